This is an optimization exercise on Yosys and OpenROAD, whose aim is small area, not a production implementation.
Where RTL was checked, it was by simulation tests only, not by an equivalence proof against the original.
Order is by start time. A run may have started before the one above it ended, and the first run may already hold edits.
The series may have gaps, and a smaller design here may also do less where the tests do not look.
The RTL of runs 6, 29, 32 and 35 was laid out without a check of its function.
The clock port is modelled as an ideal driver; clocking choices that lean on that would not hold on a real chip.
Power is estimated from default activity; no workload was simulated.

## design/flow/design.v

```verilog
module spi_slave(clk, rst_n, ss_n, mosi, miso, we, wdata, rgrp, rdata);
input clk, rst_n, ss_n, mosi;
output miso;
output [15:0] we;
output [7:0] wdata;
output [3:0] rgrp;
input [7:0] rdata;
reg [4:0] cnt;         
reg [3:0] ph;          
reg wpend;             
reg [8:0] sh;          
reg [7:0] addr;        
reg [7:0] wa, wd;      
reg [7:0] rb;          
wire frame_end = (cnt == 5'd11);      
wire [7:0] fbyte = {sh[6:0], mosi};
wire set_addr = frame_end & ~sh[7];   
wire write = frame_end & sh[7] & ~sh[8];
wire commit = wpend & (ph == wa[3:0]);
wire shift_out = (cnt >= 5'd15) & (cnt <= 5'd21);
always @(posedge clk or negedge rst_n)
  if (~rst_n) begin
    cnt <= 5'd0;
    ph <= 4'd0;
    wpend <= 1'b0;
  end else begin
    ph <= ph + 4'd1;
    if (ss_n)
      cnt <= 5'd0;
    else if (cnt != 5'd31)
      cnt <= cnt + 5'd1;
    if (write)
      wpend <= 1'b1;
    else if (commit)
      wpend <= 1'b0;
  end
always @(posedge clk) begin
  sh <= {sh[7:0], mosi};
  if (set_addr)
    addr <= fbyte;
  if (write) begin
    wd <= fbyte;
    wa <= addr;
  end
  if (shift_out)
    rb <= {rb[6:0], 1'b0};
  else if (ph == addr[3:0])
    rb <= rdata;
end
assign miso = rb[7];
assign wdata = wd;
assign rgrp = addr[7:4];
assign we = commit ? (16'd1 << wa[7:4]) : 16'd0;
endmodule
module ram(clk, we, wdata, rgrp, rdata);
input clk;
input [15:0] we;       
input [7:0] wdata;
input [3:0] rgrp;      
output [7:0] rdata;    
wire [127:0] ins;
genvar g;
generate
  for (g = 0; g < 16; g = g + 1) begin : grp
    reg [127:0] r;     
    assign ins[8*g+7:8*g] = we[g] ? wdata : r[127:120];
    always @(posedge clk)
      r <= {r[119:0], ins[8*g+7:8*g]};
  end
endgenerate
assign rdata = ins[8*rgrp +: 8];
endmodule
module spi_ram(clk,rst_n,ss_n,mosi,miso);
input clk,rst_n,ss_n,mosi;
output miso;
wire [15:0] we;
wire [7:0] wdata, rdata;
wire [3:0] rgrp;
ram r(clk,we,wdata,rgrp,rdata);
spi_slave s(clk,rst_n,ss_n,mosi,miso,we,wdata,rgrp,rdata);
endmodule
```

## design/flow/constraint.sdc

```tcl
create_clock -name core_clock -period 10.0 [get_ports {clk}]
set_input_delay 2.0000 -clock core_clock [delete_from_list [all_inputs] [get_ports {clk}]]
set_output_delay 2.0000 -clock core_clock [all_outputs]
set_load 0.01 [all_outputs]
```

## design/flow/config.mk

```make
export PLATFORM = sky130hd
export DESIGN_NAME = spi_ram
export DESIGN_NICKNAME = spi_ram
export VERILOG_FILES = /design/flow/design.v
export SDC_FILE = /design/flow/constraint.sdc
export NUM_CORES = 4
export LEC_CHECK = 0
export CAP_MARGIN = 40
export CORE_MARGIN = 2
export CORE_UTILIZATION = 40
export SLEW_MARGIN = 40
```

## design/flow/run.sh

```bash
#!/bin/bash
# synth_recipe.tcl (not shown) runs the flow's synth.tcl, then flattens the netlist and writes it again
# the make line also repeats each setting of config.mk as NAME=value (left out here)
make -C /OpenROAD-flow-scripts/flow DESIGN_CONFIG=/design/flow/config.mk WORK_HOME=/design/flow/orfs CLKGATE_MAP_FILE= SYNTH_SCRIPT=/design/flow/synth_recipe.tcl finish
```

==> summary.txt, run 1 <==
Global route
  – Total GRT Usage: 12.9%
  – Vias in the first global route: 18,200
  – First-pass GRT wire length: 113,000 um
  – GR Util met2: 19.0%
  – Grt peak-use layer: met2
  – Met1 Track Usage GR: 18.1%
  – Largest net degree at the start of global routing: 49
  – Initial antenna violation count: 12
  – Total grt overflow: 0
  – GR Layer Usage met3: 3.06%

Synthesis
  – Ys flop type: dfxtp_1
  – Post-Syn Nets: 2,768
  – Asr flop ratio synth: 0.476%
  – Synthesized area: 0.0466 mm2
  – Post-synth EDFFs: 31
  – Sequential share of the synthesized area: 90.9%
  – Syn Inst Count: 2,759
  – Flops & latches, synth: 2,099
  – Avg Cell Area, Syn: 16.9 um2
  – YS warnings: 2
  – Count of cell types in the netlist: 72

Routing
  – Routed vias/inst: 4.12
  – Vias post-DR: 18,800
  – Drt initial violations: 1,115
  – Post-route antenna net violation count: 0
  – First drt pass iteration count: 5
  – DRC viols: 0
  – Final wirelength: 76,600 um
  – DR WL/cell: 16.8 um

Setup path
  – Critical Path Slowest Stage Cell: clkdlybuf4s50_1
  – CP Cell Sequence: clkdlybuf4s50_1
  – Worst path bufs/invs: 1
  – CP top delay family: buffers and inverters
  – Max FO, Critical Path: 1
  – Worst EP arrival: 1750 ps
  – Largest stage delay, worst path: 600 ps
  – Worst setup path class: reg2out
  – Crit path required time: 8000 ps
  – Worst Setup End Kind: output pin
  – Startpoint Class: register

Clock network
  – Num CTS Buffers: 181
  – Number of H-tree levels: 4
  – Clock root cell: clkbuf_16
  – Clk buf depth: 3
  – Clock sinks: 2,099
  – Post-CTS setup repair buffer count: 0
  – Clk pin slew, worst setup/hold paths: 60 ps
  – Worst-skew pair later-pin latency: 770 ps
  – Post-CTS Hold Buffers: 0
  – CTS tree: done
  – # resized after CTS: 0

STA
  – Final min period: 3750 ps
  – Final Max Tran Viols: 0
  – Rel. slew slack: 44.5%
  – Tcrit/Tclk final: 37.5%
  – Final hold vios: 0
  – Least-Margin Pin Slew: 827 ps
  – Clock skew: 52.4 ps
  – TNS Setup: 0 ps
  – FMAX: 267 MHz
  – Setup-failing EPs final: 0
  – RSZ-0062 raised after global routing: no

Floorplanning
  – Die Y: 345 um
  – Die width: 345 um
  – Core region area: 0.116 mm2
  – FP Rows: 125
  – Die Area: 0.119 mm2
  – IO Pins: 5
  – Initial Util: 40.2%

Placed design
  – Port bufs: 4
  – Routability congestion estimate: 0.899
  – Post-DP HPWL: 48,500 um

Finish
  – Fillers: 9,739
  – Layout overhead on the synthesized area: 17.2%
  – Layout cells sized above 1: 13.4%
  – # nets final: 2,907

Run
  – Maxcap violations: 0

Worst hold path
  – Hold Crit Class: reg2reg

Outcome
  – Outcome: finished clean
synthesized netlist by cell type (8+ instances only):
master | number | area [um2]
dfxtp_1 | 2058 | 41200
xnor2_1 | 12 | 105
dfrtp_1 | 10 | 250
inv_1 | 23 | 86.3
nand3_1 | 25 | 125
clkbuf_1 | 47 | 176
edfxtp_1 | 31 | 931
o211ai_1 | 13 | 97.6
o32ai_1 | 8 | 70.1
nor3_1 | 27 | 135
a31oi_1 | 13 | 81.3
mux2_2 | 74 | 833
nand2_1 | 96 | 360
nand4_1 | 13 | 81.3
buf_2 | 13 | 65.1
o221ai_1 | 12 | 105
a21oi_1 | 17 | 85.1
and3_1 | 11 | 68.8
o21ai_0 | 67 | 335
nor4_1 | 9 | 56.3
or3_1 | 9 | 56.3
nor2_1 | 44 | 165
o22ai_1 | 8 | 50.1
metrics by stage:
step           std cells  hold slack [ps]  utilization, %  cell area (um2)  setup slack (ps)
6_report            4573              278            47.1            54600              6250
5_1_grt             4571              282            47.1            54600              6130
4_1_cts             4571              269            47.1            54600              6150
3_5_place_dp        4239              312            41.8            48500              6470
3_3_place_gp        4237              309            41.8            48400              6430
2_1_floorplan       2759              310               -            46600              7210
sequential cells by signal (all words and copies together) (netlist names):
name,count
r.grp.r,2048
s.sh,9
s.addr,8
s.rb,8
s.wa,8
s.wd,8
s.cnt,5
s.ph,4
s.wpend,1
path summary, 6_finish.rpt:
check | start | to | slack (ps) | depth (start not counted)
max in group asynchronous | rst_n | s.ph[1]$_DFF_PN0_ | 8050 | 1
worst max register to register | s.ph[0]$_DFF_PN0_ | s.rb[0]$_SDFFE_PP0P_ | 6480 | 7
worst min-delay path | r.grp[1].r[8]$_DFF_P_ | r.grp[1].r[16]$_DFF_P_ | 280 | 0
worst min register to register | r.grp[1].r[8]$_DFF_P_ | r.grp[1].r[16]$_DFF_P_ | 280 | 0
worst max-delay path | s.rb[7]$_DFFE_PP_ | miso | 6250 | 1
min in group asynchronous | rst_n | s.ph[3]$_DFF_PN0_ | 1580 | 1
layout by cell type (no fill, tap or decap), types with 8 or more instances in the layout:
| cell | count |
|---|---|
| o32ai_1 | 8 |
| nor2_1 | 44 |
| buf_4 | 17 |
| nand2_1 | 96 |
| clkbuf_8 | 42 |
| nor4_1 | 8 |
| dfrtp_1 | 10 |
| clkbuf_1 | 43 |
| bufinv_16 | 11 |
| clkbuf_16 | 183 |
| a31oi_1 | 13 |
| nand4_1 | 13 |
| nor3_1 | 26 |
| edfxtp_1 | 31 |
| and3_1 | 11 |
| o22ai_1 | 8 |
| dfxtp_1 | 2058 |
| nand3_1 | 25 |
| o211ai_1 | 13 |
| clkinv_2 | 24 |
| o221ai_1 | 12 |
| xnor2_1 | 12 |
| or3_1 | 9 |
| a21oi_1 | 17 |
| mux2_2 | 74 |
| inv_1 | 22 |
| o21ai_0 | 67 |
kinds of logic after synthesis:
family | after synthesis | share of synthesized area, %
AO/OA/AOI/OAI | 200 | 2.94
XOR/XNOR | 17 | 0.319
adder cells (fa/ha/maj) | 5 | 0.134
buffers and inverters | 90 | 0.807
flip-flops | 2099 | 90.9
multiplexers | 84 | 2.10
AND/OR/NAND/NOR | 264 | 2.82
layer usage:
| metal | share of wire (%) | vias up |
|---|---|---|
| met5 | 0 | - |
| met4 | 3.3 | 0 |
| met3 | 4.9 | 167 |
| met2 | 42 | 419 |
| met1 | 50 | 8949 |
| li1 | - | 9308 |
cell type report:
cell class / instances / area (um2) / area share, %
Antenna cell: 2 / 5.00 / 0.00916
Clock buffer: 268 / 5320 / 9.73
Clock inverter: 64 / 857 / 1.57
Inverter: 23 / 86.3 / 0.158
Multi-Input combinational cell: 570 / 3890 / 7.13
Sequential cell: 2099 / 42400 / 77.6
Tap cell: 1524 / 1910 / 3.49
Timing Repair Buffer: 23 / 194 / 0.355
Power of run 1 is not shown: the default activity estimate is doubtful for this run.
==> run 2, diff against run 1 <==
--- a/design/flow/config.mk
+++ b/design/flow/config.mk
@@ -7,5 +7,5 @@
 export LEC_CHECK = 0
 export CAP_MARGIN = 40
 export CORE_MARGIN = 2
-export CORE_UTILIZATION = 40
+export CORE_UTILIZATION = 70
 export SLEW_MARGIN = 40
==> run 2 against run 1 <==
Still clean. Critical path depth grew 6. Utilization grew 34 points. Synthesized area is the same. Die area shrank 42%. Worst setup slack lost 21 ps. Final area shrank 2.0%. Flip-flop and latch count is the same. Count of clock-buffer cells in the layout shrank 11. Register-to-register slack lost 250 ps. Global-route usage grew 17 points. Critical endpoint is now s.rb[5]$_DFFE_PP_. Largest cell class unchanged.
==> summary.txt, run 2 <==
STA
  – FMAX: 265 MHz (-0.55%)
  – Min Hold Slack: 304 ps (+25.3 ps)
  – Clock skew: 47.0 ps (-5.49 ps)
  – Setup-failing EPs final: 0 (unchanged)
  – Final Max Tran Viols: 0 (unchanged)
  – Least-Margin Pin Slew: 925 ps (+98.0 ps)
  – TNS Setup: 0 ps (unchanged)
  – Final min period: 3770 ps (+20.9 ps)
  – RSZ-0062 raised after global routing: no
  – Final hold vios: 0 (unchanged)
  – Tcrit/Tclk final: 37.7% (+0.21 points)
  – Rel. slew slack: 38.2% (-6.3 points)

Setup path
  – CP top delay family: simple AND/OR/NAND/NOR gates
  – Reg-to-reg startpoint: s.ph[0]$_DFF_PN0_
  – Worst EP arrival: 4250 ps (+2500 ps)
  – Crit path top cell by count: nand3_1
  – Worst Reg2Reg Path Length in Cells: 7 (unchanged)
  – Critical Path Slowest Stage Cell: nand3_1
  – Worst Setup End Kind: register
  – Worst setup path class: reg2reg
  – CP Cell Sequence: xnor2_1, and4_4, nand3_1, nand3_1, o21ai_0, a2111oi_0, o41ai_1
  – Crit path required time: 10,470 ps (+2470 ps)
  – Startpoint Class: register
  – Max FO, Critical Path: 48 (+47)
  – Worst path bufs/invs: 0 (-1)
  – Largest stage delay, worst path: 740 ps (+140 ps)
  – Setup slack of the most critical reg-to-reg path: 6230 ps (-250 ps)
  – Reg2Reg Capture Point: s.rb[5]$_DFFE_PP_

Floorplanning
  – IO Pins: 5 (unchanged)
  – Die Y: 262 um (-24%)
  – FP Rows: 94 (-25%)
  – Die Area: 0.0687 mm2 (-42%)
  – Core region area: 0.0659 mm2 (-43%)
  – Die width: 262 um (-24%)
  – Initial Util: 70.8% (+31 points)

Finish
  – Final Non-Filler Cells: 3,897 (-15%)
  – Regs by FF count: r.grp.r: 2048 flops, s.sh: 9 flops
  – Layout cells sized above 1: 13.0% (-0.42 points)
  – Cell area after layout: 0.0536 mm2 (-2.0%)
  – Layout overhead on the synthesized area: 14.9%
  – Commonest non-fill, non-tap cell in the layout: dfxtp_1
  – Top reg by flops: r.grp.r
  – Max reg flops: 2,048 (unchanged)
  – # nets final: 2,897 (-0.34%)
  – Commonest non-fill, non-tap cells in the layout: dfxtp_1 (2,058), clkbuf_16 (175), nand2_1 (96), mux2_2 (74), o21ai_0 (67)

Synthesis
  – Sequential share of the synthesized area: 90.9% (unchanged)
  – Ys flop type: dfxtp_1
  – Area leader, netlist: dfxtp_1
  – Flops & latches, synth: 2,099 (unchanged)
  – Asr flop ratio synth: 0.476% (unchanged)
  – Post-synth top cells: dfxtp_1 (2,058), nand2_1 (96), mux2_2 (74)
  – Avg Cell Area, Syn: 16.9 um2 (unchanged)
  – Post-synth EDFFs: 31 (unchanged)
  – Post-Syn Nets: 2,768 (unchanged)
  – Most frequent cell after synthesis: dfxtp_1
  – Synth top area share: 88.3% (unchanged)
  – Top post-synthesis cells by area: dfxtp_1 (88%), edfxtp_1 (2.0%), mux2_2 (1.8%), nand2_1 (0.77%), o21ai_0 (0.72%)
  – Syn Inst Count: 2,759 (unchanged)
  – Count of cell types in the netlist: 72 (unchanged)
  – Synthesized area: 0.0466 mm2 (unchanged)
  – YS warnings: 2 (unchanged)

Routing
  – Routed vias/inst: 5.35 (+30%)
  – Drt initial violations: 2,211 (+98%)
  – DRC viols: 0 (unchanged)
  – First drt pass iteration count: 7 (+2)
  – Final wirelength: 102,000 um (+33%)
  – DR WL/cell: 26.1 um (+56%)
  – Vias post-DR: 20,800 (+11%)
  – Post-route antenna net violation count: 0 (unchanged)

Run
  – Maxcap violations: 0 (unchanged)

Clock network
  – Clk buf depth: 3 (unchanged)
  – # resized after CTS: 0 (unchanged)
  – Post-CTS setup repair buffer count: 0 (unchanged)
  – Num CTS Buffers: 172 (-5.0%)
  – Clock sinks: 2,099 (unchanged)
  – Post-CTS Hold Buffers: 0 (unchanged)
  – Clock root cell: clkbuf_16
  – Clk pin slew, worst setup/hold paths: 70 ps (about the same)
  – CTS tree: done
  – Worst-skew pair later-pin latency: 780 ps (about the same)
  – Number of H-tree levels: 4 (unchanged)

Worst hold path
  – Hold Crit Class: reg2reg
  – Hold path depth: 0 (unchanged)
  – Hold path startpoint: r.grp[0].r[13]$_DFF_P_
  – Hold path endpoint: r.grp[0].r[21]$_DFF_P_

Global route
  – Vias in the first global route: 22,400 (+23%)
  – First-pass GRT wire length: 149,000 um (+32%)
  – Total grt overflow: 0 (unchanged)
  – Largest net degree at the start of global routing: 49 (unchanged)
  – Initial antenna violation count: 13 (+1)
  – Total GRT Usage: 30.1% (+17 points)

Placed design
  – Placed insts: 3,578 (-16%)
  – Routability congestion estimate: 0.847 (-5.8%)
  – Post-DP HPWL: 51,800 um (+6.8%)
  – Post-DP Area: 0.0476 mm2 (-1.7%)
  – Port bufs: 4 (unchanged)

Outcome
  – Outcome: finished clean
[run 2: final cells by class]
| type | instances | area, um2 |
|---|---|---|
| Multi-Input combinational cell | 570 | 3900 |
| Clock inverter | 59 | 832 |
| Timing Repair Buffer | 22 | 179 |
| Inverter | 23 | 86.3 |
| Antenna cell | 3 | 7.51 |
| Sequential cell | 2099 | 42400 |
| Fill cell | 2737 | 12300 |
| Tap cell | 864 | 1080 |
| Clock buffer | 257 | 5110 |
[run 2: worst reg2reg max path, stage by stage, from the launching register on]
cell       delay (ps)
dfrtp_1           460
xnor2_1           290
and4_4            660
nand3_1           750
nand3_1           330
o21ai_0           140
a2111oi_0         670
o41ai_1           180
[run 2: logic make-up after synthesis]
logic type	count (synthesis)	share of synthesized area, %
xor+xnor	17	0.319
simple gates	264	2.82
compound gates	200	2.94
mux	84	2.10
buf+inv	90	0.807
flops	2099	90.9
fa+ha+maj	5	0.134
[run 2: worst max path at each step]
stage                                    to  cells past startpoint            startpoint
after floorplan           s.wa[0]$_DFFE_PP_                      3  s.cnt[0]$_DFFE_PN0P_
after CTS                              miso                      1     s.rb[7]$_DFFE_PP_
after global routing      s.rb[5]$_DFFE_PP_                      7     s.ph[0]$_DFF_PN0_
after global placement    s.rb[3]$_DFFE_PP_                      6     s.wa[6]$_DFFE_PP_
after detailed placement  s.rb[3]$_DFFE_PP_                      7     s.wa[6]$_DFFE_PP_
final                     s.rb[5]$_DFFE_PP_                      7     s.ph[0]$_DFF_PN0_
[run 2: per-layer routing]
layer	part of all wire, %	track usage [%]	up-vias	routed length, um
li1	-	-	9303	-
met1	43	40.6	10200	43500
met2	47	47.7	998	47400
met3	6.7	6.84	283	6840
met4	3.9	12.3	4	3940
met5	0.019	0	-	19
[run 2: through the flow]
step / util [%] / worst slack [ps]
5_1_grt: 81.3 / 5950
6_report: 81.3 / 6230
4_1_cts: 81.3 / 6220
2_1_floorplan: - / 7210
3_3_place_gp: 72.3 / 6380
3_5_place_dp: 72.3 / 6410
Power of run 2 is not shown: the default activity estimate is doubtful for this run.
==> run 3, diff against run 2 <==
--- a/design/flow/config.mk
+++ b/design/flow/config.mk
@@ -7,5 +7,8 @@
 export LEC_CHECK = 0
 export CAP_MARGIN = 40
 export CORE_MARGIN = 2
-export CORE_UTILIZATION = 70
+export CORE_UTILIZATION = 60
+export CTS_BUF_LIST = sky130_fd_sc_hd__clkbuf_4 sky130_fd_sc_hd__clkbuf_8
+export CTS_CLUSTER_DIAMETER = 60
+export CTS_CLUSTER_SIZE = 20
 export SLEW_MARGIN = 40
==> run 3 against run 2 <==
Routed wire length down 27%. Maximum frequency down 0.56%. Cell count up 0.15%. Synthesized area unchanged. Critical path type is now reg2out. Worst hold slack better by 3.0 ps. Still clean on timing, DRC and antenna. Count of clock-buffer cells in the layout down 126. Clock skew down 3.3 ps. Die area up 16%. Register-to-register slack better by 180 ps. Worst setup slack worse by 21 ps. Sequential share of layout area up 6.0 points. Critical path depth down 6.
==> summary.txt, run 3 <==
Floorplanning
  – FP Rows: 102 (+8.5%)
  – Die width: 283 um (+7.9%)
  – Die Area: 0.0800 mm2 (+16%)
  – Core region area: 0.0772 mm2 (+17%)
  – Die Y: 283 um (+7.9%)
  – Initial Util: 60.4% (-10 points)
  – IO Pins: 5 (unchanged)

Placed design
  – Placed insts: 3,754 (+4.9%)
  – Routability congestion estimate: 0.836 (-1.4%)
  – Port bufs: 4 (unchanged)
  – DP Worst Slack: 6410 ps (+4.98 ps)
  – Post-DP HPWL: 48,500 um (-6.4%)

Clock network
  – # resized after CTS: 0 (unchanged)
  – Clock root cell: clkbuf_8
  – Clk buf depth: 3 (unchanged)
  – Clock sinks: 2,099 (unchanged)
  – CTS tree: done
  – Clk pin slew, worst setup/hold paths: 120 ps (+50 ps)
  – Number of H-tree levels: 3 (-1)
  – Worst-skew pair later-pin latency: 780 ps (about the same)
  – Num CTS Buffers: 120 (-30%)
  – Post-CTS setup repair buffer count: 0 (unchanged)
  – Post-CTS Hold Buffers: 0 (unchanged)

Setup path
  – Worst EP arrival: 1790 ps (-2460 ps)
  – Crit path required time: 8000 ps (-2470 ps)
  – Largest stage delay, worst path: 570 ps (-170 ps)
  – Startpoint Class: register
  – CP Cell Sequence: clkdlybuf4s50_1
  – Worst Reg2Reg Path Length in Cells: 7 (unchanged)
  – Setup slack of the most critical reg-to-reg path: 6410 ps (+180 ps)
  – Critical Path Slowest Stage Cell: clkdlybuf4s50_1
  – Worst path bufs/invs: 1 (+1)
  – Worst setup path class: reg2out
  – Number of cells on the critical path: 1 (-6)
  – Max FO, Critical Path: 1 (-98%)
  – Worst Setup End Kind: output pin
  – CP top delay family: buffers and inverters

Routing
  – DR WL/cell: 19.0 um (-27%)
  – Post-route antenna net violation count: 0 (unchanged)
  – Final wirelength: 74,300 um (-27%)
  – Drt initial violations: 1,200 (-46%)
  – First drt pass iteration count: 6 (-1)
  – DRC viols: 0 (unchanged)
  – Routed vias/inst: 4.68 (-13%)
  – Vias post-DR: 18,300 (-12%)

STA
  – Final min period: 3790 ps (+21.3 ps)
  – Setup-failing EPs final: 0 (unchanged)
  – FMAX: 264 MHz (-0.56%)
  – Clock skew: 43.7 ps (-3.25 ps)
  – Final Max Tran Viols: 0 (unchanged)
  – Min Hold Slack: 307 ps (+2.98 ps)
  – Setup ws final: 6210 ps (-21.3 ps)
  – Tcrit/Tclk final: 37.9% (+0.21 points)
  – Final hold vios: 0 (unchanged)
  – RSZ-0062 raised after global routing: no
  – Rel. slew slack: 48.2% (+10 points)
  – Least-Margin Pin Slew: 775 ps (-151 ps)
  – TNS Setup: 0 ps (unchanged)

Finish
  – Fillers: 5,350 (+95%)
  – Final Non-Filler Cells: 3,903 (+0.15%)
  – Layout overhead on the synthesized area: 6.82%
  – Multi-input gate area: 0.00390 mm2 (unchanged)
  – Commonest non-fill, non-tap cell in the layout: dfxtp_1
  – Max reg flops: 2,048 (unchanged)
  – Layout cells sized above 1: 9.23% (-3.7 points)
  – # nets final: 2,845 (-1.8%)
  – Register Area: 0.0424 mm2 (unchanged)
  – Top reg by flops: r.grp.r
  – Commonest non-fill, non-tap cells in the layout: dfxtp_1 (2,058), clkbuf_8 (124), nand2_1 (96), mux2_2 (74), o21ai_0 (67)
  – Regs by FF count: r.grp.r: 2048 flops, s.sh: 9 flops

Synthesis
  – Post-synth EDFFs: 31 (unchanged)
  – Most frequent cell after synthesis: dfxtp_1
  – Synth top area share: 88.3% (unchanged)
  – Top post-synthesis cells by area: dfxtp_1 (88%), edfxtp_1 (2.0%), mux2_2 (1.8%), nand2_1 (0.77%), o21ai_0 (0.72%)
  – Sequential share of the synthesized area: 90.9% (unchanged)
  – Flops & latches, synth: 2,099 (unchanged)
  – Post-Syn Nets: 2,768 (unchanged)
  – Synthesized area: 0.0466 mm2 (unchanged)
  – Post-synth top cells: dfxtp_1 (2,058), nand2_1 (96), mux2_2 (74)
  – Area leader, netlist: dfxtp_1
  – Asr flop ratio synth: 0.476% (unchanged)
  – YS warnings: 2 (unchanged)
  – Syn Inst Count: 2,759 (unchanged)
  – Count of cell types in the netlist: 72 (unchanged)
  – Avg Cell Area, Syn: 16.9 um2 (unchanged)
  – Ys flop type: dfxtp_1

Global route
  – GR Layer Usage met3: 4.15% (-2.7 points)
  – GR Util met2: 26.7% (-21 points)
  – Total GRT Usage: 18.7% (-11 points)
  – First-pass GRT wire length: 109,000 um (-27%)
  – Grt peak-use layer: met1
  – Total grt overflow: 0 (unchanged)
  – Initial antenna violation count: 6 (-7)
  – Vias in the first global route: 17,700 (-21%)
  – Largest net degree at the start of global routing: 58 (+18%)
  – Met1 Track Usage GR: 27.6% (-13 points)

Worst hold path
  – Hold Crit Class: reg2reg
  – Hold path depth: 0 (unchanged)

Outcome
  – Outcome: finished clean

Run
  – Maxcap violations: 0 (unchanged)
==> run 3: kinds of logic (layout without fill, tap and decap cells) <==
| logic type | Yosys count | count (layout) | share of synthesized area [%] |
|---|---|---|---|
| fa+ha+maj | 5 | 5 | 0.134 |
| other cells | 0 | 3 | 0 |
| simple gates | 264 | 264 | 2.82 |
| flops | 2099 | 2099 | 90.9 |
| buf+inv | 90 | 191 | 0.807 |
| xor+xnor | 17 | 17 | 0.319 |
| mux | 84 | 84 | 2.10 |
| compound gates | 200 | 200 | 2.94 |
==> run 3: worst paths after layout <==
kind,to,startpoint
min in group asynchronous,s.cnt[1]$_DFFE_PN0P_,rst_n
setup / recovery,miso,s.rb[7]$_DFFE_PP_
hold / removal,r.grp[13].r[103]$_DFF_P_,r.grp[13].r[95]$_DFF_P_
setup reg to reg,s.rb[0]$_SDFFE_PP0P_,s.ph[1]$_DFF_PN0_
hold reg to reg,r.grp[13].r[103]$_DFF_P_,r.grp[13].r[95]$_DFF_P_
max in group asynchronous,s.wpend$_DFFE_PN0P_,rst_n
==> run 3: cell type report <==
type,count,share of cell area [%]
multi-input cells,570,7.83
clock inverters,15,0.404
clock buffers,131,3.53
repair buffers,22,0.367
inverters,23,0.173
flip-flops and latches,2099,85.1
well taps,1040,2.61
diodes,3,0.0151
==> run 3: metrics by stage <==
step           instance area (um2)  util, %
3_5_place_dp                 47800     62.0
4_1_cts                      49800     64.5
2_1_floorplan                46600        -
6_report                     49800     64.5
3_3_place_gp                 47800     61.9
5_1_grt                      49800     64.5
==> run 3: layer usage <==
metal,routed length (um),up-vias
li1,-,9045
met1,37400,8655
met2,30300,412
met3,3690,143
met4,2950,0
met5,0,-
Power of run 3 is not shown: the default activity estimate is doubtful for this run.
==> run 4, diff against run 3 <==
--- a/design/flow/config.mk
+++ b/design/flow/config.mk
@@ -8,7 +8,7 @@
 export CAP_MARGIN = 40
 export CORE_MARGIN = 2
 export CORE_UTILIZATION = 60
-export CTS_BUF_LIST = sky130_fd_sc_hd__clkbuf_4 sky130_fd_sc_hd__clkbuf_8
-export CTS_CLUSTER_DIAMETER = 60
+export CTS_BUF_LIST = sky130_fd_sc_hd__clkbuf_8
+export CTS_CLUSTER_DIAMETER = 50
 export CTS_CLUSTER_SIZE = 20
 export SLEW_MARGIN = 40
==> run 4 against run 3 <==
Largest cell class unchanged. Worst hold slack worse by 6.3 ps. Routed wire length is 0.80% higher. Highest routed layer unchanged. Synthesized area did not move. Sequential share of layout area shrank 0.99 points. Register-to-register slack hardly changed. Via count is 0.54% higher. Global-route usage up 0.32 points.
==> summary.txt, run 4 <==
STA
  – FMAX: 262 MHz (-0.52%)
  – Min Hold Slack: 300 ps (-6.29 ps)
  – Final min period: 3810 ps (+19.9 ps)
  – RSZ-0062 raised after global routing: no
  – TNS Setup: 0 ps (unchanged)
  – Setup ws final: 6190 ps (-19.9 ps)
  – Setup-failing EPs final: 0 (unchanged)
  – Tcrit/Tclk final: 38.1% (+0.20 points)
  – Rel. slew slack: 46.5% (-1.8 points)
  – Least-Margin Pin Slew: 802 ps (+27.3 ps)
  – Final Max Tran Viols: 0 (unchanged)
  – Final hold vios: 0 (unchanged)
  – Clock skew: 34.1 ps (-9.61 ps)

Synthesis
  – YS warnings: 2 (unchanged)
  – Count of cell types in the netlist: 72 (unchanged)
  – Top post-synthesis cells by area: dfxtp_1 (88%), edfxtp_1 (2.0%), mux2_2 (1.8%), nand2_1 (0.77%), o21ai_0 (0.72%)
  – Area leader, netlist: dfxtp_1
  – Post-synth top cells: dfxtp_1 (2,058), nand2_1 (96), mux2_2 (74)
  – Asr flop ratio synth: 0.476% (unchanged)
  – Synth top area share: 88.3% (unchanged)
  – Post-synth EDFFs: 31 (unchanged)
  – Synthesized area: 0.0466 mm2 (unchanged)
  – Flops & latches, synth: 2,099 (unchanged)
  – Post-Syn Nets: 2,768 (unchanged)
  – Sequential share of the synthesized area: 90.9% (unchanged)
  – Ys flop type: dfxtp_1
  – Avg Cell Area, Syn: 16.9 um2 (unchanged)
  – Most frequent cell after synthesis: dfxtp_1
  – Syn Inst Count: 2,759 (unchanged)

Floorplanning
  – Die Area: 0.0800 mm2 (unchanged)
  – FP Rows: 102 (unchanged)
  – Core region area: 0.0772 mm2 (unchanged)
  – Initial Util: 60.4% (unchanged)
  – IO Pins: 5 (unchanged)
  – Die width: 283 um (unchanged)
  – Die Y: 283 um (unchanged)

Worst hold path
  – Hold Crit Class: reg2reg
  – Hold path endpoint: r.grp[9].r[59]$_DFF_P_
  – Hold path depth: 0 (unchanged)
  – Hold path startpoint: r.grp[9].r[51]$_DFF_P_

Finish
  – Top reg by flops: r.grp.r
  – Commonest non-fill, non-tap cells in the layout: dfxtp_1 (2,058), clkbuf_8 (140), nand2_1 (96), mux2_2 (74), o21ai_0 (67)
  – Max reg flops: 2,048 (unchanged)
  – Multi-input gate area: 0.00390 mm2 (unchanged)
  – Register Area: 0.0424 mm2 (unchanged)
  – Layout cells sized above 1: 10.2% (+1.0 points)
  – # nets final: 2,859 (+0.49%)
  – Util after Layout: 65.3% (+0.76 points)
  – Layout overhead on the synthesized area: 8.09%
  – Commonest non-fill, non-tap cell in the layout: dfxtp_1
  – Fillers: 5,295 (-1.0%)
  – Regs by FF count: r.grp.r: 2048 flops, s.sh: 9 flops

Setup path
  – Crit path required time: 8000 ps (about the same)
  – Max FO, Critical Path: 1 (unchanged)
  – Worst path bufs/invs: 1 (unchanged)
  – Worst setup path class: reg2out
  – Worst Setup End Kind: output pin
  – Setup slack of the most critical reg-to-reg path: 6410 ps (about the same)
  – Largest stage delay, worst path: 570 ps (about the same)
  – Reg2Reg Capture Point: s.rb[0]$_SDFFE_PP0P_
  – Startpoint Class: register
  – Worst Reg2Reg Path Length in Cells: 7 (unchanged)
  – CP top delay family: buffers and inverters
  – Critical Path Slowest Stage Cell: clkdlybuf4s50_1
  – CP Cell Sequence: clkdlybuf4s50_1
  – Worst EP arrival: 1810 ps (+20 ps)
  – Reg-to-reg startpoint: s.ph[0]$_DFF_PN0_

Global route
  – Vias in the first global route: 17,900 (+1.1%)
  – Total grt overflow: 0 (unchanged)
  – Initial antenna violation count: 3 (-3)
  – Total GRT Usage: 19.0% (+0.32 points)
  – First-pass GRT wire length: 110,000 um (+1.3%)
  – Largest net degree at the start of global routing: 58 (unchanged)

Routing
  – First drt pass iteration count: 5 (-1)
  – Final wirelength: 74,900 um (+0.80%)
  – Drt initial violations: 1,104 (-8.0%)
  – DR WL/cell: 19.0 um (-0.22%)
  – Post-route antenna net violation count: 0 (unchanged)
  – DRC viols: 0 (unchanged)
  – Routed vias/inst: 4.65 (-0.48%)
  – Vias post-DR: 18,400 (+0.54%)

Clock network
  – Number of H-tree levels: 4 (+1)
  – # resized after CTS: 0 (unchanged)
  – Post-CTS Hold Buffers: 0 (unchanged)
  – Post-CTS setup repair buffer count: 0 (unchanged)
  – CTS tree: done
  – Clock root cell: clkbuf_8
  – Clk pin slew, worst setup/hold paths: 110 ps (about the same)
  – Num CTS Buffers: 134 (+12%)
  – Worst-skew pair later-pin latency: 810 ps (+30 ps)
  – Clock sinks: 2,099 (unchanged)
  – Clk buf depth: 3 (unchanged)

Placed design
  – Port bufs: 4 (unchanged)
  – Post-DP HPWL: 48,500 um (unchanged)
  – Routability congestion estimate: 0.836 (unchanged)
  – DP Worst Slack: 6410 ps (unchanged)

Outcome
  – Outcome: finished clean

Run
  – Maxcap violations: 0 (unchanged)
run 4: cell families after synthesis:
kind of cell | after synthesis | synth area share, %
xor gates and xnor gates | 17 | 0.319
adders and majority gates | 5 | 0.134
and+or+nand+nor | 264 | 2.82
buffers and inverters | 90 | 0.807
AOI/OAI and AO/OA | 200 | 2.94
DFF | 2099 | 90.9
muxes | 84 | 2.10
run 4: worst max path at each step:
stage                            to  cells past startpoint  slack, ps            startpoint
5_1_grt                        miso                      1       6110     s.rb[7]$_DFFE_PP_
2_1_floorplan     s.wa[0]$_DFFE_PP_                      3       7210  s.cnt[0]$_DFFE_PN0P_
3_5_place_dp   s.rb[0]$_SDFFE_PP0P_                      7       6410     s.ph[0]$_DFF_PN0_
3_3_place_gp   s.rb[0]$_SDFFE_PP0P_                      7       6470     s.ph[0]$_DFF_PN0_
4_1_cts                        miso                      1       6100     s.rb[7]$_DFFE_PP_
6_report                       miso                      1       6190     s.rb[7]$_DFFE_PP_
run 4: layer usage:
layer	vias to the layer above	GRT usage, %	wire (um)
met5	-	0	0
met4	0	8.06	2520
met3	134	4.11	3350
met2	391	27.4	31200
met1	8720	28.0	37900
li1	9108	-	-
run 4: through the flow:
| stage | instances | area [um2] |
|---|---|---|
| 2_1_floorplan | 2759 | 46600 |
| 3_3_place_gp | 3753 | 47800 |
| 3_5_place_dp | 3754 | 47800 |
| 4_1_cts | 3941 | 50400 |
| 5_1_grt | 3942 | 50400 |
| 6_report | 3943 | 50400 |
run 4: layout make-up:
type / count / area share, %
antenna: 2 / 0.00993
tap: 1040 / 2.58
sequential: 2099 / 84.1
multi-input combinational: 570 / 7.74
timing repair buffer: 22 / 0.362
clock inverter: 47 / 1.24
clock buffer: 140 / 3.82
inverter: 23 / 0.171
Power of run 4 is not shown: the default activity estimate is doubtful for this run.
==> run 5, diff against run 4 <==
--- a/design/flow/config.mk
+++ b/design/flow/config.mk
@@ -8,7 +8,7 @@
 export CAP_MARGIN = 40
 export CORE_MARGIN = 2
 export CORE_UTILIZATION = 60
-export CTS_BUF_LIST = sky130_fd_sc_hd__clkbuf_8
-export CTS_CLUSTER_DIAMETER = 50
-export CTS_CLUSTER_SIZE = 20
+export CTS_BUF_LIST = sky130_fd_sc_hd__clkbuf_16
+export CTS_CLUSTER_DIAMETER = 60
+export CTS_CLUSTER_SIZE = 30
 export SLEW_MARGIN = 40
==> run 5 against run 4 <==
Maximum frequency up 2.5%. Synthesized cell count is the same. Count of clock-buffer cells in the layout fell by 43. Critical path depth stayed put. Flip-flop and latch count did not move. Non-clock buffer count unchanged. Worst hold slack improved by 11 ps. Utilization increased by 0.76 points. Critical endpoint unchanged. Largest cell class unchanged.
==> summary.txt, run 5 <==
Clock network
  – Worst-skew pair later-pin latency: 680 ps (-130 ps)
  – Num CTS Buffers: 94 (-30%)
  – Clk pin slew, worst setup/hold paths: 100 ps (about the same)
  – Clock sinks: 2,099 (unchanged)
  – Post-CTS setup repair buffer count: 0 (unchanged)
  – CTS tree: done
  – Clk buf depth: 3 (unchanged)
  – Number of H-tree levels: 3 (-1)
  – # resized after CTS: 0 (unchanged)
  – Clock root cell: clkbuf_16
  – Post-CTS Hold Buffers: 0 (unchanged)

Synthesis
  – Avg Cell Area, Syn: 16.9 um2 (unchanged)
  – Sequential share of the synthesized area: 90.9% (unchanged)
  – Area leader, netlist: dfxtp_1
  – Synthesized area: 0.0466 mm2 (unchanged)
  – Syn Inst Count: 2,759 (unchanged)
  – Asr flop ratio synth: 0.476% (unchanged)
  – YS warnings: 2 (unchanged)
  – Flops & latches, synth: 2,099 (unchanged)
  – Synth top area share: 88.3% (unchanged)
  – Most frequent cell after synthesis: dfxtp_1
  – Post-synth top cells: dfxtp_1 (2,058), nand2_1 (96), mux2_2 (74)
  – Ys flop type: dfxtp_1
  – Top post-synthesis cells by area: dfxtp_1 (88%), edfxtp_1 (2.0%), mux2_2 (1.8%), nand2_1 (0.77%), o21ai_0 (0.72%)
  – Count of cell types in the netlist: 72 (unchanged)
  – Post-Syn Nets: 2,768 (unchanged)
  – Post-synth EDFFs: 31 (unchanged)

Routing
  – Drt initial violations: 1,157 (+4.8%)
  – Routed vias/inst: 4.67 (+0.38%)
  – Post-route antenna net violation count: 0 (unchanged)
  – DR WL/cell: 19.4 um (+1.9%)
  – Final wirelength: 75,600 um (+0.97%)
  – First drt pass iteration count: 7 (+2)
  – DRC viols: 0 (unchanged)
  – Vias post-DR: 18,300 (-0.53%)

STA
  – Least-Margin Pin Slew: 876 ps (+73.9 ps)
  – FMAX: 269 MHz (+2.5%)
  – Rel. slew slack: 40.7% (-5.8 points)
  – Tcrit/Tclk final: 37.2% (-0.93 points)
  – Final min period: 3720 ps (-93.4 ps)
  – Final hold vios: 0 (unchanged)
  – TNS Setup: 0 ps (unchanged)
  – Final Max Tran Viols: 0 (unchanged)
  – Setup-failing EPs final: 0 (unchanged)
  – Clock skew: 36.4 ps (+2.36 ps)
  – RSZ-0062 raised after global routing: no

Placed design
  – Post-DP HPWL: 48,500 um (unchanged)
  – Port bufs: 4 (unchanged)
  – Routability congestion estimate: 0.836 (unchanged)

Global route
  – Largest net degree at the start of global routing: 58 (unchanged)
  – Initial antenna violation count: 1 (-2)
  – First-pass GRT wire length: 110,000 um (+0.37%)
  – Total grt overflow: 0 (unchanged)
  – Total GRT Usage: 19.1% (+0.052 points)
  – Vias in the first global route: 17,600 (-1.5%)

Setup path
  – Worst EP arrival: 1720 ps (-90 ps)
  – Worst setup path class: reg2out
  – CP top delay family: buffers and inverters
  – Worst Setup End Kind: output pin
  – Startpoint Class: register
  – Largest stage delay, worst path: 580 ps (about the same)
  – Crit path required time: 8000 ps (about the same)
  – CP Cell Sequence: clkdlybuf4s50_1
  – Max FO, Critical Path: 1 (unchanged)
  – Worst path bufs/invs: 1 (unchanged)
  – Critical Path Slowest Stage Cell: clkdlybuf4s50_1

Floorplanning
  – Die Area: 0.0800 mm2 (unchanged)
  – FP Rows: 102 (unchanged)
  – Die width: 283 um (unchanged)
  – IO Pins: 5 (unchanged)
  – Initial Util: 60.4% (unchanged)
  – Die Y: 283 um (unchanged)
  – Core region area: 0.0772 mm2 (unchanged)

Finish
  – # nets final: 2,819 (-1.4%)
  – Regs by FF count: r.grp.r: 2048 flops, s.sh: 9 flops
  – Commonest non-fill, non-tap cell in the layout: dfxtp_1
  – Layout overhead on the synthesized area: 9.34%
  – Commonest non-fill, non-tap cells in the layout: dfxtp_1 (2,058), clkbuf_16 (97), nand2_1 (96), mux2_2 (74), o21ai_0 (67)
  – Max reg flops: 2,048 (unchanged)
  – Top reg by flops: r.grp.r
  – Layout cells sized above 1: 9.18% (-1.1 points)

Run
  – Maxcap violations: 0 (unchanged)

Outcome
  – Outcome: finished clean

Worst hold path
  – Hold Crit Class: reg2reg
[run 5: per-layer routing]
| layer | vias up | share of wire [%] | GRT usage [%] |
|---|---|---|---|
| met5 | - | 0 | 0 |
| met2 | 363 | 42 | 27.8 |
| met4 | 0 | 4.0 | 8.06 |
| li1 | 9050 | - | - |
| met3 | 141 | 4.3 | 3.53 |
| met1 | 8701 | 50 | 28.2 |
[run 5: cells by family after synthesis]
group	count (synthesis)	share of synthesized area, %
buffers and inverters	90	0.807
multiplexers	84	2.10
XOR/XNOR	17	0.319
AO/OA/AOI/OAI	200	2.94
AND/OR/NAND/NOR	264	2.82
adder cells (fa/ha/maj)	5	0.134
flip-flops	2099	90.9
[run 5: final cells by class]
type	count	area, um2
antenna	2	5.00
clock buffer	97	2430
clock inverter	54	709
fill	5184	26200
inverter	23	86.3
multi-input combinational	570	3900
sequential	2099	42400
tap	1040	1300
timing repair buffer	22	183
[run 5: per-stage QoR]
step	util [%]	worst slack, ps	hold slack (ps)	instance area (um2)	cells
global route	66.0	6220	312	51000	3905
finish	66.0	6280	311	51000	3907
floorplan	-	7210	310	46600	2759
CTS	66.0	6230	307	51000	3905
detailed placement	62.0	6410	312	47800	3754
global placement	61.9	6470	310	47800	3753
[run 5: final timing paths]
check / start / endpoint / slack [ps] / depth (start not counted)
worst max-delay path: s.rb[7]$_DFFE_PP_ / miso / 6280 / 1
min in group asynchronous: rst_n / s.cnt[1]$_DFFE_PN0P_ / 1720 / 1
worst min register to register: r.grp[9].r[51]$_DFF_P_ / r.grp[9].r[59]$_DFF_P_ / 310 / 0
max in group asynchronous: rst_n / s.wpend$_DFFE_PN0P_ / 7830 / 1
worst min-delay path: r.grp[9].r[51]$_DFF_P_ / r.grp[9].r[59]$_DFF_P_ / 310 / 0
worst max register to register: s.ph[0]$_DFF_PN0_ / s.rb[0]$_SDFFE_PP0P_ / 6420 / 7
Power of run 5 is not shown: the default activity estimate is doubtful for this run.
==> run 6, diff against run 5 <==
--- a/design/flow/design.v
+++ b/design/flow/design.v
@@ -3,7 +3,7 @@
 output miso;
 output [15:0] we;
 output [7:0] wdata;
-output [3:0] rgrp;
+output [15:0] rgrp;
 input [7:0] rdata;
 reg [4:0] cnt;         
 reg [3:0] ph;          
@@ -18,6 +18,7 @@
 wire write = frame_end & sh[7] & ~sh[8];
 wire commit = wpend & (ph == wa[3:0]);
 wire shift_out = (cnt >= 5'd15) & (cnt <= 5'd21);
+wire bypass = commit & (wa[7:4] == addr[7:4]);
 always @(posedge clk or negedge rst_n)
   if (~rst_n) begin
     cnt <= 5'd0;
@@ -45,37 +46,40 @@
   if (shift_out)
     rb <= {rb[6:0], 1'b0};
   else if (ph == addr[3:0])
-    rb <= rdata;
+    rb <= bypass ? wd : rdata;
 end
 assign miso = rb[7];
 assign wdata = wd;
-assign rgrp = addr[7:4];
+assign rgrp = 16'd1 << addr[7:4];
 assign we = commit ? (16'd1 << wa[7:4]) : 16'd0;
 endmodule
 module ram(clk, we, wdata, rgrp, rdata);
 input clk;
 input [15:0] we;       
 input [7:0] wdata;
-input [3:0] rgrp;      
+input [15:0] rgrp;     
 output [7:0] rdata;    
-wire [127:0] ins;
+wire [127:0] sel;
 genvar g;
 generate
   for (g = 0; g < 16; g = g + 1) begin : grp
     reg [127:0] r;     
-    assign ins[8*g+7:8*g] = we[g] ? wdata : r[127:120];
     always @(posedge clk)
-      r <= {r[119:0], ins[8*g+7:8*g]};
+      r <= {r[119:0], we[g] ? wdata : r[127:120]};
+    assign sel[8*g+7:8*g] = rgrp[g] ? r[127:120] : 8'd0;
   end
 endgenerate
-assign rdata = ins[8*rgrp +: 8];
+assign rdata = sel[7:0] | sel[15:8] | sel[23:16] | sel[31:24]
+             | sel[39:32] | sel[47:40] | sel[55:48] | sel[63:56]
+             | sel[71:64] | sel[79:72] | sel[87:80] | sel[95:88]
+             | sel[103:96] | sel[111:104] | sel[119:112] | sel[127:120];
 endmodule
 module spi_ram(clk,rst_n,ss_n,mosi,miso);
 input clk,rst_n,ss_n,mosi;
 output miso;
 wire [15:0] we;
 wire [7:0] wdata, rdata;
-wire [3:0] rgrp;
+wire [15:0] rgrp;
 ram r(clk,we,wdata,rgrp,rdata);
 spi_slave s(clk,rst_n,ss_n,mosi,miso,we,wdata,rgrp,rdata);
 endmodule
--- a/design/flow/config.mk
+++ b/design/flow/config.mk
@@ -8,7 +8,7 @@
 export CAP_MARGIN = 40
 export CORE_MARGIN = 2
 export CORE_UTILIZATION = 60
-export CTS_BUF_LIST = sky130_fd_sc_hd__clkbuf_16
+export CTS_BUF_LIST = sky130_fd_sc_hd__clkbuf_4 sky130_fd_sc_hd__clkbuf_8
 export CTS_CLUSTER_DIAMETER = 60
-export CTS_CLUSTER_SIZE = 30
+export CTS_CLUSTER_SIZE = 20
 export SLEW_MARGIN = 40
==> run 6 against run 5 <==
Maximum frequency decreased by 1.7%. Clock skew is 9.5 ps lower. First-iteration DRC count is 9.9% lower. Critical path type unchanged. Cell count fell by 6.8%. Non-clock buffer count fell by 1. Via count decreased by 8.8%. Die area decreased by 1.6%. Worst setup slack worse by 64 ps.
==> summary.txt, run 6 <==
Outcome
  – Outcome: finished clean

Synthesis
  – Top post-synthesis cells by area: dfxtp_1 (90%), mux2_2 (3.3%), edfxtp_1 (2.0%), dfrtp_1 (0.55%), mux2i_1 (0.48%)
  – YS warnings: 2 (unchanged)
  – Synth top area share: 89.7% (+1.4 points)
  – Avg Cell Area, Syn: 18.1 um2 (+7.2%)
  – Count of cell types in the netlist: 56 (-22%)
  – Post-Syn Nets: 2,541 (-8.2%)
  – Flops & latches, synth: 2,099 (unchanged)
  – Post-synth top cells: dfxtp_1 (2,058), mux2_2 (136), edfxtp_1 (31)
  – Syn Inst Count: 2,532 (-8.2%)
  – Ys flop type: dfxtp_1
  – Synthesized area: 0.0459 mm2 (-1.6%)
  – Asr flop ratio synth: 0.476% (unchanged)
  – Most frequent cell after synthesis: dfxtp_1
  – Sequential share of the synthesized area: 92.3% (+1.5 points)
  – Post-synth EDFFs: 31 (unchanged)
  – Area leader, netlist: dfxtp_1

Global route
  – First-pass GRT wire length: 95,600 um (-13%)
  – Vias in the first global route: 16,400 (-6.8%)
  – Largest net degree at the start of global routing: 56 (-3.4%)
  – Total GRT Usage: 16.4% (-2.6 points)
  – Total grt overflow: 0 (unchanged)
  – GR Util met2: 24.1% (-3.7 points)
  – Initial antenna violation count: 4 (+3)
  – Grt peak-use layer: met1
  – Met1 Track Usage GR: 24.3% (-3.8 points)
  – GR Layer Usage met3: 2.97% (-0.56 points)

Setup path
  – Setup slack of the most critical reg-to-reg path: 6900 ps (+480 ps)
  – Max FO, Critical Path: 1 (unchanged)
  – Worst Reg2Reg Path Length in Cells: 7 (unchanged)
  – Worst setup path class: reg2out
  – CP top delay family: buffers and inverters
  – Largest stage delay, worst path: 570 ps (about the same)
  – Worst EP arrival: 1780 ps (+60 ps)
  – Worst Setup End Kind: output pin
  – Reg2Reg Capture Point: s.rb[4]$_DFFE_PP_
  – Critical Path Slowest Stage Cell: clkdlybuf4s50_1
  – Worst path bufs/invs: 1 (unchanged)
  – CP Cell Sequence: clkdlybuf4s50_1
  – Reg-to-reg startpoint: s.addr[6]$_DFFE_PP_
  – Crit path required time: 8000 ps (about the same)
  – Startpoint Class: register

Routing
  – Drt initial violations: 1,043 (-9.9%)
  – DR WL/cell: 17.4 um (-10%)
  – First drt pass iteration count: 5 (-2)
  – Post-route antenna net violation count: 0 (unchanged)
  – DRC viols: 0 (unchanged)
  – Vias post-DR: 16,600 (-8.8%)
  – Routed vias/inst: 4.57 (-2.2%)
  – Final wirelength: 63,300 um (-16%)

Placed design
  – Port bufs: 4 (unchanged)
  – Routability congestion estimate: 0.870 (+4.1%)
  – Post-DP HPWL: 39,500 um (-19%)
  – DP Worst Slack: 6970 ps (+555 ps)

Worst hold path
  – Hold path endpoint: r.grp[10].r[121]$_DFF_P_
  – Hold path startpoint: r.grp[10].r[113]$_DFF_P_
  – Hold Crit Class: reg2reg
  – Hold path depth: 0 (unchanged)

Clock network
  – CTS tree: done
  – Num CTS Buffers: 117 (+24%)
  – Clock sinks: 2,099 (unchanged)
  – Clk pin slew, worst setup/hold paths: 120 ps (+20 ps)
  – Clk buf depth: 3 (unchanged)
  – Post-CTS setup repair buffer count: 0 (unchanged)
  – Clock root cell: clkbuf_8
  – # resized after CTS: 0 (unchanged)
  – Number of H-tree levels: 3 (unchanged)
  – Post-CTS Hold Buffers: 0 (unchanged)
  – Worst-skew pair later-pin latency: 760 ps (+80 ps)

Finish
  – Commonest non-fill, non-tap cell in the layout: dfxtp_1
  – Fillers: 5,315 (+2.5%)
  – Commonest non-fill, non-tap cells in the layout: dfxtp_1 (2,058), mux2_2 (136), clkbuf_8 (121), edfxtp_1 (31)
  – Top reg by flops: r.grp.r
  – Regs by FF count: r.grp.r: 2048 flops, s.sh: 9 flops
  – Layout cells sized above 1: 11.9% (+2.7 points)
  – Layout overhead on the synthesized area: 6.97%
  – Max reg flops: 2,048 (unchanged)
  – # nets final: 2,649 (-6.0%)

Floorplanning
  – Die Area: 0.0787 mm2 (-1.6%)
  – Core region area: 0.0758 mm2 (-1.8%)
  – IO Pins: 5 (unchanged)
  – Die width: 281 um (-0.78%)
  – Die Y: 281 um (-0.78%)
  – FP Rows: 101 (-0.98%)
  – Initial Util: 60.5% (+0.14 points)

STA
  – TNS Setup: 0 ps (unchanged)
  – Final Max Tran Viols: 0 (unchanged)
  – Setup ws final: 6220 ps (-63.7 ps)
  – Rel. slew slack: 50.0% (+9.3 points)
  – Final min period: 3780 ps (+63.7 ps)
  – FMAX: 264 MHz (-1.7%)
  – Final hold vios: 0 (unchanged)
  – Setup-failing EPs final: 0 (unchanged)
  – Least-Margin Pin Slew: 750 ps (-126 ps)
  – Tcrit/Tclk final: 37.8% (+0.64 points)
  – RSZ-0062 raised after global routing: no
  – Clock skew: 27.0 ps (-9.47 ps)

Run
  – Maxcap violations: 0 (unchanged)
==> run 6: cell count changes after synthesis, moves of 12 or more <==
cell      previous run  this run
mux2_2              74       136
nor2_1              44        21
inv_1               23         8
a21oi_1             17         5
nand3_1             25        11
clkbuf_1            47        16
o211ai_1            13         1
o21ai_0             67        28
mux2i_1              5        22
nor3_1              27         2
nand2_1             96        28
==> run 6: worst max path at each step <==
stage,endpoint,depth (start not counted),from,slack [ps]
finish,miso,1,s.rb[7]$_DFFE_PP_,6220
global route,miso,1,s.rb[7]$_DFFE_PP_,6130
CTS,miso,1,s.rb[7]$_DFFE_PP_,6160
detailed placement,s.rb[4]$_DFFE_PP_,7,s.addr[6]$_DFFE_PP_,6970
global placement,s.rb[4]$_DFFE_PP_,7,s.addr[6]$_DFFE_PP_,7000
floorplan,s.wa[0]$_DFFE_PP_,3,s.cnt[0]$_DFFE_PN0P_,7230
==> run 6: area by class of cell <==
type | instances | area (um2) | share of cell area (%)
Clock buffer | 127 | 1710 | 3.48
Sequential cell | 2099 | 42400 | 86.3
Antenna cell | 3 | 7.51 | 0.0153
Tap cell | 978 | 1220 | 2.49
Clock inverter | 13 | 200 | 0.408
Multi-Input combinational cell | 393 | 3370 | 6.86
Timing Repair Buffer | 21 | 183 | 0.372
Inverter | 8 | 30.0 | 0.0612
==> run 6: metal layers <==
metal  up-vias  wire length (um)
met4         0              2010
met2       269             26500
met3       121              2500
met1      7998             32300
li1       8252                 -
met5         -                 0
==> run 6: cells by family after synthesis <==
| kind of cell | Yosys count | share of synthesized area (%) |
|---|---|---|
| AO/OA/AOI/OAI | 78 | 1.15 |
| flip-flops | 2099 | 92.3 |
| XOR/XNOR | 16 | 0.305 |
| multiplexers | 163 | 4.01 |
| AND/OR/NAND/NOR | 131 | 1.72 |
| adder cells (fa/ha/maj) | 5 | 0.136 |
| buffers and inverters | 40 | 0.354 |
==> run 6: stage by stage <==
step           cell area (um2)  cells  utilization (%)  hold WS (ps)
4_1_cts                  49100   3639             64.8           316
3_3_place_gp             47100   3495             62.2           310
6_report                 49100   3642             64.8           315
2_1_floorplan            45900   2532                -           310
5_1_grt                  49100   3641             64.8           313
3_5_place_dp             47200   3499             62.2           312
Power of run 6 is not shown: the default activity estimate is doubtful for this run.
==> run 7, diff against run 6 <==
--- a/design/flow/design.v
+++ b/design/flow/design.v
@@ -8,14 +8,14 @@
 reg [4:0] cnt;         
 reg [3:0] ph;          
 reg wpend;             
-reg [8:0] sh;          
+reg m1;                
+reg ta, tw;            
 reg [7:0] addr;        
 reg [7:0] wa, wd;      
 reg [7:0] rb;          
-wire frame_end = (cnt == 5'd11);      
-wire [7:0] fbyte = {sh[6:0], mosi};
-wire set_addr = frame_end & ~sh[7];   
-wire write = frame_end & sh[7] & ~sh[8];
+wire typ = (cnt == 5'd3);                      
+wire body = (cnt >= 5'd4) & (cnt <= 5'd11);    
+wire write = (cnt == 5'd11) & tw;
 wire commit = wpend & (ph == wa[3:0]);
 wire shift_out = (cnt >= 5'd15) & (cnt <= 5'd21);
 wire bypass = commit & (wa[7:4] == addr[7:4]);
@@ -36,13 +36,17 @@
       wpend <= 1'b0;
   end
 always @(posedge clk) begin
-  sh <= {sh[7:0], mosi};
-  if (set_addr)
-    addr <= fbyte;
-  if (write) begin
-    wd <= fbyte;
+  m1 <= mosi;
+  if (typ) begin
+    ta <= ~mosi;
+    tw <= mosi & ~m1;
+  end
+  if (body & ta)
+    addr <= {addr[6:0], mosi};
+  if (body & tw)
+    wd <= {wd[6:0], mosi};
+  if (write)
     wa <= addr;
-  end
   if (shift_out)
     rb <= {rb[6:0], 1'b0};
   else if (ph == addr[3:0])
==> run 7 against run 6 <==
Final area down 0.31%. Clock skew down 4.9 ps. Count of clock-buffer cells in the layout up 2. First-iteration DRC count down 4.3%. Die area down 0.15%. Sequential share of layout area up 0.063 points. Via count up 0.25%. Flip-flop and latch count down 6. Synthesized area down 0.16%. Critical path depth unchanged. Synthesized cell count down 0.55%. Register-to-register slack better by 110 ps.
==> summary.txt, run 7 <==
Setup path
  – Number of cells on the critical path: 1 (unchanged)
  – Worst Reg2Reg Path Length in Cells: 8 (+1)
  – Critical Path Slowest Stage Cell: clkdlybuf4s50_1
  – Setup slack of the most critical reg-to-reg path: 7010 ps (+110 ps)
  – Reg-to-reg startpoint: s.cnt[0]$_DFFE_PN0P_
  – Startpoint Class: register
  – Crit path required time: 8000 ps (about the same)
  – Worst Setup End Kind: output pin
  – Crit path from: s.rb[7]$_DFFE_PP_
  – Worst path bufs/invs: 1 (unchanged)
  – Max FO, Critical Path: 1 (unchanged)
  – Largest stage delay, worst path: 540 ps (-30 ps)
  – Worst setup path class: reg2out
  – Setup crit end: miso
  – CP Cell Sequence: clkdlybuf4s50_1
  – CP top delay family: buffers and inverters
  – Worst EP arrival: 1630 ps (-150 ps)
  – Reg2Reg Capture Point: s.rb[7]$_DFFE_PP_

Clock network
  – CTS tree: done
  – # resized after CTS: 0 (unchanged)
  – Clock root cell: clkbuf_8
  – Clock sinks: 2,093 (-0.29%)
  – Number of H-tree levels: 3 (unchanged)
  – Clk buf depth: 3 (unchanged)
  – Clk pin slew, worst setup/hold paths: 110 ps (about the same)
  – Worst-skew pair later-pin latency: 760 ps (about the same)
  – Post-CTS setup repair buffer count: 0 (unchanged)
  – Num CTS Buffers: 116 (-0.85%)
  – Post-CTS Hold Buffers: 0 (unchanged)

Synthesis
  – Post-synth EDFFs: 33 (+6.5%)
  – YS warnings: 2 (unchanged)
  – Post-synth top cells: dfxtp_1 (2,050), mux2_2 (137), edfxtp_1 (33)
  – Synthesized area: 0.0458 mm2 (-0.16%)
  – Sequential share of the synthesized area: 92.2% (about the same)
  – Synth top area share: 89.5% (-0.21 points)
  – Post-Syn Nets: 2,528 (-0.51%)
  – Asr flop ratio synth: 0.478% (+0.0014 points)
  – Top post-synthesis cells by area: dfxtp_1 (90%), mux2_2 (3.4%), edfxtp_1 (2.2%), dfrtp_1 (0.55%), mux2i_1 (0.35%)
  – Avg Cell Area, Syn: 18.2 um2 (+0.40%)
  – Flops & latches, synth: 2,093 (-0.29%)
  – Most frequent cell after synthesis: dfxtp_1
  – Count of cell types in the netlist: 65 (+16%)
  – Area leader, netlist: dfxtp_1
  – Ys flop type: dfxtp_1
  – Syn Inst Count: 2,518 (-0.55%)

Routing
  – First drt pass iteration count: 5 (unchanged)
  – Routed vias/inst: 4.60 (+0.72%)
  – Drt initial violations: 998 (-4.3%)
  – DRC viols: 0 (unchanged)
  – Post-route antenna net violation count: 0 (unchanged)
  – Final wirelength: 64,000 um (+1.1%)
  – DR WL/cell: 17.6 um (+1.5%)
  – Vias post-DR: 16,700 (+0.25%)

Placed design
  – Routability congestion estimate: 0.883 (+1.5%)
  – Post-DP Area: 0.0471 mm2 (-0.17%)
  – Post-DP HPWL: 40,500 um (+2.6%)
  – Port bufs: 4 (unchanged)
  – DP Worst Slack: 7120 ps (+158 ps)

Floorplanning
  – Die Y: 280 um (about the same)
  – IO Pins: 5 (unchanged)
  – Die width: 280 um (about the same)
  – Die Area: 0.0786 mm2 (-0.15%)
  – Initial Util: 60.4% (-0.096 points)
  – Core region area: 0.0758 mm2 (unchanged)
  – FP Rows: 101 (unchanged)

Finish
  – Cell area after layout: 0.0490 mm2 (-0.31%)
  – # nets final: 2,631 (-0.68%)
  – Layout overhead on the synthesized area: 6.81%
  – Layout cells sized above 1: 11.8% (-0.11 points)
  – Commonest non-fill, non-tap cells in the layout: dfxtp_1 (2,050), mux2_2 (137), clkbuf_8 (120), edfxtp_1 (33), nor2_1 (18)
  – Top reg by flops: r.grp.r
  – Max reg flops: 2,048 (unchanged)
  – Commonest non-fill, non-tap cell in the layout: dfxtp_1

STA
  – RSZ-0062 raised after global routing: no
  – Least-Margin Pin Slew: 811 ps (+60.6 ps)
  – Tcrit/Tclk final: 36.3% (-1.5 points)
  – Final Max Tran Viols: 0 (unchanged)
  – Setup ws final: 6370 ps (+150 ps)
  – Setup-failing EPs final: 0 (unchanged)
  – Rel. slew slack: 45.8% (-4.2 points)
  – FMAX: 275 MHz (+4.1%)
  – Final hold vios: 0 (unchanged)
  – Clock skew: 22.1 ps (-4.92 ps)
  – Final min period: 3630 ps (-150 ps)
  – TNS Setup: 0 ps (unchanged)

Global route
  – Total GRT Usage: 16.6% (+0.14 points)
  – Met1 Track Usage GR: 24.5% (+0.14 points)
  – First-pass GRT wire length: 96,100 um (+0.50%)
  – Vias in the first global route: 16,200 (-1.4%)
  – Total grt overflow: 0 (unchanged)
  – GR Layer Usage met3: 3.17% (+0.20 points)
  – Initial antenna violation count: 2 (-2)
  – GR Util met2: 24.7% (+0.54 points)
  – Largest net degree at the start of global routing: 49 (-13%)
  – Grt peak-use layer: met2

Outcome
  – Outcome: finished clean

Run
  – Maxcap violations: 0 (unchanged)

Worst hold path
  – Hold Crit Class: reg2reg
## run 7: cell count changes after synthesis, moves of 5 or more
cell	before	now
buf_2	10	5
clkbuf_1	16	22
nand2_1	28	16
dfxtp_1	2058	2050
o21ai_0	28	14
mux2i_1	22	16
inv_1	8	13
## run 7: per-layer routing
metal  share of wire, %  vias to the layer above
met3                3.8                      136
met4                3.1                        0
met5                  0                        -
met1                 50                     8018
li1                   -                     8237
met2                 43                      291
## run 7: logic make-up after synthesis
logic type,share of synthesized area (%)
fa+ha+maj,0.164
buf+inv,0.382
simple gates,1.44
mux,3.91
compound gates,1.52
flops,92.2
xor+xnor,0.325
## run 7: final cells by class
type	count	area, um2
fill	5345	26900
antenna	4	10.0
inverter	13	48.8
timing repair buffer	17	153
sequential	2093	42300
clock inverter	11	111
tap	978	1220
multi-input combinational	380	3410
clock buffer	129	1720
## run 7: worst min-delay path by stage
stage	startpoint	end	slack, ps	cells after the start
after CTS	r.grp[1].r[23]$_DFF_P_	r.grp[1].r[31]$_DFF_P_	320	0
after floorplan	r.grp[0].r[92]$_DFF_P_	r.grp[0].r[100]$_DFF_P_	310	0
after detailed placement	r.grp[0].r[111]$_DFF_P_	r.grp[0].r[119]$_DFF_P_	310	0
after global placement	r.grp[0].r[84]$_DFF_P_	r.grp[0].r[92]$_DFF_P_	310	0
final	r.grp[12].r[4]$_DFF_P_	r.grp[12].r[12]$_DFF_P_	320	0
after global routing	r.grp[8].r[108]$_DFF_P_	r.grp[8].r[116]$_DFF_P_	330	0
## run 7: per-stage QoR
stage                     util [%]  instances  hold WS [ps]
after floorplan                  -       2518           310
after global placement        62.0       3478           309
after detailed placement      62.1       3481           312
after CTS                     64.5       3621           317
after global routing          64.6       3622           327
final                         64.6       3625           322
Power of run 7 is not shown: the default activity estimate is doubtful for this run.
==> run 8, diff against run 7 <==
--- a/design/flow/config.mk
+++ b/design/flow/config.mk
@@ -12,3 +12,4 @@
 export CTS_CLUSTER_DIAMETER = 60
 export CTS_CLUSTER_SIZE = 20
 export SLEW_MARGIN = 40
+export SYNTH_HIERARCHICAL = 1
==> run 8 against run 7 <==
Synthesized cell count down 1.2%. Utilization up 0.10 points. Worst hold slack worse by 7.5 ps. Via count down 1.1%. Die area down 0.55%. Flip-flop and latch count unchanged. Worst setup slack worse by 120 ps. Maximum frequency down 3.1%. Register-to-register slack worse by 30 ps. Synthesized area down 0.56%.
==> summary.txt, run 8 <==
Placed design
  – Routability congestion estimate: 0.846 (-4.2%)
  – Post-DP Area: 0.0468 mm2 (-0.57%)
  – DP Worst Slack: 6880 ps (-246 ps)
  – Port bufs: 4 (unchanged)
  – Post-DP HPWL: 38,800 um (-4.1%)

Floorplanning
  – Die Area: 0.0782 mm2 (-0.55%)
  – Die width: 280 um (-0.28%)
  – Die Y: 280 um (-0.28%)
  – Core region area: 0.0756 mm2 (-0.33%)
  – Initial Util: 60.3% (-0.14 points)
  – FP Rows: 101 (unchanged)
  – IO Pins: 5 (unchanged)

Clock network
  – Clk buf depth: 3 (unchanged)
  – Worst-skew pair later-pin latency: 750 ps (about the same)
  – Num CTS Buffers: 119 (+2.6%)
  – # resized after CTS: 0 (unchanged)
  – Clock sinks: 2,093 (unchanged)
  – CTS tree: done
  – Clk pin slew, worst setup/hold paths: 100 ps (about the same)
  – Post-CTS setup repair buffer count: 0 (unchanged)
  – Number of H-tree levels: 3 (unchanged)
  – Clock root cell: clkbuf_8
  – Post-CTS Hold Buffers: 0 (unchanged)

Global route
  – Total grt overflow: 0 (unchanged)
  – First-pass GRT wire length: 93,100 um (-3.1%)
  – Largest net degree at the start of global routing: 22 (-55%)
  – Total GRT Usage: 16.0% (-0.60 points)
  – Initial antenna violation count: 2 (unchanged)
  – Vias in the first global route: 16,000 (-1.1%)

Synthesis
  – Post-synth EDFFs: 33 (unchanged)
  – Count of cell types in the netlist: 46 (-29%)
  – Post-Syn Nets: 2,499 (-1.1%)
  – Sequential share of the synthesized area: 92.8% (+0.52 points)
  – Synthesized area: 0.0456 mm2 (-0.56%)
  – Syn Inst Count: 2,489 (-1.2%)
  – Flops & latches, synth: 2,093 (unchanged)
  – Post-synth top cells: dfxtp_1 (2,050), mux2_2 (128), edfxtp_1 (33)
  – Top post-synthesis cells by area: dfxtp_1 (90%), mux2_2 (3.2%), edfxtp_1 (2.2%), a221oi_1 (0.61%), a22o_1 (0.61%)
  – Most frequent cell after synthesis: dfxtp_1
  – Asr flop ratio synth: 0.478% (unchanged)
  – Avg Cell Area, Syn: 18.3 um2 (+0.60%)
  – Ys flop type: dfxtp_1
  – YS warnings: 8 (+6)
  – Synth top area share: 90.0% (+0.50 points)
  – Area leader, netlist: dfxtp_1

Finish
  – Commonest non-fill, non-tap cells in the layout: dfxtp_1 (2,050), mux2_2 (128), clkbuf_8 (122), edfxtp_1 (33)
  – Cell area after layout: 0.0489 mm2 (-0.18%)
  – Layout overhead on the synthesized area: 7.21%
  – # nets final: 2,594 (-1.4%)
  – Max reg flops: 2,048 (unchanged)
  – Top reg by flops: r.grp.r
  – Commonest non-fill, non-tap cell in the layout: dfxtp_1
  – Layout cells sized above 1: 12.5% (+0.69 points)
  – Fillers: 5,303 (-0.79%)

Outcome
  – Outcome: finished clean

STA
  – Final min period: 3750 ps (+117 ps)
  – Final Max Tran Viols: 0 (unchanged)
  – Clock skew: 37.2 ps (+15.2 ps)
  – Setup ws final: 6250 ps (-117 ps)
  – Min Hold Slack: 314 ps (-7.50 ps)
  – Final hold vios: 0 (unchanged)
  – RSZ-0062 raised after global routing: no
  – Setup-failing EPs final: 0 (unchanged)
  – Least-Margin Pin Slew: 849 ps (+37.8 ps)
  – TNS Setup: 0 ps (unchanged)
  – Rel. slew slack: 43.3% (-2.5 points)
  – FMAX: 267 MHz (-3.1%)
  – Tcrit/Tclk final: 37.5% (+1.2 points)

Setup path
  – Worst Setup End Kind: output pin
  – Crit path required time: 8000 ps (about the same)
  – Startpoint Class: register
  – Max FO, Critical Path: 1 (unchanged)
  – Worst EP arrival: 1750 ps (+120 ps)
  – Worst path bufs/invs: 1 (unchanged)
  – Worst setup path class: reg2out
  – Largest stage delay, worst path: 570 ps (+30 ps)
  – Critical Path Slowest Stage Cell: clkdlybuf4s50_1
  – CP top delay family: buffers and inverters
  – CP Cell Sequence: clkdlybuf4s50_1

Routing
  – Drt initial violations: 978 (-2.0%)
  – Final wirelength: 61,600 um (-3.8%)
  – Post-route antenna net violation count: 0 (unchanged)
  – Vias post-DR: 16,500 (-1.1%)
  – DRC viols: 0 (unchanged)
  – DR WL/cell: 17.1 um (-3.1%)
  – Routed vias/inst: 4.58 (-0.42%)
  – First drt pass iteration count: 8 (+3)

Worst hold path
  – Hold Crit Class: reg2reg

Run
  – Maxcap violations: 0 (unchanged)
[run 8: cell types whose count changed after synthesis, moves of 7 or more]
cell / previous run / this run
nor2_2: 9 / 1
nand4_1: 2 / 19
nand2_1: 16 / 6
a22oi_1: 10 / 0
o21ai_0: 14 / 0
a22o_1: 5 / 32
nand3_1: 8 / 1
a221oi_1: 6 / 32
mux2i_1: 16 / 1
buf_2: 5 / 21
clkbuf_1: 22 / 13
mux2_2: 137 / 128
o31ai_1: 0 / 8
nor2_1: 18 / 26
[run 8: layout make-up]
class	instances	area (um2)	share of cell area (%)
repair buffers	25	225	0.461
diodes	3	7.51	0.0154
clock buffers	134	1770	3.62
flip-flops and latches	2093	42300	86.5
clock inverters	21	211	0.433
inverters	9	33.8	0.0691
well taps	978	1220	2.50
multi-input cells	336	3110	6.37
[run 8: kinds of logic after synthesis]
| group | count (synthesis) | synth area share (%) |
|---|---|---|
| flops | 2093 | 92.8 |
| simple gates | 89 | 1.13 |
| compound gates | 95 | 1.76 |
| xor+xnor | 17 | 0.327 |
| mux | 129 | 3.18 |
| buf+inv | 60 | 0.673 |
| fa+ha+maj | 6 | 0.165 |
[run 8: worst paths after layout]
check,from,endpoint,slack [ps],depth (start not counted)
setup reg to reg,s.ph[2]$_DFF_PN0_,r.grp[1].r[4]$_DFF_P_,6980,5
max in group asynchronous,rst_n,s.ph[3]$_DFF_PN0_,8070,1
setup / recovery,s.rb[7]$_DFFE_PP_,miso,6250,1
hold / removal,r.grp[15].r[75]$_DFF_P_,r.grp[15].r[83]$_DFF_P_,310,0
min in group asynchronous,rst_n,s.ph[0]$_DFF_PN0_,1570,1
hold reg to reg,r.grp[15].r[75]$_DFF_P_,r.grp[15].r[83]$_DFF_P_,310,0
[run 8: Yosys stat by module, one instance, submodules excluded, excerpt]
module | flops+latches | copies in the design | cells inside
ram | 2048 | 1 | 2288
spi_slave | 45 | 1 | 201
[run 8: per-layer routing]
| metal | share of wire [%] | wire length [um] | track usage (%) | vias up |
|---|---|---|---|---|
| met4 | 3.4 | 2090 | 6.32 | 0 |
| met3 | 4.3 | 2660 | 3.40 | 128 |
| met1 | 50 | 30700 | 23.2 | 7916 |
| met5 | 0 | 0 | 0 | - |
| met2 | 42 | 26100 | 23.6 | 298 |
| li1 | - | - | - | 8150 |
[run 8: through the flow]
stage / util, % / cells
finish: 64.7 / 3599
detailed placement: 62.0 / 3440
floorplan: - / 2489
global placement: 61.8 / 3434
global route: 64.7 / 3597
CTS: 64.6 / 3595
Power of run 8 is not shown: the default activity estimate is doubtful for this run.
==> run 9, diff against run 8 <==
==> design/flow/config.mk (replaced) <==
export PLATFORM = sky130hd
export DESIGN_NAME = spi_ram
export DESIGN_NICKNAME = spi_ram
export VERILOG_FILES = /design/flow/design.v
export SDC_FILE = /design/flow/constraint.sdc
export NUM_CORES = 4
export LEC_CHECK = 0
export CAP_MARGIN = 40
export CORE_MARGIN = 2
export CORE_UTILIZATION = 75
export CTS_BUF_LIST = sky130_fd_sc_hd__clkbuf_16
export CTS_CLUSTER_DIAMETER = 40
export CTS_CLUSTER_SIZE = 40
export SLEW_MARGIN = 40
==> run 9 against run 8 <==
Largest cell class unchanged. Register-to-register slack barely moved. Utilization rose by 22 points. Non-clock buffer count fell by 8. Worst setup slack improved by 160 ps. Worst hold slack got worse by 9.7 ps.
==> summary.txt, run 9 <==
Clock network
  – Post-CTS Hold Buffers: 0 (unchanged)
  – Clk pin slew, worst setup/hold paths: 90 ps (about the same)
  – Clock root cell: clkbuf_16
  – Clk buf depth: 3 (unchanged)
  – Post-CTS setup repair buffer count: 0 (unchanged)
  – Worst-skew pair later-pin latency: 740 ps (about the same)
  – Number of H-tree levels: 4 (+1)
  – Num CTS Buffers: 142 (+19%)
  – CTS tree: done
  – # resized after CTS: 0 (unchanged)
  – Clock sinks: 2,093 (unchanged)

Synthesis
  – YS warnings: 2 (-6)
  – Area leader, netlist: dfxtp_1
  – Avg Cell Area, Syn: 18.2 um2 (-0.60%)
  – Syn Inst Count: 2,518 (+1.2%)
  – Flops & latches, synth: 2,093 (unchanged)
  – Synthesized area: 0.0458 mm2 (+0.56%)
  – Post-synth EDFFs: 33 (unchanged)
  – Ys flop type: dfxtp_1
  – Count of cell types in the netlist: 65 (+41%)
  – Most frequent cell after synthesis: dfxtp_1
  – Synth top area share: 89.5% (-0.50 points)
  – Post-Syn Nets: 2,528 (+1.2%)
  – Sequential share of the synthesized area: 92.2% (-0.52 points)
  – Post-synth top cells: dfxtp_1 (2,050), mux2_2 (137), edfxtp_1 (33)
  – Asr flop ratio synth: 0.478% (unchanged)
  – Top post-synthesis cells by area: dfxtp_1 (90%), mux2_2 (3.4%), edfxtp_1 (2.2%), dfrtp_1 (0.55%), mux2i_1 (0.35%)

STA
  – FMAX: 278 MHz (+4.3%)
  – Final hold vios: 0 (unchanged)
  – Tcrit/Tclk final: 36.0% (-1.6 points)
  – Clock skew: 36.7 ps (-0.545 ps)
  – RSZ-0062 raised after global routing: no
  – Rel. slew slack: 39.4% (-3.9 points)
  – Least-Margin Pin Slew: 908 ps (+59.5 ps)
  – Final Max Tran Viols: 0 (unchanged)
  – TNS Setup: 0 ps (unchanged)
  – Final min period: 3600 ps (-155 ps)
  – Setup-failing EPs final: 0 (unchanged)

Floorplanning
  – Initial Util: 75.9% (+16 points)
  – Die Y: 251 um (-10%)
  – IO Pins: 5 (unchanged)
  – FP Rows: 90 (-11%)
  – Die width: 251 um (-10%)
  – Core region area: 0.0604 mm2 (-20%)
  – Die Area: 0.0631 mm2 (-19%)

Global route
  – Total grt overflow: 0 (unchanged)
  – Vias in the first global route: 20,400 (+27%)
  – Total GRT Usage: 28.5% (+13 points)
  – Initial antenna violation count: 7 (+5)
  – First-pass GRT wire length: 129,000 um (+39%)
  – Largest net degree at the start of global routing: 54 (+150%)

Setup path
  – Largest stage delay, worst path: 540 ps (-30 ps)
  – CP top delay family: buffers and inverters
  – CP Cell Sequence: clkdlybuf4s50_1
  – Worst Setup End Kind: output pin
  – Crit path required time: 8000 ps (about the same)
  – Worst path bufs/invs: 1 (unchanged)
  – Max FO, Critical Path: 1 (unchanged)
  – Worst EP arrival: 1600 ps (-150 ps)
  – Worst setup path class: reg2out
  – Startpoint Class: register
  – Critical Path Slowest Stage Cell: clkdlybuf4s50_1

Routing
  – Routed vias/inst: 5.20 (+14%)
  – DRC viols: 0 (unchanged)
  – Final wirelength: 88,100 um (+43%)
  – Post-route antenna net violation count: 0 (unchanged)
  – DR WL/cell: 24.8 um (+45%)
  – Vias post-DR: 18,500 (+12%)
  – Drt initial violations: 1,586 (+62%)
  – First drt pass iteration count: 8 (unchanged)

Finish
  – Layout cells sized above 1: 14.9% (+2.5 points)
  – Multi-input gate area: 0.00341 mm2 (+9.4%)
  – Layout overhead on the synthesized area: 13.6%
  – Fillers: 2,130 (-60%)
  – # nets final: 2,657 (+2.4%)
  – Commonest non-fill, non-tap cells in the layout: dfxtp_1 (2,050), clkbuf_16 (152), mux2_2 (137), edfxtp_1 (33)
  – Top reg by flops: r.grp.r
  – Commonest non-fill, non-tap cell in the layout: dfxtp_1
  – Max reg flops: 2,048 (unchanged)
  – Register Area: 0.0423 mm2 (unchanged)

Outcome
  – Outcome: finished clean

Placed design
  – Post-DP HPWL: 41,800 um (+7.7%)
  – Routability congestion estimate: 0.834 (-1.5%)
  – Port bufs: 4 (unchanged)

Run
  – Maxcap violations: 0 (unchanged)

Worst hold path
  – Hold Crit Class: reg2reg
run 9: path summary, 6_finish.rpt:
check / startpoint / endpoint / slack, ps / cells after the start
max in group asynchronous: rst_n / s.ph[0]$_DFF_PN0_ / 8060 / 1
worst max-delay path: s.rb[7]$_DFFE_PP_ / miso / 6400 / 1
worst min register to register: r.grp[13].r[29]$_DFF_P_ / r.grp[13].r[37]$_DFF_P_ / 300 / 0
min in group asynchronous: rst_n / s.ph[1]$_DFF_PN0_ / 1600 / 1
worst max register to register: s.addr[6]$_DFFE_PP_ / s.rb[7]$_DFFE_PP_ / 6990 / 6
worst min-delay path: r.grp[13].r[29]$_DFF_P_ / r.grp[13].r[37]$_DFF_P_ / 300 / 0
run 9: routing by layer:
layer	vias up	global-route usage (%)	share of wire [%]
li1	8417	-	-
met1	9073	36.3	42
met2	709	47.0	48
met3	257	5.40	5.2
met4	4	15.0	5.1
met5	-	0	0.027
run 9: area by class of cell:
class / instances / share of cell area (%)
clock inverters: 109 / 2.60
clock buffers: 152 / 7.31
flip-flops and latches: 2093 / 81.2
repair buffers: 17 / 0.344
multi-input cells: 380 / 6.54
well taps: 782 / 1.88
diodes: 3 / 0.0144
inverters: 13 / 0.0937
run 9: cell families after synthesis:
family,count (synthesis),share of synthesized area [%]
buffers and inverters,45,0.382
muxes,157,3.91
and+or+nand+nor,109,1.44
xor gates and xnor gates,17,0.325
adders and majority gates,6,0.164
AOI/OAI and AO/OA,91,1.52
DFF,2093,92.2
run 9: per-stage QoR:
step	utilization, %	setup WS, ps	area [um2]	hold slack, ps	std cells
finish	86.2	6400	52100	305	3549
global route	86.2	6360	52000	304	3546
CTS	86.2	6370	52000	307	3544
detailed placement	77.6	7100	46900	312	3283
global placement	77.5	7120	46800	309	3276
floorplan	-	7610	45800	310	2518
Power of run 9 is not shown: the default activity estimate is doubtful for this run.
==> run 10, diff against run 9 <==
==> design/flow/config.mk (replaced) <==
export PLATFORM = sky130hd
export DESIGN_NAME = spi_ram
export DESIGN_NICKNAME = spi_ram
export VERILOG_FILES = /design/flow/design.v
export SDC_FILE = /design/flow/constraint.sdc
export NUM_CORES = 4
export LEC_CHECK = 0
export CAP_MARGIN = 40
export CORE_MARGIN = 2
export CORE_UTILIZATION = 60
export CTS_BUF_LIST = sky130_fd_sc_hd__clkbuf_8
export CTS_CLUSTER_DIAMETER = 60
export CTS_CLUSTER_SIZE = 18
export SLEW_MARGIN = 40
==> run 10 against run 9 <==
Still clean on timing, DRC and antenna. Maximum frequency shrank 1.8%. Register-to-register slack gained 70 ps. Clock skew shrank 9.7 ps. Cell count grew 2.9%. Non-clock buffer count is the same. Final area shrank 5.3%. Sequential share of layout area grew 4.6 points. Critical path depth is the same. Via count shrank 8.8%. Synthesized cell count is the same. Worst hold slack gained 16 ps. Critical path type unchanged.
==> summary.txt, run 10 <==
STA
  – Final min period: 3660 ps (+65.0 ps)
  – Tcrit/Tclk final: 36.6% (+0.65 points)
  – Setup-failing EPs final: 0 (unchanged)
  – Least-Margin Pin Slew: 822 ps (-86.2 ps)
  – Final hold vios: 0 (unchanged)
  – Final Max Tran Viols: 0 (unchanged)
  – Rel. slew slack: 45.1% (+5.8 points)
  – Min Hold Slack: 320 ps (+15.5 ps)
  – Setup ws final: 6340 ps (-65.0 ps)
  – FMAX: 273 MHz (-1.8%)
  – TNS Setup: 0 ps (unchanged)
  – Clock skew: 27.0 ps (-9.68 ps)
  – RSZ-0062 raised after global routing: no

Routing
  – Drt initial violations: 957 (-40%)
  – DRC viols: 0 (unchanged)
  – Post-route antenna net violation count: 0 (unchanged)
  – Vias post-DR: 16,800 (-8.8%)
  – Final wirelength: 64,300 um (-27%)
  – DR WL/cell: 17.6 um (-29%)
  – First drt pass iteration count: 6 (-2)
  – Routed vias/inst: 4.61 (-11%)

Clock network
  – CTS tree: done
  – Clock sinks: 2,093 (unchanged)
  – Clk pin slew, worst setup/hold paths: 100 ps (about the same)
  – # resized after CTS: 0 (unchanged)
  – Number of H-tree levels: 4 (unchanged)
  – Clk buf depth: 3 (unchanged)
  – Clock root cell: clkbuf_8
  – Num CTS Buffers: 136 (-4.2%)
  – Post-CTS Hold Buffers: 0 (unchanged)
  – Post-CTS setup repair buffer count: 0 (unchanged)
  – Worst-skew pair later-pin latency: 790 ps (+50 ps)

Floorplanning
  – Core region area: 0.0758 mm2 (+26%)
  – FP Rows: 101 (+12%)
  – Initial Util: 60.4% (-15 points)
  – Die Area: 0.0786 mm2 (+25%)
  – Die width: 280 um (+12%)
  – IO Pins: 5 (unchanged)
  – Die Y: 280 um (+12%)

Synthesis
  – Top post-synthesis cells by area: dfxtp_1 (90%), mux2_2 (3.4%), edfxtp_1 (2.2%), dfrtp_1 (0.55%), mux2i_1 (0.35%)
  – Area leader, netlist: dfxtp_1
  – YS warnings: 2 (unchanged)
  – Avg Cell Area, Syn: 18.2 um2 (unchanged)
  – Sequential share of the synthesized area: 92.2% (unchanged)
  – Synthesized area: 0.0458 mm2 (unchanged)
  – Post-synth top cells: dfxtp_1 (2,050), mux2_2 (137), edfxtp_1 (33)
  – Post-synth EDFFs: 33 (unchanged)
  – Asr flop ratio synth: 0.478% (unchanged)
  – Count of cell types in the netlist: 65 (unchanged)
  – Syn Inst Count: 2,518 (unchanged)
  – Flops & latches, synth: 2,093 (unchanged)
  – Synth top area share: 89.5% (unchanged)
  – Ys flop type: dfxtp_1
  – Most frequent cell after synthesis: dfxtp_1
  – Post-Syn Nets: 2,528 (unchanged)

Worst hold path
  – Hold Crit Class: reg2reg

Setup path
  – Worst EP arrival: 1660 ps (+60 ps)
  – CP top delay family: buffers and inverters
  – Worst Setup End Kind: output pin
  – Worst path bufs/invs: 1 (unchanged)
  – CP Cell Sequence: clkdlybuf4s50_1
  – Setup slack of the most critical reg-to-reg path: 7060 ps (+70 ps)
  – Largest stage delay, worst path: 540 ps (about the same)
  – Startpoint Class: register
  – Crit path required time: 8000 ps (about the same)
  – Max FO, Critical Path: 1 (unchanged)
  – Worst setup path class: reg2out
  – Critical Path Slowest Stage Cell: clkdlybuf4s50_1

Finish
  – Fillers: 5,322 (+150%)
  – Top reg by flops: r.grp.r
  – Commonest non-fill, non-tap cell in the layout: dfxtp_1
  – Layout overhead on the synthesized area: 7.52%
  – Multi-input gate area: 0.00341 mm2 (unchanged)
  – Commonest non-fill, non-tap cells in the layout: dfxtp_1 (2,050), clkbuf_8 (144), mux2_2 (137), edfxtp_1 (33), inv_1 (22)
  – Layout cells sized above 1: 12.3% (-2.7 points)
  – # nets final: 2,651 (-0.23%)
  – Register Area: 0.0423 mm2 (unchanged)
  – Max reg flops: 2,048 (unchanged)

Global route
  – Largest net degree at the start of global routing: 49 (-9.3%)
  – Initial antenna violation count: 3 (-4)
  – First-pass GRT wire length: 96,500 um (-25%)
  – Vias in the first global route: 16,400 (-20%)
  – Total grt overflow: 0 (unchanged)
  – Total GRT Usage: 16.8% (-12 points)

Outcome
  – Outcome: finished clean

Placed design
  – Post-DP HPWL: 40,500 um (-3.2%)
  – Routability congestion estimate: 0.883 (+5.9%)
  – Port bufs: 4 (unchanged)
  – DP Worst Slack: 7120 ps (+25.8 ps)

Run
  – Maxcap violations: 0 (unchanged)
==> run 10: stage by stage <==
stage	std cells	util (%)	instance area, um2
2_1_floorplan	2518	-	45800
3_3_place_gp	3478	62.0	47000
3_5_place_dp	3481	62.1	47100
4_1_cts	3647	65.0	49300
5_1_grt	3648	65.0	49300
6_report	3652	65.0	49300
==> run 10: routing by layer <==
metal	track usage [%]	vias to the layer above	share of wire, %
met1	24.3	8102	50
li1	-	8285	-
met2	24.7	306	42
met3	3.77	147	4.2
met4	6.61	0	3.1
met5	0	-	0
==> run 10: path summary, 6_finish.rpt <==
check | start | endpoint | cells past startpoint
max | s.rb[7]$_DFFE_PP_ | miso | 1
min | r.grp[6].r[89]$_DFF_P_ | r.grp[6].r[97]$_DFF_P_ | 0
max reg2reg | s.cnt[0]$_DFFE_PN0P_ | s.rb[7]$_DFFE_PP_ | 8
min reg2reg | r.grp[6].r[89]$_DFF_P_ | r.grp[6].r[97]$_DFF_P_ | 0
max in group asynchronous | rst_n | s.ph[2]$_DFF_PN0_ | 1
min in group asynchronous | rst_n | s.cnt[3]$_DFFE_PN0P_ | 1
==> run 10: final cells by class <==
| type | instances | share of cell area, % |
|---|---|---|
| Timing Repair Buffer | 17 | 0.310 |
| Inverter | 13 | 0.0990 |
| Clock buffer | 144 | 4.02 |
| Antenna cell | 5 | 0.0254 |
| Sequential cell | 2093 | 85.8 |
| Tap cell | 978 | 2.48 |
| Clock inverter | 22 | 0.353 |
| Multi-Input combinational cell | 380 | 6.91 |
==> run 10: logic make-up (layout without fill, tap and decap cells) <==
family | Yosys count | after routing | share of synthesized area (%)
DFF | 2093 | 2093 | 92.2
muxes | 157 | 157 | 3.91
and+or+nand+nor | 109 | 109 | 1.44
AOI/OAI and AO/OA | 91 | 91 | 1.52
buffers and inverters | 45 | 196 | 0.382
xor gates and xnor gates | 17 | 17 | 0.325
adders and majority gates | 6 | 6 | 0.164
other | 0 | 5 | 0
Power of run 10 is not shown: the default activity estimate is doubtful for this run.
==> run 11, diff against run 10 <==
--- a/design/flow/config.mk
+++ b/design/flow/config.mk
@@ -8,7 +8,7 @@
 export CAP_MARGIN = 40
 export CORE_MARGIN = 2
 export CORE_UTILIZATION = 60
-export CTS_BUF_LIST = sky130_fd_sc_hd__clkbuf_8
-export CTS_CLUSTER_DIAMETER = 60
-export CTS_CLUSTER_SIZE = 18
+export CTS_BUF_LIST = sky130_fd_sc_hd__clkbuf_16
+export CTS_CLUSTER_DIAMETER = 80
+export CTS_CLUSTER_SIZE = 32
 export SLEW_MARGIN = 40
==> run 11 against run 10 <==
Synthesized cell count unchanged. Worst setup slack gained 120 ps. First-iteration DRC count grew 10%. Via count is 2.7% lower. Sequential share of layout area increased by 0.18 points. Maximum frequency up 3.5%. Cell count fell by 2.1%. Still clean. Final area down 0.21%.
==> summary.txt, run 11 <==
Global route
  – Vias in the first global route: 15,700 (-4.1%)
  – Total grt overflow: 0 (unchanged)
  – Initial antenna violation count: 2 (-1)
  – Total GRT Usage: 16.4% (-0.40 points)
  – Largest net degree at the start of global routing: 49 (unchanged)
  – First-pass GRT wire length: 94,800 um (-1.8%)

Worst hold path
  – Hold Crit Class: reg2reg
  – Hold path depth: 0 (unchanged)
  – Hold path endpoint: r.grp[0].r[48]$_DFF_P_
  – Hold path startpoint: r.grp[0].r[40]$_DFF_P_

Synthesis
  – YS warnings: 2 (unchanged)
  – Count of cell types in the netlist: 65 (unchanged)
  – Synthesized area: 0.0458 mm2 (unchanged)
  – Post-Syn Nets: 2,528 (unchanged)
  – Post-synth EDFFs: 33 (unchanged)
  – Sequential share of the synthesized area: 92.2% (unchanged)
  – Avg Cell Area, Syn: 18.2 um2 (unchanged)
  – Synth top area share: 89.5% (unchanged)
  – Area leader, netlist: dfxtp_1
  – Asr flop ratio synth: 0.478% (unchanged)
  – Top post-synthesis cells by area: dfxtp_1 (90%), mux2_2 (3.4%), edfxtp_1 (2.2%), dfrtp_1 (0.55%), mux2i_1 (0.35%)
  – Syn Inst Count: 2,518 (unchanged)
  – Flops & latches, synth: 2,093 (unchanged)
  – Ys flop type: dfxtp_1
  – Most frequent cell after synthesis: dfxtp_1
  – Post-synth top cells: dfxtp_1 (2,050), mux2_2 (137), edfxtp_1 (33)

Setup path
  – Worst setup path class: reg2out
  – Worst EP arrival: 1540 ps (-120 ps)
  – Largest stage delay, worst path: 540 ps (about the same)
  – CP top delay family: buffers and inverters
  – Startpoint Class: register
  – Setup slack of the most critical reg-to-reg path: 7070 ps (about the same)
  – Reg2Reg Capture Point: s.rb[7]$_DFFE_PP_
  – Max FO, Critical Path: 1 (unchanged)
  – Crit path required time: 8000 ps (about the same)
  – Critical Path Slowest Stage Cell: clkdlybuf4s50_1
  – Worst Reg2Reg Path Length in Cells: 8 (unchanged)
  – Worst Setup End Kind: output pin
  – Reg-to-reg startpoint: s.cnt[0]$_DFFE_PN0P_
  – CP Cell Sequence: clkdlybuf4s50_1
  – Worst path bufs/invs: 1 (unchanged)

Finish
  – # nets final: 2,590 (-2.3%)
  – Commonest non-fill, non-tap cells in the layout: dfxtp_1 (2,050), mux2_2 (137), clkbuf_16 (78), edfxtp_1 (33), inv_1 (22)
  – Max reg flops: 2,048 (unchanged)
  – Top reg by flops: r.grp.r
  – Layout overhead on the synthesized area: 7.29%
  – Cell area after layout: 0.0492 mm2 (-0.21%)
  – Layout cells sized above 1: 9.79% (-2.5 points)
  – Commonest non-fill, non-tap cell in the layout: dfxtp_1

Clock network
  – # resized after CTS: 0 (unchanged)
  – Number of H-tree levels: 3 (-1)
  – Clk buf depth: 3 (unchanged)
  – CTS tree: done
  – Clock sinks: 2,093 (unchanged)
  – Clk pin slew, worst setup/hold paths: 110 ps (about the same)
  – Worst-skew pair later-pin latency: 660 ps (-130 ps)
  – Post-CTS Hold Buffers: 0 (unchanged)
  – Clock root cell: clkbuf_16
  – Post-CTS setup repair buffer count: 0 (unchanged)
  – Num CTS Buffers: 75 (-45%)

STA
  – Setup-failing EPs final: 0 (unchanged)
  – Final hold vios: 0 (unchanged)
  – Final Max Tran Viols: 0 (unchanged)
  – RSZ-0062 raised after global routing: no
  – Least-Margin Pin Slew: 818 ps (-4.10 ps)
  – Final min period: 3540 ps (-124 ps)
  – FMAX: 283 MHz (+3.5%)
  – Setup ws final: 6460 ps (+124 ps)
  – Tcrit/Tclk final: 35.4% (-1.2 points)
  – Rel. slew slack: 45.4% (+0.27 points)
  – TNS Setup: 0 ps (unchanged)
  – Clock skew: 22.6 ps (-4.39 ps)

Floorplanning
  – Die width: 280 um (unchanged)
  – Die Area: 0.0786 mm2 (unchanged)
  – Core region area: 0.0758 mm2 (unchanged)
  – Initial Util: 60.4% (unchanged)
  – IO Pins: 5 (unchanged)
  – Die Y: 280 um (unchanged)
  – FP Rows: 101 (unchanged)

Placed design
  – Post-DP Area: 0.0471 mm2 (unchanged)
  – Routability congestion estimate: 0.883 (unchanged)
  – DP Worst Slack: 7120 ps (unchanged)
  – Port bufs: 4 (unchanged)
  – Post-DP HPWL: 40,500 um (unchanged)

Outcome
  – Outcome: finished clean

Routing
  – First drt pass iteration count: 5 (-1)
  – Routed vias/inst: 4.58 (-0.59%)
  – Post-route antenna net violation count: 0 (unchanged)
  – DR WL/cell: 17.8 um (+1.1%)
  – DRC viols: 0 (unchanged)
  – Vias post-DR: 16,400 (-2.7%)
  – Final wirelength: 63,600 um (-1.0%)
  – Drt initial violations: 1,053 (+10%)

Run
  – Maxcap violations: 0 (unchanged)
[run 11: cell counts after synthesis]
No cell type changed its count.
[run 11: layout make-up]
class,count,area (um2)
Sequential cell,2093,42300
Fill cell,5295,26600
Multi-Input combinational cell,380,3410
Clock buffer,78,1950
Tap cell,978,1220
Timing Repair Buffer,17,153
Clock inverter,14,108
Inverter,13,48.8
Antenna cell,2,5.00
[run 11: worst register-to-register path, cell delays in order, from the launching register on]
cell and delay, ps:
dfrtp_1 480, ha_1 280, and3_1 220, ha_1 210, a41oi_1 220, nor2_1 80
nor3b_2 580, nand2_1 120, o21ai_0 480
[run 11: metrics by stage]
step | instances | util (%) | hold slack, ps
finish | 3575 | 64.9 | 315
global route | 3573 | 64.8 | 317
CTS | 3573 | 64.8 | 318
detailed placement | 3481 | 62.1 | 312
global placement | 3478 | 62.0 | 309
floorplan | 2518 | - | 310
[run 11: routing by layer]
| metal | GRT usage (%) | wire length (um) | part of all wire [%] |
|---|---|---|---|
| met3 | 2.81 | 2180 | 3.4 |
| met5 | 0 | 0 | 0 |
| met1 | 24.5 | 32700 | 51 |
| met2 | 24.7 | 27200 | 43 |
| met4 | 4.70 | 1610 | 2.5 |
[run 11: worst max path at each step]
| stage | startpoint | to | slack (ps) | cells after the start |
|---|---|---|---|---|
| 3_5_place_dp | mosi | s.tw$_DFFE_PN_ | 7120 | 3 |
| 6_report | s.rb[7]$_DFFE_PP_ | miso | 6460 | 1 |
| 4_1_cts | s.rb[7]$_DFFE_PP_ | miso | 6410 | 1 |
| 3_3_place_gp | s.cnt[0]$_DFFE_PN0P_ | s.rb[7]$_DFFE_PP_ | 6840 | 8 |
| 5_1_grt | s.rb[7]$_DFFE_PP_ | miso | 6370 | 1 |
| 2_1_floorplan | s.rb[7]$_DFFE_PP_ | miso | 7610 | 0 |
[run 11: kinds of logic after synthesis]
family / share of synthesized area (%)
mux: 3.91
compound gates: 1.52
simple gates: 1.44
buf+inv: 0.382
fa+ha+maj: 0.164
flops: 92.2
xor+xnor: 0.325
Power of run 11 is not shown: the default activity estimate is doubtful for this run.
==> run 12, diff against run 11 <==
==> design/flow/config.mk (replaced) <==
export PLATFORM = sky130hd
export DESIGN_NAME = spi_ram
export DESIGN_NICKNAME = spi_ram
export VERILOG_FILES = /design/flow/design.v
export SDC_FILE = /design/flow/constraint.sdc
export NUM_CORES = 4
export LEC_CHECK = 0
export CAP_MARGIN = 0
export CORE_MARGIN = 2
export CORE_UTILIZATION = 60
export CTS_BUF_LIST = sky130_fd_sc_hd__clkbuf_8
export CTS_CLUSTER_DIAMETER = 60
export CTS_CLUSTER_SIZE = 18
export SLEW_MARGIN = 0
==> run 12 against run 11 <==
First-iteration DRC count down 28%. Utilization rose by 0.055 points. Flip-flop and latch count is the same. Still clean on timing, DRC and antenna. Final area about the same. Cell count increased by 2.0%. Critical path depth is the same. Largest cell class unchanged. Critical path type unchanged.
==> summary.txt, run 12 <==
Clock network
  – Worst-skew pair later-pin latency: 810 ps (+150 ps)
  – Clk buf depth: 3 (unchanged)
  – Post-CTS Hold Buffers: 0 (unchanged)
  – Clock sinks: 2,093 (unchanged)
  – # resized after CTS: 0 (unchanged)
  – Clock root cell: clkbuf_8
  – Clk pin slew, worst setup/hold paths: 110 ps (about the same)
  – CTS tree: done
  – Number of H-tree levels: 4 (+1)
  – Post-CTS setup repair buffer count: 0 (unchanged)
  – Num CTS Buffers: 136 (+81%)

Synthesis
  – Post-synth top cells: dfxtp_1 (2,050), mux2_2 (137), edfxtp_1 (33)
  – Syn Inst Count: 2,518 (unchanged)
  – Most frequent cell after synthesis: dfxtp_1
  – Asr flop ratio synth: 0.478% (unchanged)
  – Synth top area share: 89.5% (unchanged)
  – Flops & latches, synth: 2,093 (unchanged)
  – YS warnings: 2 (unchanged)
  – Sequential share of the synthesized area: 92.2% (unchanged)
  – Post-Syn Nets: 2,528 (unchanged)
  – Ys flop type: dfxtp_1
  – Avg Cell Area, Syn: 18.2 um2 (unchanged)
  – Count of cell types in the netlist: 65 (unchanged)
  – Area leader, netlist: dfxtp_1
  – Synthesized area: 0.0458 mm2 (unchanged)
  – Top post-synthesis cells by area: dfxtp_1 (90%), mux2_2 (3.4%), edfxtp_1 (2.2%), dfrtp_1 (0.55%), mux2i_1 (0.35%)
  – Post-synth EDFFs: 33 (unchanged)

Routing
  – Routed vias/inst: 4.60 (+0.42%)
  – DR WL/cell: 17.6 um (-1.2%)
  – Metal3 WL: 2420 um (+11%)
  – Top Layer Used: met4
  – Post-route antenna net violation count: 0 (unchanged)
  – Final wirelength: 64,100 um (+0.75%)
  – Met1 WL: 32,100 um (-1.6%)
  – First drt pass iteration count: 5 (unchanged)
  – DRC viols: 0 (unchanged)
  – Met2 wire len: 27,400 um (+0.79%)
  – Drt initial violations: 762 (-28%)
  – Vias post-DR: 16,800 (+2.4%)

Setup path
  – Largest stage delay, worst path: 530 ps (about the same)
  – Startpoint Class: register
  – Number of cells on the critical path: 1 (unchanged)
  – Critical Path Slowest Stage Cell: clkdlybuf4s50_1
  – Max FO, Critical Path: 1 (unchanged)
  – Worst Setup End Kind: output pin
  – CP Cell Sequence: clkdlybuf4s50_1
  – Worst EP arrival: 1670 ps (+130 ps)
  – Worst setup path class: reg2out
  – Worst path bufs/invs: 1 (unchanged)
  – Worst Reg2Reg Path Length in Cells: 8 (unchanged)
  – CP top delay family: buffers and inverters
  – Crit path required time: 8000 ps (about the same)

STA
  – TNS Setup: 0 ps (unchanged)
  – Final Max Tran Viols: 0 (unchanged)
  – Setup ws final: 6330 ps (-136 ps)
  – Final hold vios: 0 (unchanged)
  – Setup-failing EPs final: 0 (unchanged)
  – Final min period: 3670 ps (+136 ps)
  – Least-Margin Pin Slew: 1240 ps (+427 ps)
  – Tcrit/Tclk final: 36.7% (+1.4 points)
  – Rel. slew slack: 16.6% (-29 points)
  – Min Hold Slack: 310 ps (-4.19 ps)
  – FMAX: 272 MHz (-3.7%)
  – RSZ-0062 raised after global routing: no
  – Clock skew: 33.3 ps (+10.7 ps)

Placed design
  – Routability congestion estimate: 0.883 (unchanged)
  – Port bufs: 4 (unchanged)
  – DP Worst Slack: 6780 ps (-347 ps)
  – Placed insts: 3,478 (-0.086%)
  – Post-DP HPWL: 40,300 um (-0.56%)

Global route
  – Vias in the first global route: 16,400 (+4.4%)
  – Largest net degree at the start of global routing: 49 (unchanged)
  – First-pass GRT wire length: 96,100 um (+1.4%)
  – Total grt overflow: 0 (unchanged)
  – Total GRT Usage: 16.7% (+0.33 points)
  – Initial antenna violation count: 7 (+5)

Outcome
  – Outcome: finished clean

Finish
  – Max reg flops: 2,048 (unchanged)
  – Top reg by flops: r.grp.r
  – # nets final: 2,648 (+2.2%)
  – Commonest non-fill, non-tap cells in the layout: dfxtp_1 (2,050), clkbuf_8 (140), mux2_2 (137), edfxtp_1 (33), inv_1 (21)
  – Layout overhead on the synthesized area: 7.38% (about the same)
  – Multi-input gate area: 0.00338 mm2 (-0.85%)
  – Commonest non-fill, non-tap cell in the layout: dfxtp_1
  – Fillers: 5,362 (+1.3%)
  – Register Area: 0.0423 mm2 (unchanged)
  – Final Non-Filler Cells: 3,647 (+2.0%)
  – Layout cells sized above 1: 12.2% (+2.4 points)

Floorplanning
  – Die width: 280 um (unchanged)
  – Initial Util: 60.4% (unchanged)
  – Die Y: 280 um (unchanged)
  – FP Rows: 101 (unchanged)
  – Die Area: 0.0786 mm2 (unchanged)
  – IO Pins: 5 (unchanged)
  – Core region area: 0.0758 mm2 (unchanged)

Run
  – Maxcap violations: 0 (unchanged)

Worst hold path
  – Hold Crit Class: reg2reg
  – Hold path depth: 0 (unchanged)
run 12: cell types whose count changed in the layout (fill, tap and decap cells not counted), sizes merged:
cell,delta
buf,-3
clkbuf,+62
clkinv,+3
clkinvlp,+6
inv,+3
bufinv,+1
run 12: kinds of logic (layout without fill, tap and decap cells):
family	after synthesis	count (layout)	synth area share, %
flip-flops	2093	2093	92.2
multiplexers	157	157	3.91
AND/OR/NAND/NOR	109	109	1.44
AO/OA/AOI/OAI	91	91	1.52
buffers and inverters	45	194	0.382
XOR/XNOR	17	17	0.325
adder cells (fa/ha/maj)	6	6	0.164
other	0	2	0
run 12: path summary, 6_finish.rpt:
check / startpoint / endpoint / slack (ps)
hold / removal: r.grp[5].r[113]$_DFF_P_ / r.grp[5].r[121]$_DFF_P_ / 310
min in group asynchronous: rst_n / s.cnt[2]$_DFFE_PN0P_ / 1510
setup / recovery: s.rb[7]$_DFFE_PP_ / miso / 6330
setup reg to reg: s.cnt[0]$_DFFE_PN0P_ / s.rb[7]$_DFFE_PP_ / 6560
max in group asynchronous: rst_n / s.ph[3]$_DFF_PN0_ / 8120
hold reg to reg: r.grp[5].r[113]$_DFF_P_ / r.grp[5].r[121]$_DFF_P_ / 310
run 12: layer usage:
layer	GRT usage, %	vias to the layer above
met5	0	-
met4	7.43	0
met3	3.46	140
met2	24.6	289
met1	24.1	8079
li1	-	8279
run 12: cell type report:
class / instances / area share, %
Antenna cell: 2 / 0.0102
Multi-Input combinational cell: 380 / 6.86
Timing Repair Buffer: 14 / 0.234
Tap cell: 978 / 2.49
Sequential cell: 2093 / 85.9
Clock inverter: 27 / 0.488
Inverter: 13 / 0.0991
Clock buffer: 140 / 3.91
run 12: metrics by stage:
step           utilization, %  instance area (um2)
2_1_floorplan               -                45800
3_3_place_gp             62.0                47000
3_5_place_dp             62.0                47000
4_1_cts                  64.9                49200
5_1_grt                  64.9                49200
6_report                 64.9                49200
Power of run 12 is not shown: the default activity estimate is doubtful for this run.
==> run 13, diff against run 12 <==
--- a/design/flow/config.mk
+++ b/design/flow/config.mk
@@ -7,8 +7,9 @@
 export LEC_CHECK = 0
 export CAP_MARGIN = 0
 export CORE_MARGIN = 2
-export CORE_UTILIZATION = 60
+export CORE_UTILIZATION = 50
 export CTS_BUF_LIST = sky130_fd_sc_hd__clkbuf_8
 export CTS_CLUSTER_DIAMETER = 60
 export CTS_CLUSTER_SIZE = 18
+export PLACE_DENSITY = 0.7
 export SLEW_MARGIN = 0
==> run 13 against run 12 <==
Cell count grew 5.5%. Critical path depth unchanged. Non-clock buffer count fell by 5. Sequential share of layout area down 0.32 points. Still clean. Final area rose by 0.38%. Synthesized area is the same. Via count grew 1.3%. Clock skew grew 5.1 ps. Register-to-register slack better by 370 ps. Utilization shrank 11 points. Maximum frequency decreased by 6.1%.
==> summary.txt, run 13 <==
Synthesis
  – Most frequent cell after synthesis: dfxtp_1
  – Ys flop type: dfxtp_1
  – Flops & latches, synth: 2,093 (unchanged)
  – Post-synth EDFFs: 33 (unchanged)
  – Area leader, netlist: dfxtp_1
  – Synth top area share: 89.5% (unchanged)
  – Asr flop ratio synth: 0.478% (unchanged)
  – Avg Cell Area, Syn: 18.2 um2 (unchanged)
  – Synthesized area: 0.0458 mm2 (unchanged)
  – Post-Syn Nets: 2,528 (unchanged)
  – Top post-synthesis cells by area: dfxtp_1 (90%), mux2_2 (3.4%), edfxtp_1 (2.2%), dfrtp_1 (0.55%), mux2i_1 (0.35%)
  – YS warnings: 2 (unchanged)
  – Sequential share of the synthesized area: 92.2% (unchanged)
  – Count of cell types in the netlist: 65 (unchanged)
  – Post-synth top cells: dfxtp_1 (2,050), mux2_2 (137), edfxtp_1 (33)
  – Syn Inst Count: 2,518 (unchanged)

STA
  – Final min period: 3910 ps (+240 ps)
  – RSZ-0062 raised after global routing: no
  – FMAX: 256 MHz (-6.1%)
  – Least-Margin Pin Slew: 1120 ps (-127 ps)
  – TNS Setup: 0 ps (unchanged)
  – Rel. slew slack: 25.1% (+8.5 points)
  – Setup-failing EPs final: 0 (unchanged)
  – Final Max Tran Viols: 0 (unchanged)
  – Final hold vios: 0 (unchanged)
  – Tcrit/Tclk final: 39.1% (+2.4 points)
  – Clock skew: 38.3 ps (+5.07 ps)

Setup path
  – CP Cell Sequence: clkdlybuf4s50_1
  – CP top delay family: buffers and inverters
  – Startpoint Class: register
  – Worst path bufs/invs: 1 (unchanged)
  – Worst EP arrival: 1910 ps (+240 ps)
  – Critical Path Slowest Stage Cell: clkdlybuf4s50_1
  – Worst setup path class: reg2out
  – Crit path required time: 8000 ps (about the same)
  – Worst Setup End Kind: output pin
  – Largest stage delay, worst path: 600 ps (+70 ps)
  – Max FO, Critical Path: 1 (unchanged)

Routing
  – Top Layer Used: met4
  – DRC viols: 0 (unchanged)
  – Met2 wire len: 27,600 um (+0.90%)
  – Metal3 WL: 3180 um (+31%)
  – Vias post-DR: 17,000 (+1.3%)
  – Routed vias/inst: 4.42 (-4.0%)
  – First drt pass iteration count: 8 (+3)
  – Final wirelength: 64,300 um (+0.34%)
  – Met1 WL: 31,400 um (-2.3%)
  – Drt initial violations: 1,047 (+37%)
  – DR WL/cell: 16.7 um (-4.9%)
  – Post-route antenna net violation count: 0 (unchanged)

Finish
  – Layout cells sized above 1: 11.9% (-0.31 points)
  – Top reg by flops: r.grp.r
  – Commonest non-fill, non-tap cell in the layout: dfxtp_1
  – Layout overhead on the synthesized area: 7.79%
  – Max reg flops: 2,048 (unchanged)
  – # nets final: 2,643 (-0.19%)
  – Commonest non-fill, non-tap cells in the layout: dfxtp_1 (2,050), clkbuf_8 (140), mux2_2 (137), edfxtp_1 (33), inv_1 (23)

Global route
  – First-pass GRT wire length: 98,500 um (+2.5%)
  – Initial antenna violation count: 7 (unchanged)
  – Total grt overflow: 0 (unchanged)
  – Total GRT Usage: 14.0% (-2.7 points)
  – Largest net degree at the start of global routing: 47 (-4.1%)
  – Vias in the first global route: 17,400 (+5.7%)

Outcome
  – Outcome: finished clean

Floorplanning
  – FP Rows: 111 (+9.9%)
  – IO Pins: 5 (unchanged)
  – Die Y: 307 um (+9.4%)
  – Initial Util: 50.2% (-10 points)
  – Core region area: 0.0912 mm2 (+20%)
  – Die width: 307 um (+9.4%)
  – Die Area: 0.0941 mm2 (+20%)

Clock network
  – Clk buf depth: 3 (unchanged)
  – CTS tree: done
  – Post-CTS setup repair buffer count: 0 (unchanged)
  – Clock root cell: clkbuf_8
  – Worst-skew pair later-pin latency: 820 ps (about the same)
  – Clk pin slew, worst setup/hold paths: 110 ps (about the same)
  – Num CTS Buffers: 136 (unchanged)
  – Clock sinks: 2,093 (unchanged)
  – Number of H-tree levels: 4 (unchanged)
  – Post-CTS Hold Buffers: 0 (unchanged)
  – # resized after CTS: 0 (unchanged)

Run
  – Maxcap violations: 0 (unchanged)

Placed design
  – Post-DP HPWL: 40,200 um (-0.28%)
  – Port bufs: 4 (unchanged)
  – Routability congestion estimate: 0.913 (+3.4%)

Worst hold path
  – Hold Crit Class: reg2reg
-- run 13: cell counts after synthesis --
No cell type changed its count.
-- run 13: metrics by stage --
step / cell area [um2] / cells / utilization (%) / setup slack (ps) / hold slack [ps]
floorplan: 45800 / 2518 / - / 7610 / 310
global placement: 47300 / 3681 / 51.8 / 6990 / 310
detailed placement: 47300 / 3681 / 51.8 / 6930 / 312
CTS: 49400 / 3846 / 54.1 / 6040 / 298
global route: 49400 / 3847 / 54.1 / 6030 / 308
finish: 49400 / 3847 / 54.1 / 6090 / 304
-- run 13: area by class of cell --
type                       count  area, um2
antenna                        1       2.50
clock buffer                 140       1930
timing repair buffer           9       77.6
sequential                  2093      42300
clock inverter                25        206
tap                         1186       1480
inverter                      13       48.8
fill                        6850      41800
multi-input combinational    380       3380
-- run 13: path summary, 6_finish.rpt --
path / slack (ps) / to / startpoint / cells past startpoint
max: 6090 / miso / s.rb[7]$_DFFE_PP_ / 1
min: 300 / r.grp[11].r[77]$_DFF_P_ / r.grp[11].r[69]$_DFF_P_ / 0
max reg2reg: 6930 / s.rb[1]$_DFFE_PP_ / s.cnt[1]$_DFFE_PN0P_ / 6
min reg2reg: 300 / r.grp[11].r[77]$_DFF_P_ / r.grp[11].r[69]$_DFF_P_ / 0
max in group asynchronous: 8080 / s.ph[0]$_DFF_PN0_ / rst_n / 1
min in group asynchronous: 1530 / s.cnt[0]$_DFFE_PN0P_ / rst_n / 1
-- run 13: cells by family (layout without fill, tap and decap cells) --
family / Yosys count / count (layout) / share of synthesized area [%]
fa+ha+maj: 6 / 6 / 0.164
buf+inv: 45 / 187 / 0.382
xor+xnor: 17 / 17 / 0.325
mux: 157 / 157 / 3.91
simple gates: 109 / 109 / 1.44
flops: 2093 / 2093 / 92.2
other cells: 0 / 1 / 0
compound gates: 91 / 91 / 1.52
-- run 13: worst register-to-register path: stages, from the launching register on --
cell	delay (ps)
dfrtp_1	470
inv_1	90
ha_1	180
o311ai_0	640
o21ai_0	610
a2111oi_0	650
a22oi_1	140
-- run 13: layer usage --
metal | up-vias | global-route usage, %
li1 | 8271 | -
met1 | 8155 | 19.5
met2 | 423 | 21.0
met3 | 154 | 3.14
met4 | 0 | 6.32
met5 | - | 0
Power of run 13 is not shown: the default activity estimate is doubtful for this run.
==> run 14, diff against run 13 <==
--- a/design/flow/design.v
+++ b/design/flow/design.v
@@ -1,7 +1,7 @@
-module spi_slave(clk, rst_n, ss_n, mosi, miso, we, wdata, rgrp, rdata);
+module spi_slave(clk, rst_n, ss_n, mosi, miso, we, nwe, wdata, rgrp, rdata);
 input clk, rst_n, ss_n, mosi;
 output miso;
-output [15:0] we;
+output [15:0] we, nwe;
 output [7:0] wdata;
 output [15:0] rgrp;
 input [7:0] rdata;
@@ -56,10 +56,12 @@
 assign wdata = wd;
 assign rgrp = 16'd1 << addr[7:4];
 assign we = commit ? (16'd1 << wa[7:4]) : 16'd0;
+assign nwe = ~we;
 endmodule
-module ram(clk, we, wdata, rgrp, rdata);
+module ram(clk, we, nwe, wdata, rgrp, rdata);
 input clk;
 input [15:0] we;       
+input [15:0] nwe;      
 input [7:0] wdata;
 input [15:0] rgrp;     
 output [7:0] rdata;    
@@ -69,7 +71,7 @@
   for (g = 0; g < 16; g = g + 1) begin : grp
     reg [127:0] r;     
     always @(posedge clk)
-      r <= {r[119:0], we[g] ? wdata : r[127:120]};
+      r <= {r[119:0], {8{we[g]}} & wdata | {8{nwe[g]}} & r[127:120]};
     assign sel[8*g+7:8*g] = rgrp[g] ? r[127:120] : 8'd0;
   end
 endgenerate
@@ -81,9 +83,9 @@
 module spi_ram(clk,rst_n,ss_n,mosi,miso);
 input clk,rst_n,ss_n,mosi;
 output miso;
-wire [15:0] we;
+wire [15:0] we, nwe;
 wire [7:0] wdata, rdata;
 wire [15:0] rgrp;
-ram r(clk,we,wdata,rgrp,rdata);
-spi_slave s(clk,rst_n,ss_n,mosi,miso,we,wdata,rgrp,rdata);
+ram r(clk,we,nwe,wdata,rgrp,rdata);
+spi_slave s(clk,rst_n,ss_n,mosi,miso,we,nwe,wdata,rgrp,rdata);
 endmodule
==> design/flow/flow/run.sh (new file) <==
#!/bin/bash
# The standard layout, with two changes to clock tree synthesis: the sinks are
# clustered under clkbuf_8 leaf buffers without dummy loads, and afterwards
# post_cts.tcl upsizes every clock buffer whose sinks see a slow clock edge.
set -euo pipefail
here=$(pwd)
export CTS_ARGS="-sink_clustering_enable -repair_clock_nets -sink_clustering_size ${CTS_SIZE:-24} -sink_clustering_max_diameter ${CTS_DIAM:-70} -buf_list sky130_fd_sc_hd__clkbuf_8 -dont_use_dummy_load"
export POST_CTS_TCL="$here/flow/post_cts.tcl"
export CLK_SLEW_TARGET="${CLK_SLEW_TARGET:-0.100}"
bash standard.sh > "$here/standard.log" 2>&1
==> design/flow/flow/post_cts.tcl (new file) <==
# Upsize clock buffers whose flip-flop clock pins see a slew above
# CLK_SLEW_TARGET (ns, placement-estimated parasitics), then legalize.
set thr $::env(CLK_SLEW_TARGET)
set up [dict create \
  sky130_fd_sc_hd__clkbuf_1 sky130_fd_sc_hd__clkbuf_2 \
  sky130_fd_sc_hd__clkbuf_2 sky130_fd_sc_hd__clkbuf_4 \
  sky130_fd_sc_hd__clkbuf_4 sky130_fd_sc_hd__clkbuf_8 \
  sky130_fd_sc_hd__clkbuf_8 sky130_fd_sc_hd__clkbuf_16]
for {set it 0} {$it < 4} {incr it} {
  estimate_parasitics -placement
  set drv [dict create]
  set worst 0
  foreach pin [get_pins -hierarchical */CLK] {
    set s [get_property $pin slew_max]
    if {$s > $worst} { set worst $s }
    if {$s > $thr} {
      foreach d [get_pins -of_objects [get_nets -of_objects $pin] -filter "direction==output"] {
        dict set drv [get_full_name [get_cells -of_objects $d]] 1
      }
    }
  }
  set n 0
  foreach inst [dict keys $drv] {
    set master [get_property [get_cells $inst] ref_name]
    if {[dict exists $up $master]} {
      replace_cell $inst [dict get $up $master]
      incr n
    }
  }
  puts "post_cts: pass $it worst clock pin slew $worst, upsized $n buffers"
  if {$n == 0} { break }
}
detailed_placement
check_placement -verbose
estimate_parasitics -placement
==> design/flow/standard.sh (new file) <==
#!/bin/bash
# synth_recipe.tcl (not shown) runs the flow's synth.tcl, then flattens the netlist and writes it again
# the make line also repeats each setting of config.mk as NAME=value (left out here)
make -C /OpenROAD-flow-scripts/flow DESIGN_CONFIG=/design/flow/config.mk WORK_HOME=/design/flow/orfs CLKGATE_MAP_FILE= SYNTH_SCRIPT=/design/flow/synth_recipe.tcl "${@:-finish}"
==> design/flow/config.mk (replaced) <==
export PLATFORM = sky130hd
export DESIGN_NAME = spi_ram
export DESIGN_NICKNAME = spi_ram
export VERILOG_FILES = /design/flow/design.v
export SDC_FILE = /design/flow/constraint.sdc
export NUM_CORES = 4
export LEC_CHECK = 0
export CAP_MARGIN = 40
export CORE_MARGIN = 2
export CORE_UTILIZATION = 60
export CTS_BUF_LIST = sky130_fd_sc_hd__clkbuf_16
export CTS_CLUSTER_DIAMETER = 80
export CTS_CLUSTER_SIZE = 32
export SLEW_MARGIN = 40
export SYNTH_HIERARCHICAL = 1
removed: design/flow/run.sh
==> run 14 against run 13 <==
Sequential share of layout area grew 1.0 points. Utilization grew 11 points. Non-clock buffer count grew 8. Still clean. Highest routed layer unchanged.
==> summary.txt, run 14 <==
Outcome
  – Outcome: finished clean

Global route
  – Total grt overflow: 0 (unchanged)
  – Largest net degree at the start of global routing: 25 (-47%)
  – First-pass GRT wire length: 92,900 um (-5.7%)
  – Total GRT Usage: 16.1% (+2.1 points)
  – Initial antenna violation count: 4 (-3)
  – Vias in the first global route: 15,800 (-9.0%)

Finish
  – Layout overhead on the synthesized area: 7.49%
  – Commonest non-fill, non-tap cells in the layout: dfxtp_1 (2,050), a22o_1 (160), clkbuf_16 (87), edfxtp_1 (33), a221oi_1 (32)
  – Final Non-Filler Cells: 3,541 (-8.0%)
  – # nets final: 2,580 (-2.4%)
  – Fillers: 5,178 (-24%)
  – Layout cells sized above 1: 4.95% (-7.0 points)
  – Top reg by flops: r.grp.r
  – Cell area after layout: 0.0488 mm2 (-1.2%)
  – Commonest non-fill, non-tap cell in the layout: dfxtp_1
  – Max reg flops: 2,048 (unchanged)

Placed design
  – Placed insts: 3,440 (-6.5%)
  – Port bufs: 4 (unchanged)
  – Post-DP HPWL: 39,200 um (-2.3%)
  – Post-DP Area: 0.0465 mm2 (-1.7%)
  – Routability congestion estimate: 0.785 (-14%)
  – DP Worst Slack: 7090 ps (+160 ps)

Floorplanning
  – Core region area: 0.0747 mm2 (-18%)
  – Initial Util: 60.8% (+11 points)
  – Die Y: 279 um (-9.0%)
  – Die width: 279 um (-9.0%)
  – IO Pins: 5 (unchanged)
  – FP Rows: 100 (-9.9%)
  – Die Area: 0.0779 mm2 (-17%)

Synthesis
  – Avg Cell Area, Syn: 17.9 um2 (-1.5%)
  – Ys flop type: dfxtp_1
  – Post-Syn Nets: 2,543 (+0.59%)
  – Post-synth top cells: dfxtp_1 (2,050), a22o_1 (160), clkbuf_1 (41)
  – Count of cell types in the netlist: 45 (-31%)
  – Sequential share of the synthesized area: 93.1% (+0.83 points)
  – Post-synth EDFFs: 33 (unchanged)
  – YS warnings: 8 (+6)
  – Synth top area share: 90.3% (+0.80 points)
  – Synthesized area: 0.0454 mm2 (-0.89%)
  – Asr flop ratio synth: 0.478% (unchanged)
  – Syn Inst Count: 2,533 (+0.60%)
  – Top post-synthesis cells by area: dfxtp_1 (90%), a22o_1 (3.1%), edfxtp_1 (2.2%), a221oi_1 (0.62%), dfrtp_1 (0.55%)
  – Flops & latches, synth: 2,093 (unchanged)
  – Most frequent cell after synthesis: dfxtp_1
  – Area leader, netlist: dfxtp_1

STA
  – Tcrit/Tclk final: 36.1% (-3.0 points)
  – Rel. slew slack: 39.6% (+15 points)
  – RSZ-0062 raised after global routing: no
  – Final hold vios: 0 (unchanged)
  – Setup-failing EPs final: 0 (unchanged)
  – Least-Margin Pin Slew: 898 ps (-220 ps)
  – Clock skew: 83.3 ps (+44.9 ps)
  – Final min period: 3610 ps (-300 ps)
  – Setup ws final: 6390 ps (+300 ps)
  – Final Max Tran Viols: 0 (unchanged)
  – TNS Setup: 0 ps (unchanged)
  – FMAX: 277 MHz (+8.3%)

Setup path
  – Crit path required time: 8000 ps (about the same)
  – Max FO, Critical Path: 1 (unchanged)
  – CP Cell Sequence: clkdlybuf4s50_1
  – Largest stage delay, worst path: 530 ps (-70 ps)
  – Worst Setup End Kind: output pin
  – Worst setup path class: reg2out
  – Critical Path Slowest Stage Cell: clkdlybuf4s50_1
  – Reg-to-reg startpoint: s.cnt[0]$_DFFE_PN0P_
  – Crit path from: s.rb[7]$_DFFE_PP_
  – Worst path bufs/invs: 1 (unchanged)
  – CP top delay family: buffers and inverters
  – Startpoint Class: register
  – Worst EP arrival: 1610 ps (-300 ps)

Routing
  – Vias post-DR: 16,600 (-2.3%)
  – Post-route antenna net violation count: 0 (unchanged)
  – Routed vias/inst: 4.69 (+6.2%)
  – Drt initial violations: 1,027 (-1.9%)
  – DR WL/cell: 17.6 um (+5.1%)
  – Final wirelength: 62,200 um (-3.2%)
  – DRC viols: 0 (unchanged)
  – First drt pass iteration count: 4 (-4)

Clock network
  – Clock sinks: 2,093 (unchanged)
  – Worst-skew pair later-pin latency: 780 ps (-40 ps)
  – CTS tree: done
  – Clk pin slew, worst setup/hold paths: 90 ps (-20 ps)

Run
  – Maxcap violations: 0 (unchanged)

Worst hold path
  – Hold path startpoint: r.grp[6].r[23]$_DFF_P_
  – Hold Crit Class: reg2reg
run 14: cell count changes in the layout (fill, tap and decap cells not counted), moves of 17 or more:
cell / previous run / this run
nand4_1: 2 / 19
a221oi_1: 6 / 32
clkbuf_16: 0 / 87
mux2_2: 137 / 0
clkbuf_8: 140 / 10
a22o_1: 5 / 160
run 14: cells by family after synthesis:
| logic type | share of synthesized area [%] |
|---|---|
| AO/OA/AOI/OAI | 4.21 |
| XOR/XNOR | 0.328 |
| adder cells (fa/ha/maj) | 0.165 |
| buffers and inverters | 0.859 |
| flip-flops | 93.1 |
| multiplexers | 0.0220 |
| AND/OR/NAND/NOR | 1.34 |
run 14: Yosys stat by module, one instance, submodules excluded, a selection:
module,area (um2),flops+latches,cells inside
ram,43000,2048,2312
spi_slave,2400,45,221
run 14: final timing paths:
kind | slack, ps | depth (start not counted) | endpoint
max | 6390 | 1 | miso
min | 260 | 0 | r.grp[6].r[31]$_DFF_P_
max reg2reg | 7050 | 7 | s.rb[4]$_DFFE_PP_
min reg2reg | 260 | 0 | r.grp[6].r[31]$_DFF_P_
max in group asynchronous | 8050 | 1 | s.wpend$_DFFE_PN0P_
min in group asynchronous | 1540 | 1 | s.cnt[3]$_DFFE_PN0P_
run 14: cell type report:
type                       count  area [um2]  area share [%]
antenna                        4        10.0          0.0205
clock buffer                  97        2310            4.74
sequential                  2093       42300            86.6
inverter                       9        33.8          0.0692
tap                          969        1210            2.48
multi-input combinational    352        2840            5.81
timing repair buffer          17         135           0.277
run 14: stage by stage:
step                      utilization, %  hold slack (ps)
after floorplan                        -              310
after global placement              62.1              309
after detailed placement            62.2              312
after global routing                65.4              240
final                               65.4              258
run 14: metal layers:
metal | share of wire, % | GRT usage, % | wire, um
met1 | 52 | 24.6 | 32500
met2 | 40 | 22.4 | 25000
met3 | 4.5 | 3.40 | 2810
met4 | 3.2 | 6.08 | 1980
met5 | 0 | 0 | 0
Power of run 14 is not shown: the default activity estimate is doubtful for this run.
==> run 15, diff against run 14 <==
==> design/flow/run.sh (new file) <==
#!/bin/bash
# synth_recipe.tcl (not shown) runs the flow's synth.tcl, then flattens the netlist and writes it again
# the make line also repeats each setting of config.mk as NAME=value (left out here)
make -C /OpenROAD-flow-scripts/flow DESIGN_CONFIG=/design/flow/config.mk WORK_HOME=/design/flow/orfs CLKGATE_MAP_FILE= SYNTH_SCRIPT=/design/flow/synth_recipe.tcl finish
removed: design/flow/flow/run.sh
removed: design/flow/flow/post_cts.tcl
removed: design/flow/standard.sh
==> run 15 against run 14 <==
Global-route usage is 0.14 points lower. Worst hold slack better by 48 ps. Non-clock buffer count did not move. Clock skew fell by 46 ps. Routed wire length shrank 0.59%. Sequential share of layout area up 0.35 points. Maximum frequency increased by 2.9%. Flip-flop and latch count is the same. Synthesized cell count did not move. Worst setup slack gained 100 ps. Critical path depth did not move. Critical path type unchanged. Critical endpoint unchanged.
==> summary.txt, run 15 <==
Clock network
  – Worst-skew pair later-pin latency: 670 ps (-110 ps)
  – Post-CTS setup repair buffer count: 0
  – Clock sinks: 2,093 (unchanged)
  – Clk buf depth: 3
  – Number of H-tree levels: 3
  – # resized after CTS: 0
  – Num CTS Buffers: 76
  – CTS tree: done
  – Post-CTS Hold Buffers: 0
  – Clock root cell: clkbuf_16
  – Clk pin slew, worst setup/hold paths: 110 ps (+20 ps)

Setup path
  – Crit path required time: 8000 ps (about the same)
  – Worst Setup End Kind: output pin
  – Worst path bufs/invs: 1 (unchanged)
  – CP top delay family: buffers and inverters
  – Worst setup path class: reg2out
  – Worst Reg2Reg Path Length in Cells: 7 (unchanged)
  – Worst EP arrival: 1510 ps (-100 ps)
  – Reg-to-reg startpoint: s.addr[4]$_DFFE_PP_
  – Crit path from: s.rb[7]$_DFFE_PP_
  – Critical Path Slowest Stage Cell: clkdlybuf4s50_1
  – Reg2Reg Capture Point: s.rb[7]$_DFFE_PP_
  – Setup slack of the most critical reg-to-reg path: 7070 ps (+20 ps)
  – Startpoint Class: register
  – CP Cell Sequence: clkdlybuf4s50_1
  – Max FO, Critical Path: 1 (unchanged)
  – Largest stage delay, worst path: 530 ps (about the same)

STA
  – Final hold vios: 0 (unchanged)
  – Final min period: 3510 ps (-103 ps)
  – Tcrit/Tclk final: 35.1% (-1.0 points)
  – Rel. slew slack: 42.8% (+3.1 points)
  – Final Max Tran Viols: 0 (unchanged)
  – TNS Setup: 0 ps (unchanged)
  – Least-Margin Pin Slew: 851 ps (-46.5 ps)
  – FMAX: 285 MHz (+2.9%)
  – RSZ-0062 raised after global routing: no
  – Clock skew: 36.8 ps (-46.4 ps)
  – Setup-failing EPs final: 0 (unchanged)
  – Setup ws final: 6490 ps (+103 ps)

Routing
  – First drt pass iteration count: 5 (+1)
  – Final wirelength: 61,900 um (-0.59%)
  – Post-route antenna net violation count: 0 (unchanged)
  – Routed vias/inst: 4.66 (-0.64%)
  – Drt initial violations: 997 (-2.9%)
  – DRC viols: 0 (unchanged)
  – Vias post-DR: 16,500 (-0.70%)
  – DR WL/cell: 17.5 um (-0.53%)

Finish
  – Max reg flops: 2,048 (unchanged)
  – Layout overhead on the synthesized area: 7.06%
  – Commonest non-fill, non-tap cell in the layout: dfxtp_1
  – # nets final: 2,559 (-0.81%)
  – Commonest non-fill, non-tap cells in the layout: dfxtp_1 (2,050), a22o_1 (160), clkbuf_16 (79), edfxtp_1 (33), a221oi_1 (32)
  – Layout cells sized above 1: 4.52% (-0.43 points)
  – Top reg by flops: r.grp.r

Worst hold path
  – Hold path startpoint: r.grp[0].r[45]$_DFF_P_
  – Hold path depth: 0 (unchanged)
  – Hold path endpoint: r.grp[0].r[53]$_DFF_P_
  – Hold Crit Class: reg2reg

Floorplanning
  – Initial Util: 60.8% (unchanged)
  – Core region area: 0.0747 mm2 (unchanged)
  – Die Area: 0.0779 mm2 (unchanged)
  – Die width: 279 um (unchanged)
  – IO Pins: 5 (unchanged)
  – FP Rows: 100 (unchanged)
  – Die Y: 279 um (unchanged)

Synthesis
  – Synth Area in Adders: 0.165% (unchanged)
  – Synth top area share: 90.3% (unchanged)
  – Synth Area in Compound Gates: 4.21% (unchanged)
  – Most frequent cell after synthesis: dfxtp_1
  – Post-Syn Nets: 2,543 (unchanged)
  – Post-synth top cells: dfxtp_1 (2,050), a22o_1 (160), clkbuf_1 (41)
  – Asr flop ratio synth: 0.478% (unchanged)
  – Ys flop type: dfxtp_1
  – Simple-gate share of the synthesized area: 1.34% (unchanged)
  – Flops & latches, synth: 2,093 (unchanged)
  – Synth Area in XOR/XNOR: 0.328% (unchanged)
  – Count of cell types in the netlist: 45 (unchanged)
  – Avg Cell Area, Syn: 17.9 um2 (unchanged)
  – Post-synthesis mux area share: 0.0220% (unchanged)
  – Sequential share of the synthesized area: 93.1% (unchanged)
  – Synthesized area: 0.0454 mm2 (unchanged)
  – Top post-synthesis cells by area: dfxtp_1 (90%), a22o_1 (3.1%), edfxtp_1 (2.2%), a221oi_1 (0.62%), dfrtp_1 (0.55%)
  – Area leader, netlist: dfxtp_1
  – Main combinational cell family by area after synthesis: compound AO/OA/AOI/OAI gates
  – YS warnings: 8 (unchanged)
  – Syn Inst Count: 2,533 (unchanged)
  – Post-synth EDFFs: 33 (unchanged)

Global route
  – Total GRT Usage: 15.9% (-0.14 points)
  – Initial antenna violation count: 4 (unchanged)
  – Total grt overflow: 0 (unchanged)
  – Largest net degree at the start of global routing: 34 (+36%)
  – Vias in the first global route: 15,700 (-0.94%)
  – First-pass GRT wire length: 92,200 um (-0.74%)

Placed design
  – Routability congestion estimate: 0.785 (unchanged)
  – Post-DP HPWL: 39,200 um (unchanged)
  – Port bufs: 4 (unchanged)
  – DP Worst Slack: 7090 ps (unchanged)

Run
  – Maxcap violations: 0 (unchanged)

Outcome
  – Outcome: finished clean
-- run 15: area by class of cell --
class / instances / area [um2]
antenna: 2 / 5.00
clock buffer: 79 / 1980
clock inverter: 18 / 149
fill: 5199 / 26100
inverter: 9 / 33.8
multi-input combinational: 352 / 2840
sequential: 2093 / 42300
tap: 969 / 1210
timing repair buffer: 17 / 135
-- run 15: how the worst max path moves through the flow --
stage / end / slack [ps] / cells past startpoint
5_1_grt: miso / 6420 / 1
4_1_cts: miso / 6440 / 1
3_3_place_gp: s.rb[7]$_DFFE_PP_ / 6420 / 6
6_report: miso / 6490 / 1
2_1_floorplan: miso / 7610 / 0
3_5_place_dp: s.tw$_DFFE_PN_ / 7090 / 3
-- run 15: modules after synthesis (local to each module, per instance), a selection --
module	copies in the design	cell area, um2	cells inside
ram	1	43000	2312
spi_slave	1	2400	221
-- run 15: kinds of logic after synthesis --
kind of cell / after synthesis
buffers and inverters: 88
AND/OR/NAND/NOR: 105
multiplexers: 1
adder cells (fa/ha/maj): 6
flip-flops: 2093
AO/OA/AOI/OAI: 223
XOR/XNOR: 17
-- run 15: through the flow --
step,utilization [%],cells,area (um2),hold slack (ps)
after floorplan,-,2533,45400,310
after global placement,62.1,3439,46400,309
after detailed placement,62.2,3440,46500,312
after CTS,65.1,3537,48600,301
after global routing,65.1,3537,48600,307
final,65.1,3539,48600,306
-- run 15: metal layers --
metal,up-vias,GRT usage (%),wire (um),share of wire [%]
met5,-,0,0,0
met4,0,5.73,1880,3.0
met3,132,3.07,2370,3.8
met2,296,22.3,24800,40
met1,7858,24.7,32900,53
li1,8217,-,-,-
Power of run 15 is not shown: the default activity estimate is doubtful for this run.
==> run 16, diff against run 15 <==
--- a/design/flow/config.mk
+++ b/design/flow/config.mk
@@ -7,9 +7,9 @@
 export LEC_CHECK = 0
 export CAP_MARGIN = 40
 export CORE_MARGIN = 2
-export CORE_UTILIZATION = 60
+export CORE_UTILIZATION = 80
 export CTS_BUF_LIST = sky130_fd_sc_hd__clkbuf_16
 export CTS_CLUSTER_DIAMETER = 80
-export CTS_CLUSTER_SIZE = 32
+export CTS_CLUSTER_SIZE = 36
 export SLEW_MARGIN = 40
 export SYNTH_HIERARCHICAL = 1
==> run 16 against run 15 <==
The run now fails in clock tree synthesis (4_1_cts). Synthesized cell count is the same. Synthesized area did not move.
==> summary.txt, run 16 <==
Placed design
  – Post-DP Area: 0.0462 mm2 (-0.58%)
  – Placed insts: 3,223 (-6.3%)
  – Port bufs: 4 (unchanged)
  – Post-DP HPWL: 45,900 um (+17%)
  – Routability congestion estimate: 0.863 (+10%)

Synthesis
  – Most frequent cell after synthesis: dfxtp_1
  – Top post-synthesis cells by area: dfxtp_1 (90%), a22o_1 (3.1%), edfxtp_1 (2.2%), a221oi_1 (0.62%), dfrtp_1 (0.55%)
  – Asr flop ratio synth: 0.478% (unchanged)
  – Post-synth top cells: dfxtp_1 (2,050), a22o_1 (160), clkbuf_1 (41)
  – Flops & latches, synth: 2,093 (unchanged)
  – Post-Syn Nets: 2,543 (unchanged)
  – YS warnings: 8 (unchanged)
  – Ys flop type: dfxtp_1
  – Area leader, netlist: dfxtp_1
  – Synth top area share: 90.3% (unchanged)
  – Post-synth EDFFs: 33 (unchanged)
  – Syn Inst Count: 2,533 (unchanged)
  – Avg Cell Area, Syn: 17.9 um2 (unchanged)
  – Sequential share of the synthesized area: 93.1% (unchanged)
  – Count of cell types in the netlist: 45 (unchanged)
  – Synthesized area: 0.0454 mm2 (unchanged)

Floorplanning
  – FP Rows: 87 (-13%)
  – IO Pins: 5 (unchanged)
  – Die width: 242 um (-13%)
  – Die Y: 242 um (-13%)
  – Initial Util: 80.7% (+20 points)

Clock network
  – Clock root cell: clkbuf_16
  – Clock sinks: 2,093 (unchanged)
  – Clk buf depth: 3 (unchanged)
  – Post-CTS Hold Buffers: 0 (unchanged)
  – Post-CTS setup repair buffer count: 0 (unchanged)
  – # resized after CTS: 0 (unchanged)
  – Num CTS Buffers: 68 (-11%)
  – Number of H-tree levels: 3 (unchanged)

Outcome
  – Tool Error: [ERROR DPL-0033] detailed placement checks failed during check placement.
  – Last stage reached: clock tree synthesis (4_1_cts)
  – Outcome: stopped before the end
[run 16: cells by family after synthesis]
| logic type | count (synthesis) | share of synthesized area, % |
|---|---|---|
| and+or+nand+nor | 105 | 1.34 |
| buffers and inverters | 88 | 0.859 |
| adders and majority gates | 6 | 0.165 |
| xor gates and xnor gates | 17 | 0.328 |
| DFF | 2093 | 93.1 |
| muxes | 1 | 0.0220 |
| AOI/OAI and AO/OA | 223 | 4.21 |
[run 16: per-module statistics from Yosys (local to each module, per instance), excerpt]
module | flops+latches | copies in the design | area (um2)
ram | 2048 | 1 | 43000
spi_slave | 45 | 1 | 2400
[run 16: through the flow]
stage / setup WS, ps / utilization [%]
after detailed placement: 6890 / 82.1
after global placement: 6670 / 81.9
after floorplan: 7610 / -
[run 16: worst max path at each step]
stage	from	endpoint	slack (ps)	cells past startpoint
floorplan	s.rb[7]$_DFFE_PP_	miso	7610	0
global placement	s.addr[5]$_DFFE_PP_	s.rb[7]$_DFFE_PP_	6670	6
detailed placement	s.addr[7]$_DFFE_PP_	s.rb[7]$_DFFE_PP_	6890	7
[run 16: power by group through the flow]
stage                     clock, mW  sequential, mW  combinational (mW)
after detailed placement          0            8.55              0.0210
after global placement            0            8.55              0.0178
after floorplan                   0            8.55              0.0126
==> run 17, diff against run 16 <==
==> design/flow/flow/run.sh (new file) <==
#!/bin/bash
# The standard layout, with two changes to clock tree synthesis: the sinks are
# clustered under clkbuf_8 leaf buffers without dummy loads, and afterwards
# post_cts.tcl upsizes every clock buffer whose sinks see a slow clock edge.
set -euo pipefail
here=$(pwd)
export CTS_ARGS="-sink_clustering_enable -repair_clock_nets -sink_clustering_size ${CTS_SIZE:-24} -sink_clustering_max_diameter ${CTS_DIAM:-70} -buf_list sky130_fd_sc_hd__clkbuf_8 -dont_use_dummy_load"
export POST_CTS_TCL="$here/flow/post_cts.tcl"
export CLK_SLEW_TARGET="${CLK_SLEW_TARGET:-0.112}"
bash standard.sh > "$here/standard.log" 2>&1
==> design/flow/flow/post_cts.tcl (new file) <==
# Upsize clock buffers whose flip-flop clock pins see a slew above
# CLK_SLEW_TARGET (ns, placement-estimated parasitics), then legalize.
set thr $::env(CLK_SLEW_TARGET)
set up [dict create \
  sky130_fd_sc_hd__clkbuf_1 sky130_fd_sc_hd__clkbuf_2 \
  sky130_fd_sc_hd__clkbuf_2 sky130_fd_sc_hd__clkbuf_4 \
  sky130_fd_sc_hd__clkbuf_4 sky130_fd_sc_hd__clkbuf_8 \
  sky130_fd_sc_hd__clkbuf_8 sky130_fd_sc_hd__clkbuf_16]
for {set it 0} {$it < 4} {incr it} {
  estimate_parasitics -placement
  set drv [dict create]
  set worst 0
  foreach pin [get_pins -hierarchical */CLK] {
    set s [get_property $pin slew_max]
    if {$s > $worst} { set worst $s }
    if {$s > $thr} {
      foreach d [get_pins -of_objects [get_nets -of_objects $pin] -filter "direction==output"] {
        dict set drv [get_full_name [get_cells -of_objects $d]] 1
      }
    }
  }
  if {$it == 0} {
    set hist [dict create]
    foreach pin [get_pins -hierarchical */CLK] {
      set b [expr {int([get_property $pin slew_max] * 100) * 10}]
      dict incr hist $b
    }
    puts "post_cts: clock pin slew histogram (ps bucket: pins) [lsort -stride 2 -integer $hist]"
  }
  set n 0
  foreach inst [dict keys $drv] {
    set master [get_property [get_cells $inst] ref_name]
    if {[dict exists $up $master]} {
      replace_cell $inst [dict get $up $master]
      incr n
    }
  }
  puts "post_cts: pass $it worst clock pin slew $worst, upsized $n buffers"
  if {$n == 0} { break }
}
detailed_placement
check_placement -verbose
estimate_parasitics -placement
==> design/flow/standard.sh (new file) <==
#!/bin/bash
# synth_recipe.tcl (not shown) runs the flow's synth.tcl, then flattens the netlist and writes it again
# the make line also repeats each setting of config.mk as NAME=value (left out here)
make -C /OpenROAD-flow-scripts/flow DESIGN_CONFIG=/design/flow/config.mk WORK_HOME=/design/flow/orfs CLKGATE_MAP_FILE= SYNTH_SCRIPT=/design/flow/synth_recipe.tcl "${@:-finish}"
--- a/design/flow/config.mk
+++ b/design/flow/config.mk
@@ -7,9 +7,9 @@
 export LEC_CHECK = 0
 export CAP_MARGIN = 40
 export CORE_MARGIN = 2
-export CORE_UTILIZATION = 80
+export CORE_UTILIZATION = 60
 export CTS_BUF_LIST = sky130_fd_sc_hd__clkbuf_16
 export CTS_CLUSTER_DIAMETER = 80
-export CTS_CLUSTER_SIZE = 36
+export CTS_CLUSTER_SIZE = 32
 export SLEW_MARGIN = 40
 export SYNTH_HIERARCHICAL = 1
removed: design/flow/run.sh
==> run 17 against run 16 <==
Now clean on timing, DRC and antenna. Synthesized area unchanged. Synthesized cell count unchanged.
==> summary.txt, run 17 <==
Setup path
  – Worst Setup End Kind: output pin
  – Worst path bufs/invs: 1
  – Largest stage delay, worst path: 530 ps
  – Max FO, Critical Path: 1
  – Worst setup path class: reg2out
  – CP Cell Sequence: clkdlybuf4s50_1
  – Reg2Reg Capture Point: s.rb[4]$_DFFE_PP_
  – Crit path required time: 8000 ps
  – Setup slack of the most critical reg-to-reg path: 6980 ps
  – Startpoint Class: register
  – Worst Reg2Reg Path Length in Cells: 7
  – Critical Path Slowest Stage Cell: clkdlybuf4s50_1
  – Worst EP arrival: 1610 ps
  – Reg-to-reg startpoint: s.cnt[0]$_DFFE_PN0P_
  – Number of cells on the critical path: 1
  – CP top delay family: buffers and inverters

Synthesis
  – Synthesized area: 0.0454 mm2 (unchanged)
  – Flops & latches, synth: 2,093 (unchanged)
  – Area leader, netlist: dfxtp_1
  – Avg Cell Area, Syn: 17.9 um2 (unchanged)
  – Post-synth EDFFs: 33 (unchanged)
  – Asr flop ratio synth: 0.478% (unchanged)
  – Post-synth top cells: dfxtp_1 (2,050), a22o_1 (160), clkbuf_1 (41)
  – Sequential share of the synthesized area: 93.1% (unchanged)
  – Top post-synthesis cells by area: dfxtp_1 (90%), a22o_1 (3.1%), edfxtp_1 (2.2%), a221oi_1 (0.62%), dfrtp_1 (0.55%)
  – Ys flop type: dfxtp_1
  – YS warnings: 8 (unchanged)
  – Most frequent cell after synthesis: dfxtp_1
  – Post-Syn Nets: 2,543 (unchanged)
  – Synth top area share: 90.3% (unchanged)
  – Count of cell types in the netlist: 45 (unchanged)
  – Syn Inst Count: 2,533 (unchanged)

Global route
  – Total grt overflow: 0
  – Total GRT Usage: 16.1%
  – Vias in the first global route: 15,800
  – Largest net degree at the start of global routing: 25
  – Initial antenna violation count: 4
  – First-pass GRT wire length: 92,900 um

Finish
  – Max reg flops: 2,048
  – Commonest non-fill, non-tap cell in the layout: dfxtp_1
  – Layout cells sized above 1: 4.95%
  – Util after Layout: 65.3%
  – # nets final: 2,580
  – Layout overhead on the synthesized area: 7.45%
  – Top reg by flops: r.grp.r
  – Commonest non-fill, non-tap cells in the layout: dfxtp_1 (2,050), a22o_1 (160), clkbuf_16 (86), edfxtp_1 (33), a221oi_1 (32)

STA
  – Least-Margin Pin Slew: 882 ps
  – RSZ-0062 raised after global routing: no
  – Rel. slew slack: 40.7%
  – Tcrit/Tclk final: 36.1%
  – Final hold vios: 0
  – Min Hold Slack: 257 ps
  – Final Max Tran Viols: 0
  – Clock skew: 81.2 ps
  – Final min period: 3610 ps
  – Setup-failing EPs final: 0
  – FMAX: 277 MHz
  – TNS Setup: 0 ps

Floorplanning
  – Initial Util: 60.8% (-20 points)
  – Core region area: 0.0747 mm2
  – Die Y: 279 um (+15%)
  – IO Pins: 5 (unchanged)
  – Die width: 279 um (+15%)
  – FP Rows: 100 (+15%)
  – Die Area: 0.0779 mm2

Placed design
  – Post-DP HPWL: 39,200 um (-15%)
  – Routability congestion estimate: 0.785 (-9.1%)
  – Port bufs: 4 (unchanged)

Worst hold path
  – Hold path endpoint: r.grp[6].r[31]$_DFF_P_
  – Hold path startpoint: r.grp[6].r[23]$_DFF_P_
  – Hold path depth: 0
  – Hold Crit Class: reg2reg

Routing
  – Vias post-DR: 16,700
  – DRC viols: 0
  – Post-route antenna net violation count: 0
  – First drt pass iteration count: 5
  – Final wirelength: 62,200 um
  – Drt initial violations: 1,024
  – DR WL/cell: 17.6 um
  – Routed vias/inst: 4.71

Outcome
  – Outcome: finished clean

Clock network
  – CTS tree: done
  – Worst-skew pair later-pin latency: 780 ps
  – Clock sinks: 2,093 (unchanged)
  – Clk pin slew, worst setup/hold paths: 90 ps

Run
  – Maxcap violations: 0
run 17: cell families after synthesis:
kind of cell               count (synthesis)  share of synthesized area, %
DFF                                     2093                          93.1
xor gates and xnor gates                  17                         0.328
muxes                                      1                        0.0220
buffers and inverters                     88                         0.859
and+or+nand+nor                          105                          1.34
adders and majority gates                  6                         0.165
AOI/OAI and AO/OA                        223                          4.21
run 17: metrics by stage:
stage | cells | instance area (um2) | worst slack, ps
global route | 3538 | 48800 | 6280
finish | 3539 | 48800 | 6390
floorplan | 2533 | 45400 | 7610
detailed placement | 3440 | 46500 | 7090
global placement | 3439 | 46400 | 6420
run 17: cell type report:
class / instances / area [um2]
clock buffers: 97 / 2300
fillers: 5178 / 25900
flip-flops and latches: 2093 / 42300
diodes: 2 / 5.00
inverters: 9 / 33.8
multi-input cells: 352 / 2840
repair buffers: 17 / 135
well taps: 969 / 1210
run 17: how the worst max path moves through the flow:
stage,start,to
floorplan,s.rb[7]$_DFFE_PP_,miso
global placement,s.addr[4]$_DFFE_PP_,s.rb[7]$_DFFE_PP_
detailed placement,mosi,s.tw$_DFFE_PN_
global route,s.rb[7]$_DFFE_PP_,miso
finish,s.rb[7]$_DFFE_PP_,miso
run 17: modules after synthesis, one instance, submodules excluded, excerpt:
module	flops+latches	cells	times used
ram	2048	2312	1
spi_slave	45	221	1
run 17: metal layers:
layer  global-route usage [%]  vias to the layer above  share of wire, %
li1                         -                     8253                 -
met5                        0                        -                 0
met3                     3.40                      126               4.6
met1                     24.6                     7937                52
met2                     22.4                      336                40
met4                     6.08                        0               3.2
Power of run 17 is not shown: the default activity estimate is doubtful for this run.
==> run 18, diff against run 17 <==
==> design/flow/flow/run.sh (replaced) <==
#!/bin/bash
# The standard layout, with two changes to clock tree synthesis: the sinks are
# clustered under clkbuf_8 leaf buffers without dummy loads, and afterwards
# post_cts.tcl upsizes every clock buffer whose sinks see a slow clock edge.
set -euo pipefail
here=$(pwd)
export CTS_ARGS="-sink_clustering_enable -repair_clock_nets -sink_clustering_size ${CTS_SIZE:-26} -sink_clustering_max_diameter ${CTS_DIAM:-70} -buf_list sky130_fd_sc_hd__clkbuf_8 -dont_use_dummy_load"
export POST_CTS_TCL="$here/flow/post_cts.tcl"
export CLK_SLEW_TARGET="${CLK_SLEW_TARGET:-0.115}"
bash standard.sh > "$here/standard.log" 2>&1
==> design/flow/flow/post_cts.tcl (replaced) <==
# Make the clock edges at the flip-flops sharp enough: upsize the clock
# buffers above the leaf level to clkbuf_16, then upsize any leaf buffer
# whose flip-flop clock pins see a slew above CLK_SLEW_TARGET (ns, with
# placement-estimated parasitics), and legalize the placement.
set thr $::env(CLK_SLEW_TARGET)
set up [dict create \
  sky130_fd_sc_hd__clkbuf_1 sky130_fd_sc_hd__clkbuf_2 \
  sky130_fd_sc_hd__clkbuf_2 sky130_fd_sc_hd__clkbuf_4 \
  sky130_fd_sc_hd__clkbuf_4 sky130_fd_sc_hd__clkbuf_8 \
  sky130_fd_sc_hd__clkbuf_8 sky130_fd_sc_hd__clkbuf_16]

proc clock_loads {inst} {
  set x [get_pins -of_objects $inst -filter "direction==output"]
  return [get_pins -of_objects [get_nets -of_objects $x] -filter "direction==input"]
}

set n 0
foreach inst [get_cells clkbuf_*] {
  set inner 0
  foreach l [clock_loads $inst] {
    if {[string match *clkbuf* [get_property [get_cells -of_objects $l] ref_name]]} {
      set inner 1
    }
  }
  if {$inner && [get_property $inst ref_name] ne "sky130_fd_sc_hd__clkbuf_16"} {
    replace_cell [get_full_name $inst] sky130_fd_sc_hd__clkbuf_16
    incr n
  }
}
puts "post_cts: upsized $n clock buffers above the leaves"

for {set it 0} {$it < 4} {incr it} {
  estimate_parasitics -placement
  set drv [dict create]
  set worst 0
  set hist [dict create]
  foreach pin [get_pins -hierarchical */CLK] {
    set s [get_property $pin slew_max]
    dict incr hist [expr {int($s * 200) * 5}]
    if {$s > $worst} { set worst $s }
    if {$s > $thr} {
      foreach d [get_pins -of_objects [get_nets -of_objects $pin] -filter "direction==output"] {
        dict set drv [get_full_name [get_cells -of_objects $d]] 1
      }
    }
  }
  puts "post_cts: pass $it clock pin slews (ps bucket: pins) [lsort -stride 2 -integer $hist]"
  set n 0
  foreach inst [dict keys $drv] {
    set master [get_property [get_cells $inst] ref_name]
    if {[dict exists $up $master]} {
      replace_cell $inst [dict get $up $master]
      incr n
    }
  }
  puts "post_cts: pass $it worst clock pin slew $worst, upsized $n leaf buffers"
  if {$n == 0} { break }
}
detailed_placement
check_placement -verbose
estimate_parasitics -placement
==> design/flow/config.mk (replaced) <==
export PLATFORM = sky130hd
export DESIGN_NAME = spi_ram
export DESIGN_NICKNAME = spi_ram
export VERILOG_FILES = /design/flow/design.v
export SDC_FILE = /design/flow/constraint.sdc
export NUM_CORES = 4
export LEC_CHECK = 0
export CAP_MARGIN = 40
export CORE_MARGIN = 2
export CORE_UTILIZATION = 70
export SLEW_MARGIN = 40
export SYNTH_HIERARCHICAL = 1
==> run 18 against run 17 <==
Still clean. Count of clock-buffer cells in the layout down 7. Via count up 2.5%. Worst hold slack better by 23 ps. Sequential share of layout area up 0.37 points. Flip-flop and latch count unchanged. Synthesized area unchanged. Worst setup slack better by 95 ps. Routed wire length up 7.1%. Non-clock buffer count down 1. Critical path type unchanged.
==> summary.txt, run 18 <==
Routing
  – Vias post-DR: 17,100 (+2.5%)
  – First drt pass iteration count: 5 (unchanged)
  – Post-route antenna net violation count: 0 (unchanged)
  – DRC viols: 0 (unchanged)
  – Routed vias/inst: 4.99 (+6.1%)
  – DR WL/cell: 19.5 um (+11%)
  – Drt initial violations: 1,128 (+10%)
  – Final wirelength: 66,700 um (+7.1%)

Global route
  – Vias in the first global route: 16,900 (+6.6%)
  – First-pass GRT wire length: 99,300 um (+6.9%)
  – Initial antenna violation count: 8 (+4)
  – Total grt overflow: 0 (unchanged)
  – Largest net degree at the start of global routing: 27 (+8.0%)
  – Total GRT Usage: 20.1% (+4.0 points)

Finish
  – Cell area after layout: 0.0486 mm2 (-0.43%)
  – Top reg by flops: r.grp.r
  – Layout overhead on the synthesized area: 6.99%
  – Layout cells sized above 1: 4.65% (-0.30 points)
  – # nets final: 2,572 (-0.31%)
  – Commonest non-fill, non-tap cell in the layout: dfxtp_1
  – Max reg flops: 2,048 (unchanged)
  – Commonest non-fill, non-tap cells in the layout: dfxtp_1 (2,050), a22o_1 (160), clkbuf_16 (89), edfxtp_1 (33), a221oi_1 (32)
  – Final Non-Filler Cells: 3,421 (-3.3%)

Floorplanning
  – Die Y: 259 um (-7.3%)
  – Die Area: 0.0669 mm2 (-14%)
  – IO Pins: 5 (unchanged)
  – Die width: 259 um (-7.3%)
  – Core region area: 0.0643 mm2 (-14%)
  – Initial Util: 70.6% (+9.8 points)
  – FP Rows: 93 (-7.0%)

Placed design
  – Port bufs: 4 (unchanged)
  – Placed insts: 3,324 (-3.4%)
  – Post-DP Area: 0.0463 mm2 (-0.34%)
  – Post-DP HPWL: 39,600 um (+1.0%)
  – Routability congestion estimate: 0.872 (+11%)

Setup path
  – Worst setup path class: reg2out
  – Largest stage delay, worst path: 530 ps (about the same)
  – CP top delay family: buffers and inverters
  – Crit path required time: 8000 ps (about the same)
  – Worst path bufs/invs: 1 (unchanged)
  – Critical Path Slowest Stage Cell: clkdlybuf4s50_1
  – CP Cell Sequence: clkdlybuf4s50_1
  – Max FO, Critical Path: 1 (unchanged)
  – Startpoint Class: register
  – Worst EP arrival: 1520 ps (-90 ps)
  – Worst Setup End Kind: output pin

STA
  – RSZ-0062 raised after global routing: no
  – FMAX: 284 MHz (+2.7%)
  – Min Hold Slack: 280 ps (+23.0 ps)
  – Rel. slew slack: 43.2% (+2.5 points)
  – Final min period: 3520 ps (-95.1 ps)
  – Least-Margin Pin Slew: 845 ps (-36.9 ps)
  – Final Max Tran Viols: 0 (unchanged)
  – Final hold vios: 0 (unchanged)
  – Tcrit/Tclk final: 35.2% (-0.95 points)
  – TNS Setup: 0 ps (unchanged)
  – Clock skew: 53.0 ps (-28.1 ps)
  – Setup-failing EPs final: 0 (unchanged)

Synthesis
  – Flops & latches, synth: 2,093 (unchanged)
  – Asr flop ratio synth: 0.478% (unchanged)
  – Post-synth top cells: dfxtp_1 (2,050), a22o_1 (160), clkbuf_1 (41)
  – Sequential share of the synthesized area: 93.1% (unchanged)
  – Ys flop type: dfxtp_1
  – Count of cell types in the netlist: 45 (unchanged)
  – Post-synth EDFFs: 33 (unchanged)
  – YS warnings: 8 (unchanged)
  – Area leader, netlist: dfxtp_1
  – Synth top area share: 90.3% (unchanged)
  – Avg Cell Area, Syn: 17.9 um2 (unchanged)
  – Syn Inst Count: 2,533 (unchanged)
  – Most frequent cell after synthesis: dfxtp_1
  – Synthesized area: 0.0454 mm2 (unchanged)
  – Post-Syn Nets: 2,543 (unchanged)
  – Top post-synthesis cells by area: dfxtp_1 (90%), a22o_1 (3.1%), edfxtp_1 (2.2%), a221oi_1 (0.62%), dfrtp_1 (0.55%)

Clock network
  – Worst-skew pair later-pin latency: 650 ps (-130 ps)
  – Clk pin slew, worst setup/hold paths: 100 ps (about the same)
  – CTS tree: done
  – Clock sinks: 2,093 (unchanged)

Outcome
  – Outcome: finished clean

Run
  – Maxcap violations: 0 (unchanged)

Worst hold path
  – Hold Crit Class: reg2reg
run 18: cell counts after synthesis:
No cell type changed its count.
run 18: final timing paths:
kind	from	endpoint	slack, ps	depth (start not counted)
hold / removal	r.grp[1].r[11]$_DFF_P_	r.grp[1].r[19]$_DFF_P_	280	0
hold reg to reg	r.grp[1].r[11]$_DFF_P_	r.grp[1].r[19]$_DFF_P_	280	0
setup reg to reg	s.addr[5]$_DFFE_PP_	s.rb[7]$_DFFE_PP_	6940	7
setup / recovery	s.rb[7]$_DFFE_PP_	miso	6480	1
min in group asynchronous	rst_n	s.cnt[1]$_DFFE_PN0P_	1680	1
max in group asynchronous	rst_n	s.wpend$_DFFE_PN0P_	7920	1
run 18: cell families (layout without fill, tap and decap cells):
group	Yosys count	in the layout	synth area share, %
multiplexers	1	1	0.0220
adder cells (fa/ha/maj)	6	6	0.165
AND/OR/NAND/NOR	105	105	1.34
buffers and inverters	88	115	0.859
XOR/XNOR	17	17	0.328
other	0	6	0
flip-flops	2093	2093	93.1
AO/OA/AOI/OAI	223	223	4.21
run 18: final cells by class:
type | instances | area (um2)
flip-flops and latches | 2093 | 42300
fillers | 3601 | 15700
multi-input cells | 352 | 2820
clock buffers | 90 | 2240
well taps | 855 | 1070
repair buffers | 16 | 138
inverters | 9 | 33.8
diodes | 6 | 15.0
run 18: per-layer routing:
metal  vias to the layer above  global-route usage (%)  share of wire (%)
met5                         -                       0                  0
met3                       143                    2.96                4.0
li1                       8228                       -                  -
met2                       436                    29.6                 43
met4                         0                    8.35                3.5
met1                      8266                    30.3                 50
run 18: Yosys stat by module (local to each module, per instance), excerpt:
module / copies in the design / flip-flops and latches / cells
spi_slave: 1 / 45 / 221
ram: 1 / 2048 / 2312
run 18: stage by stage:
stage,util (%),worst slack (ps)
after floorplan,-,7610
final,75.5,6480
after global placement,71.9,6790
after detailed placement,72.0,6970
after global routing,75.5,6410
Power of run 18 is not shown: the default activity estimate is doubtful for this run.
==> run 19, diff against run 18 <==
==> design/flow/flow/run.sh (replaced) <==
#!/bin/bash
# The standard layout, with two changes to clock tree synthesis: the sinks are
# clustered under clkbuf_8 leaf buffers without dummy loads, and afterwards
# post_cts.tcl upsizes every clock buffer whose sinks see a slow clock edge.
set -euo pipefail
here=$(pwd)
export CTS_ARGS="-sink_clustering_enable -repair_clock_nets -sink_clustering_size ${CTS_SIZE:-22} -sink_clustering_max_diameter ${CTS_DIAM:-65} -buf_list sky130_fd_sc_hd__clkbuf_8 -dont_use_dummy_load"
export POST_CTS_TCL="$here/flow/post_cts.tcl"
export CLK_SLEW_TARGET="${CLK_SLEW_TARGET:-0.115}"
bash standard.sh > "$here/standard.log" 2>&1
==> run 19 against run 18 <==
Still clean. Utilization barely moved. First-iteration DRC count fell by 4.5%. Cell count rose by 0.32%. Maximum frequency fell by 1.4%. Final area barely moved. Non-clock buffer count did not move. Flip-flop and latch count did not move. Worst setup slack got worse by 50 ps.
==> summary.txt, run 19 <==
Synthesis
  – Area leader, netlist: dfxtp_1
  – Synth Area in XOR/XNOR: 0.328% (unchanged)
  – Post-synth top cells: dfxtp_1 (2,050), a22o_1 (160), clkbuf_1 (41)
  – Simple-gate share of the synthesized area: 1.34% (unchanged)
  – Synth Area in Adders: 0.165% (unchanged)
  – Post-Syn Nets: 2,543 (unchanged)
  – Syn Inst Count: 2,533 (unchanged)
  – Flops & latches, synth: 2,093 (unchanged)
  – Synth Area in Compound Gates: 4.21% (unchanged)
  – Post-synth EDFFs: 33 (unchanged)
  – Avg Cell Area, Syn: 17.9 um2 (unchanged)
  – Post-synthesis mux area share: 0.0220% (unchanged)
  – Top post-synthesis cells by area: dfxtp_1 (90%), a22o_1 (3.1%), edfxtp_1 (2.2%), a221oi_1 (0.62%), dfrtp_1 (0.55%)
  – Main combinational cell family by area after synthesis: compound AO/OA/AOI/OAI gates
  – Synth top area share: 90.3% (unchanged)
  – Asr flop ratio synth: 0.478% (unchanged)
  – Sequential share of the synthesized area: 93.1% (unchanged)
  – YS warnings: 8 (unchanged)
  – Count of cell types in the netlist: 45 (unchanged)
  – Synthesized area: 0.0454 mm2 (unchanged)
  – Most frequent cell after synthesis: dfxtp_1
  – Ys flop type: dfxtp_1

Floorplanning
  – Die Area: 0.0669 mm2 (unchanged)
  – IO Pins: 5 (unchanged)
  – FP Rows: 93 (unchanged)
  – Initial Util: 70.6% (unchanged)
  – Core region area: 0.0643 mm2 (unchanged)
  – Die width: 259 um (unchanged)
  – Die Y: 259 um (unchanged)

STA
  – Min Hold Slack: 279 ps (-1.24 ps)
  – Setup-failing EPs final: 0 (unchanged)
  – Tcrit/Tclk final: 35.7% (+0.50 points)
  – Least-Margin Pin Slew: 872 ps (+26.7 ps)
  – Final hold vios: 0 (unchanged)
  – TNS Setup: 0 ps (unchanged)
  – Final min period: 3570 ps (+49.8 ps)
  – FMAX: 280 MHz (-1.4%)
  – RSZ-0062 raised after global routing: no
  – Rel. slew slack: 41.8% (-1.4 points)
  – Final Max Tran Viols: 0 (unchanged)
  – Clock skew: 94.8 ps (+41.8 ps)

Finish
  – Multi-input gate area: 0.00282 mm2 (unchanged)
  – Layout overhead on the synthesized area: 6.97% (about the same)
  – Fillers: 3,639 (+1.1%)
  – Top reg by flops: r.grp.r
  – Layout cells sized above 1: 5.20% (+0.56 points)
  – Register Area: 0.0423 mm2 (unchanged)
  – # nets final: 2,587 (+0.58%)
  – Max reg flops: 2,048 (unchanged)
  – Commonest non-fill, non-tap cell in the layout: dfxtp_1
  – Commonest non-fill, non-tap cells in the layout: dfxtp_1 (2,050), a22o_1 (160), clkbuf_16 (71), clkbuf_8 (34), edfxtp_1 (33)

Clock network
  – Clock sinks: 2,093 (unchanged)
  – CTS tree: done
  – Worst-skew pair later-pin latency: 690 ps (+40 ps)
  – Clk pin slew, worst setup/hold paths: 120 ps (+20 ps)

Routing
  – Vias post-DR: 16,900 (-0.98%)
  – Final wirelength: 64,600 um (-3.1%)
  – DR WL/cell: 18.8 um (-3.4%)
  – Drt initial violations: 1,077 (-4.5%)
  – Post-route antenna net violation count: 0 (unchanged)
  – First drt pass iteration count: 5 (unchanged)
  – Routed vias/inst: 4.93 (-1.3%)
  – DRC viols: 0 (unchanged)

Setup path
  – Worst Reg2Reg Path Length in Cells: 7 (unchanged)
  – Critical Path Slowest Stage Cell: clkdlybuf4s50_1
  – Largest stage delay, worst path: 530 ps (about the same)
  – Reg-to-reg startpoint: s.addr[6]$_DFFE_PP_
  – Max FO, Critical Path: 1 (unchanged)
  – Reg2Reg Capture Point: s.rb[7]$_DFFE_PP_
  – CP top delay family: buffers and inverters
  – Worst path bufs/invs: 1 (unchanged)
  – Crit path required time: 8000 ps (about the same)
  – Worst setup path class: reg2out
  – Startpoint Class: register
  – CP Cell Sequence: clkdlybuf4s50_1
  – Setup slack of the most critical reg-to-reg path: 6960 ps (+20 ps)
  – Worst EP arrival: 1570 ps (+50 ps)
  – Number of cells on the critical path: 1 (unchanged)
  – Worst Setup End Kind: output pin

Worst hold path
  – Hold path startpoint: r.grp[0].r[35]$_DFF_P_
  – Hold path depth: 0 (unchanged)
  – Hold Crit Class: reg2reg
  – Hold path endpoint: r.grp[0].r[43]$_DFF_P_

Global route
  – First-pass GRT wire length: 96,600 um (-2.6%)
  – Initial antenna violation count: 3 (-5)
  – Largest net degree at the start of global routing: 23 (-15%)
  – Total GRT Usage: 19.5% (-0.56 points)
  – Vias in the first global route: 16,600 (-1.7%)
  – Total grt overflow: 0 (unchanged)

Placed design
  – Port bufs: 4 (unchanged)
  – Post-DP HPWL: 39,600 um (unchanged)
  – Routability congestion estimate: 0.872 (unchanged)

Outcome
  – Outcome: finished clean

Run
  – Maxcap violations: 0 (unchanged)
==> run 19: per-module statistics from Yosys, one instance, submodules excluded, a selection <==
module | cells inside | copies in the design | cell area (um2) | flops+latches
ram | 2312 | 1 | 43000 | 2048
spi_slave | 221 | 1 | 2400 | 45
==> run 19: logic make-up (layout without fill, tap and decap cells) <==
| group | after synthesis | count (layout) |
|---|---|---|
| buffers and inverters | 88 | 130 |
| xor gates and xnor gates | 17 | 17 |
| other | 0 | 2 |
| and+or+nand+nor | 105 | 105 |
| muxes | 1 | 1 |
| DFF | 2093 | 2093 |
| AOI/OAI and AO/OA | 223 | 223 |
| adders and majority gates | 6 | 6 |
==> run 19: worst max-delay path by stage <==
stage | end | slack [ps] | from
2_1_floorplan | miso | 7610 | s.rb[7]$_DFFE_PP_
3_3_place_gp | s.rb[7]$_DFFE_PP_ | 6790 | s.addr[4]$_DFFE_PP_
3_5_place_dp | s.rb[7]$_DFFE_PP_ | 6970 | s.addr[6]$_DFFE_PP_
5_1_grt | miso | 6350 | s.rb[7]$_DFFE_PP_
6_report | miso | 6430 | s.rb[7]$_DFFE_PP_
==> run 19: metrics by stage <==
| stage | utilization, % | std cells | setup slack, ps | instance area, um2 |
|---|---|---|---|---|
| global route | 75.5 | 3430 | 6350 | 48600 |
| global placement | 71.9 | 3324 | 6790 | 46300 |
| finish | 75.5 | 3432 | 6430 | 48600 |
| detailed placement | 72.0 | 3324 | 6970 | 46300 |
| floorplan | - | 2533 | 7610 | 45400 |
==> run 19: area by class of cell <==
type                            instances  area share (%)
Timing Repair Buffer                   16           0.283
Antenna cell                            2          0.0103
Clock buffer                          105            4.62
Multi-Input combinational cell        352            5.81
Sequential cell                      2093            87.0
Tap cell                              855            2.20
Inverter                                9          0.0695
==> run 19: metal layers <==
metal / share of wire [%] / wire [um] / vias up / global-route usage (%)
li1: - / - / 8245 / -
met5: 0 / 0 / - / 0
met3: 4.7 / 3060 / 155 / 3.63
met2: 41 / 26500 / 415 / 27.8
met4: 3.5 / 2270 / 0 / 8.19
met1: 51 / 32700 / 8091 / 29.8
Power of run 19 is not shown: the default activity estimate is doubtful for this run.
==> run 20, diff against run 19 <==
==> design/flow/flow/run.sh (replaced) <==
#!/bin/bash
# The standard layout, with two changes to clock tree synthesis: the sinks are
# clustered under clkbuf_8 leaf buffers without dummy loads, and afterwards
# post_cts.tcl upsizes every clock buffer whose sinks see a slow clock edge.
set -euo pipefail
here=$(pwd)
export CTS_ARGS="-sink_clustering_enable -repair_clock_nets -sink_clustering_size ${CTS_SIZE:-20} -sink_clustering_max_diameter ${CTS_DIAM:-60} -buf_list sky130_fd_sc_hd__clkbuf_8 -dont_use_dummy_load"
export POST_CTS_TCL="$here/flow/post_cts.tcl"
export CLK_SLEW_TARGET="${CLK_SLEW_TARGET:-0.115}"
bash standard.sh > "$here/standard.log" 2>&1
--- a/design/flow/config.mk
+++ b/design/flow/config.mk
@@ -7,6 +7,6 @@
 export LEC_CHECK = 0
 export CAP_MARGIN = 40
 export CORE_MARGIN = 2
-export CORE_UTILIZATION = 70
+export CORE_UTILIZATION = 75
 export SLEW_MARGIN = 40
 export SYNTH_HIERARCHICAL = 1
==> run 20 against run 19 <==
Routed wire length grew 3.5%. Utilization grew 4.3 points. Die area shrank 6.6%. Maximum frequency grew 1.5%. Critical path type unchanged. Cell count shrank 1.9%. Synthesized area is the same. Critical path depth is the same.
==> summary.txt, run 20 <==
STA
  – TNS Setup: 0 ps (unchanged)
  – FMAX: 284 MHz (+1.5%)
  – Rel. slew slack: 43.6% (+1.8 points)
  – Final min period: 3520 ps (-52.7 ps)
  – Final hold vios: 0 (unchanged)
  – RSZ-0062 raised after global routing: no
  – Final Max Tran Viols: 0 (unchanged)
  – Setup-failing EPs final: 0 (unchanged)
  – Least-Margin Pin Slew: 841 ps (-30.8 ps)
  – Tcrit/Tclk final: 35.2% (-0.53 points)
  – Clock skew: 58.0 ps (-36.7 ps)

Worst hold path
  – Hold Crit Class: reg2reg

Synthesis
  – Ys flop type: dfxtp_1
  – Synthesized area: 0.0454 mm2 (unchanged)
  – Post-synthesis mux area share: 0.0220% (unchanged)
  – Flops & latches, synth: 2,093 (unchanged)
  – Post-synth top cells: dfxtp_1 (2,050), a22o_1 (160), clkbuf_1 (41)
  – Most frequent cell after synthesis: dfxtp_1
  – Synth top area share: 90.3% (unchanged)
  – Main combinational cell family by area after synthesis: compound AO/OA/AOI/OAI gates
  – YS warnings: 8 (unchanged)
  – Synth Area in Compound Gates: 4.21% (unchanged)
  – Simple-gate share of the synthesized area: 1.34% (unchanged)
  – Sequential share of the synthesized area: 93.1% (unchanged)
  – Avg Cell Area, Syn: 17.9 um2 (unchanged)
  – Synth Area in Adders: 0.165% (unchanged)
  – Count of cell types in the netlist: 45 (unchanged)
  – Area leader, netlist: dfxtp_1
  – Post-Syn Nets: 2,543 (unchanged)
  – Post-synth EDFFs: 33 (unchanged)
  – Synth Area in XOR/XNOR: 0.328% (unchanged)
  – Asr flop ratio synth: 0.478% (unchanged)
  – Syn Inst Count: 2,533 (unchanged)
  – Top post-synthesis cells by area: dfxtp_1 (90%), a22o_1 (3.1%), edfxtp_1 (2.2%), a221oi_1 (0.62%), dfrtp_1 (0.55%)

Global route
  – Initial antenna violation count: 3 (unchanged)
  – Vias in the first global route: 16,900 (+2.1%)
  – Total GRT Usage: 21.6% (+2.0 points)
  – First-pass GRT wire length: 99,800 um (+3.3%)
  – Total grt overflow: 0 (unchanged)
  – Largest net degree at the start of global routing: 21 (-8.7%)

Run
  – Maxcap violations: 0 (unchanged)

Setup path
  – Largest stage delay, worst path: 540 ps (about the same)
  – CP top delay family: buffers and inverters
  – Worst setup path class: reg2out
  – Worst EP arrival: 1520 ps (-50 ps)
  – CP Cell Sequence: clkdlybuf4s50_1
  – Worst path bufs/invs: 1 (unchanged)
  – Worst Setup End Kind: output pin
  – Critical Path Slowest Stage Cell: clkdlybuf4s50_1
  – Crit path required time: 8000 ps (about the same)
  – Max FO, Critical Path: 1 (unchanged)
  – Startpoint Class: register

Routing
  – DR WL/cell: 19.9 um (+5.5%)
  – Post-route antenna net violation count: 0 (unchanged)
  – Drt initial violations: 1,122 (+4.2%)
  – First drt pass iteration count: 6 (+1)
  – Final wirelength: 66,900 um (+3.5%)
  – Routed vias/inst: 5.06 (+2.6%)
  – Vias post-DR: 17,000 (+0.69%)
  – DRC viols: 0 (unchanged)

Floorplanning
  – Core region area: 0.0601 mm2 (-6.6%)
  – Die Y: 250 um (-3.3%)
  – Die width: 250 um (-3.3%)
  – FP Rows: 90 (-3.2%)
  – Die Area: 0.0626 mm2 (-6.6%)
  – Initial Util: 75.5% (+4.9 points)
  – IO Pins: 5 (unchanged)

Finish
  – Layout overhead on the synthesized area: 5.60%
  – Max reg flops: 2,048 (unchanged)
  – Commonest non-fill, non-tap cell in the layout: dfxtp_1
  – Cell area after layout: 0.0480 mm2 (-1.3%)
  – # nets final: 2,596 (+0.35%)
  – Commonest non-fill, non-tap cells in the layout: dfxtp_1 (2,050), a22o_1 (160), clkbuf_8 (102), edfxtp_1 (33), a221oi_1 (32)
  – Layout cells sized above 1: 5.57% (+0.37 points)
  – Top reg by flops: r.grp.r

Clock network
  – CTS tree: done
  – Worst-skew pair later-pin latency: 640 ps (-50 ps)
  – Clock sinks: 2,093 (unchanged)
  – Clk pin slew, worst setup/hold paths: 110 ps (about the same)

Placed design
  – Port bufs: 4 (unchanged)
  – Post-DP Area: 0.0462 mm2 (-0.19%)
  – Post-DP HPWL: 40,800 um (+3.1%)
  – Routability congestion estimate: 0.896 (+2.8%)

Outcome
  – Outcome: finished clean
run 20: Yosys stat by module (local to each module, per instance), excerpt:
module	copies in the design	flops+latches	cells inside
ram	1	2048	2312
spi_slave	1	45	221
run 20: cell families (layout without fill, tap and decap cells):
kind of cell	after synthesis	in the layout
flip-flops	2093	2093
AND/OR/NAND/NOR	105	105
other	0	1
AO/OA/AOI/OAI	223	223
adder cells (fa/ha/maj)	6	6
multiplexers	1	1
buffers and inverters	88	139
XOR/XNOR	17	17
run 20: routing by layer:
metal	track usage, %	share of wire [%]	up-vias	wire, um
li1	-	-	8249	-
met1	32.2	49	8157	32800
met2	31.6	43	454	28400
met3	4.23	5.0	160	3330
met4	8.73	3.4	2	2270
met5	0	0.019	-	13
run 20: path summary, 6_finish.rpt:
path / cells after the start / end / from / slack [ps]
worst max-delay path: 1 / miso / s.rb[7]$_DFFE_PP_ / 6480
worst min-delay path: 0 / r.grp[1].r[57]$_DFF_P_ / r.grp[1].r[49]$_DFF_P_ / 290
worst max register to register: 7 / s.rb[7]$_DFFE_PP_ / s.addr[4]$_DFFE_PP_ / 6870
worst min register to register: 0 / r.grp[1].r[57]$_DFF_P_ / r.grp[1].r[49]$_DFF_P_ / 290
max in group asynchronous: 1 / s.ph[2]$_DFF_PN0_ / rst_n / 7910
min in group asynchronous: 1 / s.wpend$_DFFE_PN0P_ / rst_n / 1720
run 20: area by class of cell:
cell class              count  area [um2]
diodes                      1        2.50
clock buffers             114        1700
inverters                   9        33.8
well taps                 782         978
flip-flops and latches   2093       42300
repair buffers             16         141
multi-input cells         352        2830
fillers                  3081       12200
run 20: per-stage QoR:
step                hold slack [ps]  util, %  worst slack (ps)  cells
floorplan                       310        -              7610   2533
global route                    293     79.8              6440   3366
global placement                309     76.8              6800   3250
finish                          291     79.8              6480   3367
detailed placement              312     76.9              6910   3251
Power of run 20 is not shown: the default activity estimate is doubtful for this run.
==> run 21, diff against run 20 <==
--- a/design/flow/config.mk
+++ b/design/flow/config.mk
@@ -7,6 +7,6 @@
 export LEC_CHECK = 0
 export CAP_MARGIN = 40
 export CORE_MARGIN = 2
-export CORE_UTILIZATION = 75
+export CORE_UTILIZATION = 70
 export SLEW_MARGIN = 40
 export SYNTH_HIERARCHICAL = 1
==> run 21 against run 20 <==
Final area up 0.20%. Clock skew decreased by 1.1 ps. Die area rose by 7.0%. Synthesized cell count is the same. Global-route usage is 2.5 points lower. Maximum frequency grew 0.26%. Register-to-register slack improved by 70 ps. Flip-flop and latch count stayed put. Still clean.
==> summary.txt, run 21 <==
Finish
  – # nets final: 2,597 (+0.039%)
  – Layout cells sized above 1: 5.57% (about the same)
  – Commonest non-fill, non-tap cells in the layout: dfxtp_1 (2,050), a22o_1 (160), clkbuf_8 (103), edfxtp_1 (33), a221oi_1 (32)
  – Top reg by flops: r.grp.r
  – Register Area: 0.0423 mm2 (unchanged)
  – Max reg flops: 2,048 (unchanged)
  – Fillers: 3,745 (+22%)
  – Commonest non-fill, non-tap cell in the layout: dfxtp_1
  – Layout overhead on the synthesized area: 5.81%
  – Multi-input gate area: 0.00282 mm2 (-0.22%)
  – Cell area after layout: 0.0481 mm2 (+0.20%)

Floorplanning
  – Die Area: 0.0669 mm2 (+7.0%)
  – Core region area: 0.0643 mm2 (+7.0%)
  – Die width: 259 um (+3.5%)
  – FP Rows: 93 (+3.3%)
  – IO Pins: 5 (unchanged)
  – Die Y: 259 um (+3.5%)
  – Initial Util: 70.6% (-4.9 points)

Setup path
  – Crit path from: s.rb[7]$_DFFE_PP_
  – Critical Path Slowest Stage Cell: clkdlybuf4s50_1
  – Crit path required time: 8000 ps (about the same)
  – Max FO, Critical Path: 1 (unchanged)
  – CP top delay family: buffers and inverters
  – Reg-to-reg startpoint: s.addr[5]$_DFFE_PP_
  – Worst path bufs/invs: 1 (unchanged)
  – Worst Setup End Kind: output pin
  – Worst setup path class: reg2out
  – CP Cell Sequence: clkdlybuf4s50_1
  – Worst EP arrival: 1510 ps (about the same)
  – Startpoint Class: register
  – Largest stage delay, worst path: 530 ps (about the same)

Synthesis
  – Synthesized area: 0.0454 mm2 (unchanged)
  – Post-synth EDFFs: 33 (unchanged)
  – Avg Cell Area, Syn: 17.9 um2 (unchanged)
  – Most frequent cell after synthesis: dfxtp_1
  – Sequential share of the synthesized area: 93.1% (unchanged)
  – Area leader, netlist: dfxtp_1
  – Post-synth top cells: dfxtp_1 (2,050), a22o_1 (160), clkbuf_1 (41)
  – Flops & latches, synth: 2,093 (unchanged)
  – Count of cell types in the netlist: 45 (unchanged)
  – Ys flop type: dfxtp_1
  – Asr flop ratio synth: 0.478% (unchanged)
  – Synth top area share: 90.3% (unchanged)
  – Top post-synthesis cells by area: dfxtp_1 (90%), a22o_1 (3.1%), edfxtp_1 (2.2%), a221oi_1 (0.62%), dfrtp_1 (0.55%)
  – YS warnings: 8 (unchanged)
  – Syn Inst Count: 2,533 (unchanged)
  – Post-Syn Nets: 2,543 (unchanged)

STA
  – Least-Margin Pin Slew: 857 ps (+16.4 ps)
  – Clock skew: 56.9 ps (-1.12 ps)
  – Final min period: 3510 ps (-9.00 ps)
  – Setup-failing EPs final: 0 (unchanged)
  – Final hold vios: 0 (unchanged)
  – Min Hold Slack: 279 ps (-12.1 ps)
  – FMAX: 285 MHz (+0.26%)
  – Rel. slew slack: 42.7% (-0.81 points)
  – Final Max Tran Viols: 0 (unchanged)
  – Tcrit/Tclk final: 35.1% (-0.090 points)
  – Setup ws final: 6490 ps (+9.00 ps)
  – TNS Setup: 0 ps (unchanged)
  – RSZ-0062 raised after global routing: no

Routing
  – DR WL/cell: 18.3 um (-8.1%)
  – Vias post-DR: 16,800 (-1.2%)
  – Routed vias/inst: 4.89 (-3.3%)
  – First drt pass iteration count: 5 (-1)
  – Post-route antenna net violation count: 0 (unchanged)
  – DRC viols: 0 (unchanged)
  – Final wirelength: 62,900 um (-6.0%)
  – Drt initial violations: 992 (-12%)

Global route
  – Initial antenna violation count: 2 (-1)
  – Vias in the first global route: 16,500 (-2.6%)
  – First-pass GRT wire length: 94,300 um (-5.6%)
  – Total grt overflow: 0 (unchanged)
  – Largest net degree at the start of global routing: 21 (unchanged)
  – Total GRT Usage: 19.0% (-2.5 points)

Outcome
  – Outcome: finished clean

Placed design
  – Port bufs: 4 (unchanged)
  – Post-DP HPWL: 39,600 um (-3.0%)
  – DP Worst Slack: 6970 ps (+58.4 ps)
  – Post-DP Area: 0.0463 mm2 (+0.19%)
  – Routability congestion estimate: 0.872 (-2.7%)

Worst hold path
  – Hold Crit Class: reg2reg
  – Hold path startpoint: r.grp[15].r[55]$_DFF_P_

Clock network
  – CTS tree: done
  – Clk pin slew, worst setup/hold paths: 110 ps (about the same)
  – Clock sinks: 2,093 (unchanged)
  – Worst-skew pair later-pin latency: 640 ps (about the same)

Run
  – Maxcap violations: 0 (unchanged)
run 21: cell counts after synthesis:
Identical to the previous run, type by type.
run 21: modules after synthesis (local to each module, per instance), excerpt:
| module | area [um2] | flops+latches |
|---|---|---|
| ram | 43000 | 2048 |
| spi_slave | 2400 | 45 |
run 21: per-stage QoR:
stage	utilization [%]	instances
floorplan	-	2533
global placement	71.9	3324
detailed placement	72.0	3324
global route	74.7	3440
finish	74.7	3442
run 21: logic make-up (layout without fill, tap and decap cells):
family                     after synthesis  in the layout  synth area share (%)
AOI/OAI and AO/OA                      223            223                  4.21
xor gates and xnor gates                17             17                 0.328
adders and majority gates                6              6                 0.165
buffers and inverters                   88            140                 0.859
DFF                                   2093           2093                  93.1
muxes                                    1              1                0.0220
other                                    0              2                     0
and+or+nand+nor                        105            105                  1.34
run 21: worst paths after layout:
kind,end,slack (ps),cells after the start
worst min-delay path,r.grp[15].r[63]$_DFF_P_,280,0
min in group asynchronous,s.wpend$_DFFE_PN0P_,1710,1
worst min register to register,r.grp[15].r[63]$_DFF_P_,280,0
worst max register to register,s.rb[7]$_DFFE_PP_,6940,7
worst max-delay path,miso,6490,1
max in group asynchronous,s.cnt[3]$_DFFE_PN0P_,7930,1
run 21: layout make-up:
class	count	area share, %
antenna	2	0.0104
multi-input combinational	352	5.87
timing repair buffer	16	0.286
inverter	9	0.0703
clock buffer	115	3.57
sequential	2093	88.0
tap	855	2.23
run 21: layer usage:
metal  part of all wire, %  routed length [um]  global-route usage (%)
met3                   5.1                3210                    3.93
met2                    41               25600                    26.9
met1                    51               31900                    28.7
met4                   3.4                2140                    8.35
met5                     0                   0                       0
Power of run 21 is not shown: the default activity estimate is doubtful for this run.
==> run 22, diff against run 21 <==
--- a/design/flow/design.v
+++ b/design/flow/design.v
@@ -18,7 +18,6 @@
 wire write = (cnt == 5'd11) & tw;
 wire commit = wpend & (ph == wa[3:0]);
 wire shift_out = (cnt >= 5'd15) & (cnt <= 5'd21);
-wire bypass = commit & (wa[7:4] == addr[7:4]);
 always @(posedge clk or negedge rst_n)
   if (~rst_n) begin
     cnt <= 5'd0;
@@ -50,7 +49,7 @@
   if (shift_out)
     rb <= {rb[6:0], 1'b0};
   else if (ph == addr[3:0])
-    rb <= bypass ? wd : rdata;
+    rb <= rdata;
 end
 assign miso = rb[7];
 assign wdata = wd;
@@ -70,9 +69,10 @@
 generate
   for (g = 0; g < 16; g = g + 1) begin : grp
     reg [127:0] r;     
+    wire [7:0] ins = {8{we[g]}} & wdata | {8{nwe[g]}} & r[127:120];
     always @(posedge clk)
-      r <= {r[119:0], {8{we[g]}} & wdata | {8{nwe[g]}} & r[127:120]};
-    assign sel[8*g+7:8*g] = rgrp[g] ? r[127:120] : 8'd0;
+      r <= {r[119:0], ins};
+    assign sel[8*g+7:8*g] = rgrp[g] ? ins : 8'd0;
   end
 endgenerate
 assign rdata = sel[7:0] | sel[15:8] | sel[23:16] | sel[31:24]
==> run 22 against run 21 <==
Synthesized area is 0.21% lower. Still clean on timing, DRC and antenna. Critical path depth is 9 higher. Critical path type is now reg2reg. Largest cell class unchanged. Flip-flop and latch count stayed put. Highest routed layer unchanged.
==> summary.txt, run 22 <==
Synthesis
  – Asr flop ratio synth: 0.478% (unchanged)
  – Top post-synthesis cells by area: dfxtp_1 (91%), a22o_1 (3.1%), edfxtp_1 (2.2%), a221oi_1 (0.58%), dfrtp_1 (0.55%)
  – Flops & latches, synth: 2,093 (unchanged)
  – Ys flop type: dfxtp_1
  – Most frequent cell after synthesis: dfxtp_1
  – Synth Area in XOR/XNOR: 0.251% (-0.077 points)
  – Synth top area share: 90.5% (+0.19 points)
  – Count of cell types in the netlist: 41 (-8.9%)
  – Post-Syn Nets: 2,525 (-0.71%)
  – Synthesized area: 0.0453 mm2 (-0.21%)
  – Synth Area in Adders: 0.166% (+0.00034 points)
  – Sequential share of the synthesized area: 93.3% (+0.19 points)
  – Synth Area in Compound Gates: 3.82% (-0.39 points)
  – Area leader, netlist: dfxtp_1
  – Avg Cell Area, Syn: 18.0 um2 (+0.51%)
  – Post-synth EDFFs: 33 (unchanged)
  – Simple-gate share of the synthesized area: 1.27% (-0.069 points)
  – YS warnings: 8 (unchanged)
  – Syn Inst Count: 2,515 (-0.71%)
  – Post-synthesis mux area share: 0.210% (+0.19 points)
  – Main combinational cell family by area after synthesis: compound AO/OA/AOI/OAI gates
  – Post-synth top cells: dfxtp_1 (2,050), a22o_1 (160), clkbuf_1 (41)

Floorplanning
  – IO Pins: 5 (unchanged)
  – Die width: 258 um (-0.10%)
  – Die Area: 0.0668 mm2 (-0.20%)
  – Initial Util: 70.6% (about the same)
  – Core region area: 0.0642 mm2 (-0.18%)
  – Die Y: 258 um (-0.10%)
  – FP Rows: 93 (unchanged)

Finish
  – Layout overhead on the synthesized area: 5.44%
  – Final Non-Filler Cells: 3,428 (-0.41%)
  – Layout cells sized above 1: 5.14% (-0.43 points)
  – Util after Layout: 74.4% (-0.28 points)
  – Fillers: 3,849 (+2.8%)
  – Commonest non-fill, non-tap cells in the layout: dfxtp_1 (2,050), a22o_1 (160), clkbuf_8 (104), nor2_1 (33), edfxtp_1 (33)
  – # nets final: 2,581 (-0.62%)
  – Register Area: 0.0423 mm2 (unchanged)
  – Commonest non-fill, non-tap cell in the layout: dfxtp_1
  – Cell area after layout: 0.0478 mm2 (-0.56%)
  – Multi-input gate area: 0.00262 mm2 (-7.1%)
  – Top reg by flops: r.grp.r
  – Max reg flops: 2,048 (unchanged)

Worst hold path
  – Hold Crit Class: reg2reg
  – Hold path endpoint: r.grp[15].r[22]$_DFF_P_
  – Hold path startpoint: r.grp[15].r[14]$_DFF_P_
  – Hold path depth: 0 (unchanged)

Setup path
  – Worst Setup End Kind: register
  – CP Cell Sequence: xnor2_1, nand4_1, nor3_1, nand2_1, a22o_1, a22o_1, a221oi_1, nand4_1, mux2_4, and2_1
  – Worst path bufs/invs: 0 (-1)
  – Crit path required time: 10,520 ps (+2520 ps)
  – Setup slack of the most critical reg-to-reg path: 6330 ps (-610 ps)
  – Reg2Reg Capture Point: s.rb[0]$_SDFFE_PP0N_
  – Worst EP arrival: 4190 ps (+2680 ps)
  – Worst setup path class: reg2reg
  – CP top delay family: simple AND/OR/NAND/NOR gates
  – Reg-to-reg startpoint: s.ph[2]$_DFF_PN0_
  – Max FO, Critical Path: 9 (+8)
  – Critical Path Slowest Stage Cell: nor3_1
  – Largest stage delay, worst path: 580 ps (+50 ps)
  – Startpoint Class: register
  – Worst Reg2Reg Path Length in Cells: 10 (+3)

Placed design
  – Post-DP HPWL: 41,600 um (+4.9%)
  – Port bufs: 4 (unchanged)
  – Placed insts: 3,307 (-0.51%)
  – Post-DP Area: 0.0461 mm2 (-0.52%)
  – Routability congestion estimate: 0.929 (+6.4%)

STA
  – FMAX: 273 MHz (-4.4%)
  – Final hold vios: 0 (unchanged)
  – Rel. slew slack: 37.9% (-4.8 points)
  – Clock skew: 35.5 ps (-21.5 ps)
  – Tcrit/Tclk final: 36.7% (+1.6 points)
  – Final min period: 3670 ps (+160 ps)
  – Least-Margin Pin Slew: 931 ps (+74.0 ps)
  – Setup-failing EPs final: 0 (unchanged)
  – Final Max Tran Viols: 0 (unchanged)
  – TNS Setup: 0 ps (unchanged)
  – RSZ-0062 raised after global routing: no

Routing
  – DRC viols: 0 (unchanged)
  – DR WL/cell: 18.4 um (+0.72%)
  – Drt initial violations: 1,002 (+1.0%)
  – First drt pass iteration count: 5 (unchanged)
  – Routed vias/inst: 4.79 (-1.9%)
  – Vias post-DR: 16,400 (-2.3%)
  – Post-route antenna net violation count: 0 (unchanged)
  – Final wirelength: 63,000 um (+0.31%)

Global route
  – Largest net degree at the start of global routing: 21 (unchanged)
  – Initial antenna violation count: 7 (+5)
  – Total GRT Usage: 18.9% (-0.14 points)
  – First-pass GRT wire length: 92,200 um (-2.2%)
  – Total grt overflow: 0 (unchanged)
  – Vias in the first global route: 15,800 (-4.4%)

Run
  – Maxcap violations: 0 (unchanged)

Clock network
  – CTS tree: done
  – Clk pin slew, worst setup/hold paths: 110 ps (about the same)
  – Clock sinks: 2,093 (unchanged)
  – Worst-skew pair later-pin latency: 630 ps (about the same)

Outcome
  – Outcome: finished clean
-- run 22: final cells by class --
| class | count | share of cell area [%] |
|---|---|---|
| flip-flops and latches | 2093 | 88.5 |
| repair buffers | 8 | 0.170 |
| multi-input cells | 340 | 5.48 |
| inverters | 14 | 0.110 |
| diodes | 4 | 0.0209 |
| well taps | 855 | 2.24 |
| clock buffers | 114 | 3.52 |
-- run 22: how the worst max path moves through the flow --
stage / start / to / slack, ps / depth (start not counted)
2_1_floorplan: s.ph[2]$_DFF_PN0_ / s.rb[0]$_SDFFE_PP0N_ / 7320 / 11
3_3_place_gp: s.ph[3]$_DFF_PN0_ / s.rb[0]$_SDFFE_PP0N_ / 6460 / 10
3_5_place_dp: s.ph[2]$_DFF_PN0_ / s.rb[0]$_SDFFE_PP0N_ / 6450 / 10
6_report: s.ph[2]$_DFF_PN0_ / s.rb[0]$_SDFFE_PP0N_ / 6330 / 10
5_1_grt: s.ph[2]$_DFF_PN0_ / s.rb[5]$_DFFE_PP_ / 6170 / 10
-- run 22: kinds of logic (layout without fill, tap and decap cells) --
group / after synthesis / count (layout)
AO/OA/AOI/OAI: 198 / 198
XOR/XNOR: 13 / 13
adder cells (fa/ha/maj): 6 / 6
buffers and inverters: 82 / 136
flip-flops: 2093 / 2093
multiplexers: 9 / 9
other: 0 / 4
AND/OR/NAND/NOR: 114 / 114
-- run 22: metal layers --
layer / vias to the layer above / wire [um] / GRT usage, %
met4: 0 / 1960 / 7.51
met1: 7717 / 32500 / 29.3
met5: - / 0 / 0
met3: 121 / 3500 / 3.77
met2: 446 / 25100 / 26.3
li1: 8143 / - / -
-- run 22: modules after synthesis, one instance, submodules excluded, a selection --
module / area, um2 / copies in the design / cells / flip-flops and latches
ram: 43100 / 1 / 2312 / 2048
spi_slave: 2200 / 1 / 203 / 45
-- run 22: metrics by stage --
stage | worst slack [ps] | hold slack [ps]
final | 6330 | 301
after global routing | 6170 | 310
after detailed placement | 6450 | 312
after global placement | 6460 | 309
after floorplan | 7320 | 310
-- run 22: worst reg2reg max path: stages (launching register included) --
cell and delay [ps]:
dfrtp_1 470, xnor2_1 200, nand4_1 320, nor3_1 580, nand2_1 370, a22o_1 300
a22o_1 230, a221oi_1 520, nand4_1 160, mux2_4 280, and2_1 150
Power of run 22 is not shown: the default activity estimate is doubtful for this run.
==> run 23, diff against run 22 <==
--- a/design/flow/flow/run.sh
+++ b/design/flow/flow/run.sh
@@ -6,5 +6,5 @@
 here=$(pwd)
 export CTS_ARGS="-sink_clustering_enable -repair_clock_nets -sink_clustering_size ${CTS_SIZE:-20} -sink_clustering_max_diameter ${CTS_DIAM:-60} -buf_list sky130_fd_sc_hd__clkbuf_8 -dont_use_dummy_load"
 export POST_CTS_TCL="$here/flow/post_cts.tcl"
-export CLK_SLEW_TARGET="${CLK_SLEW_TARGET:-0.115}"
+export CLK_SLEW_TARGET="${CLK_SLEW_TARGET:-0.110}"
 bash standard.sh > "$here/standard.log" 2>&1
==> run 23 against run 22 <==
Still clean. Critical path depth did not move. Flip-flop and latch count did not move. Synthesized cell count is the same. Register-to-register slack barely moved. Worst hold slack better by 0.67 ps. Routed wire length is essentially flat. Maximum frequency barely moved. Global-route usage is essentially flat. Die area unchanged. Via count is 0.12% lower. Critical endpoint is now s.rb[5]$_DFFE_PP_.
==> summary.txt, run 23 <==
Outcome
  – Outcome: finished clean

Synthesis
  – Avg Cell Area, Syn: 18.0 um2 (unchanged)
  – Post-synth EDFFs: 33 (unchanged)
  – YS warnings: 8 (unchanged)
  – Area leader, netlist: dfxtp_1
  – Top post-synthesis cells by area: dfxtp_1 (91%), a22o_1 (3.1%), edfxtp_1 (2.2%), a221oi_1 (0.58%), dfrtp_1 (0.55%)
  – Ys flop type: dfxtp_1
  – Syn Inst Count: 2,515 (unchanged)
  – Synth top area share: 90.5% (unchanged)
  – Post-synth top cells: dfxtp_1 (2,050), a22o_1 (160), clkbuf_1 (41)
  – Most frequent cell after synthesis: dfxtp_1
  – Synthesized area: 0.0453 mm2 (unchanged)
  – Sequential share of the synthesized area: 93.3% (unchanged)
  – Asr flop ratio synth: 0.478% (unchanged)
  – Count of cell types in the netlist: 41 (unchanged)
  – Flops & latches, synth: 2,093 (unchanged)
  – Post-Syn Nets: 2,525 (unchanged)

Floorplanning
  – Die width: 258 um (unchanged)
  – Initial Util: 70.6% (unchanged)
  – IO Pins: 5 (unchanged)
  – Core region area: 0.0642 mm2 (unchanged)
  – Die Area: 0.0668 mm2 (unchanged)
  – Die Y: 258 um (unchanged)
  – FP Rows: 93 (unchanged)

Routing
  – Drt initial violations: 1,112 (+11%)
  – Vias post-DR: 16,400 (-0.12%)
  – Routed vias/inst: 4.79 (about the same)
  – DR WL/cell: 18.4 um (about the same)
  – Post-route antenna net violation count: 0 (unchanged)
  – First drt pass iteration count: 5 (unchanged)
  – Final wirelength: 63,000 um (about the same)
  – DRC viols: 0 (unchanged)

STA
  – Final hold vios: 0 (unchanged)
  – Final Max Tran Viols: 0 (unchanged)
  – Tcrit/Tclk final: 36.7% (about the same)
  – Final min period: 3670 ps (+1.69 ps)
  – TNS Setup: 0 ps (unchanged)
  – Setup-failing EPs final: 0 (unchanged)
  – Least-Margin Pin Slew: 918 ps (-13.2 ps)
  – Clock skew: 38.5 ps (+3.04 ps)
  – RSZ-0062 raised after global routing: no
  – Rel. slew slack: 38.8% (+0.88 points)
  – FMAX: 272 MHz (about the same)

Setup path
  – Critical Path Slowest Stage Cell: a221oi_1
  – CP top delay family: simple AND/OR/NAND/NOR gates
  – Worst Setup End Kind: register
  – Worst EP arrival: 4000 ps (-190 ps)
  – Worst path bufs/invs: 0 (unchanged)
  – Reg2Reg Capture Point: s.rb[5]$_DFFE_PP_
  – Max FO, Critical Path: 9 (unchanged)
  – Largest stage delay, worst path: 590 ps (about the same)
  – Reg-to-reg startpoint: s.ph[2]$_DFF_PN0_
  – Crit path required time: 10,330 ps (-190 ps)
  – Startpoint Class: register
  – Worst setup path class: reg2reg
  – CP Cell Sequence: xnor2_1, nand4_1, nor3_1, nand2_1, a22o_1, a22o_1, a221oi_1, nand4_1, nand2_1, mux2i_1
  – Setup slack of the most critical reg-to-reg path: 6330 ps (about the same)
  – Worst Reg2Reg Path Length in Cells: 10 (unchanged)

Finish
  – Top reg by flops: r.grp.r
  – Final Non-Filler Cells: 3,426 (-0.058%)
  – # nets final: 2,581 (unchanged)
  – Layout overhead on the synthesized area: 5.63%
  – Commonest non-fill, non-tap cell in the layout: dfxtp_1
  – Commonest non-fill, non-tap cells in the layout: dfxtp_1 (2,050), a22o_1 (160), clkbuf_8 (96), nor2_1 (33), edfxtp_1 (33)
  – Layout cells sized above 1: 5.14% (unchanged)
  – Max reg flops: 2,048 (unchanged)

Clock network
  – Clock sinks: 2,093 (unchanged)
  – Clk pin slew, worst setup/hold paths: 110 ps (about the same)
  – Worst-skew pair later-pin latency: 630 ps (about the same)
  – CTS tree: done

Global route
  – Vias in the first global route: 15,800 (+0.019%)
  – Total grt overflow: 0 (unchanged)
  – Total GRT Usage: 18.9% (about the same)
  – First-pass GRT wire length: 92,300 um (about the same)
  – Initial antenna violation count: 7 (unchanged)
  – Largest net degree at the start of global routing: 21 (unchanged)

Placed design
  – Post-DP HPWL: 41,600 um (unchanged)
  – Placed insts: 3,307 (unchanged)
  – Port bufs: 4 (unchanged)
  – Routability congestion estimate: 0.929 (unchanged)

Worst hold path
  – Hold path startpoint: r.grp[7].r[14]$_DFF_P_
  – Hold path depth: 0 (unchanged)
  – Hold Crit Class: reg2reg
  – Hold path endpoint: r.grp[7].r[22]$_DFF_P_

Run
  – Maxcap violations: 0 (unchanged)
-- run 23: cell type report --
type | instances | area [um2]
clock buffer | 114 | 1770
multi-input combinational | 340 | 2620
tap | 855 | 1070
timing repair buffer | 8 | 81.3
antenna | 2 | 5.00
sequential | 2093 | 42300
fill | 3840 | 16300
inverter | 14 | 52.6
-- run 23: per-layer routing --
| layer | wire, um | track usage (%) | vias to the layer above |
|---|---|---|---|
| li1 | - | - | 8136 |
| met1 | 32500 | 29.4 | 7710 |
| met2 | 25000 | 26.3 | 434 |
| met3 | 3510 | 3.75 | 128 |
| met4 | 1990 | 7.55 | 0 |
| met5 | 0 | 0 | - |
-- run 23: worst max path at each step --
stage,start,to,cells past startpoint
3_5_place_dp,s.ph[2]$_DFF_PN0_,s.rb[0]$_SDFFE_PP0N_,10
5_1_grt,s.ph[2]$_DFF_PN0_,s.rb[5]$_DFFE_PP_,10
6_report,s.ph[2]$_DFF_PN0_,s.rb[5]$_DFFE_PP_,10
2_1_floorplan,s.ph[2]$_DFF_PN0_,s.rb[0]$_SDFFE_PP0N_,11
3_3_place_gp,s.ph[3]$_DFF_PN0_,s.rb[0]$_SDFFE_PP0N_,10
-- run 23: metrics by stage --
step / utilization [%] / area, um2 / worst slack (ps) / hold slack (ps)
finish: 74.5 / 47900 / 6330 / 302
global placement: 71.7 / 46000 / 6460 / 309
floorplan: - / 45300 / 7320 / 310
global route: 74.5 / 47900 / 6170 / 296
detailed placement: 71.7 / 46100 / 6450 / 312
-- run 23: logic make-up after synthesis --
group / synth area share (%)
AND/OR/NAND/NOR: 1.27
buffers and inverters: 1.01
AO/OA/AOI/OAI: 3.82
adder cells (fa/ha/maj): 0.166
multiplexers: 0.210
flip-flops: 93.3
XOR/XNOR: 0.251
-- run 23: per-module statistics from Yosys (local to each module, per instance), excerpt --
module     copies in the design  area [um2]
spi_slave                     1        2200
ram                           1       43100
-- run 23: worst reg2reg max path, stage by stage, from the launching register on --
cell and delay (ps):
dfrtp_1 460, xnor2_1 200, nand4_1 320, nor3_1 580, nand2_1 370, a22o_1 290
a22o_1 230, a221oi_1 590, nand4_1 180, nand2_1 100, mux2i_1 60
Power of run 23 is not shown: the default activity estimate is doubtful for this run.
==> run 24, diff against run 23 <==
--- a/design/flow/design.v
+++ b/design/flow/design.v
@@ -13,21 +13,21 @@
 reg [7:0] addr;        
 reg [7:0] wa, wd;      
 reg [7:0] rb;          
-wire typ = (cnt == 5'd3);                      
-wire body = (cnt >= 5'd4) & (cnt <= 5'd11);    
-wire write = (cnt == 5'd11) & tw;
+wire typ = (cnt == 5'd7);                      
+wire body = (cnt[4:3] == 2'b01);               
+wire write = (cnt == 5'd15) & tw;
 wire commit = wpend & (ph == wa[3:0]);
-wire shift_out = (cnt >= 5'd15) & (cnt <= 5'd21);
+wire shift_out = (cnt >= 5'd19);                  
 always @(posedge clk or negedge rst_n)
   if (~rst_n) begin
-    cnt <= 5'd0;
+    cnt <= 5'd4;
     ph <= 4'd0;
     wpend <= 1'b0;
   end else begin
-    ph <= ph + 4'd1;
+    ph <= {ph[2:0], ph[3] ^ (ph[2] | ~(ph[1] | ph[0]))};
     if (ss_n)
-      cnt <= 5'd0;
-    else if (cnt != 5'd31)
+      cnt <= 5'd4;
+    else if (~shift_out)
       cnt <= cnt + 5'd1;
     if (write)
       wpend <= 1'b1;
==> design/flow/flow/run.sh (replaced) <==
#!/bin/bash
# The standard layout, with two changes to clock tree synthesis: the sinks are
# clustered under clkbuf_8 leaf buffers without dummy loads, and afterwards
# post_cts.tcl upsizes every clock buffer whose sinks see a slow clock edge.
set -euo pipefail
here=$(pwd)
export CTS_ARGS="-sink_clustering_enable -repair_clock_nets -sink_clustering_size ${CTS_SIZE:-10} -sink_clustering_max_diameter ${CTS_DIAM:-40} -buf_list sky130_fd_sc_hd__clkbuf_4 -dont_use_dummy_load"
export POST_CTS_TCL="$here/flow/post_cts.tcl"
export CLK_SLEW_TARGET="${CLK_SLEW_TARGET:-0.110}"
bash standard.sh > "$here/standard.log" 2>&1
==> run 24 against run 23 <==
Still clean on timing, DRC and antenna. Worst hold slack worse by 7.0 ps. Cell count grew 2.6%. Synthesized area down 0.44%. Sequential share of layout area shrank 0.19 points.
==> summary.txt, run 24 <==
Setup path
  – Startpoint Class: register
  – CP Cell Sequence: xnor2_1, nand4_2, nor3_1, nand2_1, a22o_1, a22o_1, a221oi_1, nand4_1, a22o_1
  – CP top delay family: compound AO/OA/AOI/OAI gates
  – Number of cells on the critical path: 9 (-1)
  – Worst Reg2Reg Path Length in Cells: 9 (-1)
  – Crit path top cell by count: a22o_1
  – Worst Setup End Kind: register
  – Critical Path Slowest Stage Cell: a221oi_1
  – Max FO, Critical Path: 9 (unchanged)
  – Worst EP arrival: 4320 ps (+320 ps)
  – Largest stage delay, worst path: 780 ps (+190 ps)
  – Worst path bufs/invs: 0 (unchanged)
  – Worst setup path class: reg2reg
  – Crit path required time: 10,460 ps (+130 ps)

Finish
  – Max reg flops: 2,048 (unchanged)
  – Top reg by flops: r.grp.r
  – Commonest non-fill, non-tap cell in the layout: dfxtp_1
  – Layout cells sized above 1: 9.52% (+4.4 points)
  – Commonest non-fill, non-tap cells in the layout: dfxtp_1 (2,050), clkbuf_4 (211), a22o_1 (167), edfxtp_1 (33), nor2_1 (31)
  – # nets final: 2,665 (+3.3%)
  – Layout overhead on the synthesized area: 6.32%

Power and ir drop
  – Maximum vdd drop: 0.000183 V
  – P_leak: 19.0 nW
  – Switch Pwr: 2.31 mW
  – Sw frac: 19.2%
  – Combinational fraction of design power: 0.6%
  – Total power: 12.0 mW
  – Pwr Density: 250 mW/mm2
  – Seq pwr share: 70.1%
  – Internal power: 9.68 mW
  – Clk pwr share: 29.3%

STA
  – Tcrit/Tclk final: 38.6% (+2.0 points)
  – Final Max Tran Viols: 0 (unchanged)
  – RSZ-0062 raised after global routing: no
  – FMAX: 259 MHz (-5.0%)
  – TNS Setup: 0 ps (unchanged)
  – Rel. slew slack: 33.9% (-4.9 points)
  – Least-Margin Pin Slew: 991 ps (+72.9 ps)
  – Final min period: 3860 ps (+195 ps)
  – Setup ws final: 6140 ps (-195 ps)
  – Clock skew: 53.8 ps (+15.3 ps)
  – Setup-failing EPs final: 0 (unchanged)
  – Final hold vios: 0 (unchanged)

Routing
  – Routed vias/inst: 4.79 (+0.12%)
  – DR WL/cell: 18.0 um (-2.1%)
  – Drt initial violations: 1,029 (-7.5%)
  – First drt pass iteration count: 7 (+2)
  – Post-route antenna net violation count: 0 (unchanged)
  – Final wirelength: 63,300 um (+0.41%)
  – Vias post-DR: 16,800 (+2.7%)
  – DRC viols: 0 (unchanged)

Synthesis
  – Post-synth EDFFs: 33 (unchanged)
  – Asr flop ratio synth: 0.478% (unchanged)
  – Top post-synthesis cells by area: dfxtp_1 (91%), a22o_1 (3.2%), edfxtp_1 (2.2%), a221oi_1 (0.58%), dfrtp_1 (0.50%)
  – Count of cell types in the netlist: 40 (-2.4%)
  – Synth top area share: 90.9% (+0.40 points)
  – Avg Cell Area, Syn: 18.2 um2 (+0.88%)
  – Post-synth top cells: dfxtp_1 (2,050), a22o_1 (167), clkbuf_1 (37)
  – Area leader, netlist: dfxtp_1
  – Syn Inst Count: 2,482 (-1.3%)
  – YS warnings: 8 (unchanged)
  – Flops & latches, synth: 2,093 (unchanged)
  – Synthesized area: 0.0451 mm2 (-0.44%)
  – Post-Syn Nets: 2,488 (-1.5%)
  – Ys flop type: dfxtp_1
  – Most frequent cell after synthesis: dfxtp_1
  – Sequential share of the synthesized area: 93.7% (+0.42 points)

Floorplanning
  – Initial Util: 70.4% (-0.18 points)
  – Die width: 258 um (-0.22%)
  – Die Area: 0.0665 mm2 (-0.43%)
  – IO Pins: 5 (unchanged)
  – FP Rows: 93 (unchanged)
  – Die Y: 258 um (-0.22%)
  – Core region area: 0.0641 mm2 (-0.18%)

Clock network
  – Clock sinks: 2,093 (unchanged)
  – Clk pin slew, worst setup/hold paths: 110 ps (about the same)
  – Worst-skew pair later-pin latency: 700 ps (+70 ps)
  – CTS tree: done

Global route
  – Met1 Track Usage GR: 30.2% (+0.86 points)
  – GR Layer Usage met3: 5.20% (+1.5 points)
  – Total grt overflow: 0 (unchanged)
  – Total GRT Usage: 19.6% (+0.71 points)
  – GR Util met2: 26.2% (-0.12 points)
  – Vias in the first global route: 16,600 (+5.6%)
  – Largest net degree at the start of global routing: 18 (-14%)
  – First-pass GRT wire length: 95,400 um (+3.4%)
  – Grt peak-use layer: met1
  – Initial antenna violation count: 6 (-1)

Worst hold path
  – Hold path depth: 0 (unchanged)
  – Hold Crit Class: reg2reg

Placed design
  – Routability congestion estimate: 0.884 (-4.8%)
  – Post-DP HPWL: 40,700 um (-2.1%)
  – Port bufs: 4 (unchanged)
  – DP Worst Slack: 6250 ps (-196 ps)

Run
  – Maxcap violations: 0 (unchanged)

Outcome
  – Outcome: finished clean
## run 24: cell types whose count changed in the layout (fill, tap and decap cells not counted), moves of 5 or more
cell,change
clkbuf_4,+211
nand3_1,-5
mux2i_1,-7
clkbuf_8,-96
a22o_1,+7
inv_1,-11
## run 24: cell families (layout without fill, tap and decap cells)
group	Yosys count	in the layout	share of synthesized area (%)
other cells	0	2	0
flops	2093	2093	93.7
xor+xnor	11	11	0.213
compound gates	207	207	4.01
mux	1	1	0.0222
simple gates	100	100	1.11
buf+inv	68	243	0.904
fa+ha+maj	2	2	0.0554
## run 24: modules after synthesis, one instance, submodules excluded, a selection
module     cell area [um2]  cells  copies in the design  flops+latches
spi_slave             2000    170                     1             45
ram                  43100   2312                     1           2048
## run 24: per-layer routing
layer / share of wire [%] / wire (um) / vias up
li1: - / - / 8387
met1: 52 / 32900 / 7943
met2: 40 / 25600 / 402
met3: 4.9 / 3100 / 115
met4: 2.7 / 1680 / 2
met5: 0.022 / 14 / -
## run 24: final cells by class
type / instances / area, um2
antenna: 2 / 5.00
clock buffer: 228 / 2010
fill: 3741 / 16100
inverter: 3 / 11.3
multi-input combinational: 321 / 2470
sequential: 2093 / 42300
tap: 855 / 1070
timing repair buffer: 12 / 134
## run 24: worst reg2reg max path, delay by kind of cell, from the launching register on
family           cells  cell delay, ps
AO/OA/AOI/OAI        4            1540
XOR/XNOR             1             240
flip-flops           1             440
AND/OR/NAND/NOR      4            1430
## run 24: path summary, 6_finish.rpt
kind	startpoint	to	slack, ps
max in group asynchronous	rst_n	s.ph[1]$_DFF_PN0_	7880
setup / recovery	s.ph[0]$_DFF_PN0_	s.rb[6]$_DFFE_PP_	6140
min in group asynchronous	rst_n	s.cnt[3]$_DFFE_PN0P_	1670
hold reg to reg	r.grp[12].r[83]$_DFF_P_	r.grp[12].r[91]$_DFF_P_	290
hold / removal	r.grp[12].r[83]$_DFF_P_	r.grp[12].r[91]$_DFF_P_	290
setup reg to reg	s.ph[0]$_DFF_PN0_	s.rb[6]$_DFFE_PP_	6140
## run 24: per-stage QoR
step	hold slack (ps)	instances	utilization [%]	area (um2)
floorplan	310	2482	-	45100
global route	297	3512	74.8	48000
detailed placement	312	3281	71.6	45900
global placement	310	3277	71.5	45900
finish	295	3514	74.8	48000
## run 24: power groups by stage
stage                     sequential (mW)  clock [mW]  combinational (mW)
final                                8.40        3.52              0.0719
after global routing                 8.41        4.01              0.0776
after detailed placement             8.60           0              0.0669
after global placement               8.60           0              0.0557
after floorplan                      8.58           0              0.0555
==> run 25, diff against run 24 <==
==> design/flow/flow/run.sh (replaced) <==
#!/bin/bash
# The standard layout, with two changes to clock tree synthesis: the sinks are
# clustered under clkbuf_8 leaf buffers without dummy loads, and afterwards
# post_cts.tcl upsizes every clock buffer whose sinks see a slow clock edge.
set -euo pipefail
here=$(pwd)
export CTS_ARGS="-sink_clustering_enable -repair_clock_nets -sink_clustering_size ${CTS_SIZE:-14} -sink_clustering_max_diameter ${CTS_DIAM:-45} -buf_list sky130_fd_sc_hd__clkbuf_4 -dont_use_dummy_load"
export POST_CTS_TCL="$here/flow/post_cts.tcl"
export CLK_SLEW_TARGET="${CLK_SLEW_TARGET:-0.110}"
bash standard.sh > "$here/standard.log" 2>&1
==> run 25 against run 24 <==
Non-clock buffer count shrank 1. Final area up 0.96%. Sequential share of layout area shrank 0.84 points. Utilization up 0.72 points. Register-to-register slack worse by 40 ps.
==> summary.txt, run 25 <==
Routing
  – DRC viols: 0 (unchanged)
  – First drt pass iteration count: 5 (-2)
  – Routed vias/inst: 4.80 (+0.11%)
  – Drt initial violations: 1,095 (+6.4%)
  – Post-route antenna net violation count: 0 (unchanged)
  – Vias post-DR: 16,600 (-1.6%)
  – Final wirelength: 64,800 um (+2.4%)
  – DR WL/cell: 18.8 um (+4.2%)

Synthesis
  – Post-Syn Nets: 2,488 (unchanged)
  – Asr flop ratio synth: 0.478% (unchanged)
  – Post-synth top cells: dfxtp_1 (2,050), a22o_1 (167), clkbuf_1 (37)
  – Area leader, netlist: dfxtp_1
  – Most frequent cell after synthesis: dfxtp_1
  – Flops & latches, synth: 2,093 (unchanged)
  – Ys flop type: dfxtp_1
  – Count of cell types in the netlist: 40 (unchanged)
  – Syn Inst Count: 2,482 (unchanged)
  – Synth top area share: 90.9% (unchanged)
  – Post-synth EDFFs: 33 (unchanged)
  – Top post-synthesis cells by area: dfxtp_1 (91%), a22o_1 (3.2%), edfxtp_1 (2.2%), a221oi_1 (0.58%), dfrtp_1 (0.50%)
  – Avg Cell Area, Syn: 18.2 um2 (unchanged)
  – Sequential share of the synthesized area: 93.7% (unchanged)
  – YS warnings: 8 (unchanged)
  – Synthesized area: 0.0451 mm2 (unchanged)

STA
  – Final Max Tran Viols: 0 (unchanged)
  – TNS Setup: 0 ps (unchanged)
  – FMAX: 256 MHz (-1.1%)
  – Final min period: 3910 ps (+43.0 ps)
  – RSZ-0062 raised after global routing: no
  – Least-Margin Pin Slew: 992 ps (+1.12 ps)
  – Rel. slew slack: 33.9% (-0.075 points)
  – Clock skew: 50.6 ps (-3.16 ps)
  – Tcrit/Tclk final: 39.1% (+0.43 points)
  – Final hold vios: 0 (unchanged)
  – Setup-failing EPs final: 0 (unchanged)

Run
  – Maxcap violations: 0 (unchanged)

Setup path
  – Critical Path Slowest Stage Cell: a221oi_1
  – Max FO, Critical Path: 9 (unchanged)
  – Crit path top cell by count: a22o_1
  – Reg2Reg Capture Point: s.rb[6]$_DFFE_PP_
  – Reg-to-reg startpoint: s.ph[0]$_DFF_PN0_
  – Worst Setup End Kind: register
  – Crit path required time: 10,420 ps (-40 ps)
  – Largest stage delay, worst path: 780 ps (about the same)
  – Worst Reg2Reg Path Length in Cells: 9 (unchanged)
  – Worst EP arrival: 4330 ps (about the same)
  – Worst setup path class: reg2reg
  – CP Cell Sequence: xnor2_1, nand4_2, nor3_1, nand2_1, a22o_1, a22o_1, a221oi_1, nand4_1, a22o_1
  – Startpoint Class: register
  – Setup slack of the most critical reg-to-reg path: 6090 ps (-40 ps)

Finish
  – # nets final: 2,605 (-2.3%)
  – Commonest non-fill, non-tap cells in the layout: dfxtp_1 (2,050), a22o_1 (167), clkbuf_8 (147), edfxtp_1 (33), nor2_1 (31)
  – Layout cells sized above 1: 7.43% (-2.1 points)
  – Top reg by flops: r.grp.r
  – Layout overhead on the synthesized area: 7.35%
  – Max reg flops: 2,048 (unchanged)
  – Commonest non-fill, non-tap cell in the layout: dfxtp_1
  – Cell area after layout: 0.0484 mm2 (+0.96%)
  – Final Non-Filler Cells: 3,453 (-1.7%)

Worst hold path
  – Hold path startpoint: r.grp[12].r[83]$_DFF_P_
  – Hold path endpoint: r.grp[12].r[91]$_DFF_P_
  – Hold Crit Class: reg2reg
  – Hold path depth: 0 (unchanged)

Clock network
  – Worst-skew pair later-pin latency: 700 ps (about the same)
  – CTS tree: done
  – Clk pin slew, worst setup/hold paths: 80 ps (-30 ps)
  – Clock sinks: 2,093 (unchanged)

Power and ir drop
  – Internal power: 10.0 mW (+3.7%)
  – Sw frac: 19.1% (-0.18 points)
  – Combinational fraction of design power: 0.6% (about the same)
  – Seq pwr share: 67.7% (-2.4 points)
  – Switch Pwr: 2.37 mW (+2.5%)
  – P_leak: 19.1 nW (+0.54%)
  – Maximum vdd drop: 0.000212 V (+16%)
  – Pwr Density: 256 mW/mm2 (+2.5%)
  – Clk pwr share: 31.7% (+2.4 points)

Floorplanning
  – Die Area: 0.0665 mm2 (unchanged)
  – FP Rows: 93 (unchanged)
  – IO Pins: 5 (unchanged)
  – Initial Util: 70.4% (unchanged)
  – Die width: 258 um (unchanged)
  – Die Y: 258 um (unchanged)
  – Core region area: 0.0641 mm2 (unchanged)

Placed design
  – Post-DP Area: 0.0459 mm2 (unchanged)
  – Routability congestion estimate: 0.884 (unchanged)
  – Post-DP HPWL: 40,700 um (unchanged)
  – Placed insts: 3,281 (unchanged)
  – Port bufs: 4 (unchanged)

Global route
  – Largest net degree at the start of global routing: 18 (unchanged)
  – Initial antenna violation count: 4 (-2)
  – Total GRT Usage: 20.0% (+0.40 points)
  – First-pass GRT wire length: 96,700 um (+1.3%)
  – Vias in the first global route: 16,300 (-2.2%)
  – Total grt overflow: 0 (unchanged)

Outcome
  – Outcome: finished clean
[run 25: changes by cell type in the layout (fill, tap and decap cells not counted)]
cell	before	now
buf_6	5	4
clkbuf_8	0	147
clkbuf_4	211	5
diode_2	2	1
[run 25: metal layers]
layer / track usage, % / share of wire [%] / up-vias
met3: 4.27 / 4.2 / 148
met4: 8.69 / 3.3 / 0
met5: 0 / 0 / -
met1: 31.0 / 52 / 7865
li1: - / - / 8193
met2: 27.4 / 40 / 369
[run 25: layout make-up]
cell class	instances	area [um2]
clock buffer	169	2490
fill	3561	15700
inverter	3	11.3
sequential	2093	42300
antenna	1	2.50
multi-input combinational	321	2470
timing repair buffer	11	123
tap	855	1070
[run 25: worst max path at each step]
stage	startpoint	end	slack [ps]	cells past startpoint
floorplan	s.ph[2]$_DFF_PN0_	s.rb[7]$_DFFE_PP_	7430	10
global placement	s.ph[3]$_DFF_PN0_	s.rb[3]$_DFFE_PP_	6330	9
detailed placement	s.ph[0]$_DFF_PN0_	s.rb[6]$_DFFE_PP_	6250	9
global route	s.ph[0]$_DFF_PN0_	s.rb[3]$_DFFE_PP_	6100	9
finish	s.ph[0]$_DFF_PN0_	s.rb[6]$_DFFE_PP_	6090	9
[run 25: cells by family after synthesis]
group | Yosys count | synth area share (%)
adders and majority gates | 2 | 0.0554
buffers and inverters | 68 | 0.904
DFF | 2093 | 93.7
xor gates and xnor gates | 11 | 0.213
AOI/OAI and AO/OA | 207 | 4.01
muxes | 1 | 0.0222
and+or+nand+nor | 100 | 1.11
[run 25: power by group through the flow]
| stage | combinational, mW | sequential [mW] | clock, mW |
|---|---|---|---|
| final | 0.0709 | 8.40 | 3.93 |
| after global routing | 0.0762 | 8.41 | 4.38 |
| after detailed placement | 0.0669 | 8.60 | 0 |
| after global placement | 0.0557 | 8.60 | 0 |
| after floorplan | 0.0555 | 8.58 | 0 |
[run 25: metrics by stage]
stage / hold WS, ps / setup slack [ps] / power [mW] / util (%)
after floorplan: 310 / 7430 / 8.64 / -
after global placement: 310 / 6330 / 8.66 / 71.5
after detailed placement: 312 / 6250 / 8.67 / 71.6
after global routing: 289 / 6100 / 12.9 / 75.6
final: 293 / 6090 / 12.4 / 75.6
[run 25: per-module statistics from Yosys (local to each module, per instance), excerpt]
module     area, um2  flip-flops and latches  copies in the design  cells inside
spi_slave       2000                      45                     1           170
ram            43100                    2048                     1          2312
[run 25: worst max-delay path, delay by kind of cell, from the launching register on]
family	cells	cell delay, ps
DFF	1	440
xor gates and xnor gates	1	250
and+or+nand+nor	4	1430
AOI/OAI and AO/OA	4	1540
==> run 26, diff against run 25 <==
==> design/flow/flow/run.sh (replaced) <==
#!/bin/bash
# The standard layout, with two changes to clock tree synthesis: the sinks are
# clustered under clkbuf_8 leaf buffers without dummy loads, and afterwards
# post_cts.tcl upsizes every clock buffer whose sinks see a slow clock edge.
set -euo pipefail
here=$(pwd)
export CTS_ARGS="-sink_clustering_enable -repair_clock_nets -sink_clustering_size ${CTS_SIZE:-12} -sink_clustering_max_diameter ${CTS_DIAM:-45} -buf_list sky130_fd_sc_hd__clkbuf_4 -dont_use_dummy_load"
export POST_CTS_TCL="$here/flow/post_cts.tcl"
export CLK_SLEW_TARGET="${CLK_SLEW_TARGET:-0.110}"
bash standard.sh > "$here/standard.log" 2>&1
==> run 26 against run 25 <==
Synthesized cell count stayed put. First-iteration DRC count fell by 16%. Worst setup slack better by 10 ps. Via count up 0.75%. Register-to-register slack is essentially flat. Flip-flop and latch count stayed put. Cell count increased by 0.75%. Non-clock buffer count increased by 1.
==> summary.txt, run 26 <==
Setup path
  – Startpoint Class: register
  – Largest stage delay, worst path: 760 ps (-20 ps)
  – Worst path bufs/invs: 0 (unchanged)
  – CP top delay family: compound AO/OA/AOI/OAI gates
  – Crit path top cell by count: a22o_1
  – Critical Path Slowest Stage Cell: a221oi_1
  – Reg2Reg Capture Point: s.rb[6]$_DFFE_PP_
  – Max FO, Critical Path: 9 (unchanged)
  – Setup slack of the most critical reg-to-reg path: 6100 ps (about the same)
  – Worst Reg2Reg Path Length in Cells: 9 (unchanged)
  – Crit path required time: 10,410 ps (about the same)
  – Worst EP arrival: 4310 ps (-20 ps)
  – Worst setup path class: reg2reg
  – Worst Setup End Kind: register
  – CP Cell Sequence: xnor2_1, nand4_2, nor3_1, nand2_1, a22o_1, a22o_1, a221oi_1, nand4_1, a22o_1
  – Reg-to-reg startpoint: s.ph[0]$_DFF_PN0_

Power and ir drop
  – Maximum vdd drop: 0.000210 V (-0.97%)
  – P_leak: 19.1 nW (-0.41%)
  – Total power: 12.1 mW (-2.1%)
  – Pwr Density: 252 mW/mm2 (-1.5%)

Floorplanning
  – Core region area: 0.0641 mm2 (unchanged)
  – Die Area: 0.0665 mm2 (unchanged)
  – IO Pins: 5 (unchanged)
  – Initial Util: 70.4% (unchanged)
  – Die Y: 258 um (unchanged)
  – Die width: 258 um (unchanged)
  – FP Rows: 93 (unchanged)

Clock network
  – Clock sinks: 2,093 (unchanged)
  – CTS tree: done
  – Worst-skew pair later-pin latency: 710 ps (about the same)
  – Clk pin slew, worst setup/hold paths: 110 ps (+30 ps)

Synthesis
  – Area leader, netlist: dfxtp_1
  – Asr flop ratio synth: 0.478% (unchanged)
  – Post-synth EDFFs: 33 (unchanged)
  – Avg Cell Area, Syn: 18.2 um2 (unchanged)
  – Count of cell types in the netlist: 40 (unchanged)
  – Most frequent cell after synthesis: dfxtp_1
  – Synthesized area: 0.0451 mm2 (unchanged)
  – Post-synth top cells: dfxtp_1 (2,050), a22o_1 (167), clkbuf_1 (37)
  – Synth top area share: 90.9% (unchanged)
  – Ys flop type: dfxtp_1
  – Post-Syn Nets: 2,488 (unchanged)
  – Top post-synthesis cells by area: dfxtp_1 (91%), a22o_1 (3.2%), edfxtp_1 (2.2%), a221oi_1 (0.58%), dfrtp_1 (0.50%)
  – YS warnings: 8 (unchanged)
  – Flops & latches, synth: 2,093 (unchanged)
  – Syn Inst Count: 2,482 (unchanged)
  – Sequential share of the synthesized area: 93.7% (unchanged)

Global route
  – Initial antenna violation count: 4 (unchanged)
  – Largest net degree at the start of global routing: 18 (unchanged)
  – Vias in the first global route: 16,500 (+1.4%)
  – Total grt overflow: 0 (unchanged)
  – First-pass GRT wire length: 95,800 um (-0.93%)
  – Total GRT Usage: 19.7% (-0.27 points)

Placed design
  – Placed insts: 3,281 (unchanged)
  – DP Worst Slack: 6250 ps (unchanged)
  – Routability congestion estimate: 0.884 (unchanged)
  – Post-DP HPWL: 40,700 um (unchanged)
  – Port bufs: 4 (unchanged)
  – Post-DP Area: 0.0459 mm2 (unchanged)

Routing
  – First drt pass iteration count: 5 (unchanged)
  – Final wirelength: 63,700 um (-1.7%)
  – Routed vias/inst: 4.80 (about the same)
  – Post-route antenna net violation count: 0 (unchanged)
  – Drt initial violations: 925 (-16%)
  – Vias post-DR: 16,700 (+0.75%)
  – DRC viols: 0 (unchanged)
  – DR WL/cell: 18.3 um (-2.4%)

Worst hold path
  – Hold path depth: 0 (unchanged)
  – Hold Crit Class: reg2reg
  – Hold path endpoint: r.grp[14].r[53]$_DFF_P_
  – Hold path startpoint: r.grp[14].r[45]$_DFF_P_

STA
  – FMAX: 257 MHz (+0.26%)
  – Clock skew: 65.8 ps (+15.2 ps)
  – Final hold vios: 0 (unchanged)
  – Min Hold Slack: 260 ps (-33.9 ps)
  – Setup ws final: 6100 ps (+10.1 ps)
  – Final min period: 3900 ps (-10.1 ps)
  – RSZ-0062 raised after global routing: no
  – Setup-failing EPs final: 0 (unchanged)
  – TNS Setup: 0 ps (unchanged)
  – Final Max Tran Viols: 0 (unchanged)
  – Rel. slew slack: 35.3% (+1.4 points)
  – Tcrit/Tclk final: 39.0% (-0.10 points)
  – Least-Margin Pin Slew: 971 ps (-21.0 ps)

Finish
  – Commonest non-fill, non-tap cell in the layout: dfxtp_1
  – Final Non-Filler Cells: 3,479 (+0.75%)
  – Util after Layout: 75.1% (-0.44 points)
  – Max reg flops: 2,048 (unchanged)
  – Top reg by flops: r.grp.r
  – Cell area after layout: 0.0482 mm2 (-0.58%)
  – Fillers: 3,671 (+3.1%)
  – Layout overhead on the synthesized area: 6.72%
  – Commonest non-fill, non-tap cells in the layout: dfxtp_1 (2,050), a22o_1 (167), clkbuf_4 (107), clkbuf_8 (70), edfxtp_1 (33)
  – # nets final: 2,631 (+1.0%)
  – Layout cells sized above 1: 8.35% (+0.92 points)

Outcome
  – Outcome: finished clean

Run
  – Maxcap violations: 0 (unchanged)
[run 26: cell type report]
type                            count  area [um2]  share of cell area [%]
Antenna cell                        1        2.50                 0.00520
Clock buffer                      194        2190                    4.55
Inverter                            3        11.3                  0.0234
Multi-Input combinational cell    321        2470                    5.14
Sequential cell                  2093       42300                    87.8
Tap cell                          855        1070                    2.22
Timing Repair Buffer               12         134                   0.278
[run 26: cells by family after synthesis]
kind of cell / share of synthesized area (%)
DFF: 93.7
AOI/OAI and AO/OA: 4.01
xor gates and xnor gates: 0.213
buffers and inverters: 0.904
adders and majority gates: 0.0554
muxes: 0.0222
and+or+nand+nor: 1.11
[run 26: worst max-delay path by stage]
stage | endpoint | slack [ps] | start | depth (start not counted)
floorplan | s.rb[7]$_DFFE_PP_ | 7430 | s.ph[2]$_DFF_PN0_ | 10
global placement | s.rb[3]$_DFFE_PP_ | 6330 | s.ph[3]$_DFF_PN0_ | 9
detailed placement | s.rb[6]$_DFFE_PP_ | 6250 | s.ph[0]$_DFF_PN0_ | 9
global route | s.rb[3]$_DFFE_PP_ | 6090 | s.ph[0]$_DFF_PN0_ | 9
finish | s.rb[6]$_DFFE_PP_ | 6100 | s.ph[0]$_DFF_PN0_ | 9
[run 26: power breakdown]
group          total [mW]  leakage (nW)  switching (mW)  internal (mW)
clock network        3.67          1.21            2.24           1.43
logic              0.0728         0.915          0.0494         0.0233
registers            8.41          16.9          0.0281           8.38
[run 26: per-layer routing]
| layer | up-vias | part of all wire, % | routed length, um | GRT usage, % |
|---|---|---|---|---|
| li1 | 8273 | - | - | - |
| met5 | - | 0 | 0 | 0 |
| met1 | 7901 | 52 | 33300 | 30.8 |
| met3 | 134 | 4.6 | 2950 | 4.44 |
| met2 | 392 | 40 | 25500 | 26.4 |
| met4 | 0 | 3.2 | 2030 | 9.07 |
[run 26: modules after synthesis, one instance, submodules excluded, excerpt]
module	cell area, um2	times used
ram	43100	1
spi_slave	2000	1
==> run 27, diff against run 26 <==
==> design/flow/flow/run.sh (replaced) <==
#!/bin/bash
# The standard layout, with two changes to clock tree synthesis: the sinks are
# clustered under clkbuf_8 leaf buffers without dummy loads, and afterwards
# post_cts.tcl upsizes every clock buffer whose sinks see a slow clock edge.
set -euo pipefail
here=$(pwd)
export CTS_ARGS="-sink_clustering_enable -repair_clock_nets -sink_clustering_size ${CTS_SIZE:-34} -sink_clustering_max_diameter ${CTS_DIAM:-70} -buf_list sky130_fd_sc_hd__clkbuf_16 -dont_use_dummy_load"
export POST_CTS_TCL="$here/flow/post_cts.tcl"
export CLK_SLEW_TARGET="${CLK_SLEW_TARGET:-0.110}"
bash standard.sh > "$here/standard.log" 2>&1
==> run 27 against run 26 <==
Maximum frequency decreased by 1.2%. Utilization decreased by 0.61 points. Sequential power about the same. Clock power decreased by 4%. Flip-flop and latch count unchanged. Via count decreased by 3.0%. Count of clock-buffer cells in the layout decreased by 122. Register-to-register slack got worse by 50 ps. Highest routed layer unchanged.
==> summary.txt, run 27 <==
Clock network
  – Clock sinks: 2,093 (unchanged)
  – Worst-skew pair later-pin latency: 650 ps (-60 ps)
  – CTS tree: done
  – Clk pin slew, worst setup/hold paths: 110 ps (about the same)

Synthesis
  – YS warnings: 8 (unchanged)
  – Most frequent cell after synthesis: dfxtp_1
  – Count of cell types in the netlist: 40 (unchanged)
  – Flops & latches, synth: 2,093 (unchanged)
  – Asr flop ratio synth: 0.478% (unchanged)
  – Sequential share of the synthesized area: 93.7% (unchanged)
  – Post-synth EDFFs: 33 (unchanged)
  – Synth top area share: 90.9% (unchanged)
  – Ys flop type: dfxtp_1
  – Syn Inst Count: 2,482 (unchanged)
  – Top post-synthesis cells by area: dfxtp_1 (91%), a22o_1 (3.2%), edfxtp_1 (2.2%), a221oi_1 (0.58%), dfrtp_1 (0.50%)
  – Post-Syn Nets: 2,488 (unchanged)
  – Post-synth top cells: dfxtp_1 (2,050), a22o_1 (167), clkbuf_1 (37)
  – Avg Cell Area, Syn: 18.2 um2 (unchanged)
  – Area leader, netlist: dfxtp_1
  – Synthesized area: 0.0451 mm2 (unchanged)

Global route
  – Vias in the first global route: 15,900 (-3.4%)
  – Total GRT Usage: 20.2% (+0.50 points)
  – Initial antenna violation count: 5 (+1)
  – Largest net degree at the start of global routing: 35 (+17)
  – First-pass GRT wire length: 98,400 um (+2.6%)
  – Total grt overflow: 0 (unchanged)

Finish
  – Commonest non-fill, non-tap cells in the layout: dfxtp_1 (2,050), a22o_1 (167), clkbuf_16 (72), edfxtp_1 (33), nor2_1 (31)
  – Commonest non-fill, non-tap cell in the layout: dfxtp_1
  – Fillers: 3,637 (-0.93%)
  – Layout overhead on the synthesized area: 5.86%
  – # nets final: 2,509 (-4.6%)
  – Cell area after layout: 0.0478 mm2 (-0.81%)
  – Layout cells sized above 1: 3.88% (-4.5 points)
  – Final Non-Filler Cells: 3,357 (-3.5%)
  – Top reg by flops: r.grp.r
  – Max reg flops: 2,048 (unchanged)

Worst hold path
  – Hold Crit Class: reg2reg
  – Hold path startpoint: r.grp[9].r[34]$_DFF_P_
  – Hold path endpoint: r.grp[9].r[42]$_DFF_P_
  – Hold path depth: 0 (unchanged)

Floorplanning
  – Initial Util: 70.4% (unchanged)
  – Die width: 258 um (unchanged)
  – Core region area: 0.0641 mm2 (unchanged)
  – Die Y: 258 um (unchanged)
  – FP Rows: 93 (unchanged)
  – Die Area: 0.0665 mm2 (unchanged)
  – IO Pins: 5 (unchanged)

Setup path
  – Worst EP arrival: 4320 ps (about the same)
  – Crit path required time: 10,370 ps (-40 ps)
  – Startpoint Class: register
  – Worst setup path class: reg2reg
  – Worst Reg2Reg Path Length in Cells: 9 (unchanged)
  – Reg-to-reg startpoint: s.ph[0]$_DFF_PN0_
  – Max FO, Critical Path: 9 (unchanged)
  – Setup slack of the most critical reg-to-reg path: 6050 ps (-50 ps)
  – Reg2Reg Capture Point: s.rb[6]$_DFFE_PP_
  – Worst Setup End Kind: register
  – Crit path from: s.ph[0]$_DFF_PN0_

STA
  – TNS Setup: 0 ps (unchanged)
  – Least-Margin Pin Slew: 990 ps (+19.2 ps)
  – Rel. slew slack: 34.0% (-1.3 points)
  – RSZ-0062 raised after global routing: no
  – Final Max Tran Viols: 0 (unchanged)
  – Min Hold Slack: 291 ps (+31.6 ps)
  – Clock skew: 70.4 ps (+4.57 ps)
  – Final hold vios: 0 (unchanged)
  – Setup-failing EPs final: 0 (unchanged)
  – Final min period: 3950 ps (+49.3 ps)
  – FMAX: 253 MHz (-1.2%)
  – Tcrit/Tclk final: 39.5% (+0.49 points)
  – Setup ws final: 6050 ps (-49.3 ps)

Placed design
  – Post-DP Area: 0.0459 mm2 (unchanged)
  – Post-DP HPWL: 40,700 um (unchanged)
  – Routability congestion estimate: 0.884 (unchanged)
  – Port bufs: 4 (unchanged)
  – DP Worst Slack: 6250 ps (unchanged)
  – Placed insts: 3,281 (unchanged)

Run
  – Maxcap violations: 0 (unchanged)

Routing
  – Final wirelength: 66,700 um (+4.7%)
  – First drt pass iteration count: 5 (unchanged)
  – DR WL/cell: 19.9 um (+8.5%)
  – Routed vias/inst: 4.83 (+0.54%)
  – DRC viols: 0 (unchanged)
  – Drt initial violations: 1,247 (+35%)
  – Post-route antenna net violation count: 0 (unchanged)
  – Vias post-DR: 16,200 (-3.0%)

Power and ir drop
  – P_leak: 18.7 nW (-1.7%)
  – Maximum vdd drop: 0.000190 V (-9.6%)
  – Pwr Density: 251 mW/mm2 (-0.45%)

Outcome
  – Outcome: finished clean
run 27: cell type report:
class                           count  area, um2  share of cell area [%]
Antenna cell                        1       2.50                 0.00524
Clock buffer                       72       1800                    3.77
Multi-Input combinational cell    321       2470                    5.18
Sequential cell                  2093      42300                    88.5
Timing Repair Buffer               12        134                   0.280
Tap cell                          855       1070                    2.24
Inverter                            3       11.3                  0.0236
run 27: kinds of logic (layout without fill, tap and decap cells):
logic type | Yosys count | in the layout | share of synthesized area, %
flops | 2093 | 2093 | 93.7
compound gates | 207 | 207 | 4.01
simple gates | 100 | 100 | 1.11
buf+inv | 68 | 87 | 0.904
xor+xnor | 11 | 11 | 0.213
fa+ha+maj | 2 | 2 | 0.0554
mux | 1 | 1 | 0.0222
other cells | 0 | 1 | 0
run 27: how the worst max path moves through the flow:
stage / end / cells past startpoint
3_3_place_gp: s.rb[3]$_DFFE_PP_ / 9
5_1_grt: s.rb[3]$_DFFE_PP_ / 9
3_5_place_dp: s.rb[6]$_DFFE_PP_ / 9
2_1_floorplan: s.rb[7]$_DFFE_PP_ / 10
6_report: s.rb[6]$_DFFE_PP_ / 9
run 27: power breakdown:
| part | internal, mW | leakage [nW] | switching (mW) | total [mW] |
|---|---|---|---|---|
| Combinational | 0.0237 | 0.915 | 0.0520 | 0.0757 |
| Sequential | 8.38 | 16.9 | 0.0289 | 8.41 |
| Clock | 1.31 | 0.887 | 2.20 | 3.51 |
run 27: worst max-delay path: stages (launching register included):
cell and delay, ps:
dfrtp_1 450, xnor2_1 250, nand4_2 250, nor3_1 620, nand2_1 420, a22o_1 330, a22o_1 180, a221oi_1 780
nand4_1 170, a22o_1 270
run 27: stage by stage:
| stage | power [mW] | utilization, % |
|---|---|---|
| after global routing | 12.4 | 74.5 |
| after global placement | 8.66 | 71.5 |
| final | 12.0 | 74.5 |
| after detailed placement | 8.67 | 71.6 |
| after floorplan | 8.64 | - |
run 27: routing by layer:
metal	track usage (%)	vias up	routed length, um
met2	28.9	322	27500
met5	0	-	0
met1	31.7	7748	34600
li1	-	8002	-
met3	2.71	129	2280
met4	7.98	0	2380
run 27: Yosys stat by module, one instance, submodules excluded, a selection:
module / flip-flops and latches / cells / area (um2) / copies in the design
spi_slave: 45 / 170 / 2000 / 1
ram: 2048 / 2312 / 43100 / 1
==> run 28, diff against run 27 <==
==> design/flow/flow/run.sh (replaced) <==
#!/bin/bash
# The standard layout, with two changes to clock tree synthesis: the sinks are
# clustered under clkbuf_8 leaf buffers without dummy loads, and afterwards
# post_cts.tcl upsizes every clock buffer whose sinks see a slow clock edge.
set -euo pipefail
here=$(pwd)
export CTS_ARGS="-sink_clustering_enable -repair_clock_nets -sink_clustering_size ${CTS_SIZE:-20} -sink_clustering_max_diameter ${CTS_DIAM:-60} -buf_list sky130_fd_sc_hd__clkbuf_8 -dont_use_dummy_load"
export POST_CTS_TCL="$here/flow/post_cts.tcl"
export CLK_SLEW_TARGET="${CLK_SLEW_TARGET:-0.110}"
bash standard.sh > "$here/standard.log" 2>&1
==> run 28 against run 27 <==
Sequential share of layout area shrank 0.090 points. Largest cell class unchanged. Synthesized cell count is the same. Power shrank 0.76%. Critical endpoint unchanged. Routed wire length shrank 5.8%. Clock skew shrank 20 ps. Maximum frequency grew 2.2%.
==> summary.txt, run 28 <==
Global route
  – Vias in the first global route: 15,700 (-1.9%)
  – Initial antenna violation count: 4 (-1)
  – Total GRT Usage: 19.1% (-1.2 points)
  – First-pass GRT wire length: 93,100 um (-5.4%)
  – Total grt overflow: 0 (unchanged)
  – Largest net degree at the start of global routing: 21 (-40%)

Power and ir drop
  – Maximum vdd drop: 0.000205 V (+8.1%)
  – P_leak: 18.8 nW (+0.32%)
  – Sw frac: 18.9% (-0.11 points)
  – Seq pwr share: 70.6% (+0.5 points)
  – Pwr Density: 249 mW/mm2 (-0.86%)
  – Combinational fraction of design power: 0.6% (about the same)
  – Switch Pwr: 2.25 mW (-1.3%)
  – Clk pwr share: 28.8% (-0.5 points)
  – Internal power: 9.66 mW (-0.62%)

Synthesis
  – Post-Syn Nets: 2,488 (unchanged)
  – Flops & latches, synth: 2,093 (unchanged)
  – Synth top area share: 90.9% (unchanged)
  – Area leader, netlist: dfxtp_1
  – Avg Cell Area, Syn: 18.2 um2 (unchanged)
  – Ys flop type: dfxtp_1
  – Count of cell types in the netlist: 40 (unchanged)
  – Syn Inst Count: 2,482 (unchanged)
  – Sequential share of the synthesized area: 93.7% (unchanged)
  – Synthesized area: 0.0451 mm2 (unchanged)
  – Most frequent cell after synthesis: dfxtp_1
  – Top post-synthesis cells by area: dfxtp_1 (91%), a22o_1 (3.2%), edfxtp_1 (2.2%), a221oi_1 (0.58%), dfrtp_1 (0.50%)
  – Post-synth EDFFs: 33 (unchanged)
  – Asr flop ratio synth: 0.478% (unchanged)
  – YS warnings: 8 (unchanged)
  – Post-synth top cells: dfxtp_1 (2,050), a22o_1 (167), clkbuf_1 (37)

STA
  – RSZ-0062 raised after global routing: no
  – Setup-failing EPs final: 0 (unchanged)
  – Final min period: 3860 ps (-83.4 ps)
  – Final Max Tran Viols: 0 (unchanged)
  – Least-Margin Pin Slew: 984 ps (-6.67 ps)
  – Clock skew: 50.5 ps (-19.9 ps)
  – Tcrit/Tclk final: 38.6% (-0.83 points)
  – FMAX: 259 MHz (+2.2%)
  – Final hold vios: 0 (unchanged)
  – Rel. slew slack: 34.4% (+0.44 points)
  – TNS Setup: 0 ps (unchanged)

Floorplanning
  – Die Area: 0.0665 mm2 (unchanged)
  – FP Rows: 93 (unchanged)
  – Initial Util: 70.4% (unchanged)
  – Core region area: 0.0641 mm2 (unchanged)
  – IO Pins: 5 (unchanged)
  – Die width: 258 um (unchanged)
  – Die Y: 258 um (unchanged)

Placed design
  – Post-DP HPWL: 40,700 um (unchanged)
  – Routability congestion estimate: 0.884 (unchanged)
  – Port bufs: 4 (unchanged)
  – Post-DP Area: 0.0459 mm2 (unchanged)

Routing
  – Routed vias/inst: 4.77 (-1.2%)
  – Final wirelength: 62,800 um (-5.8%)
  – Vias post-DR: 16,200 (+0.012%)
  – First drt pass iteration count: 5 (unchanged)
  – Post-route antenna net violation count: 0 (unchanged)
  – Drt initial violations: 1,011 (-19%)
  – DR WL/cell: 18.5 um (-7.0%)
  – DRC viols: 0 (unchanged)

Finish
  – Register Area: 0.0423 mm2 (unchanged)
  – Commonest non-fill, non-tap cell in the layout: dfxtp_1
  – Util after Layout: 74.6% (+0.076 points)
  – Fillers: 3,663 (+0.71%)
  – Max reg flops: 2,048 (unchanged)
  – Top reg by flops: r.grp.r
  – # nets final: 2,551 (+1.7%)
  – Multi-input gate area: 0.00247 mm2 (unchanged)
  – Layout cells sized above 1: 5.47% (+1.6 points)
  – Commonest non-fill, non-tap cells in the layout: dfxtp_1 (2,050), a22o_1 (167), clkbuf_8 (89), edfxtp_1 (33), nor2_1 (31)
  – Layout overhead on the synthesized area: 5.97%
  – Cell area after layout: 0.0478 mm2 (+0.10%)

Outcome
  – Outcome: finished clean

Clock network
  – Clock sinks: 2,093 (unchanged)
  – Worst-skew pair later-pin latency: 650 ps (about the same)
  – Clk pin slew, worst setup/hold paths: 110 ps (about the same)
  – CTS tree: done

Worst hold path
  – Hold Crit Class: reg2reg

Setup path
  – Worst setup path class: reg2reg
  – Worst Setup End Kind: register
  – Startpoint Class: register
  – Max FO, Critical Path: 9 (unchanged)
  – Crit path required time: 10,390 ps (+20 ps)
  – Worst EP arrival: 4250 ps (-70 ps)

Run
  – Maxcap violations: 0 (unchanged)
[run 28: Yosys stat by module (local to each module, per instance), excerpt]
module / times used / flops+latches
ram: 1 / 2048
spi_slave: 1 / 45
[run 28: layout make-up]
type                            count  share of cell area [%]
Timing Repair Buffer               12                   0.280
Clock buffer                      114                    3.87
Antenna cell                        1                 0.00523
Multi-Input combinational cell    321                    5.17
Sequential cell                  2093                    88.4
Inverter                            3                  0.0235
Tap cell                          855                    2.24
[run 28: cell families (layout without fill, tap and decap cells)]
logic type	count (synthesis)	count (layout)	synth area share (%)
adders and majority gates	2	2	0.0554
muxes	1	1	0.0222
DFF	2093	2093	93.7
and+or+nand+nor	100	100	1.11
other	0	1	0
AOI/OAI and AO/OA	207	207	4.01
buffers and inverters	68	129	0.904
xor gates and xnor gates	11	11	0.213
[run 28: final timing paths]
kind / start / endpoint / slack, ps / cells after the start
worst max register to register: s.ph[0]$_DFF_PN0_ / s.rb[6]$_DFFE_PP_ / 6140 / 9
worst max-delay path: s.ph[0]$_DFF_PN0_ / s.rb[6]$_DFFE_PP_ / 6140 / 9
max in group asynchronous: rst_n / s.cnt[4]$_DFFE_PN0P_ / 7850 / 1
worst min register to register: r.grp[7].r[21]$_DFF_P_ / r.grp[7].r[29]$_DFF_P_ / 280 / 0
worst min-delay path: r.grp[7].r[21]$_DFF_P_ / r.grp[7].r[29]$_DFF_P_ / 280 / 0
min in group asynchronous: rst_n / s.ph[3]$_DFF_PN0_ / 1750 / 1
[run 28: metrics by stage]
step / total power [mW] / cells / setup WS, ps / hold slack, ps
finish: 11.9 / 3399 / 6140 / 284
global route: 12.3 / 3398 / 6080 / 280
detailed placement: 8.67 / 3281 / 6250 / 312
global placement: 8.66 / 3277 / 6330 / 310
floorplan: 8.64 / 2482 / 7430 / 310
[run 28: worst max-delay path, stage by stage, from the launching register on]
cell and delay [ps]:
dfrtp_1 440, xnor2_1 250, nand4_2 250, nor3_1 590, nand2_1 410, a22o_1 320
a22o_1 170, a221oi_1 770, nand4_1 170, a22o_1 260
[run 28: routing by layer]
layer	vias to the layer above	track usage [%]	part of all wire, %
li1	8070	-	-
met1	7694	30.3	53
met2	312	26.1	39
met3	125	3.07	3.9
met4	2	8.06	3.3
met5	-	0	0.027
[run 28: power by group through the flow]
stage / registers, mW / logic [mW] / clock network, mW
6_report: 8.40 / 0.0732 / 3.43
5_1_grt: 8.41 / 0.0782 / 3.83
3_5_place_dp: 8.60 / 0.0669 / 0
3_3_place_gp: 8.60 / 0.0557 / 0
2_1_floorplan: 8.58 / 0.0555 / 0
==> run 29, diff against run 28 <==
--- a/design/flow/design.v
+++ b/design/flow/design.v
@@ -7,6 +7,8 @@
 input [7:0] rdata;
 reg [4:0] cnt;         
 reg [3:0] ph;          
+reg lap;               
+reg rbp;               
 reg wpend;             
 reg m1;                
 reg ta, tw;            
@@ -22,9 +24,12 @@
   if (~rst_n) begin
     cnt <= 5'd4;
     ph <= 4'd0;
+    lap <= 1'b0;
     wpend <= 1'b0;
   end else begin
     ph <= {ph[2:0], ph[3] ^ (ph[2] | ~(ph[1] | ph[0]))};
+    if (ph == 4'd0)
+      lap <= ~lap;
     if (ss_n)
       cnt <= 5'd4;
     else if (~shift_out)
@@ -48,11 +53,13 @@
     wa <= addr;
   if (shift_out)
     rb <= {rb[6:0], 1'b0};
-  else if (ph == addr[3:0])
+  else if (ph == addr[3:0]) begin
     rb <= rdata;
+    rbp <= lap;
+  end
 end
-assign miso = rb[7];
-assign wdata = wd;
+assign miso = rb[7] ^ rbp;
+assign wdata = wd ^ {8{~lap}};
 assign rgrp = 16'd1 << addr[7:4];
 assign we = commit ? (16'd1 << wa[7:4]) : 16'd0;
 assign nwe = ~we;
@@ -61,7 +68,7 @@
 input clk;
 input [15:0] we;       
 input [15:0] nwe;      
-input [7:0] wdata;
+input [7:0] wdata;     
 input [15:0] rgrp;     
 output [7:0] rdata;    
 wire [127:0] sel;
@@ -69,7 +76,7 @@
 generate
   for (g = 0; g < 16; g = g + 1) begin : grp
     reg [127:0] r;     
-    wire [7:0] ins = {8{we[g]}} & wdata | {8{nwe[g]}} & r[127:120];
+    wire [7:0] ins = ~(({8{we[g]}} | r[127:120]) & ({8{nwe[g]}} | wdata));
     always @(posedge clk)
       r <= {r[119:0], ins};
     assign sel[8*g+7:8*g] = rgrp[g] ? ins : 8'd0;
==> design/flow/flow/run.sh (replaced) <==
#!/bin/bash
# The standard layout, with two changes to clock tree synthesis: the sinks are
# clustered under clkbuf_8 leaf buffers without dummy loads, and afterwards
# post_cts.tcl upsizes every clock buffer whose sinks see a slow clock edge.
set -euo pipefail
here=$(pwd)
export CTS_ARGS="-sink_clustering_enable -repair_clock_nets -sink_clustering_size ${CTS_SIZE:-34} -sink_clustering_max_diameter ${CTS_DIAM:-70} -buf_list sky130_fd_sc_hd__clkbuf_16 -dont_use_dummy_load"
export POST_CTS_TCL="$here/flow/post_cts.tcl"
export CLK_SLEW_TARGET="${CLK_SLEW_TARGET:-0.110}"
bash standard.sh > "$here/standard.log" 2>&1
--- a/design/flow/config.mk
+++ b/design/flow/config.mk
@@ -5,8 +5,8 @@
 export SDC_FILE = /design/flow/constraint.sdc
 export NUM_CORES = 4
 export LEC_CHECK = 0
-export CAP_MARGIN = 40
+export CAP_MARGIN = 10
 export CORE_MARGIN = 2
 export CORE_UTILIZATION = 70
-export SLEW_MARGIN = 40
+export SLEW_MARGIN = 10
 export SYNTH_HIERARCHICAL = 1
==> run 29 against run 28 <==
Critical path type is now reg2out. Global-route usage up 0.73 points. Critical path depth decreased by 7. Routed wire length increased by 4.4%. Worst hold slack better by 17 ps. Count of clock-buffer cells in the layout is 42 lower. Register-to-register slack about the same. Sequential share of layout area rose by 0.053 points. Die area up 0.34%.
==> summary.txt, run 29 <==
Floorplanning
  – FP Rows: 93 (unchanged)
  – Initial Util: 70.5% (+0.12 points)
  – Die Area: 0.0667 mm2 (+0.34%)
  – Die width: 258 um (+0.17%)
  – Core region area: 0.0642 mm2 (+0.18%)
  – IO Pins: 5 (unchanged)
  – Die Y: 258 um (+0.17%)

Setup path
  – CP Cell Sequence: xor2_1, clkdlybuf4s50_1
  – Reg-to-reg startpoint: s.ph[2]$_DFF_PN0_
  – CP top delay family: buffers and inverters
  – Worst setup path class: reg2out
  – Worst path bufs/invs: 1 (+1)
  – Setup slack of the most critical reg-to-reg path: 6140 ps (about the same)
  – Crit path required time: 8000 ps (-2390 ps)
  – Worst Reg2Reg Path Length in Cells: 9 (unchanged)
  – Largest stage delay, worst path: 630 ps (-140 ps)
  – Max FO, Critical Path: 1 (-8)
  – Reg2Reg Capture Point: s.rb[1]$_DFFE_PP_
  – Critical Path Slowest Stage Cell: clkdlybuf4s50_1
  – Worst EP arrival: 2110 ps (-2140 ps)
  – Worst Setup End Kind: output pin
  – Startpoint Class: register

Synthesis
  – Asr flop ratio synth: 0.525% (+0.047 points)
  – Post-synthesis mux area share: 0.0221% (-0.000077 points)
  – Synth Area in Adders: 0.0553% (-0.00019 points)
  – Syn Inst Count: 2,497 (+0.60%)
  – Area leader, netlist: dfxtp_1
  – Sequential share of the synthesized area: 93.5% (-0.20 points)
  – YS warnings: 8 (unchanged)
  – Top post-synthesis cells by area: dfxtp_1 (91%), edfxtp_1 (2.3%), o22ai_1 (1.5%), a22o_1 (0.75%), dfrtp_1 (0.55%)
  – Main combinational cell family by area after synthesis: compound AO/OA/AOI/OAI gates
  – Ys flop type: dfxtp_1
  – Synthesized area: 0.0453 mm2 (+0.35%)
  – Count of cell types in the netlist: 45 (+13%)
  – Synth Area in Compound Gates: 3.80% (-0.21 points)
  – Post-Syn Nets: 2,503 (+0.60%)
  – Simple-gate share of the synthesized area: 1.14% (+0.027 points)
  – Synth top area share: 90.6% (-0.31 points)
  – Avg Cell Area, Syn: 18.1 um2 (-0.26%)
  – Post-synth top cells: dfxtp_1 (2,050), o22ai_1 (106), a22o_1 (39)
  – Post-synth EDFFs: 34 (+3.0%)
  – Flops & latches, synth: 2,095 (+0.096%)
  – Most frequent cell after synthesis: dfxtp_1
  – Synth Area in XOR/XNOR: 0.406% (+0.19 points)

Power and ir drop
  – Combinational fraction of design power: 0.7% (about the same)
  – Sw frac: 18.8% (-0.070 points)
  – Clk pwr share: 29.1% (+0.3 points)
  – Switch Pwr: 2.25 mW (+0.31%)
  – Seq pwr share: 70.2% (-0.4 points)
  – Maximum vdd drop: 0.000195 V (-5.0%)
  – P_leak: 18.8 nW (+0.18%)
  – Internal power: 9.73 mW (+0.77%)
  – Total power: 12.0 mW (+0.68%)
  – Pwr Density: 250 mW/mm2 (+0.61%)

STA
  – FMAX: 244 MHz (-5.9%)
  – Clock skew: 51.4 ps (+0.873 ps)
  – Final Max Tran Viols: 0 (unchanged)
  – RSZ-0062 raised after global routing: no
  – Final min period: 4110 ps (+242 ps)
  – Least-Margin Pin Slew: 1260 ps (+279 ps)
  – Final hold vios: 0 (unchanged)
  – TNS Setup: 0 ps (unchanged)
  – Rel. slew slack: 15.5% (-19 points)
  – Setup-failing EPs final: 0 (unchanged)
  – Tcrit/Tclk final: 41.1% (+2.4 points)

Routing
  – DR WL/cell: 19.4 um (+5.2%)
  – First drt pass iteration count: 5 (unchanged)
  – Post-route antenna net violation count: 0 (unchanged)
  – DRC viols: 0 (unchanged)
  – Final wirelength: 65,600 um (+4.4%)
  – Vias post-DR: 16,500 (+1.9%)
  – Routed vias/inst: 4.89 (+2.6%)
  – Drt initial violations: 1,089 (+7.7%)

Finish
  – Fillers: 3,710 (+1.3%)
  – # nets final: 2,524 (-1.1%)
  – Layout overhead on the synthesized area: 5.67%
  – Commonest non-fill, non-tap cells in the layout: dfxtp_1 (2,050), o22ai_1 (106), clkbuf_16 (72), a22o_1 (39), edfxtp_1 (34)
  – Max reg flops: 2,048 (unchanged)
  – Layout cells sized above 1: 4.93% (-0.54 points)
  – Commonest non-fill, non-tap cell in the layout: dfxtp_1
  – Top reg by flops: r.grp.r

Clock network
  – Worst-skew pair later-pin latency: 650 ps (about the same)
  – Clk pin slew, worst setup/hold paths: 110 ps (about the same)
  – CTS tree: done
  – Clock sinks: 2,095 (+0.096%)

Placed design
  – Port bufs: 4 (unchanged)
  – Routability congestion estimate: 0.934 (+5.7%)
  – Post-DP HPWL: 42,400 um (+4.1%)

Worst hold path
  – Hold path depth: 0 (unchanged)
  – Hold path endpoint: r.grp[1].r[31]$_DFF_P_
  – Hold Crit Class: reg2reg
  – Hold path startpoint: r.grp[1].r[23]$_DFF_P_

Global route
  – Total grt overflow: 0 (unchanged)
  – Total GRT Usage: 19.8% (+0.73 points)
  – Vias in the first global route: 16,100 (+3.0%)
  – Largest net degree at the start of global routing: 35 (+67%)
  – First-pass GRT wire length: 96,600 um (+3.7%)
  – Initial antenna violation count: 9 (+5)

Run
  – Maxcap violations: 0 (unchanged)

Outcome
  – Outcome: finished clean
run 29: changes by cell type after synthesis, moves of 6 or more:
cell	previous run	this run
a22o_1	167	39
buf_12	0	6
buf_2	5	16
buf_4	0	11
buf_8	7	0
clkbuf_1	37	13
o22ai_1	0	106
o22ai_2	0	10
o22ai_4	0	12
xnor2_1	8	17
run 29: routing by layer:
layer / part of all wire, % / GRT usage (%) / up-vias
met4: 3.7 / 7.42 / 4
met3: 4.2 / 3.40 / 146
li1: - / - / 8055
met5: 0.035 / 0 / -
met1: 50 / 29.8 / 7921
met2: 42 / 29.3 / 390
run 29: final cells by class:
cell class	instances	area [um2]	share of cell area [%]
flip-flops and latches	2095	42300	88.5
well taps	855	1070	2.24
multi-input cells	333	2520	5.26
diodes	5	12.5	0.0261
clock buffers	72	1800	3.76
repair buffers	13	108	0.225
inverters	3	11.3	0.0235
run 29: power groups by stage:
stage	Combinational, mW	Sequential, mW	Clock [mW]
2_1_floorplan	0.0635	8.60	0
3_3_place_gp	0.0787	8.60	0
3_5_place_dp	0.0841	8.60	0
5_1_grt	0.0931	8.42	3.82
6_report	0.0856	8.41	3.49
run 29: worst max-delay path by stage:
stage,from,end,slack [ps],depth (start not counted)
finish,s.rbp$_DFFE_PP_,miso,5890,2
global placement,s.ph[3]$_DFF_PN0_,s.rb[3]$_DFFE_PP_,6200,9
global route,s.rbp$_DFFE_PP_,miso,5880,2
detailed placement,s.ph[0]$_DFF_PN0_,s.rb[1]$_DFFE_PP_,6160,9
floorplan,s.rbp$_DFFE_PP_,miso,7400,1
run 29: stage by stage:
stage	cell area [um2]	worst slack, ps	std cells	hold WS, ps	utilization, %
6_report	47900	5890	3376	302	74.5
5_1_grt	47800	5880	3371	298	74.5
3_5_place_dp	46000	6160	3299	312	71.7
3_3_place_gp	46000	6200	3299	310	71.7
2_1_floorplan	45300	7400	2497	310	-
run 29: cells by family after synthesis:
group | after synthesis
and+or+nand+nor | 103
adders and majority gates | 2
DFF | 2095
AOI/OAI and AO/OA | 206
buffers and inverters | 69
muxes | 1
xor gates and xnor gates | 21
run 29: per-module statistics from Yosys (local to each module, per instance), excerpt:
module | copies in the design | cells | area (um2)
spi_slave | 1 | 185 | 2150
ram | 1 | 2312 | 43100
==> run 30, diff against run 29 <==
--- a/design/flow/design.v
+++ b/design/flow/design.v
@@ -7,8 +7,6 @@
 input [7:0] rdata;
 reg [4:0] cnt;         
 reg [3:0] ph;          
-reg lap;               
-reg rbp;               
 reg wpend;             
 reg m1;                
 reg ta, tw;            
@@ -24,12 +22,9 @@
   if (~rst_n) begin
     cnt <= 5'd4;
     ph <= 4'd0;
-    lap <= 1'b0;
     wpend <= 1'b0;
   end else begin
     ph <= {ph[2:0], ph[3] ^ (ph[2] | ~(ph[1] | ph[0]))};
-    if (ph == 4'd0)
-      lap <= ~lap;
     if (ss_n)
       cnt <= 5'd4;
     else if (~shift_out)
@@ -53,13 +48,11 @@
     wa <= addr;
   if (shift_out)
     rb <= {rb[6:0], 1'b0};
-  else if (ph == addr[3:0]) begin
+  else if (ph == addr[3:0])
     rb <= rdata;
-    rbp <= lap;
-  end
 end
-assign miso = rb[7] ^ rbp;
-assign wdata = wd ^ {8{~lap}};
+assign miso = rb[7];
+assign wdata = wd;
 assign rgrp = 16'd1 << addr[7:4];
 assign we = commit ? (16'd1 << wa[7:4]) : 16'd0;
 assign nwe = ~we;
@@ -68,7 +61,7 @@
 input clk;
 input [15:0] we;       
 input [15:0] nwe;      
-input [7:0] wdata;     
+input [7:0] wdata;
 input [15:0] rgrp;     
 output [7:0] rdata;    
 wire [127:0] sel;
@@ -76,7 +69,7 @@
 generate
   for (g = 0; g < 16; g = g + 1) begin : grp
     reg [127:0] r;     
-    wire [7:0] ins = ~(({8{we[g]}} | r[127:120]) & ({8{nwe[g]}} | wdata));
+    wire [7:0] ins = {8{we[g]}} & wdata | {8{nwe[g]}} & r[127:120];
     always @(posedge clk)
       r <= {r[119:0], ins};
     assign sel[8*g+7:8*g] = rgrp[g] ? ins : 8'd0;
==> design/flow/flow/run.sh (replaced) <==
#!/bin/bash
# The standard layout, with two changes to clock tree synthesis: the sinks are
# clustered under clkbuf_8 leaf buffers without dummy loads, and afterwards
# post_cts.tcl upsizes every clock buffer whose sinks see a slow clock edge.
set -euo pipefail
here=$(pwd)
export CTS_ARGS="-sink_clustering_enable -repair_clock_nets -sink_clustering_size ${CTS_SIZE:-35} -sink_clustering_max_diameter ${CTS_DIAM:-75} -buf_list sky130_fd_sc_hd__clkbuf_16 -root_buf sky130_fd_sc_hd__clkbuf_16 -tree_buf sky130_fd_sc_hd__clkbuf_16 -dont_use_dummy_load"
export POST_CTS_TCL="$here/flow/post_cts.tcl"
export CLK_SLEW_TARGET="${CLK_SLEW_TARGET:-0.110}"
bash standard.sh > "$here/standard.log" 2>&1
==> run 30 against run 29 <==
Routed wire length grew 0.96%. Clock power barely moved. Sequential share of layout area grew 0.34 points. Via count is 2.7% lower. Count of clock-buffer cells in the layout fell by 2. Non-clock buffer count shrank 8. Flip-flop and latch count fell by 2. Worst setup slack gained 200 ps. Cell count down 0.74%. Global-route usage rose by 0.31 points. Synthesized cell count shrank 0.60%.
==> summary.txt, run 30 <==
Routing
  – Final wirelength: 66,300 um (+0.96%)
  – DRC viols: 0 (unchanged)
  – DR WL/cell: 19.8 um (+1.7%)
  – Vias post-DR: 16,100 (-2.7%)
  – First drt pass iteration count: 5 (unchanged)
  – Routed vias/inst: 4.79 (-2.0%)
  – Post-route antenna net violation count: 0 (unchanged)
  – Drt initial violations: 1,230 (+13%)

STA
  – Tcrit/Tclk final: 39.0% (-2.0 points)
  – Setup-failing EPs final: 0 (unchanged)
  – Final hold vios: 0 (unchanged)
  – RSZ-0062 raised after global routing: no
  – TNS Setup: 0 ps (unchanged)
  – Clock skew: 63.5 ps (+12.2 ps)
  – FMAX: 256 MHz (+5.2%)
  – Final min period: 3900 ps (-201 ps)
  – Rel. slew slack: 17.7% (+2.1 points)
  – Least-Margin Pin Slew: 1230 ps (-36.8 ps)
  – Final Max Tran Viols: 0 (unchanged)

Setup path
  – Setup slack of the most critical reg-to-reg path: 6100 ps (-40 ps)
  – Reg-to-reg startpoint: s.ph[0]$_DFF_PN0_
  – CP Cell Sequence: xnor2_1, nand4_2, nor3_1, nand2_1, a22o_1, a22o_1, a221oi_1, nand4_1, a22o_1
  – Setup crit end: s.rb[6]$_DFFE_PP_
  – Critical Path Slowest Stage Cell: a221oi_1
  – Largest stage delay, worst path: 750 ps (+120 ps)
  – Crit path from: s.ph[0]$_DFF_PN0_
  – Max FO, Critical Path: 9 (+8)
  – Startpoint Class: register
  – Worst EP arrival: 4300 ps (+2190 ps)
  – Worst Reg2Reg Path Length in Cells: 9 (unchanged)
  – Crit path required time: 10,390 ps (+2390 ps)
  – Reg2Reg Capture Point: s.rb[6]$_DFFE_PP_
  – Worst Setup End Kind: register
  – Worst setup path class: reg2reg
  – Crit path top cell by count: a22o_1

Synthesis
  – Post-Syn Nets: 2,488 (-0.60%)
  – Synth top area share: 90.9% (+0.31 points)
  – Synthesized area: 0.0451 mm2 (-0.35%)
  – Top post-synthesis cells by area: dfxtp_1 (91%), a22o_1 (3.2%), edfxtp_1 (2.2%), a221oi_1 (0.58%), dfrtp_1 (0.50%)
  – Asr flop ratio synth: 0.478% (-0.047 points)
  – YS warnings: 8 (unchanged)
  – Flops & latches, synth: 2,093 (-0.095%)
  – Most frequent cell after synthesis: dfxtp_1
  – Syn Inst Count: 2,482 (-0.60%)
  – Ys flop type: dfxtp_1
  – Area leader, netlist: dfxtp_1
  – Sequential share of the synthesized area: 93.7% (+0.20 points)
  – Avg Cell Area, Syn: 18.2 um2 (+0.26%)
  – Post-synth top cells: dfxtp_1 (2,050), a22o_1 (167), clkbuf_1 (37)
  – Post-synth EDFFs: 33 (-2.9%)
  – Count of cell types in the netlist: 40 (-11%)

Global route
  – Total GRT Usage: 20.1% (+0.31 points)
  – Initial antenna violation count: 6 (-3)
  – Largest net degree at the start of global routing: 36 (+2.9%)
  – Total grt overflow: 0 (unchanged)
  – Vias in the first global route: 15,900 (-1.6%)
  – First-pass GRT wire length: 97,400 um (+0.86%)

Power and ir drop
  – P_leak: 18.7 nW (-0.90%)
  – Pwr Density: 251 mW/mm2 (+0.18%)
  – Maximum vdd drop: 0.000195 V (about the same)

Placed design
  – Placed insts: 3,277 (-0.67%)
  – Routability congestion estimate: 0.884 (-5.4%)
  – Post-DP HPWL: 40,500 um (-4.5%)
  – Port bufs: 4 (unchanged)

Clock network
  – CTS tree: done
  – Clock sinks: 2,093 (-0.095%)
  – Worst-skew pair later-pin latency: 650 ps (about the same)
  – Clk pin slew, worst setup/hold paths: 110 ps (about the same)

Finish
  – Commonest non-fill, non-tap cell in the layout: dfxtp_1
  – Max reg flops: 2,048 (unchanged)
  – Layout cells sized above 1: 3.25% (-1.7 points)
  – Final Non-Filler Cells: 3,351 (-0.74%)
  – Multi-input gate area: 0.00244 mm2 (-3.0%)
  – # nets final: 2,500 (-0.95%)
  – Top reg by flops: r.grp.r
  – Fillers: 3,605 (-2.8%)
  – Layout overhead on the synthesized area: 5.50%
  – Register Area: 0.0423 mm2 (-0.13%)
  – Commonest non-fill, non-tap cells in the layout: dfxtp_1 (2,050), a22o_1 (167), clkbuf_16 (70), edfxtp_1 (33), nor2_1 (32)

Floorplanning
  – Core region area: 0.0641 mm2 (-0.18%)
  – FP Rows: 93 (unchanged)
  – Initial Util: 70.4% (-0.12 points)
  – IO Pins: 5 (unchanged)
  – Die Y: 258 um (-0.17%)
  – Die width: 258 um (-0.17%)
  – Die Area: 0.0665 mm2 (-0.34%)

Outcome
  – Outcome: finished clean

Run
  – Maxcap violations: 0 (unchanged)

Worst hold path
  – Hold Crit Class: reg2reg
==> run 30: layer usage <==
metal,track usage (%),share of wire [%],vias up
met4,6.55,2.9,0
met1,31.8,52,7679
met5,0,0,-
met3,3.13,3.9,110
met2,28.7,41,290
li1,-,-,7989
==> run 30: modules after synthesis, one instance, submodules excluded, excerpt <==
module | cell area [um2] | copies in the design | cells
ram | 43100 | 1 | 2312
spi_slave | 2000 | 1 | 170
==> run 30: stage by stage <==
stage	power (mW)	hold slack, ps	utilization (%)	worst slack, ps	area [um2]
2_1_floorplan	8.64	310	-	7430	45100
6_report	11.9	257	74.3	6100	47600
5_1_grt	12.3	254	74.2	6040	47600
3_3_place_gp	8.66	310	71.5	6330	45900
3_5_place_dp	8.66	312	71.5	6280	45900
==> run 30: power by group <==
group / internal (mW) / total, mW / switching [mW]
logic: 0.0196 / 0.0623 / 0.0427
clock network: 1.28 / 3.47 / 2.19
registers: 8.38 / 8.42 / 0.0355
==> run 30: cell type report <==
| type | count | area share, % |
|---|---|---|
| Tap cell | 855 | 2.25 |
| Inverter | 3 | 0.0237 |
| Multi-Input combinational cell | 321 | 5.13 |
| Timing Repair Buffer | 5 | 0.0999 |
| Sequential cell | 2093 | 88.8 |
| Antenna cell | 4 | 0.0210 |
| Clock buffer | 70 | 3.68 |
==> run 30: worst min path at each step <==
stage,start,endpoint,cells past startpoint
2_1_floorplan,r.grp[0].r[92]$_DFF_P_,r.grp[0].r[100]$_DFF_P_,0
3_3_place_gp,r.grp[6].r[69]$_DFF_P_,r.grp[6].r[77]$_DFF_P_,0
3_5_place_dp,r.grp[0].r[98]$_DFF_P_,r.grp[0].r[106]$_DFF_P_,0
5_1_grt,r.grp[8].r[18]$_DFF_P_,r.grp[8].r[26]$_DFF_P_,0
6_report,r.grp[8].r[18]$_DFF_P_,r.grp[8].r[26]$_DFF_P_,0
==> run 30: cell families after synthesis <==
logic type,after synthesis,share of synthesized area [%]
DFF,2093,93.7
adders and majority gates,2,0.0554
muxes,1,0.0222
xor gates and xnor gates,11,0.213
AOI/OAI and AO/OA,207,4.01
and+or+nand+nor,100,1.11
buffers and inverters,68,0.904
==> run 30: critical path, delay by kind of cell (launching register included) <==
family	cells	cell delay, ps
AOI/OAI and AO/OA	4	1510
and+or+nand+nor	4	1450
DFF	1	450
xor gates and xnor gates	1	240
==> run 31, diff against run 30 <==
==> design/flow/flow/run.sh (replaced) <==
#!/bin/bash
# The standard layout, with two changes to clock tree synthesis: the sinks are
# clustered under clkbuf_8 leaf buffers without dummy loads, and afterwards
# post_cts.tcl upsizes every clock buffer whose sinks see a slow clock edge.
set -euo pipefail
here=$(pwd)
export CTS_ARGS="-sink_clustering_enable -repair_clock_nets -sink_clustering_size ${CTS_SIZE:-32} -sink_clustering_max_diameter ${CTS_DIAM:-70} -buf_list sky130_fd_sc_hd__clkbuf_16 -root_buf sky130_fd_sc_hd__clkbuf_16 -tree_buf sky130_fd_sc_hd__clkbuf_16 -dont_use_dummy_load"
export POST_CTS_TCL="$here/flow/post_cts.tcl"
export CLK_SLEW_TARGET="${CLK_SLEW_TARGET:-0.110}"
bash standard.sh > "$here/standard.log" 2>&1
==> run 31 against run 30 <==
Clock power grew 3%. Critical path type unchanged. Highest routed layer unchanged. Flip-flop and latch count stayed put. Utilization rose by 0.19 points. Non-clock buffer count did not move. Via count increased by 1.2%. Final area grew 0.25%. Synthesized cell count unchanged. Maximum frequency is 1.2% higher.
==> summary.txt, run 31 <==
Floorplanning
  – Core region area: 0.0641 mm2 (unchanged)
  – IO Pins: 5 (unchanged)
  – Die Y: 258 um (unchanged)
  – Die Area: 0.0665 mm2 (unchanged)
  – FP Rows: 93 (unchanged)
  – Initial Util: 70.4% (unchanged)
  – Die width: 258 um (unchanged)

Synthesis
  – Synth top area share: 90.9% (unchanged)
  – Asr flop ratio synth: 0.478% (unchanged)
  – Synth Area in Compound Gates: 4.01% (unchanged)
  – Post-synth EDFFs: 33 (unchanged)
  – Synth Area in XOR/XNOR: 0.213% (unchanged)
  – YS warnings: 8 (unchanged)
  – Post-Syn Nets: 2,488 (unchanged)
  – Post-synthesis mux area share: 0.0222% (unchanged)
  – Most frequent cell after synthesis: dfxtp_1
  – Synthesized area: 0.0451 mm2 (unchanged)
  – Count of cell types in the netlist: 40 (unchanged)
  – Post-synth top cells: dfxtp_1 (2,050), a22o_1 (167), clkbuf_1 (37)
  – Avg Cell Area, Syn: 18.2 um2 (unchanged)
  – Top post-synthesis cells by area: dfxtp_1 (91%), a22o_1 (3.2%), edfxtp_1 (2.2%), a221oi_1 (0.58%), dfrtp_1 (0.50%)
  – Simple-gate share of the synthesized area: 1.11% (unchanged)
  – Syn Inst Count: 2,482 (unchanged)
  – Sequential share of the synthesized area: 93.7% (unchanged)
  – Flops & latches, synth: 2,093 (unchanged)
  – Area leader, netlist: dfxtp_1
  – Main combinational cell family by area after synthesis: compound AO/OA/AOI/OAI gates
  – Ys flop type: dfxtp_1
  – Synth Area in Adders: 0.0554% (unchanged)

STA
  – Rel. slew slack: 16.0% (-1.7 points)
  – Tcrit/Tclk final: 38.6% (-0.46 points)
  – Final hold vios: 0 (unchanged)
  – RSZ-0062 raised after global routing: no
  – FMAX: 259 MHz (+1.2%)
  – Setup-failing EPs final: 0 (unchanged)
  – Setup ws final: 6140 ps (+46.1 ps)
  – Final Max Tran Viols: 0 (unchanged)
  – Least-Margin Pin Slew: 1250 ps (+25.5 ps)
  – Clock skew: 34.1 ps (-29.4 ps)
  – Final min period: 3860 ps (-46.1 ps)
  – TNS Setup: 0 ps (unchanged)

Routing
  – DR WL/cell: 19.9 um (+0.47%)
  – Drt initial violations: 1,178 (-4.2%)
  – Post-route antenna net violation count: 0 (unchanged)
  – Routed vias/inst: 4.85 (+1.1%)
  – DRC viols: 0 (unchanged)
  – Final wirelength: 66,600 um (+0.56%)
  – First drt pass iteration count: 5 (unchanged)
  – Vias post-DR: 16,300 (+1.2%)

Setup path
  – Largest stage delay, worst path: 780 ps (+30 ps)
  – Crit path required time: 10,380 ps (about the same)
  – Worst EP arrival: 4240 ps (-60 ps)
  – Critical Path Slowest Stage Cell: a221oi_1
  – Crit path top cell by count: a22o_1
  – Startpoint Class: register
  – CP Cell Sequence: xnor2_1, nand4_2, nor3_1, nand2_1, a22o_1, a22o_1, a221oi_1, nand4_1, a22o_1
  – Worst Setup End Kind: register
  – Setup slack of the most critical reg-to-reg path: 6140 ps (+50 ps)
  – Worst setup path class: reg2reg
  – Max FO, Critical Path: 9 (unchanged)

Global route
  – Vias in the first global route: 16,200 (+2.1%)
  – First-pass GRT wire length: 98,400 um (+1.1%)
  – Total GRT Usage: 20.2% (+0.14 points)
  – Largest net degree at the start of global routing: 33 (-8.3%)
  – Total grt overflow: 0 (unchanged)
  – Initial antenna violation count: 6 (unchanged)

Placed design
  – Routability congestion estimate: 0.884 (unchanged)
  – Placed insts: 3,277 (unchanged)
  – Post-DP HPWL: 40,500 um (unchanged)
  – DP Worst Slack: 6280 ps (unchanged)
  – Port bufs: 4 (unchanged)

Power and ir drop
  – Maximum vdd drop: 0.000209 V (+7.2%)
  – P_leak: 18.7 nW (+0.33%)
  – Pwr Density: 252 mW/mm2 (+0.50%)

Run
  – Maxcap violations: 0 (unchanged)

Outcome
  – Outcome: finished clean

Finish
  – Commonest non-fill, non-tap cell in the layout: dfxtp_1
  – Top reg by flops: r.grp.r
  – # nets final: 2,505 (+0.20%)
  – Util after Layout: 74.4% (+0.19 points)
  – Layout overhead on the synthesized area: 5.77%
  – Fillers: 3,580 (-0.69%)
  – Layout cells sized above 1: 3.44% (+0.19 points)
  – Commonest non-fill, non-tap cells in the layout: dfxtp_1 (2,050), a22o_1 (167), clkbuf_16 (75), edfxtp_1 (33), nor2_1 (32)
  – Max reg flops: 2,048 (unchanged)
  – Final Non-Filler Cells: 3,354 (+0.090%)

Clock network
  – CTS tree: done
  – Worst-skew pair later-pin latency: 640 ps (about the same)
  – Clk pin slew, worst setup/hold paths: 110 ps (about the same)
  – Clock sinks: 2,093 (unchanged)

Worst hold path
  – Hold Crit Class: reg2reg
==> run 31: changes by cell type in the layout (fill, tap and decap cells not counted) <==
cell / before / now
clkbuf_16: 70 / 75
diode_2: 4 / 2
==> run 31: routing by layer <==
layer  GRT usage (%)  share of wire, %  up-vias
met3            3.23               4.1      136
met4            7.21               3.2        0
met1            31.7                51     7796
met5               0                 0        -
li1                -                 -     7995
met2            28.9                41      340
==> run 31: modules after synthesis, one instance, submodules excluded, a selection <==
module     cells  flops+latches  copies in the design
ram         2312           2048                     1
spi_slave    170             45                     1
==> run 31: layout make-up <==
cell class	instances	area, um2	area share [%]
Timing Repair Buffer	5	47.5	0.0996
Antenna cell	2	5.00	0.0105
Multi-Input combinational cell	321	2440	5.11
Tap cell	855	1070	2.24
Inverter	3	11.3	0.0236
Clock buffer	75	1880	3.93
Sequential cell	2093	42300	88.6
==> run 31: final timing paths <==
kind                                             start                endpoint  cells after the start
worst max-delay path                 s.ph[0]$_DFF_PN0_       s.rb[6]$_DFFE_PP_                      9
worst min-delay path            r.grp[9].r[34]$_DFF_P_  r.grp[9].r[42]$_DFF_P_                      0
worst max register to register       s.ph[0]$_DFF_PN0_       s.rb[6]$_DFFE_PP_                      9
worst min register to register  r.grp[9].r[34]$_DFF_P_  r.grp[9].r[42]$_DFF_P_                      0
max in group asynchronous                        rst_n     s.wpend$_DFFE_PN0P_                      1
min in group asynchronous                        rst_n    s.cnt[3]$_DFFE_PN0P_                      1
==> run 31: logic make-up after synthesis <==
family | Yosys count
buf+inv | 68
mux | 1
simple gates | 100
flops | 2093
compound gates | 207
fa+ha+maj | 2
xor+xnor | 11
==> run 31: through the flow <==
stage | hold slack (ps) | cell area (um2) | power [mW]
6_report | 307 | 47700 | 12.0
3_5_place_dp | 312 | 45900 | 8.66
2_1_floorplan | 310 | 45100 | 8.64
5_1_grt | 312 | 47700 | 12.4
3_3_place_gp | 310 | 45900 | 8.66
==> run 31: power by group <==
part	internal, mW	leakage, nW	switching (mW)
logic	0.0193	0.863	0.0429
clock network	1.36	0.924	2.19
registers	8.38	16.9	0.0353
total	9.76	18.7	2.27
==> run 31: worst max-delay path: cells and delay by family, from the launching register on <==
kind | cells | cell delay [ps]
XOR/XNOR | 1 | 240
flip-flops | 1 | 440
AND/OR/NAND/NOR | 4 | 1400
AO/OA/AOI/OAI | 4 | 1530
==> run 32, diff against run 31 <==
--- a/design/flow/design.v
+++ b/design/flow/design.v
@@ -7,6 +7,8 @@
 input [7:0] rdata;
 reg [4:0] cnt;         
 reg [3:0] ph;          
+reg lap;               
+reg rbp;               
 reg wpend;             
 reg m1;                
 reg ta, tw;            
@@ -22,9 +24,12 @@
   if (~rst_n) begin
     cnt <= 5'd4;
     ph <= 4'd0;
+    lap <= 1'b0;
     wpend <= 1'b0;
   end else begin
     ph <= {ph[2:0], ph[3] ^ (ph[2] | ~(ph[1] | ph[0]))};
+    if (ph == 4'd0)
+      lap <= ~lap;
     if (ss_n)
       cnt <= 5'd4;
     else if (~shift_out)
@@ -48,11 +53,13 @@
     wa <= addr;
   if (shift_out)
     rb <= {rb[6:0], 1'b0};
-  else if (ph == addr[3:0])
+  else if (ph == addr[3:0]) begin
     rb <= rdata;
+    rbp <= lap;
+  end
 end
-assign miso = rb[7];
-assign wdata = wd;
+assign miso = rb[7] ^ rbp;
+assign wdata = wd ^ {8{~lap}};
 assign rgrp = 16'd1 << addr[7:4];
 assign we = commit ? (16'd1 << wa[7:4]) : 16'd0;
 assign nwe = ~we;
@@ -61,7 +68,7 @@
 input clk;
 input [15:0] we;       
 input [15:0] nwe;      
-input [7:0] wdata;
+input [7:0] wdata;     
 input [15:0] rgrp;     
 output [7:0] rdata;    
 wire [127:0] sel;
@@ -69,7 +76,7 @@
 generate
   for (g = 0; g < 16; g = g + 1) begin : grp
     reg [127:0] r;     
-    wire [7:0] ins = {8{we[g]}} & wdata | {8{nwe[g]}} & r[127:120];
+    wire [7:0] ins = ~(({8{we[g]}} | r[127:120]) & ({8{nwe[g]}} | wdata));
     always @(posedge clk)
       r <= {r[119:0], ins};
     assign sel[8*g+7:8*g] = rgrp[g] ? ins : 8'd0;
==> design/flow/flow/run.sh (replaced) <==
#!/bin/bash
# The standard layout, with two changes to clock tree synthesis: the sinks are
# clustered under clkbuf_8 leaf buffers without dummy loads, and afterwards
# post_cts.tcl upsizes every clock buffer whose sinks see a slow clock edge.
set -euo pipefail
here=$(pwd)
export CTS_ARGS="-sink_clustering_enable -repair_clock_nets -sink_clustering_size ${CTS_SIZE:-34} -sink_clustering_max_diameter ${CTS_DIAM:-70} -buf_list sky130_fd_sc_hd__clkbuf_16 -dont_use_dummy_load"
export POST_CTS_TCL="$here/flow/post_cts.tcl"
export POST_FLOORPLAN_TCL="$here/flow/post_floorplan.tcl"
export CLK_SLEW_TARGET="${CLK_SLEW_TARGET:-0.110}"
bash standard.sh > "$here/standard.log" 2>&1
==> design/flow/flow/post_floorplan.tcl (new file) <==
# Give every logic cell that synthesis sized up its smallest drive strength;
# the repair after global placement sizes cells up again wherever slew,
# capacitance or fanout need it. Flip-flops and clock cells are left alone.
set n 0
foreach inst [get_cells *] {
  set m [get_property $inst ref_name]
  if {![regexp {^sky130_fd_sc_hd__([a-z0-9]+)_([0-9]+)$} $m -> base drv]} { continue }
  if {$drv <= 1} { continue }
  if {[regexp {^(s?e?df|dl|clk|conb|tap|fill|decap|diode|ebuf|einv|lpflow|probe)} $base]} { continue }
  set new sky130_fd_sc_hd__${base}_1
  if {[llength [get_lib_cells -quiet */$new]] == 0} { continue }
  replace_cell [get_full_name $inst] $new
  incr n
}
puts "post_floorplan: downsized $n cells"
==> run 32 against run 31 <==
Global-route usage rose by 0.83 points. Sequential share of layout area rose by 0.38 points. Worst hold slack got worse by 7.0 ps. Final area fell by 0.30%.
==> summary.txt, run 32 <==
Synthesis
  – Synth Area in Compound Gates: 3.80% (-0.21 points)
  – Post-synth top cells: dfxtp_1 (2,050), o22ai_1 (106), a22o_1 (39)
  – Main combinational cell family by area after synthesis: compound AO/OA/AOI/OAI gates
  – Area leader, netlist: dfxtp_1
  – Sequential share of the synthesized area: 93.5% (-0.20 points)
  – Ys flop type: dfxtp_1
  – Most frequent cell after synthesis: dfxtp_1
  – Flops & latches, synth: 2,095 (+0.096%)
  – Synthesized area: 0.0453 mm2 (+0.35%)
  – Synth top area share: 90.6% (-0.31 points)
  – Top post-synthesis cells by area: dfxtp_1 (91%), edfxtp_1 (2.3%), o22ai_1 (1.5%), a22o_1 (0.75%), dfrtp_1 (0.55%)
  – Avg Cell Area, Syn: 18.1 um2 (-0.26%)
  – Syn Inst Count: 2,497 (+0.60%)
  – Post-Syn Nets: 2,503 (+0.60%)
  – Synth Area in Adders: 0.0553% (-0.00019 points)
  – Post-synth EDFFs: 34 (+3.0%)
  – Synth Area in XOR/XNOR: 0.406% (+0.19 points)
  – YS warnings: 8 (unchanged)
  – Post-synthesis mux area share: 0.0221% (-0.000077 points)
  – Asr flop ratio synth: 0.525% (+0.047 points)
  – Simple-gate share of the synthesized area: 1.14% (+0.027 points)
  – Count of cell types in the netlist: 45 (+13%)

Clock network
  – Clk pin slew, worst setup/hold paths: 110 ps (about the same)
  – CTS tree: done
  – Worst-skew pair later-pin latency: 650 ps (about the same)
  – Clock sinks: 2,095 (+0.096%)

Setup path
  – Worst EP arrival: 2070 ps (-2170 ps)
  – Worst Setup End Kind: output pin
  – Worst setup path class: reg2out
  – Startpoint Class: register
  – Crit path from: s.rbp$_DFFE_PP_
  – Critical Path Slowest Stage Cell: clkdlybuf4s50_1
  – Max FO, Critical Path: 1 (-8)
  – Crit path required time: 8000 ps (-2380 ps)
  – Reg-to-reg startpoint: s.ph[0]$_DFF_PN0_
  – CP Cell Sequence: xor2_1, clkdlybuf4s50_1
  – Largest stage delay, worst path: 630 ps (-150 ps)

Routing
  – DR WL/cell: 20.7 um (+4.1%)
  – Final wirelength: 69,700 um (+4.6%)
  – Drt initial violations: 1,632 (+39%)
  – Routed vias/inst: 4.89 (+0.82%)
  – DRC viols: 0 (unchanged)
  – First drt pass iteration count: 5 (unchanged)
  – Post-route antenna net violation count: 0 (unchanged)
  – Vias post-DR: 16,500 (+1.3%)

STA
  – Final hold vios: 0 (unchanged)
  – Setup-failing EPs final: 0 (unchanged)
  – RSZ-0062 raised after global routing: no
  – Rel. slew slack: 12.3% (-3.6 points)
  – TNS Setup: 0 ps (unchanged)
  – Final Max Tran Viols: 0 (unchanged)
  – Setup ws final: 5930 ps (-209 ps)
  – FMAX: 246 MHz (-5.1%)
  – Least-Margin Pin Slew: 1310 ps (+54.0 ps)
  – Final min period: 4070 ps (+209 ps)
  – Clock skew: 76.2 ps (+42.0 ps)
  – Tcrit/Tclk final: 40.7% (+2.1 points)

Power and ir drop
  – P_leak: 18.8 nW (+0.35%)
  – Internal power: 9.75 mW (-0.14%)
  – Sw frac: 19.0% (+0.11 points)
  – Clk pwr share: 29.4% (-0.2 points)
  – Seq pwr share: 69.9% (about the same)
  – Switch Pwr: 2.29 mW (+0.58%)
  – Combinational fraction of design power: 0.7% (+0.2 points)
  – Maximum vdd drop: 0.000193 V (-7.7%)
  – Pwr Density: 253 mW/mm2 (+0.30%)

Placed design
  – Post-DP HPWL: 41,900 um (+3.5%)
  – Post-DP Area: 0.0457 mm2 (-0.23%)
  – Port bufs: 4 (unchanged)
  – DP Worst Slack: 6250 ps (-25.7 ps)
  – Routability congestion estimate: 0.885 (+0.16%)

Finish
  – Cell area after layout: 0.0476 mm2 (-0.30%)
  – # nets final: 2,522 (+0.68%)
  – Commonest non-fill, non-tap cells in the layout: dfxtp_1 (2,050), o22ai_1 (128), clkbuf_16 (73), a22o_1 (39), nor2_1 (35)
  – Max reg flops: 2,048 (unchanged)
  – Top reg by flops: r.grp.r
  – Fillers: 3,580 (unchanged)
  – Commonest non-fill, non-tap cell in the layout: dfxtp_1
  – Layout cells sized above 1: 3.54% (+0.096 points)
  – Layout overhead on the synthesized area: 5.08%

Global route
  – First-pass GRT wire length: 103,000 um (+4.4%)
  – Vias in the first global route: 16,500 (+2.1%)
  – Total grt overflow: 0 (unchanged)
  – Initial antenna violation count: 10 (+4)
  – Total GRT Usage: 21.1% (+0.83 points)
  – Largest net degree at the start of global routing: 35 (+6.1%)

Worst hold path
  – Hold path startpoint: r.grp[1].r[6]$_DFF_P_
  – Hold Crit Class: reg2reg

Floorplanning
  – Die width: 258 um (+0.17%)
  – Core region area: 0.0642 mm2 (+0.18%)
  – Die Area: 0.0667 mm2 (+0.34%)
  – Die Y: 258 um (+0.17%)
  – IO Pins: 5 (unchanged)
  – FP Rows: 93 (unchanged)
  – Initial Util: 70.5% (+0.12 points)

Outcome
  – Outcome: finished clean

Run
  – Maxcap violations: 0 (unchanged)
-- run 32: cell count changes in the layout (fill, tap and decap cells not counted), sizes merged, moves of 2 or more --
cell and change:
a22o -128, o22ai +128, xnor2 +9, buf +5
clkbuf -2, nor2 +2
-- run 32: modules after synthesis (local to each module, per instance), a selection --
module	copies in the design	cells
ram	1	2312
spi_slave	1	185
-- run 32: worst paths after layout --
kind,endpoint,slack [ps],cells past startpoint
max in group asynchronous,s.wpend$_DFFE_PN0P_,7860,1
min reg2reg,r.grp[1].r[14]$_DFF_P_,300,0
max reg2reg,s.rb[3]$_DFFE_PP_,6150,9
min in group asynchronous,s.cnt[0]$_DFFE_PN0P_,1700,1
min,r.grp[1].r[14]$_DFF_P_,300,0
max,miso,5930,2
-- run 32: layout make-up --
class / count / area, um2 / share of cell area [%]
antenna: 1 / 2.50 / 0.00526
clock buffer: 73 / 1830 / 3.84
inverter: 3 / 11.3 / 0.0237
multi-input combinational: 333 / 2250 / 4.74
sequential: 2095 / 42300 / 89.0
tap: 855 / 1070 / 2.25
timing repair buffer: 10 / 88.8 / 0.187
-- run 32: worst max-delay path: cells and delay by family (launching register included) --
kind                   cells  cell delay [ps]
XOR/XNOR                   1              440
flip-flops                 1              420
buffers and inverters      1              630
-- run 32: per-layer routing --
metal / wire, um / track usage (%) / vias to the layer above
met3: 3170 / 3.39 / 140
met4: 2070 / 7.16 / 0
met5: 0 / 0 / -
met1: 34400 / 32.0 / 7898
met2: 30000 / 31.4 / 412
li1: - / - / 8029
-- run 32: cells by family (layout without fill, tap and decap cells) --
logic type	count (synthesis)	in the layout
flops	2095	2095
simple gates	103	103
other cells	0	1
compound gates	206	206
xor+xnor	21	21
fa+ha+maj	2	2
buf+inv	69	86
mux	1	1
-- run 32: power groups by stage --
stage / combinational [mW] / sequential [mW] / clock (mW)
6_report: 0.0833 / 8.42 / 3.54
5_1_grt: 0.0907 / 8.42 / 3.88
3_5_place_dp: 0.0794 / 8.60 / 0
3_3_place_gp: 0.0768 / 8.60 / 0
2_1_floorplan: 0.0635 / 8.60 / 0
-- run 32: through the flow --
stage                     utilization [%]  std cells  hold slack (ps)  power (mW)
after floorplan                         -       2497              310        8.66
after global placement               71.2       3295              310        8.68
after detailed placement             71.2       3295              312        8.68
after global routing                 74.1       3369              290        12.4
final                                74.1       3370              300        12.0
==> run 33, diff against run 32 <==
--- a/design/flow/design.v
+++ b/design/flow/design.v
@@ -7,8 +7,6 @@
 input [7:0] rdata;
 reg [4:0] cnt;         
 reg [3:0] ph;          
-reg lap;               
-reg rbp;               
 reg wpend;             
 reg m1;                
 reg ta, tw;            
@@ -24,12 +22,9 @@
   if (~rst_n) begin
     cnt <= 5'd4;
     ph <= 4'd0;
-    lap <= 1'b0;
     wpend <= 1'b0;
   end else begin
     ph <= {ph[2:0], ph[3] ^ (ph[2] | ~(ph[1] | ph[0]))};
-    if (ph == 4'd0)
-      lap <= ~lap;
     if (ss_n)
       cnt <= 5'd4;
     else if (~shift_out)
@@ -53,13 +48,11 @@
     wa <= addr;
   if (shift_out)
     rb <= {rb[6:0], 1'b0};
-  else if (ph == addr[3:0]) begin
+  else if (ph == addr[3:0])
     rb <= rdata;
-    rbp <= lap;
-  end
 end
-assign miso = rb[7] ^ rbp;
-assign wdata = wd ^ {8{~lap}};
+assign miso = rb[7];
+assign wdata = wd;
 assign rgrp = 16'd1 << addr[7:4];
 assign we = commit ? (16'd1 << wa[7:4]) : 16'd0;
 assign nwe = ~we;
@@ -68,7 +61,7 @@
 input clk;
 input [15:0] we;       
 input [15:0] nwe;      
-input [7:0] wdata;     
+input [7:0] wdata;
 input [15:0] rgrp;     
 output [7:0] rdata;    
 wire [127:0] sel;
@@ -76,7 +69,7 @@
 generate
   for (g = 0; g < 16; g = g + 1) begin : grp
     reg [127:0] r;     
-    wire [7:0] ins = ~(({8{we[g]}} | r[127:120]) & ({8{nwe[g]}} | wdata));
+    wire [7:0] ins = {8{we[g]}} & wdata | {8{nwe[g]}} & r[127:120];
     always @(posedge clk)
       r <= {r[119:0], ins};
     assign sel[8*g+7:8*g] = rgrp[g] ? ins : 8'd0;
==> design/flow/flow/run.sh (replaced) <==
#!/bin/bash
# The standard layout, with two changes to clock tree synthesis: the sinks are
# clustered under clkbuf_8 leaf buffers without dummy loads, and afterwards
# post_cts.tcl upsizes every clock buffer whose sinks see a slow clock edge.
set -euo pipefail
here=$(pwd)
export CTS_ARGS="-sink_clustering_enable -repair_clock_nets -sink_clustering_size ${CTS_SIZE:-38} -sink_clustering_max_diameter ${CTS_DIAM:-80} -buf_list sky130_fd_sc_hd__clkbuf_16 -dont_use_dummy_load"
export POST_CTS_TCL="$here/flow/post_cts.tcl"
export POST_FLOORPLAN_TCL="$here/flow/post_floorplan.tcl"
export CLK_SLEW_TARGET="${CLK_SLEW_TARGET:-0.112}"
bash standard.sh > "$here/standard.log" 2>&1
--- a/design/flow/flow/post_cts.tcl
+++ b/design/flow/flow/post_cts.tcl
@@ -1,17 +1,69 @@
-# Make the clock edges at the flip-flops sharp enough: upsize the clock
-# buffers above the leaf level to clkbuf_16, then upsize any leaf buffer
-# whose flip-flop clock pins see a slew above CLK_SLEW_TARGET (ns, with
-# placement-estimated parasitics), and legalize the placement.
+# Make the clock edges at the flip-flops sharp enough. First upsize the clock
+# buffers above the leaf level to clkbuf_16. Then, while a leaf buffer's
+# flip-flop clock pins see a slew above CLK_SLEW_TARGET (ns, with
+# placement-estimated parasitics), upsize it, or if it already is a clkbuf_16,
+# split its sinks in two halves and give the farther half a new clkbuf_16
+# driven from the same net as the leaf. Finally legalize the placement.
 set thr $::env(CLK_SLEW_TARGET)
 set up [dict create \
   sky130_fd_sc_hd__clkbuf_1 sky130_fd_sc_hd__clkbuf_2 \
   sky130_fd_sc_hd__clkbuf_2 sky130_fd_sc_hd__clkbuf_4 \
   sky130_fd_sc_hd__clkbuf_4 sky130_fd_sc_hd__clkbuf_8 \
   sky130_fd_sc_hd__clkbuf_8 sky130_fd_sc_hd__clkbuf_16]
+set block [ord::get_db_block]
+set big [[ord::get_db] findMaster sky130_fd_sc_hd__clkbuf_16]
 
 proc clock_loads {inst} {
   set x [get_pins -of_objects $inst -filter "direction==output"]
   return [get_pins -of_objects [get_nets -of_objects $x] -filter "direction==input"]
+}
+
+# split the sinks of leaf buffer name in two; the half away from the buffer
+# gets a new clkbuf_16 at its centre, on the same input net
+proc split_leaf {name} {
+  global block big
+  set leaf [$block findInst $name]
+  set onet [[$leaf findITerm X] getNet]
+  set inet [[$leaf findITerm A] getNet]
+  set pts {}
+  foreach it [$onet getITerms] {
+    if {[$it isInputSignal]} {
+      lassign [[$it getInst] getLocation] x y
+      lappend pts [list $it $x $y]
+    }
+  }
+  set n [llength $pts]
+  if {$n < 8} { return 0 }
+  set xs [lsort -integer [lmap p $pts {lindex $p 1}]]
+  set ys [lsort -integer [lmap p $pts {lindex $p 2}]]
+  if {[lindex $xs end] - [lindex $xs 0] >= [lindex $ys end] - [lindex $ys 0]} {
+    set k 1
+  } else {
+    set k 2
+  }
+  set pts [lsort -integer -index $k $pts]
+  set lo [lrange $pts 0 [expr {$n / 2 - 1}]]
+  set hi [lrange $pts [expr {$n / 2}] end]
+  lassign [$leaf getLocation] bx by
+  set b [expr {$k == 1 ? $bx : $by}]
+  set mid [lindex [lindex $hi 0] $k]
+  set moved [expr {$b < $mid ? $hi : $lo}]
+  set sx 0; set sy 0
+  foreach p $moved { set sx [expr {$sx + [lindex $p 1]}]; set sy [expr {$sy + [lindex $p 2]}] }
+  set m [llength $moved]
+  set new [odb::dbInst_create $block $big ${name}_split]
+  set net [odb::dbNet_create $block ${name}_split]
+  $net setSigType CLOCK
+  [$new findITerm A] connect $inet
+  [$new findITerm X] connect $net
+  foreach p $moved {
+    set it [lindex $p 0]
+    $it disconnect
+    $it connect $net
+  }
+  $new setLocation [expr {$sx / $m}] [expr {$sy / $m}]
+  $new setPlacementStatus PLACED
+  return 1
 }
 
 set n 0
@@ -46,16 +98,21 @@
   }
   puts "post_cts: pass $it clock pin slews (ps bucket: pins) [lsort -stride 2 -integer $hist]"
   set n 0
+  set s 0
   foreach inst [dict keys $drv] {
     set master [get_property [get_cells $inst] ref_name]
     if {[dict exists $up $master]} {
       replace_cell $inst [dict get $up $master]
       incr n
+    } elseif {$master eq "sky130_fd_sc_hd__clkbuf_16" && [string match clkbuf_* $inst]} {
+      incr s [split_leaf $inst]
     }
   }
-  puts "post_cts: pass $it worst clock pin slew $worst, upsized $n leaf buffers"
-  if {$n == 0} { break }
+  puts "post_cts: pass $it worst clock pin slew $worst, upsized $n and split $s leaf buffers"
+  if {$n + $s == 0} { break }
+  detailed_placement
 }
+global_connect
 detailed_placement
 check_placement -verbose
 estimate_parasitics -placement
==> run 33 against run 32 <==
The run now fails in clock tree synthesis (4_1_cts). Synthesized area decreased by 0.35%. Synthesized cell count is 0.60% lower.
==> summary.txt, run 33 <==
Outcome
  – Last stage reached: clock tree synthesis (4_1_cts)
  – Outcome: stopped before the end
  – Tool Error: Error: cts.tcl, 90 can't read "block": no such variable

Synthesis
  – Post-synth top cells: dfxtp_1 (2,050), a22o_1 (167), clkbuf_1 (37)
  – Syn Inst Count: 2,482 (-0.60%)
  – Count of cell types in the netlist: 40 (-11%)
  – Post-Syn Nets: 2,488 (-0.60%)
  – Asr flop ratio synth: 0.478% (-0.047 points)
  – Ys flop type: dfxtp_1
  – Top post-synthesis cells by area: dfxtp_1 (91%), a22o_1 (3.2%), edfxtp_1 (2.2%), a221oi_1 (0.58%), dfrtp_1 (0.50%)
  – Avg Cell Area, Syn: 18.2 um2 (+0.26%)
  – Synthesized area: 0.0451 mm2 (-0.35%)
  – YS warnings: 8 (unchanged)
  – Synth top area share: 90.9% (+0.31 points)
  – Flops & latches, synth: 2,093 (-0.095%)
  – Sequential share of the synthesized area: 93.7% (+0.20 points)
  – Most frequent cell after synthesis: dfxtp_1
  – Post-synth EDFFs: 33 (-2.9%)
  – Area leader, netlist: dfxtp_1

Placed design
  – Post-DP HPWL: 41,000 um (-2.0%)
  – DP Worst Slack: 6270 ps (+13.4 ps)
  – Port bufs: 4 (unchanged)
  – Routability congestion estimate: 0.894 (+0.97%)
  – Post-DP Area: 0.0458 mm2 (+0.19%)

Floorplanning
  – Initial Util: 70.4% (-0.12 points)
  – Die width: 258 um (-0.17%)
  – Die Y: 258 um (-0.17%)
  – IO Pins: 5 (unchanged)
  – FP Rows: 93 (unchanged)

Clock network
  – Clock sinks: 2,093 (-0.095%)
==> run 33: worst min-delay path by stage <==
stage	slack, ps	end	depth (start not counted)
after floorplan	310	r.grp[0].r[100]$_DFF_P_	0
after global placement	310	r.grp[3].r[102]$_DFF_P_	0
after detailed placement	310	r.grp[0].r[113]$_DFF_P_	0
==> run 33: Yosys stat by module (local to each module, per instance), a selection <==
module / cells / area (um2)
ram: 2312 / 43100
spi_slave: 170 / 2000
==> run 33: power by group through the flow <==
| stage | Combinational [mW] | Clock (mW) | Sequential [mW] |
|---|---|---|---|
| floorplan | 0.0555 | 0 | 8.58 |
| detailed placement | 0.0587 | 0 | 8.60 |
| global placement | 0.0562 | 0 | 8.60 |
==> run 33: cells by family after synthesis <==
group	Yosys count	synth area share, %
muxes	1	0.0222
buffers and inverters	68	0.904
adders and majority gates	2	0.0554
DFF	2093	93.7
AOI/OAI and AO/OA	207	4.01
and+or+nand+nor	100	1.11
xor gates and xnor gates	11	0.213
==> run 33: through the flow <==
step	hold WS, ps	instances
after floorplan	310	2482
after global placement	309	3278
after detailed placement	312	3278
==> run 34, diff against run 33 <==
==> design/flow/flow/run.sh (replaced) <==
#!/bin/bash
# The standard layout, with two changes to clock tree synthesis: the sinks are
# clustered under clkbuf_8 leaf buffers without dummy loads, and afterwards
# post_cts.tcl upsizes every clock buffer whose sinks see a slow clock edge.
set -euo pipefail
here=$(pwd)
export CTS_ARGS="-sink_clustering_enable -repair_clock_nets -sink_clustering_size ${CTS_SIZE:-34} -sink_clustering_max_diameter ${CTS_DIAM:-70} -buf_list sky130_fd_sc_hd__clkbuf_16 -dont_use_dummy_load"
export POST_CTS_TCL="$here/flow/post_cts.tcl"
export CLK_SLEW_TARGET="${CLK_SLEW_TARGET:-0.110}"
bash standard.sh > "$here/standard.log" 2>&1
==> design/flow/flow/post_cts.tcl (replaced) <==
# Make the clock edges at the flip-flops sharp enough: upsize the clock
# buffers above the leaf level to clkbuf_16, then upsize any leaf buffer
# whose flip-flop clock pins see a slew above CLK_SLEW_TARGET (ns, with
# placement-estimated parasitics), and legalize the placement.
set thr $::env(CLK_SLEW_TARGET)
set up [dict create \
  sky130_fd_sc_hd__clkbuf_1 sky130_fd_sc_hd__clkbuf_2 \
  sky130_fd_sc_hd__clkbuf_2 sky130_fd_sc_hd__clkbuf_4 \
  sky130_fd_sc_hd__clkbuf_4 sky130_fd_sc_hd__clkbuf_8 \
  sky130_fd_sc_hd__clkbuf_8 sky130_fd_sc_hd__clkbuf_16]

proc clock_loads {inst} {
  set x [get_pins -of_objects $inst -filter "direction==output"]
  return [get_pins -of_objects [get_nets -of_objects $x] -filter "direction==input"]
}

set n 0
foreach inst [get_cells clkbuf_*] {
  set inner 0
  foreach l [clock_loads $inst] {
    if {[string match *clkbuf* [get_property [get_cells -of_objects $l] ref_name]]} {
      set inner 1
    }
  }
  if {$inner && [get_property $inst ref_name] ne "sky130_fd_sc_hd__clkbuf_16"} {
    replace_cell [get_full_name $inst] sky130_fd_sc_hd__clkbuf_16
    incr n
  }
}
puts "post_cts: upsized $n clock buffers above the leaves"

for {set it 0} {$it < 4} {incr it} {
  estimate_parasitics -placement
  set drv [dict create]
  set worst 0
  set hist [dict create]
  foreach pin [get_pins -hierarchical */CLK] {
    set s [get_property $pin slew_max]
    dict incr hist [expr {int($s * 200) * 5}]
    if {$s > $worst} { set worst $s }
    if {$s > $thr} {
      foreach d [get_pins -of_objects [get_nets -of_objects $pin] -filter "direction==output"] {
        dict set drv [get_full_name [get_cells -of_objects $d]] 1
      }
    }
  }
  puts "post_cts: pass $it clock pin slews (ps bucket: pins) [lsort -stride 2 -integer $hist]"
  set n 0
  foreach inst [dict keys $drv] {
    set master [get_property [get_cells $inst] ref_name]
    if {[dict exists $up $master]} {
      replace_cell $inst [dict get $up $master]
      incr n
    }
  }
  puts "post_cts: pass $it worst clock pin slew $worst, upsized $n leaf buffers"
  if {$n == 0} { break }
}
detailed_placement
check_placement -verbose
estimate_parasitics -placement
removed: design/flow/flow/post_floorplan.tcl
==> run 34 against run 33 <==
The run now finishes clean. Synthesized cell count did not move. Synthesized area did not move.
==> summary.txt, run 34 <==
Synthesis
  – YS warnings: 8 (unchanged)
  – Post-synth top cells: dfxtp_1 (2,050), a22o_1 (167), clkbuf_1 (37)
  – Ys flop type: dfxtp_1
  – Most frequent cell after synthesis: dfxtp_1
  – Post-Syn Nets: 2,488 (unchanged)
  – Sequential share of the synthesized area: 93.7% (unchanged)
  – Count of cell types in the netlist: 40 (unchanged)
  – Asr flop ratio synth: 0.478% (unchanged)
  – Area leader, netlist: dfxtp_1
  – Avg Cell Area, Syn: 18.2 um2 (unchanged)
  – Synthesized area: 0.0451 mm2 (unchanged)
  – Synth top area share: 90.9% (unchanged)
  – Post-synth EDFFs: 33 (unchanged)
  – Flops & latches, synth: 2,093 (unchanged)
  – Syn Inst Count: 2,482 (unchanged)
  – Top post-synthesis cells by area: dfxtp_1 (91%), a22o_1 (3.2%), edfxtp_1 (2.2%), a221oi_1 (0.58%), dfrtp_1 (0.50%)

Finish
  – Commonest non-fill, non-tap cells in the layout: dfxtp_1 (2,050), a22o_1 (167), clkbuf_16 (72), edfxtp_1 (33), nor2_1 (32)
  – Max reg flops: 2,048
  – Top reg by flops: r.grp.r
  – Final Non-Filler Cells: 3,349
  – Layout cells sized above 1: 3.33%
  – Fillers: 3,617
  – Util after Layout: 74.3%
  – # nets final: 2,502
  – Cell area after layout: 0.0477 mm2
  – # diodes: 0
  – Layout overhead on the synthesized area: 5.59%
  – Commonest non-fill, non-tap cell in the layout: dfxtp_1

STA
  – Final Max Tran Viols: 0
  – Final hold vios: 0
  – Setup-failing EPs final: 0
  – TNS Setup: 0 ps
  – Clock skew: 65.6 ps
  – Min Hold Slack: 293 ps
  – RSZ-0062 raised after global routing: no
  – Rel. slew slack: 14.4%
  – FMAX: 256 MHz
  – Setup ws final: 6100 ps
  – Tcrit/Tclk final: 39.0%
  – Least-Margin Pin Slew: 1270 ps
  – Final min period: 3900 ps

Routing
  – Post-route antenna net violation count: 0
  – Vias post-DR: 16,200
  – Drt initial violations: 1,064
  – DR WL/cell: 19.7 um
  – DRC viols: 0
  – First drt pass iteration count: 5
  – Routed vias/inst: 4.83
  – Final wirelength: 65,900 um

Clock network
  – CTS tree: done
  – Clk pin slew, worst setup/hold paths: 110 ps
  – Worst-skew pair later-pin latency: 650 ps
  – Clock sinks: 2,093 (unchanged)

Power and ir drop
  – Total power: 12.0 mW
  – Pwr Density: 251 mW/mm2
  – P_leak: 18.7 nW
  – Maximum vdd drop: 0.000202 V

Placed design
  – Routability congestion estimate: 0.884 (-1.1%)
  – DP Worst Slack: 6280 ps (+12.3 ps)
  – Port bufs: 4 (unchanged)
  – Post-DP Area: 0.0459 mm2 (about the same)
  – Post-DP HPWL: 40,500 um (-1.4%)
  – Placed insts: 3,277 (-0.031%)

Setup path
  – Reg2Reg Capture Point: s.rb[6]$_DFFE_PP_
  – Worst Setup End Kind: register
  – Crit path from: s.ph[0]$_DFF_PN0_
  – Setup slack of the most critical reg-to-reg path: 6100 ps
  – Crit path required time: 10,380 ps
  – Max FO, Critical Path: 9
  – Worst EP arrival: 4280 ps
  – Worst Reg2Reg Path Length in Cells: 9
  – Worst setup path class: reg2reg
  – Reg-to-reg startpoint: s.ph[0]$_DFF_PN0_
  – Startpoint Class: register
  – Setup crit end: s.rb[6]$_DFFE_PP_

Floorplanning
  – FP Rows: 93 (unchanged)
  – Die Y: 258 um (unchanged)
  – IO Pins: 5 (unchanged)
  – Die width: 258 um (unchanged)
  – Core region area: 0.0641 mm2
  – Die Area: 0.0665 mm2
  – Initial Util: 70.4% (unchanged)

Worst hold path
  – Hold Crit Class: reg2reg

Global route
  – Largest net degree at the start of global routing: 35
  – Initial antenna violation count: 8
  – First-pass GRT wire length: 97,300 um
  – Total GRT Usage: 20.0%
  – Total grt overflow: 0
  – Vias in the first global route: 15,800

Run
  – Maxcap violations: 0

Outcome
  – Outcome: finished clean
## run 34: cell counts after synthesis
No cell type changed its count.
## run 34: critical path, cell delays in order, from the launching register on
cell      delay [ps]
dfrtp_1          440
xnor2_1          250
nand4_2          250
nor3_1           600
nand2_1          420
a22o_1           320
a22o_1           170
a221oi_1         790
nand4_1          170
a22o_1           260
## run 34: Yosys stat by module (local to each module, per instance), excerpt
module | area (um2) | flops+latches | cells inside
spi_slave | 2000 | 45 | 170
ram | 43100 | 2048 | 2312
## run 34: worst min path at each step
stage	start	to	slack (ps)	cells past startpoint
detailed placement	r.grp[0].r[98]$_DFF_P_	r.grp[0].r[106]$_DFF_P_	310	0
finish	r.grp[9].r[34]$_DFF_P_	r.grp[9].r[42]$_DFF_P_	290	0
global route	r.grp[9].r[34]$_DFF_P_	r.grp[9].r[42]$_DFF_P_	300	0
global placement	r.grp[6].r[69]$_DFF_P_	r.grp[6].r[77]$_DFF_P_	310	0
floorplan	r.grp[0].r[92]$_DFF_P_	r.grp[0].r[100]$_DFF_P_	310	0
## run 34: cells by family after synthesis
kind of cell             after synthesis  synth area share [%]
multiplexers                           1                0.0222
AND/OR/NAND/NOR                      100                  1.11
buffers and inverters                 68                 0.904
AO/OA/AOI/OAI                        207                  4.01
flip-flops                          2093                  93.7
adder cells (fa/ha/maj)                2                0.0554
XOR/XNOR                              11                 0.213
## run 34: layout make-up
type	count	area [um2]	share of cell area, %
tap	855	1070	2.24
inverter	3	11.3	0.0236
clock buffer	72	1800	3.78
sequential	2093	42300	88.7
multi-input combinational	321	2440	5.12
timing repair buffer	5	47.5	0.0998
## run 34: routing by layer
layer | up-vias | global-route usage, % | wire length (um)
met5 | - | 0 | 0
met4 | 0 | 5.80 | 1790
met3 | 107 | 3.07 | 2380
met2 | 291 | 29.2 | 27600
met1 | 7784 | 31.6 | 34200
li1 | 7985 | - | -
## run 34: report_power, final
group          leakage [nW]  internal [mW]  switching [mW]
registers              16.9           8.38          0.0350
clock network         0.887           1.31            2.18
logic                 0.863         0.0193          0.0436
total                  18.7           9.71            2.26
==> run 35, diff against run 34 <==
--- a/design/flow/design.v
+++ b/design/flow/design.v
@@ -7,6 +7,8 @@
 input [7:0] rdata;
 reg [4:0] cnt;         
 reg [3:0] ph;          
+reg lap;               
+reg rbp;               
 reg wpend;             
 reg m1;                
 reg ta, tw;            
@@ -22,9 +24,12 @@
   if (~rst_n) begin
     cnt <= 5'd4;
     ph <= 4'd0;
+    lap <= 1'b0;
     wpend <= 1'b0;
   end else begin
     ph <= {ph[2:0], ph[3] ^ (ph[2] | ~(ph[1] | ph[0]))};
+    if (ph == 4'd0)
+      lap <= ~lap;
     if (ss_n)
       cnt <= 5'd4;
     else if (~shift_out)
@@ -48,11 +53,13 @@
     wa <= addr;
   if (shift_out)
     rb <= {rb[6:0], 1'b0};
-  else if (ph == addr[3:0])
+  else if (ph == addr[3:0]) begin
     rb <= rdata;
+    rbp <= lap;
+  end
 end
-assign miso = rb[7];
-assign wdata = wd;
+assign miso = rb[7] ^ rbp;
+assign wdata = wd ^ {8{~lap}};
 assign rgrp = 16'd1 << addr[7:4];
 assign we = commit ? (16'd1 << wa[7:4]) : 16'd0;
 assign nwe = ~we;
@@ -61,7 +68,7 @@
 input clk;
 input [15:0] we;       
 input [15:0] nwe;      
-input [7:0] wdata;
+input [7:0] wdata;     
 input [15:0] rgrp;     
 output [7:0] rdata;    
 wire [127:0] sel;
@@ -69,7 +76,7 @@
 generate
   for (g = 0; g < 16; g = g + 1) begin : grp
     reg [127:0] r;     
-    wire [7:0] ins = {8{we[g]}} & wdata | {8{nwe[g]}} & r[127:120];
+    wire [7:0] ins = ~(({8{we[g]}} | r[127:120]) & ({8{nwe[g]}} | wdata));
     always @(posedge clk)
       r <= {r[119:0], ins};
     assign sel[8*g+7:8*g] = rgrp[g] ? ins : 8'd0;
==> design/flow/flow/run.sh (replaced) <==
#!/bin/bash
# The standard layout, with two changes to clock tree synthesis: the sinks are
# clustered under clkbuf_8 leaf buffers without dummy loads, and afterwards
# post_cts.tcl upsizes every clock buffer whose sinks see a slow clock edge.
set -euo pipefail
here=$(pwd)
export CTS_ARGS="-sink_clustering_enable -repair_clock_nets -sink_clustering_size ${CTS_SIZE:-32} -sink_clustering_max_diameter ${CTS_DIAM:-70} -buf_list sky130_fd_sc_hd__clkbuf_16 -dont_use_dummy_load"
export POST_CTS_TCL="$here/flow/post_cts.tcl"
export POST_FLOORPLAN_TCL="$here/flow/post_floorplan.tcl"
export CLK_SLEW_TARGET="${CLK_SLEW_TARGET:-0.110}"
bash standard.sh > "$here/standard.log" 2>&1
==> design/flow/flow/post_floorplan.tcl (new file) <==
# Give every logic cell that synthesis sized up its smallest drive strength;
# the repair after global placement sizes cells up again wherever slew,
# capacitance or fanout need it. Flip-flops and clock cells are left alone.
set n 0
foreach inst [get_cells *] {
  set m [get_property $inst ref_name]
  if {![regexp {^sky130_fd_sc_hd__([a-z0-9]+)_([0-9]+)$} $m -> base drv]} { continue }
  if {$drv <= 1} { continue }
  if {[regexp {^(s?e?df|dl|clk|conb|tap|fill|decap|diode|ebuf|einv|lpflow|probe)} $base]} { continue }
  set new sky130_fd_sc_hd__${base}_1
  if {[llength [get_lib_cells -quiet */$new]] == 0} { continue }
  replace_cell [get_full_name $inst] $new
  incr n
}
puts "post_floorplan: downsized $n cells"
==> run 35 against run 34 <==
Sequential power about the same. Flip-flop and latch count increased by 2. Worst hold slack got worse by 4.6 ps. Via count increased by 2.7%. Synthesized area increased by 0.35%. Clock power increased by 4%. Synthesized cell count increased by 0.60%.
==> summary.txt, run 35 <==
Outcome
  – Outcome: finished clean

Floorplanning
  – FP Rows: 93 (unchanged)
  – Core region area: 0.0642 mm2 (+0.18%)
  – IO Pins: 5 (unchanged)
  – Die width: 258 um (+0.17%)
  – Initial Util: 70.5% (+0.12 points)
  – Die Y: 258 um (+0.17%)
  – Die Area: 0.0667 mm2 (+0.34%)

Synthesis
  – Post-Syn Nets: 2,503 (+0.60%)
  – Count of cell types in the netlist: 45 (+13%)
  – Asr flop ratio synth: 0.525% (+0.047 points)
  – Top post-synthesis cells by area: dfxtp_1 (91%), edfxtp_1 (2.3%), o22ai_1 (1.5%), a22o_1 (0.75%), dfrtp_1 (0.55%)
  – Synth top area share: 90.6% (-0.31 points)
  – Area leader, netlist: dfxtp_1
  – Flops & latches, synth: 2,095 (+0.096%)
  – Post-synth top cells: dfxtp_1 (2,050), o22ai_1 (106), a22o_1 (39)
  – Avg Cell Area, Syn: 18.1 um2 (-0.26%)
  – Post-synth EDFFs: 34 (+3.0%)
  – Synthesized area: 0.0453 mm2 (+0.35%)
  – Ys flop type: dfxtp_1
  – YS warnings: 8 (unchanged)
  – Most frequent cell after synthesis: dfxtp_1
  – Syn Inst Count: 2,497 (+0.60%)
  – Sequential share of the synthesized area: 93.5% (-0.20 points)

Worst hold path
  – Hold Crit Class: reg2reg

STA
  – FMAX: 244 MHz (-4.9%)
  – Final hold vios: 0 (unchanged)
  – Rel. slew slack: 8.87% (-5.5 points)
  – Final min period: 4100 ps (+200 ps)
  – Final Max Tran Viols: 0 (unchanged)
  – Clock skew: 64.7 ps (-0.931 ps)
  – Tcrit/Tclk final: 41.0% (+2.0 points)
  – Least-Margin Pin Slew: 1360 ps (+81.9 ps)
  – RSZ-0062 raised after global routing: no
  – TNS Setup: 0 ps (unchanged)
  – Min Hold Slack: 288 ps (-4.57 ps)
  – Setup-failing EPs final: 0 (unchanged)

Routing
  – Vias post-DR: 16,600 (+2.7%)
  – Routed vias/inst: 4.92 (+1.9%)
  – Drt initial violations: 1,521 (+43%)
  – Post-route antenna net violation count: 0 (unchanged)
  – DR WL/cell: 21.0 um (+6.5%)
  – DRC viols: 0 (unchanged)
  – First drt pass iteration count: 8 (+3)
  – Final wirelength: 70,800 um (+7.3%)

Clock network
  – Worst-skew pair later-pin latency: 640 ps (about the same)
  – CTS tree: done
  – Clock sinks: 2,095 (+0.096%)
  – Clk pin slew, worst setup/hold paths: 110 ps (about the same)

Setup path
  – Critical Path Slowest Stage Cell: clkdlybuf4s50_1
  – Largest stage delay, worst path: 630 ps (-160 ps)
  – Worst EP arrival: 2100 ps (-2180 ps)
  – Max FO, Critical Path: 1 (-8)
  – Crit path required time: 8000 ps (-2380 ps)
  – CP Cell Sequence: xor2_1, clkdlybuf4s50_1
  – Startpoint Class: register
  – Worst path bufs/invs: 1 (+1)
  – Worst Setup End Kind: output pin
  – CP top delay family: buffers and inverters
  – Worst setup path class: reg2out

Global route
  – Largest net degree at the start of global routing: 33 (-5.7%)
  – Vias in the first global route: 16,600 (+5.5%)
  – First-pass GRT wire length: 104,000 um (+6.9%)
  – Total grt overflow: 0 (unchanged)
  – Total GRT Usage: 21.4% (+1.3 points)
  – Initial antenna violation count: 6 (-2)

Finish
  – Commonest non-fill, non-tap cells in the layout: dfxtp_1 (2,050), o22ai_1 (128), clkbuf_16 (77), a22o_1 (39), nor2_1 (35)
  – Max reg flops: 2,048 (unchanged)
  – Layout cells sized above 1: 3.69% (+0.36 points)
  – # nets final: 2,527 (+1.0%)
  – Cell area after layout: 0.0477 mm2 (about the same)
  – Top reg by flops: r.grp.r
  – Commonest non-fill, non-tap cell in the layout: dfxtp_1
  – Final Non-Filler Cells: 3,375 (+0.78%)
  – Layout overhead on the synthesized area: 5.31%

Placed design
  – Routability congestion estimate: 0.885 (+0.16%)
  – Post-DP HPWL: 41,900 um (+3.5%)
  – Placed insts: 3,295 (+0.55%)
  – Post-DP Area: 0.0457 mm2 (-0.23%)
  – Port bufs: 4 (unchanged)

Power and ir drop
  – Total power: 12.1 mW (+1.4%)
  – Maximum vdd drop: 0.000199 V (-1.4%)
  – P_leak: 18.8 nW (+0.83%)
  – Pwr Density: 254 mW/mm2 (+1.3%)

Run
  – Maxcap violations: 0 (unchanged)
## run 35: cell types whose count changed in the layout (fill, tap and decap cells not counted), moves of 3 or more
cell       delta
a22o_1      -128
o22ai_1     +128
xnor2_2       +8
clkbuf_16     +5
buf_4         +4
nor2_1        +3
or3b_1        +3
## run 35: layout make-up
cell class / count / area (um2)
Tap cell: 855 / 1070
Antenna cell: 1 / 2.50
Clock buffer: 77 / 1930
Inverter: 3 / 11.3
Sequential cell: 2095 / 42300
Fill cell: 3565 / 16500
Timing Repair Buffer: 11 / 96.3
Multi-Input combinational cell: 333 / 2250
## run 35: layer usage
| metal | up-vias | GRT usage (%) | routed length [um] |
|---|---|---|---|
| met5 | - | 0 | 0 |
| met4 | 0 | 7.08 | 2020 |
| met3 | 138 | 3.57 | 3060 |
| met2 | 409 | 32.2 | 30800 |
| met1 | 8009 | 32.1 | 34900 |
| li1 | 8049 | - | - |
## run 35: cells by family after synthesis
kind of cell	synth area share, %
muxes	0.0221
and+or+nand+nor	1.14
adders and majority gates	0.0552
buffers and inverters	1.09
AOI/OAI and AO/OA	3.80
DFF	93.5
xor gates and xnor gates	0.406
## run 35: power by group
part	switching, mW	internal [mW]	total [mW]	leakage, nW
clock	2.23	1.40	3.63	0.949
combinational	0.0618	0.0247	0.0865	0.803
sequential	0.0223	8.39	8.41	17.1
## run 35: worst paths after layout
check,start,endpoint,slack (ps),cells after the start
max in group asynchronous,rst_n,s.wpend$_DFFE_PN0P_,7890,1
min in group asynchronous,rst_n,s.cnt[4]$_DFFE_PN0P_,1710,1
worst min-delay path,r.grp[7].r[5]$_DFF_P_,r.grp[7].r[13]$_DFF_P_,290,0
worst max-delay path,s.rbp$_DFFE_PP_,miso,5900,2
worst max register to register,s.ph[0]$_DFF_PN0_,s.rb[3]$_DFFE_PP_,6070,9
worst min register to register,r.grp[7].r[5]$_DFF_P_,r.grp[7].r[13]$_DFF_P_,290,0
## run 35: worst register-to-register path: cells and delay by family (launching register included)
kind            cells  cell delay [ps]
simple gates        4             1640
compound gates      4             1320
flops               1              450
xor+xnor            1              210
## run 35: stage by stage
stage               utilization, %  worst slack (ps)
detailed placement            71.2              6250
floorplan                        -              7400
finish                        74.3              5900
global placement              71.2              6360
global route                  74.2              5880
## run 35: per-module statistics from Yosys, one instance, submodules excluded, a selection
module	flops+latches	area (um2)	cells inside	times used
ram	2048	43100	2312	1
spi_slave	47	2150	185	1
==> run 36, diff against run 35 <==
--- a/design/flow/design.v
+++ b/design/flow/design.v
@@ -7,8 +7,6 @@
 input [7:0] rdata;
 reg [4:0] cnt;         
 reg [3:0] ph;          
-reg lap;               
-reg rbp;               
 reg wpend;             
 reg m1;                
 reg ta, tw;            
@@ -24,12 +22,9 @@
   if (~rst_n) begin
     cnt <= 5'd4;
     ph <= 4'd0;
-    lap <= 1'b0;
     wpend <= 1'b0;
   end else begin
     ph <= {ph[2:0], ph[3] ^ (ph[2] | ~(ph[1] | ph[0]))};
-    if (ph == 4'd0)
-      lap <= ~lap;
     if (ss_n)
       cnt <= 5'd4;
     else if (~shift_out)
@@ -53,13 +48,11 @@
     wa <= addr;
   if (shift_out)
     rb <= {rb[6:0], 1'b0};
-  else if (ph == addr[3:0]) begin
+  else if (ph == addr[3:0])
     rb <= rdata;
-    rbp <= lap;
-  end
 end
-assign miso = rb[7] ^ rbp;
-assign wdata = wd ^ {8{~lap}};
+assign miso = rb[7];
+assign wdata = wd;
 assign rgrp = 16'd1 << addr[7:4];
 assign we = commit ? (16'd1 << wa[7:4]) : 16'd0;
 assign nwe = ~we;
@@ -68,7 +61,7 @@
 input clk;
 input [15:0] we;       
 input [15:0] nwe;      
-input [7:0] wdata;     
+input [7:0] wdata;
 input [15:0] rgrp;     
 output [7:0] rdata;    
 wire [127:0] sel;
@@ -76,7 +69,7 @@
 generate
   for (g = 0; g < 16; g = g + 1) begin : grp
     reg [127:0] r;     
-    wire [7:0] ins = ~(({8{we[g]}} | r[127:120]) & ({8{nwe[g]}} | wdata));
+    wire [7:0] ins = {8{we[g]}} & wdata | {8{nwe[g]}} & r[127:120];
     always @(posedge clk)
       r <= {r[119:0], ins};
     assign sel[8*g+7:8*g] = rgrp[g] ? ins : 8'd0;
==> design/flow/flow/run.sh (replaced) <==
#!/bin/bash
# The standard layout, with two changes to clock tree synthesis: the sinks are
# clustered under clkbuf_8 leaf buffers without dummy loads, and afterwards
# post_cts.tcl upsizes every clock buffer whose sinks see a slow clock edge.
set -euo pipefail
here=$(pwd)
export CTS_ARGS="-sink_clustering_enable -repair_clock_nets -sink_clustering_size ${CTS_SIZE:-34} -sink_clustering_max_diameter ${CTS_DIAM:-60} -buf_list sky130_fd_sc_hd__clkbuf_16 -dont_use_dummy_load"
export POST_CTS_TCL="$here/flow/post_cts.tcl"
export POST_FLOORPLAN_TCL="$here/flow/post_floorplan.tcl"
export CLK_SLEW_TARGET="${CLK_SLEW_TARGET:-0.110}"
bash standard.sh > "$here/standard.log" 2>&1
--- a/design/flow/config.mk
+++ b/design/flow/config.mk
@@ -7,6 +7,6 @@
 export LEC_CHECK = 0
 export CAP_MARGIN = 10
 export CORE_MARGIN = 2
-export CORE_UTILIZATION = 70
+export CORE_UTILIZATION = 75
 export SLEW_MARGIN = 10
 export SYNTH_HIERARCHICAL = 1
==> run 36 against run 35 <==
Still clean on timing, DRC and antenna. Routed wire length grew 8.4%. First-iteration DRC count shrank 0.66%. Non-clock buffer count shrank 6. Critical path type is now reg2reg. Critical endpoint is now s.rb[3]$_DFFE_PP_. Largest cell class unchanged. Largest power group unchanged.
==> summary.txt, run 36 <==
Outcome
  – Outcome: finished clean

Synthesis
  – Top post-synthesis cells by area: dfxtp_1 (91%), a22o_1 (3.2%), edfxtp_1 (2.2%), a221oi_1 (0.58%), dfrtp_1 (0.50%)
  – Post-synth top cells: dfxtp_1 (2,050), a22o_1 (167), clkbuf_1 (37)
  – Asr flop ratio synth: 0.478% (-0.047 points)
  – Synthesized area: 0.0451 mm2 (-0.35%)
  – Synth top area share: 90.9% (+0.31 points)
  – Count of cell types in the netlist: 40 (-11%)
  – Most frequent cell after synthesis: dfxtp_1
  – Post-Syn Nets: 2,488 (-0.60%)
  – YS warnings: 8 (unchanged)
  – Flops & latches, synth: 2,093 (-0.095%)
  – Sequential share of the synthesized area: 93.7% (+0.20 points)
  – Avg Cell Area, Syn: 18.2 um2 (+0.26%)
  – Post-synth EDFFs: 33 (-2.9%)
  – Area leader, netlist: dfxtp_1
  – Syn Inst Count: 2,482 (-0.60%)
  – Ys flop type: dfxtp_1

Clock network
  – CTS tree: done
  – Clock sinks: 2,093 (-0.095%)
  – Worst-skew pair later-pin latency: 650 ps (about the same)
  – Clk pin slew, worst setup/hold paths: 120 ps (about the same)

Floorplanning
  – Die width: 249 um (-3.5%)
  – Initial Util: 76.2% (+5.7 points)
  – Die Y: 249 um (-3.5%)
  – FP Rows: 89 (-4.3%)
  – IO Pins: 5 (unchanged)
  – Core region area: 0.0592 mm2 (-7.8%)
  – Die Area: 0.0622 mm2 (-6.9%)

Global route
  – Total GRT Usage: 25.1% (+3.7 points)
  – Largest net degree at the start of global routing: 35 (+6.1%)
  – First-pass GRT wire length: 113,000 um (+8.9%)
  – Total grt overflow: 0 (unchanged)
  – Initial antenna violation count: 12 (+6)
  – Vias in the first global route: 17,700 (+6.5%)

Routing
  – Vias post-DR: 16,800 (+1.4%)
  – Drt initial violations: 1,511 (-0.66%)
  – Top Layer Used: met5
  – Met2 wire len: 35,300 um (+15%)
  – First drt pass iteration count: 5 (-3)
  – Routed vias/inst: 5.15 (+4.6%)
  – Met1 WL: 35,900 um (+2.9%)
  – Post-route antenna net violation count: 0 (unchanged)
  – DRC viols: 0 (unchanged)
  – DR WL/cell: 23.4 um (+12%)
  – Final wirelength: 76,700 um (+8.4%)
  – Metal3 WL: 3400 um (+11%)

Placed design
  – Port bufs: 4 (unchanged)
  – Routability congestion estimate: 0.937 (+5.9%)
  – Post-DP HPWL: 44,700 um (+6.7%)
  – DP Worst Slack: 6180 ps (-74.1 ps)
  – Placed insts: 3,195 (-3.0%)

Run
  – Maxcap violations: 0 (unchanged)

Finish
  – # nets final: 2,502 (-0.99%)
  – Commonest non-fill, non-tap cells in the layout: dfxtp_1 (2,050), a22o_1 (167), clkbuf_16 (72), nor2_1 (33), edfxtp_1 (33)
  – Final Non-Filler Cells: 3,272 (-3.1%)
  – Max reg flops: 2,048 (unchanged)
  – Layout overhead on the synthesized area: 5.34% (about the same)
  – Layout cells sized above 1: 3.01% (-0.68 points)
  – Commonest non-fill, non-tap cell in the layout: dfxtp_1
  – Top reg by flops: r.grp.r
  – Util after Layout: 80.3% (+6.0 points)

Worst hold path
  – Hold Crit Class: reg2reg
  – Hold path depth: 0 (unchanged)

STA
  – Least-Margin Pin Slew: 1340 ps (-17.3 ps)
  – Tcrit/Tclk final: 39.3% (-1.8 points)
  – Final hold vios: 0 (unchanged)
  – Setup ws final: 6070 ps (+176 ps)
  – Rel. slew slack: 10.0% (+1.2 points)
  – Final Max Tran Viols: 0 (unchanged)
  – RSZ-0062 raised after global routing: no
  – Min Hold Slack: 297 ps (+9.49 ps)
  – Setup-failing EPs final: 0 (unchanged)
  – Final min period: 3930 ps (-176 ps)
  – TNS Setup: 0 ps (unchanged)
  – FMAX: 255 MHz (+4.5%)
  – Clock skew: 52.3 ps (-12.4 ps)

Setup path
  – Max FO, Critical Path: 9 (+8)
  – Worst Setup End Kind: register
  – Worst setup path class: reg2reg
  – Crit path required time: 10,390 ps (+2390 ps)
  – Setup slack of the most critical reg-to-reg path: 6070 ps (about the same)
  – Startpoint Class: register
  – Worst Reg2Reg Path Length in Cells: 9 (unchanged)
  – Worst EP arrival: 4320 ps (+2220 ps)

Power and ir drop
  – Maximum vdd drop: 0.000214 V (+7.1%)
  – P_leak: 18.7 nW (-0.89%)
  – Pwr Density: 254 mW/mm2 (-0.31%)
==> run 36: cell types whose count changed in the layout (fill, tap and decap cells not counted), sizes merged <==
cell	previous run	this run
a22o	39	167
edfxtp	34	33
xor2	4	3
clkbuf	78	72
nor2	35	33
o21bai	1	2
nor4	2	1
diode	1	5
xnor2	17	8
o22ai	128	0
dfrtp	10	9
buf	6	1
==> run 36: Yosys stat by module, one instance, submodules excluded, a selection <==
module	flops+latches	cell area, um2
ram	2048	43100
spi_slave	45	2000
==> run 36: metal layers <==
| layer | GRT usage [%] | vias to the layer above |
|---|---|---|
| met2 | 40.2 | 471 |
| met5 | 0 | - |
| met1 | 36.1 | 8248 |
| met3 | 4.25 | 144 |
| li1 | - | 7977 |
| met4 | 6.71 | 4 |
==> run 36: cell families after synthesis <==
family          after synthesis  synth area share [%]
buf+inv                      68                 0.904
compound gates              207                  4.01
xor+xnor                     11                 0.213
fa+ha+maj                     2                0.0554
mux                           1                0.0222
flops                      2093                  93.7
simple gates                100                  1.11
==> run 36: power by group <==
group / total [mW] / switching, mW / internal, mW
clock network: 3.57 / 2.25 / 1.32
logic: 0.0682 / 0.0482 / 0.0200
registers: 8.42 / 0.0386 / 8.38
total: 12.1 / 2.34 / 9.72
==> run 36: final cells by class <==
class,instances,area (um2)
antenna,5,12.5
clock buffer,72,1800
fill,2748,11700
inverter,3,11.3
multi-input combinational,321,2420
sequential,2093,42300
tap,773,967
timing repair buffer,5,47.5
==> run 36: worst paths after layout <==
check,from,endpoint
min in group asynchronous,rst_n,s.cnt[3]$_DFFE_PN0P_
worst max register to register,s.ph[0]$_DFF_PN0_,s.rb[3]$_DFFE_PP_
worst min-delay path,r.grp[9].r[45]$_DFF_P_,r.grp[9].r[53]$_DFF_P_
worst max-delay path,s.ph[0]$_DFF_PN0_,s.rb[3]$_DFFE_PP_
max in group asynchronous,rst_n,s.ph[3]$_DFF_PN0_
worst min register to register,r.grp[9].r[45]$_DFF_P_,r.grp[9].r[53]$_DFF_P_
==> run 36: critical path, stage by stage (launching register included) <==
cell and delay (ps):
dfrtp_1 460, xnor2_1 230, nand4_1 350, nor3b_1 660, nand2_1 460, a22o_1 360
a22o_1 210, a221oi_1 550, nand4_1 160, a22o_1 240
==> run 36: per-stage QoR <==
stage	total power, mW	instance area, um2
after floorplan	8.64	45100
after global placement	8.66	45700
after detailed placement	8.67	45700
after global routing	12.4	47500
final	12.1	47500
==> run 37, diff against run 36 <==
==> design/flow/run.sh (new file) <==
#!/bin/bash
# synth_recipe.tcl (not shown) runs the flow's synth.tcl, then flattens the netlist and writes it again
# the make line also repeats each setting of config.mk as NAME=value (left out here)
make -C /OpenROAD-flow-scripts/flow DESIGN_CONFIG=/design/flow/config.mk WORK_HOME=/design/flow/orfs CLKGATE_MAP_FILE= SYNTH_SCRIPT=/design/flow/synth_recipe.tcl finish
--- a/design/flow/config.mk
+++ b/design/flow/config.mk
@@ -7,6 +7,9 @@
 export LEC_CHECK = 0
 export CAP_MARGIN = 10
 export CORE_MARGIN = 2
-export CORE_UTILIZATION = 75
+export CORE_UTILIZATION = 70
+export CTS_BUF_LIST = sky130_fd_sc_hd__clkbuf_16
+export CTS_CLUSTER_DIAMETER = 70
+export CTS_CLUSTER_SIZE = 30
 export SLEW_MARGIN = 10
 export SYNTH_HIERARCHICAL = 1
removed: design/flow/flow/run.sh
removed: design/flow/flow/post_cts.tcl
removed: design/flow/flow/post_floorplan.tcl
removed: design/flow/standard.sh
==> run 37 against run 36 <==
Critical endpoint is now s.rb[6]$_DFFE_PP_. Register-to-register slack better by 100 ps. Count of clock-buffer cells in the layout up 8. Synthesized cell count did not move. Critical path depth unchanged. Routed wire length down 12%. Global-route usage shrank 4.6 points.
==> summary.txt, run 37 <==
Routing
  – Post-route antenna net violation count: 0 (unchanged)
  – Vias post-DR: 16,300 (-3.1%)
  – Drt initial violations: 1,209 (-20%)
  – Routed vias/inst: 4.84 (-6.1%)
  – Final wirelength: 67,600 um (-12%)
  – DRC viols: 0 (unchanged)
  – First drt pass iteration count: 5 (unchanged)
  – DR WL/cell: 20.0 um (-15%)

Synthesis
  – Post-synthesis mux area share: 0.0222% (unchanged)
  – Flops & latches, synth: 2,093 (unchanged)
  – Ys flop type: dfxtp_1
  – Synth Area in Adders: 0.0554% (unchanged)
  – Count of cell types in the netlist: 40 (unchanged)
  – Avg Cell Area, Syn: 18.2 um2 (unchanged)
  – Most frequent cell after synthesis: dfxtp_1
  – Synth top area share: 90.9% (unchanged)
  – Synth Area in Compound Gates: 4.01% (unchanged)
  – Post-synth EDFFs: 33 (unchanged)
  – Area leader, netlist: dfxtp_1
  – Sequential share of the synthesized area: 93.7% (unchanged)
  – Main combinational cell family by area after synthesis: compound AO/OA/AOI/OAI gates
  – Post-Syn Nets: 2,488 (unchanged)
  – Asr flop ratio synth: 0.478% (unchanged)
  – Synth Area in XOR/XNOR: 0.213% (unchanged)
  – Simple-gate share of the synthesized area: 1.11% (unchanged)
  – Post-synth top cells: dfxtp_1 (2,050), a22o_1 (167), clkbuf_1 (37)
  – Syn Inst Count: 2,482 (unchanged)
  – Synthesized area: 0.0451 mm2 (unchanged)
  – YS warnings: 8 (unchanged)
  – Top post-synthesis cells by area: dfxtp_1 (91%), a22o_1 (3.2%), edfxtp_1 (2.2%), a221oi_1 (0.58%), dfrtp_1 (0.50%)

Clock network
  – Post-CTS Hold Buffers: 0
  – CTS tree: done
  – Clock sinks: 2,093 (unchanged)
  – Clk buf depth: 3
  – Clk pin slew, worst setup/hold paths: 120 ps (about the same)
  – # resized after CTS: 0
  – Num CTS Buffers: 80
  – Worst-skew pair later-pin latency: 660 ps (about the same)
  – Post-CTS setup repair buffer count: 0
  – Clock root cell: clkbuf_16
  – Number of H-tree levels: 3

Run
  – Maxcap violations: 0 (unchanged)

Setup path
  – Worst EP arrival: 4220 ps (-100 ps)
  – Worst Setup End Kind: register
  – Max FO, Critical Path: 9 (unchanged)
  – Crit path required time: 10,400 ps (about the same)
  – Reg-to-reg startpoint: s.ph[0]$_DFF_PN0_
  – Worst Reg2Reg Path Length in Cells: 9 (unchanged)
  – Worst setup path class: reg2reg
  – Crit path top cell by count: a22o_1
  – Startpoint Class: register
  – CP Cell Sequence: xnor2_1, nand4_2, nor3_1, nand2_1, a22o_1, a22o_1, a221oi_1, nand4_1, a22o_1
  – Reg2Reg Capture Point: s.rb[6]$_DFFE_PP_
  – Largest stage delay, worst path: 770 ps (+110 ps)
  – Crit path from: s.ph[0]$_DFF_PN0_
  – Critical Path Slowest Stage Cell: a221oi_1
  – Setup slack of the most critical reg-to-reg path: 6180 ps (+100 ps)

Finish
  – Top reg by flops: r.grp.r
  – Layout cells sized above 1: 4.01% (+1.0 points)
  – Max reg flops: 2,048 (unchanged)
  – Commonest non-fill, non-tap cell in the layout: dfxtp_1
  – Commonest non-fill, non-tap cells in the layout: dfxtp_1 (2,050), a22o_1 (167), clkbuf_16 (80), edfxtp_1 (33), nor2_1 (32)
  – Cell area after layout: 0.0480 mm2 (+0.96%)
  – # nets final: 2,510 (+0.32%)
  – Layout overhead on the synthesized area: 6.35%

Placed design
  – Port bufs: 4 (unchanged)
  – Routability congestion estimate: 0.884 (-5.7%)
  – Post-DP HPWL: 40,500 um (-9.5%)
  – Post-DP Area: 0.0459 mm2 (+0.28%)
  – DP Worst Slack: 6280 ps (+99.9 ps)

STA
  – Setup-failing EPs final: 0 (unchanged)
  – Final min period: 3820 ps (-104 ps)
  – TNS Setup: 0 ps (unchanged)
  – Min Hold Slack: 312 ps (+14.7 ps)
  – Final Max Tran Viols: 0 (unchanged)
  – Clock skew: 36.5 ps (-15.8 ps)
  – Setup ws final: 6180 ps (+104 ps)
  – Least-Margin Pin Slew: 1220 ps (-121 ps)
  – Tcrit/Tclk final: 38.2% (-1.0 points)
  – FMAX: 262 MHz (+2.7%)
  – RSZ-0062 raised after global routing: no
  – Rel. slew slack: 18.5% (+8.5 points)
  – Final hold vios: 0 (unchanged)

Global route
  – Total GRT Usage: 20.5% (-4.6 points)
  – Largest net degree at the start of global routing: 32 (-8.6%)
  – Vias in the first global route: 16,100 (-9.0%)
  – First-pass GRT wire length: 99,500 um (-12%)
  – Initial antenna violation count: 7 (-5)
  – Total grt overflow: 0 (unchanged)

Floorplanning
  – Initial Util: 70.4% (-5.8 points)
  – IO Pins: 5 (unchanged)
  – Die width: 258 um (+3.5%)
  – FP Rows: 93 (+4.5%)
  – Core region area: 0.0641 mm2 (+8.2%)
  – Die Area: 0.0665 mm2 (+7.0%)
  – Die Y: 258 um (+3.5%)

Worst hold path
  – Hold path startpoint: r.grp[1].r[69]$_DFF_P_
  – Hold Crit Class: reg2reg
  – Hold path endpoint: r.grp[1].r[77]$_DFF_P_
  – Hold path depth: 0 (unchanged)

Outcome
  – Outcome: finished clean

Power and ir drop
  – Maximum vdd drop: 0.000223 V (+4.2%)
  – Pwr Density: 255 mW/mm2 (+0.54%)
  – P_leak: 18.9 nW (+1.1%)
==> run 37: cell counts after synthesis <==
No cell type changed its count.
==> run 37: modules after synthesis, one instance, submodules excluded, excerpt <==
module     flip-flops and latches  area [um2]  cells inside
ram                          2048       43100          2312
spi_slave                      45        2000           170
==> run 37: layout make-up <==
| type | instances | area (um2) |
|---|---|---|
| sequential | 2093 | 42300 |
| fill | 3578 | 16100 |
| multi-input combinational | 321 | 2440 |
| clock buffer | 80 | 2000 |
| tap | 855 | 1070 |
| clock inverter | 17 | 140 |
| timing repair buffer | 5 | 47.5 |
| inverter | 3 | 11.3 |
| antenna | 2 | 5.00 |
==> run 37: critical path, delay by kind of cell (launching register included) <==
family / cells / cell delay [ps]
flops: 1 / 440
simple gates: 4 / 1400
compound gates: 4 / 1510
xor+xnor: 1 / 230
==> run 37: how the worst max path moves through the flow <==
stage | endpoint | slack [ps]
CTS | s.rb[6]$_DFFE_PP_ | 6270
finish | s.rb[6]$_DFFE_PP_ | 6180
global placement | s.rb[3]$_DFFE_PP_ | 6330
floorplan | s.rb[7]$_DFFE_PP_ | 7430
global route | s.rb[6]$_DFFE_PP_ | 6070
detailed placement | s.rb[6]$_DFFE_PP_ | 6280
==> run 37: per-stage QoR <==
stage | util (%) | std cells | power [mW]
after global routing | 74.9 | 3374 | 12.6
after floorplan | - | 2482 | 8.64
after detailed placement | 71.5 | 3277 | 8.66
after CTS | 74.9 | 3374 | 12.3
after global placement | 71.5 | 3277 | 8.66
final | 74.9 | 3376 | 12.2
==> run 37: kinds of logic after synthesis <==
group                    after synthesis
AO/OA/AOI/OAI                        207
XOR/XNOR                              11
adder cells (fa/ha/maj)                2
buffers and inverters                 68
flip-flops                          2093
multiplexers                           1
AND/OR/NAND/NOR                      100
==> run 37: per-layer routing <==
layer  part of all wire (%)  up-vias  global-route usage, %
met3                    3.9      111                   3.26
met2                     42      301                   29.9
li1                       -     8036                      -
met1                     51     7876                   31.9
met4                    3.0        0                   6.81
met5                      0        -                      0
==> run 37: power breakdown <==
part	internal (mW)	leakage, nW	total (mW)	switching (mW)
sequential	8.38	16.9	8.41	0.0354
clock	1.50	1.08	3.76	2.26
combinational	0.0194	0.863	0.0618	0.0425
total	9.90	18.9	12.2	2.34
==> run 38, diff against run 37 <==
==> design/flow/flow/run.sh (new file) <==
#!/bin/bash
# The standard layout, with two changes to clock tree synthesis: the sinks are
# clustered under clkbuf_8 leaf buffers without dummy loads, and afterwards
# post_cts.tcl upsizes every clock buffer whose sinks see a slow clock edge.
set -euo pipefail
here=$(pwd)
export CTS_ARGS="-sink_clustering_enable -repair_clock_nets -sink_clustering_size ${CTS_SIZE:-22} -sink_clustering_max_diameter ${CTS_DIAM:-55} -buf_list sky130_fd_sc_hd__clkbuf_8 -dont_use_dummy_load"
export POST_CTS_TCL="$here/flow/post_cts.tcl"
export POST_FLOORPLAN_TCL="$here/flow/post_floorplan.tcl"
export CLK_SLEW_TARGET="${CLK_SLEW_TARGET:-0.110}"
bash standard.sh > "$here/standard.log" 2>&1
==> design/flow/flow/post_cts.tcl (new file) <==
# Make the clock edges at the flip-flops sharp enough: upsize the clock
# buffers above the leaf level to clkbuf_16, then upsize any leaf buffer
# whose flip-flop clock pins see a slew above CLK_SLEW_TARGET (ns, with
# placement-estimated parasitics), and legalize the placement.
set thr $::env(CLK_SLEW_TARGET)
set up [dict create \
  sky130_fd_sc_hd__clkbuf_1 sky130_fd_sc_hd__clkbuf_2 \
  sky130_fd_sc_hd__clkbuf_2 sky130_fd_sc_hd__clkbuf_4 \
  sky130_fd_sc_hd__clkbuf_4 sky130_fd_sc_hd__clkbuf_8 \
  sky130_fd_sc_hd__clkbuf_8 sky130_fd_sc_hd__clkbuf_16]

proc clock_loads {inst} {
  set x [get_pins -of_objects $inst -filter "direction==output"]
  return [get_pins -of_objects [get_nets -of_objects $x] -filter "direction==input"]
}

set n 0
foreach inst [get_cells clkbuf_*] {
  set inner 0
  foreach l [clock_loads $inst] {
    if {[string match *clkbuf* [get_property [get_cells -of_objects $l] ref_name]]} {
      set inner 1
    }
  }
  if {$inner && [get_property $inst ref_name] ne "sky130_fd_sc_hd__clkbuf_16"} {
    replace_cell [get_full_name $inst] sky130_fd_sc_hd__clkbuf_16
    incr n
  }
}
puts "post_cts: upsized $n clock buffers above the leaves"

for {set it 0} {$it < 4} {incr it} {
  estimate_parasitics -placement
  set drv [dict create]
  set worst 0
  set hist [dict create]
  foreach pin [get_pins -hierarchical */CLK] {
    set s [get_property $pin slew_max]
    dict incr hist [expr {int($s * 200) * 5}]
    if {$s > $worst} { set worst $s }
    if {$s > $thr} {
      foreach d [get_pins -of_objects [get_nets -of_objects $pin] -filter "direction==output"] {
        dict set drv [get_full_name [get_cells -of_objects $d]] 1
      }
    }
  }
  puts "post_cts: pass $it clock pin slews (ps bucket: pins) [lsort -stride 2 -integer $hist]"
  set n 0
  foreach inst [dict keys $drv] {
    set master [get_property [get_cells $inst] ref_name]
    if {[dict exists $up $master]} {
      replace_cell $inst [dict get $up $master]
      incr n
    }
  }
  puts "post_cts: pass $it worst clock pin slew $worst, upsized $n leaf buffers"
  if {$n == 0} { break }
}
detailed_placement
check_placement -verbose
estimate_parasitics -placement
==> design/flow/flow/post_floorplan.tcl (new file) <==
# Give every logic cell that synthesis sized up its smallest drive strength;
# the repair after global placement sizes cells up again wherever slew,
# capacitance or fanout need it. Flip-flops and clock cells are left alone.
set n 0
foreach inst [get_cells *] {
  set m [get_property $inst ref_name]
  if {![regexp {^sky130_fd_sc_hd__([a-z0-9]+)_([0-9]+)$} $m -> base drv]} { continue }
  if {$drv <= 1} { continue }
  if {[regexp {^(s?e?df|dl|clk|conb|tap|fill|decap|diode|ebuf|einv|lpflow|probe)} $base]} { continue }
  set new sky130_fd_sc_hd__${base}_1
  if {[llength [get_lib_cells -quiet */$new]] == 0} { continue }
  replace_cell [get_full_name $inst] $new
  incr n
}
puts "post_floorplan: downsized $n cells"
==> design/flow/standard.sh (new file) <==
#!/bin/bash
# synth_recipe.tcl (not shown) runs the flow's synth.tcl, then flattens the netlist and writes it again
# the make line also repeats each setting of config.mk as NAME=value (left out here)
make -C /OpenROAD-flow-scripts/flow DESIGN_CONFIG=/design/flow/config.mk WORK_HOME=/design/flow/orfs CLKGATE_MAP_FILE= SYNTH_SCRIPT=/design/flow/synth_recipe.tcl "${@:-finish}"
==> design/flow/config.mk (replaced) <==
export PLATFORM = sky130hd
export DESIGN_NAME = spi_ram
export DESIGN_NICKNAME = spi_ram
export VERILOG_FILES = /design/flow/design.v
export SDC_FILE = /design/flow/constraint.sdc
export NUM_CORES = 4
export LEC_CHECK = 0
export CAP_MARGIN = 10
export CORE_MARGIN = 2
export CORE_UTILIZATION = 75
export SLEW_MARGIN = 10
export SYNTH_HIERARCHICAL = 1
removed: design/flow/run.sh
==> run 38 against run 37 <==
Critical endpoint is now s.rb[5]$_DFFE_PP_. First-iteration DRC count is 22% higher. Synthesized area stayed put. Clock skew is 18 ps higher. Synthesized cell count stayed put.
==> summary.txt, run 38 <==
STA
  – FMAX: 252 MHz (-3.7%)
  – Tcrit/Tclk final: 39.7% (+1.5 points)
  – Final hold vios: 0 (unchanged)
  – Clock skew: 54.7 ps (+18.2 ps)
  – Least-Margin Pin Slew: 1340 ps (+124 ps)
  – Final min period: 3970 ps (+146 ps)
  – Setup-failing EPs final: 0 (unchanged)
  – RSZ-0062 raised after global routing: no
  – Final Max Tran Viols: 0 (unchanged)
  – TNS Setup: 0 ps (unchanged)
  – Rel. slew slack: 9.85% (-8.6 points)

Synthesis
  – Avg Cell Area, Syn: 18.2 um2 (unchanged)
  – Top post-synthesis cells by area: dfxtp_1 (91%), a22o_1 (3.2%), edfxtp_1 (2.2%), a221oi_1 (0.58%), dfrtp_1 (0.50%)
  – Post-synth top cells: dfxtp_1 (2,050), a22o_1 (167), clkbuf_1 (37)
  – Post-synth EDFFs: 33 (unchanged)
  – Area leader, netlist: dfxtp_1
  – Synthesized area: 0.0451 mm2 (unchanged)
  – Sequential share of the synthesized area: 93.7% (unchanged)
  – Flops & latches, synth: 2,093 (unchanged)
  – Syn Inst Count: 2,482 (unchanged)
  – Most frequent cell after synthesis: dfxtp_1
  – YS warnings: 8 (unchanged)
  – Post-Syn Nets: 2,488 (unchanged)
  – Ys flop type: dfxtp_1
  – Asr flop ratio synth: 0.478% (unchanged)
  – Count of cell types in the netlist: 40 (unchanged)
  – Synth top area share: 90.9% (unchanged)

Global route
  – Initial antenna violation count: 9 (+2)
  – Total grt overflow: 0 (unchanged)
  – Largest net degree at the start of global routing: 23 (-28%)
  – First-pass GRT wire length: 120,000 um (+20%)
  – Total GRT Usage: 26.5% (+6.0 points)
  – Vias in the first global route: 18,700 (+16%)

Setup path
  – CP Cell Sequence: xnor2_1, nand4_1, nor3b_1, nand2_1, a22o_1, a22o_1, a221oi_1, nand4_1, a22o_1
  – Worst setup path class: reg2reg
  – Setup slack of the most critical reg-to-reg path: 6030 ps (-150 ps)
  – Worst Setup End Kind: register
  – Startpoint Class: register
  – Max FO, Critical Path: 9 (unchanged)
  – Critical Path Slowest Stage Cell: nor3b_1
  – Worst EP arrival: 4390 ps (+170 ps)
  – Largest stage delay, worst path: 650 ps (-120 ps)
  – Crit path required time: 10,420 ps (+20 ps)
  – Worst Reg2Reg Path Length in Cells: 9 (unchanged)
  – Reg2Reg Capture Point: s.rb[5]$_DFFE_PP_
  – Reg-to-reg startpoint: s.ph[0]$_DFF_PN0_
  – Crit path top cell by count: a22o_1

Finish
  – Fillers: 2,601 (-27%)
  – Layout overhead on the synthesized area: 6.90%
  – Layout cells sized above 1: 4.39% (+0.38 points)
  – Cell area after layout: 0.0482 mm2 (+0.51%)
  – Top reg by flops: r.grp.r
  – Max reg flops: 2,048 (unchanged)
  – Commonest non-fill, non-tap cells in the layout: dfxtp_1 (2,050), a22o_1 (167), clkbuf_16 (91), nor2_1 (33), edfxtp_1 (33)
  – Commonest non-fill, non-tap cell in the layout: dfxtp_1
  – # nets final: 2,538 (+1.1%)

Routing
  – DR WL/cell: 24.5 um (+22%)
  – Final wirelength: 81,000 um (+20%)
  – DRC viols: 0 (unchanged)
  – Routed vias/inst: 5.26 (+8.7%)
  – First drt pass iteration count: 5 (unchanged)
  – Vias post-DR: 17,400 (+6.4%)
  – Post-route antenna net violation count: 0 (unchanged)
  – Drt initial violations: 1,476 (+22%)

Clock network
  – CTS tree: done
  – Worst-skew pair later-pin latency: 680 ps (+20 ps)
  – Clock sinks: 2,093 (unchanged)
  – Clk pin slew, worst setup/hold paths: 120 ps (about the same)

Floorplanning
  – Die Area: 0.0622 mm2 (-6.6%)
  – Core region area: 0.0592 mm2 (-7.6%)
  – FP Rows: 89 (-4.3%)
  – Die Y: 249 um (-3.3%)
  – Die width: 249 um (-3.3%)
  – IO Pins: 5 (unchanged)
  – Initial Util: 76.2% (+5.8 points)

Power and ir drop
  – Pwr Density: 262 mW/mm2 (+2.8%)
  – P_leak: 19.0 nW (+0.79%)
  – Maximum vdd drop: 0.000189 V (-15%)

Worst hold path
  – Hold path endpoint: r.grp[14].r[80]$_DFF_P_
  – Hold Crit Class: reg2reg
  – Hold path startpoint: r.grp[14].r[72]$_DFF_P_
  – Hold path depth: 0 (unchanged)

Outcome
  – Outcome: finished clean

Placed design
  – Post-DP Area: 0.0457 mm2 (-0.28%)
  – Routability congestion estimate: 0.937 (+6.0%)
  – Port bufs: 4 (unchanged)
  – Post-DP HPWL: 44,700 um (+10%)

Run
  – Maxcap violations: 0 (unchanged)
==> run 38: cell counts after synthesis <==
Identical to the previous run, type by type.
==> run 38: per-layer routing <==
| metal | track usage, % | up-vias | routed length (um) |
|---|---|---|---|
| li1 | - | 8051 | - |
| met1 | 37.0 | 8574 | 36200 |
| met2 | 42.7 | 553 | 38000 |
| met3 | 4.69 | 186 | 3990 |
| met4 | 9.41 | 8 | 2760 |
| met5 | 0 | - | 39 |
==> run 38: worst max path at each step <==
stage	startpoint	to	slack [ps]	depth (start not counted)
after floorplan	s.ph[2]$_DFF_PN0_	s.rb[7]$_DFFE_PP_	7430	10
after global routing	s.ph[0]$_DFF_PN0_	s.rb[3]$_DFFE_PP_	5800	9
after global placement	s.ph[3]$_DFF_PN0_	s.rb[3]$_DFFE_PP_	6330	9
after detailed placement	s.ph[0]$_DFF_PN0_	s.rb[3]$_DFFE_PP_	6180	9
final	s.ph[0]$_DFF_PN0_	s.rb[5]$_DFFE_PP_	6030	9
==> run 38: critical path: cells and delay by family, from the launching register on <==
family | cells | cell delay (ps)
compound gates | 4 | 1270
xor+xnor | 1 | 330
flops | 1 | 470
simple gates | 4 | 1630
==> run 38: cell families after synthesis <==
| family | after synthesis | share of synthesized area, % |
|---|---|---|
| AO/OA/AOI/OAI | 207 | 4.01 |
| XOR/XNOR | 11 | 0.213 |
| adder cells (fa/ha/maj) | 2 | 0.0554 |
| buffers and inverters | 68 | 0.904 |
| flip-flops | 2093 | 93.7 |
| multiplexers | 1 | 0.0222 |
| AND/OR/NAND/NOR | 100 | 1.11 |
==> run 38: final cells by class <==
class / instances / area [um2] / share of cell area, %
Multi-Input combinational cell: 321 / 2420 / 5.02
Tap cell: 773 / 967 / 2.00
Clock buffer: 108 / 2510 / 5.21
Inverter: 3 / 11.3 / 0.0233
Sequential cell: 2093 / 42300 / 87.6
Antenna cell: 2 / 5.00 / 0.0104
Timing Repair Buffer: 5 / 47.5 / 0.0986
==> run 38: power by group <==
group | switching [mW] | internal, mW
Combinational | 0.0482 | 0.0201
Sequential | 0.0396 | 8.37
Clock | 2.39 | 1.78
Total | 2.48 | 10.2
==> run 38: through the flow <==
step | power (mW) | hold WS [ps] | worst slack, ps | util [%] | cells
6_report | 12.6 | 298 | 6030 | 81.4 | 3305
3_5_place_dp | 8.67 | 312 | 6180 | 77.2 | 3195
3_3_place_gp | 8.66 | 309 | 6330 | 77.2 | 3195
2_1_floorplan | 8.64 | 310 | 7430 | - | 2482
5_1_grt | 13.0 | 297 | 5800 | 81.4 | 3303
==> run 38: Yosys stat by module, one instance, submodules excluded, excerpt <==
| module | flops+latches | cell area (um2) | cells | times used |
|---|---|---|---|---|
| ram | 2048 | 43100 | 2312 | 1 |
| spi_slave | 45 | 2000 | 170 | 1 |
==> run 39, diff against run 38 <==
==> design/flow/flow/run.sh (replaced) <==
#!/bin/bash
# The standard layout (standard.sh, with its standard synthesis), with two
# changes to clock tree synthesis: the sinks are clustered under clkbuf_16
# leaf buffers without dummy loads, and afterwards post_cts.tcl upsizes the
# clock buffers above the leaves, and any leaf buffer whose sinks see a slow
# clock edge. The make output goes to standard.log, each step's to orfs/logs.
set -euo pipefail
here=$(pwd)
export CTS_ARGS="-sink_clustering_enable -repair_clock_nets -sink_clustering_size 34 -sink_clustering_max_diameter 70 -buf_list sky130_fd_sc_hd__clkbuf_16 -dont_use_dummy_load"
export POST_CTS_TCL="$here/flow/post_cts.tcl"
export CLK_SLEW_TARGET=0.110
bash standard.sh > "$here/standard.log" 2>&1
--- a/design/flow/config.mk
+++ b/design/flow/config.mk
@@ -7,6 +7,6 @@
 export LEC_CHECK = 0
 export CAP_MARGIN = 10
 export CORE_MARGIN = 2
-export CORE_UTILIZATION = 75
+export CORE_UTILIZATION = 70
 export SLEW_MARGIN = 10
 export SYNTH_HIERARCHICAL = 1
removed: design/flow/flow/post_floorplan.tcl
==> run 39 against run 38 <==
Non-clock buffer count did not move. Critical endpoint is now s.rb[6]$_DFFE_PP_. Cell count rose by 1.3%. Clock skew rose by 11 ps. Critical path type unchanged.
==> summary.txt, run 39 <==
Routing
  – Drt initial violations: 1,064 (-28%)
  – DRC viols: 0 (unchanged)
  – Routed vias/inst: 4.83 (-8.2%)
  – First drt pass iteration count: 5 (unchanged)
  – Vias post-DR: 16,200 (-6.9%)
  – Final wirelength: 65,900 um (-19%)
  – Post-route antenna net violation count: 0 (unchanged)
  – DR WL/cell: 19.7 um (-20%)

Setup path
  – Worst EP arrival: 4280 ps (-110 ps)
  – Worst setup path class: reg2reg
  – Setup slack of the most critical reg-to-reg path: 6100 ps (+70 ps)
  – Worst Setup End Kind: register
  – Crit path required time: 10,380 ps (-40 ps)
  – Startpoint Class: register
  – Max FO, Critical Path: 9 (unchanged)

Synthesis
  – Avg Cell Area, Syn: 18.2 um2 (unchanged)
  – Syn Inst Count: 2,482 (unchanged)
  – Post-synth top cells: dfxtp_1 (2,050), a22o_1 (167), clkbuf_1 (37)
  – Most frequent cell after synthesis: dfxtp_1
  – YS warnings: 8 (unchanged)
  – Synth top area share: 90.9% (unchanged)
  – Post-Syn Nets: 2,488 (unchanged)
  – Synthesized area: 0.0451 mm2 (unchanged)
  – Asr flop ratio synth: 0.478% (unchanged)
  – Post-synth EDFFs: 33 (unchanged)
  – Flops & latches, synth: 2,093 (unchanged)
  – Top post-synthesis cells by area: dfxtp_1 (91%), a22o_1 (3.2%), edfxtp_1 (2.2%), a221oi_1 (0.58%), dfrtp_1 (0.50%)
  – Area leader, netlist: dfxtp_1
  – Count of cell types in the netlist: 40 (unchanged)
  – Ys flop type: dfxtp_1
  – Sequential share of the synthesized area: 93.7% (unchanged)

Global route
  – GR Layer Usage met3: 3.07% (-1.6 points)
  – Met1 Track Usage GR: 31.6% (-5.4 points)
  – Initial antenna violation count: 8 (-1)
  – Grt peak-use layer: met1
  – Largest net degree at the start of global routing: 35 (+52%)
  – First-pass GRT wire length: 97,300 um (-19%)
  – Vias in the first global route: 15,800 (-16%)
  – Total GRT Usage: 20.0% (-6.5 points)
  – GR Util met2: 29.2% (-14 points)
  – Total grt overflow: 0 (unchanged)

STA
  – TNS Setup: 0 ps (unchanged)
  – Final hold vios: 0 (unchanged)
  – RSZ-0062 raised after global routing: no
  – FMAX: 256 MHz (+1.7%)
  – Tcrit/Tclk final: 39.0% (-0.65 points)
  – Setup-failing EPs final: 0 (unchanged)
  – Least-Margin Pin Slew: 1270 ps (-67.4 ps)
  – Setup ws final: 6100 ps (+65.5 ps)
  – Final Max Tran Viols: 0 (unchanged)
  – Rel. slew slack: 14.4% (+4.5 points)
  – Clock skew: 65.6 ps (+10.9 ps)
  – Final min period: 3900 ps (-65.5 ps)

Finish
  – Top reg by flops: r.grp.r
  – Max reg flops: 2,048 (unchanged)
  – Final Non-Filler Cells: 3,349 (+1.3%)
  – Commonest non-fill, non-tap cell in the layout: dfxtp_1
  – # diodes: 0 (-2)
  – Commonest non-fill, non-tap cells in the layout: dfxtp_1 (2,050), a22o_1 (167), clkbuf_16 (72), edfxtp_1 (33), nor2_1 (32)
  – Layout cells sized above 1: 3.33% (-1.1 points)
  – Layout overhead on the synthesized area: 5.59%
  – # nets final: 2,502 (-1.4%)

Floorplanning
  – IO Pins: 5 (unchanged)
  – Initial Util: 70.4% (-5.8 points)
  – FP Rows: 93 (+4.5%)
  – Core region area: 0.0641 mm2 (+8.2%)
  – Die Y: 258 um (+3.5%)
  – Die Area: 0.0665 mm2 (+7.0%)
  – Die width: 258 um (+3.5%)

Worst hold path
  – Hold Crit Class: reg2reg

Placed design
  – DP Worst Slack: 6280 ps (+99.9 ps)
  – Placed insts: 3,277 (+2.6%)
  – Port bufs: 4 (unchanged)
  – Routability congestion estimate: 0.884 (-5.7%)
  – Post-DP HPWL: 40,500 um (-9.5%)

Run
  – Maxcap violations: 0 (unchanged)

Outcome
  – Outcome: finished clean

Clock network
  – Worst-skew pair later-pin latency: 650 ps (-30 ps)
  – CTS tree: done
  – Clk pin slew, worst setup/hold paths: 110 ps (about the same)
  – Clock sinks: 2,093 (unchanged)

Power and ir drop
  – Total power: 12.0 mW (-5.4%)
  – P_leak: 18.7 nW (-1.8%)
  – Maximum vdd drop: 0.000202 V (+6.9%)
  – Pwr Density: 251 mW/mm2 (-4.2%)
-- run 39: cell counts after synthesis --
No cell type changed its count.
-- run 39: logic make-up after synthesis --
group                      Yosys count  synth area share (%)
adders and majority gates            2                0.0554
xor gates and xnor gates            11                 0.213
muxes                                1                0.0222
AOI/OAI and AO/OA                  207                  4.01
DFF                               2093                  93.7
buffers and inverters               68                 0.904
and+or+nand+nor                    100                  1.11
-- run 39: where the power goes --
part	switching (mW)	internal (mW)	total [mW]	leakage [nW]
clock	2.18	1.31	3.49	0.887
combinational	0.0436	0.0193	0.0629	0.863
sequential	0.0350	8.38	8.42	16.9
total	2.26	9.71	12.0	18.7
-- run 39: critical path, cell delays in order, from the launching register on --
cell	delay [ps]
dfrtp_1	440
xnor2_1	250
nand4_2	250
nor3_1	600
nand2_1	420
a22o_1	320
a22o_1	170
a221oi_1	790
nand4_1	170
a22o_1	260
-- run 39: modules after synthesis (local to each module, per instance), a selection --
module	copies in the design	area, um2
ram	1	43100
spi_slave	1	2000
-- run 39: path summary, 6_finish.rpt --
kind | startpoint | cells after the start | end
setup reg to reg | s.ph[0]$_DFF_PN0_ | 9 | s.rb[6]$_DFFE_PP_
hold reg to reg | r.grp[9].r[34]$_DFF_P_ | 0 | r.grp[9].r[42]$_DFF_P_
setup / recovery | s.ph[0]$_DFF_PN0_ | 9 | s.rb[6]$_DFFE_PP_
max in group asynchronous | rst_n | 1 | s.wpend$_DFFE_PN0P_
hold / removal | r.grp[9].r[34]$_DFF_P_ | 0 | r.grp[9].r[42]$_DFF_P_
min in group asynchronous | rst_n | 1 | s.cnt[3]$_DFFE_PN0P_
-- run 39: area by class of cell --
cell class / instances / area [um2]
clock buffer: 72 / 1800
tap: 855 / 1070
inverter: 3 / 11.3
fill: 3617 / 16500
timing repair buffer: 5 / 47.5
multi-input combinational: 321 / 2440
sequential: 2093 / 42300
-- run 39: metal layers --
metal	vias up	routed length (um)
met5	-	0
li1	7985	-
met4	0	1790
met3	107	2380
met1	7784	34200
met2	291	27600
-- run 39: per-stage QoR --
step / utilization [%] / hold WS (ps) / instance area, um2
floorplan: - / 310 / 45100
finish: 74.3 / 293 / 47700
global placement: 71.5 / 310 / 45900
global route: 74.3 / 301 / 47700
detailed placement: 71.5 / 312 / 45900
==> run 40, diff against run 39 <==
--- a/design/flow/flow/run.sh
+++ b/design/flow/flow/run.sh
@@ -6,7 +6,7 @@
 # clock edge. The make output goes to standard.log, each step's to orfs/logs.
 set -euo pipefail
 here=$(pwd)
-export CTS_ARGS="-sink_clustering_enable -repair_clock_nets -sink_clustering_size 34 -sink_clustering_max_diameter 70 -buf_list sky130_fd_sc_hd__clkbuf_16 -dont_use_dummy_load"
+export CTS_ARGS="-sink_clustering_enable -repair_clock_nets -sink_clustering_size 36 -sink_clustering_max_diameter 60 -clustering_unbalance_ratio 0.3 -buf_list sky130_fd_sc_hd__clkbuf_16 -dont_use_dummy_load"
 export POST_CTS_TCL="$here/flow/post_cts.tcl"
 export CLK_SLEW_TARGET=0.110
 bash standard.sh > "$here/standard.log" 2>&1
==> run 40 against run 39 <==
Still clean. Synthesized area did not move. Worst setup slack improved by 47 ps. Via count rose by 0.12%. Non-clock buffer count did not move. Critical path depth did not move. Clock power barely moved. Critical path type unchanged. Critical endpoint unchanged. Highest routed layer is now met5.
==> summary.txt, run 40 <==
Finish
  – Layout cells sized above 1: 3.33% (unchanged)
  – Commonest non-fill, non-tap cell in the layout: dfxtp_1
  – Fillers: 3,603 (-0.39%)
  – Final Non-Filler Cells: 3,352 (+0.090%)
  – Layout overhead on the synthesized area: 5.61% (about the same)
  – Top reg by flops: r.grp.r
  – Commonest non-fill, non-tap cells in the layout: dfxtp_1 (2,050), a22o_1 (167), clkbuf_16 (72), edfxtp_1 (33), nor2_1 (32)
  – # nets final: 2,502 (unchanged)
  – Util after Layout: 74.3% (about the same)
  – Max reg flops: 2,048 (unchanged)

Power and ir drop
  – Pwr Density: 252 mW/mm2 (+0.16%)
  – Sw frac: 19.0% (+0.15 points)
  – Combinational fraction of design power: 0.5% (about the same)
  – Internal power: 9.71 mW (about the same)
  – Seq pwr share: 70.2% (about the same)
  – Switch Pwr: 2.28 mW (+0.99%)
  – Total power: 12.0 mW (+0.17%)
  – Clk pwr share: 29.3% (about the same)
  – P_leak: 18.7 nW (unchanged)
  – Maximum vdd drop: 0.000211 V (+4.3%)

Setup path
  – Critical Path Slowest Stage Cell: a221oi_1
  – Startpoint Class: register
  – Worst EP arrival: 4270 ps (about the same)
  – CP top delay family: compound AO/OA/AOI/OAI gates
  – Worst Setup End Kind: register
  – Worst setup path class: reg2reg
  – Largest stage delay, worst path: 790 ps (about the same)
  – Worst path bufs/invs: 0 (unchanged)
  – Crit path required time: 10,420 ps (+40 ps)
  – Crit path top cell by count: a22o_1
  – CP Cell Sequence: xnor2_1, nand4_2, nor3_1, nand2_1, a22o_1, a22o_1, a221oi_1, nand4_1, a22o_1
  – Max FO, Critical Path: 9 (unchanged)

Routing
  – First drt pass iteration count: 5 (unchanged)
  – DR WL/cell: 20.0 um (+1.5%)
  – Routed vias/inst: 4.83 (about the same)
  – DRC viols: 0 (unchanged)
  – Drt initial violations: 1,272 (+20%)
  – Final wirelength: 67,000 um (+1.5%)
  – Vias post-DR: 16,200 (+0.12%)
  – Post-route antenna net violation count: 0 (unchanged)

STA
  – Rel. slew slack: 16.9% (+2.5 points)
  – Final min period: 3860 ps (-47.3 ps)
  – Least-Margin Pin Slew: 1240 ps (-37.5 ps)
  – TNS Setup: 0 ps (unchanged)
  – Setup-failing EPs final: 0 (unchanged)
  – FMAX: 259 MHz (+1.2%)
  – Final hold vios: 0 (unchanged)
  – Clock skew: 94.6 ps (+29.0 ps)
  – Tcrit/Tclk final: 38.6% (-0.47 points)
  – Final Max Tran Viols: 0 (unchanged)
  – RSZ-0062 raised after global routing: no

Synthesis
  – Ys flop type: dfxtp_1
  – Sequential share of the synthesized area: 93.7% (unchanged)
  – Area leader, netlist: dfxtp_1
  – YS warnings: 8 (unchanged)
  – Post-synth top cells: dfxtp_1 (2,050), a22o_1 (167), clkbuf_1 (37)
  – Post-synth EDFFs: 33 (unchanged)
  – Post-Syn Nets: 2,488 (unchanged)
  – Count of cell types in the netlist: 40 (unchanged)
  – Syn Inst Count: 2,482 (unchanged)
  – Asr flop ratio synth: 0.478% (unchanged)
  – Top post-synthesis cells by area: dfxtp_1 (91%), a22o_1 (3.2%), edfxtp_1 (2.2%), a221oi_1 (0.58%), dfrtp_1 (0.50%)
  – Avg Cell Area, Syn: 18.2 um2 (unchanged)
  – Synth top area share: 90.9% (unchanged)
  – Synthesized area: 0.0451 mm2 (unchanged)
  – Most frequent cell after synthesis: dfxtp_1
  – Flops & latches, synth: 2,093 (unchanged)

Global route
  – Initial antenna violation count: 10 (+2)
  – Largest net degree at the start of global routing: 37 (+5.7%)
  – First-pass GRT wire length: 98,600 um (+1.3%)
  – Total GRT Usage: 20.3% (+0.28 points)
  – Total grt overflow: 0 (unchanged)
  – Vias in the first global route: 16,100 (+1.8%)

Floorplanning
  – IO Pins: 5 (unchanged)
  – Die Y: 258 um (unchanged)
  – Die width: 258 um (unchanged)
  – Initial Util: 70.4% (unchanged)
  – FP Rows: 93 (unchanged)
  – Die Area: 0.0665 mm2 (unchanged)
  – Core region area: 0.0641 mm2 (unchanged)

Worst hold path
  – Hold Crit Class: reg2reg

Run
  – Maxcap violations: 0 (unchanged)

Clock network
  – Worst-skew pair later-pin latency: 700 ps (+50 ps)
  – Clk pin slew, worst setup/hold paths: 110 ps (about the same)
  – CTS tree: done
  – Clock sinks: 2,093 (unchanged)

Placed design
  – Port bufs: 4 (unchanged)
  – Routability congestion estimate: 0.884 (unchanged)
  – Post-DP HPWL: 40,500 um (unchanged)
  – Placed insts: 3,277 (unchanged)

Outcome
  – Outcome: finished clean
==> run 40: cell type report <==
| class | instances | area, um2 | share of cell area, % |
|---|---|---|---|
| multi-input combinational | 321 | 2440 | 5.12 |
| timing repair buffer | 5 | 47.5 | 0.0998 |
| sequential | 2093 | 42300 | 88.7 |
| tap | 855 | 1070 | 2.24 |
| inverter | 3 | 11.3 | 0.0236 |
| antenna | 3 | 7.51 | 0.0158 |
| clock buffer | 72 | 1800 | 3.78 |
==> run 40: routing by layer <==
metal  vias to the layer above  track usage, %  share of wire (%)
li1                       7982               -                  -
met1                      7747            31.4                 51
met2                       328            29.3                 41
met3                       128            3.46                4.6
met4                         2            7.43                3.5
met5                         -               0              0.019
==> run 40: worst paths after layout <==
kind	from	endpoint	slack, ps	cells after the start
max in group asynchronous	rst_n	s.ph[3]$_DFF_PN0_	7860	1
min in group asynchronous	rst_n	s.cnt[3]$_DFFE_PN0P_	1720	1
setup / recovery	s.ph[0]$_DFF_PN0_	s.rb[6]$_DFFE_PP_	6140	9
setup reg to reg	s.ph[0]$_DFF_PN0_	s.rb[6]$_DFFE_PP_	6140	9
hold reg to reg	r.grp[10].r[105]$_DFF_P_	r.grp[10].r[113]$_DFF_P_	260	0
hold / removal	r.grp[10].r[105]$_DFF_P_	r.grp[10].r[113]$_DFF_P_	260	0
==> run 40: Yosys stat by module, one instance, submodules excluded, a selection <==
module | flops+latches | area, um2 | cells | copies in the design
ram | 2048 | 43100 | 2312 | 1
spi_slave | 45 | 2000 | 170 | 1
==> run 40: metrics by stage <==
stage               hold WS (ps)  setup slack (ps)  instance area [um2]
floorplan                    310              7430                45100
global placement             310              6330                45900
detailed placement           312              6280                45900
global route                 248              6090                47700
finish                       260              6140                47700
==> run 40: power groups by stage <==
stage	registers [mW]	clock network, mW	logic (mW)
floorplan	8.58	0	0.0555
global placement	8.60	0	0.0557
detailed placement	8.60	0	0.0584
global route	8.42	3.86	0.0676
finish	8.42	3.51	0.0618
==> run 40: logic make-up (layout without fill, tap and decap cells) <==
logic type / Yosys count / in the layout / share of synthesized area (%)
AOI/OAI and AO/OA: 207 / 207 / 4.01
DFF: 2093 / 2093 / 93.7
muxes: 1 / 1 / 0.0222
buffers and inverters: 68 / 80 / 0.904
adders and majority gates: 2 / 2 / 0.0554
xor gates and xnor gates: 11 / 11 / 0.213
and+or+nand+nor: 100 / 100 / 1.11
other: 0 / 3 / 0
==> run 41, diff against run 40 <==
--- a/design/flow/flow/run.sh
+++ b/design/flow/flow/run.sh
@@ -6,7 +6,7 @@
 # clock edge. The make output goes to standard.log, each step's to orfs/logs.
 set -euo pipefail
 here=$(pwd)
-export CTS_ARGS="-sink_clustering_enable -repair_clock_nets -sink_clustering_size 36 -sink_clustering_max_diameter 60 -clustering_unbalance_ratio 0.3 -buf_list sky130_fd_sc_hd__clkbuf_16 -dont_use_dummy_load"
+export CTS_ARGS="-sink_clustering_enable -repair_clock_nets -sink_clustering_size 34 -sink_clustering_max_diameter 70 -sink_clustering_levels 1 -buf_list sky130_fd_sc_hd__clkbuf_16 -dont_use_dummy_load"
 export POST_CTS_TCL="$here/flow/post_cts.tcl"
 export CLK_SLEW_TARGET=0.110
 bash standard.sh > "$here/standard.log" 2>&1
==> run 41 against run 40 <==
Worst hold slack improved by 32 ps. Worst setup slack got worse by 47 ps. Non-clock buffer count did not move.
==> summary.txt, run 41 <==
Power and ir drop
  – Total power: 12.0 mW (-0.17%)
  – Switch Pwr: 2.26 mW (-0.98%)
  – Combinational fraction of design power: 0.5% (about the same)
  – P_leak: 18.7 nW (unchanged)
  – Internal power: 9.71 mW (about the same)
  – Clk pwr share: 29.2% (about the same)
  – Seq pwr share: 70.3% (about the same)
  – Maximum vdd drop: 0.000202 V (-4.1%)
  – Pwr Density: 251 mW/mm2 (-0.16%)
  – Sw frac: 18.8% (-0.15 points)

Setup path
  – Worst setup path class: reg2reg
  – Crit path top cell by count: a22o_1
  – Largest stage delay, worst path: 790 ps (about the same)
  – Setup slack of the most critical reg-to-reg path: 6100 ps (-50 ps)
  – Crit path from: s.ph[0]$_DFF_PN0_
  – Worst Setup End Kind: register
  – Setup crit end: s.rb[6]$_DFFE_PP_
  – Crit path required time: 10,380 ps (-40 ps)
  – Max FO, Critical Path: 9 (unchanged)
  – Reg-to-reg startpoint: s.ph[0]$_DFF_PN0_
  – Critical Path Slowest Stage Cell: a221oi_1
  – CP Cell Sequence: xnor2_1, nand4_2, nor3_1, nand2_1, a22o_1, a22o_1, a221oi_1, nand4_1, a22o_1
  – Reg2Reg Capture Point: s.rb[6]$_DFFE_PP_
  – Worst EP arrival: 4280 ps (about the same)
  – Worst Reg2Reg Path Length in Cells: 9 (unchanged)
  – Startpoint Class: register

Synthesis
  – Most frequent cell after synthesis: dfxtp_1
  – Post-Syn Nets: 2,488 (unchanged)
  – Top post-synthesis cells by area: dfxtp_1 (91%), a22o_1 (3.2%), edfxtp_1 (2.2%), a221oi_1 (0.58%), dfrtp_1 (0.50%)
  – Synthesized area: 0.0451 mm2 (unchanged)
  – Post-synth top cells: dfxtp_1 (2,050), a22o_1 (167), clkbuf_1 (37)
  – Post-synth EDFFs: 33 (unchanged)
  – Flops & latches, synth: 2,093 (unchanged)
  – Ys flop type: dfxtp_1
  – YS warnings: 8 (unchanged)
  – Synth top area share: 90.9% (unchanged)
  – Sequential share of the synthesized area: 93.7% (unchanged)
  – Count of cell types in the netlist: 40 (unchanged)
  – Syn Inst Count: 2,482 (unchanged)
  – Avg Cell Area, Syn: 18.2 um2 (unchanged)
  – Area leader, netlist: dfxtp_1
  – Asr flop ratio synth: 0.478% (unchanged)

Finish
  – Max reg flops: 2,048 (unchanged)
  – Layout cells sized above 1: 3.33% (unchanged)
  – # diodes: 0 (-3)
  – Commonest non-fill, non-tap cells in the layout: dfxtp_1 (2,050), a22o_1 (167), clkbuf_16 (72), edfxtp_1 (33), nor2_1 (32)
  – Util after Layout: 74.3% (about the same)
  – Commonest non-fill, non-tap cell in the layout: dfxtp_1
  – Layout overhead on the synthesized area: 5.59% (about the same)
  – Fillers: 3,617 (+0.39%)
  – Cell area after layout: 0.0477 mm2 (about the same)
  – # nets final: 2,502 (unchanged)
  – Final Non-Filler Cells: 3,349 (-0.089%)
  – Top reg by flops: r.grp.r

Floorplanning
  – FP Rows: 93 (unchanged)
  – Die Y: 258 um (unchanged)
  – Die Area: 0.0665 mm2 (unchanged)
  – Initial Util: 70.4% (unchanged)
  – IO Pins: 5 (unchanged)
  – Core region area: 0.0641 mm2 (unchanged)
  – Die width: 258 um (unchanged)

Global route
  – Total GRT Usage: 20.0% (-0.28 points)
  – Largest net degree at the start of global routing: 35 (-5.4%)
  – Vias in the first global route: 15,800 (-1.8%)
  – Total grt overflow: 0 (unchanged)
  – First-pass GRT wire length: 97,300 um (-1.3%)
  – Initial antenna violation count: 8 (-2)

Routing
  – DR WL/cell: 19.7 um (-1.4%)
  – Post-route antenna net violation count: 0 (unchanged)
  – Drt initial violations: 1,064 (-16%)
  – Vias post-DR: 16,200 (-0.12%)
  – First drt pass iteration count: 5 (unchanged)
  – Routed vias/inst: 4.83 (about the same)
  – DRC viols: 0 (unchanged)
  – Final wirelength: 65,900 um (-1.5%)

Outcome
  – Outcome: finished clean

STA
  – RSZ-0062 raised after global routing: no
  – Rel. slew slack: 14.4% (-2.5 points)
  – Final min period: 3900 ps (+47.3 ps)
  – TNS Setup: 0 ps (unchanged)
  – FMAX: 256 MHz (-1.2%)
  – Final hold vios: 0 (unchanged)
  – Least-Margin Pin Slew: 1270 ps (+37.5 ps)
  – Clock skew: 65.6 ps (-29.0 ps)
  – Setup-failing EPs final: 0 (unchanged)
  – Setup ws final: 6100 ps (-47.3 ps)
  – Min Hold Slack: 293 ps (+32.1 ps)
  – Tcrit/Tclk final: 39.0% (+0.47 points)
  – Final Max Tran Viols: 0 (unchanged)

Clock network
  – Worst-skew pair later-pin latency: 650 ps (-50 ps)
  – CTS tree: done
  – Clk pin slew, worst setup/hold paths: 110 ps (about the same)
  – Clock sinks: 2,093 (unchanged)

Run
  – Maxcap violations: 0 (unchanged)

Placed design
  – Port bufs: 4 (unchanged)
  – Post-DP HPWL: 40,500 um (unchanged)
  – Routability congestion estimate: 0.884 (unchanged)
  – DP Worst Slack: 6280 ps (unchanged)
  – Post-DP Area: 0.0459 mm2 (unchanged)
  – Placed insts: 3,277 (unchanged)

Worst hold path
  – Hold path depth: 0 (unchanged)
  – Hold Crit Class: reg2reg
run 41: cell counts after synthesis:
No cell type changed its count.
run 41: logic make-up after synthesis:
group | synth area share [%]
xor+xnor | 0.213
flops | 93.7
buf+inv | 0.904
compound gates | 4.01
simple gates | 1.11
fa+ha+maj | 0.0554
mux | 0.0222
run 41: how the worst min path moves through the flow:
stage	startpoint	to	slack [ps]
after global routing	r.grp[9].r[34]$_DFF_P_	r.grp[9].r[42]$_DFF_P_	300
after floorplan	r.grp[0].r[92]$_DFF_P_	r.grp[0].r[100]$_DFF_P_	310
after global placement	r.grp[6].r[69]$_DFF_P_	r.grp[6].r[77]$_DFF_P_	310
after detailed placement	r.grp[0].r[98]$_DFF_P_	r.grp[0].r[106]$_DFF_P_	310
final	r.grp[9].r[34]$_DFF_P_	r.grp[9].r[42]$_DFF_P_	290
run 41: Yosys stat by module, one instance, submodules excluded, excerpt:
module | copies in the design | flip-flops and latches | cells | cell area (um2)
spi_slave | 1 | 45 | 170 | 2000
ram | 1 | 2048 | 2312 | 43100
run 41: layer usage:
| layer | share of wire [%] | wire (um) | vias to the layer above | global-route usage (%) |
|---|---|---|---|---|
| met3 | 3.6 | 2380 | 107 | 3.07 |
| met5 | 0 | 0 | - | 0 |
| li1 | - | - | 7985 | - |
| met2 | 42 | 27600 | 291 | 29.2 |
| met1 | 52 | 34200 | 7784 | 31.6 |
| met4 | 2.7 | 1790 | 0 | 5.80 |
run 41: power groups by stage:
stage	clock, mW	sequential, mW	combinational [mW]
after floorplan	0	8.58	0.0555
final	3.49	8.42	0.0629
after detailed placement	0	8.60	0.0584
after global placement	0	8.60	0.0557
after global routing	3.84	8.42	0.0675
run 41: layout make-up:
class	count	area (um2)	share of cell area, %
clock buffers	72	1800	3.78
flip-flops and latches	2093	42300	88.7
multi-input cells	321	2440	5.12
repair buffers	5	47.5	0.0998
well taps	855	1070	2.24
inverters	3	11.3	0.0236
run 41: critical path, delay by kind of cell, from the launching register on:
| family | cells | cell delay (ps) |
|---|---|---|
| and+or+nand+nor | 4 | 1440 |
| xor gates and xnor gates | 1 | 250 |
| AOI/OAI and AO/OA | 4 | 1540 |
| DFF | 1 | 440 |
==> run 42, diff against run 41 <==
--- a/design/flow/flow/run.sh
+++ b/design/flow/flow/run.sh
@@ -6,7 +6,7 @@
 # clock edge. The make output goes to standard.log, each step's to orfs/logs.
 set -euo pipefail
 here=$(pwd)
-export CTS_ARGS="-sink_clustering_enable -repair_clock_nets -sink_clustering_size 34 -sink_clustering_max_diameter 70 -sink_clustering_levels 1 -buf_list sky130_fd_sc_hd__clkbuf_16 -dont_use_dummy_load"
+export CTS_ARGS="-sink_clustering_enable -repair_clock_nets -sink_clustering_size 36 -sink_clustering_max_diameter 70 -sink_clustering_levels 1 -buf_list sky130_fd_sc_hd__clkbuf_16 -dont_use_dummy_load"
 export POST_CTS_TCL="$here/flow/post_cts.tcl"
 export CLK_SLEW_TARGET=0.110
 bash standard.sh > "$here/standard.log" 2>&1
==> run 42 against run 41 <==
Still clean. Utilization is 0.14 points lower. Synthesized area stayed put. Power is 0.68% lower. Synthesized cell count stayed put. Worst setup slack better by 79 ps. Clock skew is 17 ps higher. Cell count hardly changed.
==> summary.txt, run 42 <==
Outcome
  – Outcome: finished clean

Synthesis
  – Post-synthesis mux area share: 0.0222% (unchanged)
  – Synth top area share: 90.9% (unchanged)
  – Asr flop ratio synth: 0.478% (unchanged)
  – Synthesized area: 0.0451 mm2 (unchanged)
  – Flops & latches, synth: 2,093 (unchanged)
  – Post-synth top cells: dfxtp_1 (2,050), a22o_1 (167), clkbuf_1 (37)
  – Syn Inst Count: 2,482 (unchanged)
  – Post-Syn Nets: 2,488 (unchanged)
  – Main combinational cell family by area after synthesis: compound AO/OA/AOI/OAI gates
  – Avg Cell Area, Syn: 18.2 um2 (unchanged)
  – Post-synth EDFFs: 33 (unchanged)
  – Count of cell types in the netlist: 40 (unchanged)
  – Simple-gate share of the synthesized area: 1.11% (unchanged)
  – Top post-synthesis cells by area: dfxtp_1 (91%), a22o_1 (3.2%), edfxtp_1 (2.2%), a221oi_1 (0.58%), dfrtp_1 (0.50%)
  – YS warnings: 8 (unchanged)
  – Most frequent cell after synthesis: dfxtp_1
  – Ys flop type: dfxtp_1
  – Synth Area in Adders: 0.0554% (unchanged)
  – Synth Area in XOR/XNOR: 0.213% (unchanged)
  – Synth Area in Compound Gates: 4.01% (unchanged)
  – Sequential share of the synthesized area: 93.7% (unchanged)
  – Area leader, netlist: dfxtp_1

Setup path
  – Worst Setup End Kind: register
  – Crit path required time: 10,390 ps (about the same)
  – Worst EP arrival: 4210 ps (-70 ps)
  – Largest stage delay, worst path: 730 ps (-60 ps)
  – Max FO, Critical Path: 9 (unchanged)
  – Critical Path Slowest Stage Cell: a221oi_1
  – CP Cell Sequence: xnor2_1, nand4_2, nor3_1, nand2_1, a22o_1, a22o_1, a221oi_1, nand4_1, a22o_1
  – Worst setup path class: reg2reg
  – Crit path top cell by count: a22o_1
  – Startpoint Class: register

Power and ir drop
  – P_leak: 18.6 nW (-0.26%)
  – Internal power: 9.65 mW (-0.67%)
  – Total power: 11.9 mW (-0.68%)
  – Seq pwr share: 70.8% (+0.5 points)
  – Switch Pwr: 2.24 mW (-0.71%)
  – Maximum vdd drop: 0.000201 V (-0.71%)
  – Sw frac: 18.8% (about the same)
  – Combinational fraction of design power: 0.5% (about the same)
  – Clk pwr share: 28.7% (-0.5 points)
  – Pwr Density: 250 mW/mm2 (-0.49%)

STA
  – Final hold vios: 0 (unchanged)
  – Setup-failing EPs final: 0 (unchanged)
  – Final Max Tran Viols: 0 (unchanged)
  – RSZ-0062 raised after global routing: no
  – Min Hold Slack: 279 ps (-13.5 ps)
  – Clock skew: 82.3 ps (+16.7 ps)
  – Setup ws final: 6180 ps (+79.1 ps)
  – TNS Setup: 0 ps (unchanged)
  – Rel. slew slack: 17.6% (+3.2 points)
  – Tcrit/Tclk final: 38.2% (-0.79 points)
  – Least-Margin Pin Slew: 1230 ps (-42.4 ps)
  – FMAX: 261 MHz (+2.1%)
  – Final min period: 3820 ps (-79.1 ps)

Floorplanning
  – Die Area: 0.0665 mm2 (unchanged)
  – FP Rows: 93 (unchanged)
  – IO Pins: 5 (unchanged)
  – Die Y: 258 um (unchanged)
  – Die width: 258 um (unchanged)
  – Core region area: 0.0641 mm2 (unchanged)
  – Initial Util: 70.4% (unchanged)

Placed design
  – Post-DP HPWL: 40,500 um (unchanged)
  – Placed insts: 3,277 (unchanged)
  – DP Worst Slack: 6280 ps (unchanged)
  – Routability congestion estimate: 0.884 (unchanged)
  – Port bufs: 4 (unchanged)
  – Post-DP Area: 0.0459 mm2 (unchanged)

Finish
  – Cell area after layout: 0.0476 mm2 (-0.18%)
  – Commonest non-fill, non-tap cell in the layout: dfxtp_1
  – Max reg flops: 2,048 (unchanged)
  – Commonest non-fill, non-tap cells in the layout: dfxtp_1 (2,050), a22o_1 (167), clkbuf_16 (68), edfxtp_1 (33), nor2_1 (32)
  – Util after Layout: 74.2% (-0.14 points)
  – Top reg by flops: r.grp.r
  – # nets final: 2,498 (-0.16%)
  – Layout cells sized above 1: 3.17% (-0.16 points)
  – Layout overhead on the synthesized area: 5.40%
  – Final Non-Filler Cells: 3,350 (+0.030%)

Global route
  – First-pass GRT wire length: 95,400 um (-2.0%)
  – Total GRT Usage: 19.6% (-0.42 points)
  – Initial antenna violation count: 7 (-1)
  – Vias in the first global route: 15,600 (-0.86%)
  – Largest net degree at the start of global routing: 37 (+5.7%)
  – Total grt overflow: 0 (unchanged)

Clock network
  – CTS tree: done
  – Worst-skew pair later-pin latency: 650 ps (about the same)
  – Clock sinks: 2,093 (unchanged)
  – Clk pin slew, worst setup/hold paths: 120 ps (about the same)

Routing
  – First drt pass iteration count: 5 (unchanged)
  – Post-route antenna net violation count: 0 (unchanged)
  – Vias post-DR: 16,100 (-0.24%)
  – DRC viols: 0 (unchanged)
  – DR WL/cell: 19.4 um (-1.5%)
  – Final wirelength: 65,000 um (-1.4%)
  – Drt initial violations: 1,078 (+1.3%)
  – Routed vias/inst: 4.81 (-0.27%)

Run
  – Maxcap violations: 0 (unchanged)

Worst hold path
  – Hold Crit Class: reg2reg
==> run 42: cell counts after synthesis <==
Identical to the previous run, type by type.
==> run 42: logic make-up after synthesis <==
kind of cell    after synthesis
compound gates              207
xor+xnor                     11
fa+ha+maj                     2
buf+inv                      68
flops                      2093
mux                           1
simple gates                100
==> run 42: worst paths after layout <==
kind | from | depth (start not counted) | to | slack, ps
max | s.ph[0]$_DFF_PN0_ | 9 | s.rb[6]$_DFFE_PP_ | 6180
min | r.grp[6].r[1]$_DFF_P_ | 0 | r.grp[6].r[9]$_DFF_P_ | 280
max reg2reg | s.ph[0]$_DFF_PN0_ | 9 | s.rb[6]$_DFFE_PP_ | 6180
min reg2reg | r.grp[6].r[1]$_DFF_P_ | 0 | r.grp[6].r[9]$_DFF_P_ | 280
max in group asynchronous | rst_n | 1 | s.ph[2]$_DFF_PN0_ | 7870
min in group asynchronous | rst_n | 1 | s.cnt[3]$_DFFE_PN0P_ | 1710
==> run 42: modules after synthesis, one instance, submodules excluded, excerpt <==
module / cells inside / flip-flops and latches / times used / cell area [um2]
spi_slave: 170 / 45 / 1 / 2000
ram: 2312 / 2048 / 1 / 43100
==> run 42: power by group through the flow <==
stage / Combinational [mW] / Sequential (mW) / Clock [mW]
global route: 0.0684 / 8.42 / 3.75
finish: 0.0642 / 8.42 / 3.41
floorplan: 0.0555 / 8.58 / 0
detailed placement: 0.0584 / 8.60 / 0
global placement: 0.0557 / 8.60 / 0
==> run 42: metal layers <==
metal / vias up / wire (um) / global-route usage, %
met5: - / 0 / 0
met4: 0 / 1800 / 5.92
met3: 104 / 2150 / 2.98
met2: 287 / 26800 / 28.1
met1: 7758 / 34300 / 31.2
li1: 7979 / - / -
==> run 42: critical path, delay by kind of cell (launching register included) <==
kind | cells | cell delay, ps
AO/OA/AOI/OAI | 4 | 1470
flip-flops | 1 | 450
XOR/XNOR | 1 | 250
AND/OR/NAND/NOR | 4 | 1420
==> run 42: cell type report <==
type                       count  area [um2]
sequential                  2093       42300
clock buffer                  68        1700
fill                        3639       16500
multi-input combinational    321        2440
inverter                       3        11.3
antenna                        5        12.5
tap                          855        1070
timing repair buffer           5        47.5

-- port drivers added, routing unchanged --
Ports are ideal in the flow. The routed layouts listed here were re-timed in OpenROAD. Step 1 sets driving cells, clkbuf_16 on the clock port and buf_2 on the other inputs (assumed; they add their load-dependent delay and slew). Step 2 also shifts input and output timing later by t, the mid clock arrival at the registers, as if the neighbouring blocks saw the same clock. Three values: ideal, step 1, step 2; two values: the first two.
run	shift t [ns]	setup WS [ns]	hold WS [ns]
run 1	0.811	6.248 / 6.178 / 6.477	0.278 / 0.278 / 0.278
run 2	0.817	6.227 / 6.170 / 6.227	0.304 / 0.304 / 0.304
run 3	0.821	6.206 / 6.146 / 6.409	0.307 / 0.307 / 0.307
run 4	0.851	6.186 / 6.126 / 6.408	0.300 / 0.300 / 0.300
run 5	0.733	6.279 / 6.211 / 6.425	0.311 / 0.311 / 0.311
run 6	0.800	6.215 / 6.158 / 6.904	0.315 / 0.315 / 0.315
run 7	0.804	6.365 / 6.307 / 7.010	0.322 / 0.322 / 0.322
run 8	0.797	6.249 / 6.192 / 6.982	0.314 / 0.314 / 0.314
run 9	0.790	6.404 / 6.339 / 6.985	0.305 / 0.305 / 0.305
run 10	0.833	6.339 / 6.280 / 7.057	0.320 / 0.320 / 0.320
run 11	0.710	6.463 / 6.399 / 7.067	0.315 / 0.315 / 0.315
run 12	0.847	6.327 / 6.270 / 6.558	0.310 / 0.310 / 0.310
run 13	0.861	6.087 / 6.022 / 6.882	0.304 / 0.304 / 0.304
run 14	0.805	6.387 / 6.325 / 7.046	0.258 / 0.258 / 0.258
run 15	0.708	6.490 / 6.424 / 7.068	0.306 / 0.306 / 0.306
run 17	0.808	6.385 / 6.324 / 6.981	0.257 / 0.257 / 0.257
run 18	0.686	6.480 / 6.419 / 6.936	0.280 / 0.280 / 0.280
run 19	0.708	6.430 / 6.369 / 6.958	0.279 / 0.279 / 0.279
run 20	0.671	6.483 / 6.421 / 6.869	0.291 / 0.291 / 0.291
run 21	0.677	6.492 / 6.427 / 6.937	0.279 / 0.279 / 0.279
run 22	0.677	6.332 / 6.289 / 6.332	0.301 / 0.301 / 0.301
run 23	0.675	6.330 / 6.318 / 6.330	0.302 / 0.302 / 0.302
run 24	0.743	6.135 / 6.135 / 6.135	0.295 / 0.295 / 0.295
run 25	0.736	6.092 / 6.092 / 6.092	0.293 / 0.293 / 0.293
run 26	0.747	6.102 / 6.102 / 6.102	0.260 / 0.260 / 0.260
run 27	0.676	6.053 / 6.053 / 6.053	0.291 / 0.291 / 0.291
run 28	0.681	6.136 / 6.136 / 6.136	0.284 / 0.284 / 0.284
run 29	0.686	5.894 / 5.831 / 6.141	0.302 / 0.302 / 0.302
run 30	0.693	6.095 / 6.095 / 6.095	0.257 / 0.257 / 0.257
run 31	0.687	6.141 / 6.141 / 6.141	0.307 / 0.307 / 0.307
run 32	0.680	5.932 / 5.869 / 6.146	0.300 / 0.300 / 0.300
run 34	0.682	6.096 / 6.096 / 6.096	0.293 / 0.293 / 0.293
run 35	0.677	5.896 / 5.827 / 6.070	0.288 / 0.288 / 0.288
run 36	0.690	6.072 / 6.072 / 6.072	0.297 / 0.297 / 0.297
run 37	0.704	6.177 / 6.177 / 6.177	0.312 / 0.312 / 0.312
run 38	0.717	6.031 / 6.031 / 6.031	0.298 / 0.298 / 0.298
run 39	0.682	6.096 / 6.096 / 6.096	0.293 / 0.293 / 0.293
run 40	0.697	6.143 / 6.143 / 6.143	0.260 / 0.260 / 0.260
run 41	0.682	6.096 / 6.096 / 6.096	0.293 / 0.293 / 0.293
run 42	0.675	6.175 / 6.175 / 6.175	0.279 / 0.279 / 0.279
After both steps every run listed still meets setup and hold.
